What follows belongs to an exercise in optimizing a design on an open flow for small area and a short achievable clock period; a production flow would make more cautious choices.
At most, simulation tests tie the RTL to the original design; equivalence was not proved.
The runs stand in the order in which they began. Some may have run side by side, so a run need not build on the results above it, and the first need not be the original design.
The series may have gaps, and a smaller design here may also do less where the tests do not look.
For runs 2 to 11, 16, 20, 22, 24 and 30, only the layout was checked, not whether the RTL still works.
No activity file was given, so power comes from the tool's default toggle rates.

[flow/run.sh]
#!/bin/bash
# synth_recipe.tcl (not shown) runs the flow's synth.tcl, then flattens the netlist and writes it again
# the make line also repeats each setting of config.mk as NAME=value (left out here)
make -C /OpenROAD-flow-scripts/flow DESIGN_CONFIG=/design/flow/config.mk WORK_HOME=/design/flow/orfs CLKGATE_MAP_FILE= SYNTH_SCRIPT=/design/flow/synth_recipe.tcl finish
[flow/config.mk]
export PLATFORM = sky130hd
export DESIGN_NAME = video_gen
export DESIGN_NICKNAME = video_gen
export VERILOG_FILES = /design/flow/design.v
export SDC_FILE = /design/flow/constraint.sdc
export NUM_CORES = 4
export LEC_CHECK = 0
export CAP_MARGIN = 20
export CORE_AREA = 2.3 2.72 207.7 207.12
export DIE_AREA = 0 0 210 210
export SLEW_MARGIN = 20
[flow/constraint.sdc]
create_clock -name core_clock -period 5.0 [get_ports {clk}]
set_input_delay 1.0000 -clock core_clock [delete_from_list [all_inputs] [get_ports {clk}]]
set_output_delay 1.0000 -clock core_clock [all_outputs]
set_load 0.01 [all_outputs]
[flow/design.v]
module sync_vg
#(
 parameter 
 X_BITS=12,
 Y_BITS=12
)
(
 input wire clk,
 input wire reset,
 input wire interlaced,
 input wire [Y_BITS-1:0] v_total_0,
 input wire [Y_BITS-1:0] v_fp_0,
 input wire [Y_BITS-1:0] v_bp_0,
 input wire [Y_BITS-1:0] v_sync_0,
 input wire [Y_BITS-1:0] v_total_1,
 input wire [Y_BITS-1:0] v_fp_1,
 input wire [Y_BITS-1:0] v_bp_1,
 input wire [Y_BITS-1:0] v_sync_1,
 input wire [X_BITS-1:0] h_total,
 input wire [X_BITS-1:0] h_fp,
 input wire [X_BITS-1:0] h_bp,
 input wire [X_BITS-1:0] h_sync,
 input wire [X_BITS-1:0] hv_offset_0,
 input wire [X_BITS-1:0] hv_offset_1,
 output reg vs_out,
 output reg hs_out,
 output reg de_out,
 output reg [Y_BITS:0] v_count_out,
 output reg [X_BITS-1:0] h_count_out,
 output reg [X_BITS-1:0] x_out,
 output reg [Y_BITS:0] y_out,
 output reg field_out
);
reg [X_BITS-1:0] h_count;
reg [Y_BITS-1:0] v_count;
reg field;
reg [Y_BITS-1:0] v_total;
reg [Y_BITS-1:0] v_fp;
reg [Y_BITS-1:0] v_bp;
reg [Y_BITS-1:0] v_sync;
reg [X_BITS-1:0] hv_offset;
always @(posedge clk)
 if (reset)
 h_count <= 0;
 else
 if (h_count < h_total - 1)
 h_count <= h_count + 1;
 else
 h_count <= 0;
always @(posedge clk)
 if (reset)
 v_count <= 0;
 else
 if (h_count == h_total - 1)
 begin
 if (v_count == v_total - 1)
 v_count <= 0;
 else
 v_count <= v_count + 1;
 end
always @(posedge clk)
 if (reset)
 begin
   field <= 0;
   v_total <= v_total_0;
   v_fp <= interlaced ? v_fp_1 : v_fp_0;  
   v_bp <= v_bp_0;
   v_sync <= v_sync_0;
   hv_offset <= hv_offset_0;
 end
  else
 if ((interlaced) && ((v_count == v_total - 1) && (h_count == h_total - 1)))
 begin
   field <= field + interlaced;
   v_total <= field ? v_total_0 : v_total_1;
   v_fp <= field ? v_fp_1 : v_fp_0;  
   v_bp <= field ? v_bp_0 : v_bp_1;
   v_sync <= field ? v_sync_0 : v_sync_1;
   hv_offset <= field ? hv_offset_0 : hv_offset_1;
 end
always @(posedge clk)
if (reset)
 { vs_out, hs_out, de_out, field_out } <= 4'b0;
else begin
 hs_out <=  ((h_count < h_sync));
 de_out <=  (((v_count >= v_sync + v_bp) && (v_count <= v_total - v_fp - 1)) && 
            ((h_count >= h_sync + h_bp) && (h_count <= h_total - h_fp - 1)));
 if ((v_count == 0) && (h_count == hv_offset))
  vs_out <= 1'b1;
 else if ((v_count == v_sync) && (h_count == hv_offset))
  vs_out <= 1'b0;
  h_count_out <= h_count;
 if (field)
  v_count_out <= v_count + v_total_0;
 else
  v_count_out <= v_count;
 x_out <= h_count - (h_sync + h_bp);
 if (interlaced)
  y_out <= { (v_count - (v_sync + v_bp)) , field };
 else
  y_out <= { 1'b0, (v_count - (v_sync + v_bp)) };
  field_out <= field;
 end
endmodule
module pattern_vg
 #(
 parameter B=8,  
 X_BITS=12,
 Y_BITS=12,
 FRACTIONAL_BITS = 12
 )
 (input reset, clk_in,
 input wire [X_BITS-1:0] x,
 input wire [Y_BITS-1:0] y,
 input wire vn_in, hn_in, dn_in,
 input wire [B-1:0] r_in, g_in, b_in,
 output reg vn_out, hn_out, den_out,
 output reg [B-1:0] r_out, g_out, b_out,
 input wire [X_BITS-1:0] total_active_pix,
 input wire [Y_BITS-1:0] total_active_lines,
 input wire [7:0] pattern,
 input wire [B+FRACTIONAL_BITS-1:0] ramp_step
 );
reg [B+FRACTIONAL_BITS-1:0] ramp_values;  
always @(posedge clk_in)
begin
   vn_out <= vn_in;
   hn_out <= hn_in;
   den_out <= dn_in;
 if (reset)
  ramp_values <= 0;
 else if (pattern == 8'b0)  
   begin
     r_out <= r_in;
     g_out <= g_in;
     b_out <= b_in;
   end
 else if (pattern == 8'b1)  
 begin
 if (dn_in && ((y == 12'b0) || (x == 12'b0) || (x == total_active_pix - 1) || (y == total_active_lines - 1)))
 begin
   r_out <= 8'hFF;
   g_out <= 8'hFF;
   b_out <= 8'hFF;
 end
 else
 begin
   r_out <= r_in;
   g_out <= g_in;
   b_out <= b_in;
 end
 end
 else if (pattern == 8'd2)  
 begin
 if ((dn_in) && x[0] == 1'b1)
 begin
 r_out <= 8'hFF;
 g_out <= 8'hFF;
 b_out <= 8'hFF;
 end
 else
 begin
 r_out <= 8'b0;
 g_out <= 8'b0;
 b_out <= 8'b0;
 end
 end
 else if (pattern == 8'd3)  
 begin
 if ((dn_in) && y[0] == 1'b1)
 begin
  r_out <= 8'hFF;
  g_out <= 8'hFF;
  b_out <= 8'hFF;
 end
 else
 begin
  r_out <= 8'b0;
  g_out <= 8'b0;
  b_out <= 8'b0;
 end
 end
 else if (pattern == 8'd4)  
 begin
 r_out <= ramp_values[B+FRACTIONAL_BITS-1:FRACTIONAL_BITS];
 g_out <= ramp_values[B+FRACTIONAL_BITS-1:FRACTIONAL_BITS];
 b_out <= ramp_values[B+FRACTIONAL_BITS-1:FRACTIONAL_BITS];
 if ((x == total_active_pix - 1) && (dn_in))
  ramp_values <= 0;
 else if ((x == 0) && (dn_in))
  ramp_values <= ramp_step;
 else if (dn_in)
  ramp_values <= ramp_values + ramp_step;
 end
end
endmodule
module video_gen (
  input  wire        clk,
  input  wire        reset,
  input  wire        interlaced,
  input  wire [11:0] v_total_0,
  input  wire [11:0] v_fp_0,
  input  wire [11:0] v_bp_0,
  input  wire [11:0] v_sync_0,
  input  wire [11:0] v_total_1,
  input  wire [11:0] v_fp_1,
  input  wire [11:0] v_bp_1,
  input  wire [11:0] v_sync_1,
  input  wire [11:0] h_total,
  input  wire [11:0] h_fp,
  input  wire [11:0] h_bp,
  input  wire [11:0] h_sync,
  input  wire [11:0] hv_offset_0,
  input  wire [11:0] hv_offset_1,
  input  wire [11:0] total_active_pix,
  input  wire [11:0] total_active_lines,
  input  wire [7:0]  pattern,
  input  wire [19:0] ramp_step,
  input  wire [7:0]  r_in,
  input  wire [7:0]  g_in,
  input  wire [7:0]  b_in,
  output wire [12:0] v_count_out,
  output wire [11:0] h_count_out,
  output wire [11:0] x_out,
  output wire [12:0] y_out,
  output wire        field_out,
  output wire        vs_out,
  output wire        hs_out,
  output wire        de_out,
  output wire [7:0]  r_out,
  output wire [7:0]  g_out,
  output wire [7:0]  b_out
);
wire vs_t, hs_t, de_t;
sync_vg #(.X_BITS(12), .Y_BITS(12)) i_sync_vg (
  .clk(clk),
  .reset(reset),
  .interlaced(interlaced),
  .v_total_0(v_total_0),
  .v_fp_0(v_fp_0),
  .v_bp_0(v_bp_0),
  .v_sync_0(v_sync_0),
  .v_total_1(v_total_1),
  .v_fp_1(v_fp_1),
  .v_bp_1(v_bp_1),
  .v_sync_1(v_sync_1),
  .h_total(h_total),
  .h_fp(h_fp),
  .h_bp(h_bp),
  .h_sync(h_sync),
  .hv_offset_0(hv_offset_0),
  .hv_offset_1(hv_offset_1),
  .vs_out(vs_t),
  .hs_out(hs_t),
  .de_out(de_t),
  .v_count_out(v_count_out),
  .h_count_out(h_count_out),
  .x_out(x_out),
  .y_out(y_out),
  .field_out(field_out)
);
pattern_vg #(.B(8), .X_BITS(12), .Y_BITS(12), .FRACTIONAL_BITS(12)) i_pattern_vg (
  .reset(reset),
  .clk_in(clk),
  .x(x_out),
  .y(y_out[11:0]),
  .vn_in(vs_t),
  .hn_in(hs_t),
  .dn_in(de_t),
  .r_in(r_in),
  .g_in(g_in),
  .b_in(b_in),
  .vn_out(vs_out),
  .hn_out(hs_out),
  .den_out(de_out),
  .r_out(r_out),
  .g_out(g_out),
  .b_out(b_out),
  .total_active_pix(total_active_pix),
  .total_active_lines(total_active_lines),
  .pattern(pattern),
  .ramp_step(ramp_step)
);
endmodule
==> summary.md, run 1 <==
| Metric | Value |
|---|---|
| Clock share of power | 0.283 |
| Insertion delay to the later sink of the worst-skew pair | 0.45 ns |
| Die width | 210 um |
| Share of post-route cells with drive strength above 1 | 0.108 |
| Nets | between 2k and 3k |
| Synth Area in Adders | 0.140 |
| R2r startpoint | i_sync_vg.v_fp[0]$_DFFE_PP_ |
| RSZ-0062 raised after global routing | no |
| Vias/cell | 5.42 |
| Hold path depth | 0 |
| Commonest non-fill, non-tap cell in the layout | clkdlybuf4s50_1 |
| Full die area | 44,100 um2 |
| Pre-Repair DR Iteration Count | 7 |
| Max-cap violation count | 0 |
| Most frequent cells in the layout | clkdlybuf4s50_1 (323), nor2_1 (171), ha_1 (165) |
| Power Dens Cells | 223 nW/um2 |
| Clk buf depth | 2 |
| Fin util | 0.497 |
| Largest net degree at the start of global routing | 50 |
| Hold_sp | i_sync_vg.hs_out$_SDFF_PP0_ |
| Routed WL per cell | 17.7 um |
| Vias in the first global route | 14.1k |
| WHS Endpoint | i_pattern_vg.hn_out$_DFF_P_ |
| Die height | between 200 and 250 um |
| Initial antenna violation count | 1 |
| Clock Skews | 0.0146 ns |
| CTS tree | built |
| IO buf count | 324 |
| Worst reg2reg path endpoint | i_sync_vg.de_out$_SDFF_PP0_ |
| Clk sink count | roughly 190 |
| Critical-path cell list | clkdlybuf4s50_1 > ha_1 > or4_1 > o21ai_1 > a211oi_1 > o311a_1 > or4b_1 > o311ai_2 > nor2_1 > nand3_1 > ha_1 > or4b_2 > nor3_1 > nand3_1 > o221a_1 |
| Rows | 75 |
| Critical Path AT | 5.12 ns |
| Slew HR | 0.402 |
| Post-synthesis compound-gate area fraction | 0.169 |
| Root Buffer | clkbuf_16 |
| Reg2Reg Depth | 19 |
| Fillers | between 3k and 4k |
| Vias | between 10k and 15k |
| Starting Density | 0.379 |
| Final instance area | 20,800 um2 |
| Synth Area in XOR/XNOR | 0.0972 |
| Gpl congestion | 0.864 |
| Area grow syn2layout | 31.0% |
| Largest family of logic cells by synthesized area | simple AND/OR/NAND/NOR gates |
| EDFF count, synth | 134 |
| Final count of hold timing violations | 0 |
| CP Launch Type | primary input |
| Clk slew on worst S/H paths | approximately 0.07 ns |
| H-tree depth | 4 |
| Predominant post-synthesis flop cell | edfxtp_1 |
| Unique masters post-synth | 89 |
| Net Sw Frac | 0.315 |
| Slowest-stage cell, CP | or4b_2 |
| First-pass GRT wire length | between 70,000 and 80,000 um |
| # IOs | 325 |
| Comb pwr share | 0.316 |
| Fmax | 209 MHz |
| Crit path required time | 5.34 ns |
| Leak | 8.18 nW |
| Met1 GRT Util | 0.278 |
| Sw Pwr | 1.46 mW |
| Grt ovf | 0 |
| Met3 GRT Util | 0.0316 |
| Final Cycle Share | 0.956 |
| CTS buffer count | 17 |
| All-layer global routing usage | 0.210 |
| Multiplexer area fraction after synthesis | 0.0590 |
| Period minus WS final | between 4 and 5 ns |
| Synth warn | 2 |
| Initial DRC Count | 1,018 |
| Mapped Area | 15,900 um2 |
| Slowest stage delay, CP | 0.67 ns |
| Grt met2 use | 0.355 |
| Async SR Flop Fraction | 0 |
| VDD IR max | 0.187 mV |
| Setup CP Type | in2reg |
| Residual DRC | 0 |
| Detailed Place HPWL | 37,500 um |
| Post-DP Area | 20,200 um2 |
| Post-synthesis register bit count | 186 |
| Post-synthesis simple-gate area fraction | 0.180 |
| Post-route ant nets | 0 |
| Core area | about 42,000 um2 |
| Max-slew violations | 0 |
| Worst hold path type | reg2reg |
| Most used routing layer | met2 |
| Status | timing/DRC/antenna clean |
| Flop-to-flop setup slack | 0.24 ns |
| Syn Nets | 2,150 |
| Worst Max-Slew Pin Slew | 0.895 ns |
| Reg power frac | 0.401 |
| Yosys top cell area share | 0.254 |
| Avg Cell Area, Syn | 9.17 um2 |
| Setup violators final | 0 |
| Internal Power | 3.18 mW |
| Sequential element share of the synthesized area | 0.319 |
| Top area cells in the synthesized netlist | edfxtp_1 (25%), ha_1 (13%), dfxtp_1 (6.6%) |
| Crit-path max FO | 4 |
| CP Capture Type | register |
| Final hold slack | ~0.33 ns |
| Setup_tns | 0 ns |
| Yosys top cell by area | edfxtp_1 |
| Mapped Cells | around 1.7k |
| Routed wire length | between 40,000 and 50,000 um |
==> what timing repair did <==
| item | CTS | global route |
|---|---|---|
| gates resized for setup | 0 | 9 |
| endpoints found under the setup margin | 0 | 1 |
| buffers inserted | 0 | 0 |
| endpoints found under the hold margin | 0 | 0 |
| hold buffers | 0 | 0 |
==> worst max-delay path: cells and delay by family <==
family          cells  cell delay [ns]
fa+ha+maj           2             0.56
compound gates      5             0.87
buf+inv             1             0.48
simple gates        7             2.22
==> cell usage after synthesis (33+ instances only) <==
cell type,n
edfxtp_1,134
xor2_1,83
nor3_1,55
a21oi_1,118
nand3_1,67
nor2b_1,33
nor2_1,174
inv_1,98
mux2_2,76
nand2_1,71
o21ai_0,81
xnor2_1,93
clkbuf_1,36
dfxtp_1,52
ha_1,165
==> power by group through the flow <==
stage               combinational (mW)  sequential, mW  clock (mW)
finish                            1.46            1.86        1.32
global route                      1.62            1.87        1.41
CTS                               1.46            1.86        1.35
detailed placement                1.45            1.90           0
global placement                  1.43            1.90           0
floorplan                        0.843            1.88           0
==> flip-flops by register name, summed over array words and instances (netlist names), 12 cells and up <==
signal and count:
i_sync_vg.hv_offset 12, i_sync_vg.v_total 12, i_sync_vg.x_out 12, i_sync_vg.h_count_out 12, i_sync_vg.h_count 12, i_sync_vg.v_sync 12
i_sync_vg.v_count 12, i_sync_vg.v_bp 12, i_sync_vg.v_fp 12, i_sync_vg.v_count_out 13, i_pattern_vg.ramp_values 20, i_sync_vg.y_out 13
==> final cells by class <==
class                      instances  area [um2]  area share
multi-input combinational       1400       10300       0.497
tap                              539         674      0.0324
timing repair buffer             394        3790       0.182
clock inverter                    15         133     0.00638
sequential                       186        5060       0.244
antenna                            1        2.50    0.000120
inverter                          99         372      0.0179
clock buffer                      17         425      0.0205
==> cell families after synthesis <==
family,after synthesis
xor gates and xnor gates,176
buffers and inverters,144
adders and majority gates,173
DFF,186
and+or+nand+nor,558
muxes,84
AOI/OAI and AO/OA,409
==> per-layer routing <==
metal / vias to the layer above / part of all wire
li1: 7162 / -
met1: 6685 / 0.46
met2: 449 / 0.46
met3: 63 / 0.054
met4: 2 / 0.021
met5: - / 0.00036
==> stage by stage <==
step           instances  worst slack (ns)  total power [mW]
6_report            2651             0.218              4.64
5_1_grt             2650           0.00242              4.90
4_1_cts             2650             0.114              4.67
3_5_place_dp        2618            -0.297              3.35
3_3_place_gp        2618            -0.190              3.32
2_1_floorplan       1730           0.00384              2.72
==> worst max-delay path by stage <==
stage,cells after the start,endpoint,from
after floorplan,14,i_sync_vg.hv_offset[0]$_DFFE_PP_,h_total[2]
after global placement,15,i_sync_vg.de_out$_SDFF_PP0_,h_total[4]
after detailed placement,17,i_sync_vg.de_out$_SDFF_PP0_,h_total[0]
after CTS,16,i_sync_vg.de_out$_SDFF_PP0_,i_sync_vg.v_fp[0]$_DFFE_PP_
after global routing,19,i_sync_vg.de_out$_SDFF_PP0_,i_sync_vg.v_fp[0]$_DFFE_PP_
final,15,i_sync_vg.de_out$_SDFF_PP0_,h_total[4]
==> inputs of run 2 (changes only) <==
==> flow/design.v (replaced) <==
module sync_vg (
 input wire clk,
 input wire reset,
 input wire interlaced,
 input wire [11:0] v_total_0,
 input wire [11:0] v_fp_0,
 input wire [11:0] v_bp_0,
 input wire [11:0] v_sync_0,
 input wire [11:0] v_total_1,
 input wire [11:0] v_fp_1,
 input wire [11:0] v_bp_1,
 input wire [11:0] v_sync_1,
 input wire [11:0] h_total,
 input wire [11:0] h_fp,
 input wire [11:0] h_bp,
 input wire [11:0] h_sync,
 input wire [11:0] hv_offset_0,
 input wire [11:0] hv_offset_1,
 output reg vs_out,
 output reg hs_out,
 output reg de_out,
 output reg [12:0] v_count_out,
 output reg [11:0] h_count_out,
 output reg [11:0] x_out,
 output reg [12:0] y_out,
 output reg field_out
);
reg [11:0] h;
reg [11:0] v;
reg field;
wire [11:0] vt  = field ? v_total_1 : v_total_0;
wire [11:0] vfp = (interlaced & ~field) ? v_fp_1 : v_fp_0;
wire [11:0] vbp = field ? v_bp_1 : v_bp_0;
wire [11:0] vsy = field ? v_sync_1 : v_sync_0;
wire [11:0] hvo = field ? hv_offset_1 : hv_offset_0;
wire [12:0] hp1 = {1'b0, h} + 13'd1;
wire [12:0] vp1 = {1'b0, v} + 13'd1;
wire line_end = (hp1 == {1'b0, h_total});
wire frame_end = (vp1 == {1'b0, vt});
wire [11:0] hk = h_sync + h_bp;
wire [12:0] xd = {1'b0, h} - {1'b0, hk};       
wire [12:0] hu = {1'b0, h_total} + {1'b1, ~h_fp};  
wire h_de = ~xd[12] & (hu[12] | (h <= hu[11:0]));
wire [11:0] vk = vsy + vbp;
wire [12:0] yd = {1'b0, v} - {1'b0, vk};
wire [12:0] vu = {1'b0, vt} + {1'b1, ~vfp};
wire v_de = ~yd[12] & (vu[12] | (v <= vu[11:0]));
wire at_hvo = (h == hvo);
always @(posedge clk) begin
 if (reset) begin
  h <= 12'd0;
  v <= 12'd0;
  field <= 1'b0;
  vs_out <= 1'b0;
  hs_out <= 1'b0;
  de_out <= 1'b0;
  field_out <= 1'b0;
 end else begin
  h <= line_end ? 12'd0 : hp1[11:0];
  if (line_end)
   v <= frame_end ? 12'd0 : vp1[11:0];
  if (interlaced & line_end & frame_end)
   field <= ~field;
  hs_out <= (h < h_sync);
  de_out <= v_de & h_de;
  if ((v == 12'd0) & at_hvo)
   vs_out <= 1'b1;
  else if ((v == vsy) & at_hvo)
   vs_out <= 1'b0;
  h_count_out <= h;
  v_count_out <= field ? {1'b0, v} + {1'b0, v_total_0} : {1'b0, v};
  x_out <= xd[11:0];
  y_out <= interlaced ? {yd[11:0], field} : {1'b0, yd[11:0]};
  field_out <= field;
 end
end
endmodule
module pattern_vg (
 input wire reset,
 input wire clk_in,
 input wire [11:0] x,
 input wire [11:0] y,
 input wire vn_in, hn_in, dn_in,
 input wire [7:0] r_in, g_in, b_in,
 output reg vn_out, hn_out, den_out,
 output reg [7:0] r_out, g_out, b_out,
 input wire [11:0] total_active_pix,
 input wire [11:0] total_active_lines,
 input wire [7:0] pattern,
 input wire [19:0] ramp_step
);
reg [19:0] ramp;
wire x_last = ({1'b0, x} + 13'd1 == {1'b0, total_active_pix});
wire y_last = ({1'b0, y} + 13'd1 == {1'b0, total_active_lines});
wire x_first = (x == 12'd0);
wire border = dn_in & ((y == 12'd0) | x_first | x_last | y_last);
wire sel_in = (pattern == 8'd0) | ((pattern == 8'd1) & ~border);
wire sel_ff = ((pattern == 8'd1) & border) | ((pattern == 8'd2) & dn_in & x[0]) |
              ((pattern == 8'd3) & dn_in & y[0]);
wire sel_ramp = (pattern == 8'd4);
wire upd = ~pattern[7] & ~pattern[6] & ~pattern[5] & ~pattern[4] & ~pattern[3] &
           (~pattern[2] | (~pattern[1] & ~pattern[0]));
always @(posedge clk_in) begin
 vn_out <= vn_in;
 hn_out <= hn_in;
 den_out <= dn_in;
 if (reset)
  ramp <= 20'd0;
 else if (sel_ramp & dn_in)
  ramp <= x_last ? 20'd0 : x_first ? ramp_step : ramp + ramp_step;
 if (~reset & upd) begin
  r_out <= sel_in ? r_in : sel_ramp ? ramp[19:12] : {8{sel_ff}};
  g_out <= sel_in ? g_in : sel_ramp ? ramp[19:12] : {8{sel_ff}};
  b_out <= sel_in ? b_in : sel_ramp ? ramp[19:12] : {8{sel_ff}};
 end
end
endmodule
module video_gen (
  input  wire        clk,
  input  wire        reset,
  input  wire        interlaced,
  input  wire [11:0] v_total_0,
  input  wire [11:0] v_fp_0,
  input  wire [11:0] v_bp_0,
  input  wire [11:0] v_sync_0,
  input  wire [11:0] v_total_1,
  input  wire [11:0] v_fp_1,
  input  wire [11:0] v_bp_1,
  input  wire [11:0] v_sync_1,
  input  wire [11:0] h_total,
  input  wire [11:0] h_fp,
  input  wire [11:0] h_bp,
  input  wire [11:0] h_sync,
  input  wire [11:0] hv_offset_0,
  input  wire [11:0] hv_offset_1,
  input  wire [11:0] total_active_pix,
  input  wire [11:0] total_active_lines,
  input  wire [7:0]  pattern,
  input  wire [19:0] ramp_step,
  input  wire [7:0]  r_in,
  input  wire [7:0]  g_in,
  input  wire [7:0]  b_in,
  output wire [12:0] v_count_out,
  output wire [11:0] h_count_out,
  output wire [11:0] x_out,
  output wire [12:0] y_out,
  output wire        field_out,
  output wire        vs_out,
  output wire        hs_out,
  output wire        de_out,
  output wire [7:0]  r_out,
  output wire [7:0]  g_out,
  output wire [7:0]  b_out
);
wire vs_t, hs_t, de_t;
sync_vg i_sync_vg (
  .clk(clk),
  .reset(reset),
  .interlaced(interlaced),
  .v_total_0(v_total_0),
  .v_fp_0(v_fp_0),
  .v_bp_0(v_bp_0),
  .v_sync_0(v_sync_0),
  .v_total_1(v_total_1),
  .v_fp_1(v_fp_1),
  .v_bp_1(v_bp_1),
  .v_sync_1(v_sync_1),
  .h_total(h_total),
  .h_fp(h_fp),
  .h_bp(h_bp),
  .h_sync(h_sync),
  .hv_offset_0(hv_offset_0),
  .hv_offset_1(hv_offset_1),
  .vs_out(vs_t),
  .hs_out(hs_t),
  .de_out(de_t),
  .v_count_out(v_count_out),
  .h_count_out(h_count_out),
  .x_out(x_out),
  .y_out(y_out),
  .field_out(field_out)
);
pattern_vg i_pattern_vg (
  .reset(reset),
  .clk_in(clk),
  .x(x_out),
  .y(y_out[11:0]),
  .vn_in(vs_t),
  .hn_in(hs_t),
  .dn_in(de_t),
  .r_in(r_in),
  .g_in(g_in),
  .b_in(b_in),
  .vn_out(vs_out),
  .hn_out(hs_out),
  .den_out(de_out),
  .r_out(r_out),
  .g_out(g_out),
  .b_out(b_out),
  .total_active_pix(total_active_pix),
  .total_active_lines(total_active_lines),
  .pattern(pattern),
  .ramp_step(ramp_step)
);
endmodule
==> summary.md, run 2 <==
| Metric | Value |
|---|---|
| Vias in the first global route | ~12k |
| Gpl congestion | between 0.9 and 1 |
| CP dominant cell by count | nor2_1 |
| Initial antenna violation count | 1 |
| Yosys top cell area share | 0.177 |
| Tot Pwr | 3.70 mW |
| Full die area | 44,100 um2 |
| Biggest regs | i_pattern_vg.ramp x20, i_sync_vg.v_count_out x13, i_sync_vg.y_out x13 |
| Pre-Repair DR Iteration Count | 5 |
| Detailed Place HPWL | 34,700 um |
| Setup violators final | 0 |
| Vias | roughly 12k |
| Mapped Cells | about 1.4k |
| Crit-path max FO | 5 |
| Comb pwr share | 0.314 |
| Reg power frac | 0.335 |
| Die width | 210 um |
| Internal Power | 2.58 mW |
| VDD IR max | 0.219 mV |
| Fmax | ~220 MHz |
| Avg Cell Area, Syn | 8.84 um2 |
| Routed WL per cell | ~18 um |
| Max reg flops | 20 |
| Clock Skews | 0.00904 ns |
| Crit path max-delay family | compound AO/OA/AOI/OAI gates |
| Worst Slack Setup Final | 0.364 ns |
| Slew HR | 0.437 |
| Most frequent cells in the layout | clkdlybuf4s50_1 (324), ha_1 (143), nand2_1 (108) |
| Critical Path AT | around 5 ns |
| Residual DRC | 0 |
| Setup CP Type | in2reg |
| Mapped Area | approximately 13,000 um2 |
| Largest net degree at the start of global routing | 35 |
| Root Buffer | clkbuf_16 |
| Yosys top cell by area | edfxtp_1 |
| Post-route ant nets | 0 |
| CP Capture Type | register |
| Max-cap violation count | 0 |
| Syn Nets | 1,822 |
| Most common cell in the netlist | ha_1 |
| Synth top cells by count | ha_1 (143), nand2_1 (108), xnor2_1 (101) |
| Period minus WS final | 4.64 ns |
| Worst hold path type | reg2reg |
| Largest Register | i_pattern_vg.ramp |
| Routed wire length | 42,100 um |
| Starting Density | 0.301 |
| Power Dens Cells | about 210 nW/um2 |
| RSZ-0062 raised after global routing | no |
| Top area cells in the synthesized netlist | edfxtp_1 (18%), ha_1 (14%), dfxtp_1 (8.3%) |
| Clk slew on worst S/H paths | 0.06 ns |
| All-layer global routing usage | 0.189 |
| Crit path required time | ~5.3 ns |
| Share of post-route cells with drive strength above 1 | 0.0870 |
| First-pass GRT wire length | 64,800 um |
| Vias/cell | slightly above 5 |
| Grt ovf | 0 |
| Clk sink count | 126 |
| EDFF count, synth | 74 |
| Buf/Inv on CP | 4 |
| Final count of hold timing violations | 0 |
| Async SR Flop Fraction | 0 |
| Slowest-stage cell, CP | clkdlybuf4s50_1 |
| IO buf count | ~320 |
| Commonest non-fill, non-tap cell in the layout | clkdlybuf4s50_1 |
| Area grow syn2layout | 38.2% |
| Clock share of power | 0.351 |
| H-tree depth | 4 |
| CTS tree | built |
| Post-synthesis register bit count | approximately 130 |
| Fillers | a little over 4k |
| Clk buf depth | 2 |
| Post-CTS Hold Buffers | 0 |
| Status | timing/DRC/antenna clean |
| Leak | 7.06 nW |
| Insertion delay to the later sink of the worst-skew pair | 0.44 ns |
| Die height | ~210 um |
| Nets | 2,179 |
| Sequential element share of the synthesized area | 0.259 |
| Synth warn | 2 |
| CTS buffer count | 17 |
| # IOs | 325 |
| Critical-path cell list | clkdlybuf4s50_1 > clkinv_1 > nor2_1 > buf_6 > mux2_2 > buf_4 > fa_1 > nor2b_1 > o21ai_0 > a21oi_1 > nor2_1 > xor2_1 > ha_1 > a211oi_2 > nor2_1 > nor3_1 > o21bai_1 > a221oi_2 > a211oi_2 > a2111oi_2 |
| Rows | 75 |
| Worst Max-Slew Pin Slew | 0.842 ns |
| Core area | between 40,000 and 50,000 um2 |
| Unique masters post-synth | 80 |
| Predominant post-synthesis flop cell | edfxtp_1 |
| CP Launch Type | primary input |
| Max-slew violations | 0 |
| # diodes | 0 |
| Initial DRC Count | 487 |
| Sw Pwr | 1.12 mW |
| Slowest stage delay, CP | 0.49 ns |
| Net Sw Frac | 0.302 |
| Final Cycle Share | 0.927 |
| Setup slack after placement | -0.349 ns |
run 2: cell types whose count changed in the layout (fill, tap and decap cells not counted), moves of 25 or more:
cell | previous run | this run
mux2i_1 | 8 | 41
edfxtp_1 | 134 | 74
o211ai_1 | 8 | 33
mux2_2 | 76 | 44
nand2_1 | 70 | 108
nor2_1 | 171 | 84
nand3_1 | 67 | 40
run 2: repair_timing:
action,4_1_cts,5_1_grt
endpoints found under the setup margin,0,1
gates resized for setup,0,10
setup buffers,0,0
run 2: final cells by class:
type	count	area (um2)	share of cell area
Multi-Input combinational cell	1158	8810	0.507
Timing Repair Buffer	377	3660	0.210
Sequential cell	126	3270	0.188
Clock buffer	18	429	0.0247
Inverter	101	379	0.0218
Clock inverter	14	169	0.00971
Tap cell	539	674	0.0388
run 2: metal layers:
layer | GRT usage | vias to the layer above | part of all wire
met5 | 0 | - | 0.00040
met4 | 0.0465 | 2 | 0.016
met3 | 0.0358 | 43 | 0.057
met2 | 0.339 | 352 | 0.49
met1 | 0.233 | 5610 | 0.44
li1 | - | 5925 | -
run 2: logic make-up (layout without fill, tap and decap cells):
logic type,after synthesis,in the layout,share of synthesized area
mux,86,86,0.0731
buf+inv,140,510,0.0446
simple gates,410,410,0.167
compound gates,340,340,0.173
fa+ha+maj,152,152,0.156
flops,126,126,0.259
xor+xnor,170,170,0.127
run 2: worst paths after layout:
| kind | endpoint | slack [ns] | from | cells past startpoint |
|---|---|---|---|---|
| setup reg to reg | i_sync_vg.y_out[11]$_DFFE_PN_ | 0.63 | i_sync_vg.field$_SDFFE_PP0P_ | 18 |
| hold reg to reg | i_pattern_vg.hn_out$_DFF_P_ | 0.33 | i_sync_vg.hs_out$_SDFF_PP0_ | 0 |
| hold / removal | i_pattern_vg.hn_out$_DFF_P_ | 0.33 | i_sync_vg.hs_out$_SDFF_PP0_ | 0 |
| setup / recovery | i_sync_vg.de_out$_SDFF_PP0_ | 0.36 | interlaced | 20 |
run 2: through the flow:
| stage | instances | TNS [ns] | utilization | hold slack [ns] | instance area, um2 |
|---|---|---|---|---|---|
| 3_5_place_dp | 2301 | -0.349 | 0.400 | 0.314 | 16800 |
| 5_1_grt | 2333 | 0 | 0.415 | 0.345 | 17400 |
| 2_1_floorplan | 1424 | 0 | - | 0.310 | 12600 |
| 4_1_cts | 2333 | 0 | 0.415 | 0.329 | 17400 |
| 3_3_place_gp | 2301 | -0.115 | 0.400 | 0.323 | 16800 |
| 6_report | 2333 | 0 | 0.415 | 0.329 | 17400 |
run 2: power groups by stage:
stage | Sequential [mW] | Clock [mW] | Combinational [mW]
2_1_floorplan | 1.25 | 0 | 0.639
3_3_place_gp | 1.26 | 0 | 1.14
3_5_place_dp | 1.26 | 0 | 1.15
4_1_cts | 1.24 | 1.32 | 1.17
5_1_grt | 1.25 | 1.36 | 1.29
6_report | 1.24 | 1.30 | 1.16
==> inputs of run 3 (changes only) <==
--- a/flow/design.v
+++ b/flow/design.v
@@ -23,34 +23,60 @@
  output reg [11:0] h_count_out,
  output reg [11:0] x_out,
  output reg [12:0] y_out,
- output reg field_out
-);
+ output reg field_out,
+ output wire [12:0] x_inc
+);
+function sum_zero;
+ input [11:0] a, b;
+ begin
+  sum_zero = ((a ^ b) == {(a[10:0] | b[10:0]), 1'b0});
+ end
+endfunction
+function sum_eq;
+ input [11:0] a, b, c;
+ reg [12:0] s, cy;
+ begin
+  s  = {1'b0, a} ^ {1'b0, b} ^ {1'b1, ~c};
+  cy = ({1'b0, a} & {1'b0, b}) | ({1'b0, a} & {1'b1, ~c}) | ({1'b0, b} & {1'b1, ~c});
+  sum_eq = &(s ^ {cy[11:0], 1'b0});
+ end
+endfunction
 reg [11:0] h;
 reg [11:0] v;
 reg field;
+reg lo_r, hi_r, vlo_r, vhi_r, le_d;
 wire [11:0] vt  = field ? v_total_1 : v_total_0;
 wire [11:0] vfp = (interlaced & ~field) ? v_fp_1 : v_fp_0;
 wire [11:0] vbp = field ? v_bp_1 : v_bp_0;
 wire [11:0] vsy = field ? v_sync_1 : v_sync_0;
 wire [11:0] hvo = field ? hv_offset_1 : hv_offset_0;
+wire h0 = ~|h;
 wire [12:0] hp1 = {1'b0, h} + 13'd1;
+wire line_end = (hp1 == {1'b0, h_total});
+assign x_inc = {1'b0, x_out} + 13'd1;
+wire [11:0] nk = ~h_sync + ~h_bp + 12'd2;           
+wire lo = h0 ? sum_zero(h_sync, h_bp) : (lo_r | (&x_out));    
+wire hi = h0 | (hi_r & ~sum_eq(h, h_fp, h_total));    
+wire v0 = ~|v;
 wire [12:0] vp1 = {1'b0, v} + 13'd1;
-wire line_end = (hp1 == {1'b0, h_total});
 wire frame_end = (vp1 == {1'b0, vt});
-wire [11:0] hk = h_sync + h_bp;
-wire [12:0] xd = {1'b0, h} - {1'b0, hk};       
-wire [12:0] hu = {1'b0, h_total} + {1'b1, ~h_fp};  
-wire h_de = ~xd[12] & (hu[12] | (h <= hu[11:0]));
-wire [11:0] vk = vsy + vbp;
-wire [12:0] yd = {1'b0, v} - {1'b0, vk};
-wire [12:0] vu = {1'b0, vt} + {1'b1, ~vfp};
-wire v_de = ~yd[12] & (vu[12] | (v <= vu[11:0]));
+wire [11:0] yd_old = interlaced ? y_out[12:1] : y_out[11:0];
+wire [11:0] nkv = ~vsy + ~vbp + 12'd2;               
+wire [11:0] yd = v0 ? nkv : yd_old + 12'd1;
+wire vlo = v0 ? sum_zero(vsy, vbp) : (vlo_r | (le_d & (&yd_old)));
+wire vhi = v0 | (vhi_r & ~(le_d & sum_eq(v, vfp, vt)));
+wire v_en = v0 | le_d;
 wire at_hvo = (h == hvo);
 always @(posedge clk) begin
+ lo_r <= lo;
+ hi_r <= hi;
+ vlo_r <= vlo;
+ vhi_r <= vhi;
  if (reset) begin
   h <= 12'd0;
   v <= 12'd0;
   field <= 1'b0;
+  le_d <= 1'b0;
   vs_out <= 1'b0;
   hs_out <= 1'b0;
   de_out <= 1'b0;
@@ -61,16 +87,19 @@
    v <= frame_end ? 12'd0 : vp1[11:0];
   if (interlaced & line_end & frame_end)
    field <= ~field;
+  le_d <= line_end;
   hs_out <= (h < h_sync);
-  de_out <= v_de & h_de;
-  if ((v == 12'd0) & at_hvo)
+  de_out <= lo & hi & vlo & vhi;
+  if (v0 & at_hvo)
    vs_out <= 1'b1;
   else if ((v == vsy) & at_hvo)
    vs_out <= 1'b0;
   h_count_out <= h;
-  v_count_out <= field ? {1'b0, v} + {1'b0, v_total_0} : {1'b0, v};
-  x_out <= xd[11:0];
-  y_out <= interlaced ? {yd[11:0], field} : {1'b0, yd[11:0]};
+  x_out <= h0 ? nk : x_inc[11:0];
+  if (v_en) begin
+   v_count_out <= v0 ? (field ? {1'b0, v_total_0} : 13'd0) : v_count_out + 13'd1;
+   y_out <= interlaced ? {yd, field} : {1'b0, yd};
+  end
   field_out <= field;
  end
 end
@@ -79,6 +108,7 @@
  input wire reset,
  input wire clk_in,
  input wire [11:0] x,
+ input wire [12:0] x_inc,
  input wire [11:0] y,
  input wire vn_in, hn_in, dn_in,
  input wire [7:0] r_in, g_in, b_in,
@@ -90,7 +120,7 @@
  input wire [19:0] ramp_step
 );
 reg [19:0] ramp;
-wire x_last = ({1'b0, x} + 13'd1 == {1'b0, total_active_pix});
+wire x_last = (x_inc == {1'b0, total_active_pix});
 wire y_last = ({1'b0, y} + 13'd1 == {1'b0, total_active_lines});
 wire x_first = (x == 12'd0);
 wire border = dn_in & ((y == 12'd0) | x_first | x_last | y_last);
@@ -98,8 +128,7 @@
 wire sel_ff = ((pattern == 8'd1) & border) | ((pattern == 8'd2) & dn_in & x[0]) |
               ((pattern == 8'd3) & dn_in & y[0]);
 wire sel_ramp = (pattern == 8'd4);
-wire upd = ~pattern[7] & ~pattern[6] & ~pattern[5] & ~pattern[4] & ~pattern[3] &
-           (~pattern[2] | (~pattern[1] & ~pattern[0]));
+wire upd = (pattern[7:3] == 5'd0) & (~pattern[2] | (pattern[1:0] == 2'd0));
 always @(posedge clk_in) begin
  vn_out <= vn_in;
  hn_out <= hn_in;
@@ -153,6 +182,7 @@
   output wire [7:0]  b_out
 );
 wire vs_t, hs_t, de_t;
+wire [12:0] x_inc;
 sync_vg i_sync_vg (
   .clk(clk),
   .reset(reset),
@@ -178,12 +208,14 @@
   .h_count_out(h_count_out),
   .x_out(x_out),
   .y_out(y_out),
-  .field_out(field_out)
+  .field_out(field_out),
+  .x_inc(x_inc)
 );
 pattern_vg i_pattern_vg (
   .reset(reset),
   .clk_in(clk),
   .x(x_out),
+  .x_inc(x_inc),
   .y(y_out[11:0]),
   .vn_in(vs_t),
   .hn_in(hs_t),
==> summary.md, run 3 <==
| Metric | Value |
|---|---|
| Slowest stage delay, CP | 0.48 ns |
| Critical-path cell list | clkdlybuf4s50_1 > mux2i_1 > ha_1 > ha_1 > nor2b_1 > o21ai_0 > a21boi_0 > o21a_1 > o41ai_1 > o21ai_0 > xnor2_1 > o21ai_0 |
| Largest Register | i_pattern_vg.ramp |
| Clk slew on worst S/H paths | 0.07 ns |
| Worst hold path type | reg2reg |
| Yosys top cell by area | edfxtp_1 |
| First-pass GRT wire length | 61,100 um |
| Setup CP Type | in2reg |
| Async SR Flop Fraction | 0 |
| Post-synthesis register bit count | ~130 |
| Worst Max-Slew Pin Slew | between 0.9 and 1 ns |
| Power Dens Cells | 225 nW/um2 |
| Tot Pwr | approximately 3.7 mW |
| Biggest regs | i_pattern_vg.ramp x20, i_sync_vg.v_count_out x13, i_sync_vg.y_out x13 |
| Commonest non-fill, non-tap cell in the layout | clkdlybuf4s50_1 |
| Starting Density | 0.286 |
| Synth top cells by count | inv_1 (119), xnor2_1 (104), nand2_1 (100) |
| Slew HR | 0.360 |
| Vias/cell | 5.02 |
| Clk buf depth | 2 |
| Full die area | 44,100 um2 |
| Period minus WS final | 4.05 ns |
| Routed wire length | 39,700 um |
| Postcts setup bufs | 0 |
| Post-CTS Hold Buffers | 0 |
| Max-slew violations | 0 |
| Synth warn | 2 |
| CP Capture Type | register |
| Mapped Cells | around 1.4k |
| Residual DRC | 0 |
| Root Buffer | clkbuf_16 |
| Final instance area | 16,300 um2 |
| CP Launch Type | primary input |
| Die width | 210 um |
| Initial DRC Count | 679 |
| Final count of hold timing violations | 0 |
| CP dominant cell by count | o21ai_0 |
| Max-cap violation count | 0 |
| IO buf count | 324 |
| Avg Cell Area, Syn | 8.86 um2 |
| Initial antenna violation count | 2 |
| Insertion delay to the later sink of the worst-skew pair | around 0.45 ns |
| CTS buffer count | 17 |
| Post-DP Area | 15,700 um2 |
| Share of post-route cells with drive strength above 1 | 0.0465 |
| Rows | 75 |
| Die height | 210 um |
| Crit path required time | 5.20 ns |
| Vias | 11.0k |
| Routed WL per cell | approximately 18 um |
| Top area cells in the synthesized netlist | edfxtp_1 (19%), dfxtp_1 (9.5%), ha_1 (9.0%) |
| Crit-path max FO | 4 |
| Unique masters post-synth | 75 |
| Status | timing/DRC/antenna clean |
| Sequential element share of the synthesized area | 0.281 |
| RSZ-0062 raised after global routing | no |
| Post-route ant nets | 0 |
| CTS tree | built |
| Syn Nets | 1,712 |
| Mapped Area | 12,000 um2 |
| Nets | about 2k |
| # diodes | 0 |
| Setup violators final | 0 |
| Max reg flops | 20 |
| Final hold slack | 0.327 ns |
| Final Cycle Share | 0.810 |
| Most frequent cells in the layout | clkdlybuf4s50_1 (323), inv_1 (119), xnor2_1 (104) |
| Predominant post-synthesis flop cell | edfxtp_1 |
| Fmax | 247 MHz |
| Critical Path AT | 4.25 ns |
| Clock Skews | 0.0109 ns |
| Pre-Repair DR Iteration Count | 5 |
| Most common cell in the netlist | inv_1 |
| Area grow syn2layout | 36.5% |
| EDFF count, synth | 74 |
| Grt ovf | 0 |
| Core area | 41,900 um2 |
| Clk sink count | 131 |
| Detailed Place HPWL | 31,700 um |
| Cts repair resizes | 0 |
| Yosys top cell area share | 0.186 |
| VDD IR max | 0.153 mV |
| # IOs | 325 |
| Slowest-stage cell, CP | o41ai_1 |
| Vias in the first global route | 11.0k |
| Gpl congestion | between 0.8 and 0.9 |
| All-layer global routing usage | 0.178 |
| Leak | 6.42 nW |
| H-tree depth | 4 |
| Setup_tns | 0 ns |
| Largest net degree at the start of global routing | 32 |
[run 3: cell types whose count changed after synthesis, sizes merged, moves of 19 or more]
cell | before | now
o21ai | 79 | 60
fa | 8 | 27
inv | 100 | 119
mux2 | 44 | 10
mux2i | 42 | 72
clkbuf | 20 | 45
ha | 143 | 86
[run 3: power by group]
group	switching, mW	internal (mW)
sequential	0.101	1.20
combinational	0.474	0.547
clock	0.557	0.803
total	1.13	2.55
[run 3: final timing paths]
check	startpoint	to	slack (ns)	cells past startpoint
hold / removal	i_sync_vg.hs_out$_SDFF_PP0_	i_pattern_vg.hn_out$_DFF_P_	0.33	0
setup / recovery	v_sync_1[3]	i_sync_vg.y_out[12]$_SDFFCE_PN0P_	0.95	12
setup reg to reg	i_sync_vg.field$_SDFFE_PP0P_	i_sync_vg.y_out[12]$_SDFFCE_PN0P_	1.28	11
hold reg to reg	i_sync_vg.hs_out$_SDFF_PP0_	i_pattern_vg.hn_out$_DFF_P_	0.33	0
[run 3: metrics by stage]
| stage | setup WS (ns) | cells | utilization |
|---|---|---|---|
| 6_report | 0.948 | 2196 | 0.390 |
| 5_1_grt | 0.693 | 2196 | 0.390 |
| 4_1_cts | 0.996 | 2196 | 0.390 |
| 3_5_place_dp | 0.506 | 2164 | 0.376 |
| 3_3_place_gp | 0.514 | 2164 | 0.376 |
| 2_1_floorplan | 0.586 | 1352 | - |
[run 3: critical path, delay by kind of cell]
kind                     cells  cell delay (ns)
AO/OA/AOI/OAI                6             1.41
XOR/XNOR                     1             0.17
adder cells (fa/ha/maj)      2             0.68
buffers and inverters        1             0.39
multiplexers                 1             0.43
AND/OR/NAND/NOR              1             0.14
[run 3: cell type report]
| class | instances | area [um2] |
|---|---|---|
| repair buffers | 338 | 3340 |
| fillers | 4223 | 25500 |
| inverters | 119 | 447 |
| clock inverters | 14 | 178 |
| well taps | 539 | 674 |
| clock buffers | 18 | 439 |
| multi-input cells | 1037 | 7890 |
| flip-flops and latches | 131 | 3370 |
[run 3: layer usage]
metal / share of wire / vias to the layer above / GRT usage / routed length [um]
li1: - / 5449 / - / -
met2: 0.47 / 352 / 0.301 / 18800
met5: 0.00083 / - / 0 / 33
met3: 0.060 / 48 / 0.0392 / 2380
met1: 0.45 / 5170 / 0.231 / 17800
met4: 0.016 / 4 / 0.0460 / 650
[run 3: kinds of logic (layout without fill, tap and decap cells)]
family | count (synthesis) | in the layout | synth area share
muxes | 83 | 83 | 0.0715
adders and majority gates | 113 | 113 | 0.135
xor gates and xnor gates | 165 | 165 | 0.129
and+or+nand+nor | 384 | 384 | 0.167
AOI/OAI and AO/OA | 292 | 292 | 0.156
buffers and inverters | 184 | 489 | 0.0609
DFF | 131 | 131 | 0.281
==> inputs of run 4 (changes only) <==
==> flow/flow/run.sh (new file) <==
#!/bin/bash
set -euo pipefail
export BUFFER_PORTS_ARGS="-buffer_cell sky130_fd_sc_hd__buf_1"
bash standard.sh > standard_flow.log 2>&1
==> flow/standard.sh (new file) <==
#!/bin/bash
# synth_recipe.tcl (not shown) runs the flow's synth.tcl, then flattens the netlist and writes it again
# the make line also repeats each setting of config.mk as NAME=value (left out here)
make -C /OpenROAD-flow-scripts/flow DESIGN_CONFIG=/design/flow/config.mk WORK_HOME=/design/flow/orfs CLKGATE_MAP_FILE= SYNTH_SCRIPT=/design/flow/synth_recipe.tcl "${@:-finish}"
removed: flow/run.sh
==> summary.md, run 4 <==
| Metric | Value |
|---|---|
| Power Dens Cells | 242 nW/um2 |
| Final count of hold timing violations | 0 |
| CP Launch Type | register |
| Multi-input gate area | approximately 7900 um2 |
| Mapped Area | between 10,000 and 15,000 um2 |
| Top area cells in the synthesized netlist | edfxtp_1 (19%), dfxtp_1 (9.5%), ha_1 (9.0%) |
| Post-route ant nets | 0 |
| Setup CP Type | reg2reg |
| Yosys top cell by area | edfxtp_1 |
| Worst hold path type | reg2reg |
| Final Cycle Share | 0.774 |
| Fillers | 4,393 |
| Root Buffer | clkbuf_16 |
| Insertion delay to the later sink of the worst-skew pair | 0.48 ns |
| Slew HR | 0.324 |
| Vias/cell | ~5.1 |
| Mapped Cells | 1,352 |
| Clk buf depth | 2 |
| Die height | about 210 um |
| Routed WL per cell | 17.6 um |
| CTS buffer count | 17 |
| H-tree depth | 4 |
| Nets | 2,004 |
| Slowest-stage cell, CP | mux2i_1 |
| Final instance area | 14,300 um2 |
| Clock Skews | about 0.013 ns |
| Biggest regs | i_pattern_vg.ramp x20, i_sync_vg.v_count_out x13, i_sync_vg.y_out x13 |
| Largest Register | i_pattern_vg.ramp |
| Critical Path AT | 4.10 ns |
| EDFF count, synth | 74 |
| Max-cap violation count | 0 |
| Max-slew violations | 0 |
| VDD IR max | 0.183 mV |
| Sequential element share of the synthesized area | 0.281 |
| CP dominant cell by count | o21ai_0 |
| Detailed Place HPWL | 31,000 um |
| Full die area | between 40,000 and 50,000 um2 |
| Critical-path cell list | mux2i_1 > ha_1 > ha_1 > nor2b_1 > o21ai_0 > a21boi_0 > o21a_1 > o41ai_1 > o21ai_0 > xnor2_1 > o21ai_0 |
| Initial DRC Count | between 800 and 900 |
| Buf/Inv on CP | 0 |
| Starting Density | 0.286 |
| Max layer used | met5 |
| Area grow syn2layout | 19.4% |
| Commonest non-fill, non-tap cell in the layout | buf_1 |
| Fmax | 258 MHz |
| Final hold slack | around 0.33 ns |
| Met2 routed WL | around 18,000 um |
| Final Non-Filler Cells | 2,196 |
| FF+latch area | around 3400 um2 |
| Clk slew on worst S/H paths | 0.06 ns |
| Period minus WS final | 3.87 ns |
| CTS tree | built |
| Status | timing/DRC/antenna clean |
| Crit path max-delay family | compound AO/OA/AOI/OAI gates |
| First-pass GRT wire length | 59,100 um |
| All-layer global routing usage | 0.175 |
| Synth top cells by count | inv_1 (119), xnor2_1 (104), nand2_1 (100) |
| Worst Max-Slew Pin Slew | 1.01 ns |
| Residual DRC | 0 |
| Yosys top cell area share | 0.186 |
| Setup_tns | 0 ns |
| CP Capture Type | register |
| Share of post-route cells with drive strength above 1 | 0.0459 |
| Setup violators final | 0 |
| Post-DP Area | approximately 14,000 um2 |
| Internal Power | 2.34 mW |
| Pre-Repair DR Iteration Count | 5 |
| Rows | 75 |
| Leak | 5.55 nW |
| Reg power frac | 0.377 |
| Syn Nets | 1,712 |
| Die width | 210 um |
| Detail Route met3 WL | 2080 um |
| Crit-path max FO | 17 |
| Postcts setup bufs | 0 |
| # diodes | 0 |
| Synth warn | 2 |
| Post-synthesis register bit count | ~130 |
| Clock share of power | 0.377 |
| Core area | about 42,000 um2 |
| Async SR Flop Fraction | 0 |
| Predominant post-synthesis flop cell | edfxtp_1 |
| Slowest stage delay, CP | 0.58 ns |
| # IOs | 325 |
| Grt ovf | 0 |
| Most common cell in the netlist | inv_1 |
| Clk sink count | approximately 130 |
| Sw Pwr | 1.12 mW |
| Avg Cell Area, Syn | 8.86 um2 |
| IO buf count | 324 |
| Post-CTS Hold Buffers | 0 |
| Most frequent cells in the layout | buf_1 (323), inv_1 (119), xnor2_1 (104) |
| Initial antenna violation count | 2 |
| Wl on met1 | 17,600 um |
| RSZ-0062 raised after global routing | no |
| Gpl congestion | 0.931 |
| Routed wire length | 38,700 um |
| Comb pwr share | 0.246 |
| Vias in the first global route | 10.8k |
| Cts repair resizes | 0 |
| Crit path required time | 5.23 ns |
| Max reg flops | 20 |
| Net Sw Frac | 0.323 |
| Dpl cells | 2,164 |
| Largest net degree at the start of global routing | 33 |
| Unique masters post-synth | between 70 and 80 |
| Vias | 11.1k |
run 4: cell counts after synthesis:
Identical to the previous run, type by type.
run 4: through the flow:
stage	total power, mW	util	setup slack, ns
final	3.46	0.342	1.13
after global routing	3.64	0.342	0.785
after CTS	3.50	0.342	1.11
after detailed placement	2.17	0.327	0.687
after global placement	2.15	0.327	0.792
after floorplan	1.88	-	0.586
run 4: area by class of cell:
class / count / share of cell area
Inverter: 119 / 0.0312
Tap cell: 539 / 0.0472
Clock buffer: 22 / 0.0354
Multi-Input combinational cell: 1037 / 0.552
Clock inverter: 10 / 0.00647
Sequential cell: 131 / 0.235
Timing Repair Buffer: 338 / 0.0925
run 4: logic make-up after synthesis:
group           Yosys count  share of synthesized area
buf+inv                 184                     0.0609
fa+ha+maj               113                      0.135
simple gates            384                      0.167
flops                   131                      0.281
mux                      83                     0.0715
xor+xnor                165                      0.129
compound gates          292                      0.156
run 4: worst paths after layout:
check	start	end	slack, ns	depth (start not counted)
setup / recovery	i_sync_vg.field$_SDFFE_PP0P_	i_sync_vg.y_out[12]$_SDFFCE_PN0P_	1.13	11
hold / removal	i_sync_vg.hs_out$_SDFF_PP0_	i_pattern_vg.hn_out$_DFF_P_	0.33	0
setup reg to reg	i_sync_vg.field$_SDFFE_PP0P_	i_sync_vg.y_out[12]$_SDFFCE_PN0P_	1.13	11
hold reg to reg	i_sync_vg.hs_out$_SDFF_PP0_	i_pattern_vg.hn_out$_DFF_P_	0.33	0
run 4: power by group through the flow:
stage	Combinational, mW	Clock (mW)	Sequential (mW)
2_1_floorplan	0.596	0	1.28
3_3_place_gp	0.831	0	1.32
3_5_place_dp	0.847	0	1.33
4_1_cts	0.855	1.34	1.30
5_1_grt	0.954	1.37	1.31
6_report	0.850	1.30	1.30
run 4: worst reg2reg max path, delay by kind of cell, from the launching register on:
family          cells  cell delay, ns
compound gates      6            1.47
xor+xnor            1            0.19
fa+ha+maj           2            0.71
mux                 1            0.59
simple gates        1            0.15
flops               1            0.52
run 4: metal layers:
metal,up-vias,global-route usage
li1,5438,-
met1,5262,0.222
met2,346,0.294
met3,44,0.0374
met4,6,0.0611
met5,-,0
==> inputs of run 5 (changes only) <==
--- a/flow/design.v
+++ b/flow/design.v
@@ -60,10 +60,17 @@
 wire v0 = ~|v;
 wire [12:0] vp1 = {1'b0, v} + 13'd1;
 wire frame_end = (vp1 == {1'b0, vt});
-wire [11:0] yd_old = interlaced ? y_out[12:1] : y_out[11:0];
 wire [11:0] nkv = ~vsy + ~vbp + 12'd2;               
-wire [11:0] yd = v0 ? nkv : yd_old + 12'd1;
-wire vlo = v0 ? sum_zero(vsy, vbp) : (vlo_r | (le_d & (&yd_old)));
+wire [12:0] y_cy;
+assign y_cy[0] = ~interlaced;
+assign y_cy[1] = interlaced | y_out[0];
+genvar gi;
+generate for (gi = 2; gi <= 12; gi = gi + 1) begin : ycarry
+ assign y_cy[gi] = y_cy[gi-1] & y_out[gi-1];
+end endgenerate
+wire [12:0] y_inc = y_out ^ {y_cy[12] & interlaced, y_cy[11:0]};
+wire y_ones = (&y_out[11:1]) & (interlaced ? y_out[12] : y_out[0]);
+wire vlo = v0 ? sum_zero(vsy, vbp) : (vlo_r | (le_d & y_ones));
 wire vhi = v0 | (vhi_r & ~(le_d & sum_eq(v, vfp, vt)));
 wire v_en = v0 | le_d;
 wire at_hvo = (h == hvo);
@@ -98,7 +105,7 @@
   x_out <= h0 ? nk : x_inc[11:0];
   if (v_en) begin
    v_count_out <= v0 ? (field ? {1'b0, v_total_0} : 13'd0) : v_count_out + 13'd1;
-   y_out <= interlaced ? {yd, field} : {1'b0, yd};
+   y_out <= v0 ? (interlaced ? {nkv, field} : {1'b0, nkv}) : y_inc;
   end
   field_out <= field;
  end
@@ -121,7 +128,9 @@
 );
 reg [19:0] ramp;
 wire x_last = (x_inc == {1'b0, total_active_pix});
-wire y_last = ({1'b0, y} + 13'd1 == {1'b0, total_active_lines});
+wire [12:0] yl_a = {1'b0, total_active_lines};
+wire [12:0] yl_b = {1'b1, ~y};
+wire y_last = ((yl_a ^ yl_b) == {(yl_a[11:0] | yl_b[11:0]), 1'b0});
 wire x_first = (x == 12'd0);
 wire border = dn_in & ((y == 12'd0) | x_first | x_last | y_last);
 wire sel_in = (pattern == 8'd0) | ((pattern == 8'd1) & ~border);
@@ -136,7 +145,7 @@
  if (reset)
   ramp <= 20'd0;
  else if (sel_ramp & dn_in)
-  ramp <= x_last ? 20'd0 : x_first ? ramp_step : ramp + ramp_step;
+  ramp <= x_last ? 20'd0 : (x_first ? 20'd0 : ramp) + ramp_step;
  if (~reset & upd) begin
   r_out <= sel_in ? r_in : sel_ramp ? ramp[19:12] : {8{sel_ff}};
   g_out <= sel_in ? g_in : sel_ramp ? ramp[19:12] : {8{sel_ff}};
--- a/flow/config.mk
+++ b/flow/config.mk
@@ -8,4 +8,5 @@
 export CAP_MARGIN = 20
 export CORE_AREA = 2.3 2.72 207.7 207.12
 export DIE_AREA = 0 0 210 210
+export SETUP_SLACK_MARGIN = 2.6
 export SLEW_MARGIN = 20
==> summary.md, run 5 <==
| Metric | Value |
|---|---|
| R2r startpoint | i_sync_vg.x_out[1]$_DFFE_PN_ |
| Clk sink count | 131 |
| Internal Power | 2.48 mW |
| Top area cells in the synthesized netlist | edfxtp_1 (19%), ha_1 (12%), dfxtp_1 (10%) |
| All-layer global routing usage | 0.179 |
| Slew HR | 0.477 |
| Yosys top cell area share | 0.194 |
| Worst Max-Slew Pin Slew | 0.774 ns |
| Sequential element share of the synthesized area | 0.294 |
| Reg power frac | 0.343 |
| Setup violators final | 0 |
| Clock share of power | 0.330 |
| Critical Path End | i_pattern_vg.ramp[19]$_SDFFE_PP0P_ |
| Grt met2 use | 0.303 |
| Leak | a little under 7 nW |
| Syn Nets | 1,609 |
| # IOs | 325 |
| Core area | ~42,000 um2 |
| Setup CP Type | reg2reg |
| Routed WL per cell | 18.4 um |
| Met3 GRT Util | 0.0356 |
| Final Cycle Share | 0.665 |
| Largest Register | i_pattern_vg.ramp |
| Flop-to-flop setup slack | 1.67 ns |
| Residual DRC | 0 |
| Yosys top cell by area | edfxtp_1 |
| Die height | 210 um |
| # diodes | 0 |
| Mapped Area | between 10,000 and 15,000 um2 |
| Post-route ant nets | 0 |
| Setup_tns | 0 ns |
| Full die area | 44,100 um2 |
| Final instance area | 17,300 um2 |
| H-tree depth | 4 |
| Hold_sp | i_sync_vg.hs_out$_SDFF_PP0_ |
| Fin util | 0.414 |
| First-pass GRT wire length | 61,000 um |
| Unique masters post-synth | 72 |
| Period minus WS final | 3.33 ns |
| Setup slack after placement | 1.25 ns |
| Power Dens Cells | about 210 nW/um2 |
| Slowest stage delay, CP | roughly 0.43 ns |
| Most used routing layer | met2 |
| Nets | between 2k and 2.5k |
| Predominant post-synthesis flop cell | edfxtp_1 |
| Insertion delay to the later sink of the worst-skew pair | about 0.46 ns |
| Post-DP Area | ~14,000 um2 |
| Sw Pwr | 1.23 mW |
| Post-CTS Hold Buffers | 0 |
| Initial antenna violation count | 0 |
| Final Non-Filler Cells | 2,235 |
| Biggest regs | i_pattern_vg.ramp x20, i_sync_vg.v_count_out x13, i_sync_vg.y_out x13 |
| Starting Density | 0.274 |
| CP Capture Type | register |
| Grt ovf | 0 |
| Final count of hold timing violations | 0 |
| Worst Slack Setup Final | ~1.7 ns |
| Routed wire length | 41,100 um |
| Critical Path AT | approximately 3.7 ns |
| IO buf count | around 320 |
| Die width | 210 um |
| Dpl cells | 2,049 |
| Pre-Repair DR Iteration Count | 5 |
| Fmax | roughly 300 MHz |
| Area grow syn2layout | 51.5% |
| Worst hold path type | reg2reg |
| Worst reg2reg path endpoint | i_pattern_vg.ramp[19]$_SDFFE_PP0P_ |
| Status | timing/DRC/antenna clean |
| RSZ-0062 raised after global routing | yes |
| Commonest non-fill, non-tap cell in the layout | buf_1 |
| Max-cap violation count | 0 |
| CTS buffer count | 17 |
| Slowest-stage cell, CP | edfxtp_1 |
| Avg Cell Area, Syn | 9.32 um2 |
| Mapped Cells | 1,228 |
| Largest net degree at the start of global routing | 39 |
| Most frequent cells in the layout | buf_1 (318), buf_4 (111), xnor2_1 (82) |
| Critical-path cell list | inv_1 > ha_2 > nor4b_4 > nand3_2 > buf_8 > buf_6 > and2_4 > ha_4 > and3_4 > and3_4 > a22oi_2 > nand3_2 > a21oi_2 > a21oi_2 > xnor2_1 > mux2_4 > o31ai_2 |
| Vias | ~11k |
| Initial DRC Count | 605 |
| Post-synthesis register bit count | 131 |
| Reg2Reg Depth | 17 |
| Synth warn | 2 |
| Net Sw Frac | 0.332 |
| Gpl congestion | 0.870 |
| Clock Skews | 0.0117 ns |
| Most common cell in the netlist | ha_1 |
| Crit-path max FO | 5 |
| Clk buf depth | 2 |
| Async SR Flop Fraction | 0 |
| Max-slew violations | 0 |
| EDFF count, synth | 74 |
| Vias in the first global route | 10.9k |
| Vias/cell | 4.88 |
| CTS tree | built |
| Clk slew on worst S/H paths | 0.06 ns |
| Comb pwr share | 0.327 |
| Met1 GRT Util | 0.231 |
| Critical Path Source | i_sync_vg.x_out[1]$_DFFE_PN_ |
| Synth top cells by count | ha_1 (107), inv_1 (99), xnor2_1 (93) |
| Crit path required time | 5.37 ns |
| VDD IR max | 0.232 mV |
| Detailed Place HPWL | 29,600 um |
| Max reg flops | 20 |
| CP Launch Type | register |
| Root Buffer | clkbuf_16 |
| Rows | 75 |
| Share of post-route cells with drive strength above 1 | 0.301 |
## run 5: cell types whose count changed in the layout (fill, tap and decap cells not counted), sizes merged, moves of 15 or more
cell	previous run	this run
o211ai	36	2
a21o	19	48
mux2i	72	57
ha	86	107
inv	122	100
buf	337	481
nand2	101	77
## run 5: worst min-delay path by stage
stage | endpoint | cells after the start | slack [ns]
detailed placement | i_pattern_vg.hn_out$_DFF_P_ | 0 | 0.32
finish | i_pattern_vg.hn_out$_DFF_P_ | 0 | 0.33
global placement | i_pattern_vg.hn_out$_DFF_P_ | 0 | 0.31
floorplan | i_pattern_vg.hn_out$_DFF_P_ | 0 | 0.31
global route | i_pattern_vg.hn_out$_DFF_P_ | 0 | 0.34
CTS | i_pattern_vg.hn_out$_DFF_P_ | 0 | 0.33
## run 5: layout make-up
class | instances | area, um2
fillers | 4016 | 24500
multi-input cells | 948 | 9420
flip-flops and latches | 131 | 3400
repair buffers | 485 | 2860
well taps | 539 | 674
inverters | 100 | 437
clock buffers | 17 | 425
clock inverters | 15 | 134
## run 5: per-stage QoR
| stage | hold WS, ns | total power [mW] |
|---|---|---|
| after global routing | 0.344 | 3.88 |
| after global placement | 0.314 | 2.17 |
| after detailed placement | 0.318 | 2.19 |
| after CTS | 0.333 | 3.57 |
| after floorplan | 0.310 | 1.89 |
| final | 0.332 | 3.71 |
## run 5: what timing repair did
action / CTS / global route
endpoints found under the hold margin: 0 / 0
setup endpoints to repair: 156 / 170
buffers inserted: 93 / 55
pin swaps: 78 / 95
gates resized for setup: 180 / 139
cloned: 4 / 2
## run 5: logic make-up (layout without fill, tap and decap cells)
logic type      Yosys count  in the layout  share of synthesized area
flops                   131            131                      0.294
fa+ha+maj               134            134                      0.164
simple gates            343            344                      0.156
buf+inv                 150            617                     0.0516
compound gates          237            237                      0.133
xor+xnor                161            161                      0.137
mux                      72             72                     0.0646
## run 5: power groups by stage
stage / combinational, mW / clock [mW] / sequential (mW)
after floorplan: 0.589 / 0 / 1.30
after global placement: 0.859 / 0 / 1.32
after detailed placement: 0.873 / 0 / 1.32
after CTS: 1.03 / 1.26 / 1.28
after global routing: 1.31 / 1.29 / 1.28
final: 1.21 / 1.22 / 1.27
## run 5: worst max-delay path: cells and delay by family, from the launching register on
| family | cells | cell delay, ns |
|---|---|---|
| AOI/OAI and AO/OA | 4 | 0.60 |
| xor gates and xnor gates | 1 | 0.21 |
| adders and majority gates | 2 | 0.39 |
| buffers and inverters | 3 | 0.38 |
| DFF | 1 | 0.43 |
| muxes | 1 | 0.33 |
| and+or+nand+nor | 6 | 0.92 |
## run 5: routing by layer
metal | share of wire | vias to the layer above
met4 | 0.021 | 0
li1 | - | 5283
met3 | 0.062 | 49
met5 | 0 | -
met1 | 0.43 | 5214
met2 | 0.49 | 366
==> inputs of run 6 (changes only) <==
--- a/flow/config.mk
+++ b/flow/config.mk
@@ -8,5 +8,4 @@
 export CAP_MARGIN = 20
 export CORE_AREA = 2.3 2.72 207.7 207.12
 export DIE_AREA = 0 0 210 210
-export SETUP_SLACK_MARGIN = 2.6
 export SLEW_MARGIN = 20
==> summary.md, run 6 <==
| Metric | Value |
|---|---|
| Status | timing/DRC/antenna clean |
| Sequential element share of the synthesized area | 0.294 |
| Async SR Flop Fraction | 0 |
| Post-route ant nets | 0 |
| Initial DRC Count | 836 |
| Gpl congestion | 0.865 |
| Clk slew on worst S/H paths | about 0.070 ns |
| Pre-Repair DR Iteration Count | 5 |
| Mapped Cells | 1,228 |
| Post-DP Area | between 10,000 and 15,000 um2 |
| VDD IR max | 0.250 mV |
| EDFF count, synth | 74 |
| RSZ-0062 raised after global routing | no |
| Setup_tns | 0 ns |
| IO buf count | roughly 320 |
| Tot Pwr | 3.35 mW |
| CTS buffer count | 17 |
| Die height | 210 um |
| Die width | 210 um |
| Vias | 10.1k |
| Top area cells in the synthesized netlist | edfxtp_1 (19%), ha_1 (12%), dfxtp_1 (10%) |
| Full die area | ~44,000 um2 |
| Worst Max-Slew Pin Slew | around 0.95 ns |
| Post-CTS Hold Buffers | 0 |
| Final instance area | 13,800 um2 |
| Syn Nets | ~1.6k |
| Most used routing layer | met2 |
| Routed wire length | 36,600 um |
| Avg Cell Area, Syn | around 9.3 um2 |
| Biggest regs | i_pattern_vg.ramp x20, i_sync_vg.v_count_out x13, i_sync_vg.y_out x13 |
| Max reg flops | 20 |
| Critical Path AT | around 4.5 ns |
| Yosys top cell area share | 0.194 |
| Final Non-Filler Cells | 2,087 |
| Slew HR | 0.365 |
| Final count of hold timing violations | 0 |
| Clk buf depth | 2 |
| Most common cell in the netlist | ha_1 |
| Nets | 1,915 |
| Synth warn | 2 |
| Fmax | 242 MHz |
| # IOs | 325 |
| Clk sink count | approximately 130 |
| Initial antenna violation count | 1 |
| All-layer global routing usage | 0.165 |
| CP Capture Type | register |
| Crit path required time | 5.38 ns |
| Rows | 75 |
| Mapped Area | approximately 11,000 um2 |
| Setup violators final | 0 |
| Largest net degree at the start of global routing | 39 |
| Root Buffer | clkbuf_16 |
| H-tree depth | 4 |
| Synth top cells by count | ha_1 (107), inv_1 (99), xnor2_1 (93) |
| Largest Register | i_pattern_vg.ramp |
| Yosys top cell by area | edfxtp_1 |
| Leak | between 5 and 6 nW |
| Power Dens Cells | 243 nW/um2 |
| Clock Skews | 0.0102 ns |
| Worst Slack Setup Final | 0.862 ns |
| Vias/cell | 4.82 |
| Cts repair resizes | 0 |
| Worst hold path type | reg2reg |
| Detailed Place HPWL | 29,900 um |
| CTS tree | built |
| Most frequent cells in the layout | buf_1 (323), ha_1 (107), inv_1 (99) |
| Residual DRC | 0 |
| Postcts setup bufs | 0 |
| Share of post-route cells with drive strength above 1 | 0.0517 |
| First-pass GRT wire length | 55,500 um |
| Grt met2 use | 0.274 |
| Final Cycle Share | 0.828 |
| Area grow syn2layout | 20.7% |
| Predominant post-synthesis flop cell | edfxtp_1 |
| Starting Density | 0.274 |
| Vias in the first global route | 9,938 |
| Period minus WS final | 4.14 ns |
| Flop-to-flop setup slack | ~0.86 ns |
| Met1 GRT Util | 0.217 |
| Max-cap violation count | 0 |
| Grt ovf | 0 |
| Dpl cells | 2,054 |
| Unique masters post-synth | 72 |
| Routed WL per cell | 17.5 um |
| Met3 GRT Util | 0.0299 |
| Post-synthesis register bit count | around 130 |
| Max-slew violations | 0 |
| Insertion delay to the later sink of the worst-skew pair | 0.44 ns |
| CP Launch Type | register |
| Crit-path max FO | 21 |
| Setup CP Type | reg2reg |
| Commonest non-fill, non-tap cell in the layout | buf_1 |
| Core area | approximately 42,000 um2 |
| Setup slack after placement | 0.916 ns |
==> run 6: cell count changes in the layout (fill, tap and decap cells not counted), sizes merged <==
cell,previous run,this run
nor3,21,20
diode,0,1
buf,481,336
clkbuf,20,18
inv,100,104
bufinv,1,2
bufbuf,1,0
clkinvlp,6,4
clkinv,8,5
==> run 6: logic make-up after synthesis <==
| kind of cell | Yosys count | share of synthesized area |
|---|---|---|
| and+or+nand+nor | 343 | 0.156 |
| AOI/OAI and AO/OA | 237 | 0.133 |
| xor gates and xnor gates | 161 | 0.137 |
| buffers and inverters | 150 | 0.0516 |
| adders and majority gates | 134 | 0.164 |
| DFF | 131 | 0.294 |
| muxes | 72 | 0.0646 |
==> run 6: routing by layer <==
metal / share of wire / up-vias
met3: 0.059 / 51
met4: 0.023 / 0
met5: 0 / -
met2: 0.47 / 323
li1: - / 4979
met1: 0.45 / 4710
==> run 6: final timing paths <==
| path | cells after the start | startpoint | endpoint |
|---|---|---|---|
| worst max-delay path | 16 | i_sync_vg.x_out[0]$_DFFE_PN_ | i_pattern_vg.ramp[18]$_SDFFE_PP0P_ |
| worst min-delay path | 0 | i_sync_vg.hs_out$_SDFF_PP0_ | i_pattern_vg.hn_out$_DFF_P_ |
| worst max register to register | 16 | i_sync_vg.x_out[0]$_DFFE_PN_ | i_pattern_vg.ramp[18]$_SDFFE_PP0P_ |
| worst min register to register | 0 | i_sync_vg.hs_out$_SDFF_PP0_ | i_pattern_vg.hn_out$_DFF_P_ |
==> run 6: area by class of cell <==
type / instances / area (um2)
diodes: 1 / 2.50
clock buffers: 17 / 425
clock inverters: 15 / 156
fillers: 4369 / 28000
inverters: 100 / 375
multi-input cells: 947 / 7500
flip-flops and latches: 131 / 3370
well taps: 539 / 674
repair buffers: 337 / 1320
==> run 6: report_power, final <==
group / internal [mW] / switching (mW)
logic: 0.355 / 0.434
registers: 1.20 / 0.0870
clock network: 0.738 / 0.538
==> run 6: through the flow <==
step,hold WS (ns),util
after detailed placement,0.313,0.316
after floorplan,0.310,-
after global routing,0.328,0.330
after CTS,0.331,0.330
final,0.323,0.330
after global placement,0.312,0.316
==> run 6: critical path, stage by stage (launching register included) <==
cell      delay [ns]
edfxtp_1        0.49
inv_1           0.12
ha_1            0.15
nor4b_1         0.24
nand3_1         0.15
buf_4           0.24
and2_1          0.20
fa_1            0.41
a21oi_1         0.23
o21ai_0         0.13
a21oi_1         0.32
o21ai_0         0.25
a31o_2          0.32
a31oi_1         0.25
o21ai_0         0.18
nor4_1          0.26
a211o_1         0.14
==> inputs of run 7 (changes only) <==
--- a/flow/design.v
+++ b/flow/design.v
@@ -23,15 +23,8 @@
  output reg [11:0] h_count_out,
  output reg [11:0] x_out,
  output reg [12:0] y_out,
- output reg field_out,
- output wire [12:0] x_inc
-);
-function sum_zero;
- input [11:0] a, b;
- begin
-  sum_zero = ((a ^ b) == {(a[10:0] | b[10:0]), 1'b0});
- end
-endfunction
+ output reg field_out
+);
 function sum_eq;
  input [11:0] a, b, c;
  reg [12:0] s, cy;
@@ -45,36 +38,40 @@
 reg [11:0] v;
 reg field;
 reg lo_r, hi_r, vlo_r, vhi_r, le_d;
+reg il;
+reg [11:0] nk_r, nkv0_r, nkv1_r;
 wire [11:0] vt  = field ? v_total_1 : v_total_0;
-wire [11:0] vfp = (interlaced & ~field) ? v_fp_1 : v_fp_0;
-wire [11:0] vbp = field ? v_bp_1 : v_bp_0;
+wire [11:0] vfp = (il & ~field) ? v_fp_1 : v_fp_0;
 wire [11:0] vsy = field ? v_sync_1 : v_sync_0;
 wire [11:0] hvo = field ? hv_offset_1 : hv_offset_0;
+wire [11:0] nkv = field ? nkv1_r : nkv0_r;           
 wire h0 = ~|h;
 wire [12:0] hp1 = {1'b0, h} + 13'd1;
 wire line_end = (hp1 == {1'b0, h_total});
-assign x_inc = {1'b0, x_out} + 13'd1;
-wire [11:0] nk = ~h_sync + ~h_bp + 12'd2;           
-wire lo = h0 ? sum_zero(h_sync, h_bp) : (lo_r | (&x_out));    
+wire [12:0] x_inc = {1'b0, x_out} + 13'd1;
+wire lo = h0 ? ~|nk_r : (lo_r | (&x_out));           
 wire hi = h0 | (hi_r & ~sum_eq(h, h_fp, h_total));    
 wire v0 = ~|v;
 wire [12:0] vp1 = {1'b0, v} + 13'd1;
 wire frame_end = (vp1 == {1'b0, vt});
-wire [11:0] nkv = ~vsy + ~vbp + 12'd2;               
 wire [12:0] y_cy;
-assign y_cy[0] = ~interlaced;
-assign y_cy[1] = interlaced | y_out[0];
+assign y_cy[0] = ~il;
+assign y_cy[1] = il | y_out[0];
 genvar gi;
 generate for (gi = 2; gi <= 12; gi = gi + 1) begin : ycarry
  assign y_cy[gi] = y_cy[gi-1] & y_out[gi-1];
 end endgenerate
-wire [12:0] y_inc = y_out ^ {y_cy[12] & interlaced, y_cy[11:0]};
-wire y_ones = (&y_out[11:1]) & (interlaced ? y_out[12] : y_out[0]);
-wire vlo = v0 ? sum_zero(vsy, vbp) : (vlo_r | (le_d & y_ones));
-wire vhi = v0 | (vhi_r & ~(le_d & sum_eq(v, vfp, vt)));
+wire [12:0] y_inc = y_out ^ {y_cy[12] & il, y_cy[11:0]};
+wire y_ones = (&y_out[11:1]) & (il ? y_out[12] : y_out[0]);
+wire vlo = v0 ? ~|nkv : (vlo_r | (le_d & y_ones));   
+wire vhi = v0 | (vhi_r & ~(le_d & sum_eq(v, vfp, vt)));   
 wire v_en = v0 | le_d;
 wire at_hvo = (h == hvo);
 always @(posedge clk) begin
+ il <= interlaced;
+ nk_r <= ~h_sync + ~h_bp + 12'd2;
+ nkv0_r <= ~v_sync_0 + ~v_bp_0 + 12'd2;
+ nkv1_r <= ~v_sync_1 + ~v_bp_1 + 12'd2;
  lo_r <= lo;
  hi_r <= hi;
  vlo_r <= vlo;
@@ -92,7 +89,7 @@
   h <= line_end ? 12'd0 : hp1[11:0];
   if (line_end)
    v <= frame_end ? 12'd0 : vp1[11:0];
-  if (interlaced & line_end & frame_end)
+  if (il & line_end & frame_end)
    field <= ~field;
   le_d <= line_end;
   hs_out <= (h < h_sync);
@@ -102,10 +99,10 @@
   else if ((v == vsy) & at_hvo)
    vs_out <= 1'b0;
   h_count_out <= h;
-  x_out <= h0 ? nk : x_inc[11:0];
+  x_out <= h0 ? nk_r : x_inc[11:0];
   if (v_en) begin
    v_count_out <= v0 ? (field ? {1'b0, v_total_0} : 13'd0) : v_count_out + 13'd1;
-   y_out <= v0 ? (interlaced ? {nkv, field} : {1'b0, nkv}) : y_inc;
+   y_out <= v0 ? (il ? {nkv, field} : {1'b0, nkv}) : y_inc;
   end
   field_out <= field;
  end
@@ -115,7 +112,6 @@
  input wire reset,
  input wire clk_in,
  input wire [11:0] x,
- input wire [12:0] x_inc,
  input wire [11:0] y,
  input wire vn_in, hn_in, dn_in,
  input wire [7:0] r_in, g_in, b_in,
@@ -126,8 +122,15 @@
  input wire [7:0] pattern,
  input wire [19:0] ramp_step
 );
-reg [19:0] ramp;
-wire x_last = (x_inc == {1'b0, total_active_pix});
+reg [11:0] ramp_lo;
+reg [7:0] ramp_hi;
+reg ramp_c;
+wire [12:0] lo_sum = {1'b0, ramp_lo} + {1'b0, ramp_step[11:0]};
+wire [7:0] hi_sum = ramp_hi + ramp_step[19:12] + {7'd0, ramp_c};
+wire [7:0] ramp_q = ramp_hi + {7'd0, ramp_c};        
+wire [12:0] xl_a = {1'b0, total_active_pix};
+wire [12:0] xl_b = {1'b1, ~x};
+wire x_last = ((xl_a ^ xl_b) == {(xl_a[11:0] | xl_b[11:0]), 1'b0});
 wire [12:0] yl_a = {1'b0, total_active_lines};
 wire [12:0] yl_b = {1'b1, ~y};
 wire y_last = ((yl_a ^ yl_b) == {(yl_a[11:0] | yl_b[11:0]), 1'b0});
@@ -142,14 +145,29 @@
  vn_out <= vn_in;
  hn_out <= hn_in;
  den_out <= dn_in;
- if (reset)
-  ramp <= 20'd0;
- else if (sel_ramp & dn_in)
-  ramp <= x_last ? 20'd0 : (x_first ? 20'd0 : ramp) + ramp_step;
+ if (reset) begin
+  ramp_lo <= 12'd0;
+  ramp_hi <= 8'd0;
+  ramp_c <= 1'b0;
+ end else if (sel_ramp & dn_in) begin
+  if (x_last) begin
+   ramp_lo <= 12'd0;
+   ramp_hi <= 8'd0;
+   ramp_c <= 1'b0;
+  end else if (x_first) begin
+   ramp_lo <= ramp_step[11:0];
+   ramp_hi <= ramp_step[19:12];
+   ramp_c <= 1'b0;
+  end else begin
+   ramp_lo <= lo_sum[11:0];
+   ramp_hi <= hi_sum;
+   ramp_c <= lo_sum[12];
+  end
+ end
  if (~reset & upd) begin
-  r_out <= sel_in ? r_in : sel_ramp ? ramp[19:12] : {8{sel_ff}};
-  g_out <= sel_in ? g_in : sel_ramp ? ramp[19:12] : {8{sel_ff}};
-  b_out <= sel_in ? b_in : sel_ramp ? ramp[19:12] : {8{sel_ff}};
+  r_out <= sel_in ? r_in : sel_ramp ? ramp_q : {8{sel_ff}};
+  g_out <= sel_in ? g_in : sel_ramp ? ramp_q : {8{sel_ff}};
+  b_out <= sel_in ? b_in : sel_ramp ? ramp_q : {8{sel_ff}};
  end
 end
 endmodule
@@ -191,7 +209,6 @@
   output wire [7:0]  b_out
 );
 wire vs_t, hs_t, de_t;
-wire [12:0] x_inc;
 sync_vg i_sync_vg (
   .clk(clk),
   .reset(reset),
@@ -217,14 +234,12 @@
   .h_count_out(h_count_out),
   .x_out(x_out),
   .y_out(y_out),
-  .field_out(field_out),
-  .x_inc(x_inc)
+  .field_out(field_out)
 );
 pattern_vg i_pattern_vg (
   .reset(reset),
   .clk_in(clk),
   .x(x_out),
-  .x_inc(x_inc),
   .y(y_out[11:0]),
   .vn_in(vs_t),
   .hn_in(hs_t),
==> summary.md, run 7 <==
| Metric | Value |
|---|---|
| Routed wire length | 39,200 um |
| Routed WL per cell | 16.9 um |
| Fmax | between 200 and 300 MHz |
| Comb pwr share | 0.270 |
| All-layer global routing usage | 0.178 |
| First-pass GRT wire length | 61,800 um |
| Vias in the first global route | between 10k and 15k |
| Nets | 2,183 |
| Sw Pwr | 1.43 mW |
| Share of post-route cells with drive strength above 1 | 0.0506 |
| # IOs | 325 |
| Insertion delay to the later sink of the worst-skew pair | 0.46 ns |
| Post-route ant nets | 0 |
| Top area cells in the synthesized netlist | edfxtp_1 (17%), dfxtp_1 (14%), ha_1 (13%) |
| CTS buffer count | 17 |
| Clk slew on worst S/H paths | 0.07 ns |
| VDD IR max | 0.227 mV |
| Predominant post-synthesis flop cell | dfxtp_1 |
| Status | timing/DRC/antenna clean |
| Post-DP Area | 15,200 um2 |
| Setup CP Type | reg2reg |
| Cts repair resizes | 0 |
| Final count of hold timing violations | 0 |
| CTS tree | built |
| Avg Cell Area, Syn | 9.16 um2 |
| Rows | between 70 and 80 |
| Most common cell in the netlist | inv_1 |
| Async SR Flop Fraction | 0 |
| Final Cycle Share | 0.753 |
| FF+latch area | between 4000 and 5000 um2 |
| Residual DRC | 0 |
| Worst Max-Slew Pin Slew | 0.979 ns |
| Slowest stage delay, CP | slightly below 0.5 ns |
| CP Launch Type | register |
| Vias | approximately 12k |
| Die width | 210 um |
| Detailed Place HPWL | 31,800 um |
| Core area | 41,900 um2 |
| Largest net degree at the start of global routing | 52 |
| Mapped Cells | 1,469 |
| Yosys top cell by area | edfxtp_1 |
| IO buf count | 324 |
| Max-slew violations | 0 |
| Slowest-stage cell, CP | dfxtp_1 |
| Synth top cells by count | inv_1 (160), ha_1 (139), nand2_1 (113) |
| Most frequent cells in the layout | buf_1 (323), inv_1 (159), ha_1 (139) |
| Power Dens Cells | 277 nW/um2 |
| Postcts setup bufs | 0 |
| Clk buf depth | 2 |
| Final hold slack | ~0.36 ns |
| Leak | 6.60 nW |
| CP dominant cell by count | ha_1 |
| CP Capture Type | register |
| Crit-path max FO | 16 |
| Post-CTS Hold Buffers | 0 |
| Area grow syn2layout | 17.4% |
| Critical Path AT | approximately 4 ns |
| Max-cap violation count | 0 |
| Crit path required time | approximately 5.2 ns |
| Die height | 210 um |
| Full die area | about 44,000 um2 |
| EDFF count, synth | 74 |
| Root Buffer | clkbuf_16 |
| Sequential element share of the synthesized area | 0.307 |
| RSZ-0062 raised after global routing | no |
| Grt ovf | 0 |
| Period minus WS final | 3.77 ns |
| Yosys top cell area share | 0.165 |
| Starting Density | 0.321 |
| Setup_tns | 0 ns |
| Unique masters post-synth | 79 |
| Multi-input gate area | 8480 um2 |
| Commonest non-fill, non-tap cell in the layout | buf_1 |
| Post-synthesis register bit count | 169 |
| Internal Power | just under 3 mW |
| Clock Skews | 0.0103 ns |
| Syn Nets | 1,885 |
| Gpl congestion | around 0.87 |
| Initial DRC Count | approximately 800 |
| Mapped Area | 13,500 um2 |
| Slew HR | 0.347 |
| Fillers | around 4.3k |
| Critical-path cell list | inv_1 > ha_1 > inv_1 > ha_1 > ha_1 > ha_1 > ha_1 > ha_1 > ha_1 > ha_1 > ha_1 > ha_1 > ha_1 > ha_1 > nand3b_1 > o21ai_0 > a32o_1 |
| Pre-Repair DR Iteration Count | 5 |
| Clock share of power | 0.321 |
| Setup violators final | 0 |
| Worst hold path type | reg2reg |
| Synth warn | 2 |
| Clk sink count | 169 |
| Final instance area | around 16,000 um2 |
| Reg power frac | 0.409 |
| Initial antenna violation count | 1 |
| Net Sw Frac | 0.328 |
| Biggest regs | i_sync_vg.v_count_out x13, i_sync_vg.y_out x13 |
| H-tree depth | 4 |
| Vias/cell | 5.07 |
## run 7: area by class of cell
class	count	area share
Sequential cell	169	0.261
Inverter	160	0.0380
Multi-Input combinational cell	1086	0.537
Tap cell	539	0.0427
Clock inverter	10	0.00634
Timing Repair Buffer	333	0.0814
Clock buffer	22	0.0328
Antenna cell	1	0.000158
## run 7: kinds of logic (layout without fill, tap and decap cells)
logic type                 after synthesis  count (layout)  synth area share
and+or+nand+nor                        442             442             0.169
AOI/OAI and AO/OA                      238             238             0.117
buffers and inverters                  214             525            0.0647
adders and majority gates              169             169             0.174
DFF                                    169             169             0.307
xor gates and xnor gates               163             163             0.109
muxes                                   74              74            0.0593
other                                    0               1                 0
## run 7: path summary, 6_finish.rpt
path	startpoint	end	slack (ns)	cells past startpoint
setup reg to reg	i_sync_vg.il$_DFF_P_	i_sync_vg.y_out[12]$_DFFE_PP_	1.23	17
hold reg to reg	i_sync_vg.hs_out$_SDFF_PP0_	i_pattern_vg.hn_out$_DFF_P_	0.36	0
hold / removal	i_sync_vg.hs_out$_SDFF_PP0_	i_pattern_vg.hn_out$_DFF_P_	0.36	0
setup / recovery	i_sync_vg.il$_DFF_P_	i_sync_vg.y_out[12]$_DFFE_PP_	1.23	17
## run 7: worst max-delay path, delay by kind of cell (launching register included)
family                     cells  cell delay (ns)
adders and majority gates     12             2.22
DFF                            1             0.49
buffers and inverters          2             0.41
AOI/OAI and AO/OA              2             0.31
and+or+nand+nor                1             0.09
## run 7: per-stage QoR
stage	power [mW]	setup WS, ns	util	cells
after global placement	2.96	1.36	0.362	2287
after detailed placement	2.99	1.28	0.362	2287
final	4.37	1.23	0.377	2320
after global routing	4.63	1.03	0.377	2319
after floorplan	2.60	1.34	-	1469
after CTS	4.41	1.26	0.377	2319
## run 7: metal layers
layer	wire, um	vias up	GRT usage
met2	19200	346	0.306
met4	891	2	0.0660
met1	17100	5595	0.222
met3	2080	60	0.0323
li1	-	5770	-
met5	13	-	0
## run 7: power groups by stage
stage	Combinational, mW	Sequential, mW	Clock, mW
floorplan	0.816	1.78	0
global placement	1.15	1.82	0
detailed placement	1.17	1.82	0
CTS	1.18	1.79	1.44
global route	1.33	1.81	1.49
finish	1.18	1.79	1.40
==> inputs of run 8 (changes only) <==
--- a/flow/design.v
+++ b/flow/design.v
@@ -39,39 +39,40 @@
 reg field;
 reg lo_r, hi_r, vlo_r, vhi_r, le_d;
 reg il;
-reg [11:0] nk_r, nkv0_r, nkv1_r;
+reg [11:0] hk_r, vk0_r, vk1_r;
 wire [11:0] vt  = field ? v_total_1 : v_total_0;
 wire [11:0] vfp = (il & ~field) ? v_fp_1 : v_fp_0;
 wire [11:0] vsy = field ? v_sync_1 : v_sync_0;
 wire [11:0] hvo = field ? hv_offset_1 : hv_offset_0;
-wire [11:0] nkv = field ? nkv1_r : nkv0_r;           
+wire [11:0] vk = field ? vk1_r : vk0_r;              
 wire h0 = ~|h;
 wire [12:0] hp1 = {1'b0, h} + 13'd1;
 wire line_end = (hp1 == {1'b0, h_total});
-wire [12:0] x_inc = {1'b0, x_out} + 13'd1;
-wire lo = h0 ? ~|nk_r : (lo_r | (&x_out));           
+wire lo = h0 ? ~|hk_r : (lo_r | (&x_out));           
+wire [11:0] x_next = (h0 ? ~hk_r : x_out) + 12'd1;
 wire hi = h0 | (hi_r & ~sum_eq(h, h_fp, h_total));    
 wire v0 = ~|v;
 wire [12:0] vp1 = {1'b0, v} + 13'd1;
 wire frame_end = (vp1 == {1'b0, vt});
+wire [12:0] y_base = v0 ? (il ? {~vk, field} : {1'b0, ~vk}) : y_out;
 wire [12:0] y_cy;
 assign y_cy[0] = ~il;
-assign y_cy[1] = il | y_out[0];
+assign y_cy[1] = il | y_base[0];
 genvar gi;
 generate for (gi = 2; gi <= 12; gi = gi + 1) begin : ycarry
- assign y_cy[gi] = y_cy[gi-1] & y_out[gi-1];
+ assign y_cy[gi] = y_cy[gi-1] & y_base[gi-1];
 end endgenerate
-wire [12:0] y_inc = y_out ^ {y_cy[12] & il, y_cy[11:0]};
+wire [12:0] y_next = y_base ^ {y_cy[12] & il, y_cy[11:0]};
 wire y_ones = (&y_out[11:1]) & (il ? y_out[12] : y_out[0]);
-wire vlo = v0 ? ~|nkv : (vlo_r | (le_d & y_ones));   
+wire vlo = v0 ? ~|vk : (vlo_r | (le_d & y_ones));    
 wire vhi = v0 | (vhi_r & ~(le_d & sum_eq(v, vfp, vt)));   
 wire v_en = v0 | le_d;
 wire at_hvo = (h == hvo);
 always @(posedge clk) begin
  il <= interlaced;
- nk_r <= ~h_sync + ~h_bp + 12'd2;
- nkv0_r <= ~v_sync_0 + ~v_bp_0 + 12'd2;
- nkv1_r <= ~v_sync_1 + ~v_bp_1 + 12'd2;
+ hk_r <= h_sync + h_bp;
+ vk0_r <= v_sync_0 + v_bp_0;
+ vk1_r <= v_sync_1 + v_bp_1;
  lo_r <= lo;
  hi_r <= hi;
  vlo_r <= vlo;
@@ -99,10 +100,10 @@
   else if ((v == vsy) & at_hvo)
    vs_out <= 1'b0;
   h_count_out <= h;
-  x_out <= h0 ? nk_r : x_inc[11:0];
+  x_out <= x_next;
   if (v_en) begin
    v_count_out <= v0 ? (field ? {1'b0, v_total_0} : 13'd0) : v_count_out + 13'd1;
-   y_out <= v0 ? (il ? {nkv, field} : {1'b0, nkv}) : y_inc;
+   y_out <= y_next;
   end
   field_out <= field;
  end
==> summary.md, run 8 <==
| Metric | Value |
|---|---|
| Vias in the first global route | 11.3k |
| Yosys top cell area share | 0.170 |
| Grt ovf | 0 |
| Post-route ant nets | 0 |
| Clk sink count | 169 |
| Die height | 210 um |
| Sequential element share of the synthesized area | 0.315 |
| Commonest non-fill, non-tap cell in the layout | buf_1 |
| Net Sw Frac | 0.347 |
| Reg power frac | 0.417 |
| Predominant post-synthesis flop cell | dfxtp_1 |
| # IOs | 325 |
| Largest net degree at the start of global routing | 47 |
| Sw Pwr | 1.51 mW |
| Mapped Cells | around 1.4k |
| Residual DRC | 0 |
| Final instance area | 15,400 um2 |
| Worst Max-Slew Pin Slew | between 0.8 and 0.9 ns |
| Area grow syn2layout | 17.6% |
| Slowest-stage cell, CP | dfxtp_1 |
| Biggest regs | i_sync_vg.v_count_out x13, i_sync_vg.y_out x13 |
| CTS buffer count | 17 |
| Crit-path max FO | 27 |
| Final Cycle Share | 0.891 |
| Vias | 11.5k |
| Worst hold path type | reg2reg |
| Clock share of power | 0.303 |
| Mapped Area | 13,100 um2 |
| Setup violators final | 0 |
| H-tree depth | 4 |
| Internal Power | 2.84 mW |
| Fmax | roughly 220 MHz |
| Clk slew on worst S/H paths | 0.08 ns |
| Setup_tns | 0 ns |
| IO buf count | 324 |
| Die width | 210 um |
| Max-slew violations | 0 |
| Core area | 41,900 um2 |
| EDFF count, synth | 74 |
| All-layer global routing usage | 0.182 |
| Top area cells in the synthesized netlist | edfxtp_1 (17%), dfxtp_1 (15%), ha_1 (10%) |
| Synth warn | 2 |
| Most frequent cells in the layout | buf_1 (323), nor2_1 (115), ha_1 (108) |
| Final count of hold timing violations | 0 |
| Comb pwr share | 0.280 |
| Status | timing/DRC/antenna clean |
| Buf/Inv on CP | 2 |
| Crit path required time | 5.21 ns |
| Root Buffer | clkbuf_16 |
| First-pass GRT wire length | 62,100 um |
| Routed wire length | 39,900 um |
| Starting Density | 0.313 |
| Insertion delay to the later sink of the worst-skew pair | 0.46 ns |
| Syn Nets | between 1.5k and 2k |
| Async SR Flop Fraction | 0 |
| Clk buf depth | 2 |
| CTS tree | built |
| CP Launch Type | register |
| CP dominant cell by count | ha_1 |
| Clock Skews | between 0.01 and 0.015 ns |
| Postcts setup bufs | 0 |
| CP Capture Type | register |
| Slew HR | 0.429 |
| Max-cap violation count | 0 |
| Avg Cell Area, Syn | 9.29 um2 |
| VDD IR max | 0.232 mV |
| Power Dens Cells | 283 nW/um2 |
| Routed WL per cell | roughly 18 um |
| Slowest stage delay, CP | 0.38 ns |
| Post-CTS Hold Buffers | 0 |
| Share of post-route cells with drive strength above 1 | 0.0499 |
| Nets | 2,096 |
| Leak | 5.87 nW |
| Setup CP Type | reg2reg |
| Most common cell in the netlist | nor2_1 |
| Post-DP Area | 14,800 um2 |
| Unique masters post-synth | 81 |
| Critical Path AT | approximately 4.7 ns |
| Vias/cell | 5.08 |
| Initial antenna violation count | 0 |
| Critical-path cell list | inv_1 > ha_1 > nor4b_1 > nand3_2 > buf_4 > nand2_1 > o21ai_0 > ha_1 > ha_1 > ha_1 > ha_1 > ha_1 > ha_1 > ha_1 > ha_1 > ha_1 > ha_1 > ha_1 > xor2_1 > a21oi_1 > a21oi_1 |
| Post-synthesis register bit count | around 170 |
| Rows | 75 |
| Yosys top cell by area | edfxtp_1 |
| # diodes | 0 |
| Detailed Place HPWL | between 30,000 and 40,000 um |
| Initial DRC Count | 881 |
| Full die area | 44,100 um2 |
| RSZ-0062 raised after global routing | no |
| Crit path max-delay family | adder cells |
| Tot Pwr | 4.36 mW |
| Gpl congestion | 0.893 |
| Pre-Repair DR Iteration Count | 5 |
| Synth top cells by count | nor2_1 (116), ha_1 (108), xnor2_1 (103) |
| Period minus WS final | 4.45 ns |
| Cts repair resizes | 0 |
-- run 8: power groups by stage --
stage	clock, mW	combinational (mW)	sequential [mW]
2_1_floorplan	0	0.796	1.81
4_1_cts	1.35	1.22	1.82
3_5_place_dp	0	1.21	1.85
5_1_grt	1.40	1.37	1.84
6_report	1.32	1.22	1.82
3_3_place_gp	0	1.19	1.84
-- run 8: kinds of logic (layout without fill, tap and decap cells) --
kind of cell,Yosys count,count (layout),share of synthesized area
AOI/OAI and AO/OA,262,262,0.129
xor gates and xnor gates,173,173,0.120
adders and majority gates,138,138,0.149
buffers and inverters,158,472,0.0504
DFF,169,169,0.315
muxes,82,82,0.0642
and+or+nand+nor,428,428,0.173
-- run 8: final cells by class --
| class | instances | area (um2) |
|---|---|---|
| inverters | 103 | 387 |
| clock buffers | 18 | 429 |
| multi-input cells | 1083 | 8330 |
| clock inverters | 14 | 138 |
| fillers | 4298 | 26400 |
| well taps | 539 | 674 |
| flip-flops and latches | 169 | 4130 |
| repair buffers | 337 | 1320 |
-- run 8: final timing paths --
kind | cells past startpoint | slack [ns] | to | from
worst max-delay path | 21 | 0.55 | i_sync_vg.y_out[12]$_DFFE_PP_ | i_sync_vg.v[0]$_SDFFE_PP0P_
worst min-delay path | 0 | 0.33 | i_pattern_vg.hn_out$_DFF_P_ | i_sync_vg.hs_out$_SDFF_PP0_
worst max register to register | 21 | 0.55 | i_sync_vg.y_out[12]$_DFFE_PP_ | i_sync_vg.v[0]$_SDFFE_PP0P_
worst min register to register | 0 | 0.33 | i_pattern_vg.hn_out$_DFF_P_ | i_sync_vg.hs_out$_SDFF_PP0_
-- run 8: worst reg2reg max path, stage by stage (launching register included) --
cell     delay [ns]
dfxtp_1        0.38
inv_1          0.15
ha_1           0.18
nor4b_1        0.30
nand3_2        0.19
buf_4          0.25
nand2_1        0.09
o21ai_0        0.09
ha_1           0.20
ha_1           0.20
ha_1           0.20
ha_1           0.20
ha_1           0.20
ha_1           0.20
ha_1           0.19
ha_1           0.19
ha_1           0.20
ha_1           0.20
ha_1           0.21
xor2_1         0.16
a21oi_1        0.16
a21oi_1        0.05
-- run 8: layer usage --
metal / wire length (um) / part of all wire / vias up / global-route usage
met5: 0 / 0 / - / 0
met4: 983 / 0.025 / 0 / 0.0658
met3: 2430 / 0.061 / 60 / 0.0331
met2: 18800 / 0.47 / 385 / 0.303
met1: 17800 / 0.44 / 5391 / 0.236
li1: - / - / 5652 / -
-- run 8: metrics by stage --
| step | hold WS, ns | utilization | std cells | setup WS, ns |
|---|---|---|---|---|
| global route | 0.338 | 0.368 | 2263 | 0.270 |
| detailed placement | 0.315 | 0.354 | 2231 | 0.540 |
| finish | 0.329 | 0.368 | 2263 | 0.546 |
| CTS | 0.331 | 0.368 | 2263 | 0.552 |
| floorplan | 0.310 | - | 1410 | 0.550 |
| global placement | 0.314 | 0.354 | 2231 | 0.661 |
==> inputs of run 9 (changes only) <==
--- a/flow/design.v
+++ b/flow/design.v
@@ -25,6 +25,25 @@
  output reg [12:0] y_out,
  output reg field_out
 );
+function [12:0] inc12;
+ input [11:0] x;
+ integer i;
+ begin
+  inc12[0] = ~x[0];
+  for (i = 1; i < 12; i = i + 1)
+   inc12[i] = x[i] ^ (&(x | ~((12'd1 << i) - 12'd1)));
+  inc12[12] = &x;
+ end
+endfunction
+function [12:0] inc13;
+ input [12:0] x;
+ integer i;
+ begin
+  inc13[0] = ~x[0];
+  for (i = 1; i < 13; i = i + 1)
+   inc13[i] = x[i] ^ (&(x | ~((13'd1 << i) - 13'd1)));
+ end
+endfunction
 function sum_eq;
  input [11:0] a, b, c;
  reg [12:0] s, cy;
@@ -46,13 +65,14 @@
 wire [11:0] hvo = field ? hv_offset_1 : hv_offset_0;
 wire [11:0] vk = field ? vk1_r : vk0_r;              
 wire h0 = ~|h;
-wire [12:0] hp1 = {1'b0, h} + 13'd1;
+wire [12:0] hp1 = inc12(h);
 wire line_end = (hp1 == {1'b0, h_total});
 wire lo = h0 ? ~|hk_r : (lo_r | (&x_out));           
-wire [11:0] x_next = (h0 ? ~hk_r : x_out) + 12'd1;
+wire [12:0] x_nx = inc12(h0 ? ~hk_r : x_out);
+wire [11:0] x_next = x_nx[11:0];
 wire hi = h0 | (hi_r & ~sum_eq(h, h_fp, h_total));    
 wire v0 = ~|v;
-wire [12:0] vp1 = {1'b0, v} + 13'd1;
+wire [12:0] vp1 = inc12(v);
 wire frame_end = (vp1 == {1'b0, vt});
 wire [12:0] y_base = v0 ? (il ? {~vk, field} : {1'b0, ~vk}) : y_out;
 wire [12:0] y_cy;
@@ -60,7 +80,7 @@
 assign y_cy[1] = il | y_base[0];
 genvar gi;
 generate for (gi = 2; gi <= 12; gi = gi + 1) begin : ycarry
- assign y_cy[gi] = y_cy[gi-1] & y_base[gi-1];
+ assign y_cy[gi] = y_cy[1] & (&y_base[gi-1:1]);
 end endgenerate
 wire [12:0] y_next = y_base ^ {y_cy[12] & il, y_cy[11:0]};
 wire y_ones = (&y_out[11:1]) & (il ? y_out[12] : y_out[0]);
@@ -102,7 +122,7 @@
   h_count_out <= h;
   x_out <= x_next;
   if (v_en) begin
-   v_count_out <= v0 ? (field ? {1'b0, v_total_0} : 13'd0) : v_count_out + 13'd1;
+   v_count_out <= v0 ? (field ? {1'b0, v_total_0} : 13'd0) : inc13(v_count_out);
    y_out <= y_next;
   end
   field_out <= field;
@@ -128,7 +148,12 @@
 reg ramp_c;
 wire [12:0] lo_sum = {1'b0, ramp_lo} + {1'b0, ramp_step[11:0]};
 wire [7:0] hi_sum = ramp_hi + ramp_step[19:12] + {7'd0, ramp_c};
-wire [7:0] ramp_q = ramp_hi + {7'd0, ramp_c};        
+reg [7:0] ramp_q;                                    
+integer qi;
+always @* begin
+ for (qi = 0; qi < 8; qi = qi + 1)
+  ramp_q[qi] = ramp_hi[qi] ^ (ramp_c & (&(ramp_hi | ~((8'd1 << qi) - 8'd1))));
+end
 wire [12:0] xl_a = {1'b0, total_active_pix};
 wire [12:0] xl_b = {1'b1, ~x};
 wire x_last = ((xl_a ^ xl_b) == {(xl_a[11:0] | xl_b[11:0]), 1'b0});
==> summary.md, run 9 <==
| Metric | Value |
|---|---|
| Postcts setup bufs | 0 |
| Largest net degree at the start of global routing | 48 |
| Max-slew violations | 0 |
| IO buf count | approximately 320 |
| Detailed Place HPWL | 32,000 um |
| CP Capture Type | register |
| Starting Density | 0.308 |
| Leak | 5.88 nW |
| Final Cycle Share | 0.820 |
| Pre-Repair DR Iteration Count | 5 |
| Clk sink count | ~170 |
| Rows | 75 |
| Routed wire length | 39,600 um |
| Initial DRC Count | ~700 |
| Top area cells in the synthesized netlist | edfxtp_1 (17%), dfxtp_1 (15%), ha_1 (11%) |
| Post-DP Area | around 15,000 um2 |
| # diodes | 0 |
| Crit-path max FO | 15 |
| Core area | between 40,000 and 50,000 um2 |
| Synth Area in XOR/XNOR | 0.120 |
| Unique masters post-synth | 76 |
| Status | timing/DRC/antenna clean |
| Predominant post-synthesis flop cell | dfxtp_1 |
| First-pass GRT wire length | between 60,000 and 70,000 um |
| Largest family of logic cells by synthesized area | simple AND/OR/NAND/NOR gates |
| All-layer global routing usage | 0.178 |
| Insertion delay to the later sink of the worst-skew pair | around 0.47 ns |
| Commonest non-fill, non-tap cell in the layout | buf_1 |
| CTS tree | built |
| Setup CP Type | reg2reg |
| Final instance area | 15,300 um2 |
| Post-synthesis register bit count | 169 |
| Worst Max-Slew Pin Slew | 1.02 ns |
| Final count of hold timing violations | 0 |
| RSZ-0062 raised after global routing | no |
| Routed WL per cell | approximately 18 um |
| Crit path required time | 5.36 ns |
| Biggest regs | i_sync_vg.v_count_out x13, i_sync_vg.y_out x13 |
| CP Launch Type | register |
| VDD IR max | around 0.22 mV |
| Fmax | 244 MHz |
| Vias in the first global route | approximately 11k |
| Setup violators final | 0 |
| Period minus WS final | 4.10 ns |
| Yosys top cell by area | edfxtp_1 |
| Most frequent cells in the layout | buf_1 (323), ha_1 (109), xnor2_1 (102) |
| EDFF count, synth | 74 |
| Most common cell in the netlist | ha_1 |
| Post-CTS Hold Buffers | 0 |
| # IOs | 325 |
| Full die area | 44,100 um2 |
| Residual DRC | 0 |
| Gpl congestion | 0.893 |
| Vias | 11.4k |
| Vias/cell | 5.10 |
| H-tree depth | 4 |
| Post-synthesis compound-gate area fraction | 0.118 |
| Post-synthesis simple-gate area fraction | 0.172 |
| Clk buf depth | 2 |
| Initial antenna violation count | 1 |
| Grt ovf | 0 |
| CTS buffer count | 17 |
| Share of post-route cells with drive strength above 1 | 0.0572 |
| Setup_tns | 0 ns |
| Synth top cells by count | ha_1 (109), xnor2_1 (102), nor2_1 (99) |
| Avg Cell Area, Syn | 9.40 um2 |
| Die height | around 210 um |
| Syn Nets | 1,758 |
| Yosys top cell area share | 0.172 |
| Synth Area in Adders | 0.152 |
| Critical Path AT | between 4 and 5 ns |
| Mapped Area | 12,900 um2 |
| Async SR Flop Fraction | 0 |
| Clock Skews | 0.0176 ns |
| Max-cap violation count | 0 |
| Power Dens Cells | 285 nW/um2 |
| Post-route ant nets | 0 |
| Worst hold path type | reg2reg |
| Die width | 210 um |
| Slew HR | 0.322 |
| Clk slew on worst S/H paths | 0.08 ns |
| Area grow syn2layout | 18.7% |
| Cts repair resizes | 0 |
| Root Buffer | clkbuf_16 |
| Sequential element share of the synthesized area | 0.320 |
| Mapped Cells | roughly 1.4k |
| Synth warn | 2 |
| Nets | approximately 2.1k |
| Multiplexer area fraction after synthesis | 0.0715 |
run 9: cell type report:
class | instances | area (um2)
Timing Repair Buffer | 339 | 1340
Tap cell | 539 | 674
Inverter | 99 | 372
Multi-Input combinational cell | 1056 | 8190
Fill cell | 4368 | 26500
Clock inverter | 9 | 98.8
Sequential cell | 169 | 4130
Clock buffer | 23 | 510
run 9: power breakdown:
part	total (mW)	switching, mW	internal (mW)
combinational	1.18	0.677	0.508
sequential	1.78	0.168	1.62
clock	1.40	0.615	0.782
total	4.37	1.46	2.91
run 9: routing by layer:
layer | routed length (um) | track usage
met5 | 17 | 0
met4 | 683 | 0.0589
met3 | 2100 | 0.0282
met2 | 18900 | 0.299
met1 | 17900 | 0.234
run 9: cell families after synthesis:
logic type,count (synthesis)
AOI/OAI and AO/OA,238
and+or+nand+nor,432
adders and majority gates,139
muxes,77
DFF,169
xor gates and xnor gates,170
buffers and inverters,147
run 9: path summary, 6_finish.rpt:
path | slack (ns) | start | endpoint | cells past startpoint
worst min-delay path | 0.33 | i_sync_vg.hs_out$_SDFF_PP0_ | i_pattern_vg.hn_out$_DFF_P_ | 0
worst max-delay path | 0.90 | i_sync_vg.il$_DFF_P_ | i_sync_vg.de_out$_SDFF_PP0_ | 11
worst min register to register | 0.33 | i_sync_vg.hs_out$_SDFF_PP0_ | i_pattern_vg.hn_out$_DFF_P_ | 0
worst max register to register | 0.90 | i_sync_vg.il$_DFF_P_ | i_sync_vg.de_out$_SDFF_PP0_ | 11
run 9: per-stage QoR:
| stage | utilization | cells | power, mW | hold WS (ns) | worst slack, ns |
|---|---|---|---|---|---|
| floorplan | - | 1372 | 2.57 | 0.310 | 1.23 |
| global placement | 0.351 | 2200 | 2.97 | 0.312 | 1.06 |
| detailed placement | 0.351 | 2202 | 2.99 | 0.312 | 0.962 |
| CTS | 0.366 | 2234 | 4.40 | 0.326 | 0.943 |
| global route | 0.366 | 2234 | 4.61 | 0.343 | 0.685 |
| finish | 0.366 | 2234 | 4.37 | 0.327 | 0.898 |
run 9: worst max-delay path: stages (launching register included):
cell,delay (ns)
dfxtp_1,0.81
inv_1,0.33
nor2_1,0.60
buf_4,0.31
mux2_2,0.37
fa_1,0.47
xor2_1,0.17
nor4_1,0.31
nand4_1,0.12
o21ai_0,0.16
nand2_1,0.10
and4b_1,0.24
==> inputs of run 10 (changes only) <==
--- a/flow/config.mk
+++ b/flow/config.mk
@@ -8,4 +8,5 @@
 export CAP_MARGIN = 20
 export CORE_AREA = 2.3 2.72 207.7 207.12
 export DIE_AREA = 0 0 210 210
+export SETUP_SLACK_MARGIN = 2.5
 export SLEW_MARGIN = 20
==> summary.md, run 10 <==
| Metric | Value |
|---|---|
| # IOs | 325 |
| EDFF count, synth | 74 |
| Initial DRC Count | 691 |
| VDD IR max | 0.191 mV |
| Yosys top cell by area | edfxtp_1 |
| Fillers | between 4k and 5k |
| Pre-Repair DR Iteration Count | 5 |
| CTS buffer count | 17 |
| Reg power frac | 0.394 |
| Net Sw Frac | 0.352 |
| Clk sink count | 169 |
| Final Cycle Share | 0.574 |
| Internal Power | 2.94 mW |
| Worst hold path type | reg2reg |
| All-layer global routing usage | 0.188 |
| Core area | 41,900 um2 |
| Fmax | 348 MHz |
| Yosys top cell area share | 0.172 |
| CTS tree | built |
| Starting Density | 0.308 |
| Full die area | 44,100 um2 |
| Final hold slack | 0.341 ns |
| Vias | 12.0k |
| Commonest non-fill, non-tap cell in the layout | buf_1 |
| Insertion delay to the later sink of the worst-skew pair | approximately 0.47 ns |
| Largest net degree at the start of global routing | 39 |
| CP Launch Type | register |
| Detailed Place HPWL | 32,100 um |
| Setup violators final | 0 |
| Most common cell in the netlist | ha_1 |
| Clk slew on worst S/H paths | 0.08 ns |
| Max-slew violations | 0 |
| Avg Cell Area, Syn | 9.40 um2 |
| Post-DP Area | 15,200 um2 |
| Final count of hold timing violations | 0 |
| Setup CP Type | reg2reg |
| Biggest regs | i_sync_vg.v_count_out x13, i_sync_vg.y_out x13 |
| H-tree depth | 4 |
| Comb pwr share | 0.324 |
| Area grow syn2layout | 34.2% |
| Tot Pwr | approximately 4.5 mW |
| Routed wire length | 42,600 um |
| Sequential element share of the synthesized area | 0.320 |
| Predominant post-synthesis flop cell | dfxtp_1 |
| IO buf count | 324 |
| Clk buf depth | 2 |
| Crit-path max FO | 7 |
| Leak | 6.54 nW |
| Vias/cell | just over 5 |
| Power Dens Cells | 263 nW/um2 |
| Setup slack after placement | 1.37 ns |
| Most frequent cells in the layout | buf_1 (316), xnor2_1 (101), nor2_1 (89), nand2_1 (89), ha_1 (83) |
| Routed WL per cell | 18.4 um |
| RSZ-0062 raised after global routing | yes |
| Dpl cells | between 2k and 2.5k |
| Final Non-Filler Cells | 2,319 |
| Initial antenna violation count | 1 |
| Share of post-route cells with drive strength above 1 | 0.215 |
| Critical Path AT | just over 3 ns |
| Post-CTS Hold Buffers | 0 |
| Mapped Cells | around 1.4k |
| Rows | 75 |
| Final instance area | around 17,000 um2 |
| Synth warn | 2 |
| Post-route ant nets | 0 |
| Setup_tns | 0 ns |
| Top area cells in the synthesized netlist | edfxtp_1 (17%), dfxtp_1 (15%), ha_1 (11%) |
| Grt ovf | 0 |
| Mapped Area | between 10,000 and 15,000 um2 |
| Residual DRC | 0 |
| Worst Slack Setup Final | 2.13 ns |
| Clock Skews | 0.0145 ns |
| Post-synthesis register bit count | 169 |
| Syn Nets | 1,758 |
| Crit path required time | roughly 5.2 ns |
| Clock share of power | 0.282 |
| Async SR Flop Fraction | 0 |
| Synth top cells by count | ha_1 (109), xnor2_1 (102), nor2_1 (99) |
| Nets | 2,153 |
| Die width | ~210 um |
| Max-cap violation count | 0 |
| Root Buffer | clkbuf_16 |
| Status | timing/DRC/antenna clean |
| Die height | between 200 and 250 um |
| CP Capture Type | register |
| Fin util | 0.413 |
| Gpl congestion | slightly above 0.9 |
| # diodes | 0 |
| Period minus WS final | 2.87 ns |
| Slew HR | 0.464 |
| Unique masters post-synth | 76 |
| First-pass GRT wire length | 64,200 um |
| Worst Max-Slew Pin Slew | 0.804 ns |
| Sw Pwr | ~1.6 mW |
| Vias in the first global route | 11.7k |
==> run 10: layout make-up <==
| class | count | area, um2 | share of cell area |
|---|---|---|---|
| Multi-Input combinational cell | 1062 | 9460 | 0.546 |
| Sequential cell | 169 | 4160 | 0.241 |
| Timing Repair Buffer | 418 | 2050 | 0.119 |
| Tap cell | 539 | 674 | 0.0390 |
| Clock buffer | 20 | 458 | 0.0265 |
| Inverter | 99 | 413 | 0.0239 |
| Clock inverter | 12 | 86.3 | 0.00499 |
==> run 10: what timing repair did <==
item | 4_1_cts | 5_1_grt
cloned | 5 | 1
gates resized for setup | 90 | 96
pin swaps | 29 | 41
setup endpoints to repair | 99 | 116
buffers inserted | 52 | 33
==> run 10: final timing paths <==
path | depth (start not counted) | startpoint | slack, ns | end
hold reg to reg | 0 | i_sync_vg.hs_out$_SDFF_PP0_ | 0.34 | i_pattern_vg.hn_out$_DFF_P_
hold / removal | 0 | i_sync_vg.hs_out$_SDFF_PP0_ | 0.34 | i_pattern_vg.hn_out$_DFF_P_
setup / recovery | 12 | i_sync_vg.v[1]$_SDFFE_PP0P_ | 2.13 | i_sync_vg.y_out[7]$_DFFE_PP_
setup reg to reg | 12 | i_sync_vg.v[1]$_SDFFE_PP0P_ | 2.13 | i_sync_vg.y_out[7]$_DFFE_PP_
==> run 10: cell families after synthesis <==
logic type	after synthesis	synth area share
AOI/OAI and AO/OA	238	0.118
xor gates and xnor gates	170	0.120
adders and majority gates	139	0.152
buffers and inverters	147	0.0456
DFF	169	0.320
muxes	77	0.0715
and+or+nand+nor	432	0.172
==> run 10: critical path, stage by stage (launching register included) <==
cell,delay (ns)
dfxtp_2,0.34
inv_2,0.08
ha_4,0.13
or4b_4,0.46
or3_4,0.42
a311oi_4,0.26
a21oi_4,0.06
ha_4,0.18
nor3b_4,0.17
buf_6,0.15
nand3b_1,0.10
xnor2_1,0.17
mux2i_1,0.09
==> run 10: layer usage <==
layer | vias up | part of all wire | GRT usage
met3 | 61 | 0.061 | 0.0392
met5 | - | 0 | 0
met1 | 5739 | 0.43 | 0.239
met2 | 423 | 0.48 | 0.316
li1 | 5734 | - | -
met4 | 0 | 0.025 | 0.0682
==> run 10: power by group through the flow <==
| stage | clock network, mW | registers [mW] | logic (mW) |
|---|---|---|---|
| 6_report | 1.28 | 1.79 | 1.47 |
| 5_1_grt | 1.36 | 1.81 | 1.61 |
| 4_1_cts | 1.31 | 1.79 | 1.36 |
| 3_3_place_gp | 0 | 1.82 | 1.22 |
| 3_5_place_dp | 0 | 1.82 | 1.25 |
| 2_1_floorplan | 0 | 1.78 | 0.866 |
==> inputs of run 11 (changes only) <==
--- a/flow/config.mk
+++ b/flow/config.mk
@@ -8,5 +8,5 @@
 export CAP_MARGIN = 20
 export CORE_AREA = 2.3 2.72 207.7 207.12
 export DIE_AREA = 0 0 210 210
-export SETUP_SLACK_MARGIN = 2.5
+export SETUP_SLACK_MARGIN = 2.0
 export SLEW_MARGIN = 20
==> summary.md, run 11 <==
| Metric | Value |
|---|---|
| Nets | 2,098 |
| Gpl congestion | 0.912 |
| Crit-path max FO | 15 |
| Comb pwr share | 0.286 |
| Clk sink count | 169 |
| CTS tree | built |
| Leak | 6.07 nW |
| Async SR Flop Fraction | 0 |
| Sequential element share of the synthesized area | 0.320 |
| Avg Cell Area, Syn | 9.40 um2 |
| Crit path max-delay family | simple AND/OR/NAND/NOR gates |
| Final count of hold timing violations | 0 |
| Unique masters post-synth | 76 |
| R2r startpoint | i_sync_vg.il$_DFF_P_ |
| Setup violators final | 0 |
| Net Sw Frac | 0.353 |
| Post-CTS Hold Buffers | 0 |
| Syn Nets | 1,758 |
| Final hold slack | 0.331 ns |
| Most frequent cells in the layout | buf_1 (323), ha_1 (106), xnor2_1 (102) |
| Area grow syn2layout | 22.5% |
| H-tree depth | 4 |
| Sw Pwr | around 1.5 mW |
| All-layer global routing usage | 0.181 |
| Slowest stage delay, CP | 0.49 ns |
| Pre-Repair DR Iteration Count | 5 |
| CP Capture Type | register |
| Initial DRC Count | approximately 710 |
| Fillers | 4,254 |
| Status | timing/DRC/antenna clean |
| Vias in the first global route | 11.4k |
| Slowest-stage cell, CP | dfxtp_4 |
| Top area cells in the synthesized netlist | edfxtp_1 (17%), dfxtp_1 (15%), ha_1 (11%) |
| Clk buf depth | 2 |
| Final instance area | around 16,000 um2 |
| CP Launch Type | register |
| Worst reg2reg path endpoint | i_sync_vg.de_out$_SDFF_PP0_ |
| Die height | roughly 210 um |
| Yosys top cell area share | 0.172 |
| Mapped Cells | 1,372 |
| Multi-input gate area | 8450 um2 |
| # diodes | 0 |
| Buf/Inv on CP | 2 |
| Detailed Place HPWL | 31,700 um |
| Flop-to-flop setup slack | 2.04 ns |
| Initial antenna violation count | 4 |
| Reg2Reg Depth | 11 |
| Setup_tns | 0 ns |
| FF+latch area | 4150 um2 |
| Full die area | 44,100 um2 |
| Insertion delay to the later sink of the worst-skew pair | 0.46 ns |
| Period minus WS final | 2.96 ns |
| Commonest non-fill, non-tap cell in the layout | buf_1 |
| Max-slew violations | 0 |
| Critical-path cell list | inv_1 > nor2_4 > buf_12 > mux2i_1 > fa_1 > xnor2_1 > nor4_1 > nand4_1 > o21ai_0 > nand2_1 > and4b_1 |
| Critical Path AT | ~3.3 ns |
| Final Cycle Share | 0.592 |
| Synth warn | 2 |
| Clk slew on worst S/H paths | around 0.08 ns |
| Starting Density | 0.308 |
| Fin util | 0.377 |
| Synth top cells by count | ha_1 (109), xnor2_1 (102), nor2_1 (99) |
| Clock Skews | approximately 0.013 ns |
| Grt ovf | 0 |
| Power Dens Cells | 277 nW/um2 |
| IO buf count | 324 |
| Worst Max-Slew Pin Slew | 0.967 ns |
| Hold_sp | i_sync_vg.hs_out$_SDFF_PP0_ |
| Vias/cell | 5.13 |
| WHS Endpoint | i_pattern_vg.hn_out$_DFF_P_ |
| Reg power frac | 0.407 |
| Dpl cells | 2,197 |
| Share of post-route cells with drive strength above 1 | 0.100 |
| Post-DP Area | around 15,000 um2 |
| VDD IR max | 0.186 mV |
| Internal Power | approximately 2.8 mW |
| Predominant post-synthesis flop cell | dfxtp_1 |
| Post-route ant nets | 0 |
| Crit path required time | 5.36 ns |
| EDFF count, synth | 74 |
| Post-synthesis register bit count | between 150 and 200 |
| Rows | 75 |
| CTS buffer count | 17 |
| Most common cell in the netlist | ha_1 |
| Biggest regs | i_sync_vg.v_count_out x13, i_sync_vg.y_out x13 |
| Routed WL per cell | around 18 um |
| Mapped Area | 12,900 um2 |
| Vias | 11.6k |
| Yosys top cell by area | edfxtp_1 |
| Slew HR | 0.356 |
| Max-cap violation count | 0 |
| RSZ-0062 raised after global routing | yes |
| Residual DRC | 0 |
| Final Non-Filler Cells | 2,264 |
| First-pass GRT wire length | 62,000 um |
| Hold path depth | 0 |
| Worst hold path type | reg2reg |
| Fmax | 338 MHz |
| Setup CP Type | reg2reg |
| Largest net degree at the start of global routing | 39 |
| Clock share of power | 0.307 |
| Routed wire length | 40,400 um |
| Core area | 41,900 um2 |
| Root Buffer | clkbuf_16 |
| # IOs | ~330 |
| Die width | 210 um |
## run 11: cells by family (layout without fill, tap and decap cells)
logic type / after synthesis / after routing / share of synthesized area
compound gates: 238 / 239 / 0.118
xor+xnor: 170 / 170 / 0.120
fa+ha+maj: 139 / 139 / 0.152
buf+inv: 147 / 497 / 0.0456
flops: 169 / 169 / 0.320
mux: 77 / 77 / 0.0715
simple gates: 432 / 434 / 0.172
## run 11: worst register-to-register path, cell delays in order, from the launching register on
cell     delay (ns)
dfxtp_4        0.49
inv_1          0.21
nor2_4         0.19
buf_12         0.14
mux2i_1        0.30
fa_1           0.47
xnor2_1        0.14
nor4_1         0.33
nand4_1        0.13
o21ai_0        0.17
nand2_1        0.09
and4b_1        0.20
## run 11: routing by layer
layer  up-vias  wire length, um  track usage
met2       391            19200        0.303
met4         8              877       0.0629
met5         -               57            0
met1      5533            17800        0.232
li1       5626                -            -
met3        57             2440       0.0359
## run 11: layout make-up
| class | instances | area share |
|---|---|---|
| Clock buffer | 18 | 0.0274 |
| Timing Repair Buffer | 366 | 0.0994 |
| Tap cell | 539 | 0.0427 |
| Inverter | 99 | 0.0237 |
| Clock inverter | 14 | 0.00935 |
| Sequential cell | 169 | 0.263 |
| Multi-Input combinational cell | 1059 | 0.535 |
## run 11: power by group through the flow
stage | logic (mW) | clock network, mW | registers [mW]
finish | 1.25 | 1.34 | 1.78
global route | 1.38 | 1.42 | 1.80
CTS | 1.22 | 1.38 | 1.78
detailed placement | 1.18 | 0 | 1.81
global placement | 1.16 | 0 | 1.81
floorplan | 0.806 | 0 | 1.77
## run 11: worst max-delay path by stage
stage	from	endpoint	cells after the start
after floorplan	i_sync_vg.field$_SDFFE_PP0P_	i_sync_vg.de_out$_SDFF_PP0_	15
after global placement	i_sync_vg.il$_DFF_P_	i_sync_vg.de_out$_SDFF_PP0_	10
after detailed placement	i_sync_vg.il$_DFF_P_	i_sync_vg.de_out$_SDFF_PP0_	10
after CTS	i_sync_vg.il$_DFF_P_	i_sync_vg.de_out$_SDFF_PP0_	11
after global routing	i_sync_vg.v[0]$_SDFFE_PP0P_	i_sync_vg.field$_SDFFE_PP0P_	12
final	i_sync_vg.il$_DFF_P_	i_sync_vg.de_out$_SDFF_PP0_	11
## run 11: repair_timing
action,in CTS,in global routing
buffers inserted,22,10
gates cloned,1,2
gates resized for setup,37,31
pin swaps,8,7
setup endpoints to repair,73,52
## run 11: stage by stage
stage | worst slack [ns] | power, mW
global placement | 1.27 | 2.97
detailed placement | 1.20 | 2.99
CTS | 1.93 | 4.38
floorplan | 1.93 | 2.58
finish | 2.04 | 4.38
global route | 1.92 | 4.60
==> inputs of run 12 (changes only) <==
--- a/flow/design.v
+++ b/flow/design.v
@@ -44,6 +44,15 @@
    inc13[i] = x[i] ^ (&(x | ~((13'd1 << i) - 13'd1)));
  end
 endfunction
+function inc_eq;
+ input [11:0] x, y;
+ reg [12:0] a, b;
+ begin
+  a = {1'b0, y};
+  b = {1'b1, ~x};
+  inc_eq = ((a ^ b) == {(a[11:0] | b[11:0]), 1'b0});
+ end
+endfunction
 function sum_eq;
  input [11:0] a, b, c;
  reg [12:0] s, cy;
@@ -57,23 +66,23 @@
 reg [11:0] v;
 reg field;
 reg lo_r, hi_r, vlo_r, vhi_r, le_d;
+reg h0, v0;       
+reg fp1;          
 reg il;
 reg [11:0] hk_r, vk0_r, vk1_r;
 wire [11:0] vt  = field ? v_total_1 : v_total_0;
-wire [11:0] vfp = (il & ~field) ? v_fp_1 : v_fp_0;
+wire [11:0] vfp = fp1 ? v_fp_1 : v_fp_0;
 wire [11:0] vsy = field ? v_sync_1 : v_sync_0;
 wire [11:0] hvo = field ? hv_offset_1 : hv_offset_0;
 wire [11:0] vk = field ? vk1_r : vk0_r;              
-wire h0 = ~|h;
 wire [12:0] hp1 = inc12(h);
-wire line_end = (hp1 == {1'b0, h_total});
+wire line_end = inc_eq(h, h_total);
 wire lo = h0 ? ~|hk_r : (lo_r | (&x_out));           
 wire [12:0] x_nx = inc12(h0 ? ~hk_r : x_out);
 wire [11:0] x_next = x_nx[11:0];
 wire hi = h0 | (hi_r & ~sum_eq(h, h_fp, h_total));    
-wire v0 = ~|v;
 wire [12:0] vp1 = inc12(v);
-wire frame_end = (vp1 == {1'b0, vt});
+wire frame_end = inc_eq(v, vt);
 wire [12:0] y_base = v0 ? (il ? {~vk, field} : {1'b0, ~vk}) : y_out;
 wire [12:0] y_cy;
 assign y_cy[0] = ~il;
@@ -100,6 +109,9 @@
  if (reset) begin
   h <= 12'd0;
   v <= 12'd0;
+  h0 <= 1'b1;
+  v0 <= 1'b1;
+  fp1 <= interlaced;
   field <= 1'b0;
   le_d <= 1'b0;
   vs_out <= 1'b0;
@@ -108,10 +120,15 @@
   field_out <= 1'b0;
  end else begin
   h <= line_end ? 12'd0 : hp1[11:0];
-  if (line_end)
+  h0 <= line_end | hp1[12];
+  if (line_end) begin
    v <= frame_end ? 12'd0 : vp1[11:0];
-  if (il & line_end & frame_end)
+   v0 <= frame_end | vp1[12];
+  end
+  if (il & line_end & frame_end) begin
    field <= ~field;
+   fp1 <= field;
+  end
   le_d <= line_end;
   hs_out <= (h < h_sync);
   de_out <= lo & hi & vlo & vhi;
--- a/flow/config.mk
+++ b/flow/config.mk
@@ -8,5 +8,5 @@
 export CAP_MARGIN = 20
 export CORE_AREA = 2.3 2.72 207.7 207.12
 export DIE_AREA = 0 0 210 210
-export SETUP_SLACK_MARGIN = 2.0
+export SETUP_SLACK_MARGIN = 2.5
 export SLEW_MARGIN = 20
==> summary.md, run 12 <==
| Metric | Value |
|---|---|
| Status | timing/DRC/antenna clean |
| Most frequent cells in the layout | buf_1 (315), ha_1 (105), dfxtp_1 (93) |
| Leak | about 6.5 nW |
| Most common cell in the netlist | ha_1 |
| Rows | 75 |
| Post-route ant nets | 0 |
| Max-cap violation count | 0 |
| Unique masters post-synth | 71 |
| Routed WL per cell | 17.7 um |
| Full die area | 44,100 um2 |
| Crit-path max FO | 5 |
| Largest net degree at the start of global routing | 27 |
| Synth warn | 2 |
| Synth Area in XOR/XNOR | 0.125 |
| Final instance area | 16,400 um2 |
| Synth top cells by count | ha_1 (129), dfxtp_1 (97), nor2_1 (96) |
| Grt ovf | 0 |
| Max-slew violations | 0 |
| Yosys top cell area share | 0.181 |
| Clk slew on worst S/H paths | about 0.08 ns |
| Mapped Area | 12,400 um2 |
| Post-DP Area | 14,700 um2 |
| Insertion delay to the later sink of the worst-skew pair | 0.46 ns |
| Residual DRC | 0 |
| Final Cycle Share | 0.534 |
| Vias in the first global route | about 11k |
| RSZ-0062 raised after global routing | yes |
| Predominant post-synthesis flop cell | dfxtp_1 |
| Worst Slack Setup Final | 2.33 ns |
| Nets | 2,082 |
| Post-synthesis compound-gate area fraction | 0.115 |
| Routed wire length | 39,400 um |
| Setup CP Type | reg2reg |
| VDD IR max | ~0.24 mV |
| Post-synthesis simple-gate area fraction | 0.145 |
| Clock Skews | 0.0111 ns |
| Worst Max-Slew Pin Slew | about 0.9 ns |
| # diodes | 0 |
| EDFF count, synth | 75 |
| Root Buffer | clkbuf_16 |
| Final hold slack | 0.332 ns |
| Commonest non-fill, non-tap cell in the layout | buf_1 |
| H-tree depth | 4 |
| Async SR Flop Fraction | 0 |
| Largest family of logic cells by synthesized area | adder cells |
| # IOs | 325 |
| Share of post-route cells with drive strength above 1 | 0.155 |
| Avg Cell Area, Syn | between 9 and 10 um2 |
| CTS tree | built |
| Clk sink count | 172 |
| Final count of hold timing violations | 0 |
| All-layer global routing usage | 0.176 |
| Die height | 210 um |
| Setup slack after placement | 1.33 ns |
| Clk buf depth | 2 |
| Detailed Place HPWL | 30,500 um |
| Multiplexer area fraction after synthesis | 0.0595 |
| Starting Density | 0.297 |
| Die width | 210 um |
| Initial DRC Count | 791 |
| Pre-Repair DR Iteration Count | 5 |
| Tot Pwr | 3.92 mW |
| CP Launch Type | register |
| IO buf count | about 320 |
| Dpl cells | 2,130 |
| Worst hold path type | reg2reg |
| Sequential element share of the synthesized area | 0.337 |
| CTS buffer count | 17 |
| Synth Area in Adders | 0.178 |
| Initial antenna violation count | 0 |
| Crit path required time | slightly above 5 ns |
| Critical Path AT | around 2.9 ns |
| Area grow syn2layout | 31.5% |
| Top area cells in the synthesized netlist | edfxtp_1 (18%), dfxtp_1 (16%), ha_1 (13%) |
| Vias/cell | 4.96 |
| Biggest regs | i_sync_vg.v_count_out x13, i_sync_vg.y_out x13 |
| Vias | 11.0k |
| Gpl congestion | 0.877 |
| First-pass GRT wire length | 60,300 um |
| Syn Nets | 1,700 |
| Core area | 41,900 um2 |
| Fin util | 0.391 |
| Setup violators final | 0 |
| Post-synthesis register bit count | 172 |
| Yosys top cell by area | edfxtp_1 |
| Fmax | around 370 MHz |
| Mapped Cells | 1,294 |
| CP Capture Type | register |
| Final Non-Filler Cells | 2,228 |
| Period minus WS final | about 2.7 ns |
| Slew HR | 0.394 |
| Power Dens Cells | 240 nW/um2 |
| Setup_tns | 0 ns |
## run 12: changes by cell type after synthesis, sizes merged, moves of 11 or more
| cell | previous run | this run |
|---|---|---|
| xor2 | 64 | 87 |
| nand3 | 40 | 18 |
| ha | 109 | 129 |
| clkbuf | 35 | 22 |
| nor3 | 44 | 33 |
| xnor2 | 102 | 91 |
## run 12: cell families (layout without fill, tap and decap cells)
group / Yosys count / in the layout
mux: 71 / 71
compound gates: 229 / 229
flops: 172 / 172
buf+inv: 125 / 518
fa+ha+maj: 159 / 159
xor+xnor: 178 / 178
simple gates: 360 / 362
## run 12: metal layers
layer | up-vias | part of all wire | track usage
met3 | 54 | 0.041 | 0.0258
met1 | 5224 | 0.44 | 0.220
met2 | 367 | 0.49 | 0.309
met4 | 0 | 0.028 | 0.0658
li1 | 5395 | - | -
met5 | - | 0 | 0
## run 12: report_power, final
part	internal [mW]	leakage (nW)	switching, mW
Clock	0.668	0.288	0.667
Sequential	1.58	1.53	0.115
Combinational	0.409	4.67	0.485
Total	2.65	6.49	1.27
## run 12: repair_timing
item,4_1_cts,5_1_grt
setup endpoints to repair,100,74
gates resized for setup,54,40
hold buffers,0,0
pin swaps,15,31
endpoints found under the hold margin,0,0
cloned,4,1
setup buffers,30,31
## run 12: area by class of cell
type	instances	area (um2)
flip-flops and latches	172	4210
clock buffers	17	425
well taps	539	674
clock inverters	15	153
inverters	93	380
multi-input cells	999	8590
fillers	4220	25500
repair buffers	393	1940
## run 12: final timing paths
kind                               startpoint                            end  slack, ns  cells past startpoint
setup / recovery    i_sync_vg.v0$_SDFFE_PP1P_  i_sync_vg.y_out[12]$_DFFE_PP_       2.33                     12
hold / removal    i_sync_vg.hs_out$_SDFF_PP0_    i_pattern_vg.hn_out$_DFF_P_       0.33                      0
setup reg to reg    i_sync_vg.v0$_SDFFE_PP1P_  i_sync_vg.y_out[12]$_DFFE_PP_       2.33                     12
hold reg to reg   i_sync_vg.hs_out$_SDFF_PP0_    i_pattern_vg.hn_out$_DFF_P_       0.33                      0
## run 12: worst max-delay path: stages (launching register included)
cell and delay [ns]:
dfxtp_2 0.36, buf_12 0.12, clkinv_8 0.05, a311oi_2 0.25
a21oi_1 0.07, ha_2 0.19, inv_2 0.06, o31ai_2 0.07
or4_4 0.53, nor3b_4 0.23, and4_1 0.27, a211o_1 0.13
o211ai_1 0.08
==> inputs of run 13 (changes only) <==
--- a/flow/config.mk
+++ b/flow/config.mk
@@ -8,5 +8,5 @@
 export CAP_MARGIN = 20
 export CORE_AREA = 2.3 2.72 207.7 207.12
 export DIE_AREA = 0 0 210 210
-export SETUP_SLACK_MARGIN = 2.5
+export SETUP_SLACK_MARGIN = 2.0
 export SLEW_MARGIN = 20
==> summary.md, run 13 <==
| Metric | Value |
|---|---|
| Status | timing/DRC/antenna clean |
| CP Capture Type | register |
| Sequential element share of the synthesized area | 0.337 |
| Root Buffer | clkbuf_16 |
| Async SR Flop Fraction | 0 |
| EDFF count, synth | between 70 and 80 |
| Vias in the first global route | around 11k |
| Post-synthesis register bit count | 172 |
| Critical-path cell list | buf_1 > ha_1 > fa_2 > a211oi_2 > o21ai_0 > a2111oi_1 > o41ai_1 > xnor2_1 > o21ai_0 > a22o_1 |
| Hold_sp | i_sync_vg.hs_out$_SDFF_PP0_ |
| Yosys top cell area share | 0.181 |
| Largest net degree at the start of global routing | 34 |
| RSZ-0062 raised after global routing | yes |
| Setup violators final | 0 |
| Area grow syn2layout | 20.7% |
| Core area | 41,900 um2 |
| Residual DRC | 0 |
| CTS buffer count | 17 |
| Setup CP Type | in2reg |
| H-tree depth | 4 |
| Critical Path AT | 3.26 ns |
| Worst Max-Slew Pin Slew | 0.950 ns |
| Synth top cells by count | ha_1 (129), dfxtp_1 (97), nor2_1 (96) |
| CTS tree | built |
| WHS Endpoint | i_pattern_vg.hn_out$_DFF_P_ |
| Mapped Area | 12,400 um2 |
| Commonest non-fill, non-tap cell in the layout | buf_1 |
| Detailed Place HPWL | 30,200 um |
| Slew HR | 0.367 |
| Syn Nets | around 1.7k |
| # IOs | between 300 and 400 |
| Setup slack after placement | around 1.4 ns |
| All-layer global routing usage | 0.169 |
| Die width | 210 um |
| Vias/cell | a little under 5 |
| Clk sink count | 172 |
| IO buf count | 324 |
| Die height | approximately 210 um |
| CP dominant cell by count | o21ai_0 |
| Final Cycle Share | 0.584 |
| Yosys top cell by area | edfxtp_1 |
| Leak | 6.03 nW |
| First-pass GRT wire length | 57,500 um |
| Initial DRC Count | 579 |
| Flop-to-flop setup slack | 2.18 ns |
| Buf/Inv on CP | 1 |
| Tot Pwr | between 3 and 4 mW |
| Avg Cell Area, Syn | between 9 and 10 um2 |
| Predominant post-synthesis flop cell | dfxtp_1 |
| Routed wire length | 37,800 um |
| Top area cells in the synthesized netlist | edfxtp_1 (18%), dfxtp_1 (16%), ha_1 (13%) |
| Nets | 2,030 |
| Clk buf depth | 2 |
| Crit path required time | 5.34 ns |
| Worst reg2reg path endpoint | i_sync_vg.y_out[12]$_DFFE_PP_ |
| R2r startpoint | i_sync_vg.il$_DFF_P_ |
| Post-route ant nets | 0 |
| Fmax | 343 MHz |
| Pre-Repair DR Iteration Count | 5 |
| Mapped Cells | between 1k and 1.5k |
| Share of post-route cells with drive strength above 1 | 0.0586 |
| Unique masters post-synth | 71 |
| Insertion delay to the later sink of the worst-skew pair | roughly 0.45 ns |
| Crit-path max FO | 3 |
| CP Launch Type | primary input |
| Worst hold path type | reg2reg |
| Power Dens Cells | 253 nW/um2 |
| Crit path max-delay family | compound AO/OA/AOI/OAI gates |
| Vias | 10.7k |
| Most common cell in the netlist | ha_1 |
| Routed WL per cell | 17.4 um |
| Max-slew violations | 0 |
| Biggest regs | i_sync_vg.v_count_out x13, i_sync_vg.y_out x13 |
| Setup_tns | 0 ns |
| Grt ovf | 0 |
| Slowest-stage cell, CP | a2111oi_1 |
| Most frequent cells in the layout | buf_1 (323), ha_1 (129), nor2_1 (94), dfxtp_1 (94), inv_1 (92) |
| VDD IR max | 0.220 mV |
| Starting Density | 0.297 |
| Gpl congestion | 0.859 |
| Clk slew on worst S/H paths | 0.08 ns |
| Slowest stage delay, CP | 0.48 ns |
| Max-cap violation count | 0 |
| Full die area | 44,100 um2 |
| Clock Skews | 0.0142 ns |
| Reg2Reg Depth | 11 |
| Hold path depth | 0 |
| Initial antenna violation count | 2 |
| Rows | 75 |
| Final count of hold timing violations | 0 |
| Worst Slack Setup Final | 2.08 ns |
| Period minus WS final | about 2.9 ns |
| Synth warn | 2 |
[run 13: changes by cell type in the layout (fill, tap and decap cells not counted), moves of 11 or more]
cell / change
ha_4: -22
o21ai_0: +51
inv_2: -12
o21ai_1: -48
mux2i_4: -11
ha_1: +24
mux2i_1: +12
buf_4: -37
inv_1: +16
[run 13: repair_timing]
item | 4_1_cts | 5_1_grt
setup endpoints to repair | 31 | 51
hold buffers | 0 | 0
buffers inserted | 1 | 10
gates cloned | 0 | 1
resized for setup | 3 | 8
[run 13: cell families (layout without fill, tap and decap cells)]
group	Yosys count	count (layout)	synth area share
simple gates	360	361	0.145
compound gates	229	229	0.115
xor+xnor	178	178	0.125
flops	172	172	0.337
fa+ha+maj	159	159	0.178
buf+inv	125	467	0.0397
mux	71	71	0.0595
other cells	0	1	0
[run 13: how the worst max path moves through the flow]
stage	slack, ns	from	end	depth (start not counted)
after detailed placement	1.44	total_active_pix[3]	i_pattern_vg.r_out[1]$_DFFE_PP_	11
after global placement	1.63	h_total[8]	i_sync_vg.v[8]$_SDFFE_PP0P_	8
final	2.08	ramp_step[0]	i_pattern_vg.ramp_lo[10]$_SDFFE_PP0P_	10
after floorplan	1.96	i_sync_vg.field$_SDFFE_PP0P_	i_sync_vg.y_out[12]$_DFFE_PP_	15
after global routing	1.95	ramp_step[0]	i_pattern_vg.ramp_lo[10]$_SDFFE_PP0P_	10
after CTS	1.92	i_sync_vg.field$_SDFFE_PP0P_	i_sync_vg.y_out[12]$_DFFE_PP_	11
[run 13: per-stage QoR]
stage          hold WS (ns)   util  instances  instance area [um2]
2_1_floorplan         0.310      -       1294                12500
3_3_place_gp          0.312  0.341       2132                14300
3_5_place_dp          0.314  0.341       2132                14300
4_1_cts               0.322  0.355       2165                14900
5_1_grt               0.319  0.359       2176                15000
6_report              0.318  0.359       2177                15000
[run 13: final cells by class]
| cell class | count | area [um2] |
|---|---|---|
| Clock buffer | 19 | 454 |
| Multi-Input combinational cell | 998 | 7820 |
| Tap cell | 539 | 674 |
| Fill cell | 4273 | 26800 |
| Sequential cell | 172 | 4210 |
| Antenna cell | 1 | 2.50 |
| Timing Repair Buffer | 342 | 1400 |
| Inverter | 93 | 353 |
| Clock inverter | 13 | 114 |
[run 13: power by group]
group / leakage, nW / internal (mW) / switching, mW
registers: 1.53 / 1.58 / 0.119
clock network: 0.286 / 0.688 / 0.631
logic: 4.22 / 0.357 / 0.430
total: 6.03 / 2.62 / 1.18
[run 13: routing by layer]
| metal | wire length [um] | GRT usage | vias to the layer above |
|---|---|---|---|
| met4 | 702 | 0.0567 | 2 |
| met5 | 13 | 0 | - |
| met2 | 17900 | 0.283 | 305 |
| met3 | 1780 | 0.0299 | 36 |
| met1 | 17400 | 0.220 | 5039 |
| li1 | - | - | 5292 |
==> inputs of run 14 (changes only) <==
--- a/flow/config.mk
+++ b/flow/config.mk
@@ -6,7 +6,7 @@
 export NUM_CORES = 4
 export LEC_CHECK = 0
 export CAP_MARGIN = 20
-export CORE_AREA = 2.3 2.72 207.7 207.12
-export DIE_AREA = 0 0 210 210
-export SETUP_SLACK_MARGIN = 2.0
+export CORE_AREA = 2.3 2.72 157.78 157.76
+export DIE_AREA = 0 0 160 160
+export SETUP_SLACK_MARGIN = 2.5
 export SLEW_MARGIN = 20
==> summary.md, run 14 <==
| Metric | Value |
|---|---|
| Biggest regs | i_sync_vg.v_count_out x13, i_sync_vg.y_out x13 |
| Post-route ant nets | 0 |
| Clock Skews | 0.0139 ns |
| Root Buffer | clkbuf_16 |
| Predominant post-synthesis flop cell | dfxtp_1 |
| Tot Pwr | 3.85 mW |
| Crit path required time | a little over 5 ns |
| Avg Cell Area, Syn | 9.62 um2 |
| Setup_tns | 0 ns |
| # diodes | 0 |
| Gpl congestion | 0.887 |
| Async SR Flop Fraction | 0 |
| Nets | 2,069 |
| Initial DRC Count | 580 |
| Insertion delay to the later sink of the worst-skew pair | ~0.43 ns |
| VDD IR max | approximately 0.16 mV |
| RSZ-0062 raised after global routing | yes |
| Top area cells in the synthesized netlist | edfxtp_1 (18%), dfxtp_1 (16%), ha_1 (13%) |
| Area grow syn2layout | 28.9% |
| Clk buf depth | 2 |
| Fmax | 384 MHz |
| Leak | 6.45 nW |
| First-pass GRT wire length | around 55,000 um |
| R2r startpoint | i_sync_vg.il$_DFF_P_ |
| Syn Nets | around 1.7k |
| Slew HR | 0.453 |
| Setup slack after placement | 1.42 ns |
| Most common cell in the netlist | ha_1 |
| Vias/cell | 5.39 |
| Vias in the first global route | 10.3k |
| Power Dens Cells | roughly 240 nW/um2 |
| CTS buffer count | 17 |
| Critical Path Source | i_sync_vg.il$_DFF_P_ |
| CTS tree | built |
| H-tree depth | 4 |
| Worst Max-Slew Pin Slew | 0.821 ns |
| Routed wire length | ~36,000 um |
| Post-synthesis register bit count | 172 |
| Hold_sp | i_sync_vg.hs_out$_SDFF_PP0_ |
| Worst Slack Setup Final | 2.40 ns |
| Mapped Area | 12,400 um2 |
| Die width | 160 um |
| All-layer global routing usage | 0.272 |
| Most frequent cells in the layout | buf_1 (308), ha_1 (102), dfxtp_1 (92) |
| Unique masters post-synth | between 70 and 80 |
| Setup violators final | 0 |
| Worst hold path type | reg2reg |
| Status | timing/DRC/antenna clean |
| Grt ovf | 0 |
| Synth top cells by count | ha_1 (129), dfxtp_1 (97), nor2_1 (96) |
| CP Launch Type | register |
| Slowest stage delay, CP | 0.52 ns |
| Sequential element share of the synthesized area | 0.337 |
| Fin util | 0.665 |
| Mapped Cells | roughly 1.3k |
| Setup CP Type | reg2reg |
| Critical Path AT | 2.78 ns |
| Synth warn | 2 |
| EDFF count, synth | 75 |
| Die height | 160 um |
| Crit-path max FO | 4 |
| Clk sink count | 172 |
| CP dominant cell by count | nor2_4 |
| Slowest-stage cell, CP | or4_4 |
| Starting Density | 0.516 |
| Post-CTS Hold Buffers | 0 |
| Commonest non-fill, non-tap cell in the layout | buf_1 |
| Final Cycle Share | 0.521 |
| Max-slew violations | 0 |
| # IOs | 325 |
| Detailed Place HPWL | 27,200 um |
| Final count of hold timing violations | 0 |
| Vias | 10.8k |
| Critical-path cell list | nor2_4 > nor2_4 > a311oi_2 > a21oi_1 > ha_2 > inv_2 > o31ai_2 > or4_4 > nor3b_4 > and4_4 > a211o_1 > o211ai_1 |
| CP Capture Type | register |
| Residual DRC | 0 |
| Routed WL per cell | 17.8 um |
| Clk slew on worst S/H paths | 0.07 ns |
| IO buf count | about 320 |
| Period minus WS final | 2.60 ns |
| Share of post-route cells with drive strength above 1 | 0.166 |
| Max-cap violation count | 0 |
| Yosys top cell area share | 0.181 |
| Full die area | 25,600 um2 |
| Initial antenna violation count | 0 |
| Pre-Repair DR Iteration Count | 5 |
| Yosys top cell by area | edfxtp_1 |
| Core area | 24,100 um2 |
| Largest net degree at the start of global routing | 27 |
| Rows | 57 |
run 14: cell counts after synthesis:
Identical to the previous run, type by type.
run 14: through the flow:
step           area (um2)  hold slack (ns)  cells
2_1_floorplan       13000            0.310   1294
3_3_place_gp        14500            0.312   1913
3_5_place_dp        14500            0.314   1913
4_1_cts             15600            0.329   1980
5_1_grt             16000            0.332   2000
6_report            16000            0.327   2000
run 14: cell type report:
cell class                      count  area (um2)
Inverter                           93         380
Multi-Input combinational cell   1000        8660
Clock buffer                       17         425
Timing Repair inverter              1        7.51
Timing Repair Buffer              378        1820
Sequential cell                   172        4210
Fill cell                        2049        8060
Tap cell                          324         405
Clock inverter                     15         134
run 14: worst paths after layout:
path	to	slack [ns]	cells past startpoint
max	i_sync_vg.y_out[12]$_DFFE_PP_	2.40	12
min	i_pattern_vg.hn_out$_DFF_P_	0.33	0
max reg2reg	i_sync_vg.y_out[12]$_DFFE_PP_	2.40	12
min reg2reg	i_pattern_vg.hn_out$_DFF_P_	0.33	0
run 14: timing repair:
action / 4_1_cts / 5_1_grt
pin swaps: 18 / 50
gates cloned: 4 / 3
endpoints found under the setup margin: 127 / 66
setup buffers: 31 / 17
resized for setup: 46 / 76
run 14: critical path, delay by kind of cell, from the launching register on:
kind / cells / cell delay, ns
flops: 1 / 0.37
buf+inv: 1 / 0.06
compound gates: 5 / 0.57
simple gates: 5 / 1.16
fa+ha+maj: 1 / 0.19
run 14: power by group:
group          leakage [nW]  total [mW]  switching, mW  internal (mW)
Sequential             1.53        1.68          0.102           1.58
Combinational          4.65       0.893          0.478          0.415
Clock                 0.275        1.27          0.580          0.692
run 14: logic make-up (layout without fill, tap and decap cells):
| kind of cell | count (synthesis) | after routing | share of synthesized area |
|---|---|---|---|
| adders and majority gates | 159 | 159 | 0.178 |
| buffers and inverters | 125 | 504 | 0.0397 |
| and+or+nand+nor | 360 | 363 | 0.145 |
| muxes | 71 | 71 | 0.0595 |
| AOI/OAI and AO/OA | 229 | 229 | 0.115 |
| xor gates and xnor gates | 178 | 178 | 0.125 |
| DFF | 172 | 172 | 0.337 |
run 14: per-layer routing:
layer	track usage	part of all wire	wire length, um
met5	0	0	0
met4	0.0708	0.020	727
met2	0.465	0.48	17100
met1	0.362	0.44	15700
met3	0.0436	0.057	2010
==> inputs of run 15 (changes only) <==
--- a/flow/config.mk
+++ b/flow/config.mk
@@ -7,6 +7,7 @@
 export LEC_CHECK = 0
 export CAP_MARGIN = 20
 export CORE_AREA = 2.3 2.72 157.78 157.76
+export CTS_BUF_LIST = sky130_fd_sc_hd__clkbuf_4 sky130_fd_sc_hd__clkbuf_8
 export DIE_AREA = 0 0 160 160
 export SETUP_SLACK_MARGIN = 2.5
 export SLEW_MARGIN = 20
==> summary.md, run 15 <==
| Metric | Value |
|---|---|
| Residual DRC | 0 |
| CTS buffer count | 17 |
| Setup violators final | 0 |
| All-layer global routing usage | 0.272 |
| Worst Slack Setup Final | 2.43 ns |
| Area grow syn2layout | 25.7% |
| Vias/cell | ~5.4 |
| Initial DRC Count | 579 |
| Status | timing/DRC/antenna clean |
| Syn Nets | 1,700 |
| Tot Pwr | 3.50 mW |
| Rows | 57 |
| Clk slew on worst S/H paths | 0.08 ns |
| Vias | 10.7k |
| Root Buffer | clkbuf_8 |
| Routed wire length | between 30,000 and 40,000 um |
| Insertion delay to the later sink of the worst-skew pair | 0.47 ns |
| Hold_sp | i_sync_vg.hs_out$_SDFF_PP0_ |
| Most common cell in the netlist | ha_1 |
| Comb pwr share | 0.250 |
| Clk sink count | approximately 170 |
| Clock share of power | 0.270 |
| Final Cycle Share | 0.514 |
| Sequential element share of the synthesized area | 0.337 |
| Period minus WS final | 2.57 ns |
| Yosys top cell area share | 0.181 |
| RSZ-0062 raised after global routing | yes |
| VDD IR max | approximately 0.16 mV |
| Fin util | 0.649 |
| Async SR Flop Fraction | 0 |
| Most frequent cells in the layout | buf_1 (319), ha_1 (104), dfxtp_1 (93) |
| Net Sw Frac | 0.319 |
| Leak | around 6.3 nW |
| Full die area | 25,600 um2 |
| Critical Path AT | a little under 3 ns |
| Worst Max-Slew Pin Slew | roughly 0.81 ns |
| IO buf count | 324 |
| Internal Power | 2.38 mW |
| # diodes | 0 |
| Sw Pwr | 1.11 mW |
| Fillers | 2,097 |
| Hold path depth | 0 |
| Fmax | about 390 MHz |
| Unique masters post-synth | 71 |
| Setup CP Type | in2reg |
| Multi-input gate area | 8540 um2 |
| Pre-Repair DR Iteration Count | 6 |
| Clock Skews | 0.0227 ns |
| Avg Cell Area, Syn | approximately 9.6 um2 |
| Die height | around 160 um |
| Top area cells in the synthesized netlist | edfxtp_1 (18%), dfxtp_1 (16%), ha_1 (13%) |
| Max-cap violation count | 0 |
| Detailed Place HPWL | 27,200 um |
| Reg power frac | 0.480 |
| Die width | 160 um |
| EDFF count, synth | between 70 and 80 |
| Worst hold path type | reg2reg |
| Worst reg2reg path endpoint | i_sync_vg.y_out[12]$_DFFE_PP_ |
| Nets | 2,061 |
| Vias in the first global route | slightly above 10k |
| Commonest non-fill, non-tap cell in the layout | buf_1 |
| Yosys top cell by area | edfxtp_1 |
| Post-route ant nets | 0 |
| Flop-to-flop setup slack | ~2.4 ns |
| Max-slew violations | 0 |
| Power Dens Cells | approximately 220 nW/um2 |
| CP Capture Type | register |
| Mapped Area | 12,400 um2 |
| Gpl congestion | around 0.89 |
| CTS tree | built |
| Slew HR | 0.460 |
| # IOs | 325 |
| Share of post-route cells with drive strength above 1 | 0.141 |
| Core area | 24,100 um2 |
| Setup_tns | 0 ns |
| H-tree depth | 4 |
| CP Launch Type | primary input |
| Final hold slack | 0.332 ns |
| Post-CTS Hold Buffers | 0 |
| Setup slack after placement | between 1 and 1.5 ns |
| Clk buf depth | 2 |
| Initial antenna violation count | 0 |
| Reg2Reg Depth | 8 |
| Crit-path max FO | 2 |
| Post-synthesis register bit count | 172 |
| Crit path required time | roughly 5.4 ns |
| First-pass GRT wire length | around 55,000 um |
| Mapped Cells | around 1.3k |
| Grt ovf | 0 |
| Final count of hold timing violations | 0 |
| R2r startpoint | i_sync_vg.field$_SDFFE_PP0P_ |
| Largest net degree at the start of global routing | 27 |
| FF+latch area | 4210 um2 |
| Starting Density | 0.516 |
| WHS Endpoint | i_pattern_vg.hn_out$_DFF_P_ |
| Synth top cells by count | ha_1 (129), dfxtp_1 (97), nor2_1 (96) |
| Synth warn | 2 |
| Predominant post-synthesis flop cell | dfxtp_1 |
| Biggest regs | i_sync_vg.v_count_out x13, i_sync_vg.y_out x13 |
| Routed WL per cell | ~18 um |
[run 15: cell count changes in the layout (fill, tap and decap cells not counted), moves of 4 or more]
cell / previous run / this run
clkbuf_16: 18 / 0
clkbuf_8: 0 / 17
buf_1: 308 / 319
clkbuf_2: 12 / 1
o21ai_2: 10 / 3
buf_6: 8 / 4
mux2i_2: 7 / 3
o21ai_1: 43 / 47
[run 15: worst max-delay path, stage by stage]
cell     delay [ns]
buf_1          0.12
mux2i_2        0.26
fa_1           0.50
xnor2_1        0.15
nor4_2         0.26
nand4_1        0.24
a21o_1         0.25
nand2_1        0.09
nor2_1         0.05
[run 15: cell families (layout without fill, tap and decap cells)]
kind of cell / count (synthesis) / after routing / synth area share
buffers and inverters: 125 / 498 / 0.0397
DFF: 172 / 172 / 0.337
AOI/OAI and AO/OA: 229 / 229 / 0.115
xor gates and xnor gates: 178 / 178 / 0.125
muxes: 71 / 71 / 0.0595
adders and majority gates: 159 / 159 / 0.178
and+or+nand+nor: 360 / 361 / 0.145
[run 15: per-stage QoR]
step                      cells  area, um2
after floorplan            1294      13000
after global placement     1913      14500
after detailed placement   1913      14500
after CTS                  1979      15400
after global routing       1992      15600
final                      1992      15600
[run 15: area by class of cell]
class	instances	area share
clock inverters	15	0.00856
clock buffers	17	0.0150
well taps	324	0.0259
multi-input cells	998	0.546
flip-flops and latches	172	0.269
repair inverters	1	0.000480
repair buffers	372	0.111
inverters	93	0.0243
[run 15: worst max path at each step]
stage	from	end	depth (start not counted)
after detailed placement	total_active_pix[5]	i_pattern_vg.g_out[1]$_DFFE_PP_	10
after floorplan	i_sync_vg.field$_SDFFE_PP0P_	i_sync_vg.y_out[12]$_DFFE_PP_	15
after global placement	total_active_pix[5]	i_pattern_vg.g_out[1]$_DFFE_PP_	10
after CTS	h_total[6]	i_sync_vg.v[1]$_SDFFE_PP0P_	8
after global routing	i_sync_vg.il$_DFF_P_	i_sync_vg.y_out[12]$_DFFE_PP_	12
final	v_total_0[8]	i_sync_vg.de_out$_SDFF_PP0_	9
[run 15: timing repair]
action / CTS / global route
setup endpoints to repair: 94 / 58
endpoints found under the hold margin: 0 / 0
pin swaps: 21 / 32
buffers inserted: 30 / 13
resized for setup: 45 / 34
cloned: 4 / 0
[run 15: layer usage]
layer / up-vias / track usage / wire [um]
li1: 5345 / - / -
met1: 5026 / 0.364 / 15900
met2: 331 / 0.469 / 16900
met3: 39 / 0.0358 / 1690
met4: 0 / 0.0663 / 601
met5: - / 0 / 0
[run 15: power by group through the flow]
stage / Sequential [mW] / Combinational (mW) / Clock, mW
3_3_place_gp: 1.72 / 0.812 / 0
5_1_grt: 1.69 / 0.976 / 1.02
6_report: 1.68 / 0.876 / 0.942
2_1_floorplan: 1.69 / 0.556 / 0
4_1_cts: 1.68 / 0.863 / 0.965
3_5_place_dp: 1.72 / 0.821 / 0
==> inputs of run 16 (changes only) <==
--- a/flow/design.v
+++ b/flow/design.v
@@ -69,12 +69,12 @@
 reg h0, v0;       
 reg fp1;          
 reg il;
-reg [11:0] hk_r, vk0_r, vk1_r;
+reg [11:0] hk_r;
+reg [11:0] vk;      
 wire [11:0] vt  = field ? v_total_1 : v_total_0;
 wire [11:0] vfp = fp1 ? v_fp_1 : v_fp_0;
 wire [11:0] vsy = field ? v_sync_1 : v_sync_0;
 wire [11:0] hvo = field ? hv_offset_1 : hv_offset_0;
-wire [11:0] vk = field ? vk1_r : vk0_r;              
 wire [12:0] hp1 = inc12(h);
 wire line_end = inc_eq(h, h_total);
 wire lo = h0 ? ~|hk_r : (lo_r | (&x_out));           
@@ -96,12 +96,14 @@
 wire vlo = v0 ? ~|vk : (vlo_r | (le_d & y_ones));    
 wire vhi = v0 | (vhi_r & ~(le_d & sum_eq(v, vfp, vt)));   
 wire v_en = v0 | le_d;
+wire vk_f1 = ~reset & ~field;
+wire [11:0] vk_next = (vk_f1 ? v_sync_1 : v_sync_0) + (vk_f1 ? v_bp_1 : v_bp_0);
 wire at_hvo = (h == hvo);
 always @(posedge clk) begin
  il <= interlaced;
  hk_r <= h_sync + h_bp;
- vk0_r <= v_sync_0 + v_bp_0;
- vk1_r <= v_sync_1 + v_bp_1;
+ if (reset | (il & line_end & frame_end))
+  vk <= vk_next;
  lo_r <= lo;
  hi_r <= hi;
  vlo_r <= vlo;
==> summary.md, run 16 <==
| Metric | Value |
|---|---|
| Status | timing/DRC/antenna clean |
| IO buf count | approximately 320 |
| H-tree depth | 4 |
| Setup violators final | 0 |
| Pre-Repair DR Iteration Count | 5 |
| Vias in the first global route | 9,715 |
| Crit-path max FO | 4 |
| Residual DRC | 0 |
| Final Non-Filler Cells | 1,915 |
| Vias/cell | 5.26 |
| # IOs | 325 |
| Post-DP Area | ~14,000 um2 |
| Biggest regs | i_sync_vg.v_count_out x13, i_sync_vg.y_out x13 |
| Slowest stage delay, CP | between 0.3 and 0.4 ns |
| Routed wire length | 32,600 um |
| Fmax | approximately 320 MHz |
| Internal Power | 2.29 mW |
| Setup_tns | 0 ns |
| Clock share of power | 0.254 |
| Final instance area | ~15,000 um2 |
| Top area cells in the synthesized netlist | edfxtp_1 (22%), ha_1 (12%), dfxtp_1 (12%) |
| Final hold slack | 0.334 ns |
| Clock Skews | 0.0117 ns |
| Leak | 6.16 nW |
| RSZ-0062 raised after global routing | yes |
| Commonest non-fill, non-tap cell in the layout | buf_1 |
| CP Capture Type | register |
| Insertion delay to the later sink of the worst-skew pair | ~0.46 ns |
| Yosys top cell area share | 0.220 |
| Post-CTS Hold Buffers | 0 |
| CP Launch Type | primary input |
| Clk sink count | 160 |
| Reg power frac | 0.476 |
| Comb pwr share | 0.269 |
| Yosys top cell by area | edfxtp_1 |
| Initial antenna violation count | 2 |
| Worst hold path type | reg2reg |
| Vias | between 10k and 15k |
| Reg2Reg Depth | 11 |
| CTS tree | built |
| Mapped Area | 11,900 um2 |
| Power Dens Cells | 219 nW/um2 |
| All-layer global routing usage | 0.250 |
| Sequential element share of the synthesized area | 0.343 |
| Nets | 1,970 |
| Setup CP Type | in2reg |
| Synth warn | 2 |
| Post-synthesis register bit count | between 150 and 200 |
| Root Buffer | clkbuf_8 |
| Final count of hold timing violations | 0 |
| Largest net degree at the start of global routing | 32 |
| Tot Pwr | about 3.4 mW |
| Syn Nets | 1,600 |
| Flop-to-flop setup slack | 2.20 ns |
| Critical-path cell list | buf_8 > nor2_4 > buf_12 > mux2_4 > ha_4 > a21o_1 > a21oi_4 > o21bai_1 > or3_1 > a41o_1 > o41ai_2 > xnor2_1 |
| Fillers | ~2.2k |
| VDD IR max | 0.134 mV |
| Period minus WS final | 3.10 ns |
| EDFF count, synth | a little under 90 |
| Dpl cells | 1,827 |
| Die width | 160 um |
| Sw Pwr | 1.08 mW |
| Routed WL per cell | about 17 um |
| Most frequent cells in the layout | buf_1 (316), xnor2_1 (109), ha_1 (90) |
| Area grow syn2layout | 29.4% |
| Gpl congestion | 0.879 |
| Mapped Cells | approximately 1.2k |
| Slowest-stage cell, CP | or3_1 |
| Worst Max-Slew Pin Slew | around 0.94 ns |
| Synth top cells by count | ha_1 (118), xnor2_1 (110), inv_1 (95) |
| Critical Path AT | 3.30 ns |
| Core area | 24,100 um2 |
| Share of post-route cells with drive strength above 1 | 0.167 |
| Rows | 57 |
| Predominant post-synthesis flop cell | edfxtp_1 |
| Async SR Flop Fraction | 0 |
| Net Sw Frac | 0.321 |
| Crit path max-delay family | compound AO/OA/AOI/OAI gates |
| Post-route ant nets | 0 |
| Crit path depth | 12 |
| Max-cap violation count | 0 |
| Die height | 160 um |
| First-pass GRT wire length | 50,500 um |
| Unique masters post-synth | just over 60 |
| Full die area | approximately 26,000 um2 |
| Slew HR | 0.371 |
| CTS buffer count | 17 |
| Grt ovf | 0 |
| Clk buf depth | 2 |
| Final Cycle Share | 0.620 |
| Detailed Place HPWL | 25,100 um |
| Avg Cell Area, Syn | 9.86 um2 |
| Max-slew violations | 0 |
| Clk slew on worst S/H paths | 0.09 ns |
| Starting Density | 0.493 |
| Most common cell in the netlist | ha_1 |
| Hold path depth | 0 |
| Buf/Inv on CP | 2 |
| Crit path required time | 5.21 ns |
| Initial DRC Count | between 600 and 700 |
-- run 16: cell count changes after synthesis, moves of 14 or more --
cell and delta:
xor2_1 -28, o21ai_0 -32, dfxtp_1 -24, xnor2_1 +19, a21o_1 +16, mux2i_1 +14, mux2_2 +14, nor2_1 -21
-- run 16: timing repair --
item | in CTS | in global routing
cloned | 4 | 1
resized for setup | 63 | 64
buffers inserted | 27 | 22
pin swaps | 34 | 59
setup endpoints to repair | 106 | 85
-- run 16: path summary, 6_finish.rpt --
kind | start | end
worst max-delay path | reset | i_sync_vg.vk[11]$_DFFE_PP_
worst min register to register | i_sync_vg.hs_out$_SDFF_PP0_ | i_pattern_vg.hn_out$_DFF_P_
worst min-delay path | i_sync_vg.hs_out$_SDFF_PP0_ | i_pattern_vg.hn_out$_DFF_P_
worst max register to register | i_sync_vg.field$_SDFFE_PP0P_ | i_sync_vg.vk[11]$_DFFE_PP_
-- run 16: kinds of logic after synthesis --
| group | share of synthesized area |
|---|---|
| muxes | 0.0850 |
| xor gates and xnor gates | 0.124 |
| and+or+nand+nor | 0.129 |
| DFF | 0.343 |
| AOI/OAI and AO/OA | 0.103 |
| adders and majority gates | 0.173 |
| buffers and inverters | 0.0432 |
-- run 16: stage by stage --
stage / setup WS (ns) / util
after floorplan: 1.47 / -
after global placement: 1.13 / 0.580
after detailed placement: 1.08 / 0.580
after CTS: 1.89 / 0.619
after global routing: 1.82 / 0.638
final: 1.90 / 0.638
-- run 16: final cells by class --
class	count	area (um2)	share of cell area
multi-input cells	918	8240	0.535
inverters	95	403	0.0262
well taps	324	405	0.0263
diodes	2	5.00	0.000325
clock inverters	15	111	0.00724
flip-flops and latches	160	4090	0.265
repair buffers	384	1910	0.124
clock buffers	17	234	0.0152
-- run 16: power by group through the flow --
stage / Combinational [mW] / Clock [mW] / Sequential [mW]
final: 0.908 / 0.857 / 1.61
after detailed placement: 0.796 / 0 / 1.64
after CTS: 0.853 / 0.874 / 1.61
after global routing: 1.01 / 0.930 / 1.62
after global placement: 0.788 / 0 / 1.64
after floorplan: 0.553 / 0 / 1.61
-- run 16: routing by layer --
layer  wire length (um)  up-vias  GRT usage
met5                  0        -          0
met3               1380       28     0.0340
met2              15900      254      0.429
met4                515        0     0.0618
met1              14800     4755      0.335
li1                   -     5031          -
==> inputs of run 17 (changes only) <==
--- a/flow/design.v
+++ b/flow/design.v
@@ -69,12 +69,12 @@
 reg h0, v0;       
 reg fp1;          
 reg il;
-reg [11:0] hk_r;
-reg [11:0] vk;      
+reg [11:0] hk_r, vk0_r, vk1_r;
 wire [11:0] vt  = field ? v_total_1 : v_total_0;
 wire [11:0] vfp = fp1 ? v_fp_1 : v_fp_0;
 wire [11:0] vsy = field ? v_sync_1 : v_sync_0;
 wire [11:0] hvo = field ? hv_offset_1 : hv_offset_0;
+wire [11:0] vk = field ? vk1_r : vk0_r;              
 wire [12:0] hp1 = inc12(h);
 wire line_end = inc_eq(h, h_total);
 wire lo = h0 ? ~|hk_r : (lo_r | (&x_out));           
@@ -96,14 +96,12 @@
 wire vlo = v0 ? ~|vk : (vlo_r | (le_d & y_ones));    
 wire vhi = v0 | (vhi_r & ~(le_d & sum_eq(v, vfp, vt)));   
 wire v_en = v0 | le_d;
-wire vk_f1 = ~reset & ~field;
-wire [11:0] vk_next = (vk_f1 ? v_sync_1 : v_sync_0) + (vk_f1 ? v_bp_1 : v_bp_0);
 wire at_hvo = (h == hvo);
 always @(posedge clk) begin
  il <= interlaced;
  hk_r <= h_sync + h_bp;
- if (reset | (il & line_end & frame_end))
-  vk <= vk_next;
+ vk0_r <= v_sync_0 + v_bp_0;
+ vk1_r <= v_sync_1 + v_bp_1;
  lo_r <= lo;
  hi_r <= hi;
  vlo_r <= vlo;
--- a/flow/config.mk
+++ b/flow/config.mk
@@ -9,5 +9,5 @@
 export CORE_AREA = 2.3 2.72 157.78 157.76
 export CTS_BUF_LIST = sky130_fd_sc_hd__clkbuf_4 sky130_fd_sc_hd__clkbuf_8
 export DIE_AREA = 0 0 160 160
-export SETUP_SLACK_MARGIN = 2.5
+export SETUP_SLACK_MARGIN = 3.0
 export SLEW_MARGIN = 20
==> summary.md, run 17 <==
| Metric | Value |
|---|---|
| Clk slew on worst S/H paths | about 0.11 ns |
| Predominant post-synthesis flop cell | dfxtp_1 |
| Unique masters post-synth | 71 |
| Setup CP Type | in2reg |
| Setup_tns | 0 ns |
| Wl on met1 | 16,100 um |
| Status | timing/DRC/antenna clean |
| Share of post-route cells with drive strength above 1 | 0.345 |
| Async SR Flop Fraction | 0 |
| Mapped Area | 12,400 um2 |
| FF+latch area | 4220 um2 |
| Full die area | approximately 26,000 um2 |
| Mapped Cells | 1,294 |
| Die width | 160 um |
| Period minus WS final | 2.62 ns |
| Insertion delay to the later sink of the worst-skew pair | 0.48 ns |
| Setup violators final | 0 |
| Routed wire length | 38,800 um |
| Die height | 160 um |
| Gpl congestion | a little under 0.9 |
| Nets | 2,165 |
| Most common cell in the netlist | ha_1 |
| IO buf count | about 320 |
| Sequential element share of the synthesized area | 0.337 |
| Top area cells in the synthesized netlist | edfxtp_1 (18%), dfxtp_1 (16%), ha_1 (13%) |
| Largest net degree at the start of global routing | 27 |
| Most frequent cells in the layout | buf_1 (228), buf_4 (108), xnor2_1 (88) |
| CP Capture Type | register |
| Avg Cell Area, Syn | around 9.6 um2 |
| Synth top cells by count | ha_1 (129), dfxtp_1 (97), nor2_1 (96) |
| Post-route ant nets | 0 |
| Commonest non-fill, non-tap cell in the layout | buf_1 |
| VDD IR max | 0.161 mV |
| Residual DRC | 0 |
| Flop-to-flop setup slack | between 2 and 2.5 ns |
| Starting Density | 0.516 |
| Worst Max-Slew Pin Slew | ~0.83 ns |
| Internal Power | 2.62 mW |
| Hold path depth | 0 |
| Met2 routed WL | 19,500 um |
| # IOs | 325 |
| H-tree depth | 4 |
| Clock Skews | just under 0.03 ns |
| All-layer global routing usage | 0.290 |
| Clock share of power | 0.262 |
| Pre-Repair DR Iteration Count | 5 |
| R2r startpoint | i_sync_vg.field$_SDFFE_PP0P_ |
| RSZ-0062 raised after global routing | yes |
| Rows | 57 |
| Max-cap violation count | 0 |
| Power Dens Cells | approximately 210 nW/um2 |
| Yosys top cell by area | edfxtp_1 |
| Critical Path AT | 3.01 ns |
| Sw Pwr | roughly 1.2 mW |
| Root Buffer | clkbuf_8 |
| Multi-input gate area | 9790 um2 |
| EDFF count, synth | 75 |
| Max-slew violations | 0 |
| Post-CTS Hold Buffers | 0 |
| Vias in the first global route | ~11k |
| Clk buf depth | 2 |
| Biggest regs | i_sync_vg.v_count_out x13, i_sync_vg.y_out x13 |
| Net Sw Frac | 0.315 |
| Leak | between 7 and 8 nW |
| Crit path required time | 5.39 ns |
| Clk sink count | 172 |
| Reg2Reg Depth | 9 |
| Syn Nets | 1,700 |
| Crit-path max FO | 3 |
| Fmax | 382 MHz |
| Detail Route met3 WL | 2250 um |
| Yosys top cell area share | 0.181 |
| Max layer used | met5 |
| Final count of hold timing violations | 0 |
| Slew HR | 0.442 |
| Synth warn | 2 |
| Vias/cell | between 5 and 6 |
| Vias | 11.5k |
| Hold_sp | i_sync_vg.hs_out$_SDFF_PP0_ |
| CP Launch Type | primary input |
| Initial antenna violation count | 2 |
| Final hold slack | 0.347 ns |
| CTS tree | built |
| Post-synthesis register bit count | 172 |
| Worst hold path type | reg2reg |
| Core area | 24,100 um2 |
| WHS Endpoint | i_pattern_vg.hn_out$_DFF_P_ |
| CTS buffer count | 17 |
| Comb pwr share | 0.298 |
| Routed WL per cell | 18.5 um |
| Area grow syn2layout | 46.3% |
| Grt ovf | 0 |
| Initial DRC Count | roughly 700 |
| Detailed Place HPWL | 27,800 um |
| Reg power frac | 0.440 |
| Worst reg2reg path endpoint | i_sync_vg.y_out[12]$_DFFE_PP_ |
| Final Cycle Share | 0.523 |
| Fillers | 1,777 |
| First-pass GRT wire length | between 50,000 and 60,000 um |
## run 17: how the worst max path moves through the flow
| stage | from | cells after the start | end |
|---|---|---|---|
| final | ramp_step[0] | 10 | i_pattern_vg.ramp_lo[10]$_SDFFE_PP0P_ |
| after floorplan | i_sync_vg.field$_SDFFE_PP0P_ | 15 | i_sync_vg.y_out[12]$_DFFE_PP_ |
| after CTS | i_sync_vg.v0$_SDFFE_PP1P_ | 12 | i_sync_vg.y_out[12]$_DFFE_PP_ |
| after global routing | ramp_step[0] | 10 | i_pattern_vg.ramp_lo[10]$_SDFFE_PP0P_ |
| after detailed placement | total_active_pix[5] | 11 | i_pattern_vg.b_out[1]$_DFFE_PP_ |
| after global placement | total_active_pix[5] | 11 | i_pattern_vg.g_out[1]$_DFFE_PP_ |
## run 17: cells by family (layout without fill, tap and decap cells)
kind of cell | after synthesis | in the layout | synth area share
AOI/OAI and AO/OA | 229 | 230 | 0.115
xor gates and xnor gates | 178 | 178 | 0.125
adders and majority gates | 159 | 159 | 0.178
buffers and inverters | 125 | 597 | 0.0397
DFF | 172 | 172 | 0.337
muxes | 71 | 71 | 0.0595
other | 0 | 1 | 0
and+or+nand+nor | 360 | 365 | 0.145
## run 17: layer usage
layer | vias to the layer above | track usage
met4 | 2 | 0.0844
met5 | - | 0
met2 | 421 | 0.504
met3 | 64 | 0.0504
li1 | 5561 | -
met1 | 5471 | 0.372
## run 17: final cells by class
type                       count  area share
timing repair buffer         472       0.162
clock inverter                13     0.00756
multi-input combinational   1003       0.538
inverter                      93      0.0236
antenna                        1    0.000137
tap                          324      0.0223
sequential                   172       0.232
clock buffer                  19      0.0144
## run 17: what timing repair did
action / in CTS / in global routing
setup buffers: 109 / 32
gates cloned: 5 / 3
setup endpoints to repair: 202 / 188
resized for setup: 219 / 220
pin swaps: 85 / 89
hold endpoints to repair: 0 / 0
## run 17: critical path, stage by stage
cell	delay (ns)
buf_6	0.10
ha_4	0.16
fa_2	0.39
a211oi_2	0.26
o21ai_2	0.15
a2111oi_4	0.44
o41ai_4	0.11
xnor2_1	0.15
o21ai_1	0.07
a22o_1	0.18
## run 17: power by group through the flow
stage                     clock network (mW)  registers, mW  logic, mW
final                                   1.00           1.68       1.14
after detailed placement                   0           1.73      0.852
after global placement                     0           1.72      0.839
after global routing                    1.07           1.69       1.24
after floorplan                            0           1.70      0.582
after CTS                               1.01           1.68       1.03
## run 17: per-stage QoR
stage,instances,total power [mW],setup slack (ns),utilization,area [um2]
detailed placement,1915,2.58,1.52,0.618,14900
CTS,2061,3.72,2.38,0.710,17100
global placement,1915,2.56,1.57,0.617,14900
finish,2097,3.83,2.38,0.755,18200
global route,2096,4.01,2.31,0.755,18200
floorplan,1294,2.28,2.07,-,13500
==> inputs of run 18 (changes only) <==
--- a/flow/config.mk
+++ b/flow/config.mk
@@ -9,5 +9,5 @@
 export CORE_AREA = 2.3 2.72 157.78 157.76
 export CTS_BUF_LIST = sky130_fd_sc_hd__clkbuf_4 sky130_fd_sc_hd__clkbuf_8
 export DIE_AREA = 0 0 160 160
-export SETUP_SLACK_MARGIN = 3.0
+export SETUP_SLACK_MARGIN = 2.7
 export SLEW_MARGIN = 20
==> summary.md, run 18 <==
| Metric | Value |
|---|---|
| Status | timing/DRC/antenna clean |
| VDD IR max | 0.158 mV |
| Max-cap violation count | 0 |
| Sw Pwr | 1.14 mW |
| Post-route ant nets | 0 |
| Crit path required time | 5.21 ns |
| Async SR Flop Fraction | 0 |
| RSZ-0062 raised after global routing | yes |
| Die width | between 150 and 200 um |
| Post-synthesis register bit count | roughly 170 |
| Vias | 11.1k |
| CP Launch Type | register |
| Clk slew on worst S/H paths | 0.09 ns |
| Initial antenna violation count | 1 |
| Most common cell in the netlist | ha_1 |
| Fmax | 368 MHz |
| Worst Slack Setup Final | roughly 2.3 ns |
| Gpl congestion | slightly below 0.9 |
| Critical Path AT | just under 3 ns |
| EDFF count, synth | 75 |
| Root Buffer | clkbuf_8 |
| Period minus WS final | around 2.7 ns |
| Routed WL per cell | 18.1 um |
| Internal Power | between 2 and 2.5 mW |
| Clock share of power | 0.267 |
| All-layer global routing usage | 0.276 |
| Rows | 57 |
| H-tree depth | 4 |
| Top area cells in the synthesized netlist | edfxtp_1 (18%), dfxtp_1 (16%), ha_1 (13%) |
| Predominant post-synthesis flop cell | dfxtp_1 |
| Setup violators final | 0 |
| Worst Max-Slew Pin Slew | 0.845 ns |
| Unique masters post-synth | 71 |
| Insertion delay to the later sink of the worst-skew pair | 0.47 ns |
| First-pass GRT wire length | 55,500 um |
| Vias in the first global route | 10.5k |
| Power Dens Cells | roughly 220 nW/um2 |
| Clk buf depth | 2 |
| IO buf count | 324 |
| Final Cycle Share | 0.544 |
| Synth warn | 2 |
| Pre-Repair DR Iteration Count | 5 |
| Sequential element share of the synthesized area | 0.337 |
| Worst hold path type | reg2reg |
| Setup CP Type | reg2reg |
| Clk sink count | between 150 and 200 |
| Most frequent cells in the layout | buf_1 (293), dfxtp_1 (93), ha_1 (92) |
| CTS buffer count | 17 |
| Routed wire length | 36,800 um |
| Core area | about 24,000 um2 |
| Net Sw Frac | 0.315 |
| Clock Skews | 0.0198 ns |
| Starting Density | 0.516 |
| CTS tree | built |
| Max-slew violations | 0 |
| Crit-path max FO | 4 |
| Mapped Area | 12,400 um2 |
| Reg power frac | 0.464 |
| Comb pwr share | 0.269 |
| Initial DRC Count | roughly 730 |
| Leak | ~6.7 nW |
| Yosys top cell by area | edfxtp_1 |
| Full die area | 25,600 um2 |
| Fillers | 1,994 |
| Final count of hold timing violations | 0 |
| CP Capture Type | register |
| Nets | 2,106 |
| # IOs | 325 |
| Slew HR | 0.435 |
| Synth top cells by count | ha_1 (129), dfxtp_1 (97), nor2_1 (96) |
| Die height | 160 um |
| Avg Cell Area, Syn | 9.62 um2 |
| Commonest non-fill, non-tap cell in the layout | buf_1 |
| Largest net degree at the start of global routing | 27 |
| Yosys top cell area share | 0.181 |
| Residual DRC | 0 |
| Setup_tns | 0 ns |
| Vias/cell | between 5 and 6 |
| Mapped Cells | 1,294 |
| Grt ovf | 0 |
| Share of post-route cells with drive strength above 1 | 0.224 |
| Setup slack after placement | 1.49 ns |
| Detailed Place HPWL | 27,600 um |
| Area grow syn2layout | 33.9% |
| Syn Nets | ~1.7k |
| Biggest regs | i_sync_vg.v_count_out x13, i_sync_vg.y_out x13 |
[run 18: cell counts after synthesis]
No cell type changed its count.
[run 18: repair_timing]
item,in CTS,in global routing
resized for setup,75,136
buffers inserted,52,30
gates cloned,4,3
setup endpoints to repair,85,75
pin swaps,47,65
hold buffers,0,0
[run 18: final cells by class]
| type | count | area (um2) | area share |
|---|---|---|---|
| Inverter | 93 | 385 | 0.0231 |
| Tap cell | 324 | 405 | 0.0243 |
| Clock inverter | 11 | 106 | 0.00638 |
| Sequential cell | 172 | 4210 | 0.252 |
| Timing Repair Buffer | 415 | 2240 | 0.134 |
| Antenna cell | 1 | 2.50 | 0.000150 |
| Multi-Input combinational cell | 1001 | 9040 | 0.543 |
| Clock buffer | 21 | 277 | 0.0166 |
[run 18: metrics by stage]
step | hold WS [ns] | utilization | std cells | cell area [um2] | power [mW]
floorplan | 0.310 | - | 1294 | 13200 | 2.26
global placement | 0.312 | 0.606 | 1916 | 14600 | 2.54
detailed placement | 0.314 | 0.606 | 1916 | 14600 | 2.55
CTS | 0.335 | 0.658 | 2004 | 15900 | 3.56
global route | 0.344 | 0.691 | 2038 | 16700 | 3.81
finish | 0.335 | 0.691 | 2038 | 16700 | 3.62
[run 18: worst max-delay path, cell delays in order (launching register included)]
cell and delay, ns:
dfxtp_4 0.37, nor2_1 0.10, nor2_1 0.07, a311oi_4 0.29, a21oi_2 0.08, ha_2 0.20, inv_2 0.06, o31ai_2 0.06
or4_4 0.52, buf_6 0.14, nand2b_4 0.14, and3b_1 0.23, nand2_1 0.07, xnor2_1 0.14
[run 18: kinds of logic after synthesis]
| logic type | Yosys count | synth area share |
|---|---|---|
| AOI/OAI and AO/OA | 229 | 0.115 |
| xor gates and xnor gates | 178 | 0.125 |
| adders and majority gates | 159 | 0.178 |
| buffers and inverters | 125 | 0.0397 |
| DFF | 172 | 0.337 |
| muxes | 71 | 0.0595 |
| and+or+nand+nor | 360 | 0.145 |
[run 18: power groups by stage]
stage                     sequential (mW)  combinational [mW]  clock, mW
after global placement               1.72               0.818          0
after CTS                            1.68               0.890      0.984
after floorplan                      1.69               0.563          0
after detailed placement             1.72               0.827          0
final                                1.68               0.974      0.968
after global routing                 1.69                1.08       1.04
[run 18: path summary, 6_finish.rpt]
kind / start / end / slack [ns] / cells after the start
setup / recovery: i_sync_vg.il$_DFF_P_ / i_sync_vg.y_out[8]$_DFFE_PP_ / 2.28 / 13
hold / removal: i_sync_vg.hs_out$_SDFF_PP0_ / i_pattern_vg.hn_out$_DFF_P_ / 0.33 / 0
setup reg to reg: i_sync_vg.il$_DFF_P_ / i_sync_vg.y_out[8]$_DFFE_PP_ / 2.28 / 13
hold reg to reg: i_sync_vg.hs_out$_SDFF_PP0_ / i_pattern_vg.hn_out$_DFF_P_ / 0.33 / 0
[run 18: metal layers]
metal / track usage / vias to the layer above / share of wire
met4: 0.0659 / 0 / 0.022
met2: 0.474 / 339 / 0.49
met5: 0 / - / 0
met3: 0.0429 / 50 / 0.051
met1: 0.367 / 5287 / 0.44
li1: - / 5452 / -
==> inputs of run 19 (changes only) <==
--- a/flow/config.mk
+++ b/flow/config.mk
@@ -9,5 +9,5 @@
 export CORE_AREA = 2.3 2.72 157.78 157.76
 export CTS_BUF_LIST = sky130_fd_sc_hd__clkbuf_4 sky130_fd_sc_hd__clkbuf_8
 export DIE_AREA = 0 0 160 160
-export SETUP_SLACK_MARGIN = 2.7
+export SETUP_SLACK_MARGIN = 2.2
 export SLEW_MARGIN = 20
==> summary.md, run 19 <==
| Metric | Value |
|---|---|
| Unique masters post-synth | 71 |
| Root Buffer | clkbuf_8 |
| Die height | 160 um |
| Dpl cells | 1,917 |
| CP Launch Type | register |
| Post-synthesis compound-gate area fraction | 0.115 |
| Critical-path cell list | buf_12 > clkinv_4 > a311oi_2 > a21oi_1 > ha_2 > inv_2 > o31ai_2 > or4_4 > nor3b_4 > and4_4 > a211o_1 > o211ai_1 |
| Max-slew violations | 0 |
| Mapped Cells | roughly 1.3k |
| Flop-to-flop setup slack | around 2.2 ns |
| Max-cap violation count | 0 |
| # diodes | 0 |
| Detailed Place HPWL | 26,400 um |
| Predominant post-synthesis flop cell | dfxtp_1 |
| Vias in the first global route | 10.3k |
| Full die area | approximately 26,000 um2 |
| CTS tree | built |
| Yosys top cell area share | 0.181 |
| Post-route ant nets | 0 |
| RSZ-0062 raised after global routing | yes |
| Leak | 6.01 nW |
| Most frequent cells in the layout | buf_1 (324), ha_1 (126), dfxtp_1 (93) |
| Worst Max-Slew Pin Slew | 0.892 ns |
| Async SR Flop Fraction | 0 |
| Pre-Repair DR Iteration Count | 7 |
| Vias | 10.5k |
| Power Dens Cells | 237 nW/um2 |
| Synth top cells by count | ha_1 (129), dfxtp_1 (97), nor2_1 (96) |
| All-layer global routing usage | 0.257 |
| Share of post-route cells with drive strength above 1 | 0.0714 |
| Syn Nets | 1,700 |
| Insertion delay to the later sink of the worst-skew pair | 0.46 ns |
| Synth Area in Adders | 0.178 |
| Biggest regs | i_sync_vg.v_count_out x13, i_sync_vg.y_out x13 |
| Reg2Reg Depth | 12 |
| Multi-input gate area | 7910 um2 |
| Clk sink count | 172 |
| Initial DRC Count | slightly above 700 |
| Avg Cell Area, Syn | 9.62 um2 |
| Vias/cell | 5.37 |
| H-tree depth | 4 |
| IO buf count | 324 |
| Slew HR | 0.406 |
| Fmax | between 300 and 400 MHz |
| Mapped Area | 12,400 um2 |
| Core area | 24,100 um2 |
| FF+latch area | around 4200 um2 |
| Largest family of logic cells by synthesized area | adder cells |
| Routed WL per cell | 16.9 um |
| Rows | 57 |
| Setup violators final | 0 |
| Final Cycle Share | 0.558 |
| Clk buf depth | 2 |
| Gpl congestion | 0.927 |
| Slowest-stage cell, CP | or4_4 |
| Clock Skews | ~0.02 ns |
| Status | timing/DRC/antenna clean |
| Crit path required time | approximately 5.2 ns |
| Nets | roughly 2.0k |
| # IOs | 325 |
| Slowest stage delay, CP | 0.54 ns |
| First-pass GRT wire length | 52,400 um |
| Starting Density | 0.516 |
| Residual DRC | 0 |
| Most common cell in the netlist | ha_1 |
| Initial antenna violation count | 0 |
| Area grow syn2layout | 18.1% |
| Routed wire length | 33,200 um |
| Die width | 160 um |
| Critical Path AT | between 2 and 3 ns |
| Sequential element share of the synthesized area | 0.337 |
| Synth warn | 2 |
| Post-synthesis register bit count | 172 |
| Yosys top cell by area | edfxtp_1 |
| Commonest non-fill, non-tap cell in the layout | buf_1 |
| Clk slew on worst S/H paths | 0.09 ns |
| VDD IR max | 0.166 mV |
| CP Capture Type | register |
| CTS buffer count | 17 |
| Hold path depth | 0 |
| Fillers | roughly 2.3k |
| Worst hold path type | reg2reg |
| Post-synthesis simple-gate area fraction | 0.145 |
| Top area cells in the synthesized netlist | edfxtp_1 (18%), dfxtp_1 (16%), ha_1 (13%) |
| Synth Area in XOR/XNOR | 0.125 |
| Final Non-Filler Cells | 1,963 |
| EDFF count, synth | 75 |
| Largest net degree at the start of global routing | 35 |
| Final count of hold timing violations | 0 |
| Period minus WS final | around 2.8 ns |
| Multiplexer area fraction after synthesis | 0.0595 |
| Grt ovf | 0 |
| Setup CP Type | reg2reg |
| Setup_tns | 0 ns |
| Crit-path max FO | 17 |
run 19: critical path: cells and delay by family, from the launching register on:
kind	cells	cell delay, ns
compound gates	5	0.58
buf+inv	3	0.31
flops	1	0.39
fa+ha+maj	1	0.18
simple gates	3	1.08
run 19: final timing paths:
kind	startpoint	end
setup / recovery	i_sync_vg.v0$_SDFFE_PP1P_	i_sync_vg.y_out[12]$_DFFE_PP_
hold / removal	i_sync_vg.hs_out$_SDFF_PP0_	i_pattern_vg.hn_out$_DFF_P_
setup reg to reg	i_sync_vg.v0$_SDFFE_PP1P_	i_sync_vg.y_out[12]$_DFFE_PP_
hold reg to reg	i_sync_vg.hs_out$_SDFF_PP0_	i_pattern_vg.hn_out$_DFF_P_
run 19: kinds of logic (layout without fill, tap and decap cells):
kind of cell / after synthesis / in the layout
AND/OR/NAND/NOR: 360 / 361
AO/OA/AOI/OAI: 229 / 229
XOR/XNOR: 178 / 178
flip-flops: 172 / 172
adder cells (fa/ha/maj): 159 / 159
buffers and inverters: 125 / 469
multiplexers: 71 / 71
run 19: timing repair:
item	in CTS	in global routing
buffers inserted	4	8
resized for setup	13	20
pin swaps	0	3
setup endpoints to repair	52	38
gates cloned	0	2
hold buffers	0	0
run 19: power by group:
part           switching [mW]  total, mW  leakage, nW  internal, mW
logic                   0.444      0.809         4.27         0.365
registers              0.0974       1.67         1.53          1.58
clock network           0.546       1.01        0.203         0.461
total                    1.09       3.49         6.01          2.40
run 19: per-stage QoR:
stage	power, mW	setup slack (ns)	hold slack, ns	area [um2]	util
2_1_floorplan	2.21	2.07	0.310	12500	-
3_5_place_dp	2.50	1.50	0.316	14000	0.582
3_3_place_gp	2.49	1.60	0.310	14000	0.582
4_1_cts	3.51	2.09	0.339	14500	0.602
6_report	3.49	2.21	0.335	14700	0.610
5_1_grt	3.68	2.11	0.343	14700	0.610
run 19: layer usage:
metal  wire length, um  up-vias  track usage
met3              1740       45       0.0444
met2             15800      318        0.437
met4               706        0       0.0684
li1                  -     5276            -
met1             15000     4910        0.340
met5                 0        -            0
run 19: final cells by class:
class | instances | area share
clock inverter | 14 | 0.0106
sequential | 172 | 0.286
multi-input combinational | 998 | 0.538
inverter | 93 | 0.0241
clock buffer | 18 | 0.0164
timing repair buffer | 344 | 0.0966
tap | 324 | 0.0276
==> inputs of run 20 (changes only) <==
--- a/flow/design.v
+++ b/flow/design.v
@@ -65,7 +65,9 @@
 reg [11:0] h;
 reg [11:0] v;
 reg field;
-reg lo_r, hi_r, vlo_r, vhi_r, le_d;
+reg lo_r, vlo_r, le_d;
+reg hi_r;          
+reg vhi_r;         
 reg h0, v0;       
 reg fp1;          
 reg il;
@@ -80,7 +82,6 @@
 wire lo = h0 ? ~|hk_r : (lo_r | (&x_out));           
 wire [12:0] x_nx = inc12(h0 ? ~hk_r : x_out);
 wire [11:0] x_next = x_nx[11:0];
-wire hi = h0 | (hi_r & ~sum_eq(h, h_fp, h_total));    
 wire [12:0] vp1 = inc12(v);
 wire frame_end = inc_eq(v, vt);
 wire [12:0] y_base = v0 ? (il ? {~vk, field} : {1'b0, ~vk}) : y_out;
@@ -94,7 +95,6 @@
 wire [12:0] y_next = y_base ^ {y_cy[12] & il, y_cy[11:0]};
 wire y_ones = (&y_out[11:1]) & (il ? y_out[12] : y_out[0]);
 wire vlo = v0 ? ~|vk : (vlo_r | (le_d & y_ones));    
-wire vhi = v0 | (vhi_r & ~(le_d & sum_eq(v, vfp, vt)));   
 wire v_en = v0 | le_d;
 wire at_hvo = (h == hvo);
 always @(posedge clk) begin
@@ -103,9 +103,7 @@
  vk0_r <= v_sync_0 + v_bp_0;
  vk1_r <= v_sync_1 + v_bp_1;
  lo_r <= lo;
- hi_r <= hi;
  vlo_r <= vlo;
- vhi_r <= vhi;
  if (reset) begin
   h <= 12'd0;
   v <= 12'd0;
@@ -114,6 +112,8 @@
   fp1 <= interlaced;
   field <= 1'b0;
   le_d <= 1'b0;
+  hi_r <= 1'b1;
+  vhi_r <= 1'b1;
   vs_out <= 1'b0;
   hs_out <= 1'b0;
   de_out <= 1'b0;
@@ -121,9 +121,11 @@
  end else begin
   h <= line_end ? 12'd0 : hp1[11:0];
   h0 <= line_end | hp1[12];
+  hi_r <= line_end | hp1[12] | (hi_r & ~sum_eq(hp1[11:0], h_fp, h_total));
   if (line_end) begin
    v <= frame_end ? 12'd0 : vp1[11:0];
    v0 <= frame_end | vp1[12];
+   vhi_r <= frame_end | vp1[12] | (vhi_r & ~sum_eq(vp1[11:0], vfp, vt));
   end
   if (il & line_end & frame_end) begin
    field <= ~field;
@@ -131,7 +133,7 @@
   end
   le_d <= line_end;
   hs_out <= (h < h_sync);
-  de_out <= lo & hi & vlo & vhi;
+  de_out <= lo & hi_r & vlo & vhi_r;
   if (v0 & at_hvo)
    vs_out <= 1'b1;
   else if ((v == vsy) & at_hvo)
@@ -160,17 +162,14 @@
  input wire [7:0] pattern,
  input wire [19:0] ramp_step
 );
-reg [11:0] ramp_lo;
+reg [5:0] ramp_lo, ramp_mid;
 reg [7:0] ramp_hi;
-reg ramp_c;
-wire [12:0] lo_sum = {1'b0, ramp_lo} + {1'b0, ramp_step[11:0]};
-wire [7:0] hi_sum = ramp_hi + ramp_step[19:12] + {7'd0, ramp_c};
-reg [7:0] ramp_q;                                    
-integer qi;
-always @* begin
- for (qi = 0; qi < 8; qi = qi + 1)
-  ramp_q[qi] = ramp_hi[qi] ^ (ramp_c & (&(ramp_hi | ~((8'd1 << qi) - 8'd1))));
-end
+reg ramp_c0, ramp_c1;
+wire [6:0] lo_sum = {1'b0, ramp_lo} + {1'b0, ramp_step[5:0]};
+wire [6:0] mid_sum = {1'b0, ramp_mid} + {1'b0, ramp_step[11:6]} + {6'd0, ramp_c0};
+wire [7:0] hi_sum = ramp_hi + ramp_step[19:12] + {7'd0, ramp_c1};
+wire mid_cy = ramp_c0 & (&ramp_mid);
+wire [7:0] ramp_q = ramp_hi + {7'd0, ramp_c1} + {7'd0, mid_cy};    
 wire [12:0] xl_a = {1'b0, total_active_pix};
 wire [12:0] xl_b = {1'b1, ~x};
 wire x_last = ((xl_a ^ xl_b) == {(xl_a[11:0] | xl_b[11:0]), 1'b0});
@@ -188,23 +187,25 @@
  vn_out <= vn_in;
  hn_out <= hn_in;
  den_out <= dn_in;
- if (reset) begin
-  ramp_lo <= 12'd0;
+ if (reset | (sel_ramp & dn_in & x_last)) begin
+  ramp_lo <= 6'd0;
+  ramp_mid <= 6'd0;
   ramp_hi <= 8'd0;
-  ramp_c <= 1'b0;
+  ramp_c0 <= 1'b0;
+  ramp_c1 <= 1'b0;
  end else if (sel_ramp & dn_in) begin
-  if (x_last) begin
-   ramp_lo <= 12'd0;
-   ramp_hi <= 8'd0;
-   ramp_c <= 1'b0;
-  end else if (x_first) begin
-   ramp_lo <= ramp_step[11:0];
+  if (x_first) begin
+   ramp_lo <= ramp_step[5:0];
+   ramp_mid <= ramp_step[11:6];
    ramp_hi <= ramp_step[19:12];
-   ramp_c <= 1'b0;
+   ramp_c0 <= 1'b0;
+   ramp_c1 <= 1'b0;
   end else begin
-   ramp_lo <= lo_sum[11:0];
+   ramp_lo <= lo_sum[5:0];
+   ramp_mid <= mid_sum[5:0];
    ramp_hi <= hi_sum;
-   ramp_c <= lo_sum[12];
+   ramp_c0 <= lo_sum[6];
+   ramp_c1 <= mid_sum[6];
   end
  end
  if (~reset & upd) begin
--- a/flow/config.mk
+++ b/flow/config.mk
@@ -9,5 +9,5 @@
 export CORE_AREA = 2.3 2.72 157.78 157.76
 export CTS_BUF_LIST = sky130_fd_sc_hd__clkbuf_4 sky130_fd_sc_hd__clkbuf_8
 export DIE_AREA = 0 0 160 160
-export SETUP_SLACK_MARGIN = 2.2
+export SETUP_SLACK_MARGIN = 2.5
 export SLEW_MARGIN = 20
==> summary.md, run 20 <==
| Metric | Value |
|---|---|
| Gpl congestion | 0.891 |
| Predominant post-synthesis flop cell | dfxtp_1 |
| CP Capture Type | register |
| R2r startpoint | i_sync_vg.v[0]$_SDFFE_PP0P_ |
| Biggest regs | i_sync_vg.v_count_out x13, i_sync_vg.y_out x13 |
| Clock Skews | ~0.021 ns |
| Flop-to-flop setup slack | 2.19 ns |
| Period minus WS final | ~2.8 ns |
| Root Buffer | clkbuf_8 |
| Max-cap violation count | 0 |
| Met2 routed WL | 17,900 um |
| CTS tree | built |
| Die height | 160 um |
| Initial DRC Count | 660 |
| Fmax | 356 MHz |
| # IOs | 325 |
| Area grow syn2layout | 26.8% |
| Slew HR | 0.416 |
| Slowest-stage cell, CP | fa_1 |
| Reg2Reg Depth | 11 |
| Top area cells in the synthesized netlist | edfxtp_1 (17%), dfxtp_1 (15%), ha_1 (12%) |
| Yosys top cell area share | 0.171 |
| Largest net degree at the start of global routing | 44 |
| Worst Max-Slew Pin Slew | 0.872 ns |
| Full die area | 25,600 um2 |
| Commonest non-fill, non-tap cell in the layout | buf_1 |
| Leak | 6.56 nW |
| FF+latch area | 4250 um2 |
| Die width | 160 um |
| Crit-path max FO | 4 |
| RSZ-0062 raised after global routing | yes |
| Power Dens Cells | 219 nW/um2 |
| Insertion delay to the later sink of the worst-skew pair | 0.48 ns |
| Crit path max-delay family | simple AND/OR/NAND/NOR gates |
| Critical-path cell list | ha_4 > and3_4 > and4_4 > and4_4 > and2_4 > xnor2_2 > fa_1 > xnor2_2 > nand4_1 > o41ai_2 > o211ai_1 |
| Critical Path AT | ~3.2 ns |
| Setup CP Type | reg2reg |
| Clk slew on worst S/H paths | 0.11 ns |
| Detail Route met3 WL | roughly 1600 um |
| Max-slew violations | 0 |
| Synth warn | 2 |
| First-pass GRT wire length | 57,100 um |
| Hold path depth | 0 |
| Post-synthesis register bit count | 173 |
| All-layer global routing usage | 0.280 |
| Slowest stage delay, CP | between 0.4 and 0.5 ns |
| Vias in the first global route | 11.1k |
| Initial antenna violation count | 1 |
| Grt ovf | 0 |
| Most common cell in the netlist | ha_1 |
| CTS buffer count | 17 |
| Worst hold path type | reg2reg |
| Worst reg2reg path endpoint | i_sync_vg.vhi_r$_SDFFE_PP1P_ |
| Mapped Cells | about 1.4k |
| Status | timing/DRC/antenna clean |
| Yosys top cell by area | edfxtp_1 |
| Post-DP Area | 15,300 um2 |
| Hold_sp | i_sync_vg.hs_out$_SDFF_PP0_ |
| Vias/cell | 5.55 |
| VDD IR max | between 0.15 and 0.2 mV |
| Vias | 11.4k |
| Clk sink count | approximately 170 |
| Detailed Place HPWL | 27,900 um |
| Rows | 57 |
| Final count of hold timing violations | 0 |
| Wl on met1 | 16,200 um |
| Final instance area | 16,700 um2 |
| Routed WL per cell | 17.7 um |
| Residual DRC | 0 |
| Multi-input gate area | roughly 9500 um2 |
| Starting Density | 0.546 |
| WHS Endpoint | i_pattern_vg.hn_out$_DFF_P_ |
| Setup violators final | 0 |
| Mapped Area | ~13,000 um2 |
| Tot Pwr | 3.65 mW |
| Buf/Inv on CP | 0 |
| Sequential element share of the synthesized area | 0.320 |
| Setup_tns | 0 ns |
| IO buf count | 324 |
| Fillers | 1,945 |
| Pre-Repair DR Iteration Count | 5 |
| Async SR Flop Fraction | 0 |
| Max layer used | met4 |
| Syn Nets | 1,774 |
| Most frequent cells in the layout | buf_1 (319), nand2_1 (101), ha_1 (87) |
| H-tree depth | 4 |
| Routed wire length | 36,500 um |
| Unique masters post-synth | 74 |
| EDFF count, synth | 75 |
| Synth top cells by count | ha_1 (130), inv_1 (114), nand2_1 (105) |
| Share of post-route cells with drive strength above 1 | 0.184 |
| CP Launch Type | register |
| Nets | 2,128 |
| Final Cycle Share | 0.561 |
| Fin util | 0.693 |
| Crit path depth | 11 |
| Post-CTS Hold Buffers | 0 |
| Core area | around 24,000 um2 |
| Crit path required time | approximately 5.3 ns |
| Avg Cell Area, Syn | 9.65 um2 |
| Post-route ant nets | 0 |
| Clk buf depth | 2 |
-- run 20: worst max-delay path by stage --
| stage | startpoint | end | slack (ns) |
|---|---|---|---|
| 2_1_floorplan | h_total[8] | i_sync_vg.v[11]$_SDFFE_PP0P_ | 2.20 |
| 3_3_place_gp | h_total[8] | i_sync_vg.v[3]$_SDFFE_PP0P_ | 1.51 |
| 3_5_place_dp | pattern[2] | i_pattern_vg.ramp_hi[7]$_SDFFE_PP0P_ | 1.36 |
| 4_1_cts | i_sync_vg.v[0]$_SDFFE_PP0P_ | i_sync_vg.vhi_r$_SDFFE_PP1P_ | 2.23 |
| 5_1_grt | i_sync_vg.v[0]$_SDFFE_PP0P_ | i_sync_vg.vhi_r$_SDFFE_PP1P_ | 2.11 |
| 6_report | i_sync_vg.v[0]$_SDFFE_PP0P_ | i_sync_vg.vhi_r$_SDFFE_PP1P_ | 2.19 |
-- run 20: cell families after synthesis --
| logic type | after synthesis | synth area share |
|---|---|---|
| xor+xnor | 171 | 0.114 |
| compound gates | 258 | 0.132 |
| flops | 173 | 0.320 |
| fa+ha+maj | 163 | 0.174 |
| buf+inv | 156 | 0.0507 |
| simple gates | 373 | 0.152 |
| mux | 70 | 0.0575 |
-- run 20: layout make-up --
cell class | instances | share of cell area
timing repair buffer | 374 | 0.104
clock inverter | 15 | 0.00914
tap | 324 | 0.0243
clock buffer | 17 | 0.0140
sequential | 173 | 0.255
antenna | 1 | 0.000150
inverter | 115 | 0.0277
multi-input combinational | 1037 | 0.566
-- run 20: through the flow --
stage | worst slack, ns | std cells | hold slack, ns
6_report | 2.19 | 2056 | 0.343
5_1_grt | 2.11 | 2056 | 0.349
4_1_cts | 2.23 | 2039 | 0.344
3_5_place_dp | 1.36 | 1976 | 0.321
3_3_place_gp | 1.51 | 1976 | 0.314
2_1_floorplan | 2.20 | 1364 | 0.310
-- run 20: timing repair --
action | 4_1_cts | 5_1_grt
endpoints found under the setup margin | 89 | 65
gates cloned | 1 | 2
buffers inserted | 30 | 14
gates resized for setup | 74 | 44
pin swaps | 30 | 15
endpoints found under the hold margin | 0 | 0
-- run 20: metal layers --
| metal | vias up | GRT usage |
|---|---|---|
| met5 | - | 0 |
| met4 | 0 | 0.0872 |
| met3 | 56 | 0.0387 |
| met2 | 328 | 0.480 |
| met1 | 5432 | 0.369 |
| li1 | 5592 | - |
-- run 20: where the power goes --
group | internal, mW | switching, mW | leakage, nW
clock network | 0.372 | 0.597 | 0.192
registers | 1.59 | 0.139 | 1.52
logic | 0.452 | 0.504 | 4.85
==> inputs of run 21 (changes only) <==
==> flow/design.v: back to that of run 12 <==
--- a/flow/config.mk
+++ b/flow/config.mk
@@ -11,3 +11,4 @@
 export DIE_AREA = 0 0 160 160
 export SETUP_SLACK_MARGIN = 2.5
 export SLEW_MARGIN = 20
+export TNS_END_PERCENT = 0
==> summary.md, run 21 <==
| Metric | Value |
|---|---|
| Status | timing/DRC/antenna clean |
| Critical Path AT | approximately 3.0 ns |
| Async SR Flop Fraction | 0 |
| Clock Skews | between 0.015 and 0.02 ns |
| Synth warn | 2 |
| # IOs | 325 |
| Die height | 160 um |
| Clk slew on worst S/H paths | 0.10 ns |
| Final Non-Filler Cells | 1,974 |
| Vias | 10.6k |
| Vias in the first global route | 10.3k |
| Top area cells in the synthesized netlist | edfxtp_1 (18%), dfxtp_1 (16%), ha_1 (13%) |
| Initial DRC Count | 706 |
| Detailed Place HPWL | 26,700 um |
| Residual DRC | 0 |
| Dpl cells | between 1.5k and 2k |
| Final count of hold timing violations | 0 |
| Insertion delay to the later sink of the worst-skew pair | 0.46 ns |
| Hold path depth | 0 |
| CP Capture Type | register |
| Predominant post-synthesis flop cell | dfxtp_1 |
| Share of post-route cells with drive strength above 1 | 0.0788 |
| Crit-path max FO | 3 |
| First-pass GRT wire length | 53,500 um |
| Critical Path Source | ramp_step[0] |
| Most common cell in the netlist | ha_1 |
| Syn Nets | 1,700 |
| Mapped Area | 12,400 um2 |
| Largest net degree at the start of global routing | 30 |
| Post-route ant nets | 0 |
| Clk buf depth | 2 |
| RSZ-0062 raised after global routing | yes |
| WHS Endpoint | i_pattern_vg.hn_out$_DFF_P_ |
| Commonest non-fill, non-tap cell in the layout | buf_1 |
| IO buf count | about 320 |
| Worst hold path type | reg2reg |
| Hold_sp | i_sync_vg.hs_out$_SDFF_PP0_ |
| CTS tree | built |
| Setup CP Type | in2reg |
| Slew HR | 0.379 |
| Vias/cell | 5.39 |
| Post-synthesis register bit count | approximately 170 |
| Mapped Cells | ~1.3k |
| EDFF count, synth | 75 |
| Rows | 57 |
| Yosys top cell area share | 0.181 |
| Leak | 6.08 nW |
| Post-CTS Hold Buffers | 0 |
| Core area | 24,100 um2 |
| Routed WL per cell | ~17 um |
| Flop-to-flop setup slack | 2.35 ns |
| Max-slew violations | 0 |
| Nets | approximately 2.0k |
| Area grow syn2layout | 19.5% |
| Routed wire length | 33,800 um |
| Unique masters post-synth | 71 |
| Most frequent cells in the layout | buf_1 (324), ha_1 (127), nor2_1 (93), dfxtp_1 (93) |
| All-layer global routing usage | 0.263 |
| Fmax | 377 MHz |
| VDD IR max | 0.134 mV |
| Power Dens Cells | about 230 nW/um2 |
| Crit path required time | roughly 5.4 ns |
| Sequential element share of the synthesized area | 0.337 |
| Setup violators final | 0 |
| Starting Density | 0.516 |
| Full die area | 25,600 um2 |
| Worst Max-Slew Pin Slew | just over 0.9 ns |
| CTS buffer count | 17 |
| H-tree depth | 4 |
| Gpl congestion | 0.872 |
| Avg Cell Area, Syn | 9.62 um2 |
| Grt ovf | 0 |
| R2r startpoint | i_sync_vg.field$_SDFFE_PP0P_ |
| Yosys top cell by area | edfxtp_1 |
| Clk sink count | 172 |
| Synth top cells by count | ha_1 (129), dfxtp_1 (97), nor2_1 (96) |
| Root Buffer | clkbuf_8 |
| Setup_tns | 0 ns |
| Worst reg2reg path endpoint | i_sync_vg.y_out[12]$_DFFE_PP_ |
| Pre-Repair DR Iteration Count | 5 |
| Final Cycle Share | 0.531 |
| CP Launch Type | primary input |
| Biggest regs | i_sync_vg.v_count_out x13, i_sync_vg.y_out x13 |
| # diodes | 0 |
| Reg2Reg Depth | 11 |
| Period minus WS final | 2.66 ns |
| Max-cap violation count | 0 |
| Initial antenna violation count | 0 |
| Die width | 160 um |
## run 21: changes by cell type in the layout (fill, tap and decap cells not counted), moves of 13 or more
cell and delta:
inv_2 -28, o21ai_1 -26, ha_1 +40, xnor2_1 +22
nand2_1 -15, a21o_1 -17, ha_4 -40, mux2_2 +13
o21ai_0 +38, nor2_1 +24, xnor2_2 -14, buf_4 -17
## run 21: critical path: stages
cell	delay, ns
buf_1	0.11
ha_2	0.22
fa_2	0.38
a211oi_2	0.26
o21ai_2	0.14
a2111oi_4	0.33
o41ai_2	0.12
xnor2_1	0.13
o21ai_0	0.08
a22o_1	0.23
## run 21: metal layers
metal / track usage / wire [um] / vias to the layer above
met4: 0.0659 / 529 / 0
li1: - / - / 5303
met3: 0.0387 / 1830 / 31
met2: 0.451 / 16300 / 332
met1: 0.351 / 15100 / 4983
met5: 0 / 0 / -
## run 21: metrics by stage
stage / instance area [um2] / setup WS, ns / utilization / hold slack, ns / power (mW)
2_1_floorplan: 12500 / 2.06 / - / 0.310 / 2.21
3_3_place_gp: 14000 / 1.64 / 0.581 / 0.311 / 2.49
3_5_place_dp: 14000 / 1.50 / 0.581 / 0.312 / 2.50
4_1_cts: 14700 / 2.35 / 0.612 / 0.310 / 3.50
5_1_grt: 14900 / 2.26 / 0.617 / 0.315 / 3.68
6_report: 14900 / 2.34 / 0.617 / 0.309 / 3.49
## run 21: report_power, final
part           switching (mW)  internal (mW)
Sequential              0.100           1.58
Combinational           0.441          0.367
Clock                   0.549          0.452
## run 21: final cells by class
type,instances,area [um2]
clock buffer,17,234
fill,2235,9230
timing repair buffer,354,1540
inverter,93,362
tap,324,405
sequential,172,4210
multi-input combinational,999,7960
clock inverter,15,161
## run 21: cells by family after synthesis
group,synth area share
flops,0.337
mux,0.0595
buf+inv,0.0397
compound gates,0.115
simple gates,0.145
fa+ha+maj,0.178
xor+xnor,0.125
## run 21: worst max-delay path by stage
| stage | slack, ns | end | cells past startpoint |
|---|---|---|---|
| after global placement | 1.64 | i_sync_vg.y_out[12]$_DFFE_PP_ | 8 |
| after floorplan | 2.06 | i_pattern_vg.ramp_lo[10]$_SDFFE_PP0P_ | 9 |
| after detailed placement | 1.50 | i_pattern_vg.g_out[1]$_DFFE_PP_ | 11 |
| final | 2.34 | i_pattern_vg.ramp_lo[10]$_SDFFE_PP0P_ | 10 |
| after CTS | 2.35 | i_sync_vg.y_out[12]$_DFFE_PP_ | 11 |
| after global routing | 2.26 | i_sync_vg.y_out[12]$_DFFE_PP_ | 11 |
## run 21: what timing repair did
action                     in CTS  in global routing
gates resized for setup        35                 15
pin swaps                       6                  7
cloned                          2                  1
setup buffers                  18                  4
setup endpoints to repair      72                 83
==> inputs of run 22 (changes only) <==
--- a/flow/design.v
+++ b/flow/design.v
@@ -160,17 +160,14 @@
  input wire [7:0] pattern,
  input wire [19:0] ramp_step
 );
-reg [11:0] ramp_lo;
+reg [5:0] ramp_lo, ramp_mid;
 reg [7:0] ramp_hi;
-reg ramp_c;
-wire [12:0] lo_sum = {1'b0, ramp_lo} + {1'b0, ramp_step[11:0]};
-wire [7:0] hi_sum = ramp_hi + ramp_step[19:12] + {7'd0, ramp_c};
-reg [7:0] ramp_q;                                    
-integer qi;
-always @* begin
- for (qi = 0; qi < 8; qi = qi + 1)
-  ramp_q[qi] = ramp_hi[qi] ^ (ramp_c & (&(ramp_hi | ~((8'd1 << qi) - 8'd1))));
-end
+reg ramp_c0, ramp_c1;
+wire [6:0] lo_sum = {1'b0, ramp_lo} + {1'b0, ramp_step[5:0]};
+wire [6:0] mid_sum = {1'b0, ramp_mid} + {1'b0, ramp_step[11:6]} + {6'd0, ramp_c0};
+wire [7:0] hi_sum = ramp_hi + ramp_step[19:12] + {7'd0, ramp_c1};
+wire mid_cy = ramp_c0 & (&ramp_mid);
+wire [7:0] ramp_q = ramp_hi + {7'd0, ramp_c1} + {7'd0, mid_cy};    
 wire [12:0] xl_a = {1'b0, total_active_pix};
 wire [12:0] xl_b = {1'b1, ~x};
 wire x_last = ((xl_a ^ xl_b) == {(xl_a[11:0] | xl_b[11:0]), 1'b0});
@@ -188,23 +185,25 @@
  vn_out <= vn_in;
  hn_out <= hn_in;
  den_out <= dn_in;
- if (reset) begin
-  ramp_lo <= 12'd0;
+ if (reset | (sel_ramp & dn_in & x_last)) begin
+  ramp_lo <= 6'd0;
+  ramp_mid <= 6'd0;
   ramp_hi <= 8'd0;
-  ramp_c <= 1'b0;
+  ramp_c0 <= 1'b0;
+  ramp_c1 <= 1'b0;
  end else if (sel_ramp & dn_in) begin
-  if (x_last) begin
-   ramp_lo <= 12'd0;
-   ramp_hi <= 8'd0;
-   ramp_c <= 1'b0;
-  end else if (x_first) begin
-   ramp_lo <= ramp_step[11:0];
+  if (x_first) begin
+   ramp_lo <= ramp_step[5:0];
+   ramp_mid <= ramp_step[11:6];
    ramp_hi <= ramp_step[19:12];
-   ramp_c <= 1'b0;
+   ramp_c0 <= 1'b0;
+   ramp_c1 <= 1'b0;
   end else begin
-   ramp_lo <= lo_sum[11:0];
+   ramp_lo <= lo_sum[5:0];
+   ramp_mid <= mid_sum[5:0];
    ramp_hi <= hi_sum;
-   ramp_c <= lo_sum[12];
+   ramp_c0 <= lo_sum[6];
+   ramp_c1 <= mid_sum[6];
   end
  end
  if (~reset & upd) begin
--- a/flow/config.mk
+++ b/flow/config.mk
@@ -11,4 +11,3 @@
 export DIE_AREA = 0 0 160 160
 export SETUP_SLACK_MARGIN = 2.5
 export SLEW_MARGIN = 20
-export TNS_END_PERCENT = 0
==> summary.md, run 22 <==
| Metric | Value |
|---|---|
| Status | timing/DRC/antenna clean |
| Grt ovf | 0 |
| Initial antenna violation count | 0 |
| Worst Max-Slew Pin Slew | 0.722 ns |
| Post-synthesis compound-gate area fraction | 0.101 |
| Async SR Flop Fraction | 0 |
| Buf/Inv on CP | 2 |
| Slowest stage delay, CP | 0.50 ns |
| VDD IR max | 0.162 mV |
| First-pass GRT wire length | between 50,000 and 60,000 um |
| Gpl congestion | approximately 0.88 |
| Fmax | 387 MHz |
| Crit-path max FO | 2 |
| Post-synthesis simple-gate area fraction | 0.157 |
| Largest family of logic cells by synthesized area | adder cells |
| Max-cap violation count | 0 |
| Area grow syn2layout | 29.0% |
| Detailed Place HPWL | 26,600 um |
| # IOs | 325 |
| Post-synthesis register bit count | about 170 |
| Slew HR | 0.518 |
| Worst hold path type | reg2reg |
| Most common cell in the netlist | ha_1 |
| RSZ-0062 raised after global routing | yes |
| Synth top cells by count | ha_1 (128), dfxtp_1 (98), nand2_1 (98) |
| Multiplexer area fraction after synthesis | 0.0588 |
| Synth warn | 2 |
| FF+latch area | 4230 um2 |
| Clk sink count | about 170 |
| Share of post-route cells with drive strength above 1 | 0.166 |
| Insertion delay to the later sink of the worst-skew pair | about 0.48 ns |
| Fillers | 2,039 |
| Detail Route met3 WL | 1760 um |
| Max-slew violations | 0 |
| Crit path depth | 9 |
| Starting Density | 0.519 |
| Critical-path cell list | buf_1 > inv_1 > fa_1 > xnor2_1 > nor4_1 > nand3_2 > a21o_1 > and2_1 > and4_1 |
| # diodes | 0 |
| Max layer used | met4 |
| Mapped Cells | 1,299 |
| Multi-input gate area | roughly 9000 um2 |
| Vias/cell | about 5.4 |
| Most frequent cells in the layout | buf_1 (317), nand2_1 (94), dfxtp_1 (94) |
| Avg Cell Area, Syn | 9.63 um2 |
| Reg2Reg Depth | 9 |
| Nets | between 2k and 2.5k |
| Clk buf depth | 2 |
| Top area cells in the synthesized netlist | edfxtp_1 (18%), dfxtp_1 (16%), ha_1 (13%) |
| Synth Area in XOR/XNOR | 0.123 |
| All-layer global routing usage | 0.269 |
| H-tree depth | 4 |
| Final hold slack | ~0.34 ns |
| Clock Skews | 0.0218 ns |
| Leak | between 6 and 7 nW |
| Yosys top cell area share | 0.180 |
| Period minus WS final | approximately 2.6 ns |
| Power Dens Cells | 224 nW/um2 |
| Yosys top cell by area | edfxtp_1 |
| CP Capture Type | register |
| Initial DRC Count | 610 |
| Crit path required time | between 5 and 6 ns |
| Residual DRC | 0 |
| Full die area | 25,600 um2 |
| CTS buffer count | 17 |
| Commonest non-fill, non-tap cell in the layout | buf_1 |
| EDFF count, synth | 75 |
| Biggest regs | i_sync_vg.v_count_out x13, i_sync_vg.y_out x13 |
| Vias | 10.9k |
| Sequential element share of the synthesized area | 0.337 |
| Synth Area in Adders | 0.181 |
| Root Buffer | clkbuf_8 |
| Crit path max-delay family | simple AND/OR/NAND/NOR gates |
| Die height | 160 um |
| Post-CTS Hold Buffers | 0 |
| Predominant post-synthesis flop cell | dfxtp_1 |
| IO buf count | 324 |
| Unique masters post-synth | 65 |
| Wl on met1 | 15,900 um |
| Vias in the first global route | around 11k |
| Rows | 57 |
| CTS tree | built |
| Routed wire length | 35,600 um |
| Core area | around 24,000 um2 |
| Final count of hold timing violations | 0 |
| Routed WL per cell | about 18 um |
| Syn Nets | 1,707 |
| Setup CP Type | in2reg |
| Setup violators final | 0 |
| Final Cycle Share | 0.517 |
| Pre-Repair DR Iteration Count | 5 |
| Slowest-stage cell, CP | fa_1 |
| Tot Pwr | 3.61 mW |
| Mapped Area | roughly 13,000 um2 |
| CP Launch Type | primary input |
| Setup_tns | 0 ns |
| Met2 routed WL | 17,100 um |
| Die width | 160 um |
| Hold path depth | 0 |
| Largest net degree at the start of global routing | 35 |
| Critical Path AT | 2.95 ns |
| Clk slew on worst S/H paths | 0.10 ns |
| Post-route ant nets | 0 |
## run 22: cell types whose count changed in the layout (fill, tap and decap cells not counted), moves of 20 or more
cell and change:
o21ai_0 -52, ha_1 -35, ha_4 +33, o21ai_1 +27, inv_2 +23, buf_4 +21
inv_1 -20
## run 22: kinds of logic after synthesis
kind of cell / after synthesis
AOI/OAI and AO/OA: 196
DFF: 173
and+or+nand+nor: 390
xor gates and xnor gates: 176
buffers and inverters: 132
muxes: 71
adders and majority gates: 161
## run 22: path summary, 6_finish.rpt
| kind | startpoint | endpoint | slack (ns) |
|---|---|---|---|
| max | h_total[10] | i_sync_vg.de_out$_SDFF_PP0_ | 2.42 |
| min | i_sync_vg.hs_out$_SDFF_PP0_ | i_pattern_vg.hn_out$_DFF_P_ | 0.34 |
| max reg2reg | i_sync_vg.fp1$_DFFE_PP_ | i_sync_vg.de_out$_SDFF_PP0_ | 2.45 |
| min reg2reg | i_sync_vg.hs_out$_SDFF_PP0_ | i_pattern_vg.hn_out$_DFF_P_ | 0.34 |
## run 22: cell type report
type | count | area share
Clock buffer | 17 | 0.0145
Clock inverter | 15 | 0.00922
Inverter | 98 | 0.0240
Multi-Input combinational cell | 999 | 0.548
Sequential cell | 173 | 0.262
Tap cell | 324 | 0.0251
Timing Repair Buffer | 386 | 0.117
## run 22: per-stage QoR
stage               area (um2)  worst slack [ns]   util  std cells
floorplan                13100              2.24      -       1299
global placement         14500              1.51  0.603       1918
detailed placement       14600              1.40  0.604       1918
CTS                      15400              2.37  0.640       1978
global route             16100              2.32  0.670       2012
finish                   16100              2.42  0.670       2012
## run 22: routing by layer
| layer | vias up | GRT usage |
|---|---|---|
| met5 | - | 0 |
| met4 | 0 | 0.0872 |
| met3 | 48 | 0.0358 |
| met2 | 311 | 0.448 |
| met1 | 5168 | 0.365 |
| li1 | 5360 | - |
## run 22: power by group
part | total [mW] | switching (mW) | internal (mW)
combinational | 0.944 | 0.502 | 0.442
sequential | 1.69 | 0.104 | 1.59
clock | 0.976 | 0.604 | 0.373
## run 22: what timing repair did
action | 4_1_cts | 5_1_grt
pin swaps | 17 | 50
buffers inserted | 26 | 31
cloned | 2 | 3
setup endpoints to repair | 108 | 105
resized for setup | 43 | 75
==> inputs of run 23 (changes only) <==
--- a/flow/design.v
+++ b/flow/design.v
@@ -160,14 +160,17 @@
  input wire [7:0] pattern,
  input wire [19:0] ramp_step
 );
-reg [5:0] ramp_lo, ramp_mid;
+reg [11:0] ramp_lo;
 reg [7:0] ramp_hi;
-reg ramp_c0, ramp_c1;
-wire [6:0] lo_sum = {1'b0, ramp_lo} + {1'b0, ramp_step[5:0]};
-wire [6:0] mid_sum = {1'b0, ramp_mid} + {1'b0, ramp_step[11:6]} + {6'd0, ramp_c0};
-wire [7:0] hi_sum = ramp_hi + ramp_step[19:12] + {7'd0, ramp_c1};
-wire mid_cy = ramp_c0 & (&ramp_mid);
-wire [7:0] ramp_q = ramp_hi + {7'd0, ramp_c1} + {7'd0, mid_cy};    
+reg ramp_c;
+wire [12:0] lo_sum = {1'b0, ramp_lo} + {1'b0, ramp_step[11:0]};
+wire [7:0] hi_sum = ramp_hi + ramp_step[19:12] + {7'd0, ramp_c};
+reg [7:0] ramp_q;                                    
+integer qi;
+always @* begin
+ for (qi = 0; qi < 8; qi = qi + 1)
+  ramp_q[qi] = ramp_hi[qi] ^ (ramp_c & (&(ramp_hi | ~((8'd1 << qi) - 8'd1))));
+end
 wire [12:0] xl_a = {1'b0, total_active_pix};
 wire [12:0] xl_b = {1'b1, ~x};
 wire x_last = ((xl_a ^ xl_b) == {(xl_a[11:0] | xl_b[11:0]), 1'b0});
@@ -185,25 +188,23 @@
  vn_out <= vn_in;
  hn_out <= hn_in;
  den_out <= dn_in;
- if (reset | (sel_ramp & dn_in & x_last)) begin
-  ramp_lo <= 6'd0;
-  ramp_mid <= 6'd0;
+ if (reset) begin
+  ramp_lo <= 12'd0;
   ramp_hi <= 8'd0;
-  ramp_c0 <= 1'b0;
-  ramp_c1 <= 1'b0;
+  ramp_c <= 1'b0;
  end else if (sel_ramp & dn_in) begin
-  if (x_first) begin
-   ramp_lo <= ramp_step[5:0];
-   ramp_mid <= ramp_step[11:6];
+  if (x_last) begin
+   ramp_lo <= 12'd0;
+   ramp_hi <= 8'd0;
+   ramp_c <= 1'b0;
+  end else if (x_first) begin
+   ramp_lo <= ramp_step[11:0];
    ramp_hi <= ramp_step[19:12];
-   ramp_c0 <= 1'b0;
-   ramp_c1 <= 1'b0;
+   ramp_c <= 1'b0;
   end else begin
-   ramp_lo <= lo_sum[5:0];
-   ramp_mid <= mid_sum[5:0];
+   ramp_lo <= lo_sum[11:0];
    ramp_hi <= hi_sum;
-   ramp_c0 <= lo_sum[6];
-   ramp_c1 <= mid_sum[6];
+   ramp_c <= lo_sum[12];
   end
  end
  if (~reset & upd) begin
--- a/flow/config.mk
+++ b/flow/config.mk
@@ -9,5 +9,6 @@
 export CORE_AREA = 2.3 2.72 157.78 157.76
 export CTS_BUF_LIST = sky130_fd_sc_hd__clkbuf_4 sky130_fd_sc_hd__clkbuf_8
 export DIE_AREA = 0 0 160 160
-export SETUP_SLACK_MARGIN = 2.5
+export SETUP_SLACK_MARGIN = 2.8
 export SLEW_MARGIN = 20
+export TNS_END_PERCENT = 0
==> summary.md, run 23 <==
| Metric | Value |
|---|---|
| Gpl congestion | 0.872 |
| CP Capture Type | register |
| Mapped Area | 12,400 um2 |
| Period minus WS final | 2.66 ns |
| Root Buffer | clkbuf_8 |
| Met1 GRT Util | 0.351 |
| CP Launch Type | primary input |
| Comb pwr share | 0.232 |
| Post-synthesis register bit count | 172 |
| IO buf count | 324 |
| CTS buffer count | 17 |
| Mapped Cells | roughly 1.3k |
| Sequential element share of the synthesized area | 0.337 |
| Insertion delay to the later sink of the worst-skew pair | 0.46 ns |
| Setup violators final | 0 |
| Flop-to-flop setup slack | between 2 and 2.5 ns |
| Vias/cell | 5.39 |
| Synth warn | 2 |
| Setup slack after placement | 1.50 ns |
| Commonest non-fill, non-tap cell in the layout | buf_1 |
| Slowest stage delay, CP | 0.38 ns |
| Max-slew violations | 0 |
| Die width | 160 um |
| Reg power frac | 0.481 |
| Hold_sp | i_sync_vg.hs_out$_SDFF_PP0_ |
| Nets | 2,043 |
| Biggest regs | i_sync_vg.v_count_out x13, i_sync_vg.y_out x13 |
| Internal Power | 2.40 mW |
| Unique masters post-synth | 71 |
| Async SR Flop Fraction | 0 |
| Fin util | 0.617 |
| Yosys top cell by area | edfxtp_1 |
| Reg2Reg Depth | 11 |
| Avg Cell Area, Syn | 9.62 um2 |
| RSZ-0062 raised after global routing | yes |
| CTS tree | built |
| Slowest-stage cell, CP | fa_2 |
| Final Cycle Share | 0.531 |
| Sw Pwr | 1.09 mW |
| # IOs | 325 |
| Fmax | 377 MHz |
| Setup CP Type | in2reg |
| Critical Path AT | 3.01 ns |
| Synth top cells by count | ha_1 (129), dfxtp_1 (97), nor2_1 (96) |
| Vias in the first global route | 10.3k |
| Hold path depth | 0 |
| Critical-path cell list | buf_1 > ha_2 > fa_2 > a211oi_2 > o21ai_2 > a2111oi_4 > o41ai_2 > xnor2_1 > o21ai_0 > a22o_1 |
| Net Sw Frac | 0.313 |
| Max-cap violation count | 0 |
| Worst Slack Setup Final | between 2 and 2.5 ns |
| Crit-path max FO | 3 |
| Detailed Place HPWL | 26,700 um |
| Die height | 160 um |
| Most frequent cells in the layout | buf_1 (324), ha_1 (127), nor2_1 (93), dfxtp_1 (93) |
| VDD IR max | 0.134 mV |
| Slew HR | 0.379 |
| Met3 GRT Util | 0.0387 |
| Clock Skews | ~0.019 ns |
| Fillers | 2,235 |
| Clk slew on worst S/H paths | 0.10 ns |
| # diodes | 0 |
| Residual DRC | 0 |
| Final count of hold timing violations | 0 |
| Initial DRC Count | 706 |
| Predominant post-synthesis flop cell | dfxtp_1 |
| Clk sink count | 172 |
| Status | timing/DRC/antenna clean |
| Clk buf depth | 2 |
| Post-CTS Hold Buffers | 0 |
| Worst Max-Slew Pin Slew | 0.931 ns |
| Power Dens Cells | 234 nW/um2 |
| Share of post-route cells with drive strength above 1 | 0.0788 |
| Starting Density | 0.516 |
| Grt ovf | 0 |
| Setup_tns | 0 ns |
| Post-route ant nets | 0 |
| Worst reg2reg path endpoint | i_sync_vg.y_out[12]$_DFFE_PP_ |
| Largest net degree at the start of global routing | 30 |
| Crit path required time | 5.36 ns |
| Yosys top cell area share | 0.181 |
| Clock share of power | 0.287 |
| Vias | between 10k and 15k |
| Top area cells in the synthesized netlist | edfxtp_1 (18%), dfxtp_1 (16%), ha_1 (13%) |
| Most common cell in the netlist | ha_1 |
| First-pass GRT wire length | 53,500 um |
| Routed wire length | 33,800 um |
| Worst hold path type | reg2reg |
| R2r startpoint | i_sync_vg.field$_SDFFE_PP0P_ |
| All-layer global routing usage | 0.263 |
| EDFF count, synth | 75 |
| Full die area | between 20,000 and 30,000 um2 |
| Initial antenna violation count | 0 |
| Pre-Repair DR Iteration Count | 5 |
| Core area | 24,100 um2 |
| Most used routing layer | met2 |
| Grt met2 use | 0.451 |
| WHS Endpoint | i_pattern_vg.hn_out$_DFF_P_ |
| Area grow syn2layout | 19.5% |
| Syn Nets | between 1.5k and 2k |
| H-tree depth | 4 |
| Routed WL per cell | 17.1 um |
| Leak | 6.08 nW |
| Rows | 57 |
-- run 23: how the worst max path moves through the flow --
stage	startpoint	to	slack (ns)	cells past startpoint
after global placement	i_sync_vg.field$_SDFFE_PP0P_	i_sync_vg.y_out[12]$_DFFE_PP_	1.64	8
after global routing	i_sync_vg.field$_SDFFE_PP0P_	i_sync_vg.y_out[12]$_DFFE_PP_	2.26	11
after detailed placement	total_active_pix[8]	i_pattern_vg.g_out[1]$_DFFE_PP_	1.50	11
after CTS	i_sync_vg.field$_SDFFE_PP0P_	i_sync_vg.y_out[12]$_DFFE_PP_	2.35	11
after floorplan	ramp_step[0]	i_pattern_vg.ramp_lo[10]$_SDFFE_PP0P_	2.06	9
final	ramp_step[0]	i_pattern_vg.ramp_lo[10]$_SDFFE_PP0P_	2.34	10
-- run 23: routing by layer --
metal,routed length (um),vias up
li1,-,5303
met1,15100,4983
met2,16300,332
met3,1830,31
met4,529,0
met5,0,-
-- run 23: timing repair --
action | 4_1_cts | 5_1_grt
setup endpoints to repair | 103 | 137
resized for setup | 35 | 15
pin swaps | 6 | 7
gates cloned | 2 | 1
setup buffers | 18 | 4
-- run 23: worst max-delay path: cells and delay by family --
| family | cells | cell delay, ns |
|---|---|---|
| buffers and inverters | 1 | 0.11 |
| adders and majority gates | 2 | 0.60 |
| xor gates and xnor gates | 1 | 0.13 |
| AOI/OAI and AO/OA | 6 | 1.16 |
-- run 23: cell type report --
class                           instances  area, um2  area share
Timing Repair Buffer                  354       1540       0.104
Sequential cell                       172       4210       0.283
Clock inverter                         15        161      0.0109
Multi-Input combinational cell        999       7960       0.535
Inverter                               93        362      0.0243
Tap cell                              324        405      0.0273
Clock buffer                           17        234      0.0157
-- run 23: through the flow --
step	power, mW	cells	hold WS [ns]	cell area [um2]
detailed placement	2.50	1917	0.312	14000
floorplan	2.21	1294	0.310	12500
global placement	2.49	1917	0.311	14000
finish	3.49	1974	0.309	14900
global route	3.68	1974	0.315	14900
CTS	3.50	1969	0.310	14700
-- run 23: logic make-up after synthesis --
kind of cell    Yosys count  synth area share
xor+xnor                178             0.125
compound gates          229             0.115
buf+inv                 125            0.0397
simple gates            360             0.145
mux                      71            0.0595
fa+ha+maj               159             0.178
flops                   172             0.337
-- run 23: power groups by stage --
stage | Sequential (mW) | Combinational (mW) | Clock [mW]
2_1_floorplan | 1.69 | 0.522 | 0
3_3_place_gp | 1.72 | 0.773 | 0
3_5_place_dp | 1.72 | 0.781 | 0
4_1_cts | 1.68 | 0.800 | 1.02
5_1_grt | 1.69 | 0.907 | 1.08
6_report | 1.68 | 0.808 | 1.00
==> inputs of run 24 (changes only) <==
--- a/flow/design.v
+++ b/flow/design.v
@@ -160,17 +160,14 @@
  input wire [7:0] pattern,
  input wire [19:0] ramp_step
 );
-reg [11:0] ramp_lo;
+reg [5:0] ramp_lo, ramp_mid;
 reg [7:0] ramp_hi;
-reg ramp_c;
-wire [12:0] lo_sum = {1'b0, ramp_lo} + {1'b0, ramp_step[11:0]};
-wire [7:0] hi_sum = ramp_hi + ramp_step[19:12] + {7'd0, ramp_c};
-reg [7:0] ramp_q;                                    
-integer qi;
-always @* begin
- for (qi = 0; qi < 8; qi = qi + 1)
-  ramp_q[qi] = ramp_hi[qi] ^ (ramp_c & (&(ramp_hi | ~((8'd1 << qi) - 8'd1))));
-end
+reg ramp_c0, ramp_c1;
+wire [6:0] lo_sum = {1'b0, ramp_lo} + {1'b0, ramp_step[5:0]};
+wire [6:0] mid_sum = {1'b0, ramp_mid} + {1'b0, ramp_step[11:6]} + {6'd0, ramp_c0};
+wire [7:0] hi_sum = ramp_hi + ramp_step[19:12] + {7'd0, ramp_c1};
+wire mid_cy = ramp_c0 & (&ramp_mid);
+wire [7:0] ramp_q = ramp_hi + {7'd0, ramp_c1} + {7'd0, mid_cy};    
 wire [12:0] xl_a = {1'b0, total_active_pix};
 wire [12:0] xl_b = {1'b1, ~x};
 wire x_last = ((xl_a ^ xl_b) == {(xl_a[11:0] | xl_b[11:0]), 1'b0});
@@ -188,23 +185,25 @@
  vn_out <= vn_in;
  hn_out <= hn_in;
  den_out <= dn_in;
- if (reset) begin
-  ramp_lo <= 12'd0;
+ if (reset | (sel_ramp & dn_in & x_last)) begin
+  ramp_lo <= 6'd0;
+  ramp_mid <= 6'd0;
   ramp_hi <= 8'd0;
-  ramp_c <= 1'b0;
+  ramp_c0 <= 1'b0;
+  ramp_c1 <= 1'b0;
  end else if (sel_ramp & dn_in) begin
-  if (x_last) begin
-   ramp_lo <= 12'd0;
-   ramp_hi <= 8'd0;
-   ramp_c <= 1'b0;
-  end else if (x_first) begin
-   ramp_lo <= ramp_step[11:0];
+  if (x_first) begin
+   ramp_lo <= ramp_step[5:0];
+   ramp_mid <= ramp_step[11:6];
    ramp_hi <= ramp_step[19:12];
-   ramp_c <= 1'b0;
+   ramp_c0 <= 1'b0;
+   ramp_c1 <= 1'b0;
   end else begin
-   ramp_lo <= lo_sum[11:0];
+   ramp_lo <= lo_sum[5:0];
+   ramp_mid <= mid_sum[5:0];
    ramp_hi <= hi_sum;
-   ramp_c <= lo_sum[12];
+   ramp_c0 <= lo_sum[6];
+   ramp_c1 <= mid_sum[6];
   end
  end
  if (~reset & upd) begin
==> summary.md, run 24 <==
| Metric | Value |
|---|---|
| Share of post-route cells with drive strength above 1 | 0.106 |
| Routed WL per cell | 17.4 um |
| Vias in the first global route | 10.4k |
| IO buf count | around 320 |
| Mapped Area | 12,500 um2 |
| # diodes | 0 |
| Sequential element share of the synthesized area | 0.337 |
| CP Launch Type | primary input |
| Tot Pwr | 3.61 mW |
| Nets | 2,071 |
| Vias/cell | 5.36 |
| Crit path required time | 5.37 ns |
| Most frequent cells in the layout | buf_1 (321), ha_1 (125), nand2_1 (95), xnor2_1 (95), dfxtp_1 (95) |
| EDFF count, synth | 75 |
| Core area | 24,100 um2 |
| Leak | approximately 6.3 nW |
| Commonest non-fill, non-tap cell in the layout | buf_1 |
| Setup_tns | 0 ns |
| All-layer global routing usage | 0.270 |
| Area grow syn2layout | 22.1% |
| Syn Nets | 1,707 |
| Routed wire length | 34,800 um |
| Async SR Flop Fraction | 0 |
| Residual DRC | 0 |
| Worst Slack Setup Final | roughly 2.4 ns |
| CTS tree | built |
| Die width | between 150 and 200 um |
| Mapped Cells | between 1k and 1.5k |
| Synth warn | 2 |
| Final hold slack | 0.347 ns |
| Final Cycle Share | 0.524 |
| First-pass GRT wire length | 54,400 um |
| CP Capture Type | register |
| Initial DRC Count | 721 |
| Top area cells in the synthesized netlist | edfxtp_1 (18%), dfxtp_1 (16%), ha_1 (13%) |
| Max-slew violations | 0 |
| Clk sink count | 173 |
| Worst hold path type | reg2reg |
| Clock Skews | between 0.02 and 0.025 ns |
| Final count of hold timing violations | 0 |
| Synth top cells by count | ha_1 (128), dfxtp_1 (98), nand2_1 (98) |
| Vias | 10.7k |
| Crit-path max FO | 2 |
| Largest net degree at the start of global routing | 35 |
| VDD IR max | 0.129 mV |
| Yosys top cell area share | 0.180 |
| Clk slew on worst S/H paths | around 0.10 ns |
| Setup CP Type | in2reg |
| Post-synthesis register bit count | around 170 |
| Setup slack after placement | roughly 1.4 ns |
| Initial antenna violation count | 0 |
| Detailed Place HPWL | between 20,000 and 30,000 um |
| Critical Path AT | 2.99 ns |
| Period minus WS final | ~2.6 ns |
| Die height | 160 um |
| Full die area | 25,600 um2 |
| Avg Cell Area, Syn | approximately 9.6 um2 |
| Grt ovf | 0 |
| # IOs | 325 |
| CTS buffer count | 17 |
| Fillers | around 2.2k |
| Power Dens Cells | 236 nW/um2 |
| Gpl congestion | 0.925 |
| RSZ-0062 raised after global routing | yes |
| Predominant post-synthesis flop cell | dfxtp_1 |
| Setup violators final | 0 |
| Biggest regs | i_sync_vg.v_count_out x13, i_sync_vg.y_out x13 |
| Root Buffer | clkbuf_8 |
| Unique masters post-synth | 65 |
| H-tree depth | 4 |
| Pre-Repair DR Iteration Count | 5 |
| Starting Density | 0.519 |
| Fmax | ~380 MHz |
| Fin util | 0.634 |
| Worst Max-Slew Pin Slew | roughly 0.95 ns |
| Clk buf depth | 2 |
| Slew HR | 0.369 |
| Status | timing/DRC/antenna clean |
| Most common cell in the netlist | ha_1 |
| Rows | 57 |
| Max-cap violation count | 0 |
| Insertion delay to the later sink of the worst-skew pair | approximately 0.47 ns |
| Post-route ant nets | 0 |
| Yosys top cell by area | edfxtp_1 |
==> run 24: logic make-up after synthesis <==
| group | after synthesis | synth area share |
|---|---|---|
| buf+inv | 132 | 0.0418 |
| flops | 173 | 0.337 |
| fa+ha+maj | 161 | 0.181 |
| compound gates | 196 | 0.101 |
| simple gates | 390 | 0.157 |
| xor+xnor | 176 | 0.123 |
| mux | 71 | 0.0588 |
==> run 24: layout make-up <==
type,count,area [um2],area share
clock buffers,18,241,0.0158
clock inverters,14,185,0.0121
inverters,98,383,0.0251
multi-input cells,996,8120,0.531
flip-flops and latches,173,4230,0.277
well taps,324,405,0.0265
repair buffers,377,1720,0.113
==> run 24: repair_timing <==
action                     in CTS  in global routing
hold buffers                    0                  0
buffers inserted               38                  9
pin swaps                      14                 11
setup endpoints to repair     136                142
cloned                          3                  0
gates resized for setup        51                 30
==> run 24: stage by stage <==
| stage | cells | instance area (um2) |
|---|---|---|
| after floorplan | 1299 | 12600 |
| after global placement | 1918 | 14100 |
| after detailed placement | 1918 | 14100 |
| after CTS | 1991 | 15100 |
| after global routing | 2000 | 15300 |
| final | 2000 | 15300 |
==> run 24: power by group <==
part           internal (mW)  total, mW  switching [mW]
Combinational          0.390      0.854           0.464
Clock                  0.512       1.07           0.556
Sequential              1.59       1.69           0.102
==> run 24: layer usage <==
metal  up-vias  global-route usage  share of wire
li1       5339                   -              -
met1      4959               0.353           0.44
met2       372               0.465           0.48
met3        46              0.0382          0.059
met4         0              0.0815          0.021
met5         -                   0              0
==> run 24: critical path, stage by stage <==
cell	delay, ns
buf_1	0.12
ha_2	0.22
inv_1	0.06
fa_2	0.34
nor2b_1	0.11
o21ai_0	0.12
a21boi_1	0.28
buf_4	0.16
buf_4	0.09
buf_4	0.09
buf_4	0.09
buf_4	0.09
buf_4	0.09
buf_4	0.10
nor2_1	0.04
==> run 24: worst paths after layout <==
check	start	to	slack [ns]	cells past startpoint
min	i_sync_vg.hs_out$_SDFF_PP0_	i_pattern_vg.hn_out$_DFF_P_	0.35	0
max	v_sync_0[0]	i_sync_vg.vk0_r[4]$_DFF_P_	2.38	15
min reg2reg	i_sync_vg.hs_out$_SDFF_PP0_	i_pattern_vg.hn_out$_DFF_P_	0.35	0
max reg2reg	i_sync_vg.field$_SDFFE_PP0P_	i_sync_vg.de_out$_SDFF_PP0_	2.42	10
==> inputs of run 25 (changes only) <==
--- a/flow/design.v
+++ b/flow/design.v
@@ -69,12 +69,12 @@
 reg h0, v0;       
 reg fp1;          
 reg il;
-reg [11:0] hk_r, vk0_r, vk1_r;
+reg [11:0] hk_r, nvk0_r, nvk1_r;
 wire [11:0] vt  = field ? v_total_1 : v_total_0;
 wire [11:0] vfp = fp1 ? v_fp_1 : v_fp_0;
 wire [11:0] vsy = field ? v_sync_1 : v_sync_0;
 wire [11:0] hvo = field ? hv_offset_1 : hv_offset_0;
-wire [11:0] vk = field ? vk1_r : vk0_r;              
+wire [11:0] nvk = field ? nvk1_r : nvk0_r;           
 wire [12:0] hp1 = inc12(h);
 wire line_end = inc_eq(h, h_total);
 wire lo = h0 ? ~|hk_r : (lo_r | (&x_out));           
@@ -83,25 +83,25 @@
 wire hi = h0 | (hi_r & ~sum_eq(h, h_fp, h_total));    
 wire [12:0] vp1 = inc12(v);
 wire frame_end = inc_eq(v, vt);
-wire [12:0] y_base = v0 ? (il ? {~vk, field} : {1'b0, ~vk}) : y_out;
 wire [12:0] y_cy;
 assign y_cy[0] = ~il;
-assign y_cy[1] = il | y_base[0];
+assign y_cy[1] = il | y_out[0];
 genvar gi;
 generate for (gi = 2; gi <= 12; gi = gi + 1) begin : ycarry
- assign y_cy[gi] = y_cy[1] & (&y_base[gi-1:1]);
+ assign y_cy[gi] = y_cy[1] & (&y_out[gi-1:1]);
 end endgenerate
-wire [12:0] y_next = y_base ^ {y_cy[12] & il, y_cy[11:0]};
+wire [12:0] y_next = v0 ? (il ? {nvk, field} : {1'b0, nvk})
+                        : y_out ^ {y_cy[12] & il, y_cy[11:0]};
 wire y_ones = (&y_out[11:1]) & (il ? y_out[12] : y_out[0]);
-wire vlo = v0 ? ~|vk : (vlo_r | (le_d & y_ones));    
+wire vlo = v0 ? ~|nvk : (vlo_r | (le_d & y_ones));   
 wire vhi = v0 | (vhi_r & ~(le_d & sum_eq(v, vfp, vt)));   
 wire v_en = v0 | le_d;
 wire at_hvo = (h == hvo);
 always @(posedge clk) begin
  il <= interlaced;
  hk_r <= h_sync + h_bp;
- vk0_r <= v_sync_0 + v_bp_0;
- vk1_r <= v_sync_1 + v_bp_1;
+ nvk0_r <= 12'd0 - (v_sync_0 + v_bp_0);
+ nvk1_r <= 12'd0 - (v_sync_1 + v_bp_1);
  lo_r <= lo;
  hi_r <= hi;
  vlo_r <= vlo;
==> summary.md, run 25 <==
| Metric | Value |
|---|---|
| Starting Density | 0.540 |
| Post-route ant nets | 0 |
| Largest family of logic cells by synthesized area | adder cells |
| Detailed Place HPWL | between 20,000 and 30,000 um |
| Yosys top cell by area | edfxtp_1 |
| Vias/cell | 5.43 |
| Fillers | 2,213 |
| Slew HR | 0.505 |
| Flop-to-flop setup slack | 2.49 ns |
| Final count of hold timing violations | 0 |
| Final hold slack | 0.335 ns |
| # IOs | roughly 330 |
| Yosys top cell area share | 0.173 |
| Max-slew violations | 0 |
| Mapped Area | 13,000 um2 |
| Critical Path AT | just under 3 ns |
| Crit-path max FO | 4 |
| CP Capture Type | register |
| VDD IR max | 0.155 mV |
| Post-synthesis register bit count | 173 |
| All-layer global routing usage | 0.274 |
| Post-CTS Hold Buffers | 0 |
| Synth top cells by count | ha_1 (148), inv_1 (133), nand2_1 (116) |
| Clk buf depth | 2 |
| Predominant post-synthesis flop cell | dfxtp_1 |
| Initial DRC Count | 645 |
| IO buf count | 324 |
| Worst Max-Slew Pin Slew | 0.741 ns |
| First-pass GRT wire length | ~55,000 um |
| Clk sink count | approximately 170 |
| Largest net degree at the start of global routing | 32 |
| Vias in the first global route | 10.5k |
| Unique masters post-synth | 72 |
| RSZ-0062 raised after global routing | yes |
| Routed wire length | 35,400 um |
| Full die area | 25,600 um2 |
| Post-synthesis compound-gate area fraction | 0.107 |
| Rows | 57 |
| Core area | 24,100 um2 |
| Setup violators final | 0 |
| Synth warn | 2 |
| Status | timing/DRC/antenna clean |
| Worst hold path type | reg2reg |
| Async SR Flop Fraction | 0 |
| Sequential element share of the synthesized area | 0.324 |
| Grt ovf | 0 |
| Post-synthesis simple-gate area fraction | 0.147 |
| Initial antenna violation count | 4 |
| Post-DP Area | ~15,000 um2 |
| Synth Area in XOR/XNOR | 0.116 |
| Worst reg2reg path endpoint | i_sync_vg.de_out$_SDFF_PP0_ |
| Top area cells in the synthesized netlist | edfxtp_1 (17%), dfxtp_1 (15%), ha_1 (14%) |
| H-tree depth | 4 |
| Clk slew on worst S/H paths | 0.10 ns |
| Mapped Cells | roughly 1.4k |
| Clock Skews | approximately 0.015 ns |
| Fmax | approximately 400 MHz |
| CTS tree | built |
| Most frequent cells in the layout | buf_1 (321), ha_1 (144), inv_1 (132) |
| Gpl congestion | 0.876 |
| Die height | 160 um |
| Commonest non-fill, non-tap cell in the layout | buf_1 |
| Insertion delay to the later sink of the worst-skew pair | around 0.46 ns |
| Setup slack after placement | 1.52 ns |
| R2r startpoint | i_sync_vg.field$_SDFFE_PP0P_ |
| CP Launch Type | primary input |
| Nets | roughly 2.1k |
| Root Buffer | clkbuf_8 |
| Power Dens Cells | between 200 and 250 nW/um2 |
| Biggest regs | i_sync_vg.v_count_out x13, i_sync_vg.y_out x13 |
| Vias | 11.0k |
| Critical Path Source | ramp_step[13] |
| Final Cycle Share | 0.507 |
| Die width | 160 um |
| Final instance area | 15,300 um2 |
| Routed WL per cell | ~17 um |
| Synth Area in Adders | 0.193 |
| Period minus WS final | 2.53 ns |
| Setup_tns | 0 ns |
| Avg Cell Area, Syn | 9.64 um2 |
| Multiplexer area fraction after synthesis | 0.0592 |
| Crit path required time | 5.41 ns |
| Pre-Repair DR Iteration Count | 5 |
| Most common cell in the netlist | ha_1 |
| Area grow syn2layout | 17.5% |
| Syn Nets | approximately 1.8k |
| Reg2Reg Depth | 10 |
| Residual DRC | 0 |
| Share of post-route cells with drive strength above 1 | 0.0801 |
| Worst Slack Setup Final | 2.47 ns |
| Setup CP Type | in2reg |
| Max-cap violation count | 0 |
| EDFF count, synth | 75 |
| Leak | around 6.5 nW |
| Critical Path End | i_pattern_vg.ramp_hi[7]$_SDFFE_PP0P_ |
| CTS buffer count | 17 |
-- run 25: timing repair --
item | CTS | global route
resized for setup | 19 | 30
buffers inserted | 12 | 7
hold endpoints to repair | 0 | 0
pin swaps | 10 | 13
setup endpoints to repair | 116 | 121
gates cloned | 1 | 1
-- run 25: stage by stage --
step                      utilization  power [mW]  cells
final                           0.634        3.53   2024
after global routing            0.634        3.74   2024
after CTS                       0.627        3.53   2014
after detailed placement        0.603        2.62   1969
after global placement          0.603        2.61   1969
after floorplan                     -        2.31   1350
-- run 25: where the power goes --
part | internal (mW) | switching [mW] | total [mW]
combinational | 0.413 | 0.468 | 0.881
clock | 0.372 | 0.542 | 0.914
sequential | 1.60 | 0.134 | 1.74
-- run 25: cell families (layout without fill, tap and decap cells) --
family                   count (synthesis)  count (layout)
AO/OA/AOI/OAI                          211             212
XOR/XNOR                               173             173
adder cells (fa/ha/maj)                181             181
buffers and inverters                  170             516
flip-flops                             173             173
multiplexers                            63              63
other                                    0               2
AND/OR/NAND/NOR                        379             380
-- run 25: worst max-delay path, stage by stage --
cell and delay, ns:
buf_8 0.11, ha_4 0.20, nor2b_4 0.12, o31a_1 0.28, o41a_1 0.41, or4b_1 0.50, a31oi_1 0.20, a21o_1 0.13
-- run 25: how the worst min path moves through the flow --
| stage | slack (ns) | from | to | cells after the start |
|---|---|---|---|---|
| floorplan | 0.31 | i_sync_vg.hs_out$_SDFF_PP0_ | i_pattern_vg.hn_out$_DFF_P_ | 0 |
| global placement | 0.32 | i_sync_vg.hs_out$_SDFF_PP0_ | i_pattern_vg.hn_out$_DFF_P_ | 0 |
| detailed placement | 0.31 | i_sync_vg.hs_out$_SDFF_PP0_ | i_pattern_vg.hn_out$_DFF_P_ | 0 |
| CTS | 0.34 | i_sync_vg.hs_out$_SDFF_PP0_ | i_pattern_vg.hn_out$_DFF_P_ | 0 |
| global route | 0.35 | i_sync_vg.hs_out$_SDFF_PP0_ | i_pattern_vg.hn_out$_DFF_P_ | 0 |
| finish | 0.34 | i_sync_vg.hs_out$_SDFF_PP0_ | i_pattern_vg.hn_out$_DFF_P_ | 0 |
-- run 25: final cells by class --
cell class              count  area (um2)  share of cell area
multi-input cells        1009        8310               0.544
flip-flops and latches    173        4220               0.276
repair buffers            350        1480              0.0966
inverters                 134         505              0.0331
well taps                 324         405              0.0265
clock buffers              19         262              0.0171
clock inverters            13        91.3             0.00598
diodes                      2        5.00            0.000328
-- run 25: routing by layer --
metal / track usage / up-vias / routed length, um
met5: 0 / - / 20
met4: 0.0942 / 4 / 964
met3: 0.0610 / 53 / 2400
met2: 0.441 / 353 / 16000
met1: 0.368 / 5146 / 16000
li1: - / 5439 / -
==> inputs of run 26 (changes only) <==
--- a/flow/config.mk
+++ b/flow/config.mk
@@ -6,9 +6,10 @@
 export NUM_CORES = 4
 export LEC_CHECK = 0
 export CAP_MARGIN = 20
-export CORE_AREA = 2.3 2.72 157.78 157.76
+export CORE_AREA = 2.3 2.72 137.54 136.0
 export CTS_BUF_LIST = sky130_fd_sc_hd__clkbuf_4 sky130_fd_sc_hd__clkbuf_8
-export DIE_AREA = 0 0 160 160
+export DIE_AREA = 0 0 140 140
+export PLACE_DENSITY = 0.75
 export SETUP_SLACK_MARGIN = 2.8
 export SLEW_MARGIN = 20
 export TNS_END_PERCENT = 0
==> summary.md, run 26 <==
| Metric | Value |
|---|---|
| Status | timing/DRC/antenna clean |
| Yosys top cell by area | edfxtp_1 |
| Starting Density | 0.722 |
| Slew HR | 0.518 |
| Final count of hold timing violations | 0 |
| Commonest non-fill, non-tap cell in the layout | buf_1 |
| Die width | 140 um |
| Yosys top cell area share | 0.173 |
| Multiplexer area fraction after synthesis | 0.0592 |
| Setup violators final | 0 |
| Syn Nets | 1,778 |
| Post-CTS Hold Buffers | 0 |
| Setup CP Type | in2reg |
| Power Dens Cells | between 200 and 250 nW/um2 |
| Period minus WS final | 2.48 ns |
| # IOs | 325 |
| Predominant post-synthesis flop cell | dfxtp_1 |
| # diodes | 0 |
| Synth warn | 2 |
| Critical-path cell list | buf_1 > ha_1 > a2111oi_0 > o21ai_1 > a41o_1 > or4_1 > and3_1 |
| Residual DRC | 0 |
| Max-cap violation count | 0 |
| Crit path required time | between 5 and 6 ns |
| Internal Power | 2.48 mW |
| VDD IR max | 0.197 mV |
| Full die area | 19,600 um2 |
| Routed WL per cell | 18.3 um |
| Gpl congestion | 0.919 |
| Mapped Cells | 1,350 |
| Root Buffer | clkbuf_8 |
| Unique masters post-synth | 72 |
| Insertion delay to the later sink of the worst-skew pair | approximately 0.48 ns |
| Biggest regs | i_sync_vg.v_count_out x13, i_sync_vg.y_out x13 |
| Setup_tns | 0 ns |
| Worst hold path type | reg2reg |
| Mapped Area | 13,000 um2 |
| CP Capture Type | register |
| Async SR Flop Fraction | 0 |
| Area grow syn2layout | 17.3% |
| IO buf count | about 320 |
| Vias | 11.5k |
| Largest family of logic cells by synthesized area | adder cells |
| Clock share of power | 0.278 |
| Sequential element share of the synthesized area | 0.324 |
| Top area cells in the synthesized netlist | edfxtp_1 (17%), dfxtp_1 (15%), ha_1 (14%) |
| Die height | ~140 um |
| Net Sw Frac | 0.321 |
| Post-synthesis register bit count | about 170 |
| Post-synthesis simple-gate area fraction | 0.147 |
| Slowest stage delay, CP | 0.39 ns |
| CTS buffer count | 17 |
| CP Launch Type | primary input |
| Most frequent cells in the layout | buf_1 (322), ha_1 (145), inv_1 (133) |
| Fin util | 0.847 |
| EDFF count, synth | 75 |
| All-layer global routing usage | 0.350 |
| Clock Skews | around 0.010 ns |
| Max-slew violations | 0 |
| Share of post-route cells with drive strength above 1 | 0.0882 |
| Grt ovf | 0 |
| Final Cycle Share | 0.496 |
| Sw Pwr | 1.17 mW |
| Slowest-stage cell, CP | or4_1 |
| First-pass GRT wire length | 54,300 um |
| Comb pwr share | 0.245 |
| Clk buf depth | 2 |
| Clk slew on worst S/H paths | roughly 0.090 ns |
| Pre-Repair DR Iteration Count | 5 |
| Post-synthesis compound-gate area fraction | 0.107 |
| Crit-path max FO | 4 |
| Synth top cells by count | ha_1 (148), inv_1 (133), nand2_1 (116) |
| Fmax | around 400 MHz |
| Core area | ~18,000 um2 |
| Largest net degree at the start of global routing | 45 |
| Routed wire length | 35,300 um |
| Initial antenna violation count | 1 |
| Post-route ant nets | 0 |
| RSZ-0062 raised after global routing | yes |
| Clk sink count | 173 |
| Rows | 49 |
| Synth Area in XOR/XNOR | 0.116 |
| Vias/cell | 5.98 |
| CTS tree | built |
| Initial DRC Count | 854 |
| Avg Cell Area, Syn | 9.64 um2 |
| Synth Area in Adders | 0.193 |
| Final Non-Filler Cells | 1,930 |
| Vias in the first global route | 11.2k |
| Critical Path AT | 2.86 ns |
| Worst Max-Slew Pin Slew | 0.717 ns |
| Leak | approximately 6.5 nW |
| Detailed Place HPWL | 27,400 um |
| H-tree depth | 4 |
| Dpl cells | approximately 1.9k |
| Reg power frac | 0.477 |
| Most common cell in the netlist | ha_1 |
| Nets | 2,116 |
==> run 26: metrics by stage <==
stage / cell area [um2] / total power [mW] / worst slack [ns] / hold WS [ns]
6_report: 15300 / 3.65 / 2.52 / 0.344
5_1_grt: 15300 / 3.82 / 2.44 / 0.345
4_1_cts: 15000 / 3.63 / 2.49 / 0.343
2_1_floorplan: 13000 / 2.31 / 2.20 / 0.310
3_5_place_dp: 14400 / 2.62 / 1.55 / 0.319
3_3_place_gp: 14400 / 2.58 / 1.61 / 0.319
==> run 26: final timing paths <==
| check | to | cells past startpoint | slack, ns | start |
|---|---|---|---|---|
| max | i_sync_vg.hk_r[11]$_DFF_P_ | 7 | 2.52 | h_sync[6] |
| min | i_pattern_vg.hn_out$_DFF_P_ | 0 | 0.34 | i_sync_vg.hs_out$_SDFF_PP0_ |
| max reg2reg | i_sync_vg.fp1$_DFFE_PP_ | 8 | 2.54 | i_sync_vg.field$_SDFFE_PP0P_ |
| min reg2reg | i_pattern_vg.hn_out$_DFF_P_ | 0 | 0.34 | i_sync_vg.hs_out$_SDFF_PP0_ |
==> run 26: power by group through the flow <==
stage	Combinational, mW	Sequential [mW]	Clock [mW]
after floorplan	0.572	1.74	0
after global placement	0.817	1.77	0
after detailed placement	0.851	1.77	0
after CTS	0.876	1.74	1.01
after global routing	0.991	1.76	1.07
final	0.895	1.74	1.01
==> run 26: final cells by class <==
class | instances | area (um2)
inverters | 134 | 503
flip-flops and latches | 173 | 4220
multi-input cells | 1010 | 8350
clock buffers | 18 | 241
repair buffers | 352 | 1500
clock inverters | 14 | 159
well taps | 229 | 287
fillers | 1091 | 2770
==> run 26: what timing repair did <==
item / in CTS / in global routing
resized for setup: 32 / 29
pin swaps: 11 / 13
cloned: 2 / 2
buffers inserted: 7 / 13
setup endpoints to repair: 113 / 124
==> run 26: metal layers <==
| metal | up-vias | track usage | share of wire |
|---|---|---|---|
| met3 | 120 | 0.0821 | 0.085 |
| met4 | 2 | 0.173 | 0.049 |
| met5 | - | 0 | 0.00028 |
| met1 | 5416 | 0.420 | 0.38 |
| met2 | 553 | 0.594 | 0.48 |
| li1 | 5451 | - | - |
==> run 26: cells by family after synthesis <==
kind of cell | count (synthesis)
AND/OR/NAND/NOR | 379
AO/OA/AOI/OAI | 211
adder cells (fa/ha/maj) | 181
XOR/XNOR | 173
flip-flops | 173
buffers and inverters | 170
multiplexers | 63
==> run 26: worst max-delay path: cells and delay by family <==
| kind | cells | cell delay, ns |
|---|---|---|
| adder cells (fa/ha/maj) | 1 | 0.34 |
| buffers and inverters | 1 | 0.10 |
| AO/OA/AOI/OAI | 3 | 0.84 |
| AND/OR/NAND/NOR | 2 | 0.58 |
==> inputs of run 27 (changes only) <==
--- a/flow/config.mk
+++ b/flow/config.mk
@@ -9,7 +9,6 @@
 export CORE_AREA = 2.3 2.72 137.54 136.0
 export CTS_BUF_LIST = sky130_fd_sc_hd__clkbuf_4 sky130_fd_sc_hd__clkbuf_8
 export DIE_AREA = 0 0 140 140
-export PLACE_DENSITY = 0.75
 export SETUP_SLACK_MARGIN = 2.8
 export SLEW_MARGIN = 20
 export TNS_END_PERCENT = 0
==> summary.md, run 27 <==
| Metric | Value |
|---|---|
| Vias in the first global route | 11.2k |
| Share of post-route cells with drive strength above 1 | 0.0882 |
| Yosys top cell by area | edfxtp_1 |
| Multiplexer area fraction after synthesis | 0.0592 |
| Crit-path max FO | 4 |
| VDD IR max | 0.197 mV |
| Post-synthesis simple-gate area fraction | 0.147 |
| Grt ovf | 0 |
| CTS buffer count | 17 |
| EDFF count, synth | 75 |
| Initial DRC Count | 854 |
| Reg2Reg Depth | 8 |
| Power Dens Cells | between 200 and 250 nW/um2 |
| Starting Density | 0.722 |
| Insertion delay to the later sink of the worst-skew pair | 0.48 ns |
| Fillers | roughly 1.1k |
| Synth warn | 2 |
| Reg power frac | 0.477 |
| Most frequent cells in the layout | buf_1 (322), ha_1 (145), inv_1 (133) |
| Syn Nets | about 1.8k |
| Synth Area in Adders | 0.193 |
| Core area | 18,000 um2 |
| Crit path required time | 5.38 ns |
| Avg Cell Area, Syn | between 9 and 10 um2 |
| Max-slew violations | 0 |
| Worst reg2reg path endpoint | i_sync_vg.fp1$_DFFE_PP_ |
| Nets | around 2.1k |
| Sequential element share of the synthesized area | 0.324 |
| Top area cells in the synthesized netlist | edfxtp_1 (17%), dfxtp_1 (15%), ha_1 (14%) |
| Fin util | 0.847 |
| Pre-Repair DR Iteration Count | 5 |
| Largest net degree at the start of global routing | 45 |
| Area grow syn2layout | 17.3% |
| Setup violators final | 0 |
| Die height | 140 um |
| # diodes | 0 |
| # IOs | 325 |
| Fmax | 403 MHz |
| Post-route ant nets | 0 |
| IO buf count | 324 |
| Predominant post-synthesis flop cell | dfxtp_1 |
| Root Buffer | clkbuf_8 |
| Clk sink count | roughly 170 |
| WHS Endpoint | i_pattern_vg.hn_out$_DFF_P_ |
| Clk buf depth | 2 |
| Sw Pwr | 1.17 mW |
| All-layer global routing usage | 0.350 |
| R2r startpoint | i_sync_vg.field$_SDFFE_PP0P_ |
| Internal Power | 2.48 mW |
| Hold_sp | i_sync_vg.hs_out$_SDFF_PP0_ |
| Routed wire length | about 35,000 um |
| Post-synthesis compound-gate area fraction | 0.107 |
| CTS tree | built |
| Clock share of power | 0.278 |
| Initial antenna violation count | 1 |
| Residual DRC | 0 |
| Mapped Cells | 1,350 |
| Post-CTS Hold Buffers | 0 |
| H-tree depth | 4 |
| Detailed Place HPWL | 27,400 um |
| Clk slew on worst S/H paths | 0.09 ns |
| Unique masters post-synth | 72 |
| Vias/cell | ~6 |
| CP Capture Type | register |
| Worst hold path type | reg2reg |
| Comb pwr share | 0.245 |
| Setup_tns | 0 ns |
| Commonest non-fill, non-tap cell in the layout | buf_1 |
| Net Sw Frac | 0.321 |
| Leak | around 6.5 nW |
| Synth top cells by count | ha_1 (148), inv_1 (133), nand2_1 (116) |
| Yosys top cell area share | 0.173 |
| Die width | 140 um |
| Synth Area in XOR/XNOR | 0.116 |
| Clock Skews | 0.0105 ns |
| Mapped Area | 13,000 um2 |
| Period minus WS final | approximately 2.5 ns |
| Critical Path AT | 2.86 ns |
| Flop-to-flop setup slack | 2.54 ns |
| Rows | 49 |
| RSZ-0062 raised after global routing | yes |
| First-pass GRT wire length | 54,300 um |
| Final count of hold timing violations | 0 |
| Slew HR | 0.518 |
| Vias | 11.5k |
| CP Launch Type | primary input |
| Gpl congestion | 0.919 |
| Status | timing/DRC/antenna clean |
| Most common cell in the netlist | ha_1 |
| Routed WL per cell | 18.3 um |
| Worst Max-Slew Pin Slew | 0.717 ns |
| Post-synthesis register bit count | approximately 170 |
| Biggest regs | i_sync_vg.v_count_out x13, i_sync_vg.y_out x13 |
| Full die area | 19,600 um2 |
| Setup CP Type | in2reg |
| Async SR Flop Fraction | 0 |
| Final Cycle Share | 0.496 |
| Hold path depth | 0 |
| Largest family of logic cells by synthesized area | adder cells |
| Max-cap violation count | 0 |
==> run 27: what timing repair did <==
| item | CTS | global route |
|---|---|---|
| buffers inserted | 7 | 13 |
| endpoints found under the setup margin | 113 | 124 |
| resized for setup | 32 | 29 |
| pin swaps | 11 | 13 |
| gates cloned | 2 | 2 |
==> run 27: worst max-delay path, cell delays in order <==
cell       delay [ns]
buf_1            0.10
ha_1             0.34
a2111oi_0        0.38
o21ai_1          0.16
a41o_1           0.30
or4_1            0.39
and3_1           0.19
==> run 27: logic make-up (layout without fill, tap and decap cells) <==
kind of cell | Yosys count | in the layout
simple gates | 379 | 381
compound gates | 211 | 212
fa+ha+maj | 181 | 181
xor+xnor | 173 | 173
flops | 173 | 173
buf+inv | 170 | 518
mux | 63 | 63
==> run 27: cell type report <==
class	count	area (um2)	area share
flip-flops and latches	173	4220	0.277
inverters	134	503	0.0330
clock inverters	14	159	0.0104
multi-input cells	1010	8350	0.547
repair buffers	352	1500	0.0984
well taps	229	287	0.0188
clock buffers	18	241	0.0158
==> run 27: power by group through the flow <==
stage          registers, mW  logic [mW]  clock network (mW)
2_1_floorplan           1.74       0.572                   0
3_3_place_gp            1.77       0.817                   0
3_5_place_dp            1.77       0.851                   0
4_1_cts                 1.74       0.876                1.01
5_1_grt                 1.76       0.991                1.07
6_report                1.74       0.895                1.01
==> run 27: routing by layer <==
metal,routed length (um),GRT usage
met5,10,0
met4,1720,0.173
met3,3010,0.0821
met2,17100,0.594
met1,13500,0.420
==> run 27: worst max path at each step <==
| stage | endpoint | slack [ns] | startpoint |
|---|---|---|---|
| floorplan | i_pattern_vg.ramp_hi[7]$_SDFFE_PP0P_ | 2.20 | ramp_step[13] |
| global placement | i_pattern_vg.ramp_hi[7]$_SDFFE_PP0P_ | 1.61 | pattern[0] |
| detailed placement | i_pattern_vg.ramp_hi[7]$_SDFFE_PP0P_ | 1.55 | pattern[0] |
| finish | i_sync_vg.hk_r[11]$_DFF_P_ | 2.52 | h_sync[6] |
| CTS | i_pattern_vg.ramp_hi[7]$_SDFFE_PP0P_ | 2.49 | ramp_step[12] |
| global route | i_sync_vg.nvk1_r[10]$_DFF_P_ | 2.44 | v_sync_1[2] |
==> run 27: stage by stage <==
step | cells | total power, mW | hold WS, ns | area, um2 | setup WS (ns)
after floorplan | 1350 | 2.31 | 0.310 | 13000 | 2.20
after global placement | 1874 | 2.58 | 0.319 | 14400 | 1.61
after global routing | 1930 | 3.82 | 0.345 | 15300 | 2.44
after detailed placement | 1874 | 2.62 | 0.319 | 14400 | 1.55
final | 1930 | 3.65 | 0.344 | 15300 | 2.52
after CTS | 1915 | 3.63 | 0.343 | 15000 | 2.49
==> inputs of run 28 (changes only) <==
--- a/flow/config.mk
+++ b/flow/config.mk
@@ -9,6 +9,7 @@
 export CORE_AREA = 2.3 2.72 137.54 136.0
 export CTS_BUF_LIST = sky130_fd_sc_hd__clkbuf_4 sky130_fd_sc_hd__clkbuf_8
 export DIE_AREA = 0 0 140 140
+export GPL_TIMING_DRIVEN = 0
 export SETUP_SLACK_MARGIN = 2.8
 export SLEW_MARGIN = 20
 export TNS_END_PERCENT = 0
==> summary.md, run 28 <==
| Metric | Value |
|---|---|
| Grt ovf | 0 |
| Post-synthesis simple-gate area fraction | 0.147 |
| Crit path required time | around 5.4 ns |
| Yosys top cell area share | 0.173 |
| Worst hold path type | reg2reg |
| Slowest-stage cell, CP | fa_1 |
| Critical-path cell list | buf_6 > buf_12 > buf_12 > mux2i_4 > fa_1 > xor2_1 > nand4_1 > o31ai_2 > nand2_1 > nand2_2 > nor2_1 |
| Mapped Cells | 1,350 |
| Crit path max-delay family | adder cells |
| Dpl cells | 1,903 |
| Root Buffer | clkbuf_8 |
| Full die area | between 15,000 and 20,000 um2 |
| Unique masters post-synth | 72 |
| Clk slew on worst S/H paths | 0.10 ns |
| Sequential element share of the synthesized area | 0.324 |
| Largest net degree at the start of global routing | 30 |
| Reg power frac | 0.467 |
| Clock share of power | 0.285 |
| Syn Nets | roughly 1.8k |
| Final Cycle Share | 0.532 |
| Period minus WS final | 2.66 ns |
| CTS buffer count | 17 |
| Initial DRC Count | 1,154 |
| Vias/cell | ~6 |
| CP dominant cell by count | buf_12 |
| First-pass GRT wire length | 59,800 um |
| Slowest stage delay, CP | 0.51 ns |
| Synth warn | 2 |
| CTS tree | built |
| Post-synthesis register bit count | 173 |
| Comb pwr share | 0.248 |
| RSZ-0062 raised after global routing | yes |
| Post-CTS Hold Buffers | 0 |
| Area grow syn2layout | 19.5% |
| Setup CP Type | reg2reg |
| # IOs | 325 |
| Residual DRC | 0 |
| Insertion delay to the later sink of the worst-skew pair | 0.49 ns |
| Synth Area in XOR/XNOR | 0.116 |
| Commonest non-fill, non-tap cell in the layout | buf_1 |
| Fillers | slightly above 1k |
| Async SR Flop Fraction | 0 |
| Vias in the first global route | 11.9k |
| Pre-Repair DR Iteration Count | 6 |
| Die height | 140 um |
| Synth top cells by count | ha_1 (148), inv_1 (133), nand2_1 (116) |
| Gpl congestion | 0.917 |
| EDFF count, synth | 75 |
| Post-synthesis compound-gate area fraction | 0.107 |
| Routed wire length | 37,900 um |
| Routed WL per cell | 19.4 um |
| Buf/Inv on CP | 3 |
| Status | timing/DRC/antenna clean |
| Critical Path AT | 3.04 ns |
| Synth Area in Adders | 0.193 |
| Vias | approximately 12k |
| Max-cap violation count | 0 |
| Setup_tns | 0 ns |
| Die width | ~140 um |
| CP Launch Type | register |
| Clk buf depth | 2 |
| Clk sink count | 173 |
| Rows | 49 |
| H-tree depth | 4 |
| CP Capture Type | register |
| Final Non-Filler Cells | 1,956 |
| Mapped Area | 13,000 um2 |
| Leak | about 6.6 nW |
| Slew HR | 0.434 |
| Final count of hold timing violations | 0 |
| Top area cells in the synthesized netlist | edfxtp_1 (17%), dfxtp_1 (15%), ha_1 (14%) |
| Setup violators final | 0 |
| Max-slew violations | 0 |
| Sw Pwr | 1.19 mW |
| Starting Density | 0.722 |
| Worst Max-Slew Pin Slew | 0.849 ns |
| Crit-path max FO | 5 |
| Avg Cell Area, Syn | 9.64 um2 |
| Net Sw Frac | 0.319 |
| Share of post-route cells with drive strength above 1 | 0.0968 |
| Multiplexer area fraction after synthesis | 0.0592 |
| Predominant post-synthesis flop cell | dfxtp_1 |
| Most common cell in the netlist | ha_1 |
| Core area | between 15,000 and 20,000 um2 |
| Initial antenna violation count | 2 |
| Fmax | 376 MHz |
| Largest family of logic cells by synthesized area | adder cells |
| Clock Skews | 0.00988 ns |
| Detailed Place HPWL | 28,500 um |
| Power Dens Cells | 240 nW/um2 |
| Nets | 2,141 |
| Internal Power | 2.54 mW |
| All-layer global routing usage | 0.387 |
| Yosys top cell by area | edfxtp_1 |
| Most frequent cells in the layout | buf_1 (318), ha_1 (141), inv_1 (131) |
| Post-route ant nets | 0 |
| Biggest regs | i_sync_vg.v_count_out x13, i_sync_vg.y_out x13 |
| VDD IR max | 0.192 mV |
| IO buf count | 324 |
==> run 28: cell counts after synthesis <==
No cell type changed its count.
==> run 28: logic make-up after synthesis <==
family                   Yosys count
AO/OA/AOI/OAI                    211
XOR/XNOR                         173
adder cells (fa/ha/maj)          181
buffers and inverters            170
flip-flops                       173
multiplexers                      63
AND/OR/NAND/NOR                  379
==> run 28: layer usage <==
metal	wire length, um	GRT usage
met4	1750	0.160
met3	3380	0.0865
met1	13900	0.454
met2	18900	0.686
met5	13	0
==> run 28: stage by stage <==
step                      power, mW  hold slack, ns  cell area [um2]   util  setup slack, ns
after floorplan                2.31           0.310            13000      -             2.20
after global placement         2.58           0.312            14500  0.806             1.31
after detailed placement       2.62           0.345            14500  0.807             1.50
after CTS                      3.70           0.359            15500  0.861             2.50
after global routing           3.89           0.365            15500  0.862             2.29
final                          3.73           0.355            15500  0.862             2.34
==> run 28: worst paths after layout <==
check,startpoint,endpoint,slack (ns),cells after the start
max reg2reg,i_sync_vg.field$_SDFFE_PP0P_,i_sync_vg.de_out$_SDFF_PP0_,2.34,11
min reg2reg,i_sync_vg.hs_out$_SDFF_PP0_,i_pattern_vg.hn_out$_DFF_P_,0.36,0
max,i_sync_vg.field$_SDFFE_PP0P_,i_sync_vg.de_out$_SDFF_PP0_,2.34,11
min,i_sync_vg.hs_out$_SDFF_PP0_,i_pattern_vg.hn_out$_DFF_P_,0.36,0
==> run 28: layout make-up <==
class | instances | area (um2) | area share
antenna | 1 | 2.50 | 0.000161
buffer | 36 | 256 | 0.0165
clock buffer | 18 | 241 | 0.0155
clock inverter | 14 | 178 | 0.0114
inverter | 134 | 505 | 0.0325
multi-input combinational | 1008 | 8450 | 0.544
sequential | 173 | 4220 | 0.271
tap | 229 | 287 | 0.0184
timing repair buffer | 343 | 1410 | 0.0906
==> run 28: power groups by stage <==
stage               sequential [mW]  combinational [mW]  clock (mW)
floorplan                      1.74               0.572           0
global placement               1.76               0.827           0
detailed placement             1.76               0.857           0
CTS                            1.73               0.909        1.06
global route                   1.75                1.02        1.11
finish                         1.74               0.925        1.06
==> run 28: repair_timing <==
action                                  4_1_cts  5_1_grt
endpoints found under the setup margin      142      183
resized for setup                           100        4
setup buffers                                16        1
pin swaps                                    32        6
gates cloned                                  3        0
==> inputs of run 29 (changes only) <==
==> flow/config.mk (replaced) <==
export PLATFORM = sky130hd
export DESIGN_NAME = video_gen
export DESIGN_NICKNAME = video_gen
export VERILOG_FILES = /design/flow/design.v
export SDC_FILE = /design/flow/constraint.sdc
export NUM_CORES = 4
export LEC_CHECK = 0
export CAP_MARGIN = 0
export CORE_AREA = 2.3 2.72 137.54 136.0
export CTS_BUF_LIST = sky130_fd_sc_hd__clkbuf_4 sky130_fd_sc_hd__clkbuf_8
export DIE_AREA = 0 0 140 140
export SETUP_SLACK_MARGIN = 2.8
export SLEW_MARGIN = 0
export TNS_END_PERCENT = 0
==> summary.md, run 29 <==
| Metric | Value |
|---|---|
| # IOs | 325 |
| Synth top cells by count | ha_1 (148), inv_1 (133), nand2_1 (116) |
| Syn Nets | ~1.8k |
| R2r startpoint | i_sync_vg.field$_SDFFE_PP0P_ |
| Initial DRC Count | 854 |
| Slowest stage delay, CP | 0.39 ns |
| Critical-path cell list | buf_1 > ha_1 > a2111oi_0 > o21ai_1 > a41o_1 > or4_1 > and3_1 |
| Predominant post-synthesis flop cell | dfxtp_1 |
| Mapped Cells | roughly 1.4k |
| Power Dens Cells | roughly 240 nW/um2 |
| Clk slew on worst S/H paths | 0.09 ns |
| Vias/cell | 5.98 |
| Clock Skews | 0.0105 ns |
| Residual DRC | 0 |
| Max-slew violations | 0 |
| Top area cells in the synthesized netlist | edfxtp_1 (17%), dfxtp_1 (15%), ha_1 (14%) |
| Net Sw Frac | 0.321 |
| Pre-Repair DR Iteration Count | 5 |
| Reg2Reg Depth | 8 |
| Vias in the first global route | around 11k |
| CTS tree | built |
| IO buf count | 324 |
| Commonest non-fill, non-tap cell in the layout | buf_1 |
| Die height | 140 um |
| Sequential element share of the synthesized area | 0.324 |
| Period minus WS final | 2.48 ns |
| Vias | 11.5k |
| Final count of hold timing violations | 0 |
| Biggest regs | i_sync_vg.v_count_out x13, i_sync_vg.y_out x13 |
| Final instance area | 15,300 um2 |
| Die width | between 100 and 150 um |
| Worst reg2reg path endpoint | i_sync_vg.fp1$_DFFE_PP_ |
| Slew HR | 0.518 |
| Post-DP Area | 14,400 um2 |
| Critical Path AT | 2.86 ns |
| Status | timing/DRC/antenna clean |
| Yosys top cell area share | 0.173 |
| Mapped Area | around 13,000 um2 |
| Core area | 18,000 um2 |
| Leak | between 6 and 7 nW |
| Nets | roughly 2.1k |
| Flop-to-flop setup slack | between 2 and 3 ns |
| Hold path depth | 0 |
| Reg power frac | 0.477 |
| Clk sink count | 173 |
| Setup CP Type | in2reg |
| Gpl congestion | 0.919 |
| Crit path max-delay family | compound AO/OA/AOI/OAI gates |
| RSZ-0062 raised after global routing | yes |
| VDD IR max | 0.197 mV |
| Avg Cell Area, Syn | roughly 9.6 um2 |
| Yosys top cell by area | edfxtp_1 |
| Starting Density | 0.722 |
| Most frequent cells in the layout | buf_1 (322), ha_1 (145), inv_1 (133) |
| Clock share of power | 0.278 |
| Fin util | 0.847 |
| Comb pwr share | 0.245 |
| Fmax | approximately 400 MHz |
| Async SR Flop Fraction | 0 |
| H-tree depth | 4 |
| Setup_tns | 0 ns |
| Area grow syn2layout | 17.3% |
| Final Cycle Share | 0.496 |
| First-pass GRT wire length | 54,300 um |
| Most common cell in the netlist | ha_1 |
| Crit path required time | 5.38 ns |
| CP Capture Type | register |
| Full die area | ~20,000 um2 |
| CTS buffer count | 17 |
| Worst hold path type | reg2reg |
| Setup violators final | 0 |
| Synth warn | 2 |
| Grt ovf | 0 |
| # diodes | 0 |
| Routed WL per cell | 18.3 um |
| Root Buffer | clkbuf_8 |
| Post-route ant nets | 0 |
| Worst Max-Slew Pin Slew | a little over 0.7 ns |
| Sw Pwr | roughly 1.2 mW |
| CP Launch Type | primary input |
| Crit-path max FO | 4 |
| Hold_sp | i_sync_vg.hs_out$_SDFF_PP0_ |
| All-layer global routing usage | 0.350 |
| EDFF count, synth | 75 |
| Max-cap violation count | 0 |
| Routed wire length | 35,300 um |
| Detailed Place HPWL | 27,400 um |
| Share of post-route cells with drive strength above 1 | 0.0882 |
| Largest net degree at the start of global routing | 45 |
| Rows | 49 |
| Slowest-stage cell, CP | or4_1 |
| WHS Endpoint | i_pattern_vg.hn_out$_DFF_P_ |
| Internal Power | 2.48 mW |
| Clk buf depth | 2 |
| Unique masters post-synth | just over 70 |
| Post-synthesis register bit count | 173 |
| Initial antenna violation count | 1 |
| Buf/Inv on CP | 1 |
| Insertion delay to the later sink of the worst-skew pair | 0.48 ns |
run 29: cell counts after synthesis:
Identical to the previous run, type by type.
run 29: worst max path at each step:
stage | from | to | slack (ns) | cells after the start
floorplan | ramp_step[13] | i_pattern_vg.ramp_hi[7]$_SDFFE_PP0P_ | 2.20 | 7
global route | v_sync_1[2] | i_sync_vg.nvk1_r[10]$_DFF_P_ | 2.44 | 10
global placement | pattern[0] | i_pattern_vg.ramp_hi[7]$_SDFFE_PP0P_ | 1.61 | 7
detailed placement | pattern[0] | i_pattern_vg.ramp_hi[7]$_SDFFE_PP0P_ | 1.55 | 7
CTS | ramp_step[12] | i_pattern_vg.ramp_hi[7]$_SDFFE_PP0P_ | 2.49 | 9
finish | h_sync[6] | i_sync_vg.hk_r[11]$_DFF_P_ | 2.52 | 7
run 29: worst register-to-register path: stages, from the launching register on:
cell     delay, ns
dfxtp_4       0.43
buf_4         0.17
mux2i_2       0.30
ha_1          0.29
xor2_1        0.20
nand4_1       0.13
nor3_2        0.37
nand3_1       0.19
nand2_1       0.12
run 29: repair_timing:
| action | in CTS | in global routing |
|---|---|---|
| hold buffers | 0 | 0 |
| resized for setup | 32 | 29 |
| buffers inserted | 7 | 13 |
| setup endpoints to repair | 113 | 124 |
| hold endpoints to repair | 0 | 0 |
| pin swaps | 11 | 13 |
| cloned | 2 | 2 |
run 29: power groups by stage:
| stage | sequential, mW | combinational [mW] | clock (mW) |
|---|---|---|---|
| after detailed placement | 1.77 | 0.851 | 0 |
| after CTS | 1.74 | 0.876 | 1.01 |
| after floorplan | 1.74 | 0.572 | 0 |
| after global routing | 1.76 | 0.991 | 1.07 |
| final | 1.74 | 0.895 | 1.01 |
| after global placement | 1.77 | 0.817 | 0 |
run 29: metal layers:
metal  vias to the layer above  share of wire  track usage
li1                       5451              -            -
met5                         -        0.00028            0
met1                      5416           0.38        0.420
met2                       553           0.48        0.594
met3                       120          0.085       0.0821
met4                         2          0.049        0.173
run 29: cells by family (layout without fill, tap and decap cells):
group | after synthesis | count (layout) | synth area share
and+or+nand+nor | 379 | 381 | 0.147
AOI/OAI and AO/OA | 211 | 212 | 0.107
adders and majority gates | 181 | 181 | 0.193
xor gates and xnor gates | 173 | 173 | 0.116
DFF | 173 | 173 | 0.324
buffers and inverters | 170 | 518 | 0.0527
muxes | 63 | 63 | 0.0592
run 29: area by class of cell:
cell class / instances / area [um2]
multi-input cells: 1010 / 8350
clock buffers: 18 / 241
fillers: 1091 / 2770
inverters: 134 / 503
flip-flops and latches: 173 / 4220
repair buffers: 352 / 1500
clock inverters: 14 / 159
well taps: 229 / 287
run 29: per-stage QoR:
step	hold WS [ns]	power, mW	setup slack (ns)	std cells
finish	0.344	3.65	2.52	1930
CTS	0.343	3.63	2.49	1915
detailed placement	0.319	2.62	1.55	1874
global placement	0.319	2.58	1.61	1874
floorplan	0.310	2.31	2.20	1350
global route	0.345	3.82	2.44	1930
==> inputs of run 30 (changes only) <==
--- a/flow/design.v
+++ b/flow/design.v
@@ -164,10 +164,12 @@
 reg [7:0] ramp_hi;
 reg ramp_c0, ramp_c1;
 wire [6:0] lo_sum = {1'b0, ramp_lo} + {1'b0, ramp_step[5:0]};
-wire [6:0] mid_sum = {1'b0, ramp_mid} + {1'b0, ramp_step[11:6]} + {6'd0, ramp_c0};
-wire [7:0] hi_sum = ramp_hi + ramp_step[19:12] + {7'd0, ramp_c1};
+wire [7:0] mid_cs = {1'b0, ramp_mid, 1'b1} + {1'b0, ramp_step[11:6], ramp_c0};
+wire [6:0] mid_sum = mid_cs[7:1];
+wire [8:0] hi_cs = {ramp_hi, 1'b1} + {ramp_step[19:12], ramp_c1};
+wire [7:0] hi_sum = hi_cs[8:1];
 wire mid_cy = ramp_c0 & (&ramp_mid);
-wire [7:0] ramp_q = ramp_hi + {7'd0, ramp_c1} + {7'd0, mid_cy};    
+wire [7:0] ramp_q = ramp_hi + {6'd0, ramp_c1 & mid_cy, ramp_c1 ^ mid_cy};    
 wire [12:0] xl_a = {1'b0, total_active_pix};
 wire [12:0] xl_b = {1'b1, ~x};
 wire x_last = ((xl_a ^ xl_b) == {(xl_a[11:0] | xl_b[11:0]), 1'b0});
--- a/flow/config.mk
+++ b/flow/config.mk
@@ -5,10 +5,10 @@
 export SDC_FILE = /design/flow/constraint.sdc
 export NUM_CORES = 4
 export LEC_CHECK = 0
-export CAP_MARGIN = 0
+export CAP_MARGIN = 20
 export CORE_AREA = 2.3 2.72 137.54 136.0
 export CTS_BUF_LIST = sky130_fd_sc_hd__clkbuf_4 sky130_fd_sc_hd__clkbuf_8
 export DIE_AREA = 0 0 140 140
 export SETUP_SLACK_MARGIN = 2.8
-export SLEW_MARGIN = 0
+export SLEW_MARGIN = 20
 export TNS_END_PERCENT = 0
==> summary.md, run 30 <==
| Metric | Value |
|---|---|
| Full die area | roughly 20,000 um2 |
| Residual DRC | 0 |
| Routed wire length | 38,600 um |
| Crit path required time | 5.38 ns |
| Crit-path max FO | 5 |
| Rows | 49 |
| Top area cells in the synthesized netlist | edfxtp_1 (17%), dfxtp_1 (15%), ha_1 (15%) |
| Buf/Inv on CP | 3 |
| Tot Pwr | around 3.8 mW |
| Nets | 2,151 |
| Period minus WS final | ~2.6 ns |
| Routed WL per cell | 19.6 um |
| H-tree depth | 4 |
| # IOs | 325 |
| EDFF count, synth | 75 |
| IO buf count | between 300 and 400 |
| Pre-Repair DR Iteration Count | 5 |
| Async SR Flop Fraction | 0 |
| CP dominant cell by count | buf_4 |
| Vias/cell | 6.15 |
| Setup violators final | 0 |
| CTS buffer count | 17 |
| Gpl congestion | 0.960 |
| VDD IR max | 0.209 mV |
| Post-DP Area | around 15,000 um2 |
| Power Dens Cells | 246 nW/um2 |
| Most common cell in the netlist | ha_1 |
| Vias in the first global route | 11.4k |
| Worst hold path type | reg2reg |
| Worst Max-Slew Pin Slew | 0.945 ns |
| CTS tree | built |
| All-layer global routing usage | 0.366 |
| Synth warn | 2 |
| Slowest stage delay, CP | 0.31 ns |
| Starting Density | 0.724 |
| Fin util | 0.868 |
| Fmax | 388 MHz |
| Post-route ant nets | 0 |
| Syn Nets | approximately 1.8k |
| Grt ovf | 0 |
| Setup_tns | 0 ns |
| Initial antenna violation count | 3 |
| Status | timing/DRC/antenna clean |
| Area grow syn2layout | 19.8% |
| Mapped Area | 13,100 um2 |
| Final instance area | 15,600 um2 |
| Slew HR | 0.366 |
| Insertion delay to the later sink of the worst-skew pair | 0.48 ns |
| Crit path max-delay family | simple AND/OR/NAND/NOR gates |
| Clock Skews | roughly 0.013 ns |
| RSZ-0062 raised after global routing | yes |
| Max-slew violations | 0 |
| Biggest regs | i_sync_vg.v_count_out x13, i_sync_vg.y_out x13 |
| Critical-path cell list | buf_1 > mux2i_4 > ha_1 > xor2_1 > nand4_1 > nor3_4 > buf_4 > nor3b_4 > buf_4 > a22o_1 |
| Core area | 18,000 um2 |
| Leak | 6.73 nW |
| Share of post-route cells with drive strength above 1 | 0.0946 |
| Largest net degree at the start of global routing | 45 |
| Unique masters post-synth | 66 |
| Sequential element share of the synthesized area | 0.323 |
| Most frequent cells in the layout | buf_1 (315), ha_1 (144), inv_1 (132) |
| Die height | 140 um |
| Yosys top cell area share | 0.172 |
| Vias | 12.1k |
| Avg Cell Area, Syn | approximately 9.5 um2 |
| Final count of hold timing violations | 0 |
| Initial DRC Count | 886 |
| Commonest non-fill, non-tap cell in the layout | buf_1 |
| Clk buf depth | 2 |
| Final Cycle Share | 0.515 |
| Root Buffer | clkbuf_8 |
| CP Capture Type | register |
| Setup CP Type | in2reg |
| Clk sink count | 173 |
| CP Launch Type | primary input |
| Slowest-stage cell, CP | ha_1 |
| Predominant post-synthesis flop cell | dfxtp_1 |
| Detailed Place HPWL | 27,600 um |
| Clk slew on worst S/H paths | 0.10 ns |
| Mapped Cells | between 1k and 1.5k |
| Post-synthesis register bit count | 173 |
| Yosys top cell by area | edfxtp_1 |
| Max-cap violation count | 0 |
| Synth top cells by count | ha_1 (152), inv_1 (140), nand2_1 (106) |
| Die width | 140 um |
| Critical Path AT | 2.95 ns |
| Post-CTS Hold Buffers | 0 |
| First-pass GRT wire length | ~57,000 um |
-- run 30: final cells by class --
class | count | area (um2)
Multi-Input combinational cell | 1027 | 8530
Sequential cell | 173 | 4220
Fill cell | 979 | 2380
Timing Repair Buffer | 360 | 1590
Inverter | 141 | 553
Tap cell | 229 | 287
Clock buffer | 17 | 234
Clock inverter | 15 | 209
Antenna cell | 5 | 12.5
Timing Repair inverter | 1 | 5.00
-- run 30: where the power goes --
part	internal [mW]	switching (mW)	leakage, nW	total, mW
logic	0.449	0.527	4.93	0.976
registers	1.60	0.146	1.59	1.75
clock network	0.551	0.564	0.209	1.12
total	2.60	1.24	6.73	3.84
-- run 30: logic make-up after synthesis --
logic type / count (synthesis) / share of synthesized area
fa+ha+maj: 183 / 0.193
flops: 173 / 0.323
buf+inv: 177 / 0.0522
xor+xnor: 171 / 0.115
simple gates: 392 / 0.150
mux: 65 / 0.0605
compound gates: 214 / 0.107
-- run 30: worst paths after layout --
| kind | start | end | slack (ns) | depth (start not counted) |
|---|---|---|---|---|
| worst max-delay path | v_total_0[11] | i_sync_vg.v[1]$_SDFFE_PP0P_ | 2.43 | 10 |
| worst min-delay path | i_sync_vg.hs_out$_SDFF_PP0_ | i_pattern_vg.hn_out$_DFF_P_ | 0.34 | 0 |
| worst max register to register | i_sync_vg.fp1$_DFFE_PP_ | i_sync_vg.de_out$_SDFF_PP0_ | 2.46 | 10 |
| worst min register to register | i_sync_vg.hs_out$_SDFF_PP0_ | i_pattern_vg.hn_out$_DFF_P_ | 0.34 | 0 |
-- run 30: repair_timing --
action / 4_1_cts / 5_1_grt
setup endpoints to repair: 116 / 141
pin swaps: 15 / 34
resized for setup: 40 / 40
setup buffers: 6 / 21
cloned: 3 / 2
-- run 30: per-layer routing --
| metal | share of wire | GRT usage | vias to the layer above |
|---|---|---|---|
| met2 | 0.49 | 0.628 | 739 |
| li1 | - | - | 5557 |
| met1 | 0.37 | 0.452 | 5677 |
| met5 | 0 | 0 | - |
| met3 | 0.097 | 0.0656 | 132 |
| met4 | 0.046 | 0.168 | 0 |
-- run 30: worst reg2reg max path: cells and delay by family, from the launching register on --
family,cells,cell delay (ns)
AOI/OAI and AO/OA,1,0.26
xor gates and xnor gates,1,0.21
adders and majority gates,1,0.52
buffers and inverters,2,0.28
DFF,1,0.45
muxes,1,0.33
and+or+nand+nor,4,0.40
-- run 30: through the flow --
step / std cells / hold WS [ns] / worst slack (ns)
after floorplan: 1375 / 0.310 / 2.23
after global placement: 1899 / 0.316 / 1.77
after detailed placement: 1899 / 0.315 / 1.63
after CTS: 1940 / 0.338 / 2.59
after global routing: 1966 / 0.341 / 2.39
final: 1968 / 0.336 / 2.43
==> inputs of run 31 (changes only) <==
--- a/flow/design.v
+++ b/flow/design.v
@@ -164,12 +164,10 @@
 reg [7:0] ramp_hi;
 reg ramp_c0, ramp_c1;
 wire [6:0] lo_sum = {1'b0, ramp_lo} + {1'b0, ramp_step[5:0]};
-wire [7:0] mid_cs = {1'b0, ramp_mid, 1'b1} + {1'b0, ramp_step[11:6], ramp_c0};
-wire [6:0] mid_sum = mid_cs[7:1];
-wire [8:0] hi_cs = {ramp_hi, 1'b1} + {ramp_step[19:12], ramp_c1};
-wire [7:0] hi_sum = hi_cs[8:1];
+wire [6:0] mid_sum = {1'b0, ramp_mid} + {1'b0, ramp_step[11:6]} + {6'd0, ramp_c0};
+wire [7:0] hi_sum = ramp_hi + ramp_step[19:12] + {7'd0, ramp_c1};
 wire mid_cy = ramp_c0 & (&ramp_mid);
-wire [7:0] ramp_q = ramp_hi + {6'd0, ramp_c1 & mid_cy, ramp_c1 ^ mid_cy};    
+wire [7:0] ramp_q = ramp_hi + {7'd0, ramp_c1} + {7'd0, mid_cy};    
 wire [12:0] xl_a = {1'b0, total_active_pix};
 wire [12:0] xl_b = {1'b1, ~x};
 wire x_last = ((xl_a ^ xl_b) == {(xl_a[11:0] | xl_b[11:0]), 1'b0});
--- a/flow/config.mk
+++ b/flow/config.mk
@@ -11,4 +11,4 @@
 export DIE_AREA = 0 0 140 140
 export SETUP_SLACK_MARGIN = 2.8
 export SLEW_MARGIN = 20
-export TNS_END_PERCENT = 0
+export TNS_END_PERCENT = 10
==> summary.md, run 31 <==
| Metric | Value |
|---|---|
| Detailed Place HPWL | 27,300 um |
| Die height | between 100 and 150 um |
| Sequential element share of the synthesized area | 0.324 |
| Setup violators final | 0 |
| Gpl congestion | about 0.95 |
| R2r startpoint | i_sync_vg.fp1$_DFFE_PP_ |
| Mapped Area | 13,000 um2 |
| Setup_tns | 0 ns |
| Final count of hold timing violations | 0 |
| Post-CTS Hold Buffers | 0 |
| Vias | 11.9k |
| Clk slew on worst S/H paths | 0.10 ns |
| H-tree depth | 4 |
| Grt ovf | 0 |
| Vias/cell | 6.14 |
| Area grow syn2layout | 21.7% |
| Setup CP Type | reg2reg |
| Initial antenna violation count | 1 |
| Biggest regs | i_sync_vg.v_count_out x13, i_sync_vg.y_out x13 |
| Nets | 2,128 |
| Synth warn | 2 |
| Max-slew violations | 0 |
| EDFF count, synth | 75 |
| All-layer global routing usage | 0.354 |
| Slowest-stage cell, CP | fa_1 |
| Largest net degree at the start of global routing | 45 |
| Status | timing/DRC/antenna clean |
| Most common cell in the netlist | ha_1 |
| VDD IR max | between 0.2 and 0.25 mV |
| First-pass GRT wire length | 54,900 um |
| Die width | 140 um |
| Hold_sp | i_sync_vg.hs_out$_SDFF_PP0_ |
| Initial DRC Count | roughly 940 |
| Pre-Repair DR Iteration Count | 5 |
| Unique masters post-synth | 72 |
| Rows | 49 |
| Fmax | slightly above 400 MHz |
| Predominant post-synthesis flop cell | dfxtp_1 |
| Clock share of power | 0.262 |
| IO buf count | 324 |
| Avg Cell Area, Syn | 9.64 um2 |
| Clk sink count | 173 |
| Period minus WS final | 2.48 ns |
| Yosys top cell by area | edfxtp_1 |
| Yosys top cell area share | 0.173 |
| Vias in the first global route | 11.2k |
| CTS buffer count | 17 |
| Worst hold path type | reg2reg |
| Synth top cells by count | ha_1 (148), inv_1 (133), nand2_1 (116) |
| Routed WL per cell | between 15 and 20 um |
| Worst Max-Slew Pin Slew | 0.779 ns |
| CP Launch Type | register |
| Clock Skews | 0.0119 ns |
| Critical Path Source | i_sync_vg.fp1$_DFFE_PP_ |
| Core area | 18,000 um2 |
| Crit-path max FO | 12 |
| Dpl cells | 1,873 |
| Post-synthesis register bit count | approximately 170 |
| CTS tree | built |
| RSZ-0062 raised after global routing | yes |
| Power Dens Cells | 233 nW/um2 |
| Slowest stage delay, CP | 0.55 ns |
| Share of post-route cells with drive strength above 1 | 0.135 |
| Syn Nets | 1,778 |
| Sw Pwr | 1.26 mW |
| Reg power frac | 0.475 |
| Final Cycle Share | 0.496 |
| CP Capture Type | register |
| Routed wire length | 38,500 um |
| Full die area | 19,600 um2 |
| Critical-path cell list | buf_12 > mux2_2 > fa_1 > xor2_1 > nand4_1 > o31ai_2 > nand2_1 > nand2_2 > nor2_1 |
| Mapped Cells | 1,350 |
| Async SR Flop Fraction | 0 |
| Crit path required time | 5.38 ns |
| Starting Density | 0.722 |
| Clk buf depth | 2 |
| Net Sw Frac | 0.342 |
| # IOs | 325 |
| Max-cap violation count | 0 |
| Top area cells in the synthesized netlist | edfxtp_1 (17%), dfxtp_1 (15%), ha_1 (14%) |
| Slew HR | 0.479 |
| Internal Power | 2.43 mW |
| Post-route ant nets | 0 |
| Most frequent cells in the layout | buf_1 (308), ha_1 (124), inv_1 (119) |
| Final Non-Filler Cells | around 2k |
| Insertion delay to the later sink of the worst-skew pair | 0.48 ns |
| Fin util | 0.878 |
| Commonest non-fill, non-tap cell in the layout | buf_1 |
| Residual DRC | 0 |
| Leak | between 6 and 7 nW |
| Critical Path AT | 2.86 ns |
| Comb pwr share | 0.263 |
| Root Buffer | clkbuf_8 |
## run 31: cell types whose count changed in the layout (fill, tap and decap cells not counted), sizes merged, moves of 6 or more
cell / before / now
a311oi: 3 / 9
o211ai: 6 / 13
nor2: 89 / 73
a211oi: 20 / 13
clkbuf: 23 / 29
a21oi: 37 / 44
nor3: 44 / 32
nand2: 106 / 117
## run 31: power groups by stage
stage | combinational (mW) | sequential, mW | clock, mW
6_report | 0.971 | 1.75 | 0.968
3_3_place_gp | 0.813 | 1.77 | 0
3_5_place_dp | 0.845 | 1.78 | 0
4_1_cts | 0.873 | 1.74 | 0.958
5_1_grt | 1.06 | 1.76 | 1.01
2_1_floorplan | 0.574 | 1.74 | 0
## run 31: final cells by class
cell class	instances	area, um2
Tap cell	229	287
Fill cell	955	2190
Multi-Input combinational cell	1011	8810
Timing Repair Buffer	363	1620
Inverter	134	507
Clock buffer	17	234
Antenna cell	1	2.50
Sequential cell	173	4220
Clock inverter	15	146
## run 31: cells by family after synthesis
family	Yosys count	share of synthesized area
XOR/XNOR	173	0.116
AO/OA/AOI/OAI	211	0.107
multiplexers	63	0.0592
adder cells (fa/ha/maj)	181	0.193
flip-flops	173	0.324
AND/OR/NAND/NOR	379	0.147
buffers and inverters	170	0.0527
## run 31: path summary, 6_finish.rpt
path,endpoint,depth (start not counted),slack (ns)
min reg2reg,i_pattern_vg.hn_out$_DFF_P_,0,0.35
max reg2reg,i_sync_vg.de_out$_SDFF_PP0_,9,2.52
min,i_pattern_vg.hn_out$_DFF_P_,0,0.35
max,i_sync_vg.de_out$_SDFF_PP0_,9,2.52
## run 31: per-layer routing
metal  vias up  wire, um  global-route usage
li1       5473         -                   -
met1      5614     14100               0.418
met2       703     19000               0.616
met3       144      3570              0.0834
met4         0      1800               0.153
met5         -         0                   0
## run 31: through the flow
| stage | total power [mW] | worst slack [ns] | hold slack (ns) | cell area, um2 |
|---|---|---|---|---|
| global placement | 2.58 | 1.63 | 0.314 | 14400 |
| global route | 3.83 | 2.40 | 0.351 | 15800 |
| floorplan | 2.31 | 2.20 | 0.310 | 13100 |
| CTS | 3.57 | 2.48 | 0.351 | 15100 |
| detailed placement | 2.62 | 1.55 | 0.328 | 14400 |
| finish | 3.69 | 2.52 | 0.346 | 15800 |
## run 31: critical path: cells and delay by family (launching register included)
family                   cells  cell delay (ns)
AND/OR/NAND/NOR              4             0.42
XOR/XNOR                     1             0.20
multiplexers                 1             0.37
AO/OA/AOI/OAI                1             0.28
buffers and inverters        1             0.15
adder cells (fa/ha/maj)      1             0.55
flip-flops                   1             0.40
## run 31: timing repair
action                     CTS  global route
pin swaps                   12            52
buffers inserted            10            23
cloned                       3             1
setup endpoints to repair  131           149
gates resized for setup     45           117
==> inputs of run 32 (changes only) <==
--- a/flow/config.mk
+++ b/flow/config.mk
@@ -9,6 +9,6 @@
 export CORE_AREA = 2.3 2.72 137.54 136.0
 export CTS_BUF_LIST = sky130_fd_sc_hd__clkbuf_4 sky130_fd_sc_hd__clkbuf_8
 export DIE_AREA = 0 0 140 140
-export SETUP_SLACK_MARGIN = 2.8
+export SETUP_SLACK_MARGIN = 2.4
 export SLEW_MARGIN = 20
-export TNS_END_PERCENT = 10
+export TNS_END_PERCENT = 0
==> summary.md, run 32 <==
| Metric | Value |
|---|---|
| Net Sw Frac | 0.317 |
| Top area cells in the synthesized netlist | edfxtp_1 (17%), dfxtp_1 (15%), ha_1 (14%) |
| Power Dens Cells | 243 nW/um2 |
| Worst Max-Slew Pin Slew | around 0.80 ns |
| Final Cycle Share | 0.555 |
| Largest net degree at the start of global routing | 45 |
| Yosys top cell by area | edfxtp_1 |
| Grt ovf | 0 |
| Most frequent cells in the layout | buf_1 (324), ha_1 (148), inv_1 (133) |
| Predominant post-synthesis flop cell | dfxtp_1 |
| Flop-to-flop setup slack | about 2.3 ns |
| Clock share of power | 0.279 |
| Status | timing/DRC/antenna clean |
| Sequential element share of the synthesized area | 0.324 |
| Clk buf depth | 2 |
| # IOs | roughly 330 |
| Clk sink count | 173 |
| Die height | 140 um |
| Full die area | 19,600 um2 |
| Setup_tns | 0 ns |
| Area grow syn2layout | 14.5% |
| Final count of hold timing violations | 0 |
| Pre-Repair DR Iteration Count | 5 |
| Critical Path AT | 3.15 ns |
| Fmax | 361 MHz |
| Synth top cells by count | ha_1 (148), inv_1 (133), nand2_1 (116) |
| CTS buffer count | 17 |
| Clock Skews | 0.00946 ns |
| Crit path required time | 5.37 ns |
| CTS tree | built |
| Comb pwr share | 0.240 |
| Dpl cells | roughly 1.9k |
| WHS Endpoint | i_pattern_vg.hn_out$_DFF_P_ |
| Die width | around 140 um |
| Vias | 11.3k |
| Rows | 49 |
| Routed wire length | between 30,000 and 40,000 um |
| VDD IR max | around 0.19 mV |
| Leak | roughly 6.3 nW |
| RSZ-0062 raised after global routing | yes |
| Fillers | 1,186 |
| Final Non-Filler Cells | 1,909 |
| H-tree depth | 4 |
| Setup CP Type | in2reg |
| Routed WL per cell | approximately 18 um |
| All-layer global routing usage | 0.343 |
| Worst reg2reg path endpoint | i_sync_vg.fp1$_DFFE_PP_ |
| Reg power frac | 0.481 |
| Async SR Flop Fraction | 0 |
| Max-slew violations | 0 |
| First-pass GRT wire length | 53,300 um |
| Detailed Place HPWL | 27,400 um |
| Gpl congestion | 0.919 |
| Crit-path max FO | 23 |
| Yosys top cell area share | 0.173 |
| CP Launch Type | primary input |
| Post-route ant nets | 0 |
| Mapped Cells | 1,350 |
| R2r startpoint | i_sync_vg.field$_SDFFE_PP0P_ |
| Residual DRC | 0 |
| Share of post-route cells with drive strength above 1 | 0.0589 |
| Hold path depth | 0 |
| Commonest non-fill, non-tap cell in the layout | buf_1 |
| Max-cap violation count | 0 |
| CP Capture Type | register |
| IO buf count | 324 |
| Period minus WS final | 2.77 ns |
| Most common cell in the netlist | ha_1 |
| EDFF count, synth | 75 |
| Setup violators final | 0 |
| # diodes | 0 |
| Initial DRC Count | 708 |
| Avg Cell Area, Syn | slightly below 10 um2 |
| Root Buffer | clkbuf_8 |
| Starting Density | 0.722 |
| Mapped Area | 13,000 um2 |
| Post-synthesis register bit count | 173 |
| Vias in the first global route | 11.0k |
| Hold_sp | i_sync_vg.hs_out$_SDFF_PP0_ |
| Insertion delay to the later sink of the worst-skew pair | 0.48 ns |
| Nets | 2,095 |
| Vias/cell | approximately 5.9 |
| Worst hold path type | reg2reg |
| Internal Power | 2.47 mW |
| Synth warn | 2 |
| Syn Nets | around 1.8k |
| Initial antenna violation count | 1 |
| Slew HR | 0.466 |
| Core area | 18,000 um2 |
| Reg2Reg Depth | 7 |
| Biggest regs | i_sync_vg.v_count_out x13, i_sync_vg.y_out x13 |
| Sw Pwr | about 1.1 mW |
| Unique masters post-synth | 72 |
| Clk slew on worst S/H paths | 0.09 ns |
[run 32: cell types whose count changed in the layout (fill, tap and decap cells not counted), sizes merged, moves of 2 or more]
| cell | delta |
|---|---|
| buf | -18 |
| bufinv | +2 |
| clkbuf | -11 |
| clkinv | +3 |
| clkinvlp | -4 |
| inv | -2 |
[run 32: repair_timing]
item,4_1_cts,5_1_grt
pin swaps,0,2
setup buffers,0,2
hold endpoints to repair,0,0
resized for setup,4,7
gates cloned,0,1
hold buffers,0,0
setup endpoints to repair,53,77
[run 32: power groups by stage]
| stage | Combinational (mW) | Clock, mW | Sequential [mW] |
|---|---|---|---|
| 2_1_floorplan | 0.572 | 0 | 1.74 |
| 3_5_place_dp | 0.851 | 0 | 1.77 |
| 4_1_cts | 0.859 | 1.01 | 1.74 |
| 5_1_grt | 0.968 | 1.07 | 1.75 |
| 6_report | 0.870 | 1.01 | 1.74 |
| 3_3_place_gp | 0.817 | 0 | 1.77 |
[run 32: layout make-up]
type / count / area [um2] / area share
sequential: 173 / 4220 / 0.283
timing repair buffer: 333 / 1300 / 0.0876
multi-input combinational: 1008 / 8180 / 0.549
inverter: 134 / 503 / 0.0338
tap: 229 / 287 / 0.0192
clock buffer: 18 / 241 / 0.0162
clock inverter: 14 / 159 / 0.0107
[run 32: through the flow]
stage | hold slack, ns | utilization | cell area (um2) | power [mW] | setup slack [ns]
floorplan | 0.310 | - | 13000 | 2.31 | 2.20
global placement | 0.319 | 0.799 | 14400 | 2.58 | 1.61
detailed placement | 0.319 | 0.799 | 14400 | 2.62 | 1.55
CTS | 0.343 | 0.822 | 14800 | 3.61 | 2.22
global route | 0.345 | 0.826 | 14900 | 3.79 | 2.14
finish | 0.344 | 0.826 | 14900 | 3.62 | 2.23
[run 32: cell families (layout without fill, tap and decap cells)]
family	Yosys count	count (layout)	share of synthesized area
xor+xnor	173	173	0.116
mux	63	63	0.0592
flops	173	173	0.324
compound gates	211	211	0.107
buf+inv	170	499	0.0527
simple gates	379	380	0.147
fa+ha+maj	181	181	0.193
[run 32: worst max-delay path by stage]
stage / from / to / slack (ns)
global route: pattern[2] / i_pattern_vg.ramp_hi[7]$_SDFFE_PP0P_ / 2.14
finish: pattern[2] / i_pattern_vg.ramp_hi[7]$_SDFFE_PP0P_ / 2.23
global placement: pattern[0] / i_pattern_vg.ramp_hi[7]$_SDFFE_PP0P_ / 1.61
floorplan: ramp_step[13] / i_pattern_vg.ramp_hi[7]$_SDFFE_PP0P_ / 2.20
detailed placement: pattern[0] / i_pattern_vg.ramp_hi[7]$_SDFFE_PP0P_ / 1.55
CTS: i_sync_vg.field$_SDFFE_PP0P_ / i_sync_vg.vs_out$_SDFFE_PP0P_ / 2.22
[run 32: layer usage]
layer / wire length (um) / part of all wire / global-route usage
met5: 13 / 0.00038 / 0
met1: 13000 / 0.38 / 0.413
met3: 3030 / 0.089 / 0.0810
met2: 16500 / 0.48 / 0.582
met4: 1610 / 0.047 / 0.163
[run 32: critical path: stages]
cell	delay, ns
buf_1	0.15
or3b_4	0.43
nor4b_4	0.54
and2_4	0.39
a21o_4	0.34
a2111oi_0	0.12
a21o_1	0.16

static timing again, ports no longer ideal:
In the flow no input, the clock included, has a driving cell. The finished layouts below were timed again as built, in two steps.
Step 1: set_driving_cell puts a clkbuf_16 on clk and a buf_2 on each other input, an assumption about the parent block.
Step 2 moves the port delays by t, midway between the first and last clock arrival at a register: inputs arrive t later, outputs are due t later. That takes back most of the time a late clock gives input paths.
Slacks: no drivers / after step 1 / after step 2; pairs: no drivers / after step 1.
| run | t (ns) | setup slack, ns | worst setup path at the end | worst register clock-pin slew, ns | worst data-port slew with drivers (ns) |
|---|---|---|---|---|---|
| run 1 | 0.498 | 0.218 / 0.236 / -0.253 | input to register | 0.08 / 0.08 | 0.08 |
| run 2 | 0.491 | 0.364 / 0.271 / -0.220 | input to register | 0.06 / 0.06 | 0.14 |
| run 3 | 0.496 | 0.948 / 0.976 / 0.479 | input to register | 0.07 / 0.07 | 0.12 |
| run 4 | 0.530 | 1.130 / 1.130 / 0.672 | input to register | 0.07 / 0.07 | 0.10 |
| run 5 | 0.500 | 1.673 / 1.673 / 1.304 | input to register | 0.07 / 0.07 | 0.07 |
| run 6 | 0.482 | 0.862 / 0.862 / 0.862 | register to register | 0.07 / 0.07 | 0.08 |
| run 7 | 0.505 | 1.233 / 1.233 / 1.233 | register to register | 0.07 / 0.07 | 0.07 |
| run 8 | 0.505 | 0.546 / 0.546 / 0.546 | register to register | 0.08 / 0.08 | 0.06 |
| run 9 | 0.510 | 0.898 / 0.898 / 0.898 | register to register | 0.08 / 0.08 | 0.07 |
| run 10 | 0.508 | 2.129 / 2.129 / 1.924 | input to register | 0.08 / 0.08 | 0.07 |
| run 11 | 0.508 | 2.039 / 2.039 / 1.632 | input to register | 0.08 / 0.08 | 0.08 |
| run 12 | 0.500 | 2.329 / 2.329 / 1.935 | input to register | 0.08 / 0.08 | 0.07 |
| run 13 | 0.493 | 2.081 / 2.101 / 1.608 | input to register | 0.08 / 0.08 | 0.08 |
| run 14 | 0.473 | 2.397 / 2.397 / 1.940 | input to register | 0.07 / 0.07 | 0.08 |
| run 15 | 0.504 | 2.429 / 2.436 / 1.950 | input to register | 0.11 / 0.11 | 0.07 |
| run 16 | 0.497 | 1.901 / 1.898 / 1.401 | input to register | 0.09 / 0.09 | 0.08 |
| run 17 | 0.516 | 2.383 / 2.366 / 1.850 | input to register | 0.11 / 0.11 | 0.08 |
| run 18 | 0.508 | 2.282 / 2.282 / 1.948 | input to register | 0.10 / 0.10 | 0.09 |
| run 19 | 0.498 | 2.211 / 2.211 / 1.765 | input to register | 0.10 / 0.10 | 0.07 |
| run 20 | 0.513 | 2.193 / 2.193 / 1.908 | input to register | 0.11 / 0.11 | 0.08 |
| run 21 | 0.495 | 2.344 / 2.351 / 1.869 | input to register | 0.10 / 0.10 | 0.06 |
| run 22 | 0.520 | 2.416 / 2.436 / 1.916 | input to register | 0.11 / 0.11 | 0.06 |
| run 23 | 0.495 | 2.344 / 2.351 / 1.869 | input to register | 0.10 / 0.10 | 0.06 |
| run 24 | 0.506 | 2.379 / 2.399 / 1.893 | input to register | 0.11 / 0.11 | 0.06 |
| run 25 | 0.503 | 2.467 / 2.462 / 1.959 | input to register | 0.10 / 0.10 | 0.09 |
| run 26 | 0.519 | 2.521 / 2.510 / 1.991 | input to register | 0.10 / 0.10 | 0.07 |
| run 27 | 0.519 | 2.521 / 2.510 / 1.991 | input to register | 0.10 / 0.10 | 0.07 |
| run 28 | 0.522 | 2.342 / 2.342 / 1.936 | input to register | 0.10 / 0.10 | 0.08 |
| run 29 | 0.519 | 2.521 / 2.510 / 1.991 | input to register | 0.10 / 0.10 | 0.07 |
| run 30 | 0.519 | 2.425 / 2.443 / 1.924 | input to register | 0.10 / 0.10 | 0.10 |
| run 31 | 0.521 | 2.519 / 2.519 / 2.003 | input to register | 0.10 / 0.10 | 0.11 |
| run 32 | 0.511 | 2.227 / 2.242 / 1.731 | input to register | 0.10 / 0.10 | 0.07 |
With both steps, setup timing fails in run 1 and run 2, where it was met with ideal ports. For run 2, which loses most, drivers alone change the setup slack by -0.093 ns; drivers and shift together by -0.584 ns.
